Background: an optimization exercise with open tools, aiming at small area. Do not read the settings as production practice.
RTL that was checked went through simulation tests only; none was proved equivalent to the original.
Order is by start time. A run may have started before the one above it ended, and the first run may already hold edits.
Some runs may be left out. An edit can pass the tests and still lose a function that they never use.
Only the layout flow was run in runs 1 to 3, 12, 14, 17 and 20; the RTL was not checked for function there.

==> flow/design.v <==
module cordic_pipeline(
    input  wire         clk,
    input  wire         rst,
    input  wire         valid_in,
    input  wire  signed [15:0] x_in,
    input  wire  signed [15:0] y_in,
    output reg   signed [15:0] magnitude,
    output reg          valid
);
    wire [15:0] x0 = x_in;
    wire        s0 = y_in[15];
    wire [15:0] u0 = y_in ^ {16{~y_in[15]}};
    wire [15:0] xo1 = ~(u0 >> 0) & 16'hffff;
    wire [15:0] ad1a = x0, ad1b = xo1;
    wire [15:0] ad1g = ad1a & ad1b, ad1p = ad1a ^ ad1b;
    wire [16:0] ad1c;
    assign ad1c[0] = s0;
    wire ad1G1 = ad1g[1] | (ad1p[1] & (ad1g[0] | (ad1p[0] & ad1c[0])));
    wire ad1G2 = ad1g[3] | (ad1p[3] & ad1g[2]);
    wire ad1P2 = ad1p[3] & ad1p[2];
    wire ad1G3 = ad1g[5] | (ad1p[5] & ad1g[4]);
    wire ad1P3 = ad1p[5] & ad1p[4];
    wire ad1G4 = ad1g[7] | (ad1p[7] & ad1g[6]);
    wire ad1P4 = ad1p[7] & ad1p[6];
    wire ad1G5 = ad1g[9] | (ad1p[9] & ad1g[8]);
    wire ad1P5 = ad1p[9] & ad1p[8];
    wire ad1G6 = ad1g[11] | (ad1p[11] & ad1g[10]);
    wire ad1P6 = ad1p[11] & ad1p[10];
    wire ad1G7 = ad1g[13] | (ad1p[13] & ad1g[12]);
    wire ad1P7 = ad1p[13] & ad1p[12];
    wire ad1G8 = ad1g[15] | (ad1p[15] & ad1g[14]);
    wire ad1P8 = ad1p[15] & ad1p[14];
    wire ad1G9 = ad1G2 | (ad1P2 & ad1G1);
    wire ad1G10 = ad1G4 | (ad1P4 & ad1G3);
    wire ad1P10 = ad1P4 & ad1P3;
    wire ad1G11 = ad1G6 | (ad1P6 & ad1G5);
    wire ad1P11 = ad1P6 & ad1P5;
    wire ad1G12 = ad1G8 | (ad1P8 & ad1G7);
    wire ad1P12 = ad1P8 & ad1P7;
    wire ad1G13 = ad1G10 | (ad1P10 & ad1G9);
    wire ad1G14 = ad1G12 | (ad1P12 & ad1G11);
    wire ad1P14 = ad1P12 & ad1P11;
    wire ad1G15 = ad1G14 | (ad1P14 & ad1G13);
    wire ad1G16 = ad1G11 | (ad1P11 & ad1G13);
    wire ad1G17 = ad1G3 | (ad1P3 & ad1G9);
    wire ad1G18 = ad1G5 | (ad1P5 & ad1G13);
    wire ad1G19 = ad1G7 | (ad1P7 & ad1G16);
    wire ad1G20 = ad1g[2] | (ad1p[2] & ad1G1);
    wire ad1G21 = ad1g[4] | (ad1p[4] & ad1G9);
    wire ad1G22 = ad1g[6] | (ad1p[6] & ad1G17);
    wire ad1G23 = ad1g[8] | (ad1p[8] & ad1G13);
    wire ad1G24 = ad1g[10] | (ad1p[10] & ad1G18);
    wire ad1G25 = ad1g[12] | (ad1p[12] & ad1G16);
    wire ad1G26 = ad1g[14] | (ad1p[14] & ad1G19);
    assign ad1c[1] = (ad1g[0] | (ad1p[0] & ad1c[0]));
    assign ad1c[2] = ad1G1;
    assign ad1c[3] = ad1G20;
    assign ad1c[4] = ad1G9;
    assign ad1c[5] = ad1G21;
    assign ad1c[6] = ad1G17;
    assign ad1c[7] = ad1G22;
    assign ad1c[8] = ad1G13;
    assign ad1c[9] = ad1G23;
    assign ad1c[10] = ad1G18;
    assign ad1c[11] = ad1G24;
    assign ad1c[12] = ad1G16;
    assign ad1c[13] = ad1G25;
    assign ad1c[14] = ad1G19;
    assign ad1c[15] = ad1G26;
    assign ad1c[16] = ad1G15;
    wire [15:0] ad1 = ad1p ^ ad1c[15:0];
    wire [15:0] xn1 = ad1;
    wire [15:0] xsh1 = $signed(x0) >>> 0;
    wire [15:0] ad2a = u0, ad2b = xsh1;
    wire [15:0] ad2g = ad2a & ad2b, ad2p = ad2a ^ ad2b;
    wire [16:0] ad2c;
    assign ad2c[0] = 1'b0;
    wire ad2G1 = ad2g[1] | (ad2p[1] & (ad2g[0] | (ad2p[0] & ad2c[0])));
    wire ad2G2 = ad2g[3] | (ad2p[3] & ad2g[2]);
    wire ad2P2 = ad2p[3] & ad2p[2];
    wire ad2G3 = ad2g[5] | (ad2p[5] & ad2g[4]);
    wire ad2P3 = ad2p[5] & ad2p[4];
    wire ad2G4 = ad2g[7] | (ad2p[7] & ad2g[6]);
    wire ad2P4 = ad2p[7] & ad2p[6];
    wire ad2G5 = ad2g[9] | (ad2p[9] & ad2g[8]);
    wire ad2P5 = ad2p[9] & ad2p[8];
    wire ad2G6 = ad2g[11] | (ad2p[11] & ad2g[10]);
    wire ad2P6 = ad2p[11] & ad2p[10];
    wire ad2G7 = ad2g[13] | (ad2p[13] & ad2g[12]);
    wire ad2P7 = ad2p[13] & ad2p[12];
    wire ad2G8 = ad2g[15] | (ad2p[15] & ad2g[14]);
    wire ad2P8 = ad2p[15] & ad2p[14];
    wire ad2G9 = ad2G2 | (ad2P2 & ad2G1);
    wire ad2G10 = ad2G4 | (ad2P4 & ad2G3);
    wire ad2P10 = ad2P4 & ad2P3;
    wire ad2G11 = ad2G6 | (ad2P6 & ad2G5);
    wire ad2P11 = ad2P6 & ad2P5;
    wire ad2G12 = ad2G8 | (ad2P8 & ad2G7);
    wire ad2P12 = ad2P8 & ad2P7;
    wire ad2G13 = ad2G10 | (ad2P10 & ad2G9);
    wire ad2G14 = ad2G12 | (ad2P12 & ad2G11);
    wire ad2P14 = ad2P12 & ad2P11;
    wire ad2G15 = ad2G14 | (ad2P14 & ad2G13);
    wire ad2G16 = ad2G11 | (ad2P11 & ad2G13);
    wire ad2G17 = ad2G3 | (ad2P3 & ad2G9);
    wire ad2G18 = ad2G5 | (ad2P5 & ad2G13);
    wire ad2G19 = ad2G7 | (ad2P7 & ad2G16);
    wire ad2G20 = ad2g[2] | (ad2p[2] & ad2G1);
    wire ad2G21 = ad2g[4] | (ad2p[4] & ad2G9);
    wire ad2G22 = ad2g[6] | (ad2p[6] & ad2G17);
    wire ad2G23 = ad2g[8] | (ad2p[8] & ad2G13);
    wire ad2G24 = ad2g[10] | (ad2p[10] & ad2G18);
    wire ad2G25 = ad2g[12] | (ad2p[12] & ad2G16);
    wire ad2G26 = ad2g[14] | (ad2p[14] & ad2G19);
    assign ad2c[1] = (ad2g[0] | (ad2p[0] & ad2c[0]));
    assign ad2c[2] = ad2G1;
    assign ad2c[3] = ad2G20;
    assign ad2c[4] = ad2G9;
    assign ad2c[5] = ad2G21;
    assign ad2c[6] = ad2G17;
    assign ad2c[7] = ad2G22;
    assign ad2c[8] = ad2G13;
    assign ad2c[9] = ad2G23;
    assign ad2c[10] = ad2G18;
    assign ad2c[11] = ad2G24;
    assign ad2c[12] = ad2G16;
    assign ad2c[13] = ad2G25;
    assign ad2c[14] = ad2G19;
    assign ad2c[15] = ad2G26;
    assign ad2c[16] = ad2G15;
    wire [15:0] ad2 = ad2p ^ ad2c[15:0];
    wire [15:0] w1 = ad2;
    wire [15:0] un1 = {1'b1, w1[14:0] ^ {15{~w1[15]}}};
    wire        sn1 = w1[15] ^ ~s0;
    reg [15:0] rx0; reg [14:0] ru0; reg rs0;
    always @(posedge clk) begin rx0 <= xn1; ru0 <= un1[14:0]; rs0 <= sn1; end
    wire [15:0] ux0 = {1'b1, ru0};
    wire [15:0] xo2 = ~(ux0 >> 1) & 16'h7fff;
    wire [15:0] ad3a = rx0, ad3b = xo2;
    wire [15:0] ad3g = ad3a & ad3b, ad3p = ad3a ^ ad3b;
    wire [16:0] ad3c;
    assign ad3c[0] = rs0;
    wire ad3G1 = ad3g[1] | (ad3p[1] & (ad3g[0] | (ad3p[0] & ad3c[0])));
    wire ad3G2 = ad3g[2] | (ad3p[2] & ad3G1);
    wire ad3G3 = ad3g[3] | (ad3p[3] & ad3G2);
    wire ad3G4 = ad3g[4] | (ad3p[4] & ad3G3);
    wire ad3G5 = ad3g[5] | (ad3p[5] & ad3G4);
    wire ad3G6 = ad3g[6] | (ad3p[6] & ad3G5);
    wire ad3G7 = ad3g[7] | (ad3p[7] & ad3G6);
    wire ad3G8 = ad3g[9] | (ad3p[9] & ad3g[8]);
    wire ad3P8 = ad3p[9] & ad3p[8];
    wire ad3G9 = ad3g[11] | (ad3p[11] & ad3g[10]);
    wire ad3P9 = ad3p[11] & ad3p[10];
    wire ad3G10 = ad3g[13] | (ad3p[13] & ad3g[12]);
    wire ad3P10 = ad3p[13] & ad3p[12];
    wire ad3G11 = ad3g[15] | (ad3p[15] & ad3g[14]);
    wire ad3P11 = ad3p[15] & ad3p[14];
    wire ad3G12 = ad3G9 | (ad3P9 & ad3G8);
    wire ad3P12 = ad3P9 & ad3P8;
    wire ad3G13 = ad3G11 | (ad3P11 & ad3G10);
    wire ad3P13 = ad3P11 & ad3P10;
    wire ad3G14 = ad3G13 | (ad3P13 & ad3G12);
    wire ad3P14 = ad3P13 & ad3P12;
    wire ad3G15 = ad3G10 | (ad3P10 & ad3G12);
    wire ad3P15 = ad3P10 & ad3P12;
    wire ad3G16 = ad3g[10] | (ad3p[10] & ad3G8);
    wire ad3P16 = ad3p[10] & ad3P8;
    wire ad3G17 = ad3g[12] | (ad3p[12] & ad3G12);
    wire ad3P17 = ad3p[12] & ad3P12;
    wire ad3G18 = ad3g[14] | (ad3p[14] & ad3G15);
    wire ad3P18 = ad3p[14] & ad3P15;
    wire ad3G19 = ad3g[8] | (ad3p[8] & ad3G7);
    wire ad3G20 = ad3G8 | (ad3P8 & ad3G7);
    wire ad3G21 = ad3G16 | (ad3P16 & ad3G7);
    wire ad3G22 = ad3G12 | (ad3P12 & ad3G7);
    wire ad3G23 = ad3G17 | (ad3P17 & ad3G7);
    wire ad3G24 = ad3G15 | (ad3P15 & ad3G7);
    wire ad3G25 = ad3G18 | (ad3P18 & ad3G7);
    wire ad3G26 = ad3G14 | (ad3P14 & ad3G7);
    assign ad3c[1] = (ad3g[0] | (ad3p[0] & ad3c[0]));
    assign ad3c[2] = ad3G1;
    assign ad3c[3] = ad3G2;
    assign ad3c[4] = ad3G3;
    assign ad3c[5] = ad3G4;
    assign ad3c[6] = ad3G5;
    assign ad3c[7] = ad3G6;
    assign ad3c[8] = ad3G7;
    assign ad3c[9] = ad3G19;
    assign ad3c[10] = ad3G20;
    assign ad3c[11] = ad3G21;
    assign ad3c[12] = ad3G22;
    assign ad3c[13] = ad3G23;
    assign ad3c[14] = ad3G24;
    assign ad3c[15] = ad3G25;
    assign ad3c[16] = ad3G26;
    wire [15:0] ad3 = ad3p ^ ad3c[15:0];
    wire [15:0] xn2 = ad3;
    wire [15:0] xsh2 = $signed(rx0) >>> 1;
    wire [15:0] ad4a = ux0, ad4b = xsh2;
    wire [15:0] ad4g = ad4a & ad4b, ad4p = ad4a ^ ad4b;
    wire [16:0] ad4c;
    assign ad4c[0] = 1'b0;
    wire ad4G1 = ad4g[1] | (ad4p[1] & (ad4g[0] | (ad4p[0] & ad4c[0])));
    wire ad4G2 = ad4g[2] | (ad4p[2] & ad4G1);
    wire ad4G3 = ad4g[3] | (ad4p[3] & ad4G2);
    wire ad4G4 = ad4g[4] | (ad4p[4] & ad4G3);
    wire ad4G5 = ad4g[5] | (ad4p[5] & ad4G4);
    wire ad4G6 = ad4g[6] | (ad4p[6] & ad4G5);
    wire ad4G7 = ad4g[7] | (ad4p[7] & ad4G6);
    wire ad4G8 = ad4g[9] | (ad4p[9] & ad4g[8]);
    wire ad4P8 = ad4p[9] & ad4p[8];
    wire ad4G9 = ad4g[11] | (ad4p[11] & ad4g[10]);
    wire ad4P9 = ad4p[11] & ad4p[10];
    wire ad4G10 = ad4g[13] | (ad4p[13] & ad4g[12]);
    wire ad4P10 = ad4p[13] & ad4p[12];
    wire ad4G11 = ad4g[15] | (ad4p[15] & ad4g[14]);
    wire ad4P11 = ad4p[15] & ad4p[14];
    wire ad4G12 = ad4G9 | (ad4P9 & ad4G8);
    wire ad4P12 = ad4P9 & ad4P8;
    wire ad4G13 = ad4G11 | (ad4P11 & ad4G10);
    wire ad4P13 = ad4P11 & ad4P10;
    wire ad4G14 = ad4G13 | (ad4P13 & ad4G12);
    wire ad4P14 = ad4P13 & ad4P12;
    wire ad4G15 = ad4G10 | (ad4P10 & ad4G12);
    wire ad4P15 = ad4P10 & ad4P12;
    wire ad4G16 = ad4g[10] | (ad4p[10] & ad4G8);
    wire ad4P16 = ad4p[10] & ad4P8;
    wire ad4G17 = ad4g[12] | (ad4p[12] & ad4G12);
    wire ad4P17 = ad4p[12] & ad4P12;
    wire ad4G18 = ad4g[14] | (ad4p[14] & ad4G15);
    wire ad4P18 = ad4p[14] & ad4P15;
    wire ad4G19 = ad4g[8] | (ad4p[8] & ad4G7);
    wire ad4G20 = ad4G8 | (ad4P8 & ad4G7);
    wire ad4G21 = ad4G16 | (ad4P16 & ad4G7);
    wire ad4G22 = ad4G12 | (ad4P12 & ad4G7);
    wire ad4G23 = ad4G17 | (ad4P17 & ad4G7);
    wire ad4G24 = ad4G15 | (ad4P15 & ad4G7);
    wire ad4G25 = ad4G18 | (ad4P18 & ad4G7);
    wire ad4G26 = ad4G14 | (ad4P14 & ad4G7);
    assign ad4c[1] = (ad4g[0] | (ad4p[0] & ad4c[0]));
    assign ad4c[2] = ad4G1;
    assign ad4c[3] = ad4G2;
    assign ad4c[4] = ad4G3;
    assign ad4c[5] = ad4G4;
    assign ad4c[6] = ad4G5;
    assign ad4c[7] = ad4G6;
    assign ad4c[8] = ad4G7;
    assign ad4c[9] = ad4G19;
    assign ad4c[10] = ad4G20;
    assign ad4c[11] = ad4G21;
    assign ad4c[12] = ad4G22;
    assign ad4c[13] = ad4G23;
    assign ad4c[14] = ad4G24;
    assign ad4c[15] = ad4G25;
    assign ad4c[16] = ad4G26;
    wire [15:0] ad4 = ad4p ^ ad4c[15:0];
    wire [15:0] w2 = ad4;
    wire [15:0] un2 = {1'b1, w2[14:0] ^ {15{~w2[15]}}};
    wire        sn2 = w2[15] ^ ~rs0;
    reg [15:0] rx1; reg [14:0] ru1; reg rs1;
    always @(posedge clk) begin rx1 <= xn2; ru1 <= un2[14:0]; rs1 <= sn2; end
    wire [15:0] ux1 = {1'b1, ru1};
    wire [15:0] xo3 = ~(ux1 >> 2) & 16'h3fff;
    wire [15:0] ad5a = rx1, ad5b = xo3;
    wire [15:0] ad5g = ad5a & ad5b, ad5p = ad5a ^ ad5b;
    wire [16:0] ad5c;
    assign ad5c[0] = rs1;
    wire ad5G1 = ad5g[1] | (ad5p[1] & (ad5g[0] | (ad5p[0] & ad5c[0])));
    wire ad5G2 = ad5g[2] | (ad5p[2] & ad5G1);
    wire ad5G3 = ad5g[3] | (ad5p[3] & ad5G2);
    wire ad5G4 = ad5g[4] | (ad5p[4] & ad5G3);
    wire ad5G5 = ad5g[5] | (ad5p[5] & ad5G4);
    wire ad5G6 = ad5g[6] | (ad5p[6] & ad5G5);
    wire ad5G7 = ad5g[7] | (ad5p[7] & ad5G6);
    wire ad5G8 = ad5g[9] | (ad5p[9] & ad5g[8]);
    wire ad5P8 = ad5p[9] & ad5p[8];
    wire ad5G9 = ad5g[11] | (ad5p[11] & ad5g[10]);
    wire ad5P9 = ad5p[11] & ad5p[10];
    wire ad5G10 = ad5g[13] | (ad5p[13] & ad5g[12]);
    wire ad5P10 = ad5p[13] & ad5p[12];
    wire ad5G11 = ad5g[15] | (ad5p[15] & ad5g[14]);
    wire ad5P11 = ad5p[15] & ad5p[14];
    wire ad5G12 = ad5G9 | (ad5P9 & ad5G8);
    wire ad5P12 = ad5P9 & ad5P8;
    wire ad5G13 = ad5G11 | (ad5P11 & ad5G10);
    wire ad5P13 = ad5P11 & ad5P10;
    wire ad5G14 = ad5G13 | (ad5P13 & ad5G12);
    wire ad5P14 = ad5P13 & ad5P12;
    wire ad5G15 = ad5G10 | (ad5P10 & ad5G12);
    wire ad5P15 = ad5P10 & ad5P12;
    wire ad5G16 = ad5g[10] | (ad5p[10] & ad5G8);
    wire ad5P16 = ad5p[10] & ad5P8;
    wire ad5G17 = ad5g[12] | (ad5p[12] & ad5G12);
    wire ad5P17 = ad5p[12] & ad5P12;
    wire ad5G18 = ad5g[14] | (ad5p[14] & ad5G15);
    wire ad5P18 = ad5p[14] & ad5P15;
    wire ad5G19 = ad5g[8] | (ad5p[8] & ad5G7);
    wire ad5G20 = ad5G8 | (ad5P8 & ad5G7);
    wire ad5G21 = ad5G16 | (ad5P16 & ad5G7);
    wire ad5G22 = ad5G12 | (ad5P12 & ad5G7);
    wire ad5G23 = ad5G17 | (ad5P17 & ad5G7);
    wire ad5G24 = ad5G15 | (ad5P15 & ad5G7);
    wire ad5G25 = ad5G18 | (ad5P18 & ad5G7);
    wire ad5G26 = ad5G14 | (ad5P14 & ad5G7);
    assign ad5c[1] = (ad5g[0] | (ad5p[0] & ad5c[0]));
    assign ad5c[2] = ad5G1;
    assign ad5c[3] = ad5G2;
    assign ad5c[4] = ad5G3;
    assign ad5c[5] = ad5G4;
    assign ad5c[6] = ad5G5;
    assign ad5c[7] = ad5G6;
    assign ad5c[8] = ad5G7;
    assign ad5c[9] = ad5G19;
    assign ad5c[10] = ad5G20;
    assign ad5c[11] = ad5G21;
    assign ad5c[12] = ad5G22;
    assign ad5c[13] = ad5G23;
    assign ad5c[14] = ad5G24;
    assign ad5c[15] = ad5G25;
    assign ad5c[16] = ad5G26;
    wire [15:0] ad5 = ad5p ^ ad5c[15:0];
    wire [15:0] xn3 = ad5;
    wire [15:0] xsh3 = $signed(rx1) >>> 2;
    wire [15:0] ad6a = ux1, ad6b = xsh3;
    wire [15:0] ad6g = ad6a & ad6b, ad6p = ad6a ^ ad6b;
    wire [16:0] ad6c;
    assign ad6c[0] = 1'b0;
    wire ad6G1 = ad6g[1] | (ad6p[1] & (ad6g[0] | (ad6p[0] & ad6c[0])));
    wire ad6G2 = ad6g[2] | (ad6p[2] & ad6G1);
    wire ad6G3 = ad6g[3] | (ad6p[3] & ad6G2);
    wire ad6G4 = ad6g[4] | (ad6p[4] & ad6G3);
    wire ad6G5 = ad6g[5] | (ad6p[5] & ad6G4);
    wire ad6G6 = ad6g[6] | (ad6p[6] & ad6G5);
    wire ad6G7 = ad6g[7] | (ad6p[7] & ad6G6);
    wire ad6G8 = ad6g[9] | (ad6p[9] & ad6g[8]);
    wire ad6P8 = ad6p[9] & ad6p[8];
    wire ad6G9 = ad6g[11] | (ad6p[11] & ad6g[10]);
    wire ad6P9 = ad6p[11] & ad6p[10];
    wire ad6G10 = ad6g[13] | (ad6p[13] & ad6g[12]);
    wire ad6P10 = ad6p[13] & ad6p[12];
    wire ad6G11 = ad6g[15] | (ad6p[15] & ad6g[14]);
    wire ad6P11 = ad6p[15] & ad6p[14];
    wire ad6G12 = ad6G9 | (ad6P9 & ad6G8);
    wire ad6P12 = ad6P9 & ad6P8;
    wire ad6G13 = ad6G11 | (ad6P11 & ad6G10);
    wire ad6P13 = ad6P11 & ad6P10;
    wire ad6G14 = ad6G13 | (ad6P13 & ad6G12);
    wire ad6P14 = ad6P13 & ad6P12;
    wire ad6G15 = ad6G10 | (ad6P10 & ad6G12);
    wire ad6P15 = ad6P10 & ad6P12;
    wire ad6G16 = ad6g[10] | (ad6p[10] & ad6G8);
    wire ad6P16 = ad6p[10] & ad6P8;
    wire ad6G17 = ad6g[12] | (ad6p[12] & ad6G12);
    wire ad6P17 = ad6p[12] & ad6P12;
    wire ad6G18 = ad6g[14] | (ad6p[14] & ad6G15);
    wire ad6P18 = ad6p[14] & ad6P15;
    wire ad6G19 = ad6g[8] | (ad6p[8] & ad6G7);
    wire ad6G20 = ad6G8 | (ad6P8 & ad6G7);
    wire ad6G21 = ad6G16 | (ad6P16 & ad6G7);
    wire ad6G22 = ad6G12 | (ad6P12 & ad6G7);
    wire ad6G23 = ad6G17 | (ad6P17 & ad6G7);
    wire ad6G24 = ad6G15 | (ad6P15 & ad6G7);
    wire ad6G25 = ad6G18 | (ad6P18 & ad6G7);
    wire ad6G26 = ad6G14 | (ad6P14 & ad6G7);
    assign ad6c[1] = (ad6g[0] | (ad6p[0] & ad6c[0]));
    assign ad6c[2] = ad6G1;
    assign ad6c[3] = ad6G2;
    assign ad6c[4] = ad6G3;
    assign ad6c[5] = ad6G4;
    assign ad6c[6] = ad6G5;
    assign ad6c[7] = ad6G6;
    assign ad6c[8] = ad6G7;
    assign ad6c[9] = ad6G19;
    assign ad6c[10] = ad6G20;
    assign ad6c[11] = ad6G21;
    assign ad6c[12] = ad6G22;
    assign ad6c[13] = ad6G23;
    assign ad6c[14] = ad6G24;
    assign ad6c[15] = ad6G25;
    assign ad6c[16] = ad6G26;
    wire [15:0] ad6 = ad6p ^ ad6c[15:0];
    wire [15:0] w3 = ad6;
    wire [15:0] un3 = {1'b1, w3[14:0] ^ {15{~w3[15]}}};
    wire        sn3 = w3[15] ^ ~rs1;
    reg [15:0] rx2; reg [14:0] ru2; reg rs2;
    always @(posedge clk) begin rx2 <= xn3; ru2 <= un3[14:0]; rs2 <= sn3; end
    wire [15:0] ux2 = {1'b1, ru2};
    wire [15:0] xo4 = ~(ux2 >> 3) & 16'h1fff;
    wire [15:0] ad7a = rx2, ad7b = xo4;
    wire [15:0] ad7g = ad7a & ad7b, ad7p = ad7a ^ ad7b;
    wire [16:0] ad7c;
    assign ad7c[0] = rs2;
    wire ad7G1 = ad7g[1] | (ad7p[1] & (ad7g[0] | (ad7p[0] & ad7c[0])));
    wire ad7G2 = ad7g[2] | (ad7p[2] & ad7G1);
    wire ad7G3 = ad7g[3] | (ad7p[3] & ad7G2);
    wire ad7G4 = ad7g[4] | (ad7p[4] & ad7G3);
    wire ad7G5 = ad7g[5] | (ad7p[5] & ad7G4);
    wire ad7G6 = ad7g[6] | (ad7p[6] & ad7G5);
    wire ad7G7 = ad7g[7] | (ad7p[7] & ad7G6);
    wire ad7G8 = ad7g[9] | (ad7p[9] & ad7g[8]);
    wire ad7P8 = ad7p[9] & ad7p[8];
    wire ad7G9 = ad7g[11] | (ad7p[11] & ad7g[10]);
    wire ad7P9 = ad7p[11] & ad7p[10];
    wire ad7G10 = ad7g[13] | (ad7p[13] & ad7g[12]);
    wire ad7P10 = ad7p[13] & ad7p[12];
    wire ad7G11 = ad7g[15] | (ad7p[15] & ad7g[14]);
    wire ad7P11 = ad7p[15] & ad7p[14];
    wire ad7G12 = ad7G9 | (ad7P9 & ad7G8);
    wire ad7P12 = ad7P9 & ad7P8;
    wire ad7G13 = ad7G11 | (ad7P11 & ad7G10);
    wire ad7P13 = ad7P11 & ad7P10;
    wire ad7G14 = ad7G13 | (ad7P13 & ad7G12);
    wire ad7P14 = ad7P13 & ad7P12;
    wire ad7G15 = ad7G10 | (ad7P10 & ad7G12);
    wire ad7P15 = ad7P10 & ad7P12;
    wire ad7G16 = ad7g[10] | (ad7p[10] & ad7G8);
    wire ad7P16 = ad7p[10] & ad7P8;
    wire ad7G17 = ad7g[12] | (ad7p[12] & ad7G12);
    wire ad7P17 = ad7p[12] & ad7P12;
    wire ad7G18 = ad7g[14] | (ad7p[14] & ad7G15);
    wire ad7P18 = ad7p[14] & ad7P15;
    wire ad7G19 = ad7g[8] | (ad7p[8] & ad7G7);
    wire ad7G20 = ad7G8 | (ad7P8 & ad7G7);
    wire ad7G21 = ad7G16 | (ad7P16 & ad7G7);
    wire ad7G22 = ad7G12 | (ad7P12 & ad7G7);
    wire ad7G23 = ad7G17 | (ad7P17 & ad7G7);
    wire ad7G24 = ad7G15 | (ad7P15 & ad7G7);
    wire ad7G25 = ad7G18 | (ad7P18 & ad7G7);
    wire ad7G26 = ad7G14 | (ad7P14 & ad7G7);
    assign ad7c[1] = (ad7g[0] | (ad7p[0] & ad7c[0]));
    assign ad7c[2] = ad7G1;
    assign ad7c[3] = ad7G2;
    assign ad7c[4] = ad7G3;
    assign ad7c[5] = ad7G4;
    assign ad7c[6] = ad7G5;
    assign ad7c[7] = ad7G6;
    assign ad7c[8] = ad7G7;
    assign ad7c[9] = ad7G19;
    assign ad7c[10] = ad7G20;
    assign ad7c[11] = ad7G21;
    assign ad7c[12] = ad7G22;
    assign ad7c[13] = ad7G23;
    assign ad7c[14] = ad7G24;
    assign ad7c[15] = ad7G25;
    assign ad7c[16] = ad7G26;
    wire [15:0] ad7 = ad7p ^ ad7c[15:0];
    wire [15:0] xn4 = ad7;
    wire [15:0] xsh4 = $signed(rx2) >>> 3;
    wire [15:0] ad8a = ux2, ad8b = xsh4;
    wire [15:0] ad8g = ad8a & ad8b, ad8p = ad8a ^ ad8b;
    wire [16:0] ad8c;
    assign ad8c[0] = 1'b0;
    wire ad8G1 = ad8g[1] | (ad8p[1] & (ad8g[0] | (ad8p[0] & ad8c[0])));
    wire ad8G2 = ad8g[2] | (ad8p[2] & ad8G1);
    wire ad8G3 = ad8g[3] | (ad8p[3] & ad8G2);
    wire ad8G4 = ad8g[4] | (ad8p[4] & ad8G3);
    wire ad8G5 = ad8g[5] | (ad8p[5] & ad8G4);
    wire ad8G6 = ad8g[6] | (ad8p[6] & ad8G5);
    wire ad8G7 = ad8g[7] | (ad8p[7] & ad8G6);
    wire ad8G8 = ad8g[9] | (ad8p[9] & ad8g[8]);
    wire ad8P8 = ad8p[9] & ad8p[8];
    wire ad8G9 = ad8g[11] | (ad8p[11] & ad8g[10]);
    wire ad8P9 = ad8p[11] & ad8p[10];
    wire ad8G10 = ad8g[13] | (ad8p[13] & ad8g[12]);
    wire ad8P10 = ad8p[13] & ad8p[12];
    wire ad8G11 = ad8g[15] | (ad8p[15] & ad8g[14]);
    wire ad8P11 = ad8p[15] & ad8p[14];
    wire ad8G12 = ad8G9 | (ad8P9 & ad8G8);
    wire ad8P12 = ad8P9 & ad8P8;
    wire ad8G13 = ad8G11 | (ad8P11 & ad8G10);
    wire ad8P13 = ad8P11 & ad8P10;
    wire ad8G14 = ad8G13 | (ad8P13 & ad8G12);
    wire ad8P14 = ad8P13 & ad8P12;
    wire ad8G15 = ad8G10 | (ad8P10 & ad8G12);
    wire ad8P15 = ad8P10 & ad8P12;
    wire ad8G16 = ad8g[10] | (ad8p[10] & ad8G8);
    wire ad8P16 = ad8p[10] & ad8P8;
    wire ad8G17 = ad8g[12] | (ad8p[12] & ad8G12);
    wire ad8P17 = ad8p[12] & ad8P12;
    wire ad8G18 = ad8g[14] | (ad8p[14] & ad8G15);
    wire ad8P18 = ad8p[14] & ad8P15;
    wire ad8G19 = ad8g[8] | (ad8p[8] & ad8G7);
    wire ad8G20 = ad8G8 | (ad8P8 & ad8G7);
    wire ad8G21 = ad8G16 | (ad8P16 & ad8G7);
    wire ad8G22 = ad8G12 | (ad8P12 & ad8G7);
    wire ad8G23 = ad8G17 | (ad8P17 & ad8G7);
    wire ad8G24 = ad8G15 | (ad8P15 & ad8G7);
    wire ad8G25 = ad8G18 | (ad8P18 & ad8G7);
    wire ad8G26 = ad8G14 | (ad8P14 & ad8G7);
    assign ad8c[1] = (ad8g[0] | (ad8p[0] & ad8c[0]));
    assign ad8c[2] = ad8G1;
    assign ad8c[3] = ad8G2;
    assign ad8c[4] = ad8G3;
    assign ad8c[5] = ad8G4;
    assign ad8c[6] = ad8G5;
    assign ad8c[7] = ad8G6;
    assign ad8c[8] = ad8G7;
    assign ad8c[9] = ad8G19;
    assign ad8c[10] = ad8G20;
    assign ad8c[11] = ad8G21;
    assign ad8c[12] = ad8G22;
    assign ad8c[13] = ad8G23;
    assign ad8c[14] = ad8G24;
    assign ad8c[15] = ad8G25;
    assign ad8c[16] = ad8G26;
    wire [15:0] ad8 = ad8p ^ ad8c[15:0];
    wire [15:0] w4 = ad8;
    wire [15:0] un4 = {1'b1, w4[14:0] ^ {15{~w4[15]}}};
    wire        sn4 = w4[15] ^ ~rs2;
    reg [15:0] rx3; reg [14:0] ru3; reg rs3;
    always @(posedge clk) begin rx3 <= xn4; ru3 <= un4[14:0]; rs3 <= sn4; end
    wire [15:0] ux3 = {1'b1, ru3};
    wire [15:0] xo5 = ~(ux3 >> 4) & 16'h0fff;
    wire [15:0] ad9a = rx3, ad9b = xo5;
    wire [15:0] ad9g = ad9a & ad9b, ad9p = ad9a ^ ad9b;
    wire [16:0] ad9c;
    assign ad9c[0] = rs3;
    wire ad9G1 = ad9g[1] | (ad9p[1] & (ad9g[0] | (ad9p[0] & ad9c[0])));
    wire ad9G2 = ad9g[2] | (ad9p[2] & ad9G1);
    wire ad9G3 = ad9g[3] | (ad9p[3] & ad9G2);
    wire ad9G4 = ad9g[4] | (ad9p[4] & ad9G3);
    wire ad9G5 = ad9g[5] | (ad9p[5] & ad9G4);
    wire ad9G6 = ad9g[6] | (ad9p[6] & ad9G5);
    wire ad9G7 = ad9g[7] | (ad9p[7] & ad9G6);
    wire ad9G8 = ad9g[9] | (ad9p[9] & ad9g[8]);
    wire ad9P8 = ad9p[9] & ad9p[8];
    wire ad9G9 = ad9g[11] | (ad9p[11] & ad9g[10]);
    wire ad9P9 = ad9p[11] & ad9p[10];
    wire ad9G10 = ad9g[13] | (ad9p[13] & ad9g[12]);
    wire ad9P10 = ad9p[13] & ad9p[12];
    wire ad9G11 = ad9g[15] | (ad9p[15] & ad9g[14]);
    wire ad9P11 = ad9p[15] & ad9p[14];
    wire ad9G12 = ad9G9 | (ad9P9 & ad9G8);
    wire ad9P12 = ad9P9 & ad9P8;
    wire ad9G13 = ad9G11 | (ad9P11 & ad9G10);
    wire ad9P13 = ad9P11 & ad9P10;
    wire ad9G14 = ad9G13 | (ad9P13 & ad9G12);
    wire ad9P14 = ad9P13 & ad9P12;
    wire ad9G15 = ad9G10 | (ad9P10 & ad9G12);
    wire ad9P15 = ad9P10 & ad9P12;
    wire ad9G16 = ad9g[10] | (ad9p[10] & ad9G8);
    wire ad9P16 = ad9p[10] & ad9P8;
    wire ad9G17 = ad9g[12] | (ad9p[12] & ad9G12);
    wire ad9P17 = ad9p[12] & ad9P12;
    wire ad9G18 = ad9g[14] | (ad9p[14] & ad9G15);
    wire ad9P18 = ad9p[14] & ad9P15;
    wire ad9G19 = ad9g[8] | (ad9p[8] & ad9G7);
    wire ad9G20 = ad9G8 | (ad9P8 & ad9G7);
    wire ad9G21 = ad9G16 | (ad9P16 & ad9G7);
    wire ad9G22 = ad9G12 | (ad9P12 & ad9G7);
    wire ad9G23 = ad9G17 | (ad9P17 & ad9G7);
    wire ad9G24 = ad9G15 | (ad9P15 & ad9G7);
    wire ad9G25 = ad9G18 | (ad9P18 & ad9G7);
    wire ad9G26 = ad9G14 | (ad9P14 & ad9G7);
    assign ad9c[1] = (ad9g[0] | (ad9p[0] & ad9c[0]));
    assign ad9c[2] = ad9G1;
    assign ad9c[3] = ad9G2;
    assign ad9c[4] = ad9G3;
    assign ad9c[5] = ad9G4;
    assign ad9c[6] = ad9G5;
    assign ad9c[7] = ad9G6;
    assign ad9c[8] = ad9G7;
    assign ad9c[9] = ad9G19;
    assign ad9c[10] = ad9G20;
    assign ad9c[11] = ad9G21;
    assign ad9c[12] = ad9G22;
    assign ad9c[13] = ad9G23;
    assign ad9c[14] = ad9G24;
    assign ad9c[15] = ad9G25;
    assign ad9c[16] = ad9G26;
    wire [15:0] ad9 = ad9p ^ ad9c[15:0];
    wire [15:0] xn5 = ad9;
    wire [15:0] xsh5 = $signed(rx3) >>> 4;
    wire [15:0] ad10a = ux3, ad10b = xsh5;
    wire [15:0] ad10g = ad10a & ad10b, ad10p = ad10a ^ ad10b;
    wire [16:0] ad10c;
    assign ad10c[0] = 1'b0;
    wire ad10G1 = ad10g[1] | (ad10p[1] & (ad10g[0] | (ad10p[0] & ad10c[0])));
    wire ad10G2 = ad10g[2] | (ad10p[2] & ad10G1);
    wire ad10G3 = ad10g[3] | (ad10p[3] & ad10G2);
    wire ad10G4 = ad10g[4] | (ad10p[4] & ad10G3);
    wire ad10G5 = ad10g[5] | (ad10p[5] & ad10G4);
    wire ad10G6 = ad10g[6] | (ad10p[6] & ad10G5);
    wire ad10G7 = ad10g[7] | (ad10p[7] & ad10G6);
    wire ad10G8 = ad10g[9] | (ad10p[9] & ad10g[8]);
    wire ad10P8 = ad10p[9] & ad10p[8];
    wire ad10G9 = ad10g[11] | (ad10p[11] & ad10g[10]);
    wire ad10P9 = ad10p[11] & ad10p[10];
    wire ad10G10 = ad10g[13] | (ad10p[13] & ad10g[12]);
    wire ad10P10 = ad10p[13] & ad10p[12];
    wire ad10G11 = ad10g[15] | (ad10p[15] & ad10g[14]);
    wire ad10P11 = ad10p[15] & ad10p[14];
    wire ad10G12 = ad10G9 | (ad10P9 & ad10G8);
    wire ad10P12 = ad10P9 & ad10P8;
    wire ad10G13 = ad10G11 | (ad10P11 & ad10G10);
    wire ad10P13 = ad10P11 & ad10P10;
    wire ad10G14 = ad10G13 | (ad10P13 & ad10G12);
    wire ad10P14 = ad10P13 & ad10P12;
    wire ad10G15 = ad10G10 | (ad10P10 & ad10G12);
    wire ad10P15 = ad10P10 & ad10P12;
    wire ad10G16 = ad10g[10] | (ad10p[10] & ad10G8);
    wire ad10P16 = ad10p[10] & ad10P8;
    wire ad10G17 = ad10g[12] | (ad10p[12] & ad10G12);
    wire ad10P17 = ad10p[12] & ad10P12;
    wire ad10G18 = ad10g[14] | (ad10p[14] & ad10G15);
    wire ad10P18 = ad10p[14] & ad10P15;
    wire ad10G19 = ad10g[8] | (ad10p[8] & ad10G7);
    wire ad10G20 = ad10G8 | (ad10P8 & ad10G7);
    wire ad10G21 = ad10G16 | (ad10P16 & ad10G7);
    wire ad10G22 = ad10G12 | (ad10P12 & ad10G7);
    wire ad10G23 = ad10G17 | (ad10P17 & ad10G7);
    wire ad10G24 = ad10G15 | (ad10P15 & ad10G7);
    wire ad10G25 = ad10G18 | (ad10P18 & ad10G7);
    wire ad10G26 = ad10G14 | (ad10P14 & ad10G7);
    assign ad10c[1] = (ad10g[0] | (ad10p[0] & ad10c[0]));
    assign ad10c[2] = ad10G1;
    assign ad10c[3] = ad10G2;
    assign ad10c[4] = ad10G3;
    assign ad10c[5] = ad10G4;
    assign ad10c[6] = ad10G5;
    assign ad10c[7] = ad10G6;
    assign ad10c[8] = ad10G7;
    assign ad10c[9] = ad10G19;
    assign ad10c[10] = ad10G20;
    assign ad10c[11] = ad10G21;
    assign ad10c[12] = ad10G22;
    assign ad10c[13] = ad10G23;
    assign ad10c[14] = ad10G24;
    assign ad10c[15] = ad10G25;
    assign ad10c[16] = ad10G26;
    wire [15:0] ad10 = ad10p ^ ad10c[15:0];
    wire [15:0] w5 = ad10;
    wire [15:0] un5 = {1'b1, w5[14:0] ^ {15{~w5[15]}}};
    wire        sn5 = w5[15] ^ ~rs3;
    reg [15:0] rx4; reg [14:0] ru4; reg rs4;
    always @(posedge clk) begin rx4 <= xn5; ru4 <= un5[14:0]; rs4 <= sn5; end
    wire [15:0] ux4 = {1'b1, ru4};
    wire [15:0] xo6 = ~(ux4 >> 5) & 16'h07ff;
    wire [15:0] ad11a = rx4, ad11b = xo6;
    wire [15:0] ad11g = ad11a & ad11b, ad11p = ad11a ^ ad11b;
    wire [16:0] ad11c;
    assign ad11c[0] = rs4;
    wire ad11G1 = ad11g[1] | (ad11p[1] & (ad11g[0] | (ad11p[0] & ad11c[0])));
    wire ad11G2 = ad11g[2] | (ad11p[2] & ad11G1);
    wire ad11G3 = ad11g[3] | (ad11p[3] & ad11G2);
    wire ad11G4 = ad11g[4] | (ad11p[4] & ad11G3);
    wire ad11G5 = ad11g[5] | (ad11p[5] & ad11G4);
    wire ad11G6 = ad11g[6] | (ad11p[6] & ad11G5);
    wire ad11G7 = ad11g[7] | (ad11p[7] & ad11G6);
    wire ad11G8 = ad11g[9] | (ad11p[9] & ad11g[8]);
    wire ad11P8 = ad11p[9] & ad11p[8];
    wire ad11G9 = ad11g[11] | (ad11p[11] & ad11g[10]);
    wire ad11P9 = ad11p[11] & ad11p[10];
    wire ad11G10 = ad11g[13] | (ad11p[13] & ad11g[12]);
    wire ad11P10 = ad11p[13] & ad11p[12];
    wire ad11G11 = ad11g[15] | (ad11p[15] & ad11g[14]);
    wire ad11P11 = ad11p[15] & ad11p[14];
    wire ad11G12 = ad11G9 | (ad11P9 & ad11G8);
    wire ad11P12 = ad11P9 & ad11P8;
    wire ad11G13 = ad11G11 | (ad11P11 & ad11G10);
    wire ad11P13 = ad11P11 & ad11P10;
    wire ad11G14 = ad11G13 | (ad11P13 & ad11G12);
    wire ad11P14 = ad11P13 & ad11P12;
    wire ad11G15 = ad11G10 | (ad11P10 & ad11G12);
    wire ad11P15 = ad11P10 & ad11P12;
    wire ad11G16 = ad11g[10] | (ad11p[10] & ad11G8);
    wire ad11P16 = ad11p[10] & ad11P8;
    wire ad11G17 = ad11g[12] | (ad11p[12] & ad11G12);
    wire ad11P17 = ad11p[12] & ad11P12;
    wire ad11G18 = ad11g[14] | (ad11p[14] & ad11G15);
    wire ad11P18 = ad11p[14] & ad11P15;
    wire ad11G19 = ad11g[8] | (ad11p[8] & ad11G7);
    wire ad11G20 = ad11G8 | (ad11P8 & ad11G7);
    wire ad11G21 = ad11G16 | (ad11P16 & ad11G7);
    wire ad11G22 = ad11G12 | (ad11P12 & ad11G7);
    wire ad11G23 = ad11G17 | (ad11P17 & ad11G7);
    wire ad11G24 = ad11G15 | (ad11P15 & ad11G7);
    wire ad11G25 = ad11G18 | (ad11P18 & ad11G7);
    wire ad11G26 = ad11G14 | (ad11P14 & ad11G7);
    assign ad11c[1] = (ad11g[0] | (ad11p[0] & ad11c[0]));
    assign ad11c[2] = ad11G1;
    assign ad11c[3] = ad11G2;
    assign ad11c[4] = ad11G3;
    assign ad11c[5] = ad11G4;
    assign ad11c[6] = ad11G5;
    assign ad11c[7] = ad11G6;
    assign ad11c[8] = ad11G7;
    assign ad11c[9] = ad11G19;
    assign ad11c[10] = ad11G20;
    assign ad11c[11] = ad11G21;
    assign ad11c[12] = ad11G22;
    assign ad11c[13] = ad11G23;
    assign ad11c[14] = ad11G24;
    assign ad11c[15] = ad11G25;
    assign ad11c[16] = ad11G26;
    wire [15:0] ad11 = ad11p ^ ad11c[15:0];
    wire [15:0] xn6 = ad11;
    wire [15:0] xsh6 = $signed(rx4) >>> 5;
    wire [15:0] ad12a = ux4, ad12b = xsh6;
    wire [15:0] ad12g = ad12a & ad12b, ad12p = ad12a ^ ad12b;
    wire [16:0] ad12c;
    assign ad12c[0] = 1'b0;
    wire ad12G1 = ad12g[1] | (ad12p[1] & (ad12g[0] | (ad12p[0] & ad12c[0])));
    wire ad12G2 = ad12g[2] | (ad12p[2] & ad12G1);
    wire ad12G3 = ad12g[3] | (ad12p[3] & ad12G2);
    wire ad12G4 = ad12g[4] | (ad12p[4] & ad12G3);
    wire ad12G5 = ad12g[5] | (ad12p[5] & ad12G4);
    wire ad12G6 = ad12g[6] | (ad12p[6] & ad12G5);
    wire ad12G7 = ad12g[7] | (ad12p[7] & ad12G6);
    wire ad12G8 = ad12g[9] | (ad12p[9] & ad12g[8]);
    wire ad12P8 = ad12p[9] & ad12p[8];
    wire ad12G9 = ad12g[11] | (ad12p[11] & ad12g[10]);
    wire ad12P9 = ad12p[11] & ad12p[10];
    wire ad12G10 = ad12g[13] | (ad12p[13] & ad12g[12]);
    wire ad12P10 = ad12p[13] & ad12p[12];
    wire ad12G11 = ad12g[15] | (ad12p[15] & ad12g[14]);
    wire ad12P11 = ad12p[15] & ad12p[14];
    wire ad12G12 = ad12G9 | (ad12P9 & ad12G8);
    wire ad12P12 = ad12P9 & ad12P8;
    wire ad12G13 = ad12G11 | (ad12P11 & ad12G10);
    wire ad12P13 = ad12P11 & ad12P10;
    wire ad12G14 = ad12G13 | (ad12P13 & ad12G12);
    wire ad12P14 = ad12P13 & ad12P12;
    wire ad12G15 = ad12G10 | (ad12P10 & ad12G12);
    wire ad12P15 = ad12P10 & ad12P12;
    wire ad12G16 = ad12g[10] | (ad12p[10] & ad12G8);
    wire ad12P16 = ad12p[10] & ad12P8;
    wire ad12G17 = ad12g[12] | (ad12p[12] & ad12G12);
    wire ad12P17 = ad12p[12] & ad12P12;
    wire ad12G18 = ad12g[14] | (ad12p[14] & ad12G15);
    wire ad12P18 = ad12p[14] & ad12P15;
    wire ad12G19 = ad12g[8] | (ad12p[8] & ad12G7);
    wire ad12G20 = ad12G8 | (ad12P8 & ad12G7);
    wire ad12G21 = ad12G16 | (ad12P16 & ad12G7);
    wire ad12G22 = ad12G12 | (ad12P12 & ad12G7);
    wire ad12G23 = ad12G17 | (ad12P17 & ad12G7);
    wire ad12G24 = ad12G15 | (ad12P15 & ad12G7);
    wire ad12G25 = ad12G18 | (ad12P18 & ad12G7);
    wire ad12G26 = ad12G14 | (ad12P14 & ad12G7);
    assign ad12c[1] = (ad12g[0] | (ad12p[0] & ad12c[0]));
    assign ad12c[2] = ad12G1;
    assign ad12c[3] = ad12G2;
    assign ad12c[4] = ad12G3;
    assign ad12c[5] = ad12G4;
    assign ad12c[6] = ad12G5;
    assign ad12c[7] = ad12G6;
    assign ad12c[8] = ad12G7;
    assign ad12c[9] = ad12G19;
    assign ad12c[10] = ad12G20;
    assign ad12c[11] = ad12G21;
    assign ad12c[12] = ad12G22;
    assign ad12c[13] = ad12G23;
    assign ad12c[14] = ad12G24;
    assign ad12c[15] = ad12G25;
    assign ad12c[16] = ad12G26;
    wire [15:0] ad12 = ad12p ^ ad12c[15:0];
    wire [15:0] w6 = ad12;
    wire [15:0] un6 = {1'b1, w6[14:0] ^ {15{~w6[15]}}};
    wire        sn6 = w6[15] ^ ~rs4;
    reg [15:0] rx5; reg [14:0] ru5; reg rs5;
    always @(posedge clk) begin rx5 <= xn6; ru5 <= un6[14:0]; rs5 <= sn6; end
    wire [15:0] ux5 = {1'b1, ru5};
    wire [15:0] xo7 = ~(ux5 >> 6) & 16'h03ff;
    wire [15:0] ad13a = rx5, ad13b = xo7;
    wire [15:0] ad13g = ad13a & ad13b, ad13p = ad13a ^ ad13b;
    wire [16:0] ad13c;
    assign ad13c[0] = rs5;
    wire ad13G1 = ad13g[1] | (ad13p[1] & (ad13g[0] | (ad13p[0] & ad13c[0])));
    wire ad13G2 = ad13g[2] | (ad13p[2] & ad13G1);
    wire ad13G3 = ad13g[3] | (ad13p[3] & ad13G2);
    wire ad13G4 = ad13g[4] | (ad13p[4] & ad13G3);
    wire ad13G5 = ad13g[5] | (ad13p[5] & ad13G4);
    wire ad13G6 = ad13g[6] | (ad13p[6] & ad13G5);
    wire ad13G7 = ad13g[7] | (ad13p[7] & ad13G6);
    wire ad13G8 = ad13g[9] | (ad13p[9] & ad13g[8]);
    wire ad13P8 = ad13p[9] & ad13p[8];
    wire ad13G9 = ad13g[11] | (ad13p[11] & ad13g[10]);
    wire ad13P9 = ad13p[11] & ad13p[10];
    wire ad13G10 = ad13g[13] | (ad13p[13] & ad13g[12]);
    wire ad13P10 = ad13p[13] & ad13p[12];
    wire ad13G11 = ad13g[15] | (ad13p[15] & ad13g[14]);
    wire ad13P11 = ad13p[15] & ad13p[14];
    wire ad13G12 = ad13G9 | (ad13P9 & ad13G8);
    wire ad13P12 = ad13P9 & ad13P8;
    wire ad13G13 = ad13G11 | (ad13P11 & ad13G10);
    wire ad13P13 = ad13P11 & ad13P10;
    wire ad13G14 = ad13G13 | (ad13P13 & ad13G12);
    wire ad13P14 = ad13P13 & ad13P12;
    wire ad13G15 = ad13G10 | (ad13P10 & ad13G12);
    wire ad13P15 = ad13P10 & ad13P12;
    wire ad13G16 = ad13g[10] | (ad13p[10] & ad13G8);
    wire ad13P16 = ad13p[10] & ad13P8;
    wire ad13G17 = ad13g[12] | (ad13p[12] & ad13G12);
    wire ad13P17 = ad13p[12] & ad13P12;
    wire ad13G18 = ad13g[14] | (ad13p[14] & ad13G15);
    wire ad13P18 = ad13p[14] & ad13P15;
    wire ad13G19 = ad13g[8] | (ad13p[8] & ad13G7);
    wire ad13G20 = ad13G8 | (ad13P8 & ad13G7);
    wire ad13G21 = ad13G16 | (ad13P16 & ad13G7);
    wire ad13G22 = ad13G12 | (ad13P12 & ad13G7);
    wire ad13G23 = ad13G17 | (ad13P17 & ad13G7);
    wire ad13G24 = ad13G15 | (ad13P15 & ad13G7);
    wire ad13G25 = ad13G18 | (ad13P18 & ad13G7);
    wire ad13G26 = ad13G14 | (ad13P14 & ad13G7);
    assign ad13c[1] = (ad13g[0] | (ad13p[0] & ad13c[0]));
    assign ad13c[2] = ad13G1;
    assign ad13c[3] = ad13G2;
    assign ad13c[4] = ad13G3;
    assign ad13c[5] = ad13G4;
    assign ad13c[6] = ad13G5;
    assign ad13c[7] = ad13G6;
    assign ad13c[8] = ad13G7;
    assign ad13c[9] = ad13G19;
    assign ad13c[10] = ad13G20;
    assign ad13c[11] = ad13G21;
    assign ad13c[12] = ad13G22;
    assign ad13c[13] = ad13G23;
    assign ad13c[14] = ad13G24;
    assign ad13c[15] = ad13G25;
    assign ad13c[16] = ad13G26;
    wire [15:0] ad13 = ad13p ^ ad13c[15:0];
    wire [15:0] xn7 = ad13;
    wire [15:0] xsh7 = $signed(rx5) >>> 6;
    wire [15:0] ad14a = ux5, ad14b = xsh7;
    wire [15:0] ad14g = ad14a & ad14b, ad14p = ad14a ^ ad14b;
    wire [16:0] ad14c;
    assign ad14c[0] = 1'b0;
    wire ad14G1 = ad14g[1] | (ad14p[1] & (ad14g[0] | (ad14p[0] & ad14c[0])));
    wire ad14G2 = ad14g[2] | (ad14p[2] & ad14G1);
    wire ad14G3 = ad14g[3] | (ad14p[3] & ad14G2);
    wire ad14G4 = ad14g[4] | (ad14p[4] & ad14G3);
    wire ad14G5 = ad14g[5] | (ad14p[5] & ad14G4);
    wire ad14G6 = ad14g[6] | (ad14p[6] & ad14G5);
    wire ad14G7 = ad14g[7] | (ad14p[7] & ad14G6);
    wire ad14G8 = ad14g[9] | (ad14p[9] & ad14g[8]);
    wire ad14P8 = ad14p[9] & ad14p[8];
    wire ad14G9 = ad14g[11] | (ad14p[11] & ad14g[10]);
    wire ad14P9 = ad14p[11] & ad14p[10];
    wire ad14G10 = ad14g[13] | (ad14p[13] & ad14g[12]);
    wire ad14P10 = ad14p[13] & ad14p[12];
    wire ad14G11 = ad14g[15] | (ad14p[15] & ad14g[14]);
    wire ad14P11 = ad14p[15] & ad14p[14];
    wire ad14G12 = ad14G9 | (ad14P9 & ad14G8);
    wire ad14P12 = ad14P9 & ad14P8;
    wire ad14G13 = ad14G11 | (ad14P11 & ad14G10);
    wire ad14P13 = ad14P11 & ad14P10;
    wire ad14G14 = ad14G13 | (ad14P13 & ad14G12);
    wire ad14P14 = ad14P13 & ad14P12;
    wire ad14G15 = ad14G10 | (ad14P10 & ad14G12);
    wire ad14P15 = ad14P10 & ad14P12;
    wire ad14G16 = ad14g[10] | (ad14p[10] & ad14G8);
    wire ad14P16 = ad14p[10] & ad14P8;
    wire ad14G17 = ad14g[12] | (ad14p[12] & ad14G12);
    wire ad14P17 = ad14p[12] & ad14P12;
    wire ad14G18 = ad14g[14] | (ad14p[14] & ad14G15);
    wire ad14P18 = ad14p[14] & ad14P15;
    wire ad14G19 = ad14g[8] | (ad14p[8] & ad14G7);
    wire ad14G20 = ad14G8 | (ad14P8 & ad14G7);
    wire ad14G21 = ad14G16 | (ad14P16 & ad14G7);
    wire ad14G22 = ad14G12 | (ad14P12 & ad14G7);
    wire ad14G23 = ad14G17 | (ad14P17 & ad14G7);
    wire ad14G24 = ad14G15 | (ad14P15 & ad14G7);
    wire ad14G25 = ad14G18 | (ad14P18 & ad14G7);
    wire ad14G26 = ad14G14 | (ad14P14 & ad14G7);
    assign ad14c[1] = (ad14g[0] | (ad14p[0] & ad14c[0]));
    assign ad14c[2] = ad14G1;
    assign ad14c[3] = ad14G2;
    assign ad14c[4] = ad14G3;
    assign ad14c[5] = ad14G4;
    assign ad14c[6] = ad14G5;
    assign ad14c[7] = ad14G6;
    assign ad14c[8] = ad14G7;
    assign ad14c[9] = ad14G19;
    assign ad14c[10] = ad14G20;
    assign ad14c[11] = ad14G21;
    assign ad14c[12] = ad14G22;
    assign ad14c[13] = ad14G23;
    assign ad14c[14] = ad14G24;
    assign ad14c[15] = ad14G25;
    assign ad14c[16] = ad14G26;
    wire [15:0] ad14 = ad14p ^ ad14c[15:0];
    wire [15:0] w7 = ad14;
    wire [15:0] un7 = {1'b1, w7[14:0] ^ {15{~w7[15]}}};
    wire        sn7 = w7[15] ^ ~rs5;
    reg [15:0] rx6; reg [14:0] ru6; reg rs6;
    always @(posedge clk) begin rx6 <= xn7; ru6 <= un7[14:0]; rs6 <= sn7; end
    wire [15:0] ux6 = {1'b1, ru6};
    wire [15:0] xo8 = ~(ux6 >> 7) & 16'h01ff;
    wire [15:0] ad15a = rx6, ad15b = xo8;
    wire [15:0] ad15g = ad15a & ad15b, ad15p = ad15a ^ ad15b;
    wire [16:0] ad15c;
    assign ad15c[0] = rs6;
    wire ad15G1 = ad15g[1] | (ad15p[1] & (ad15g[0] | (ad15p[0] & ad15c[0])));
    wire ad15G2 = ad15g[2] | (ad15p[2] & ad15G1);
    wire ad15G3 = ad15g[3] | (ad15p[3] & ad15G2);
    wire ad15G4 = ad15g[4] | (ad15p[4] & ad15G3);
    wire ad15G5 = ad15g[5] | (ad15p[5] & ad15G4);
    wire ad15G6 = ad15g[6] | (ad15p[6] & ad15G5);
    wire ad15G7 = ad15g[7] | (ad15p[7] & ad15G6);
    wire ad15G8 = ad15g[9] | (ad15p[9] & ad15g[8]);
    wire ad15P8 = ad15p[9] & ad15p[8];
    wire ad15G9 = ad15g[11] | (ad15p[11] & ad15g[10]);
    wire ad15P9 = ad15p[11] & ad15p[10];
    wire ad15G10 = ad15g[13] | (ad15p[13] & ad15g[12]);
    wire ad15P10 = ad15p[13] & ad15p[12];
    wire ad15G11 = ad15g[15] | (ad15p[15] & ad15g[14]);
    wire ad15P11 = ad15p[15] & ad15p[14];
    wire ad15G12 = ad15G9 | (ad15P9 & ad15G8);
    wire ad15P12 = ad15P9 & ad15P8;
    wire ad15G13 = ad15G11 | (ad15P11 & ad15G10);
    wire ad15P13 = ad15P11 & ad15P10;
    wire ad15G14 = ad15G13 | (ad15P13 & ad15G12);
    wire ad15P14 = ad15P13 & ad15P12;
    wire ad15G15 = ad15G10 | (ad15P10 & ad15G12);
    wire ad15P15 = ad15P10 & ad15P12;
    wire ad15G16 = ad15g[10] | (ad15p[10] & ad15G8);
    wire ad15P16 = ad15p[10] & ad15P8;
    wire ad15G17 = ad15g[12] | (ad15p[12] & ad15G12);
    wire ad15P17 = ad15p[12] & ad15P12;
    wire ad15G18 = ad15g[14] | (ad15p[14] & ad15G15);
    wire ad15P18 = ad15p[14] & ad15P15;
    wire ad15G19 = ad15g[8] | (ad15p[8] & ad15G7);
    wire ad15G20 = ad15G8 | (ad15P8 & ad15G7);
    wire ad15G21 = ad15G16 | (ad15P16 & ad15G7);
    wire ad15G22 = ad15G12 | (ad15P12 & ad15G7);
    wire ad15G23 = ad15G17 | (ad15P17 & ad15G7);
    wire ad15G24 = ad15G15 | (ad15P15 & ad15G7);
    wire ad15G25 = ad15G18 | (ad15P18 & ad15G7);
    wire ad15G26 = ad15G14 | (ad15P14 & ad15G7);
    assign ad15c[1] = (ad15g[0] | (ad15p[0] & ad15c[0]));
    assign ad15c[2] = ad15G1;
    assign ad15c[3] = ad15G2;
    assign ad15c[4] = ad15G3;
    assign ad15c[5] = ad15G4;
    assign ad15c[6] = ad15G5;
    assign ad15c[7] = ad15G6;
    assign ad15c[8] = ad15G7;
    assign ad15c[9] = ad15G19;
    assign ad15c[10] = ad15G20;
    assign ad15c[11] = ad15G21;
    assign ad15c[12] = ad15G22;
    assign ad15c[13] = ad15G23;
    assign ad15c[14] = ad15G24;
    assign ad15c[15] = ad15G25;
    assign ad15c[16] = ad15G26;
    wire [15:0] ad15 = ad15p ^ ad15c[15:0];
    wire [15:0] xn8 = ad15;
    wire [15:0] xsh8 = $signed(rx6) >>> 7;
    wire [15:0] ad16a = ux6, ad16b = xsh8;
    wire [15:0] ad16g = ad16a & ad16b, ad16p = ad16a ^ ad16b;
    wire [16:0] ad16c;
    assign ad16c[0] = 1'b0;
    wire ad16G1 = ad16g[1] | (ad16p[1] & (ad16g[0] | (ad16p[0] & ad16c[0])));
    wire ad16G2 = ad16g[2] | (ad16p[2] & ad16G1);
    wire ad16G3 = ad16g[3] | (ad16p[3] & ad16G2);
    wire ad16G4 = ad16g[4] | (ad16p[4] & ad16G3);
    wire ad16G5 = ad16g[5] | (ad16p[5] & ad16G4);
    wire ad16G6 = ad16g[6] | (ad16p[6] & ad16G5);
    wire ad16G7 = ad16g[7] | (ad16p[7] & ad16G6);
    wire ad16G8 = ad16g[9] | (ad16p[9] & ad16g[8]);
    wire ad16P8 = ad16p[9] & ad16p[8];
    wire ad16G9 = ad16g[11] | (ad16p[11] & ad16g[10]);
    wire ad16P9 = ad16p[11] & ad16p[10];
    wire ad16G10 = ad16g[13] | (ad16p[13] & ad16g[12]);
    wire ad16P10 = ad16p[13] & ad16p[12];
    wire ad16G11 = ad16g[15] | (ad16p[15] & ad16g[14]);
    wire ad16P11 = ad16p[15] & ad16p[14];
    wire ad16G12 = ad16G9 | (ad16P9 & ad16G8);
    wire ad16P12 = ad16P9 & ad16P8;
    wire ad16G13 = ad16G11 | (ad16P11 & ad16G10);
    wire ad16P13 = ad16P11 & ad16P10;
    wire ad16G14 = ad16G13 | (ad16P13 & ad16G12);
    wire ad16P14 = ad16P13 & ad16P12;
    wire ad16G15 = ad16G10 | (ad16P10 & ad16G12);
    wire ad16P15 = ad16P10 & ad16P12;
    wire ad16G16 = ad16g[10] | (ad16p[10] & ad16G8);
    wire ad16P16 = ad16p[10] & ad16P8;
    wire ad16G17 = ad16g[12] | (ad16p[12] & ad16G12);
    wire ad16P17 = ad16p[12] & ad16P12;
    wire ad16G18 = ad16g[14] | (ad16p[14] & ad16G15);
    wire ad16P18 = ad16p[14] & ad16P15;
    wire ad16G19 = ad16g[8] | (ad16p[8] & ad16G7);
    wire ad16G20 = ad16G8 | (ad16P8 & ad16G7);
    wire ad16G21 = ad16G16 | (ad16P16 & ad16G7);
    wire ad16G22 = ad16G12 | (ad16P12 & ad16G7);
    wire ad16G23 = ad16G17 | (ad16P17 & ad16G7);
    wire ad16G24 = ad16G15 | (ad16P15 & ad16G7);
    wire ad16G25 = ad16G18 | (ad16P18 & ad16G7);
    wire ad16G26 = ad16G14 | (ad16P14 & ad16G7);
    assign ad16c[1] = (ad16g[0] | (ad16p[0] & ad16c[0]));
    assign ad16c[2] = ad16G1;
    assign ad16c[3] = ad16G2;
    assign ad16c[4] = ad16G3;
    assign ad16c[5] = ad16G4;
    assign ad16c[6] = ad16G5;
    assign ad16c[7] = ad16G6;
    assign ad16c[8] = ad16G7;
    assign ad16c[9] = ad16G19;
    assign ad16c[10] = ad16G20;
    assign ad16c[11] = ad16G21;
    assign ad16c[12] = ad16G22;
    assign ad16c[13] = ad16G23;
    assign ad16c[14] = ad16G24;
    assign ad16c[15] = ad16G25;
    assign ad16c[16] = ad16G26;
    wire [15:0] ad16 = ad16p ^ ad16c[15:0];
    wire [15:0] w8 = ad16;
    wire [15:0] un8 = {1'b1, w8[14:0] ^ {15{~w8[15]}}};
    wire        sn8 = w8[15] ^ ~rs6;
    reg [15:0] rx7; reg [14:0] ru7; reg rs7;
    always @(posedge clk) begin rx7 <= xn8; ru7 <= un8[14:0]; rs7 <= sn8; end
    wire [15:0] ux7 = {1'b1, ru7};
    wire [15:0] xo9 = ~(ux7 >> 8) & 16'h00ff;
    wire [15:0] ad17a = rx7, ad17b = xo9;
    wire [15:0] ad17g = ad17a & ad17b, ad17p = ad17a ^ ad17b;
    wire [16:0] ad17c;
    assign ad17c[0] = rs7;
    wire ad17G1 = ad17g[1] | (ad17p[1] & (ad17g[0] | (ad17p[0] & ad17c[0])));
    wire ad17G2 = ad17g[2] | (ad17p[2] & ad17G1);
    wire ad17G3 = ad17g[3] | (ad17p[3] & ad17G2);
    wire ad17G4 = ad17g[4] | (ad17p[4] & ad17G3);
    wire ad17G5 = ad17g[5] | (ad17p[5] & ad17G4);
    wire ad17G6 = ad17g[6] | (ad17p[6] & ad17G5);
    wire ad17G7 = ad17g[7] | (ad17p[7] & ad17G6);
    wire ad17G8 = ad17g[9] | (ad17p[9] & ad17g[8]);
    wire ad17P8 = ad17p[9] & ad17p[8];
    wire ad17G9 = ad17g[11] | (ad17p[11] & ad17g[10]);
    wire ad17P9 = ad17p[11] & ad17p[10];
    wire ad17G10 = ad17g[13] | (ad17p[13] & ad17g[12]);
    wire ad17P10 = ad17p[13] & ad17p[12];
    wire ad17G11 = ad17g[15] | (ad17p[15] & ad17g[14]);
    wire ad17P11 = ad17p[15] & ad17p[14];
    wire ad17G12 = ad17G9 | (ad17P9 & ad17G8);
    wire ad17P12 = ad17P9 & ad17P8;
    wire ad17G13 = ad17G11 | (ad17P11 & ad17G10);
    wire ad17P13 = ad17P11 & ad17P10;
    wire ad17G14 = ad17G13 | (ad17P13 & ad17G12);
    wire ad17P14 = ad17P13 & ad17P12;
    wire ad17G15 = ad17G10 | (ad17P10 & ad17G12);
    wire ad17P15 = ad17P10 & ad17P12;
    wire ad17G16 = ad17g[10] | (ad17p[10] & ad17G8);
    wire ad17P16 = ad17p[10] & ad17P8;
    wire ad17G17 = ad17g[12] | (ad17p[12] & ad17G12);
    wire ad17P17 = ad17p[12] & ad17P12;
    wire ad17G18 = ad17g[14] | (ad17p[14] & ad17G15);
    wire ad17P18 = ad17p[14] & ad17P15;
    wire ad17G19 = ad17g[8] | (ad17p[8] & ad17G7);
    wire ad17G20 = ad17G8 | (ad17P8 & ad17G7);
    wire ad17G21 = ad17G16 | (ad17P16 & ad17G7);
    wire ad17G22 = ad17G12 | (ad17P12 & ad17G7);
    wire ad17G23 = ad17G17 | (ad17P17 & ad17G7);
    wire ad17G24 = ad17G15 | (ad17P15 & ad17G7);
    wire ad17G25 = ad17G18 | (ad17P18 & ad17G7);
    wire ad17G26 = ad17G14 | (ad17P14 & ad17G7);
    assign ad17c[1] = (ad17g[0] | (ad17p[0] & ad17c[0]));
    assign ad17c[2] = ad17G1;
    assign ad17c[3] = ad17G2;
    assign ad17c[4] = ad17G3;
    assign ad17c[5] = ad17G4;
    assign ad17c[6] = ad17G5;
    assign ad17c[7] = ad17G6;
    assign ad17c[8] = ad17G7;
    assign ad17c[9] = ad17G19;
    assign ad17c[10] = ad17G20;
    assign ad17c[11] = ad17G21;
    assign ad17c[12] = ad17G22;
    assign ad17c[13] = ad17G23;
    assign ad17c[14] = ad17G24;
    assign ad17c[15] = ad17G25;
    assign ad17c[16] = ad17G26;
    wire [15:0] ad17 = ad17p ^ ad17c[15:0];
    wire [15:0] xn9 = ad17;
    wire [15:0] xsh9 = $signed(rx7) >>> 8;
    wire [15:0] ad18a = ux7, ad18b = xsh9;
    wire [15:0] ad18g = ad18a & ad18b, ad18p = ad18a ^ ad18b;
    wire [16:0] ad18c;
    assign ad18c[0] = 1'b0;
    wire ad18G1 = ad18g[1] | (ad18p[1] & (ad18g[0] | (ad18p[0] & ad18c[0])));
    wire ad18G2 = ad18g[2] | (ad18p[2] & ad18G1);
    wire ad18G3 = ad18g[3] | (ad18p[3] & ad18G2);
    wire ad18G4 = ad18g[4] | (ad18p[4] & ad18G3);
    wire ad18G5 = ad18g[5] | (ad18p[5] & ad18G4);
    wire ad18G6 = ad18g[6] | (ad18p[6] & ad18G5);
    wire ad18G7 = ad18g[7] | (ad18p[7] & ad18G6);
    wire ad18G8 = ad18g[9] | (ad18p[9] & ad18g[8]);
    wire ad18P8 = ad18p[9] & ad18p[8];
    wire ad18G9 = ad18g[11] | (ad18p[11] & ad18g[10]);
    wire ad18P9 = ad18p[11] & ad18p[10];
    wire ad18G10 = ad18g[13] | (ad18p[13] & ad18g[12]);
    wire ad18P10 = ad18p[13] & ad18p[12];
    wire ad18G11 = ad18g[15] | (ad18p[15] & ad18g[14]);
    wire ad18P11 = ad18p[15] & ad18p[14];
    wire ad18G12 = ad18G9 | (ad18P9 & ad18G8);
    wire ad18P12 = ad18P9 & ad18P8;
    wire ad18G13 = ad18G11 | (ad18P11 & ad18G10);
    wire ad18P13 = ad18P11 & ad18P10;
    wire ad18G14 = ad18G13 | (ad18P13 & ad18G12);
    wire ad18P14 = ad18P13 & ad18P12;
    wire ad18G15 = ad18G10 | (ad18P10 & ad18G12);
    wire ad18P15 = ad18P10 & ad18P12;
    wire ad18G16 = ad18g[10] | (ad18p[10] & ad18G8);
    wire ad18P16 = ad18p[10] & ad18P8;
    wire ad18G17 = ad18g[12] | (ad18p[12] & ad18G12);
    wire ad18P17 = ad18p[12] & ad18P12;
    wire ad18G18 = ad18g[14] | (ad18p[14] & ad18G15);
    wire ad18P18 = ad18p[14] & ad18P15;
    wire ad18G19 = ad18g[8] | (ad18p[8] & ad18G7);
    wire ad18G20 = ad18G8 | (ad18P8 & ad18G7);
    wire ad18G21 = ad18G16 | (ad18P16 & ad18G7);
    wire ad18G22 = ad18G12 | (ad18P12 & ad18G7);
    wire ad18G23 = ad18G17 | (ad18P17 & ad18G7);
    wire ad18G24 = ad18G15 | (ad18P15 & ad18G7);
    wire ad18G25 = ad18G18 | (ad18P18 & ad18G7);
    wire ad18G26 = ad18G14 | (ad18P14 & ad18G7);
    assign ad18c[1] = (ad18g[0] | (ad18p[0] & ad18c[0]));
    assign ad18c[2] = ad18G1;
    assign ad18c[3] = ad18G2;
    assign ad18c[4] = ad18G3;
    assign ad18c[5] = ad18G4;
    assign ad18c[6] = ad18G5;
    assign ad18c[7] = ad18G6;
    assign ad18c[8] = ad18G7;
    assign ad18c[9] = ad18G19;
    assign ad18c[10] = ad18G20;
    assign ad18c[11] = ad18G21;
    assign ad18c[12] = ad18G22;
    assign ad18c[13] = ad18G23;
    assign ad18c[14] = ad18G24;
    assign ad18c[15] = ad18G25;
    assign ad18c[16] = ad18G26;
    wire [15:0] ad18 = ad18p ^ ad18c[15:0];
    wire [15:0] w9 = ad18;
    wire [15:0] un9 = {1'b1, w9[14:0] ^ {15{~w9[15]}}};
    wire        sn9 = w9[15] ^ ~rs7;
    reg [15:0] rx8; reg [14:0] ru8; reg rs8;
    always @(posedge clk) begin rx8 <= xn9; ru8 <= un9[14:0]; rs8 <= sn9; end
    wire [15:0] ux8 = {1'b1, ru8};
    wire [15:0] xo10 = ~(ux8 >> 9) & 16'h007f;
    wire [15:0] ad19a = rx8, ad19b = xo10;
    wire [15:0] ad19g = ad19a & ad19b, ad19p = ad19a ^ ad19b;
    wire [16:0] ad19c;
    assign ad19c[0] = rs8;
    wire ad19G1 = ad19g[1] | (ad19p[1] & (ad19g[0] | (ad19p[0] & ad19c[0])));
    wire ad19G2 = ad19g[2] | (ad19p[2] & ad19G1);
    wire ad19G3 = ad19g[3] | (ad19p[3] & ad19G2);
    wire ad19G4 = ad19g[4] | (ad19p[4] & ad19G3);
    wire ad19G5 = ad19g[5] | (ad19p[5] & ad19G4);
    wire ad19G6 = ad19g[6] | (ad19p[6] & ad19G5);
    wire ad19G7 = ad19g[7] | (ad19p[7] & ad19G6);
    wire ad19G8 = ad19g[9] | (ad19p[9] & ad19g[8]);
    wire ad19P8 = ad19p[9] & ad19p[8];
    wire ad19G9 = ad19g[11] | (ad19p[11] & ad19g[10]);
    wire ad19P9 = ad19p[11] & ad19p[10];
    wire ad19G10 = ad19g[13] | (ad19p[13] & ad19g[12]);
    wire ad19P10 = ad19p[13] & ad19p[12];
    wire ad19G11 = ad19g[15] | (ad19p[15] & ad19g[14]);
    wire ad19P11 = ad19p[15] & ad19p[14];
    wire ad19G12 = ad19G9 | (ad19P9 & ad19G8);
    wire ad19P12 = ad19P9 & ad19P8;
    wire ad19G13 = ad19G11 | (ad19P11 & ad19G10);
    wire ad19P13 = ad19P11 & ad19P10;
    wire ad19G14 = ad19G13 | (ad19P13 & ad19G12);
    wire ad19P14 = ad19P13 & ad19P12;
    wire ad19G15 = ad19G10 | (ad19P10 & ad19G12);
    wire ad19P15 = ad19P10 & ad19P12;
    wire ad19G16 = ad19g[10] | (ad19p[10] & ad19G8);
    wire ad19P16 = ad19p[10] & ad19P8;
    wire ad19G17 = ad19g[12] | (ad19p[12] & ad19G12);
    wire ad19P17 = ad19p[12] & ad19P12;
    wire ad19G18 = ad19g[14] | (ad19p[14] & ad19G15);
    wire ad19P18 = ad19p[14] & ad19P15;
    wire ad19G19 = ad19g[8] | (ad19p[8] & ad19G7);
    wire ad19G20 = ad19G8 | (ad19P8 & ad19G7);
    wire ad19G21 = ad19G16 | (ad19P16 & ad19G7);
    wire ad19G22 = ad19G12 | (ad19P12 & ad19G7);
    wire ad19G23 = ad19G17 | (ad19P17 & ad19G7);
    wire ad19G24 = ad19G15 | (ad19P15 & ad19G7);
    wire ad19G25 = ad19G18 | (ad19P18 & ad19G7);
    wire ad19G26 = ad19G14 | (ad19P14 & ad19G7);
    assign ad19c[1] = (ad19g[0] | (ad19p[0] & ad19c[0]));
    assign ad19c[2] = ad19G1;
    assign ad19c[3] = ad19G2;
    assign ad19c[4] = ad19G3;
    assign ad19c[5] = ad19G4;
    assign ad19c[6] = ad19G5;
    assign ad19c[7] = ad19G6;
    assign ad19c[8] = ad19G7;
    assign ad19c[9] = ad19G19;
    assign ad19c[10] = ad19G20;
    assign ad19c[11] = ad19G21;
    assign ad19c[12] = ad19G22;
    assign ad19c[13] = ad19G23;
    assign ad19c[14] = ad19G24;
    assign ad19c[15] = ad19G25;
    assign ad19c[16] = ad19G26;
    wire [15:0] ad19 = ad19p ^ ad19c[15:0];
    wire [15:0] xn10 = ad19;
    wire [15:0] xsh10 = $signed(rx8) >>> 9;
    wire [15:0] ad20a = ux8, ad20b = xsh10;
    wire [15:0] ad20g = ad20a & ad20b, ad20p = ad20a ^ ad20b;
    wire [16:0] ad20c;
    assign ad20c[0] = 1'b0;
    wire ad20G1 = ad20g[1] | (ad20p[1] & (ad20g[0] | (ad20p[0] & ad20c[0])));
    wire ad20G2 = ad20g[2] | (ad20p[2] & ad20G1);
    wire ad20G3 = ad20g[3] | (ad20p[3] & ad20G2);
    wire ad20G4 = ad20g[4] | (ad20p[4] & ad20G3);
    wire ad20G5 = ad20g[5] | (ad20p[5] & ad20G4);
    wire ad20G6 = ad20g[6] | (ad20p[6] & ad20G5);
    wire ad20G7 = ad20g[7] | (ad20p[7] & ad20G6);
    wire ad20G8 = ad20g[9] | (ad20p[9] & ad20g[8]);
    wire ad20P8 = ad20p[9] & ad20p[8];
    wire ad20G9 = ad20g[11] | (ad20p[11] & ad20g[10]);
    wire ad20P9 = ad20p[11] & ad20p[10];
    wire ad20G10 = ad20g[13] | (ad20p[13] & ad20g[12]);
    wire ad20P10 = ad20p[13] & ad20p[12];
    wire ad20G11 = ad20g[15] | (ad20p[15] & ad20g[14]);
    wire ad20P11 = ad20p[15] & ad20p[14];
    wire ad20G12 = ad20G9 | (ad20P9 & ad20G8);
    wire ad20P12 = ad20P9 & ad20P8;
    wire ad20G13 = ad20G11 | (ad20P11 & ad20G10);
    wire ad20P13 = ad20P11 & ad20P10;
    wire ad20G14 = ad20G13 | (ad20P13 & ad20G12);
    wire ad20P14 = ad20P13 & ad20P12;
    wire ad20G15 = ad20G10 | (ad20P10 & ad20G12);
    wire ad20P15 = ad20P10 & ad20P12;
    wire ad20G16 = ad20g[10] | (ad20p[10] & ad20G8);
    wire ad20P16 = ad20p[10] & ad20P8;
    wire ad20G17 = ad20g[12] | (ad20p[12] & ad20G12);
    wire ad20P17 = ad20p[12] & ad20P12;
    wire ad20G18 = ad20g[14] | (ad20p[14] & ad20G15);
    wire ad20P18 = ad20p[14] & ad20P15;
    wire ad20G19 = ad20g[8] | (ad20p[8] & ad20G7);
    wire ad20G20 = ad20G8 | (ad20P8 & ad20G7);
    wire ad20G21 = ad20G16 | (ad20P16 & ad20G7);
    wire ad20G22 = ad20G12 | (ad20P12 & ad20G7);
    wire ad20G23 = ad20G17 | (ad20P17 & ad20G7);
    wire ad20G24 = ad20G15 | (ad20P15 & ad20G7);
    wire ad20G25 = ad20G18 | (ad20P18 & ad20G7);
    wire ad20G26 = ad20G14 | (ad20P14 & ad20G7);
    assign ad20c[1] = (ad20g[0] | (ad20p[0] & ad20c[0]));
    assign ad20c[2] = ad20G1;
    assign ad20c[3] = ad20G2;
    assign ad20c[4] = ad20G3;
    assign ad20c[5] = ad20G4;
    assign ad20c[6] = ad20G5;
    assign ad20c[7] = ad20G6;
    assign ad20c[8] = ad20G7;
    assign ad20c[9] = ad20G19;
    assign ad20c[10] = ad20G20;
    assign ad20c[11] = ad20G21;
    assign ad20c[12] = ad20G22;
    assign ad20c[13] = ad20G23;
    assign ad20c[14] = ad20G24;
    assign ad20c[15] = ad20G25;
    assign ad20c[16] = ad20G26;
    wire [15:0] ad20 = ad20p ^ ad20c[15:0];
    wire [15:0] w10 = ad20;
    wire [15:0] un10 = {1'b1, w10[14:0] ^ {15{~w10[15]}}};
    wire        sn10 = w10[15] ^ ~rs8;
    reg [15:0] rx9; reg [14:0] ru9; reg rs9;
    always @(posedge clk) begin rx9 <= xn10; ru9 <= un10[14:0]; rs9 <= sn10; end
    wire [15:0] ux9 = {1'b1, ru9};
    wire [15:0] xo11 = ~(ux9 >> 10) & 16'h003f;
    wire [15:0] ad21a = rx9, ad21b = xo11;
    wire [15:0] ad21g = ad21a & ad21b, ad21p = ad21a ^ ad21b;
    wire [16:0] ad21c;
    assign ad21c[0] = rs9;
    wire ad21G1 = ad21g[1] | (ad21p[1] & (ad21g[0] | (ad21p[0] & ad21c[0])));
    wire ad21G2 = ad21g[2] | (ad21p[2] & ad21G1);
    wire ad21G3 = ad21g[3] | (ad21p[3] & ad21G2);
    wire ad21G4 = ad21g[4] | (ad21p[4] & ad21G3);
    wire ad21G5 = ad21g[5] | (ad21p[5] & ad21G4);
    wire ad21G6 = ad21g[6] | (ad21p[6] & ad21G5);
    wire ad21G7 = ad21g[7] | (ad21p[7] & ad21G6);
    wire ad21G8 = ad21g[9] | (ad21p[9] & ad21g[8]);
    wire ad21P8 = ad21p[9] & ad21p[8];
    wire ad21G9 = ad21g[11] | (ad21p[11] & ad21g[10]);
    wire ad21P9 = ad21p[11] & ad21p[10];
    wire ad21G10 = ad21g[13] | (ad21p[13] & ad21g[12]);
    wire ad21P10 = ad21p[13] & ad21p[12];
    wire ad21G11 = ad21g[15] | (ad21p[15] & ad21g[14]);
    wire ad21P11 = ad21p[15] & ad21p[14];
    wire ad21G12 = ad21G9 | (ad21P9 & ad21G8);
    wire ad21P12 = ad21P9 & ad21P8;
    wire ad21G13 = ad21G11 | (ad21P11 & ad21G10);
    wire ad21P13 = ad21P11 & ad21P10;
    wire ad21G14 = ad21G13 | (ad21P13 & ad21G12);
    wire ad21P14 = ad21P13 & ad21P12;
    wire ad21G15 = ad21G10 | (ad21P10 & ad21G12);
    wire ad21P15 = ad21P10 & ad21P12;
    wire ad21G16 = ad21g[10] | (ad21p[10] & ad21G8);
    wire ad21P16 = ad21p[10] & ad21P8;
    wire ad21G17 = ad21g[12] | (ad21p[12] & ad21G12);
    wire ad21P17 = ad21p[12] & ad21P12;
    wire ad21G18 = ad21g[14] | (ad21p[14] & ad21G15);
    wire ad21P18 = ad21p[14] & ad21P15;
    wire ad21G19 = ad21g[8] | (ad21p[8] & ad21G7);
    wire ad21G20 = ad21G8 | (ad21P8 & ad21G7);
    wire ad21G21 = ad21G16 | (ad21P16 & ad21G7);
    wire ad21G22 = ad21G12 | (ad21P12 & ad21G7);
    wire ad21G23 = ad21G17 | (ad21P17 & ad21G7);
    wire ad21G24 = ad21G15 | (ad21P15 & ad21G7);
    wire ad21G25 = ad21G18 | (ad21P18 & ad21G7);
    wire ad21G26 = ad21G14 | (ad21P14 & ad21G7);
    assign ad21c[1] = (ad21g[0] | (ad21p[0] & ad21c[0]));
    assign ad21c[2] = ad21G1;
    assign ad21c[3] = ad21G2;
    assign ad21c[4] = ad21G3;
    assign ad21c[5] = ad21G4;
    assign ad21c[6] = ad21G5;
    assign ad21c[7] = ad21G6;
    assign ad21c[8] = ad21G7;
    assign ad21c[9] = ad21G19;
    assign ad21c[10] = ad21G20;
    assign ad21c[11] = ad21G21;
    assign ad21c[12] = ad21G22;
    assign ad21c[13] = ad21G23;
    assign ad21c[14] = ad21G24;
    assign ad21c[15] = ad21G25;
    assign ad21c[16] = ad21G26;
    wire [15:0] ad21 = ad21p ^ ad21c[15:0];
    wire [15:0] xn11 = ad21;
    wire [15:0] xsh11 = $signed(rx9) >>> 10;
    wire [15:0] ad22a = ux9, ad22b = xsh11;
    wire [15:0] ad22g = ad22a & ad22b, ad22p = ad22a ^ ad22b;
    wire [16:0] ad22c;
    assign ad22c[0] = 1'b0;
    wire ad22G1 = ad22g[1] | (ad22p[1] & (ad22g[0] | (ad22p[0] & ad22c[0])));
    wire ad22G2 = ad22g[2] | (ad22p[2] & ad22G1);
    wire ad22G3 = ad22g[3] | (ad22p[3] & ad22G2);
    wire ad22G4 = ad22g[4] | (ad22p[4] & ad22G3);
    wire ad22G5 = ad22g[5] | (ad22p[5] & ad22G4);
    wire ad22G6 = ad22g[6] | (ad22p[6] & ad22G5);
    wire ad22G7 = ad22g[7] | (ad22p[7] & ad22G6);
    wire ad22G8 = ad22g[9] | (ad22p[9] & ad22g[8]);
    wire ad22P8 = ad22p[9] & ad22p[8];
    wire ad22G9 = ad22g[11] | (ad22p[11] & ad22g[10]);
    wire ad22P9 = ad22p[11] & ad22p[10];
    wire ad22G10 = ad22g[13] | (ad22p[13] & ad22g[12]);
    wire ad22P10 = ad22p[13] & ad22p[12];
    wire ad22G11 = ad22g[15] | (ad22p[15] & ad22g[14]);
    wire ad22P11 = ad22p[15] & ad22p[14];
    wire ad22G12 = ad22G9 | (ad22P9 & ad22G8);
    wire ad22P12 = ad22P9 & ad22P8;
    wire ad22G13 = ad22G11 | (ad22P11 & ad22G10);
    wire ad22P13 = ad22P11 & ad22P10;
    wire ad22G14 = ad22G13 | (ad22P13 & ad22G12);
    wire ad22P14 = ad22P13 & ad22P12;
    wire ad22G15 = ad22G10 | (ad22P10 & ad22G12);
    wire ad22P15 = ad22P10 & ad22P12;
    wire ad22G16 = ad22g[10] | (ad22p[10] & ad22G8);
    wire ad22P16 = ad22p[10] & ad22P8;
    wire ad22G17 = ad22g[12] | (ad22p[12] & ad22G12);
    wire ad22P17 = ad22p[12] & ad22P12;
    wire ad22G18 = ad22g[14] | (ad22p[14] & ad22G15);
    wire ad22P18 = ad22p[14] & ad22P15;
    wire ad22G19 = ad22g[8] | (ad22p[8] & ad22G7);
    wire ad22G20 = ad22G8 | (ad22P8 & ad22G7);
    wire ad22G21 = ad22G16 | (ad22P16 & ad22G7);
    wire ad22G22 = ad22G12 | (ad22P12 & ad22G7);
    wire ad22G23 = ad22G17 | (ad22P17 & ad22G7);
    wire ad22G24 = ad22G15 | (ad22P15 & ad22G7);
    wire ad22G25 = ad22G18 | (ad22P18 & ad22G7);
    wire ad22G26 = ad22G14 | (ad22P14 & ad22G7);
    assign ad22c[1] = (ad22g[0] | (ad22p[0] & ad22c[0]));
    assign ad22c[2] = ad22G1;
    assign ad22c[3] = ad22G2;
    assign ad22c[4] = ad22G3;
    assign ad22c[5] = ad22G4;
    assign ad22c[6] = ad22G5;
    assign ad22c[7] = ad22G6;
    assign ad22c[8] = ad22G7;
    assign ad22c[9] = ad22G19;
    assign ad22c[10] = ad22G20;
    assign ad22c[11] = ad22G21;
    assign ad22c[12] = ad22G22;
    assign ad22c[13] = ad22G23;
    assign ad22c[14] = ad22G24;
    assign ad22c[15] = ad22G25;
    assign ad22c[16] = ad22G26;
    wire [15:0] ad22 = ad22p ^ ad22c[15:0];
    wire [15:0] w11 = ad22;
    wire [15:0] un11 = {1'b1, w11[14:0] ^ {15{~w11[15]}}};
    wire        sn11 = w11[15] ^ ~rs9;
    reg [15:0] rx10; reg [14:0] ru10; reg rs10;
    always @(posedge clk) begin rx10 <= xn11; ru10 <= un11[14:0]; rs10 <= sn11; end
    wire [15:0] ux10 = {1'b1, ru10};
    wire [15:0] xo12 = ~(ux10 >> 11) & 16'h001f;
    wire [15:0] ad23a = rx10, ad23b = xo12;
    wire [15:0] ad23g = ad23a & ad23b, ad23p = ad23a ^ ad23b;
    wire [16:0] ad23c;
    assign ad23c[0] = rs10;
    wire ad23G1 = ad23g[1] | (ad23p[1] & (ad23g[0] | (ad23p[0] & ad23c[0])));
    wire ad23G2 = ad23g[2] | (ad23p[2] & ad23G1);
    wire ad23G3 = ad23g[3] | (ad23p[3] & ad23G2);
    wire ad23G4 = ad23g[4] | (ad23p[4] & ad23G3);
    wire ad23G5 = ad23g[5] | (ad23p[5] & ad23G4);
    wire ad23G6 = ad23g[6] | (ad23p[6] & ad23G5);
    wire ad23G7 = ad23g[7] | (ad23p[7] & ad23G6);
    wire ad23G8 = ad23g[9] | (ad23p[9] & ad23g[8]);
    wire ad23P8 = ad23p[9] & ad23p[8];
    wire ad23G9 = ad23g[11] | (ad23p[11] & ad23g[10]);
    wire ad23P9 = ad23p[11] & ad23p[10];
    wire ad23G10 = ad23g[13] | (ad23p[13] & ad23g[12]);
    wire ad23P10 = ad23p[13] & ad23p[12];
    wire ad23G11 = ad23g[15] | (ad23p[15] & ad23g[14]);
    wire ad23P11 = ad23p[15] & ad23p[14];
    wire ad23G12 = ad23G9 | (ad23P9 & ad23G8);
    wire ad23P12 = ad23P9 & ad23P8;
    wire ad23G13 = ad23G11 | (ad23P11 & ad23G10);
    wire ad23P13 = ad23P11 & ad23P10;
    wire ad23G14 = ad23G13 | (ad23P13 & ad23G12);
    wire ad23P14 = ad23P13 & ad23P12;
    wire ad23G15 = ad23G10 | (ad23P10 & ad23G12);
    wire ad23P15 = ad23P10 & ad23P12;
    wire ad23G16 = ad23g[10] | (ad23p[10] & ad23G8);
    wire ad23P16 = ad23p[10] & ad23P8;
    wire ad23G17 = ad23g[12] | (ad23p[12] & ad23G12);
    wire ad23P17 = ad23p[12] & ad23P12;
    wire ad23G18 = ad23g[14] | (ad23p[14] & ad23G15);
    wire ad23P18 = ad23p[14] & ad23P15;
    wire ad23G19 = ad23g[8] | (ad23p[8] & ad23G7);
    wire ad23G20 = ad23G8 | (ad23P8 & ad23G7);
    wire ad23G21 = ad23G16 | (ad23P16 & ad23G7);
    wire ad23G22 = ad23G12 | (ad23P12 & ad23G7);
    wire ad23G23 = ad23G17 | (ad23P17 & ad23G7);
    wire ad23G24 = ad23G15 | (ad23P15 & ad23G7);
    wire ad23G25 = ad23G18 | (ad23P18 & ad23G7);
    wire ad23G26 = ad23G14 | (ad23P14 & ad23G7);
    assign ad23c[1] = (ad23g[0] | (ad23p[0] & ad23c[0]));
    assign ad23c[2] = ad23G1;
    assign ad23c[3] = ad23G2;
    assign ad23c[4] = ad23G3;
    assign ad23c[5] = ad23G4;
    assign ad23c[6] = ad23G5;
    assign ad23c[7] = ad23G6;
    assign ad23c[8] = ad23G7;
    assign ad23c[9] = ad23G19;
    assign ad23c[10] = ad23G20;
    assign ad23c[11] = ad23G21;
    assign ad23c[12] = ad23G22;
    assign ad23c[13] = ad23G23;
    assign ad23c[14] = ad23G24;
    assign ad23c[15] = ad23G25;
    assign ad23c[16] = ad23G26;
    wire [15:0] ad23 = ad23p ^ ad23c[15:0];
    wire [15:0] xn12 = ad23;
    wire [15:0] xsh12 = $signed(rx10) >>> 11;
    wire [15:0] ad24a = ux10, ad24b = xsh12;
    wire [15:0] ad24g = ad24a & ad24b, ad24p = ad24a ^ ad24b;
    wire [16:0] ad24c;
    assign ad24c[0] = 1'b0;
    wire ad24G1 = ad24g[1] | (ad24p[1] & (ad24g[0] | (ad24p[0] & ad24c[0])));
    wire ad24G2 = ad24g[2] | (ad24p[2] & ad24G1);
    wire ad24G3 = ad24g[3] | (ad24p[3] & ad24G2);
    wire ad24G4 = ad24g[4] | (ad24p[4] & ad24G3);
    wire ad24G5 = ad24g[5] | (ad24p[5] & ad24G4);
    wire ad24G6 = ad24g[6] | (ad24p[6] & ad24G5);
    wire ad24G7 = ad24g[7] | (ad24p[7] & ad24G6);
    wire ad24G8 = ad24g[9] | (ad24p[9] & ad24g[8]);
    wire ad24P8 = ad24p[9] & ad24p[8];
    wire ad24G9 = ad24g[11] | (ad24p[11] & ad24g[10]);
    wire ad24P9 = ad24p[11] & ad24p[10];
    wire ad24G10 = ad24g[13] | (ad24p[13] & ad24g[12]);
    wire ad24P10 = ad24p[13] & ad24p[12];
    wire ad24G11 = ad24g[15] | (ad24p[15] & ad24g[14]);
    wire ad24P11 = ad24p[15] & ad24p[14];
    wire ad24G12 = ad24G9 | (ad24P9 & ad24G8);
    wire ad24P12 = ad24P9 & ad24P8;
    wire ad24G13 = ad24G11 | (ad24P11 & ad24G10);
    wire ad24P13 = ad24P11 & ad24P10;
    wire ad24G14 = ad24G13 | (ad24P13 & ad24G12);
    wire ad24P14 = ad24P13 & ad24P12;
    wire ad24G15 = ad24G10 | (ad24P10 & ad24G12);
    wire ad24P15 = ad24P10 & ad24P12;
    wire ad24G16 = ad24g[10] | (ad24p[10] & ad24G8);
    wire ad24P16 = ad24p[10] & ad24P8;
    wire ad24G17 = ad24g[12] | (ad24p[12] & ad24G12);
    wire ad24P17 = ad24p[12] & ad24P12;
    wire ad24G18 = ad24g[14] | (ad24p[14] & ad24G15);
    wire ad24P18 = ad24p[14] & ad24P15;
    wire ad24G19 = ad24g[8] | (ad24p[8] & ad24G7);
    wire ad24G20 = ad24G8 | (ad24P8 & ad24G7);
    wire ad24G21 = ad24G16 | (ad24P16 & ad24G7);
    wire ad24G22 = ad24G12 | (ad24P12 & ad24G7);
    wire ad24G23 = ad24G17 | (ad24P17 & ad24G7);
    wire ad24G24 = ad24G15 | (ad24P15 & ad24G7);
    wire ad24G25 = ad24G18 | (ad24P18 & ad24G7);
    wire ad24G26 = ad24G14 | (ad24P14 & ad24G7);
    assign ad24c[1] = (ad24g[0] | (ad24p[0] & ad24c[0]));
    assign ad24c[2] = ad24G1;
    assign ad24c[3] = ad24G2;
    assign ad24c[4] = ad24G3;
    assign ad24c[5] = ad24G4;
    assign ad24c[6] = ad24G5;
    assign ad24c[7] = ad24G6;
    assign ad24c[8] = ad24G7;
    assign ad24c[9] = ad24G19;
    assign ad24c[10] = ad24G20;
    assign ad24c[11] = ad24G21;
    assign ad24c[12] = ad24G22;
    assign ad24c[13] = ad24G23;
    assign ad24c[14] = ad24G24;
    assign ad24c[15] = ad24G25;
    assign ad24c[16] = ad24G26;
    wire [15:0] ad24 = ad24p ^ ad24c[15:0];
    wire [15:0] w12 = ad24;
    wire [15:0] un12 = {1'b1, w12[14:0] ^ {15{~w12[15]}}};
    wire        sn12 = w12[15] ^ ~rs10;
    reg [15:0] rx11; reg [14:0] ru11; reg rs11;
    always @(posedge clk) begin rx11 <= xn12; ru11 <= un12[14:0]; rs11 <= sn12; end
    wire [15:0] ux11 = {1'b1, ru11};
    wire [15:0] xo13 = ~(ux11 >> 12) & 16'h000f;
    wire [15:0] ad25a = rx11, ad25b = xo13;
    wire [15:0] ad25g = ad25a & ad25b, ad25p = ad25a ^ ad25b;
    wire [16:0] ad25c;
    assign ad25c[0] = rs11;
    wire ad25G1 = ad25g[1] | (ad25p[1] & (ad25g[0] | (ad25p[0] & ad25c[0])));
    wire ad25G2 = ad25g[2] | (ad25p[2] & ad25G1);
    wire ad25G3 = ad25g[3] | (ad25p[3] & ad25G2);
    wire ad25G4 = ad25g[4] | (ad25p[4] & ad25G3);
    wire ad25G5 = ad25g[5] | (ad25p[5] & ad25G4);
    wire ad25G6 = ad25g[6] | (ad25p[6] & ad25G5);
    wire ad25G7 = ad25g[7] | (ad25p[7] & ad25G6);
    wire ad25G8 = ad25g[9] | (ad25p[9] & ad25g[8]);
    wire ad25P8 = ad25p[9] & ad25p[8];
    wire ad25G9 = ad25g[11] | (ad25p[11] & ad25g[10]);
    wire ad25P9 = ad25p[11] & ad25p[10];
    wire ad25G10 = ad25g[13] | (ad25p[13] & ad25g[12]);
    wire ad25P10 = ad25p[13] & ad25p[12];
    wire ad25G11 = ad25g[15] | (ad25p[15] & ad25g[14]);
    wire ad25P11 = ad25p[15] & ad25p[14];
    wire ad25G12 = ad25G9 | (ad25P9 & ad25G8);
    wire ad25P12 = ad25P9 & ad25P8;
    wire ad25G13 = ad25G11 | (ad25P11 & ad25G10);
    wire ad25P13 = ad25P11 & ad25P10;
    wire ad25G14 = ad25G13 | (ad25P13 & ad25G12);
    wire ad25P14 = ad25P13 & ad25P12;
    wire ad25G15 = ad25G10 | (ad25P10 & ad25G12);
    wire ad25P15 = ad25P10 & ad25P12;
    wire ad25G16 = ad25g[10] | (ad25p[10] & ad25G8);
    wire ad25P16 = ad25p[10] & ad25P8;
    wire ad25G17 = ad25g[12] | (ad25p[12] & ad25G12);
    wire ad25P17 = ad25p[12] & ad25P12;
    wire ad25G18 = ad25g[14] | (ad25p[14] & ad25G15);
    wire ad25P18 = ad25p[14] & ad25P15;
    wire ad25G19 = ad25g[8] | (ad25p[8] & ad25G7);
    wire ad25G20 = ad25G8 | (ad25P8 & ad25G7);
    wire ad25G21 = ad25G16 | (ad25P16 & ad25G7);
    wire ad25G22 = ad25G12 | (ad25P12 & ad25G7);
    wire ad25G23 = ad25G17 | (ad25P17 & ad25G7);
    wire ad25G24 = ad25G15 | (ad25P15 & ad25G7);
    wire ad25G25 = ad25G18 | (ad25P18 & ad25G7);
    wire ad25G26 = ad25G14 | (ad25P14 & ad25G7);
    assign ad25c[1] = (ad25g[0] | (ad25p[0] & ad25c[0]));
    assign ad25c[2] = ad25G1;
    assign ad25c[3] = ad25G2;
    assign ad25c[4] = ad25G3;
    assign ad25c[5] = ad25G4;
    assign ad25c[6] = ad25G5;
    assign ad25c[7] = ad25G6;
    assign ad25c[8] = ad25G7;
    assign ad25c[9] = ad25G19;
    assign ad25c[10] = ad25G20;
    assign ad25c[11] = ad25G21;
    assign ad25c[12] = ad25G22;
    assign ad25c[13] = ad25G23;
    assign ad25c[14] = ad25G24;
    assign ad25c[15] = ad25G25;
    assign ad25c[16] = ad25G26;
    wire [15:0] ad25 = ad25p ^ ad25c[15:0];
    wire [15:0] xn13 = ad25;
    wire [15:0] xsh13 = $signed(rx11) >>> 12;
    wire [15:0] ad26a = ux11, ad26b = xsh13;
    wire [15:0] ad26g = ad26a & ad26b, ad26p = ad26a ^ ad26b;
    wire [16:0] ad26c;
    assign ad26c[0] = 1'b0;
    wire ad26G1 = ad26g[1] | (ad26p[1] & (ad26g[0] | (ad26p[0] & ad26c[0])));
    wire ad26G2 = ad26g[2] | (ad26p[2] & ad26G1);
    wire ad26G3 = ad26g[3] | (ad26p[3] & ad26G2);
    wire ad26G4 = ad26g[4] | (ad26p[4] & ad26G3);
    wire ad26G5 = ad26g[5] | (ad26p[5] & ad26G4);
    wire ad26G6 = ad26g[6] | (ad26p[6] & ad26G5);
    wire ad26G7 = ad26g[7] | (ad26p[7] & ad26G6);
    wire ad26G8 = ad26g[9] | (ad26p[9] & ad26g[8]);
    wire ad26P8 = ad26p[9] & ad26p[8];
    wire ad26G9 = ad26g[11] | (ad26p[11] & ad26g[10]);
    wire ad26P9 = ad26p[11] & ad26p[10];
    wire ad26G10 = ad26g[13] | (ad26p[13] & ad26g[12]);
    wire ad26P10 = ad26p[13] & ad26p[12];
    wire ad26G11 = ad26g[15] | (ad26p[15] & ad26g[14]);
    wire ad26P11 = ad26p[15] & ad26p[14];
    wire ad26G12 = ad26G9 | (ad26P9 & ad26G8);
    wire ad26P12 = ad26P9 & ad26P8;
    wire ad26G13 = ad26G11 | (ad26P11 & ad26G10);
    wire ad26P13 = ad26P11 & ad26P10;
    wire ad26G14 = ad26G13 | (ad26P13 & ad26G12);
    wire ad26P14 = ad26P13 & ad26P12;
    wire ad26G15 = ad26G10 | (ad26P10 & ad26G12);
    wire ad26P15 = ad26P10 & ad26P12;
    wire ad26G16 = ad26g[10] | (ad26p[10] & ad26G8);
    wire ad26P16 = ad26p[10] & ad26P8;
    wire ad26G17 = ad26g[12] | (ad26p[12] & ad26G12);
    wire ad26P17 = ad26p[12] & ad26P12;
    wire ad26G18 = ad26g[14] | (ad26p[14] & ad26G15);
    wire ad26P18 = ad26p[14] & ad26P15;
    wire ad26G19 = ad26g[8] | (ad26p[8] & ad26G7);
    wire ad26G20 = ad26G8 | (ad26P8 & ad26G7);
    wire ad26G21 = ad26G16 | (ad26P16 & ad26G7);
    wire ad26G22 = ad26G12 | (ad26P12 & ad26G7);
    wire ad26G23 = ad26G17 | (ad26P17 & ad26G7);
    wire ad26G24 = ad26G15 | (ad26P15 & ad26G7);
    wire ad26G25 = ad26G18 | (ad26P18 & ad26G7);
    wire ad26G26 = ad26G14 | (ad26P14 & ad26G7);
    assign ad26c[1] = (ad26g[0] | (ad26p[0] & ad26c[0]));
    assign ad26c[2] = ad26G1;
    assign ad26c[3] = ad26G2;
    assign ad26c[4] = ad26G3;
    assign ad26c[5] = ad26G4;
    assign ad26c[6] = ad26G5;
    assign ad26c[7] = ad26G6;
    assign ad26c[8] = ad26G7;
    assign ad26c[9] = ad26G19;
    assign ad26c[10] = ad26G20;
    assign ad26c[11] = ad26G21;
    assign ad26c[12] = ad26G22;
    assign ad26c[13] = ad26G23;
    assign ad26c[14] = ad26G24;
    assign ad26c[15] = ad26G25;
    assign ad26c[16] = ad26G26;
    wire [15:0] ad26 = ad26p ^ ad26c[15:0];
    wire [15:0] w13 = ad26;
    wire [15:0] un13 = {1'b1, w13[14:0] ^ {15{~w13[15]}}};
    wire        sn13 = w13[15] ^ ~rs11;
    reg [15:0] rx12; reg [14:0] ru12; reg rs12;
    always @(posedge clk) begin rx12 <= xn13; ru12 <= un13[14:0]; rs12 <= sn13; end
    wire [15:0] ux12 = {1'b1, ru12};
    wire [15:0] xo14 = ~(ux12 >> 13) & 16'h0007;
    wire [15:0] ad27a = rx12, ad27b = xo14;
    wire [15:0] ad27g = ad27a & ad27b, ad27p = ad27a ^ ad27b;
    wire [16:0] ad27c;
    assign ad27c[0] = rs12;
    wire ad27G1 = ad27g[1] | (ad27p[1] & (ad27g[0] | (ad27p[0] & ad27c[0])));
    wire ad27G2 = ad27g[2] | (ad27p[2] & ad27G1);
    wire ad27G3 = ad27g[3] | (ad27p[3] & ad27G2);
    wire ad27G4 = ad27g[4] | (ad27p[4] & ad27G3);
    wire ad27G5 = ad27g[5] | (ad27p[5] & ad27G4);
    wire ad27G6 = ad27g[6] | (ad27p[6] & ad27G5);
    wire ad27G7 = ad27g[7] | (ad27p[7] & ad27G6);
    wire ad27G8 = ad27g[9] | (ad27p[9] & ad27g[8]);
    wire ad27P8 = ad27p[9] & ad27p[8];
    wire ad27G9 = ad27g[11] | (ad27p[11] & ad27g[10]);
    wire ad27P9 = ad27p[11] & ad27p[10];
    wire ad27G10 = ad27g[13] | (ad27p[13] & ad27g[12]);
    wire ad27P10 = ad27p[13] & ad27p[12];
    wire ad27G11 = ad27g[15] | (ad27p[15] & ad27g[14]);
    wire ad27P11 = ad27p[15] & ad27p[14];
    wire ad27G12 = ad27G9 | (ad27P9 & ad27G8);
    wire ad27P12 = ad27P9 & ad27P8;
    wire ad27G13 = ad27G11 | (ad27P11 & ad27G10);
    wire ad27P13 = ad27P11 & ad27P10;
    wire ad27G14 = ad27G13 | (ad27P13 & ad27G12);
    wire ad27P14 = ad27P13 & ad27P12;
    wire ad27G15 = ad27G10 | (ad27P10 & ad27G12);
    wire ad27P15 = ad27P10 & ad27P12;
    wire ad27G16 = ad27g[10] | (ad27p[10] & ad27G8);
    wire ad27P16 = ad27p[10] & ad27P8;
    wire ad27G17 = ad27g[12] | (ad27p[12] & ad27G12);
    wire ad27P17 = ad27p[12] & ad27P12;
    wire ad27G18 = ad27g[14] | (ad27p[14] & ad27G15);
    wire ad27P18 = ad27p[14] & ad27P15;
    wire ad27G19 = ad27g[8] | (ad27p[8] & ad27G7);
    wire ad27G20 = ad27G8 | (ad27P8 & ad27G7);
    wire ad27G21 = ad27G16 | (ad27P16 & ad27G7);
    wire ad27G22 = ad27G12 | (ad27P12 & ad27G7);
    wire ad27G23 = ad27G17 | (ad27P17 & ad27G7);
    wire ad27G24 = ad27G15 | (ad27P15 & ad27G7);
    wire ad27G25 = ad27G18 | (ad27P18 & ad27G7);
    wire ad27G26 = ad27G14 | (ad27P14 & ad27G7);
    assign ad27c[1] = (ad27g[0] | (ad27p[0] & ad27c[0]));
    assign ad27c[2] = ad27G1;
    assign ad27c[3] = ad27G2;
    assign ad27c[4] = ad27G3;
    assign ad27c[5] = ad27G4;
    assign ad27c[6] = ad27G5;
    assign ad27c[7] = ad27G6;
    assign ad27c[8] = ad27G7;
    assign ad27c[9] = ad27G19;
    assign ad27c[10] = ad27G20;
    assign ad27c[11] = ad27G21;
    assign ad27c[12] = ad27G22;
    assign ad27c[13] = ad27G23;
    assign ad27c[14] = ad27G24;
    assign ad27c[15] = ad27G25;
    assign ad27c[16] = ad27G26;
    wire [15:0] ad27 = ad27p ^ ad27c[15:0];
    wire [15:0] xn14 = ad27;
    wire [15:0] xsh14 = $signed(rx12) >>> 13;
    wire [15:0] ad28a = ux12, ad28b = xsh14;
    wire [15:0] ad28g = ad28a & ad28b, ad28p = ad28a ^ ad28b;
    wire [16:0] ad28c;
    assign ad28c[0] = 1'b0;
    wire ad28G1 = ad28g[1] | (ad28p[1] & (ad28g[0] | (ad28p[0] & ad28c[0])));
    wire ad28G2 = ad28g[2] | (ad28p[2] & ad28G1);
    wire ad28G3 = ad28g[3] | (ad28p[3] & ad28G2);
    wire ad28G4 = ad28g[4] | (ad28p[4] & ad28G3);
    wire ad28G5 = ad28g[5] | (ad28p[5] & ad28G4);
    wire ad28G6 = ad28g[6] | (ad28p[6] & ad28G5);
    wire ad28G7 = ad28g[7] | (ad28p[7] & ad28G6);
    wire ad28G8 = ad28g[9] | (ad28p[9] & ad28g[8]);
    wire ad28P8 = ad28p[9] & ad28p[8];
    wire ad28G9 = ad28g[11] | (ad28p[11] & ad28g[10]);
    wire ad28P9 = ad28p[11] & ad28p[10];
    wire ad28G10 = ad28g[13] | (ad28p[13] & ad28g[12]);
    wire ad28P10 = ad28p[13] & ad28p[12];
    wire ad28G11 = ad28g[15] | (ad28p[15] & ad28g[14]);
    wire ad28P11 = ad28p[15] & ad28p[14];
    wire ad28G12 = ad28G9 | (ad28P9 & ad28G8);
    wire ad28P12 = ad28P9 & ad28P8;
    wire ad28G13 = ad28G11 | (ad28P11 & ad28G10);
    wire ad28P13 = ad28P11 & ad28P10;
    wire ad28G14 = ad28G13 | (ad28P13 & ad28G12);
    wire ad28P14 = ad28P13 & ad28P12;
    wire ad28G15 = ad28G10 | (ad28P10 & ad28G12);
    wire ad28P15 = ad28P10 & ad28P12;
    wire ad28G16 = ad28g[10] | (ad28p[10] & ad28G8);
    wire ad28P16 = ad28p[10] & ad28P8;
    wire ad28G17 = ad28g[12] | (ad28p[12] & ad28G12);
    wire ad28P17 = ad28p[12] & ad28P12;
    wire ad28G18 = ad28g[14] | (ad28p[14] & ad28G15);
    wire ad28P18 = ad28p[14] & ad28P15;
    wire ad28G19 = ad28g[8] | (ad28p[8] & ad28G7);
    wire ad28G20 = ad28G8 | (ad28P8 & ad28G7);
    wire ad28G21 = ad28G16 | (ad28P16 & ad28G7);
    wire ad28G22 = ad28G12 | (ad28P12 & ad28G7);
    wire ad28G23 = ad28G17 | (ad28P17 & ad28G7);
    wire ad28G24 = ad28G15 | (ad28P15 & ad28G7);
    wire ad28G25 = ad28G18 | (ad28P18 & ad28G7);
    wire ad28G26 = ad28G14 | (ad28P14 & ad28G7);
    assign ad28c[1] = (ad28g[0] | (ad28p[0] & ad28c[0]));
    assign ad28c[2] = ad28G1;
    assign ad28c[3] = ad28G2;
    assign ad28c[4] = ad28G3;
    assign ad28c[5] = ad28G4;
    assign ad28c[6] = ad28G5;
    assign ad28c[7] = ad28G6;
    assign ad28c[8] = ad28G7;
    assign ad28c[9] = ad28G19;
    assign ad28c[10] = ad28G20;
    assign ad28c[11] = ad28G21;
    assign ad28c[12] = ad28G22;
    assign ad28c[13] = ad28G23;
    assign ad28c[14] = ad28G24;
    assign ad28c[15] = ad28G25;
    assign ad28c[16] = ad28G26;
    wire [15:0] ad28 = ad28p ^ ad28c[15:0];
    wire [15:0] w14 = ad28;
    wire [15:0] un14 = {1'b1, w14[14:0] ^ {15{~w14[15]}}};
    wire        sn14 = w14[15] ^ ~rs12;
    reg [15:0] rx13; reg [14:0] ru13; reg rs13;
    always @(posedge clk) begin rx13 <= xn14; ru13 <= un14[14:0]; rs13 <= sn14; end
    wire [15:0] ux13 = {1'b1, ru13};
    wire [15:0] xo15 = ~(ux13 >> 14) & 16'h0003;
    wire [15:0] ad29a = rx13, ad29b = xo15;
    wire [15:0] ad29g = ad29a & ad29b, ad29p = ad29a ^ ad29b;
    wire [16:0] ad29c;
    assign ad29c[0] = rs13;
    wire ad29G1 = ad29g[1] | (ad29p[1] & (ad29g[0] | (ad29p[0] & ad29c[0])));
    wire ad29G2 = ad29g[2] | (ad29p[2] & ad29G1);
    wire ad29G3 = ad29g[3] | (ad29p[3] & ad29G2);
    wire ad29G4 = ad29g[4] | (ad29p[4] & ad29G3);
    wire ad29G5 = ad29g[5] | (ad29p[5] & ad29G4);
    wire ad29G6 = ad29g[6] | (ad29p[6] & ad29G5);
    wire ad29G7 = ad29g[7] | (ad29p[7] & ad29G6);
    wire ad29G8 = ad29g[9] | (ad29p[9] & ad29g[8]);
    wire ad29P8 = ad29p[9] & ad29p[8];
    wire ad29G9 = ad29g[11] | (ad29p[11] & ad29g[10]);
    wire ad29P9 = ad29p[11] & ad29p[10];
    wire ad29G10 = ad29g[13] | (ad29p[13] & ad29g[12]);
    wire ad29P10 = ad29p[13] & ad29p[12];
    wire ad29G11 = ad29g[15] | (ad29p[15] & ad29g[14]);
    wire ad29P11 = ad29p[15] & ad29p[14];
    wire ad29G12 = ad29G9 | (ad29P9 & ad29G8);
    wire ad29P12 = ad29P9 & ad29P8;
    wire ad29G13 = ad29G11 | (ad29P11 & ad29G10);
    wire ad29P13 = ad29P11 & ad29P10;
    wire ad29G14 = ad29G13 | (ad29P13 & ad29G12);
    wire ad29P14 = ad29P13 & ad29P12;
    wire ad29G15 = ad29G10 | (ad29P10 & ad29G12);
    wire ad29P15 = ad29P10 & ad29P12;
    wire ad29G16 = ad29g[10] | (ad29p[10] & ad29G8);
    wire ad29P16 = ad29p[10] & ad29P8;
    wire ad29G17 = ad29g[12] | (ad29p[12] & ad29G12);
    wire ad29P17 = ad29p[12] & ad29P12;
    wire ad29G18 = ad29g[14] | (ad29p[14] & ad29G15);
    wire ad29P18 = ad29p[14] & ad29P15;
    wire ad29G19 = ad29g[8] | (ad29p[8] & ad29G7);
    wire ad29G20 = ad29G8 | (ad29P8 & ad29G7);
    wire ad29G21 = ad29G16 | (ad29P16 & ad29G7);
    wire ad29G22 = ad29G12 | (ad29P12 & ad29G7);
    wire ad29G23 = ad29G17 | (ad29P17 & ad29G7);
    wire ad29G24 = ad29G15 | (ad29P15 & ad29G7);
    wire ad29G25 = ad29G18 | (ad29P18 & ad29G7);
    wire ad29G26 = ad29G14 | (ad29P14 & ad29G7);
    assign ad29c[1] = (ad29g[0] | (ad29p[0] & ad29c[0]));
    assign ad29c[2] = ad29G1;
    assign ad29c[3] = ad29G2;
    assign ad29c[4] = ad29G3;
    assign ad29c[5] = ad29G4;
    assign ad29c[6] = ad29G5;
    assign ad29c[7] = ad29G6;
    assign ad29c[8] = ad29G7;
    assign ad29c[9] = ad29G19;
    assign ad29c[10] = ad29G20;
    assign ad29c[11] = ad29G21;
    assign ad29c[12] = ad29G22;
    assign ad29c[13] = ad29G23;
    assign ad29c[14] = ad29G24;
    assign ad29c[15] = ad29G25;
    assign ad29c[16] = ad29G26;
    wire [15:0] ad29 = ad29p ^ ad29c[15:0];
    wire [15:0] xn15 = ad29;
    reg [14:0] vp;
    always @(posedge clk) begin
        magnitude <= {xn15[15], xn15[15:1]};
        if (rst) vp <= 15'd0;
        else     vp <= {vp[13:0], valid_in};
    end
    always @(*) valid = vp[14];
endmodule
==> flow/run.sh <==
#!/bin/bash
# synth_recipe.tcl (not shown) runs the flow's synth.tcl, then flattens the netlist and writes it again
# the make line also repeats each setting of config.mk as NAME=value (left out here)
make -C /OpenROAD-flow-scripts/flow DESIGN_CONFIG=/design/flow/config.mk WORK_HOME=/design/flow/orfs CLKGATE_MAP_FILE= SYNTH_SCRIPT=/design/flow/synth_recipe.tcl finish
==> flow/config.mk <==
export PLATFORM = sky130hd
export DESIGN_NAME = cordic_pipeline
export DESIGN_NICKNAME = cordic_pipeline
export VERILOG_FILES = /design/flow/design.v
export SDC_FILE = /design/flow/constraint.sdc
export NUM_CORES = 4
export LEC_CHECK = 0
export CAP_MARGIN = 20
export CORE_MARGIN = 2
export CORE_UTILIZATION = 40
export PLACE_DENSITY = 0.6
export SLEW_MARGIN = 20
==> flow/constraint.sdc <==
create_clock -name core_clock -period 5.0 [get_ports {clk}]
set_input_delay 1.0000 -clock core_clock [delete_from_list [all_inputs] [get_ports {clk}]]
set_output_delay 1.0000 -clock core_clock [all_outputs]
set_load 0.01 [all_outputs]
==> impl_metrics.ini, run 1 <==
[timing]
final_hold_viol_count = 0
setup_tns_ps = 0
fin_skew_ps = 19.4
relSlewSlack_pct = 54.6
setup_ws_ps = 204
finalCritPeriodShare_pct = 95.9
worst_pin_slew_ps = 680
finalCriticalPeriod_ps = 4800
slew_viol_final = 0
setup_viol = 0
fmax_mhz = 208

[clock_tree]
cts_num_sinks = 464
path_clk_slew_ps = 60
numCtsBuffers = 48
cts_root_buf = clkbuf_16
h-tree-depth = 2
hold_buffers = 0
clk_path_buf_depth = 3
clk-insertion-delay-late_ps = 590
tritoncts = yes

[synth]
ys_types = 66
ys_ff_latch = 464
syn_nets = 2627
syn_area_per_cell_um2 = 10.8
synth-main-ff-cell = dfxtp_1
yosys_warnings = 1
syn_area_mm2 = 0.0238
synth_cells = 2198
seq_area_frac_synth_pct = 39.0
synth_edf_count = 0
synthArstFlopShare_pct = 0

[global_route]
grt_pass1_wl_um = 68100
grt_pass1_vias = 15000
grtUsageTotal_pct = 13.6
antenna_found_initial = 0
grt_max_degree = 17
gr-total-overflow = 0

[floorplan]
die_w_um = 248
die_y_um = 248
dieArea_mm2 = 0.0615
coreArea_mm2 = 0.0589
start_util_pct = 40.4
num_rows = 89
io_pins = 52

[routing]
ant_nets = 0
drt_wl_total_um = 39300
drt-initial-drc-count = 313
routed_via_density = 4.42
route.detailed.drc = 0
vias = 13800
wire_per_inst_um = 12.6
drt-pass1-iter-count = 5

[layout]
diodes = 0
drive_gt1_share_pct = 6.91
syn_to_final_growth_pct = 14.6
fin_nets = 2736
nFillCells = 5415

[critical_path]
worstSetupPathType = flip-flop to flip-flop
crit_arrival_ps = 5310
critPathMaxFanout = 8
end_kind = flip-flop
worstPathRequired_ps = 5510
cpMaxStageDelayCell = fa_1
path_cells = ha_1, inv_1, fa_1, fa_1, fa_1, fa_1, fa_1, fa_2, fa_2, nor2b_1, o31a_2, nor2_2, a221o_1, nor2b_1, o21ai_4, buf_12, xor2_1
start_kind = flip-flop
crit_family = adder cells
crit_top_cell = fa_1
cpPeakStageDelay_ps = 420
crit_buf_inv = 2

[outcome]
status = timing/DRC/antenna clean

[placed_design]
gp_congestion = 0.805
dpl_worst_slack_ps = -71.6
portBuffers = 51
dpl.hpwl_um = 31300

[job]
drv_cap = 0

[worst_hold_path]
hold_path_class = flip-flop to flip-flop
-- per-layer routing --
metal  track usage [%]  share of wire [%]
met1              15.2                 42
met3              2.27                3.0
met5                 0                  0
met2              25.5                 52
met4              5.14                2.9
-- synth_stat cells (3+ instances only) --
cell type | instances | area (um2)
buf_4 | 7 | 52.6
dfxtp_1 | 464 | 9290
o21ai_0 | 44 | 220
or3_1 | 8 | 50.1
inv_1 | 414 | 1550
mux2i_1 | 8 | 80.1
o21a_1 | 38 | 285
buf_2 | 4 | 20.0
o31ai_1 | 7 | 52.6
or2_2 | 6 | 37.5
nor2b_1 | 44 | 275
a311o_1 | 3 | 30.0
a21oi_1 | 44 | 220
a31oi_1 | 5 | 31.3
nor2_1 | 100 | 375
nand4_1 | 3 | 18.8
nor3_1 | 31 | 155
a311oi_4 | 4 | 105
nand3b_1 | 5 | 37.5
ha_1 | 193 | 2410
a21o_1 | 4 | 30.0
o211ai_1 | 6 | 45.0
o21bai_1 | 5 | 37.5
a21boi_1 | 5 | 37.5
buf_6 | 7 | 78.8
a21boi_0 | 5 | 37.5
nand2b_1 | 12 | 75.1
xnor2_1 | 268 | 2350
nand3_1 | 26 | 130
fa_1 | 201 | 4020
and3_1 | 7 | 43.8
a211oi_1 | 3 | 22.5
nand2_1 | 52 | 195
clkbuf_1 | 11 | 41.3
xor2_1 | 114 | 998
-- area by class of cell --
type                    instances  area [um2]  share of cell area [%]
repair buffers                 89         977                    3.58
clock inverters                21         274                    1.00
multi-input cells            1290       12800                    47.0
inverters                     414        1550                    5.69
flip-flops and latches        464        9290                    34.0
clock buffers                  66        1400                    5.13
well taps                     773         967                    3.54
-- kinds of logic (layout without fill, tap and decap cells) --
kind of cell,Yosys count,count (layout),share of synthesized area [%]
AO/OA/AOI/OAI,195,195,5.75
XOR/XNOR,384,384,14.2
adder cells (fa/ha/maj),394,394,27.0
buffers and inverters,444,590,7.35
flip-flops,464,464,39.0
multiplexers,9,9,0.384
AND/OR/NAND/NOR,308,308,6.30
-- cell usage in the layout, fill, tap and decap left out, types with 44 or more instances in the layout --
cell type	instances
dfxtp_1	462
inv_1	414
xnor2_1	267
ha_1	193
fa_1	189
xor2_1	114
nor2_1	100
nand2_1	52
clkbuf_16	51
clkdlybuf4s50_1	51
nor2b_1	44
-- final timing paths --
| check | start | endpoint | slack (ps) | depth (start not counted) |
|---|---|---|---|---|
| setup / recovery | ru6[0]$_DFF_P_ | ru7[0]$_DFF_P_ | 200 | 17 |
| hold / removal | rx13[15]$_DFF_P_ | magnitude[14]$_DFF_P_ | 430 | 1 |
| setup reg to reg | ru6[0]$_DFF_P_ | ru7[0]$_DFF_P_ | 200 | 17 |
| hold reg to reg | rx13[15]$_DFF_P_ | magnitude[14]$_DFF_P_ | 430 | 1 |
-- what timing repair did --
action,in CTS,in global routing
resized for setup,1,24
endpoints found under the setup margin,23,62
pin swaps,2,10
cloned,0,3
buffers inserted,2,5
-- metrics by stage --
| stage | instances | cell area [um2] | hold WS [ps] | utilization [%] |
|---|---|---|---|---|
| after global placement | 3020 | 25400 | 418 | 43.1 |
| after global routing | 3117 | 27300 | 455 | 46.3 |
| after CTS | 3109 | 27100 | 429 | 46.0 |
| final | 3117 | 27300 | 427 | 46.3 |
| after floorplan | 2198 | 23800 | 413 | - |
| after detailed placement | 3020 | 25400 | 420 | 43.1 |
Power of run 1 is not shown: default switching activity piles up to over one toggle a cycle in this logic, so the estimate is an artifact.
==> run 2: changes to the inputs <==
--- a/flow/config.mk
+++ b/flow/config.mk
@@ -9,4 +9,5 @@
 export CORE_MARGIN = 2
 export CORE_UTILIZATION = 40
+export CTS_BUF_LIST = sky130_fd_sc_hd__clkbuf_4
 export PLACE_DENSITY = 0.6
 export SLEW_MARGIN = 20
==> run 2 against run 1 <==
Register-to-register slack worse by 30 ps. Clock-buffer cell count increased by 94. Hold slack better by 1.4 ps. Global-route usage grew 0.065 points. Design area decreased by 0.88%. Synthesized cell count unchanged. Synthesized area stayed put. Sequential share of layout area is 0.30 points higher. Critical path depth unchanged. Clock skew grew 37 ps. Setup slack got worse by 26 ps. Critical path type unchanged. Critical endpoint unchanged. Largest cell class unchanged.
==> impl_metrics.ini, run 2 <==
[outcome]
status = timing/DRC/antenna clean

[floorplan]
start_util_pct = 40.4
io_pins = 52
die_y_um = 248
coreArea_mm2 = 0.0589
die_w_um = 248
num_rows = 89
dieArea_mm2 = 0.0615

[critical_path]
worstSetupPathType = flip-flop to flip-flop
critPathMaxFanout = 8
worstPathRequired_ps = 5770
reg2reg_depth = 17
end_kind = flip-flop
start_kind = flip-flop
r2r_start = rx6[7]$_DFF_P_
crit_arrival_ps = 5590
r2r_slack_ps = 180
r2r_end = ru7[0]$_DFF_P_

[synth]
ys_types = 66
syn_nets = 2627
synth_edf_count = 0
synth_top_area_cell = dfxtp_1
synth-main-ff-cell = dfxtp_1
synth.most_common_cell = dfxtp_1
ys_ff_latch = 464
synth_cells = 2198
synthArstFlopShare_pct = 0
syn_area_per_cell_um2 = 10.8
syn_area_mm2 = 0.0238
yosys-top-cells-count = dfxtp_1, inv_1, xnor2_1, fa_1, ha_1
seq_area_frac_synth_pct = 39.0
yosys_warnings = 1
synth_top_area_share_pct = 39.0
synthTopCellsByArea = dfxtp_1, fa_1, ha_1

[routing]
drt-initial-drc-count = 327
wire_per_inst_um = 12.1
vias = 14200
ant_nets = 0
route.detailed.drc = 0
routed_via_density = 4.38
drt_wl_total_um = 39100
drt-pass1-iter-count = 4

[global_route]
grtUsageTotal_pct = 13.6
grt_pass1_wl_um = 68200
grt_pass1_vias = 15500
gr-usage-met2_pct = 25.4
gr-total-overflow = 0
top_usage_layer = met2
antenna_found_initial = 2
grt_max_degree = 19
grt_use_met1_pct = 14.8
grtUsageMet3_pct = 3.30

[timing]
finalCriticalPeriod_ps = 4820
setup_viol = 0
relSlewSlack_pct = 55.6
slew_viol_final = 0
setup_tns_ps = 0
fin_skew_ps = 56.8
setup_ws_ps = 177
worst_pin_slew_ps = 663
final_hold_viol_count = 0
finalCritPeriodShare_pct = 96.5
fmax_mhz = 207

[layout]
final_cell_mix = dfxtp_1, inv_1, xnor2_1
fin_nets = 2802
syn_to_final_growth_pct = 13.6
stdcell_count = 3241
seqCellArea_mm2 = 0.00929
nFillCells = 5536
mostFrequentLayoutCell = dfxtp_1
fin_util_pct = 45.9
multi_input_area_mm2 = 0.0128
drive_gt1_share_pct = 10.4

[worst_hold_path]
hold_path_class = flip-flop to flip-flop
hold_depth = 1
min_from = rx13[15]$_DFF_P_
whs_endpoint = magnitude[14]$_DFF_P_

[placed_design]
dpl.hpwl_um = 31300
dp.cells = 3020
dpl_worst_slack_ps = -71.6
gp_congestion = 0.805
portBuffers = 51

[clock_tree]
cts_num_sinks = 464
tritoncts = yes
path_clk_slew_ps = 70
clk_path_buf_depth = 3
numCtsBuffers = 116
h-tree-depth = 3
clk-insertion-delay-late_ps = 840
cts_root_buf = clkbuf_4

[job]
drv_cap = 0
[run 2: cell counts after synthesis]
No cell type changed its count.
[run 2: worst max-delay path: stages, from the launching register on]
cell     delay (ps)
dfxtp_1         330
ha_1            140
inv_1            50
fa_1            370
fa_1            420
fa_1            420
fa_1            410
fa_1            400
fa_2            360
fa_2            360
nor2b_1         160
o31a_2          190
nor2_2           60
a221o_1         320
nor2b_1         160
o21ai_4         250
buf_12          180
xor2_1          160
[run 2: kinds of logic after synthesis]
group / Yosys count / share of synthesized area [%]
adder cells (fa/ha/maj): 394 / 27.0
AND/OR/NAND/NOR: 308 / 6.30
multiplexers: 9 / 0.384
buffers and inverters: 444 / 7.35
XOR/XNOR: 384 / 14.2
AO/OA/AOI/OAI: 195 / 5.75
flip-flops: 464 / 39.0
[run 2: through the flow]
step | hold slack [ps] | area, um2
after global routing | 457 | 27000
after CTS | 428 | 26900
after floorplan | 413 | 23800
final | 429 | 27000
after global placement | 418 | 25400
after detailed placement | 420 | 25400
[run 2: layer usage]
layer / part of all wire (%) / vias up
li1: - / 7219
met1: 42 / 6706
met2: 52 / 186
met3: 3.6 / 76
met4: 2.7 / 0
met5: 0 / -
[run 2: worst max path at each step]
| stage | start | end | cells after the start |
|---|---|---|---|
| after floorplan | y_in[15] | ru0[11]$_DFF_P_ | 16 |
| after global placement | ru3[4]$_DFF_P_ | rx4[15]$_DFF_P_ | 17 |
| after detailed placement | rx4[5]$_DFF_P_ | ru5[13]$_DFF_P_ | 16 |
| after CTS | ru3[4]$_DFF_P_ | rx4[13]$_DFF_P_ | 17 |
| after global routing | rx7[8]$_DFF_P_ | ru8[1]$_DFF_P_ | 18 |
| final | rx6[7]$_DFF_P_ | ru7[0]$_DFF_P_ | 17 |
[run 2: layout make-up]
cell class                      count  area share (%)
Antenna cell                        3          0.0278
Inverter                          414            5.74
Tap cell                          773            3.58
Timing Repair Buffer               87            3.49
Multi-Input combinational cell   1290            47.4
Clock inverter                     50           0.967
Clock buffer                      160            4.44
Sequential cell                   464            34.3
[run 2: what timing repair did]
item | in CTS | in global routing
cloned | 0 | 2
setup buffers | 3 | 3
gates resized for setup | 1 | 22
pin swaps | 2 | 10
hold buffers | 0 | 0
setup endpoints to repair | 21 | 74
hold endpoints to repair | 0 | 0
Power of run 2 is left out for the same reason.
==> run 3: changes to the inputs <==
--- a/flow/design.v
+++ b/flow/design.v
@@ -136,6 +136,7 @@
     always @(posedge clk) begin rx0 <= xn1; ru0 <= un1[14:0]; rs0 <= sn1; end
     wire [15:0] ux0 = {1'b1, ru0};
+    wire [15:0] xx0 = rx0;
     wire [15:0] xo2 = ~(ux0 >> 1) & 16'h7fff;
-    wire [15:0] ad3a = rx0, ad3b = xo2;
+    wire [15:0] ad3a = xx0, ad3b = xo2;
     wire [15:0] ad3g = ad3a & ad3b, ad3p = ad3a ^ ad3b;
     wire [16:0] ad3c;
@@ -196,5 +197,5 @@
     wire [15:0] ad3 = ad3p ^ ad3c[15:0];
     wire [15:0] xn2 = ad3;
-    wire [15:0] xsh2 = $signed(rx0) >>> 1;
+    wire [15:0] xsh2 = $signed(xx0) >>> 1;
     wire [15:0] ad4a = ux0, ad4b = xsh2;
     wire [15:0] ad4g = ad4a & ad4b, ad4p = ad4a ^ ad4b;
@@ -261,6 +262,7 @@
     always @(posedge clk) begin rx1 <= xn2; ru1 <= un2[14:0]; rs1 <= sn2; end
     wire [15:0] ux1 = {1'b1, ru1};
+    wire [15:0] xx1 = rx1;
     wire [15:0] xo3 = ~(ux1 >> 2) & 16'h3fff;
-    wire [15:0] ad5a = rx1, ad5b = xo3;
+    wire [15:0] ad5a = xx1, ad5b = xo3;
     wire [15:0] ad5g = ad5a & ad5b, ad5p = ad5a ^ ad5b;
     wire [16:0] ad5c;
@@ -321,5 +323,5 @@
     wire [15:0] ad5 = ad5p ^ ad5c[15:0];
     wire [15:0] xn3 = ad5;
-    wire [15:0] xsh3 = $signed(rx1) >>> 2;
+    wire [15:0] xsh3 = $signed(xx1) >>> 2;
     wire [15:0] ad6a = ux1, ad6b = xsh3;
     wire [15:0] ad6g = ad6a & ad6b, ad6p = ad6a ^ ad6b;
@@ -386,6 +388,7 @@
     always @(posedge clk) begin rx2 <= xn3; ru2 <= un3[14:0]; rs2 <= sn3; end
     wire [15:0] ux2 = {1'b1, ru2};
+    wire [15:0] xx2 = rx2;
     wire [15:0] xo4 = ~(ux2 >> 3) & 16'h1fff;
-    wire [15:0] ad7a = rx2, ad7b = xo4;
+    wire [15:0] ad7a = xx2, ad7b = xo4;
     wire [15:0] ad7g = ad7a & ad7b, ad7p = ad7a ^ ad7b;
     wire [16:0] ad7c;
@@ -446,5 +449,5 @@
     wire [15:0] ad7 = ad7p ^ ad7c[15:0];
     wire [15:0] xn4 = ad7;
-    wire [15:0] xsh4 = $signed(rx2) >>> 3;
+    wire [15:0] xsh4 = $signed(xx2) >>> 3;
     wire [15:0] ad8a = ux2, ad8b = xsh4;
     wire [15:0] ad8g = ad8a & ad8b, ad8p = ad8a ^ ad8b;
@@ -511,6 +514,7 @@
     always @(posedge clk) begin rx3 <= xn4; ru3 <= un4[14:0]; rs3 <= sn4; end
     wire [15:0] ux3 = {1'b1, ru3};
+    wire [15:0] xx3 = rx3;
     wire [15:0] xo5 = ~(ux3 >> 4) & 16'h0fff;
-    wire [15:0] ad9a = rx3, ad9b = xo5;
+    wire [15:0] ad9a = xx3, ad9b = xo5;
     wire [15:0] ad9g = ad9a & ad9b, ad9p = ad9a ^ ad9b;
     wire [16:0] ad9c;
@@ -571,5 +575,5 @@
     wire [15:0] ad9 = ad9p ^ ad9c[15:0];
     wire [15:0] xn5 = ad9;
-    wire [15:0] xsh5 = $signed(rx3) >>> 4;
+    wire [15:0] xsh5 = $signed(xx3) >>> 4;
     wire [15:0] ad10a = ux3, ad10b = xsh5;
     wire [15:0] ad10g = ad10a & ad10b, ad10p = ad10a ^ ad10b;
@@ -636,6 +640,7 @@
     always @(posedge clk) begin rx4 <= xn5; ru4 <= un5[14:0]; rs4 <= sn5; end
     wire [15:0] ux4 = {1'b1, ru4};
+    wire [15:0] xx4 = rx4;
     wire [15:0] xo6 = ~(ux4 >> 5) & 16'h07ff;
-    wire [15:0] ad11a = rx4, ad11b = xo6;
+    wire [15:0] ad11a = xx4, ad11b = xo6;
     wire [15:0] ad11g = ad11a & ad11b, ad11p = ad11a ^ ad11b;
     wire [16:0] ad11c;
@@ -696,5 +701,5 @@
     wire [15:0] ad11 = ad11p ^ ad11c[15:0];
     wire [15:0] xn6 = ad11;
-    wire [15:0] xsh6 = $signed(rx4) >>> 5;
+    wire [15:0] xsh6 = $signed(xx4) >>> 5;
     wire [15:0] ad12a = ux4, ad12b = xsh6;
     wire [15:0] ad12g = ad12a & ad12b, ad12p = ad12a ^ ad12b;
@@ -761,6 +766,7 @@
     always @(posedge clk) begin rx5 <= xn6; ru5 <= un6[14:0]; rs5 <= sn6; end
     wire [15:0] ux5 = {1'b1, ru5};
+    wire [15:0] xx5 = rx5;
     wire [15:0] xo7 = ~(ux5 >> 6) & 16'h03ff;
-    wire [15:0] ad13a = rx5, ad13b = xo7;
+    wire [15:0] ad13a = xx5, ad13b = xo7;
     wire [15:0] ad13g = ad13a & ad13b, ad13p = ad13a ^ ad13b;
     wire [16:0] ad13c;
@@ -821,5 +827,5 @@
     wire [15:0] ad13 = ad13p ^ ad13c[15:0];
     wire [15:0] xn7 = ad13;
-    wire [15:0] xsh7 = $signed(rx5) >>> 6;
+    wire [15:0] xsh7 = $signed(xx5) >>> 6;
     wire [15:0] ad14a = ux5, ad14b = xsh7;
     wire [15:0] ad14g = ad14a & ad14b, ad14p = ad14a ^ ad14b;
@@ -886,6 +892,7 @@
     always @(posedge clk) begin rx6 <= xn7; ru6 <= un7[14:0]; rs6 <= sn7; end
     wire [15:0] ux6 = {1'b1, ru6};
+    wire [15:0] xx6 = rx6;
     wire [15:0] xo8 = ~(ux6 >> 7) & 16'h01ff;
-    wire [15:0] ad15a = rx6, ad15b = xo8;
+    wire [15:0] ad15a = xx6, ad15b = xo8;
     wire [15:0] ad15g = ad15a & ad15b, ad15p = ad15a ^ ad15b;
     wire [16:0] ad15c;
@@ -946,5 +953,5 @@
     wire [15:0] ad15 = ad15p ^ ad15c[15:0];
     wire [15:0] xn8 = ad15;
-    wire [15:0] xsh8 = $signed(rx6) >>> 7;
+    wire [15:0] xsh8 = $signed(xx6) >>> 7;
     wire [15:0] ad16a = ux6, ad16b = xsh8;
     wire [15:0] ad16g = ad16a & ad16b, ad16p = ad16a ^ ad16b;
@@ -1011,6 +1018,7 @@
     always @(posedge clk) begin rx7 <= xn8; ru7 <= un8[14:0]; rs7 <= sn8; end
     wire [15:0] ux7 = {1'b1, ru7};
+    wire [15:0] xx7 = rx7;
     wire [15:0] xo9 = ~(ux7 >> 8) & 16'h00ff;
-    wire [15:0] ad17a = rx7, ad17b = xo9;
+    wire [15:0] ad17a = xx7, ad17b = xo9;
     wire [15:0] ad17g = ad17a & ad17b, ad17p = ad17a ^ ad17b;
     wire [16:0] ad17c;
@@ -1071,5 +1079,5 @@
     wire [15:0] ad17 = ad17p ^ ad17c[15:0];
     wire [15:0] xn9 = ad17;
-    wire [15:0] xsh9 = $signed(rx7) >>> 8;
+    wire [15:0] xsh9 = $signed(xx7) >>> 8;
     wire [15:0] ad18a = ux7, ad18b = xsh9;
     wire [15:0] ad18g = ad18a & ad18b, ad18p = ad18a ^ ad18b;
@@ -1136,6 +1144,7 @@
     always @(posedge clk) begin rx8 <= xn9; ru8 <= un9[14:0]; rs8 <= sn9; end
     wire [15:0] ux8 = {1'b1, ru8};
+    wire [15:0] xx8 = rx8;
     wire [15:0] xo10 = ~(ux8 >> 9) & 16'h007f;
-    wire [15:0] ad19a = rx8, ad19b = xo10;
+    wire [15:0] ad19a = xx8, ad19b = xo10;
     wire [15:0] ad19g = ad19a & ad19b, ad19p = ad19a ^ ad19b;
     wire [16:0] ad19c;
@@ -1196,5 +1205,5 @@
     wire [15:0] ad19 = ad19p ^ ad19c[15:0];
     wire [15:0] xn10 = ad19;
-    wire [15:0] xsh10 = $signed(rx8) >>> 9;
+    wire [15:0] xsh10 = $signed(xx8) >>> 9;
     wire [15:0] ad20a = ux8, ad20b = xsh10;
     wire [15:0] ad20g = ad20a & ad20b, ad20p = ad20a ^ ad20b;
@@ -1261,6 +1270,7 @@
     always @(posedge clk) begin rx9 <= xn10; ru9 <= un10[14:0]; rs9 <= sn10; end
     wire [15:0] ux9 = {1'b1, ru9};
+    wire [15:0] xx9 = rx9;
     wire [15:0] xo11 = ~(ux9 >> 10) & 16'h003f;
-    wire [15:0] ad21a = rx9, ad21b = xo11;
+    wire [15:0] ad21a = xx9, ad21b = xo11;
     wire [15:0] ad21g = ad21a & ad21b, ad21p = ad21a ^ ad21b;
     wire [16:0] ad21c;
@@ -1321,5 +1331,5 @@
     wire [15:0] ad21 = ad21p ^ ad21c[15:0];
     wire [15:0] xn11 = ad21;
-    wire [15:0] xsh11 = $signed(rx9) >>> 10;
+    wire [15:0] xsh11 = $signed(xx9) >>> 10;
     wire [15:0] ad22a = ux9, ad22b = xsh11;
     wire [15:0] ad22g = ad22a & ad22b, ad22p = ad22a ^ ad22b;
@@ -1386,6 +1396,7 @@
     always @(posedge clk) begin rx10 <= xn11; ru10 <= un11[14:0]; rs10 <= sn11; end
     wire [15:0] ux10 = {1'b1, ru10};
+    wire [15:0] xx10 = rx10;
     wire [15:0] xo12 = ~(ux10 >> 11) & 16'h001f;
-    wire [15:0] ad23a = rx10, ad23b = xo12;
+    wire [15:0] ad23a = xx10, ad23b = xo12;
     wire [15:0] ad23g = ad23a & ad23b, ad23p = ad23a ^ ad23b;
     wire [16:0] ad23c;
@@ -1446,5 +1457,5 @@
     wire [15:0] ad23 = ad23p ^ ad23c[15:0];
     wire [15:0] xn12 = ad23;
-    wire [15:0] xsh12 = $signed(rx10) >>> 11;
+    wire [15:0] xsh12 = $signed(xx10) >>> 11;
     wire [15:0] ad24a = ux10, ad24b = xsh12;
     wire [15:0] ad24g = ad24a & ad24b, ad24p = ad24a ^ ad24b;
@@ -1511,6 +1522,7 @@
     always @(posedge clk) begin rx11 <= xn12; ru11 <= un12[14:0]; rs11 <= sn12; end
     wire [15:0] ux11 = {1'b1, ru11};
+    wire [15:0] xx11 = rx11;
     wire [15:0] xo13 = ~(ux11 >> 12) & 16'h000f;
-    wire [15:0] ad25a = rx11, ad25b = xo13;
+    wire [15:0] ad25a = xx11, ad25b = xo13;
     wire [15:0] ad25g = ad25a & ad25b, ad25p = ad25a ^ ad25b;
     wire [16:0] ad25c;
@@ -1571,5 +1583,5 @@
     wire [15:0] ad25 = ad25p ^ ad25c[15:0];
     wire [15:0] xn13 = ad25;
-    wire [15:0] xsh13 = $signed(rx11) >>> 12;
+    wire [15:0] xsh13 = $signed(xx11) >>> 12;
     wire [15:0] ad26a = ux11, ad26b = xsh13;
     wire [15:0] ad26g = ad26a & ad26b, ad26p = ad26a ^ ad26b;
@@ -1636,6 +1648,7 @@
     always @(posedge clk) begin rx12 <= xn13; ru12 <= un13[14:0]; rs12 <= sn13; end
     wire [15:0] ux12 = {1'b1, ru12};
+    wire [15:0] xx12 = rx12;
     wire [15:0] xo14 = ~(ux12 >> 13) & 16'h0007;
-    wire [15:0] ad27a = rx12, ad27b = xo14;
+    wire [15:0] ad27a = xx12, ad27b = xo14;
     wire [15:0] ad27g = ad27a & ad27b, ad27p = ad27a ^ ad27b;
     wire [16:0] ad27c;
@@ -1696,5 +1709,5 @@
     wire [15:0] ad27 = ad27p ^ ad27c[15:0];
     wire [15:0] xn14 = ad27;
-    wire [15:0] xsh14 = $signed(rx12) >>> 13;
+    wire [15:0] xsh14 = $signed(xx12) >>> 13;
     wire [15:0] ad28a = ux12, ad28b = xsh14;
     wire [15:0] ad28g = ad28a & ad28b, ad28p = ad28a ^ ad28b;
@@ -1761,6 +1774,7 @@
     always @(posedge clk) begin rx13 <= xn14; ru13 <= un14[14:0]; rs13 <= sn14; end
     wire [15:0] ux13 = {1'b1, ru13};
+    wire [15:0] xx13 = rx13;
     wire [15:0] xo15 = ~(ux13 >> 14) & 16'h0003;
-    wire [15:0] ad29a = rx13, ad29b = xo15;
+    wire [15:0] ad29a = xx13, ad29b = xo15;
     wire [15:0] ad29g = ad29a & ad29b, ad29p = ad29a ^ ad29b;
     wire [16:0] ad29c;
@@ -1821,10 +1835,12 @@
     wire [15:0] ad29 = ad29p ^ ad29c[15:0];
     wire [15:0] xn15 = ad29;
-    reg [14:0] vp;
+    reg [13:0] vp;
     always @(posedge clk) begin
-        magnitude <= {xn15[15], xn15[15:1]};
-        if (rst) vp <= 15'd0;
-        else     vp <= {vp[13:0], valid_in};
+        if (rst) vp <= 14'd0;
+        else     vp <= {vp[12:0], valid_in};
+    end
+    always @(*) begin
+        magnitude = {xn15[15], xn15[15:1]};
+        valid = vp[13];
     end
-    always @(*) valid = vp[14];
 endmodule
--- a/flow/config.mk
+++ b/flow/config.mk
@@ -8,6 +8,8 @@
 export CAP_MARGIN = 20
 export CORE_MARGIN = 2
-export CORE_UTILIZATION = 40
-export CTS_BUF_LIST = sky130_fd_sc_hd__clkbuf_4
-export PLACE_DENSITY = 0.6
+export CORE_UTILIZATION = 60
+export CTS_BUF_LIST = sky130_fd_sc_hd__clkbuf_8
+export CTS_CLUSTER_DIAMETER = 60
+export CTS_CLUSTER_SIZE = 20
+export PLACE_DENSITY = 0.7
 export SLEW_MARGIN = 20
==> run 3 against run 2 <==
Critical path depth unchanged. Via count decreased by 3.6%. Global-route usage up 5.7 points. Clock-buffer cell count decreased by 123. Critical path type unchanged. Largest cell class unchanged. Highest routed layer unchanged.
==> impl_metrics.ini, run 3 <==
[routing]
routed_via_density = 4.86
wire_per_inst_um = 13.2
vias = 13700
ant_nets = 0
drt-pass1-iter-count = 4
route.detailed.drc = 0
drt_wl_total_um = 37100
drt-initial-drc-count = 298

[layout]
fin_nets = 2708
nFillCells = 3056
diodes = 0
mostFrequentLayoutCell = dfxtp_1
final_cell_mix = dfxtp_1, inv_1, xnor2_1
final_area_mm2 = 0.0257
syn_to_final_growth_pct = 9.49
drive_gt1_share_pct = 6.13
stdcell_count = 2818

[timing]
final_hold_viol_count = 0
finalCriticalPeriod_ps = 4820
setup_viol = 0
worst_pin_slew_ps = 1070
relSlewSlack_pct = 28.2
fmax_mhz = 208
fin_skew_ps = 35.7
setup_tns_ps = 0
slew_viol_final = 0
finalCritPeriodShare_pct = 96.4
rsz0062_at_grt = true

[outcome]
status = timing/DRC/antenna clean

[worst_hold_path]
hold_depth = 1
min_from = vp[9]$_SDFF_PP0_
hold_path_class = flip-flop to flip-flop
whs_endpoint = vp[10]$_SDFF_PP0_

[clock_tree]
clk-insertion-delay-late_ps = 580
clk_path_buf_depth = 3
path_clk_slew_ps = 110
h-tree-depth = 2
hold_buffers = 0
cts_num_sinks = 448
numCtsBuffers = 35
cts_root_buf = clkbuf_8
tritoncts = yes

[synth]
synth_top_area_share_pct = 38.2
synth_top_area_cell = dfxtp_1
yosys-top-cells-count = dfxtp_1, inv_1, xnor2_1, fa_1, ha_1
synth.area.mux_share_pct = 0.261
ys_ff_latch = 448
synth_edf_count = 0
synthTopCellsByArea = dfxtp_1, fa_1, ha_1
synth-xor-area-share_pct = 14.4
synth_top_family_by_area = adder cells
synthAdderAreaFrac_pct = 27.4
synth_cells = 2186
synth-main-ff-cell = dfxtp_1
syn_area_per_cell_um2 = 10.8
synth-simple-area-share_pct = 6.44
ys_types = 68
syn_nets = 2615
yosys_warnings = 1
synth-compound-area-share_pct = 5.73
synth.most_common_cell = dfxtp_1
synthArstFlopShare_pct = 0
syn_area_mm2 = 0.0235
seq_area_frac_synth_pct = 38.2

[global_route]
gr-total-overflow = 0
grt_pass1_wl_um = 65600
grt_pass1_vias = 14700
grtUsageTotal_pct = 19.3
grtUsageMet3_pct = 2.21
grt_use_met1_pct = 22.6
top_usage_layer = met2
grt_max_degree = 21
gr-usage-met2_pct = 37.2
antenna_found_initial = 0

[placed_design]
gp_congestion = 0.819
portBuffers = 51
dp.cells = 2753
dpl.hpwl_um = 30300
post_dp_cell_area_mm2 = 0.0248

[critical_path]
startpoint = rx3[4]$_DFF_P_
cpMaxStageDelayCell = fa_1
end_kind = flip-flop
r2r_start = rx3[4]$_DFF_P_
start_kind = flip-flop
reg2reg_depth = 17
cpPeakStageDelay_ps = 420
worstSetupPathType = flip-flop to flip-flop
path_cells = ha_1, inv_1, fa_1, fa_1, fa_1, fa_1, fa_1, fa_1, fa_1, nor2b_1, o31a_2, nor2_2, a221o_1, nor2b_1, o21ai_4, buf_12, xor2_2
crit_top_cell = fa_1
worstPathRequired_ps = 5490
critPathMaxFanout = 15
crit_arrival_ps = 5310
r2r_slack_ps = 180
r2r_end = ru4[0]$_DFF_P_

[floorplan]
start_util_pct = 60.8
die_w_um = 202
num_rows = 72
io_pins = 52
die_y_um = 202
dieArea_mm2 = 0.0408
coreArea_mm2 = 0.0386

[job]
drv_cap = 0
run 3: worst max path at each step:
stage / cells past startpoint / to
finish: 17 / ru4[0]$_DFF_P_
global route: 17 / rx4[15]$_DFF_P_
CTS: 17 / rx4[15]$_DFF_P_
detailed placement: 15 / ru0[7]$_DFF_P_
global placement: 15 / ru0[13]$_DFF_P_
floorplan: 16 / ru0[11]$_DFF_P_
run 3: critical path: cells and delay by family, from the launching register on:
kind | cells | cell delay [ps]
fa+ha+maj | 8 | 2900
xor+xnor | 1 | 170
compound gates | 3 | 640
buf+inv | 2 | 220
simple gates | 3 | 400
flops | 1 | 370
run 3: metrics by stage:
step / worst slack (ps) / hold slack [ps] / util, %
floorplan: 26.1 / 414 / -
global placement: -7.73 / 421 / 64.1
detailed placement: -161 / 431 / 64.1
CTS: 37.4 / 459 / 66.2
global route: -49.0 / 465 / 66.6
finish: 181 / 452 / 66.6
run 3: kinds of logic (layout without fill, tap and decap cells):
family,after synthesis,after routing
xor+xnor,386,386
compound gates,195,195
fa+ha+maj,394,394
flops,448,448
buf+inv,451,565
simple gates,306,306
mux,6,6
run 3: what timing repair did:
item                       in CTS  in global routing
gates cloned                    0                  1
setup endpoints to repair      20                147
gates resized for setup         5                 29
pin swaps                       1                 13
setup buffers                   1                  5
run 3: final cells by class:
cell class	count	area (um2)	share of cell area, %
clock buffers	37	509	1.98
clock inverters	21	297	1.15
inverters	420	1580	6.13
multi-input cells	1287	12800	49.8
flip-flops and latches	448	8970	34.9
well taps	518	648	2.52
repair buffers	87	911	3.54
run 3: per-layer routing:
metal  wire length (um)  part of all wire [%]
met4                894                   2.4
met1              15900                    43
met5                  0                     0
met3                695                   1.9
met2              19600                    53
Power of run 3 is left out for the same reason.
==> run 4: changes to the inputs <==
--- a/flow/design.v
+++ b/flow/design.v
@@ -71,5 +71,5 @@
     wire [15:0] ad1 = ad1p ^ ad1c[15:0];
     wire [15:0] xn1 = ad1;
-    wire [15:0] xsh1 = $signed(x0) >>> 0;
+    wire [15:0] xsh1 = x0;
     wire [15:0] ad2a = u0, ad2b = xsh1;
     wire [15:0] ad2g = ad2a & ad2b, ad2p = ad2a ^ ad2b;
@@ -197,5 +197,5 @@
     wire [15:0] ad3 = ad3p ^ ad3c[15:0];
     wire [15:0] xn2 = ad3;
-    wire [15:0] xsh2 = $signed(xx0) >>> 1;
+    wire [15:0] xsh2 = {{1{xx0[15]}}, xx0[15:1]};
     wire [15:0] ad4a = ux0, ad4b = xsh2;
     wire [15:0] ad4g = ad4a & ad4b, ad4p = ad4a ^ ad4b;
@@ -323,5 +323,5 @@
     wire [15:0] ad5 = ad5p ^ ad5c[15:0];
     wire [15:0] xn3 = ad5;
-    wire [15:0] xsh3 = $signed(xx1) >>> 2;
+    wire [15:0] xsh3 = {{2{xx1[15]}}, xx1[15:2]};
     wire [15:0] ad6a = ux1, ad6b = xsh3;
     wire [15:0] ad6g = ad6a & ad6b, ad6p = ad6a ^ ad6b;
@@ -449,5 +449,5 @@
     wire [15:0] ad7 = ad7p ^ ad7c[15:0];
     wire [15:0] xn4 = ad7;
-    wire [15:0] xsh4 = $signed(xx2) >>> 3;
+    wire [15:0] xsh4 = {{3{xx2[15]}}, xx2[15:3]};
     wire [15:0] ad8a = ux2, ad8b = xsh4;
     wire [15:0] ad8g = ad8a & ad8b, ad8p = ad8a ^ ad8b;
@@ -575,5 +575,5 @@
     wire [15:0] ad9 = ad9p ^ ad9c[15:0];
     wire [15:0] xn5 = ad9;
-    wire [15:0] xsh5 = $signed(xx3) >>> 4;
+    wire [15:0] xsh5 = {{4{xx3[15]}}, xx3[15:4]};
     wire [15:0] ad10a = ux3, ad10b = xsh5;
     wire [15:0] ad10g = ad10a & ad10b, ad10p = ad10a ^ ad10b;
@@ -701,5 +701,5 @@
     wire [15:0] ad11 = ad11p ^ ad11c[15:0];
     wire [15:0] xn6 = ad11;
-    wire [15:0] xsh6 = $signed(xx4) >>> 5;
+    wire [15:0] xsh6 = {{5{xx4[15]}}, xx4[15:5]};
     wire [15:0] ad12a = ux4, ad12b = xsh6;
     wire [15:0] ad12g = ad12a & ad12b, ad12p = ad12a ^ ad12b;
@@ -827,5 +827,5 @@
     wire [15:0] ad13 = ad13p ^ ad13c[15:0];
     wire [15:0] xn7 = ad13;
-    wire [15:0] xsh7 = $signed(xx5) >>> 6;
+    wire [15:0] xsh7 = {{6{xx5[15]}}, xx5[15:6]};
     wire [15:0] ad14a = ux5, ad14b = xsh7;
     wire [15:0] ad14g = ad14a & ad14b, ad14p = ad14a ^ ad14b;
@@ -953,5 +953,5 @@
     wire [15:0] ad15 = ad15p ^ ad15c[15:0];
     wire [15:0] xn8 = ad15;
-    wire [15:0] xsh8 = $signed(xx6) >>> 7;
+    wire [15:0] xsh8 = {{7{xx6[15]}}, xx6[15:7]};
     wire [15:0] ad16a = ux6, ad16b = xsh8;
     wire [15:0] ad16g = ad16a & ad16b, ad16p = ad16a ^ ad16b;
@@ -1079,5 +1079,5 @@
     wire [15:0] ad17 = ad17p ^ ad17c[15:0];
     wire [15:0] xn9 = ad17;
-    wire [15:0] xsh9 = $signed(xx7) >>> 8;
+    wire [15:0] xsh9 = {{8{xx7[15]}}, xx7[15:8]};
     wire [15:0] ad18a = ux7, ad18b = xsh9;
     wire [15:0] ad18g = ad18a & ad18b, ad18p = ad18a ^ ad18b;
@@ -1205,5 +1205,5 @@
     wire [15:0] ad19 = ad19p ^ ad19c[15:0];
     wire [15:0] xn10 = ad19;
-    wire [15:0] xsh10 = $signed(xx8) >>> 9;
+    wire [15:0] xsh10 = {{9{xx8[15]}}, xx8[15:9]};
     wire [15:0] ad20a = ux8, ad20b = xsh10;
     wire [15:0] ad20g = ad20a & ad20b, ad20p = ad20a ^ ad20b;
@@ -1331,5 +1331,5 @@
     wire [15:0] ad21 = ad21p ^ ad21c[15:0];
     wire [15:0] xn11 = ad21;
-    wire [15:0] xsh11 = $signed(xx9) >>> 10;
+    wire [15:0] xsh11 = {{10{xx9[15]}}, xx9[15:10]};
     wire [15:0] ad22a = ux9, ad22b = xsh11;
     wire [15:0] ad22g = ad22a & ad22b, ad22p = ad22a ^ ad22b;
@@ -1457,5 +1457,5 @@
     wire [15:0] ad23 = ad23p ^ ad23c[15:0];
     wire [15:0] xn12 = ad23;
-    wire [15:0] xsh12 = $signed(xx10) >>> 11;
+    wire [15:0] xsh12 = {{11{xx10[15]}}, xx10[15:11]};
     wire [15:0] ad24a = ux10, ad24b = xsh12;
     wire [15:0] ad24g = ad24a & ad24b, ad24p = ad24a ^ ad24b;
@@ -1583,5 +1583,5 @@
     wire [15:0] ad25 = ad25p ^ ad25c[15:0];
     wire [15:0] xn13 = ad25;
-    wire [15:0] xsh13 = $signed(xx11) >>> 12;
+    wire [15:0] xsh13 = {{12{xx11[15]}}, xx11[15:12]};
     wire [15:0] ad26a = ux11, ad26b = xsh13;
     wire [15:0] ad26g = ad26a & ad26b, ad26p = ad26a ^ ad26b;
@@ -1709,5 +1709,5 @@
     wire [15:0] ad27 = ad27p ^ ad27c[15:0];
     wire [15:0] xn14 = ad27;
-    wire [15:0] xsh14 = $signed(xx12) >>> 13;
+    wire [15:0] xsh14 = {{13{xx12[15]}}, xx12[15:13]};
     wire [15:0] ad28a = ux12, ad28b = xsh14;
     wire [15:0] ad28g = ad28a & ad28b, ad28p = ad28a ^ ad28b;
==> run 4 against run 3 <==
Still clean on timing, DRC and antenna. Sequential share of layout area about the same. Sequential cell count unchanged. Clock-buffer cell count increased by 3. Largest cell class unchanged. Highest routed layer unchanged.
==> impl_metrics.ini, run 4 <==
[outcome]
status = timing/DRC/antenna clean

[critical_path]
startpoint = rx11[12]$_DFF_P_
worstSetupPathType = flip-flop to flip-flop
path_cells = ha_1, inv_1, fa_1, fa_2, fa_2, fa_1, fa_1, fa_1, fa_2, nor2b_1, o21a_1, o21ai_2, and4_1, a41o_1, a311oi_4, clkbuf_16, xor2_1
crit_arrival_ps = 5360
r2r_start = rx11[12]$_DFF_P_
end_kind = flip-flop
worstPathRequired_ps = 5560
crit_family = adder cells
cpMaxStageDelayCell = fa_1
start_kind = flip-flop
critPathMaxFanout = 7
crit_top_cell = fa_1
crit_buf_inv = 2
cpPeakStageDelay_ps = 400

[global_route]
grt_pass1_wl_um = 66500
grt_use_met1_pct = 22.8
gr-usage-met2_pct = 37.6
grtUsageMet3_pct = 3.34
top_usage_layer = met2
grt_pass1_vias = 14700
gr-total-overflow = 0
antenna_found_initial = 0
grt_max_degree = 21
grtUsageTotal_pct = 19.7

[routing]
drt_wl_total_um = 37400
route.detailed.drc = 0
routed_via_density = 4.86
drt-initial-drc-count = 396
drt-pass1-iter-count = 5
ant_nets = 0
vias = 13700
wire_per_inst_um = 13.3

[clock_tree]
h-tree-depth = 2
clk-insertion-delay-late_ps = 620
cts_root_buf = clkbuf_8
path_clk_slew_ps = 110
clk_path_buf_depth = 3
numCtsBuffers = 36
tritoncts = yes
cts_num_sinks = 448

[layout]
drive_gt1_share_pct = 6.60
syn_to_final_growth_pct = 9.44
diodes = 0
fin_nets = 2707
final_cell_mix = dfxtp_1, inv_1, xnor2_1
nFillCells = 3027
stdcell_count = 2821
mostFrequentLayoutCell = dfxtp_1

[synth]
yosys_warnings = 1
ys_types = 70
synth.most_common_cell = dfxtp_1
syn_area_per_cell_um2 = 10.8
seq_area_frac_synth_pct = 38.2
syn_area_mm2 = 0.0235
synth_cells = 2185
syn_nets = 2614
yosys-top-cells-count = dfxtp_1, inv_1, xnor2_1, fa_1, ha_1
synthArstFlopShare_pct = 0
synth_top_area_cell = dfxtp_1
ys_ff_latch = 448
synthTopCellsByArea = dfxtp_1, fa_1, ha_1
synth_top_area_share_pct = 38.2
synth_edf_count = 0
synth-main-ff-cell = dfxtp_1

[job]
drv_cap = 0

[worst_hold_path]
hold_path_class = flip-flop to flip-flop
min_from = rx8[10]$_DFF_P_

[placed_design]
gp_congestion = 0.830
dpl_worst_slack_ps = -108
dpl.hpwl_um = 30600
portBuffers = 51
dp.cells = 2752

[timing]
setup_ws_ps = 195
setup_tns_ps = 0
finalCritPeriodShare_pct = 96.1
worst_pin_slew_ps = 972
slew_viol_final = 0
relSlewSlack_pct = 35.0
setup_viol = 0
fin_skew_ps = 29.4
final_hold_viol_count = 0
finalCriticalPeriod_ps = 4800
fmax_mhz = 208

[floorplan]
die_y_um = 202
start_util_pct = 60.8
die_w_um = 202
io_pins = 52
coreArea_mm2 = 0.0386
dieArea_mm2 = 0.0408
num_rows = 72
[run 4: through the flow]
| step | instance area (um2) | utilization, % | hold slack [ps] |
|---|---|---|---|
| floorplan | 23500 | - | 414 |
| global placement | 24800 | 64.1 | 422 |
| detailed placement | 24800 | 64.1 | 427 |
| CTS | 25600 | 66.2 | 458 |
| global route | 25700 | 66.5 | 465 |
| finish | 25700 | 66.5 | 450 |
[run 4: cell families after synthesis]
| kind of cell | synth area share (%) |
|---|---|
| DFF | 38.2 |
| muxes | 0.261 |
| xor gates and xnor gates | 14.4 |
| adders and majority gates | 27.4 |
| AOI/OAI and AO/OA | 5.70 |
| and+or+nand+nor | 6.53 |
| buffers and inverters | 7.54 |
[run 4: layer usage]
metal,up-vias,wire length [um]
li1,6915,-
met1,6640,15700
met2,110,20100
met3,56,932
met4,0,682
met5,-,0
[run 4: path summary, 6_finish.rpt]
| kind | end | slack, ps | depth (start not counted) |
|---|---|---|---|
| min | rx9[10]$_DFF_P_ | 450 | 1 |
| max | ru12[3]$_DFF_P_ | 200 | 17 |
| min reg2reg | rx9[10]$_DFF_P_ | 450 | 1 |
| max reg2reg | ru12[3]$_DFF_P_ | 200 | 17 |
[run 4: worst register-to-register path, delay by kind of cell, from the launching register on]
kind / cells / cell delay [ps]
buffers and inverters: 2 / 290
XOR/XNOR: 1 / 140
adder cells (fa/ha/maj): 8 / 2800
AO/OA/AOI/OAI: 4 / 870
AND/OR/NAND/NOR: 2 / 300
flip-flops: 1 / 360
[run 4: cell type report]
class / count / area [um2] / area share, %
clock buffer: 40 / 551 / 2.14
clock inverter: 23 / 234 / 0.910
inverter: 419 / 1570 / 6.12
multi-input combinational: 1288 / 12800 / 49.9
sequential: 448 / 8980 / 34.9
tap: 518 / 648 / 2.52
timing repair buffer: 85 / 891 / 3.46
[run 4: timing repair]
action	in CTS	in global routing
setup endpoints to repair	19	109
gates cloned	0	1
setup buffers	1	4
hold buffers	0	0
gates resized for setup	7	37
pin swaps	2	10
Power of run 4 is left out for the same reason.
## Run 5: large edit since run 4, in outline
flow/design.v: 1846 -> 1619 lines; modules unchanged: 0
  cordic_pipeline: edited, 1846 -> 1615 lines, shown in part
  cordic_fa: new, 4 lines
==> module cordic_pipeline as of run 5, first 45 of 1615 lines <==
module cordic_pipeline(
    input  wire         clk,
    input  wire         rst,
    input  wire         valid_in,
    input  wire  signed [15:0] x_in,
    input  wire  signed [15:0] y_in,
    output reg   signed [15:0] magnitude,
    output reg          valid
);
    wire [15:0] x0 = x_in;
    wire        s0 = y_in[15];
    wire [15:0] u0 = y_in ^ {16{~y_in[15]}};
    wire [15:0] xo1 = ~(u0 >> 0) & 16'hffff;
    wire [15:0] ad1a = x0, ad1b = xo1;
    wire [15:0] ad1g = ad1a & ad1b, ad1p = ad1a ^ ad1b;
    wire [16:0] ad1c;
    assign ad1c[0] = s0;
    wire ad1G1 = ad1g[1] | (ad1p[1] & (ad1g[0] | (ad1p[0] & ad1c[0])));
    wire ad1G2 = ad1g[3] | (ad1p[3] & ad1g[2]);
    wire ad1P2 = ad1p[3] & ad1p[2];
    wire ad1G3 = ad1g[5] | (ad1p[5] & ad1g[4]);
    wire ad1P3 = ad1p[5] & ad1p[4];
    wire ad1G4 = ad1g[7] | (ad1p[7] & ad1g[6]);
    wire ad1P4 = ad1p[7] & ad1p[6];
    wire ad1G5 = ad1g[9] | (ad1p[9] & ad1g[8]);
    wire ad1P5 = ad1p[9] & ad1p[8];
    wire ad1G6 = ad1g[11] | (ad1p[11] & ad1g[10]);
    wire ad1P6 = ad1p[11] & ad1p[10];
    wire ad1G7 = ad1g[13] | (ad1p[13] & ad1g[12]);
    wire ad1P7 = ad1p[13] & ad1p[12];
    wire ad1G8 = ad1g[15] | (ad1p[15] & ad1g[14]);
    wire ad1P8 = ad1p[15] & ad1p[14];
    wire ad1G9 = ad1G2 | (ad1P2 & ad1G1);
    wire ad1G10 = ad1G4 | (ad1P4 & ad1G3);
    wire ad1P10 = ad1P4 & ad1P3;
    wire ad1G11 = ad1G6 | (ad1P6 & ad1G5);
    wire ad1P11 = ad1P6 & ad1P5;
    wire ad1G12 = ad1G8 | (ad1P8 & ad1G7);
    wire ad1P12 = ad1P8 & ad1P7;
    wire ad1G13 = ad1G10 | (ad1P10 & ad1G9);
    wire ad1G14 = ad1G12 | (ad1P12 & ad1G11);
    wire ad1P14 = ad1P12 & ad1P11;
    wire ad1G15 = ad1G14 | (ad1P14 & ad1G13);
    wire ad1G16 = ad1G11 | (ad1P11 & ad1G13);
    wire ad1G17 = ad1G3 | (ad1P3 & ad1G9);
==> module cordic_fa as of run 5 <==
module cordic_fa(input wire a, input wire b, input wire c, output wire s, output wire co);
    assign s  = a ^ b ^ c;
    assign co = (a & b) | (c & (a ^ b));
endmodule
--- a/flow/config.mk
+++ b/flow/config.mk
@@ -14,2 +14,4 @@
 export PLACE_DENSITY = 0.7
 export SLEW_MARGIN = 20
+export SYNTH_HIERARCHICAL = 1
+export SYNTH_MINIMUM_KEEP_SIZE = 0
==> run 5 against run 4 <==
Critical path type is now flip-flop to output port. Highest routed layer unchanged. Sequential share of layout area down 0.066 points. Global-route usage down 0.44 points. Core utilization increased by 1.2 points.
==> impl_metrics.ini, run 5 <==
[timing]
slew_viol_final = 0
relSlewSlack_pct = 32.9
final_hold_viol_count = 0
fin_skew_ps = 25.1
finalCritPeriodShare_pct = 98.2
hold_slack_ps = 442
finalCriticalPeriod_ps = 4910
rsz0062_at_grt = true
worst_pin_slew_ps = 1000
fmax_mhz = 204
setup_viol = 0

[global_route]
grtUsageTotal_pct = 19.3
grt_max_degree = 21
grt_pass1_wl_um = 60300
antenna_found_initial = 0
grt_pass1_vias = 13100
gr-total-overflow = 0

[synth]
syn_area_mm2 = 0.0220
seq_area_frac_synth_pct = 38.9
synth-main-ff-cell = dfxtp_1
synth_cells = 1864
synth_edf_count = 0
ys_types = 59
synth.most_common_cell = dfxtp_1
ys_ff_latch = 429
yosys_warnings = 7
synthArstFlopShare_pct = 0
syn_area_per_cell_um2 = 11.8
synth_top_area_share_pct = 38.9
synth_top_area_cell = dfxtp_1
synthTopCellsByArea = dfxtp_1, fa_1, ha_1
syn_nets = 2280
yosys-top-cells-count = dfxtp_1, xnor2_1, fa_1, xor2_1, ha_1

[placed_design]
portBuffers = 51
dpl.hpwl_um = 28600
dp.cells = 2393
gp_congestion = 0.837

[floorplan]
start_util_pct = 60.5
io_pins = 52
dieArea_mm2 = 0.0383
coreArea_mm2 = 0.0364
die_w_um = 196
num_rows = 70
die_y_um = 196

[clock_tree]
hold_buffers = 0
clk_path_buf_depth = 3
clk-insertion-delay-late_ps = 570
cts_root_buf = clkbuf_8
h-tree-depth = 2
numCtsBuffers = 34
path_clk_slew_ps = 100
tritoncts = yes
cts_num_sinks = 429

[layout]
mostFrequentLayoutCell = dfxtp_1
fin_util_pct = 67.8
fin_nets = 2394
stdcell_count = 2468
drive_gt1_share_pct = 11.3
final_cell_mix = dfxtp_1, xnor2_1, xor2_1
syn_to_final_growth_pct = 12.0
diodes = 0

[routing]
drt_wl_total_um = 36400
ant_nets = 0
route.detailed.drc = 0
drt-initial-drc-count = 351
routed_via_density = 4.99
wire_per_inst_um = 14.7
vias = 12300
drt-pass1-iter-count = 4

[outcome]
status = timing/DRC/antenna clean

[critical_path]
crit_arrival_ps = 3910
critPathMaxFanout = 5
end_kind = output port
start_kind = flip-flop
worstPathRequired_ps = 4000
worstSetupPathType = flip-flop to output port

[worst_hold_path]
hold_path_class = flip-flop to flip-flop

[job]
drv_cap = 0
run 5: cells by family after synthesis:
group           share of synthesized area [%]
flops                                    38.9
xor+xnor                                 17.2
fa+ha+maj                                28.5
simple gates                             6.08
buf+inv                                  3.67
compound gates                           4.89
mux                                     0.687
run 5: what timing repair did:
item	in CTS	in global routing
pin swaps	8	30
resized for setup	34	60
hold endpoints to repair	0	0
gates cloned	0	12
endpoints found under the setup margin	20	125
setup buffers	2	3
run 5: layer usage:
layer,part of all wire [%],vias to the layer above,global-route usage [%]
met3,2.6,48,2.72
met5,0,-,0
met1,40,5968,21.7
met4,1.7,0,4.60
li1,-,6186,-
met2,55,102,38.0
run 5: Yosys stat by module, one instance, submodules excluded:
module           times used  area [um2]  flops+latches
cordic_fa               165        20.0              0
cordic_pipeline           1       18700            429
run 5: worst max-delay path, stage by stage, from the launching register on:
cell	delay, ps
dfxtp_4	380
buf_6	130
ha_1	310
a21oi_2	160
nor2b_1	60
o21ai_1	130
nand2b_1	100
a221o_1	330
fa_2	350
xnor3_1	180
nand2_1	90
o2111a_2	230
and4b_4	270
nand4_1	160
nor2_2	190
xnor2_2	130
buf_2	150
run 5: final timing paths:
check | start | endpoint | slack (ps) | cells past startpoint
setup / recovery | rx12[15]$_DFF_P_ | magnitude[14] | 90 | 16
hold / removal | vp[7]$_SDFF_PP0_ | vp[8]$_SDFF_PP0_ | 440 | 1
setup reg to reg | rx9[10]$_DFF_P_ | ru10[5]$_DFF_P_ | 170 | 16
hold reg to reg | vp[7]$_SDFF_PP0_ | vp[8]$_SDFF_PP0_ | 440 | 1
run 5: layout make-up:
class | count | area, um2
Clock buffer | 37 | 509
Clock inverter | 21 | 230
Fill cell | 2775 | 11700
Inverter | 171 | 642
Multi-Input combinational cell | 1237 | 12900
Sequential cell | 429 | 8600
Tap cell | 468 | 586
Timing Repair Buffer | 105 | 1230
run 5: through the flow:
| stage | TNS [ps] | setup slack [ps] | area (um2) |
|---|---|---|---|
| 2_1_floorplan | 0 | 25.3 | 22000 |
| 3_3_place_gp | -3.01 | -3.01 | 23400 |
| 3_5_place_dp | -795 | -128 | 23400 |
| 4_1_cts | 0 | 4.74 | 24200 |
| 5_1_grt | -487 | -132 | 24700 |
| 6_report | 0 | 89.0 | 24700 |
Power of run 5 is left out for the same reason.
==> run 6: changes to the inputs <==
==> flow/flow/run.sh (new file) <==
#!/bin/bash
set -euo pipefail
CTS="-sink_clustering_enable -repair_clock_nets -dont_use_dummy_load"
CTS="$CTS -buf_list sky130_fd_sc_hd__clkbuf_8 -sink_clustering_size 20 -sink_clustering_max_diameter 60"
bash standard.sh "CTS_ARGS=$CTS" finish > flow_make.log 2>&1
==> flow/standard.sh (new file) <==
#!/bin/bash
# synth_recipe.tcl (not shown) runs the flow's synth.tcl, then flattens the netlist and writes it again
# the make line also repeats each setting of config.mk as NAME=value (left out here)
make -C /OpenROAD-flow-scripts/flow DESIGN_CONFIG=/design/flow/config.mk WORK_HOME=/design/flow/orfs CLKGATE_MAP_FILE= SYNTH_SCRIPT=/design/flow/synth_recipe.tcl "${@:-finish}"
removed: flow/run.sh
==> run 6 against run 5 <==
Global-route usage decreased by 0.17 points. Highest routed layer unchanged. Sequential share of layout area grew 0.33 points. Critical endpoint unchanged. Synthesized cell count unchanged. Design area shrank 0.92%. Synthesized area is the same. Non-clock buffer count decreased by 1.
==> impl_metrics.ini, run 6 <==
[global_route]
grt_pass1_vias = 13000
antenna_found_initial = 0
grt_max_degree = 21
grtUsageTotal_pct = 19.1
grt_pass1_wl_um = 59900
gr-total-overflow = 0

[critical_path]
worstSetupPathType = flip-flop to output port
end_kind = output port
cpMaxStageDelayCell = dfxtp_4
crit_family = compound AO/OA/AOI/OAI gates
start_kind = flip-flop
crit_buf_inv = 2
cpPeakStageDelay_ps = 370
crit_arrival_ps = 3920
path_cells = buf_6, ha_4, a21o_1, a21oi_2, nor2b_1, o21ai_1, nand2b_1, a221o_1, fa_2, xnor3_1, nand2_1, o2111a_2, and4b_4, nand4_1, nor2_2, xnor2_2, buf_2
critPathMaxFanout = 5
worstPathRequired_ps = 4000

[synth]
syn_area_per_cell_um2 = 11.8
yosys-top-cells-count = dfxtp_1, xnor2_1, fa_1, xor2_1, ha_1
synth_edf_count = 0
yosys_warnings = 7
synth_top_area_share_pct = 38.9
synthArstFlopShare_pct = 0
synth.most_common_cell = dfxtp_1
syn_nets = 2280
synth-main-ff-cell = dfxtp_1
synth_top_area_cell = dfxtp_1
ys_ff_latch = 429
syn_area_mm2 = 0.0220
seq_area_frac_synth_pct = 38.9
synthTopCellsByArea = dfxtp_1, fa_1, ha_1
synth_cells = 1864
ys_types = 59

[clock_tree]
numCtsBuffers = 34
clk-insertion-delay-late_ps = 560
h-tree-depth = 2
cts_num_sinks = 429
cts_root_buf = clkbuf_8
tritoncts = yes
clk_path_buf_depth = 3
path_clk_slew_ps = 90

[placed_design]
dpl.hpwl_um = 28600
gp_congestion = 0.837
portBuffers = 51

[timing]
setup_tns_ps = 0
slew_viol_final = 0
final_hold_viol_count = 0
setup_viol = 0
fmax_mhz = 203
fin_skew_ps = 64.0
rsz0062_at_grt = true
finalCritPeriodShare_pct = 98.4
worst_pin_slew_ps = 1000
finalCriticalPeriod_ps = 4920
relSlewSlack_pct = 32.9

[layout]
fin_nets = 2393
syn_to_final_growth_pct = 10.9
diodes = 0
drive_gt1_share_pct = 10.5
mostFrequentLayoutCell = dfxtp_1
final_cell_mix = dfxtp_1, xnor2_1, xor2_1

[routing]
drt-pass1-iter-count = 5
ant_nets = 0
wire_per_inst_um = 14.8
vias = 12200
drt_wl_total_um = 36100
drt-initial-drc-count = 336
route.detailed.drc = 0
routed_via_density = 5.01

[job]
drv_cap = 0

[outcome]
status = timing/DRC/antenna clean

[worst_hold_path]
hold_path_class = flip-flop to flip-flop

[floorplan]
dieArea_mm2 = 0.0383
num_rows = 70
die_y_um = 196
io_pins = 52
coreArea_mm2 = 0.0364
die_w_um = 196
start_util_pct = 60.5
## run 6: cell counts after synthesis
Identical to the previous run, type by type.
## run 6: modules after synthesis (local to each module, per instance)
module / copies in the design / flops+latches / cell area [um2] / cells inside
cordic_fa: 165 / 0 / 20.0 / 1
cordic_pipeline: 1 / 429 / 18700 / 1699
## run 6: path summary, 6_finish.rpt
check	start	to	slack (ps)	cells past startpoint
hold / removal	vp[7]$_SDFF_PP0_	vp[8]$_SDFF_PP0_	400	1
hold reg to reg	vp[7]$_SDFF_PP0_	vp[8]$_SDFF_PP0_	400	1
setup / recovery	rx12[15]$_DFF_P_	magnitude[14]	80	17
setup reg to reg	ru0[1]$_DFF_P_	rx1[15]$_DFF_P_	180	16
## run 6: what timing repair did
action,in CTS,in global routing
setup endpoints to repair,18,123
hold endpoints to repair,0,0
resized for setup,31,71
hold buffers,0,0
gates cloned,0,12
pin swaps,8,36
buffers inserted,1,3
## run 6: kinds of logic after synthesis
group	share of synthesized area, %
fa+ha+maj	28.5
buf+inv	3.67
flops	38.9
compound gates	4.89
simple gates	6.08
mux	0.687
xor+xnor	17.2
## run 6: layer usage
| metal | track usage, % | wire (um) | part of all wire [%] | vias to the layer above |
|---|---|---|---|---|
| li1 | - | - | - | 6172 |
| met1 | 21.7 | 14700 | 41 | 5911 |
| met3 | 2.56 | 845 | 2.3 | 43 |
| met5 | 0 | 0 | 0 | - |
| met2 | 37.7 | 19900 | 55 | 109 |
| met4 | 4.38 | 666 | 1.8 | 0 |
## run 6: worst register-to-register path, delay by kind of cell, from the launching register on
kind            cells  cell delay [ps]
compound gates      4              570
xor+xnor            1              140
fa+ha+maj           8             3080
buf+inv             1               60
flops               1              350
simple gates        2              520
## run 6: area by class of cell
class	count	area [um2]
multi-input cells	1237	12900
clock buffers	34	468
fillers	2810	12000
repair buffers	104	1220
well taps	468	586
inverters	171	642
flip-flops and latches	429	8600
## run 6: per-stage QoR
step           instance area, um2  instances  hold WS, ps  setup WS (ps)  util (%)
6_report                    24500       2443          401           80.8      67.1
5_1_grt                     24500       2443          409           -101      67.1
4_1_cts                     23900       2428          399           2.53      65.6
3_5_place_dp                23400       2393          425           -128      64.2
3_3_place_gp                23400       2393          422          -3.01      64.2
2_1_floorplan               22000       1864          414           25.3         -
Power of run 6 is left out for the same reason.
==> run 7: changes to the inputs <==
==> flow/flow/run.sh (replaced) <==
#!/bin/bash
set -euo pipefail
CTS="-sink_clustering_enable -repair_clock_nets -dont_use_dummy_load"
CTS="$CTS -buf_list {sky130_fd_sc_hd__clkbuf_4 sky130_fd_sc_hd__clkbuf_8} -sink_clustering_size 16 -sink_clustering_max_diameter 50"
bash standard.sh "CTS_ARGS=$CTS" "BUFFER_PORTS_ARGS=-buffer_cell sky130_fd_sc_hd__buf_1" finish > flow_make.log 2>&1
==> run 7 against run 6 <==
Still clean. Setup slack better by 2.4 ps. Core utilization is 0.54 points lower. Die area did not move. Synthesized cell count unchanged. Via count grew 1.9%. Hold slack better by 13 ps. Register-to-register slack hardly changed. Clock skew is 5.3 ps higher. Critical path depth stayed put. Synthesized area is the same. Non-clock buffer count shrank 3. Critical path type unchanged. Critical endpoint unchanged.
==> impl_metrics.ini, run 7 <==
[clock_tree]
path_clk_slew_ps = 80
cts_num_sinks = 429
h-tree-depth = 2
cts_root_buf = clkbuf_8
tritoncts = yes
hold_buffers = 0
numCtsBuffers = 42
clk-insertion-delay-late_ps = 620
clk_path_buf_depth = 3

[synth]
syn_area_per_cell_um2 = 11.8
synth_top_area_cell = dfxtp_1
synth_cells = 1864
synthTopCellsByArea = dfxtp_1, fa_1, ha_1
synth_top_area_share_pct = 38.9
synth-main-ff-cell = dfxtp_1
syn_area_mm2 = 0.0220
seq_area_frac_synth_pct = 38.9
yosys-top-cells-count = dfxtp_1, xnor2_1, fa_1, xor2_1, ha_1
ys_ff_latch = 429
yosys_warnings = 7
synth.most_common_cell = dfxtp_1
synth_edf_count = 0
synthArstFlopShare_pct = 0
syn_nets = 2280
ys_types = 59

[layout]
fin_nets = 2398
mostFrequentLayoutCell = dfxtp_1
drive_gt1_share_pct = 11.1
stdcell_count = 2448
fin_util_pct = 66.6
syn_to_final_growth_pct = 10.0
diodes = 0
final_cell_mix = dfxtp_1, xnor2_1, xor2_1

[timing]
relSlewSlack_pct = 27.6
finalCritPeriodShare_pct = 98.3
fmax_mhz = 203
rsz0062_at_grt = true
setup_ws_ps = 83.2
final_hold_viol_count = 0
fin_skew_ps = 69.4
setup_viol = 0
finalCriticalPeriod_ps = 4920
slew_viol_final = 0
worst_pin_slew_ps = 1080

[critical_path]
critPathMaxFanout = 8
end_kind = output port
path_cells = buf_8, ha_4, a21o_1, a21oi_2, nor2b_1, o21ai_1, nand2b_1, a221o_1, fa_2, xnor3_1, nand2_1, o2111a_2, and4b_4, nand4_1, nor2_2, xnor2_2, buf_2
start_kind = flip-flop
cpMaxStageDelayCell = dfxtp_4
crit_family = compound AO/OA/AOI/OAI gates
worstPathRequired_ps = 4000
crit_buf_inv = 2
cpPeakStageDelay_ps = 390
worstSetupPathType = flip-flop to output port
crit_arrival_ps = 3920

[placed_design]
portBuffers = 51
dpl.hpwl_um = 28800
gp_congestion = 0.833
dp.cells = 2387
dpl_worst_slack_ps = 2.67

[global_route]
antenna_found_initial = 0
grt_pass1_vias = 13400
gr-total-overflow = 0
grt_pass1_wl_um = 61400
grt_max_degree = 17
grtUsageTotal_pct = 19.7

[worst_hold_path]
hold_path_class = flip-flop to flip-flop

[routing]
wire_per_inst_um = 14.9
drt-pass1-iter-count = 4
routed_via_density = 5.09
ant_nets = 0
vias = 12500
drt-initial-drc-count = 379
route.detailed.drc = 0
drt_wl_total_um = 36500

[floorplan]
die_y_um = 196
io_pins = 52
die_w_um = 196
start_util_pct = 60.5
num_rows = 70
dieArea_mm2 = 0.0383
coreArea_mm2 = 0.0364

[outcome]
status = timing/DRC/antenna clean

[job]
drv_cap = 0
run 7: cell counts after synthesis:
Identical to the previous run, type by type.
run 7: path summary, 6_finish.rpt:
kind                      endpoint  cells after the start  slack, ps             start
setup / recovery     magnitude[14]                     17         80  rx12[15]$_DFF_P_
hold / removal    vp[7]$_SDFF_PP0_                      1        410  vp[6]$_SDFF_PP0_
setup reg to reg   ru2[12]$_DFF_P_                     16        170    rx1[2]$_DFF_P_
hold reg to reg   vp[7]$_SDFF_PP0_                      1        410  vp[6]$_SDFF_PP0_
run 7: cell families (layout without fill, tap and decap cells):
kind of cell	after synthesis	count (layout)	synth area share (%)
xor gates and xnor gates	421	421	17.2
AOI/OAI and AO/OA	147	147	4.89
muxes	15	15	0.687
buffers and inverters	198	314	3.67
adders and majority gates	381	381	28.5
and+or+nand+nor	273	273	6.08
DFF	429	429	38.9
run 7: timing repair:
action                                  CTS  global route
pin swaps                                13            30
setup buffers                             5             3
resized for setup                        21            64
hold endpoints to repair                  0             0
endpoints found under the setup margin   14           131
cloned                                    0            11
run 7: metal layers:
layer / wire [um] / track usage [%] / vias up
met5: 0 / 0 / -
met4: 905 / 6.00 / 0
met3: 1210 / 3.47 / 57
met2: 19700 / 37.6 / 126
met1: 14700 / 22.5 / 6112
li1: - / - / 6173
run 7: modules after synthesis, one instance, submodules excluded:
| module | flops+latches | cell area [um2] | copies in the design | cells |
|---|---|---|---|---|
| cordic_pipeline | 429 | 18700 | 1 | 1699 |
| cordic_fa | 0 | 20.0 | 165 | 1 |
run 7: final cells by class:
class / instances / area [um2]
flip-flops and latches: 429 / 8600
fillers: 2797 / 12200
inverters: 171 / 642
well taps: 468 / 586
multi-input cells: 1237 / 12900
repair buffers: 101 / 926
clock buffers: 42 / 578
run 7: per-stage QoR:
stage | instance area [um2] | TNS [ps] | hold slack (ps)
global route | 24300 | -1080 | 421
CTS | 23700 | 0 | 413
floorplan | 22000 | 0 | 414
global placement | 23000 | 0 | 418
detailed placement | 23000 | 0 | 426
finish | 24300 | 0 | 413
run 7: worst reg2reg max path, delay by kind of cell (launching register included):
family | cells | cell delay [ps]
buffers and inverters | 1 | 250
adders and majority gates | 8 | 2890
DFF | 1 | 350
xor gates and xnor gates | 2 | 340
AOI/OAI and AO/OA | 5 | 920
Power of run 7 is left out for the same reason.
==> run 8: changes to the inputs <==
==> flow/flow/run.sh (replaced) <==
#!/bin/bash
set -euo pipefail
CTS="-sink_clustering_enable -repair_clock_nets -dont_use_dummy_load"
CTS="$CTS -buf_list sky130_fd_sc_hd__clkbuf_8 -sink_clustering_size 20 -sink_clustering_max_diameter 60"
bash standard.sh "CTS_ARGS=$CTS" "BUFFER_PORTS_ARGS=-buffer_cell sky130_fd_sc_hd__buf_1" finish > flow_make.log 2>&1
==> run 8 against run 7 <==
Sequential cell count is the same. Critical path depth down 2. Clock-buffer cell count down 8. Non-clock buffer count unchanged. Critical endpoint unchanged. Highest routed layer unchanged.
==> impl_metrics.ini, run 8 <==
[outcome]
status = timing/DRC/antenna clean

[synth]
yosys_warnings = 7
synthTopCellsByArea = dfxtp_1, fa_1, ha_1
syn_area_per_cell_um2 = 11.8
synth-main-ff-cell = dfxtp_1
synth.most_common_cell = dfxtp_1
ys_types = 59
synth_top_area_cell = dfxtp_1
yosys-top-cells-count = dfxtp_1, xnor2_1, fa_1, xor2_1, ha_1
syn_nets = 2280
synth_top_area_share_pct = 38.9
synth_edf_count = 0
synthArstFlopShare_pct = 0
synth_cells = 1864
seq_area_frac_synth_pct = 38.9
ys_ff_latch = 429
syn_area_mm2 = 0.0220

[job]
drv_cap = 0

[clock_tree]
tritoncts = yes
cts_root_buf = clkbuf_8
clk_path_buf_depth = 3
path_clk_slew_ps = 80
clk-insertion-delay-late_ps = 570
cts_num_sinks = 429
h-tree-depth = 2
numCtsBuffers = 34

[floorplan]
num_rows = 70
start_util_pct = 60.5
dieArea_mm2 = 0.0383
coreArea_mm2 = 0.0364
die_y_um = 196
die_w_um = 196
io_pins = 52

[layout]
mostFrequentLayoutCell = dfxtp_1
diodes = 0
final_cell_mix = dfxtp_1, xnor2_1, xor2_1
fin_nets = 2390
syn_to_final_growth_pct = 9.35
nFillCells = 2828
drive_gt1_share_pct = 10.6

[timing]
finalCriticalPeriod_ps = 4920
hold_slack_ps = 402
slew_viol_final = 0
final_hold_viol_count = 0
setup_tns_ps = 0
rsz0062_at_grt = true
fin_skew_ps = 58.4
worst_pin_slew_ps = 1070
finalCritPeriodShare_pct = 98.3
setup_viol = 0
relSlewSlack_pct = 28.4
fmax_mhz = 203

[routing]
drt-initial-drc-count = 379
wire_per_inst_um = 14.9
routed_via_density = 5.07
drt_wl_total_um = 36300
drt-pass1-iter-count = 4
vias = 12400
ant_nets = 0
route.detailed.drc = 0

[worst_hold_path]
hold_path_class = flip-flop to flip-flop
hold_depth = 1

[critical_path]
cpMaxStageDelayCell = dfxtp_4
worstSetupPathType = flip-flop to output port
start_kind = flip-flop
crit_arrival_ps = 3920
critPathMaxFanout = 7
path_cells = buf_12, buf_4, ha_1, o211ai_1, nor2_1, a221o_1, fa_2, xnor3_1, nand2_1, o2111a_2, and4b_4, nand4_1, nor2_2, xnor2_2, buf_2
cpPeakStageDelay_ps = 380
worstPathRequired_ps = 4000
reg2reg_depth = 16
end_kind = output port

[global_route]
gr-total-overflow = 0
grtUsageTotal_pct = 19.4
grt_pass1_vias = 13300
grt_pass1_wl_um = 60900
antenna_found_initial = 0
grt_max_degree = 21

[placed_design]
portBuffers = 51
gp_congestion = 0.833
dpl.hpwl_um = 28800
[run 8: cells by family after synthesis]
kind of cell | share of synthesized area, %
AOI/OAI and AO/OA | 4.89
xor gates and xnor gates | 17.2
adders and majority gates | 28.5
buffers and inverters | 3.67
DFF | 38.9
muxes | 0.687
and+or+nand+nor | 6.08
[run 8: layer usage]
layer  vias to the layer above  wire length [um]  part of all wire (%)  GRT usage, %
met5                         -                 0                     0             0
met2                       116             19500                    54          37.4
met1                      6066             15000                    41          22.6
met3                        49              1010                   2.8          2.63
met4                         0               813                   2.2          5.44
li1                       6151                 -                     -             -
[run 8: what timing repair did]
action                                  in CTS  in global routing
pin swaps                                   10                 35
hold endpoints to repair                     0                  0
cloned                                       0                 10
resized for setup                           18                 62
endpoints found under the setup margin      13                137
buffers inserted                             4                  5
hold buffers                                 0                  0
[run 8: worst max-delay path: cells and delay by family (launching register included)]
family	cells	cell delay, ps
buffers and inverters	3	470
AO/OA/AOI/OAI	3	790
XOR/XNOR	2	320
flip-flops	1	380
AND/OR/NAND/NOR	5	800
adder cells (fa/ha/maj)	2	620
[run 8: metrics by stage]
stage	cell area, um2	setup WS (ps)	util (%)	instances
after CTS	23600	6.56	64.7	2425
after detailed placement	23000	2.67	63.2	2387
after global placement	23000	32.8	63.2	2387
after floorplan	22000	25.3	-	1864
after global routing	24100	-121	66.2	2440
final	24100	84.5	66.2	2440
[run 8: Yosys stat by module (local to each module, per instance)]
| module | area, um2 | flops+latches | cells inside | copies in the design |
|---|---|---|---|---|
| cordic_pipeline | 18700 | 429 | 1699 | 1 |
| cordic_fa | 20.0 | 0 | 1 | 165 |
[run 8: worst paths after layout]
check                   start  slack, ps          endpoint
min          vp[6]$_SDFF_PP0_        400  vp[7]$_SDFF_PP0_
min reg2reg  vp[6]$_SDFF_PP0_        400  vp[7]$_SDFF_PP0_
max reg2reg    ru0[1]$_DFF_P_        170   rx1[15]$_DFF_P_
max          rx12[15]$_DFF_P_         80     magnitude[14]
[run 8: layout make-up]
cell class	count	area (um2)	area share [%]
clock buffer	34	468	1.94
tap	468	586	2.43
inverter	171	642	2.66
timing repair buffer	101	911	3.78
sequential	429	8600	35.7
multi-input combinational	1237	12900	53.5
Power of run 8 is left out for the same reason.
==> run 9: changes to the inputs <==
--- a/flow/config.mk
+++ b/flow/config.mk
@@ -8,9 +8,9 @@
 export CAP_MARGIN = 20
 export CORE_MARGIN = 2
-export CORE_UTILIZATION = 60
+export CORE_UTILIZATION = 72
 export CTS_BUF_LIST = sky130_fd_sc_hd__clkbuf_8
 export CTS_CLUSTER_DIAMETER = 60
 export CTS_CLUSTER_SIZE = 20
-export PLACE_DENSITY = 0.7
+export PLACE_DENSITY = 0.82
 export SLEW_MARGIN = 20
 export SYNTH_HIERARCHICAL = 1
==> run 9 against run 8 <==
Still clean on timing, DRC and antenna. Global-route usage increased by 4.7 points. Core utilization increased by 13 points. Critical path depth unchanged. Design area decreased by 0.38%. Synthesized cell count unchanged. First-iteration DRC count increased by 19%. Non-clock buffer count decreased by 1. Sequential cell count unchanged. Register-to-register slack got worse by 60 ps. Synthesized area unchanged. Final cell count decreased by 3.2%. Largest cell class unchanged.
==> impl_metrics.ini, run 9 <==
[layout]
nFillCells = 1828
drive_gt1_share_pct = 10.7
final_cell_mix = dfxtp_1, xnor2_1, xor2_1
mostFrequentLayoutCell = dfxtp_1
stdcell_count = 2362
fin_nets = 2384
diodes = 0
syn_to_final_growth_pct = 8.93

[timing]
setup_viol = 0
slew_viol_final = 0
rsz0062_at_grt = true
finalCriticalPeriod_ps = 4920
hold_slack_ps = 450
relSlewSlack_pct = 24.3
finalCritPeriodShare_pct = 98.4
fmax_mhz = 203
setup_tns_ps = 0
final_hold_viol_count = 0
fin_skew_ps = 41.7
worst_pin_slew_ps = 1130

[synth]
syn_nets = 2280
syn_area_per_cell_um2 = 11.8
synth_cells = 1864
synthTopCellsByArea = dfxtp_1, fa_1, ha_1
synth_top_area_share_pct = 38.9
seq_area_frac_synth_pct = 38.9
yosys-top-cells-count = dfxtp_1, xnor2_1, fa_1, xor2_1, ha_1
ys_types = 59
syn_area_mm2 = 0.0220
synthArstFlopShare_pct = 0
synth_top_area_cell = dfxtp_1
synth_edf_count = 0
ys_ff_latch = 429
synth-main-ff-cell = dfxtp_1
synth.most_common_cell = dfxtp_1
yosys_warnings = 7

[routing]
wl_met3_um = 977
vias = 12500
wire_per_inst_um = 16.3
m1WireLength_um = 15200
route.detailed.drc = 0
drt_wl_total_um = 38400
top_layer_used = met4
ant_nets = 0
drt-pass1-iter-count = 4
routed_via_density = 5.29
met2WireLength_um = 21300
drt-initial-drc-count = 452

[clock_tree]
cts_num_sinks = 429
cts_root_buf = clkbuf_8
tritoncts = yes
h-tree-depth = 1
path_clk_slew_ps = 110
clk_path_buf_depth = 3
numCtsBuffers = 29
clk-insertion-delay-late_ps = 610
hold_buffers = 0

[worst_hold_path]
hold_depth = 1
min_from = vp[9]$_SDFF_PP0_
hold_path_class = flip-flop to flip-flop

[floorplan]
coreArea_mm2 = 0.0303
die_w_um = 179
dieArea_mm2 = 0.0320
num_rows = 64
start_util_pct = 72.7
die_y_um = 179
io_pins = 52

[global_route]
grt_max_degree = 21
grt_pass1_wl_um = 61700
gr-total-overflow = 0
grt_pass1_vias = 13300
antenna_found_initial = 0
grtUsageTotal_pct = 24.1

[placed_design]
portBuffers = 51
dpl.hpwl_um = 29600
gp_congestion = 0.846
dp.cells = 2314

[critical_path]
critPathMaxFanout = 8
crit_arrival_ps = 3920
end_kind = output port
r2r_start = rx3[4]$_DFF_P_
reg2reg_depth = 16
worstSetupPathType = flip-flop to output port
start_kind = flip-flop
worstPathRequired_ps = 4000
startpoint = rx12[15]$_DFF_P_

[outcome]
status = timing/DRC/antenna clean

[job]
drv_cap = 0
## run 9: area by class of cell
class / instances / area, um2 / share of cell area (%)
inverter: 171 / 642 / 2.67
sequential: 429 / 8610 / 35.8
multi-input combinational: 1237 / 12900 / 53.8
clock buffer: 29 / 399 / 1.66
timing repair buffer: 100 / 950 / 3.95
tap: 396 / 495 / 2.06
## run 9: cells by family (layout without fill, tap and decap cells)
family          count (synthesis)  count (layout)  share of synthesized area [%]
buf+inv                       198             300                           3.67
simple gates                  273             273                           6.08
fa+ha+maj                     381             381                           28.5
xor+xnor                      421             421                           17.2
flops                         429             429                           38.9
compound gates                147             147                           4.89
mux                            15              15                          0.687
## run 9: path summary, 6_finish.rpt
check,to,slack (ps)
worst max-delay path,magnitude[13],80
worst min-delay path,vp[10]$_SDFF_PP0_,450
worst max register to register,ru4[6]$_DFF_P_,110
worst min register to register,vp[10]$_SDFF_PP0_,450
## run 9: routing by layer
metal  vias to the layer above  GRT usage, %
met4                         0          6.64
met5                         -             0
met3                        60          2.57
li1                       6155             -
met1                      6134          27.9
met2                       147          46.7
## run 9: stage by stage
step,utilization (%),setup WS (ps),area (um2)
after global placement,75.6,-1.62,22900
after floorplan,-,25.3,22000
after global routing,79.1,-139,24000
after detailed placement,75.6,-104,22900
after CTS,77.2,0.557,23400
final,79.1,82.2,24000
## run 9: critical path: stages (launching register included)
cell and delay [ps]:
dfxtp_4 390, buf_12 140, buf_4 160, ha_1 310, o211ai_1 110, nor2_1 80
a221o_1 380, fa_2 370, xnor3_1 200, nand2_2 100, o2111a_2 230, and4b_4 270
nand4_1 160, buf_4 180, xor2_1 120, buf_2 150
## run 9: what timing repair did
item                       4_1_cts  5_1_grt
cloned                           0       12
setup buffers                    3        4
setup endpoints to repair       14      167
gates resized for setup         17       80
pin swaps                       11       33
## run 9: Yosys stat by module, one instance, submodules excluded
module           area [um2]  cells  flip-flops and latches
cordic_fa              20.0      1                       0
cordic_pipeline       18700   1699                     429
Power of run 9 is left out for the same reason.
==> run 10: changes to the inputs <==
==> flow/flow/run.sh (replaced) <==
#!/bin/bash
set -euo pipefail
CTS="-sink_clustering_enable -repair_clock_nets -dont_use_dummy_load"
CTS="$CTS -buf_list sky130_fd_sc_hd__clkbuf_16 -sink_clustering_size 28 -sink_clustering_max_diameter 70"
bash standard.sh "CTS_ARGS=$CTS" "BUFFER_PORTS_ARGS=-buffer_cell sky130_fd_sc_hd__buf_1" finish > flow_make.log 2>&1
--- a/flow/config.mk
+++ b/flow/config.mk
@@ -8,9 +8,9 @@
 export CAP_MARGIN = 20
 export CORE_MARGIN = 2
-export CORE_UTILIZATION = 72
+export CORE_UTILIZATION = 60
 export CTS_BUF_LIST = sky130_fd_sc_hd__clkbuf_8
 export CTS_CLUSTER_DIAMETER = 60
 export CTS_CLUSTER_SIZE = 20
-export PLACE_DENSITY = 0.82
+export PLACE_DENSITY = 0.7
 export SLEW_MARGIN = 20
 export SYNTH_HIERARCHICAL = 1
==> run 10 against run 9 <==
Still clean on timing, DRC and antenna. Synthesized cell count did not move. Synthesized area unchanged. Setup slack got worse by 21 ps. Clock skew is 26 ps higher. Global-route usage is 4.6 points lower. Design area is 1.4% higher. Hold slack worse by 16 ps.
==> impl_metrics.ini, run 10 <==
[floorplan]
io_pins = 52
coreArea_mm2 = 0.0364
dieArea_mm2 = 0.0383
die_w_um = 196
num_rows = 70
die_y_um = 196
start_util_pct = 60.5

[routing]
wire_per_inst_um = 15.1
drt-initial-drc-count = 347
route.detailed.drc = 0
ant_nets = 0
drt_wl_total_um = 36700
vias = 12400
drt-pass1-iter-count = 4
routed_via_density = 5.11

[layout]
drive_gt1_share_pct = 9.86
fin_util_pct = 66.9
syn_to_final_growth_pct = 10.5
fin_nets = 2385
final_cell_mix = dfxtp_1, xnor2_1, xor2_1
diodes = 0
mostFrequentLayoutCell = dfxtp_1
nFillCells = 2766

[synth]
ys_types = 59
synthArstFlopShare_pct = 0
synth_top_area_cell = dfxtp_1
syn_area_mm2 = 0.0220
ys_ff_latch = 429
synth.most_common_cell = dfxtp_1
yosys_warnings = 7
synth_cells = 1864
syn_area_per_cell_um2 = 11.8
synth_top_area_share_pct = 38.9
seq_area_frac_synth_pct = 38.9
yosys-top-cells-count = dfxtp_1, xnor2_1, fa_1, xor2_1, ha_1
synth-main-ff-cell = dfxtp_1
synth_edf_count = 0
syn_nets = 2280
synthTopCellsByArea = dfxtp_1, fa_1, ha_1

[critical_path]
crit_end = magnitude[14]
start_kind = flip-flop
r2r_start = ru3[0]$_DFF_P_
crit_cells = 17
reg2reg_depth = 16
critPathMaxFanout = 5
crit_arrival_ps = 3940
worstPathRequired_ps = 4000
r2r_slack_ps = 150
cpPeakStageDelay_ps = 370
r2r_end = ru4[2]$_DFF_P_
end_kind = output port
path_cells = buf_6, ha_4, a21o_1, a21oi_2, nor2b_1, o21ai_1, nand2b_1, a221o_1, fa_2, xnor3_1, nand2_1, o2111a_2, and4b_4, nand4_1, nor2_2, xnor2_2, buf_2
cpMaxStageDelayCell = dfxtp_4
startpoint = rx12[15]$_DFF_P_
worstSetupPathType = flip-flop to output port
crit_family = compound AO/OA/AOI/OAI gates
crit_buf_inv = 2

[timing]
finalCritPeriodShare_pct = 98.8
rsz0062_at_grt = true
relSlewSlack_pct = 28.3
finalCriticalPeriod_ps = 4940
slew_viol_final = 0
fin_skew_ps = 67.6
hold_slack_ps = 434
setup_viol = 0
worst_pin_slew_ps = 1070
final_hold_viol_count = 0
fmax_mhz = 202
setup_ws_ps = 61.2

[global_route]
antenna_found_initial = 0
grt_pass1_wl_um = 61300
gr-usage-met2_pct = 37.7
grtUsageMet3_pct = 2.36
grtUsageTotal_pct = 19.5
grt_use_met1_pct = 22.8
top_usage_layer = met2
grt_pass1_vias = 13400
grt_max_degree = 29
gr-total-overflow = 0

[clock_tree]
cts_root_buf = clkbuf_16
clk-insertion-delay-late_ps = 600
path_clk_slew_ps = 80
numCtsBuffers = 29
tritoncts = yes
cts_num_sinks = 429
h-tree-depth = 1
clk_path_buf_depth = 3

[placed_design]
dpl_worst_slack_ps = 2.67
gp_congestion = 0.833
portBuffers = 51
dpl.hpwl_um = 28800

[job]
drv_cap = 0

[outcome]
status = timing/DRC/antenna clean

[worst_hold_path]
min_from = vp[4]$_SDFF_PP0_
hold_path_class = flip-flop to flip-flop
==> run 10: layout make-up <==
cell class,instances,area [um2],share of cell area [%]
Multi-Input combinational cell,1237,12900,53.0
Inverter,171,642,2.64
Clock buffer,29,726,2.98
Sequential cell,429,8600,35.3
Timing Repair Buffer,101,910,3.73
Tap cell,468,586,2.40
==> run 10: worst register-to-register path, stage by stage (launching register included) <==
cell       delay (ps)
dfxtp_1           340
ha_1              220
fa_1              380
fa_1              380
fa_1              390
fa_1              390
fa_1              410
fa_2              370
fa_2              360
a21o_1            170
a21oi_2           170
o21ai_1           100
a31o_2            270
a21oi_2           180
xnor2_2           200
clkbuf_16         240
xor2_1            190
==> run 10: per-stage QoR <==
stage,area [um2],cells,TNS [ps]
finish,24400,2435,0
floorplan,22000,1864,0
detailed placement,23000,2387,0
global route,24400,2435,-1160
CTS,23900,2421,0
global placement,23000,2387,0
==> run 10: cells by family (layout without fill, tap and decap cells) <==
logic type                 after synthesis  count (layout)  share of synthesized area [%]
buffers and inverters                  198             301                           3.67
DFF                                    429             429                           38.9
adders and majority gates              381             381                           28.5
AOI/OAI and AO/OA                      147             147                           4.89
muxes                                   15              15                          0.687
and+or+nand+nor                        273             273                           6.08
xor gates and xnor gates               421             421                           17.2
==> run 10: Yosys stat by module (local to each module, per instance) <==
module / flops+latches / copies in the design
cordic_pipeline: 429 / 1
cordic_fa: 0 / 165
==> run 10: worst min-delay path by stage <==
stage                   endpoint  slack, ps  depth (start not counted)
3_3_place_gp    vp[5]$_SDFF_PP0_        420                          1
2_1_floorplan  vp[10]$_SDFF_PP0_        410                          1
6_report        vp[5]$_SDFF_PP0_        430                          1
5_1_grt         vp[7]$_SDFF_PP0_        450                          1
4_1_cts         vp[5]$_SDFF_PP0_        440                          1
3_5_place_dp    vp[5]$_SDFF_PP0_        430                          1
==> run 10: timing repair <==
item / CTS / global route
pin swaps: 8 / 30
gates cloned: 0 / 10
gates resized for setup: 15 / 57
setup endpoints to repair: 10 / 128
hold endpoints to repair: 0 / 0
buffers inserted: 5 / 4
hold buffers: 0 / 0
==> run 10: routing by layer <==
metal  share of wire, %  vias to the layer above
met1                 41                     6121
met3                2.6                       51
met2                 54                      120
met4                2.5                        0
li1                   -                     6151
met5                  0                        -
Power of run 10 is left out for the same reason.
==> run 11: changes to the inputs <==
==> flow/flow/run.sh (replaced) <==
#!/bin/bash
set -euo pipefail
CTS="-sink_clustering_enable -repair_clock_nets -dont_use_dummy_load"
CTS="$CTS -buf_list sky130_fd_sc_hd__clkbuf_8 -sink_clustering_size 20 -sink_clustering_max_diameter 60"
bash standard.sh "CTS_ARGS=$CTS" "BUFFER_PORTS_ARGS=-buffer_cell sky130_fd_sc_hd__buf_1" finish > flow_make.log 2>&1
--- a/flow/config.mk
+++ b/flow/config.mk
@@ -6,5 +6,5 @@
 export NUM_CORES = 4
 export LEC_CHECK = 0
-export CAP_MARGIN = 20
+export CAP_MARGIN = 5
 export CORE_MARGIN = 2
 export CORE_UTILIZATION = 60
@@ -13,5 +13,5 @@
 export CTS_CLUSTER_SIZE = 20
 export PLACE_DENSITY = 0.7
-export SLEW_MARGIN = 20
+export SLEW_MARGIN = 5
 export SYNTH_HIERARCHICAL = 1
 export SYNTH_MINIMUM_KEEP_SIZE = 0
==> run 11 against run 10 <==
Die area is the same. Routed wire length shrank 1.1%. Sequential cell count is the same. Hold slack lost 31 ps. Largest cell class unchanged.
==> impl_metrics.ini, run 11 <==
[synth]
synth_edf_count = 0
yosys-top-cells-count = dfxtp_1, xnor2_1, fa_1, xor2_1, ha_1
syn_area_per_cell_um2 = 11.8
seq_area_frac_synth_pct = 38.9
synthTopCellsByArea = dfxtp_1, fa_1, ha_1
synth_top_area_cell = dfxtp_1
synth.most_common_cell = dfxtp_1
yosys_warnings = 7
ys_ff_latch = 429
synth-main-ff-cell = dfxtp_1
syn_nets = 2280
synth_top_area_share_pct = 38.9
syn_area_mm2 = 0.0220
synth_cells = 1864
synthArstFlopShare_pct = 0
ys_types = 59

[job]
drv_cap = 0

[layout]
mostFrequentLayoutCell = dfxtp_1
drive_gt1_share_pct = 10.5
fin_nets = 2390
final_cell_mix = dfxtp_1, xnor2_1, xor2_1
diodes = 0
syn_to_final_growth_pct = 9.32

[global_route]
grt_pass1_wl_um = 60900
grt_pass1_vias = 13300
grt_max_degree = 21
antenna_found_initial = 0
gr-total-overflow = 0
grtUsageTotal_pct = 19.4

[timing]
finalCriticalPeriod_ps = 4920
hold_slack_ps = 402
setup_viol = 0
final_hold_viol_count = 0
slew_viol_final = 0
finalCritPeriodShare_pct = 98.4
fmax_mhz = 203
rsz0062_at_grt = true
worst_pin_slew_ps = 1150
fin_skew_ps = 58.4
relSlewSlack_pct = 22.5
setup_ws_ps = 82.3

[routing]
drt-initial-drc-count = 384
vias = 12400
wire_per_inst_um = 14.9
ant_nets = 0
drt_wl_total_um = 36300
routed_via_density = 5.07
drt-pass1-iter-count = 4
route.detailed.drc = 0

[worst_hold_path]
hold_path_class = flip-flop to flip-flop

[placed_design]
dpl_worst_slack_ps = 2.67
portBuffers = 51
dpl.hpwl_um = 28800
gp_congestion = 0.833

[clock_tree]
h-tree-depth = 2
tritoncts = yes
path_clk_slew_ps = 80
cts_num_sinks = 429
hold_buffers = 0
numCtsBuffers = 34
clk_path_buf_depth = 3
cts_root_buf = clkbuf_8
clk-insertion-delay-late_ps = 570

[critical_path]
r2r_start = ru0[1]$_DFF_P_
crit_arrival_ps = 3920
r2r_end = rx1[15]$_DFF_P_
r2r_slack_ps = 170
end_kind = output port
crit_family = simple AND/OR/NAND/NOR gates
cpMaxStageDelayCell = dfxtp_4
reg2reg_depth = 16
crit_cells = 15
path_cells = buf_12, buf_4, ha_1, o211ai_1, nor2_1, a221o_1, fa_2, xnor3_1, nand2_1, o2111a_2, and4b_4, nand4_1, nor2_2, xnor2_2, buf_2
startpoint = rx12[15]$_DFF_P_
crit_buf_inv = 3
crit_end = magnitude[14]
worstSetupPathType = flip-flop to output port
critPathMaxFanout = 7
cpPeakStageDelay_ps = 380
worstPathRequired_ps = 4000
start_kind = flip-flop

[floorplan]
start_util_pct = 60.5
die_y_um = 196
num_rows = 70
io_pins = 52
die_w_um = 196
dieArea_mm2 = 0.0383
coreArea_mm2 = 0.0364

[outcome]
status = timing/DRC/antenna clean
==> run 11: cell counts after synthesis <==
No cell type changed its count.
==> run 11: worst min path at each step <==
stage,startpoint,end,slack [ps],cells after the start
global placement,vp[4]$_SDFF_PP0_,vp[5]$_SDFF_PP0_,420,1
CTS,vp[6]$_SDFF_PP0_,vp[7]$_SDFF_PP0_,400,1
global route,vp[6]$_SDFF_PP0_,vp[7]$_SDFF_PP0_,410,1
detailed placement,vp[4]$_SDFF_PP0_,vp[5]$_SDFF_PP0_,430,1
finish,vp[6]$_SDFF_PP0_,vp[7]$_SDFF_PP0_,400,1
floorplan,vp[9]$_SDFF_PP0_,vp[10]$_SDFF_PP0_,410,1
==> run 11: stage by stage <==
stage,instance area [um2],std cells,TNS (ps),utilization (%)
finish,24100,2440,0,66.2
global route,24100,2440,-634,66.2
CTS,23600,2425,0,64.7
detailed placement,23000,2387,0,63.2
global placement,23000,2387,0,63.2
floorplan,22000,1864,0,-
==> run 11: final cells by class <==
type                            instances  area [um2]
Multi-Input combinational cell       1237       12900
Fill cell                            2830       12300
Sequential cell                       429        8600
Timing Repair Buffer                  101         911
Inverter                              171         642
Tap cell                              468         586
Clock buffer                           34         468
==> run 11: kinds of logic after synthesis <==
kind of cell             share of synthesized area (%)
AND/OR/NAND/NOR                                   6.08
multiplexers                                     0.687
buffers and inverters                             3.67
AO/OA/AOI/OAI                                     4.89
adder cells (fa/ha/maj)                           28.5
XOR/XNOR                                          17.2
flip-flops                                        38.9
==> run 11: repair_timing <==
item                       in CTS  in global routing
cloned                          0                 10
hold endpoints to repair        0                  0
gates resized for setup        18                 62
pin swaps                      10                 35
setup endpoints to repair      13                137
buffers inserted                4                  5
==> run 11: Yosys stat by module, one instance, submodules excluded <==
module / times used / cells / cell area (um2) / flip-flops and latches
cordic_fa: 165 / 1 / 20.0 / 0
cordic_pipeline: 1 / 1699 / 18700 / 429
==> run 11: metal layers <==
metal | vias to the layer above | track usage (%) | routed length [um]
li1 | 6151 | - | -
met1 | 6064 | 22.6 | 15000
met2 | 112 | 37.4 | 19500
met3 | 47 | 2.63 | 1010
met4 | 0 | 5.44 | 824
met5 | - | 0 | 0
Power of run 11 is left out for the same reason.
==> run 12: changes to the inputs <==
--- a/flow/design.v
+++ b/flow/design.v
@@ -8,9 +8,8 @@
     output reg          valid
 );
-    wire [15:0] x0 = x_in;
     wire        s0 = y_in[15];
     wire [15:0] u0 = y_in ^ {16{~y_in[15]}};
     wire [15:0] xo1 = ~(u0 >> 0) & 16'hffff;
-    wire [15:0] ad1a = x0, ad1b = xo1;
+    wire [15:0] ad1a = x_in, ad1b = xo1;
     wire [15:0] ad1g = ad1a & ad1b, ad1p = ad1a ^ ad1b;
     wire [16:0] ad1c;
@@ -71,5 +70,5 @@
     wire [15:0] ad1 = ad1p ^ ad1c[15:0];
     wire [15:0] xn1 = ad1;
-    wire [15:0] xsh1 = x0;
+    wire [15:0] xsh1 = x_in;
     wire [15:0] ad2a = u0, ad2b = xsh1;
     wire [15:0] ad2g = ad2a & ad2b, ad2p = ad2a ^ ad2b;
@@ -130,13 +129,11 @@
     assign ad2c[16] = ad2G15;
     wire [15:0] ad2 = ad2p ^ ad2c[15:0];
-    wire [15:0] w1 = ad2;
-    wire [15:0] un1 = {1'b1, w1[14:0] ^ {15{~w1[15]}}};
-    wire        sn1 = w1[15] ^ ~s0;
+    wire [15:0] q1 = ad2;
+    wire        sn1 = q1[15] ^ ~s0;
     reg [15:0] rx0; reg [14:0] ru0; reg rs0;
-    always @(posedge clk) begin rx0 <= xn1; ru0 <= un1[14:0]; rs0 <= sn1; end
+    always @(posedge clk) begin rx0 <= xn1; ru0 <= q1[14:0] ^ {15{~q1[15]}}; rs0 <= sn1; end
     wire [15:0] ux0 = {1'b1, ru0};
-    wire [15:0] xx0 = rx0;
     wire [15:0] xo2 = ~(ux0 >> 1) & 16'h7fff;
-    wire [15:0] ad3a = xx0, ad3b = xo2;
+    wire [15:0] ad3a = rx0, ad3b = xo2;
     wire [15:0] ad3g = ad3a & ad3b, ad3p = ad3a ^ ad3b;
     wire [16:0] ad3c;
@@ -191,5 +188,5 @@
     wire [15:0] ad3 = {ad3p[15:8] ^ ad3c[15:8], ad3fs};
     wire [15:0] xn2 = ad3;
-    wire [15:0] xsh2 = {{1{xx0[15]}}, xx0[15:1]};
+    wire [15:0] xsh2 = {{1{rx0[15]}}, rx0[15:1]};
     wire [15:0] ad4a = ux0, ad4b = xsh2;
     wire [15:0] ad4g = ad4a & ad4b, ad4p = ad4a ^ ad4b;
@@ -245,13 +242,11 @@
     assign ad4c[16] = ad4G19;
     wire [15:0] ad4 = {ad4p[15:8] ^ ad4c[15:8], ad4fs};
-    wire [15:0] w2 = ad4;
-    wire [15:0] un2 = {1'b1, w2[14:0] ^ {15{~w2[15]}}};
-    wire        sn2 = w2[15] ^ ~rs0;
+    wire [15:0] q2 = ad4;
+    wire        sn2 = q2[15] ^ ~rs0;
     reg [15:0] rx1; reg [14:0] ru1; reg rs1;
-    always @(posedge clk) begin rx1 <= xn2; ru1 <= un2[14:0]; rs1 <= sn2; end
+    always @(posedge clk) begin rx1 <= xn2; ru1 <= q2[14:0] ^ {15{~q2[15]}}; rs1 <= sn2; end
     wire [15:0] ux1 = {1'b1, ru1};
-    wire [15:0] xx1 = rx1;
     wire [15:0] xo3 = ~(ux1 >> 2) & 16'h3fff;
-    wire [15:0] ad5a = xx1, ad5b = xo3;
+    wire [15:0] ad5a = rx1, ad5b = xo3;
     wire [15:0] ad5g = ad5a & ad5b, ad5p = ad5a ^ ad5b;
     wire [16:0] ad5c;
@@ -306,5 +301,5 @@
     wire [15:0] ad5 = {ad5p[15:8] ^ ad5c[15:8], ad5fs};
     wire [15:0] xn3 = ad5;
-    wire [15:0] xsh3 = {{2{xx1[15]}}, xx1[15:2]};
+    wire [15:0] xsh3 = {{2{rx1[15]}}, rx1[15:2]};
     wire [15:0] ad6a = ux1, ad6b = xsh3;
     wire [15:0] ad6g = ad6a & ad6b, ad6p = ad6a ^ ad6b;
@@ -360,13 +355,11 @@
     assign ad6c[16] = ad6G19;
     wire [15:0] ad6 = {ad6p[15:8] ^ ad6c[15:8], ad6fs};
-    wire [15:0] w3 = ad6;
-    wire [15:0] un3 = {1'b1, w3[14:0] ^ {15{~w3[15]}}};
-    wire        sn3 = w3[15] ^ ~rs1;
+    wire [15:0] q3 = ad6;
+    wire        sn3 = q3[15] ^ ~rs1;
     reg [15:0] rx2; reg [14:0] ru2; reg rs2;
-    always @(posedge clk) begin rx2 <= xn3; ru2 <= un3[14:0]; rs2 <= sn3; end
+    always @(posedge clk) begin rx2 <= xn3; ru2 <= q3[14:0] ^ {15{~q3[15]}}; rs2 <= sn3; end
     wire [15:0] ux2 = {1'b1, ru2};
-    wire [15:0] xx2 = rx2;
     wire [15:0] xo4 = ~(ux2 >> 3) & 16'h1fff;
-    wire [15:0] ad7a = xx2, ad7b = xo4;
+    wire [15:0] ad7a = rx2, ad7b = xo4;
     wire [15:0] ad7g = ad7a & ad7b, ad7p = ad7a ^ ad7b;
     wire [16:0] ad7c;
@@ -421,5 +414,5 @@
     wire [15:0] ad7 = {ad7p[15:8] ^ ad7c[15:8], ad7fs};
     wire [15:0] xn4 = ad7;
-    wire [15:0] xsh4 = {{3{xx2[15]}}, xx2[15:3]};
+    wire [15:0] xsh4 = {{3{rx2[15]}}, rx2[15:3]};
     wire [15:0] ad8a = ux2, ad8b = xsh4;
     wire [15:0] ad8g = ad8a & ad8b, ad8p = ad8a ^ ad8b;
@@ -475,13 +468,11 @@
     assign ad8c[16] = ad8G19;
     wire [15:0] ad8 = {ad8p[15:8] ^ ad8c[15:8], ad8fs};
-    wire [15:0] w4 = ad8;
-    wire [15:0] un4 = {1'b1, w4[14:0] ^ {15{~w4[15]}}};
-    wire        sn4 = w4[15] ^ ~rs2;
+    wire [15:0] q4 = ad8;
+    wire        sn4 = q4[15] ^ ~rs2;
     reg [15:0] rx3; reg [14:0] ru3; reg rs3;
-    always @(posedge clk) begin rx3 <= xn4; ru3 <= un4[14:0]; rs3 <= sn4; end
+    always @(posedge clk) begin rx3 <= xn4; ru3 <= q4[14:0] ^ {15{~q4[15]}}; rs3 <= sn4; end
     wire [15:0] ux3 = {1'b1, ru3};
-    wire [15:0] xx3 = rx3;
     wire [15:0] xo5 = ~(ux3 >> 4) & 16'h0fff;
-    wire [15:0] ad9a = xx3, ad9b = xo5;
+    wire [15:0] ad9a = rx3, ad9b = xo5;
     wire [15:0] ad9g = ad9a & ad9b, ad9p = ad9a ^ ad9b;
     wire [16:0] ad9c;
@@ -536,5 +527,5 @@
     wire [15:0] ad9 = {ad9p[15:8] ^ ad9c[15:8], ad9fs};
     wire [15:0] xn5 = ad9;
-    wire [15:0] xsh5 = {{4{xx3[15]}}, xx3[15:4]};
+    wire [15:0] xsh5 = {{4{rx3[15]}}, rx3[15:4]};
     wire [15:0] ad10a = ux3, ad10b = xsh5;
     wire [15:0] ad10g = ad10a & ad10b, ad10p = ad10a ^ ad10b;
@@ -590,13 +581,11 @@
     assign ad10c[16] = ad10G19;
     wire [15:0] ad10 = {ad10p[15:8] ^ ad10c[15:8], ad10fs};
-    wire [15:0] w5 = ad10;
-    wire [15:0] un5 = {1'b1, w5[14:0] ^ {15{~w5[15]}}};
-    wire        sn5 = w5[15] ^ ~rs3;
+    wire [15:0] q5 = ad10;
+    wire        sn5 = q5[15] ^ ~rs3;
     reg [15:0] rx4; reg [14:0] ru4; reg rs4;
-    always @(posedge clk) begin rx4 <= xn5; ru4 <= un5[14:0]; rs4 <= sn5; end
+    always @(posedge clk) begin rx4 <= xn5; ru4 <= q5[14:0] ^ {15{~q5[15]}}; rs4 <= sn5; end
     wire [15:0] ux4 = {1'b1, ru4};
-    wire [15:0] xx4 = rx4;
     wire [15:0] xo6 = ~(ux4 >> 5) & 16'h07ff;
-    wire [15:0] ad11a = xx4, ad11b = xo6;
+    wire [15:0] ad11a = rx4, ad11b = xo6;
     wire [15:0] ad11g = ad11a & ad11b, ad11p = ad11a ^ ad11b;
     wire [16:0] ad11c;
@@ -651,5 +640,5 @@
     wire [15:0] ad11 = {ad11p[15:8] ^ ad11c[15:8], ad11fs};
     wire [15:0] xn6 = ad11;
-    wire [15:0] xsh6 = {{5{xx4[15]}}, xx4[15:5]};
+    wire [15:0] xsh6 = {{5{rx4[15]}}, rx4[15:5]};
     wire [15:0] ad12a = ux4, ad12b = xsh6;
     wire [15:0] ad12g = ad12a & ad12b, ad12p = ad12a ^ ad12b;
@@ -705,13 +694,11 @@
     assign ad12c[16] = ad12G19;
     wire [15:0] ad12 = {ad12p[15:8] ^ ad12c[15:8], ad12fs};
-    wire [15:0] w6 = ad12;
-    wire [15:0] un6 = {1'b1, w6[14:0] ^ {15{~w6[15]}}};
-    wire        sn6 = w6[15] ^ ~rs4;
+    wire [15:0] q6 = ad12;
+    wire        sn6 = q6[15] ^ ~rs4;
     reg [15:0] rx5; reg [14:0] ru5; reg rs5;
-    always @(posedge clk) begin rx5 <= xn6; ru5 <= un6[14:0]; rs5 <= sn6; end
+    always @(posedge clk) begin rx5 <= xn6; ru5 <= q6[14:0] ^ {15{~q6[15]}}; rs5 <= sn6; end
     wire [15:0] ux5 = {1'b1, ru5};
-    wire [15:0] xx5 = rx5;
     wire [15:0] xo7 = ~(ux5 >> 6) & 16'h03ff;
-    wire [15:0] ad13a = xx5, ad13b = xo7;
+    wire [15:0] ad13a = rx5, ad13b = xo7;
     wire [15:0] ad13g = ad13a & ad13b, ad13p = ad13a ^ ad13b;
     wire [16:0] ad13c;
@@ -766,5 +753,5 @@
     wire [15:0] ad13 = {ad13p[15:8] ^ ad13c[15:8], ad13fs};
     wire [15:0] xn7 = ad13;
-    wire [15:0] xsh7 = {{6{xx5[15]}}, xx5[15:6]};
+    wire [15:0] xsh7 = {{6{rx5[15]}}, rx5[15:6]};
     wire [15:0] ad14a = ux5, ad14b = xsh7;
     wire [15:0] ad14g = ad14a & ad14b, ad14p = ad14a ^ ad14b;
@@ -820,13 +807,11 @@
     assign ad14c[16] = ad14G19;
     wire [15:0] ad14 = {ad14p[15:8] ^ ad14c[15:8], ad14fs};
-    wire [15:0] w7 = ad14;
-    wire [15:0] un7 = {1'b1, w7[14:0] ^ {15{~w7[15]}}};
-    wire        sn7 = w7[15] ^ ~rs5;
+    wire [15:0] q7 = ad14;
+    wire        sn7 = q7[15] ^ ~rs5;
     reg [15:0] rx6; reg [14:0] ru6; reg rs6;
-    always @(posedge clk) begin rx6 <= xn7; ru6 <= un7[14:0]; rs6 <= sn7; end
+    always @(posedge clk) begin rx6 <= xn7; ru6 <= q7[14:0] ^ {15{~q7[15]}}; rs6 <= sn7; end
     wire [15:0] ux6 = {1'b1, ru6};
-    wire [15:0] xx6 = rx6;
     wire [15:0] xo8 = ~(ux6 >> 7) & 16'h01ff;
-    wire [15:0] ad15a = xx6, ad15b = xo8;
+    wire [15:0] ad15a = rx6, ad15b = xo8;
     wire [15:0] ad15g = ad15a & ad15b, ad15p = ad15a ^ ad15b;
     wire [16:0] ad15c;
@@ -881,5 +866,5 @@
     wire [15:0] ad15 = {ad15p[15:8] ^ ad15c[15:8], ad15fs};
     wire [15:0] xn8 = ad15;
-    wire [15:0] xsh8 = {{7{xx6[15]}}, xx6[15:7]};
+    wire [15:0] xsh8 = {{7{rx6[15]}}, rx6[15:7]};
     wire [15:0] ad16a = ux6, ad16b = xsh8;
     wire [15:0] ad16g = ad16a & ad16b, ad16p = ad16a ^ ad16b;
@@ -935,13 +920,11 @@
     assign ad16c[16] = ad16G19;
     wire [15:0] ad16 = {ad16p[15:8] ^ ad16c[15:8], ad16fs};
-    wire [15:0] w8 = ad16;
-    wire [15:0] un8 = {1'b1, w8[14:0] ^ {15{~w8[15]}}};
-    wire        sn8 = w8[15] ^ ~rs6;
-    reg [15:0] rx7; reg [14:0] ru7; reg rs7;
-    always @(posedge clk) begin rx7 <= xn8; ru7 <= un8[14:0]; rs7 <= sn8; end
-    wire [15:0] ux7 = {1'b1, ru7};
-    wire [15:0] xx7 = rx7;
-    wire [15:0] xo9 = ~(ux7 >> 8) & 16'h00ff;
-    wire [15:0] ad17a = xx7, ad17b = xo9;
+    wire [15:0] q8 = ad16;
+    wire        sn8 = q8[15] ^ ~rs6;
+    reg [15:0] rx7; reg [15:0] rr7; reg rs7;
+    always @(posedge clk) begin rx7 <= xn8; rr7 <= q8; rs7 <= sn8; end
+    wire [15:0] nu9 = rr7 ^ {16{rr7[15]}};
+    wire [15:0] xo9 = (nu9 >> 8) & 16'h00ff;
+    wire [15:0] ad17a = rx7, ad17b = xo9;
     wire [15:0] ad17g = ad17a & ad17b, ad17p = ad17a ^ ad17b;
     wire [16:0] ad17c;
@@ -997,12 +980,13 @@
     wire [15:0] ad17 = {ad17p[15:8] ^ ad17c[15:8], ad17fs};
     wire [15:0] xn9 = ad17;
-    wire [15:0] xsh9 = {{8{xx7[15]}}, xx7[15:8]};
-    wire [15:0] ad18a = ux7, ad18b = xsh9;
+    wire [15:0] xsh9 = {{8{rx7[15]}}, rx7[15:8]};
+    wire        g9 = ~rr7[15];
+    wire [15:0] xg9 = xsh9 ^ {16{g9}};
+    wire [15:0] ad18a = rr7, ad18b = xg9;
     wire [15:0] ad18g = ad18a & ad18b, ad18p = ad18a ^ ad18b;
     wire [16:0] ad18c;
     wire [7:0] ad18fs;
-    assign ad18c[0] = 1'b0;
-    assign ad18fs[0] = ad18a[0] ^ ad18b[0];
-    assign ad18c[1] = ad18a[0] & ad18b[0];
+    assign ad18c[0] = g9;
+    cordic_fa ad18_fa0 (.a(ad18a[0]), .b(ad18b[0]), .c(ad18c[0]), .s(ad18fs[0]), .co(ad18c[1]));
     cordic_fa ad18_fa1 (.a(ad18a[1]), .b(ad18b[1]), .c(ad18c[1]), .s(ad18fs[1]), .co(ad18c[2]));
     cordic_fa ad18_fa2 (.a(ad18a[2]), .b(ad18b[2]), .c(ad18c[2]), .s(ad18fs[2]), .co(ad18c[3]));
@@ -1051,13 +1035,11 @@
     assign ad18c[16] = ad18G19;
     wire [15:0] ad18 = {ad18p[15:8] ^ ad18c[15:8], ad18fs};
-    wire [15:0] w9 = ad18;
-    wire [15:0] un9 = {1'b1, w9[14:0] ^ {15{~w9[15]}}};
-    wire        sn9 = w9[15] ^ ~rs7;
-    reg [15:0] rx8; reg [14:0] ru8; reg rs8;
-    always @(posedge clk) begin rx8 <= xn9; ru8 <= un9[14:0]; rs8 <= sn9; end
-    wire [15:0] ux8 = {1'b1, ru8};
-    wire [15:0] xx8 = rx8;
-    wire [15:0] xo10 = ~(ux8 >> 9) & 16'h007f;
-    wire [15:0] ad19a = xx8, ad19b = xo10;
+    wire [15:0] q9 = ad18;
+    wire        sn9 = q9[15] ^ g9 ^ ~rs7;
+    reg [15:0] rx8; reg [15:0] rr8; reg rs8;
+    always @(posedge clk) begin rx8 <= xn9; rr8 <= q9; rs8 <= sn9; end
+    wire [15:0] nu10 = rr8 ^ {16{rr8[15]}};
+    wire [15:0] xo10 = (nu10 >> 9) & 16'h007f;
+    wire [15:0] ad19a = rx8, ad19b = xo10;
     wire [15:0] ad19g = ad19a & ad19b, ad19p = ad19a ^ ad19b;
     wire [16:0] ad19c;
@@ -1114,12 +1096,13 @@
     wire [15:0] ad19 = {ad19p[15:8] ^ ad19c[15:8], ad19fs};
     wire [15:0] xn10 = ad19;
-    wire [15:0] xsh10 = {{9{xx8[15]}}, xx8[15:9]};
-    wire [15:0] ad20a = ux8, ad20b = xsh10;
+    wire [15:0] xsh10 = {{9{rx8[15]}}, rx8[15:9]};
+    wire        g10 = ~rr8[15];
+    wire [15:0] xg10 = xsh10 ^ {16{g10}};
+    wire [15:0] ad20a = rr8, ad20b = xg10;
     wire [15:0] ad20g = ad20a & ad20b, ad20p = ad20a ^ ad20b;
     wire [16:0] ad20c;
     wire [7:0] ad20fs;
-    assign ad20c[0] = 1'b0;
-    assign ad20fs[0] = ad20a[0] ^ ad20b[0];
-    assign ad20c[1] = ad20a[0] & ad20b[0];
+    assign ad20c[0] = g10;
+    cordic_fa ad20_fa0 (.a(ad20a[0]), .b(ad20b[0]), .c(ad20c[0]), .s(ad20fs[0]), .co(ad20c[1]));
     cordic_fa ad20_fa1 (.a(ad20a[1]), .b(ad20b[1]), .c(ad20c[1]), .s(ad20fs[1]), .co(ad20c[2]));
     cordic_fa ad20_fa2 (.a(ad20a[2]), .b(ad20b[2]), .c(ad20c[2]), .s(ad20fs[2]), .co(ad20c[3]));
@@ -1168,13 +1151,11 @@
     assign ad20c[16] = ad20G19;
     wire [15:0] ad20 = {ad20p[15:8] ^ ad20c[15:8], ad20fs};
-    wire [15:0] w10 = ad20;
-    wire [15:0] un10 = {1'b1, w10[14:0] ^ {15{~w10[15]}}};
-    wire        sn10 = w10[15] ^ ~rs8;
-    reg [15:0] rx9; reg [14:0] ru9; reg rs9;
-    always @(posedge clk) begin rx9 <= xn10; ru9 <= un10[14:0]; rs9 <= sn10; end
-    wire [15:0] ux9 = {1'b1, ru9};
-    wire [15:0] xx9 = rx9;
-    wire [15:0] xo11 = ~(ux9 >> 10) & 16'h003f;
-    wire [15:0] ad21a = xx9, ad21b = xo11;
+    wire [15:0] q10 = ad20;
+    wire        sn10 = q10[15] ^ g10 ^ ~rs8;
+    reg [15:0] rx9; reg [15:0] rr9; reg rs9;
+    always @(posedge clk) begin rx9 <= xn10; rr9 <= q10; rs9 <= sn10; end
+    wire [15:0] nu11 = rr9 ^ {16{rr9[15]}};
+    wire [15:0] xo11 = (nu11 >> 10) & 16'h003f;
+    wire [15:0] ad21a = rx9, ad21b = xo11;
     wire [15:0] ad21g = ad21a & ad21b, ad21p = ad21a ^ ad21b;
     wire [16:0] ad21c;
@@ -1232,12 +1213,13 @@
     wire [15:0] ad21 = {ad21p[15:8] ^ ad21c[15:8], ad21fs};
     wire [15:0] xn11 = ad21;
-    wire [15:0] xsh11 = {{10{xx9[15]}}, xx9[15:10]};
-    wire [15:0] ad22a = ux9, ad22b = xsh11;
+    wire [15:0] xsh11 = {{10{rx9[15]}}, rx9[15:10]};
+    wire        g11 = ~rr9[15];
+    wire [15:0] xg11 = xsh11 ^ {16{g11}};
+    wire [15:0] ad22a = rr9, ad22b = xg11;
     wire [15:0] ad22g = ad22a & ad22b, ad22p = ad22a ^ ad22b;
     wire [16:0] ad22c;
     wire [7:0] ad22fs;
-    assign ad22c[0] = 1'b0;
-    assign ad22fs[0] = ad22a[0] ^ ad22b[0];
-    assign ad22c[1] = ad22a[0] & ad22b[0];
+    assign ad22c[0] = g11;
+    cordic_fa ad22_fa0 (.a(ad22a[0]), .b(ad22b[0]), .c(ad22c[0]), .s(ad22fs[0]), .co(ad22c[1]));
     cordic_fa ad22_fa1 (.a(ad22a[1]), .b(ad22b[1]), .c(ad22c[1]), .s(ad22fs[1]), .co(ad22c[2]));
     cordic_fa ad22_fa2 (.a(ad22a[2]), .b(ad22b[2]), .c(ad22c[2]), .s(ad22fs[2]), .co(ad22c[3]));
@@ -1286,13 +1268,11 @@
     assign ad22c[16] = ad22G19;
     wire [15:0] ad22 = {ad22p[15:8] ^ ad22c[15:8], ad22fs};
-    wire [15:0] w11 = ad22;
-    wire [15:0] un11 = {1'b1, w11[14:0] ^ {15{~w11[15]}}};
-    wire        sn11 = w11[15] ^ ~rs9;
-    reg [15:0] rx10; reg [14:0] ru10; reg rs10;
-    always @(posedge clk) begin rx10 <= xn11; ru10 <= un11[14:0]; rs10 <= sn11; end
-    wire [15:0] ux10 = {1'b1, ru10};
-    wire [15:0] xx10 = rx10;
-    wire [15:0] xo12 = ~(ux10 >> 11) & 16'h001f;
-    wire [15:0] ad23a = xx10, ad23b = xo12;
+    wire [15:0] q11 = ad22;
+    wire        sn11 = q11[15] ^ g11 ^ ~rs9;
+    reg [15:0] rx10; reg [15:0] rr10; reg rs10;
+    always @(posedge clk) begin rx10 <= xn11; rr10 <= q11; rs10 <= sn11; end
+    wire [15:0] nu12 = rr10 ^ {16{rr10[15]}};
+    wire [15:0] xo12 = (nu12 >> 11) & 16'h001f;
+    wire [15:0] ad23a = rx10, ad23b = xo12;
     wire [15:0] ad23g = ad23a & ad23b, ad23p = ad23a ^ ad23b;
     wire [16:0] ad23c;
@@ -1351,12 +1331,13 @@
     wire [15:0] ad23 = {ad23p[15:8] ^ ad23c[15:8], ad23fs};
     wire [15:0] xn12 = ad23;
-    wire [15:0] xsh12 = {{11{xx10[15]}}, xx10[15:11]};
-    wire [15:0] ad24a = ux10, ad24b = xsh12;
+    wire [15:0] xsh12 = {{11{rx10[15]}}, rx10[15:11]};
+    wire        g12 = ~rr10[15];
+    wire [15:0] xg12 = xsh12 ^ {16{g12}};
+    wire [15:0] ad24a = rr10, ad24b = xg12;
     wire [15:0] ad24g = ad24a & ad24b, ad24p = ad24a ^ ad24b;
     wire [16:0] ad24c;
     wire [7:0] ad24fs;
-    assign ad24c[0] = 1'b0;
-    assign ad24fs[0] = ad24a[0] ^ ad24b[0];
-    assign ad24c[1] = ad24a[0] & ad24b[0];
+    assign ad24c[0] = g12;
+    cordic_fa ad24_fa0 (.a(ad24a[0]), .b(ad24b[0]), .c(ad24c[0]), .s(ad24fs[0]), .co(ad24c[1]));
     cordic_fa ad24_fa1 (.a(ad24a[1]), .b(ad24b[1]), .c(ad24c[1]), .s(ad24fs[1]), .co(ad24c[2]));
     cordic_fa ad24_fa2 (.a(ad24a[2]), .b(ad24b[2]), .c(ad24c[2]), .s(ad24fs[2]), .co(ad24c[3]));
@@ -1405,13 +1386,11 @@
     assign ad24c[16] = ad24G19;
     wire [15:0] ad24 = {ad24p[15:8] ^ ad24c[15:8], ad24fs};
-    wire [15:0] w12 = ad24;
-    wire [15:0] un12 = {1'b1, w12[14:0] ^ {15{~w12[15]}}};
-    wire        sn12 = w12[15] ^ ~rs10;
-    reg [15:0] rx11; reg [14:0] ru11; reg rs11;
-    always @(posedge clk) begin rx11 <= xn12; ru11 <= un12[14:0]; rs11 <= sn12; end
-    wire [15:0] ux11 = {1'b1, ru11};
-    wire [15:0] xx11 = rx11;
-    wire [15:0] xo13 = ~(ux11 >> 12) & 16'h000f;
-    wire [15:0] ad25a = xx11, ad25b = xo13;
+    wire [15:0] q12 = ad24;
+    wire        sn12 = q12[15] ^ g12 ^ ~rs10;
+    reg [15:0] rx11; reg [15:0] rr11; reg rs11;
+    always @(posedge clk) begin rx11 <= xn12; rr11 <= q12; rs11 <= sn12; end
+    wire [15:0] nu13 = rr11 ^ {16{rr11[15]}};
+    wire [15:0] xo13 = (nu13 >> 12) & 16'h000f;
+    wire [15:0] ad25a = rx11, ad25b = xo13;
     wire [15:0] ad25g = ad25a & ad25b, ad25p = ad25a ^ ad25b;
     wire [16:0] ad25c;
@@ -1471,12 +1450,13 @@
     wire [15:0] ad25 = {ad25p[15:8] ^ ad25c[15:8], ad25fs};
     wire [15:0] xn13 = ad25;
-    wire [15:0] xsh13 = {{12{xx11[15]}}, xx11[15:12]};
-    wire [15:0] ad26a = ux11, ad26b = xsh13;
+    wire [15:0] xsh13 = {{12{rx11[15]}}, rx11[15:12]};
+    wire        g13 = ~rr11[15];
+    wire [15:0] xg13 = xsh13 ^ {16{g13}};
+    wire [15:0] ad26a = rr11, ad26b = xg13;
     wire [15:0] ad26g = ad26a & ad26b, ad26p = ad26a ^ ad26b;
     wire [16:0] ad26c;
     wire [7:0] ad26fs;
-    assign ad26c[0] = 1'b0;
-    assign ad26fs[0] = ad26a[0] ^ ad26b[0];
-    assign ad26c[1] = ad26a[0] & ad26b[0];
+    assign ad26c[0] = g13;
+    cordic_fa ad26_fa0 (.a(ad26a[0]), .b(ad26b[0]), .c(ad26c[0]), .s(ad26fs[0]), .co(ad26c[1]));
     cordic_fa ad26_fa1 (.a(ad26a[1]), .b(ad26b[1]), .c(ad26c[1]), .s(ad26fs[1]), .co(ad26c[2]));
     cordic_fa ad26_fa2 (.a(ad26a[2]), .b(ad26b[2]), .c(ad26c[2]), .s(ad26fs[2]), .co(ad26c[3]));
@@ -1525,17 +1505,16 @@
     assign ad26c[16] = ad26G19;
     wire [15:0] ad26 = {ad26p[15:8] ^ ad26c[15:8], ad26fs};
-    wire [15:0] w13 = ad26;
-    wire [15:0] un13 = {1'b1, w13[14:0] ^ {15{~w13[15]}}};
-    wire        sn13 = w13[15] ^ ~rs11;
-    reg [15:0] rx12; reg [14:0] ru12; reg rs12;
-    always @(posedge clk) begin rx12 <= xn13; ru12 <= un13[14:0]; rs12 <= sn13; end
-    wire [15:0] ux12 = {1'b1, ru12};
-    wire [15:0] xx12 = rx12;
-    wire [15:0] x14 = xx12 + {14'd0, ~ux12[14:13]} + {15'd0, rs12};
-    wire [15:0] xsh14 = {{13{xx12[15]}}, xx12[15:13]};
-    wire [15:0] ad27a = ux12, ad27b = xsh14;
+    wire [15:0] q13 = ad26;
+    wire        sn13 = q13[15] ^ g13 ^ ~rs11;
+    reg [15:0] rx12; reg [15:0] rr12; reg rs12;
+    always @(posedge clk) begin rx12 <= xn13; rr12 <= q13; rs12 <= sn13; end
+    wire [15:0] xsh14 = {{13{rx12[15]}}, rx12[15:13]};
+    wire [15:0] x14 = rx12 + {14'd0, rr12[14:13] ^ {2{rr12[15]}}} + {15'd0, rs12};
+    wire g14 = ~rr12[15];
+    wire [15:0] xg14 = xsh14 ^ {16{g14}};
+    wire [15:0] ad27a = rr12, ad27b = xg14;
     wire [15:0] ad27g = ad27a & ad27b, ad27p = ad27a ^ ad27b;
     wire [16:0] ad27c;
-    assign ad27c[0] = 1'b0;
+    assign ad27c[0] = g14;
     wire ad27G1 = ad27g[1] | (ad27p[1] & (ad27g[0] | (ad27p[0] & ad27c[0])));
     wire ad27G2 = ad27g[3] | (ad27p[3] & ad27g[2]);
@@ -1592,7 +1571,7 @@
     assign ad27c[16] = ad27G15;
     wire [15:0] ad27 = ad27p ^ ad27c[15:0];
-    wire [15:0] w14 = ad27;
-    wire u14b = w14[14] ^ ~w14[15];
-    wire s14 = w14[15] ^ ~rs12;
+    wire [15:0] q14 = ad27;
+    wire u14b = q14[14] ^ ~q14[15];
+    wire s14 = q14[15] ^ g14 ^ ~rs12;
     wire e15 = (x14[0] & ~u14b) | (x14[0] & s14) | (~u14b & s14);
     wire [14:0] ones15;   
@@ -1602,6 +1581,5 @@
         assign ones15[gj] = &x14[gj:1];
     end endgenerate
-    wire [14:0] xn15h = x14[15:1] ^ ({15{e15}} & ones15);
-    wire [15:0] xn15 = {xn15h, 1'b0};
+    wire [14:0] x15h = x14[15:1] ^ ({15{e15}} & ones15);
     reg [12:0] vp;
     always @(posedge clk) begin
@@ -1610,5 +1588,5 @@
     end
     always @(*) begin
-        magnitude = {xn15[15], xn15[15:1]};
+        magnitude = {x15h[14], x15h};
         valid = vp[12];
     end
--- a/flow/config.mk
+++ b/flow/config.mk
@@ -6,5 +6,5 @@
 export NUM_CORES = 4
 export LEC_CHECK = 0
-export CAP_MARGIN = 5
+export CAP_MARGIN = 20
 export CORE_MARGIN = 2
 export CORE_UTILIZATION = 60
@@ -13,5 +13,5 @@
 export CTS_CLUSTER_SIZE = 20
 export PLACE_DENSITY = 0.7
-export SLEW_MARGIN = 5
+export SLEW_MARGIN = 20
 export SYNTH_HIERARCHICAL = 1
 export SYNTH_MINIMUM_KEEP_SIZE = 0
==> run 12 against run 11 <==
Now fails the layout checks on negative setup slack. Largest cell class unchanged. First-iteration DRC count down 28%. Routed wire length down 4.8%. Critical path depth up 3. Register-to-register slack better by 20 ps.
==> impl_metrics.ini, run 12 <==
[outcome]
status = failed layout checks
so.violations = negative setup slack

[routing]
wire_per_inst_um = 14.6
drt-pass1-iter-count = 4
drt-initial-drc-count = 275
drt_wl_total_um = 34600
route.detailed.drc = 0
routed_via_density = 4.98
vias = 11800
ant_nets = 0

[synth]
synthArstFlopShare_pct = 0
synth_cells = 1760
ys_types = 59
seq_area_frac_synth_pct = 40.6
synth-main-ff-cell = dfxtp_1
synth.most_common_cell = dfxtp_1
ys_ff_latch = 435
syn_area_per_cell_um2 = 12.2
syn_nets = 2175
synth_top_area_cell = dfxtp_1
synth_edf_count = 0
synth_top_area_share_pct = 40.6
synthTopCellsByArea = dfxtp_1, fa_1, ha_1
yosys_warnings = 7
syn_area_mm2 = 0.0215
yosys-top-cells-count = dfxtp_1, xnor2_1, fa_1, ha_1, xor2_1

[timing]
relSlewSlack_pct = 61.1
slew_viol_final = 0
setup_ws_ps = -88.7
worst_pin_slew_ps = 582
finalCriticalPeriod_ps = 5090
fmax_mhz = 197
finalCritPeriodShare_pct = 102
rsz0062_at_grt = true
final_hold_viol_count = 0
setup_viol = 6
fin_skew_ps = 53.5

[placed_design]
dp.cells = 2309
gp_congestion = 0.806
portBuffers = 51
dpl.hpwl_um = 28200

[layout]
mostFrequentLayoutCell = dfxtp_1
drive_gt1_share_pct = 14.0
diodes = 0
syn_to_final_growth_pct = 10.7
final_cell_mix = dfxtp_1, xnor2_1, ha_1
fin_nets = 2322
stdcell_count = 2366

[clock_tree]
tritoncts = yes
numCtsBuffers = 34
cts_root_buf = clkbuf_8
h-tree-depth = 2
path_clk_slew_ps = 110
clk-insertion-delay-late_ps = 570
cts_num_sinks = 435
clk_path_buf_depth = 3
hold_buffers = 0

[floorplan]
die_w_um = 193
die_y_um = 193
coreArea_mm2 = 0.0354
num_rows = 69
start_util_pct = 60.6
dieArea_mm2 = 0.0373
io_pins = 52

[critical_path]
r2r_end = ru3[8]$_DFF_P_
startpoint = rr12[15]$_DFF_P_
critPathMaxFanout = 4
worstPathRequired_ps = 4000
worstSetupPathType = flip-flop to output port
start_kind = flip-flop
end_kind = output port
reg2reg_depth = 17
r2r_slack_ps = 190
r2r_start = rx2[3]$_DFF_P_
crit_arrival_ps = 4090

[worst_hold_path]
whs_endpoint = vp[2]$_SDFF_PP0_
min_from = vp[1]$_SDFF_PP0_
hold_depth = 1
hold_path_class = flip-flop to flip-flop

[global_route]
grt_max_degree = 21
antenna_found_initial = 0
gr-total-overflow = 0
grt_pass1_vias = 12700
grt_pass1_wl_um = 59100
grtUsageTotal_pct = 19.9

[job]
drv_cap = 0
run 12: cell count changes after synthesis, sizes merged, moves of 6 or more:
cell,before,now
a21oi,42,65
nor2,91,40
nor3,34,10
mux2i,14,0
buf,18,11
o21a,18,6
o21ai,22,29
o21bai,2,14
a21o,22,39
xor2,202,174
dfxtp,429,435
nand3,14,20
a31o,15,5
inv,171,147
run 12: timing repair:
item	4_1_cts	5_1_grt
cloned	2	0
setup endpoints to repair	94	132
resized for setup	65	64
buffers inserted	16	5
pin swaps	29	16
run 12: metal layers:
metal  share of wire (%)  global-route usage, %  vias up
met5                   0                      0        -
met4                 2.4                   5.59        0
met3                 2.4                   2.52       54
met2                  54                   37.6       99
met1                  42                   23.8     5728
li1                    -                      -     5906
run 12: area by class of cell:
cell class / instances / area (um2)
Clock buffer: 34 / 468
Fill cell: 2665 / 11600
Inverter: 147 / 552
Multi-Input combinational cell: 1154 / 12500
Sequential cell: 435 / 8730
Tap cell: 461 / 577
Timing Repair Buffer: 135 / 945
run 12: worst max path at each step:
stage / cells past startpoint / slack [ps] / to
CTS: 15 / -90 / magnitude[13]
global route: 17 / -280 / magnitude[10]
detailed placement: 15 / -340 / ru6[1]$_DFF_P_
global placement: 15 / -230 / ru6[11]$_DFF_P_
finish: 18 / -90 / magnitude[5]
floorplan: 17 / 5 / rr11[15]$_DFF_P_
run 12: kinds of logic (layout without fill, tap and decap cells):
family,after synthesis,count (layout),share of synthesized area (%)
DFF,435,435,40.6
xor gates and xnor gates,392,392,16.2
adders and majority gates,382,382,29.5
and+or+nand+nor,192,192,4.58
AOI/OAI and AO/OA,187,187,5.80
buffers and inverters,171,316,3.24
muxes,1,1,0.0525
run 12: through the flow:
stage,setup slack (ps),hold slack [ps],util (%),cell area (um2),TNS (ps)
5_1_grt,-278,437,67.1,23800,-2660
4_1_cts,-85.6,429,66.5,23500,-357
3_3_place_gp,-229,422,63.9,22600,-10560
3_5_place_dp,-342,426,63.9,22600,-17620
2_1_floorplan,5.47,414,-,21500,0
6_report,-88.7,428,67.1,23800,-315
run 12: critical path, stage by stage, from the launching register on:
cell and delay, ps:
dfxtp_4 390, xnor2_4 190, ha_1 280, a21o_1 170
a21oi_2 100, nor2b_1 50, o21ai_1 120, nand2b_1 80
a21oi_2 140, o21ai_2 70, fa_2 540, maj3_2 200
o22ai_4 100, buf_4 160, o41ai_4 330, a31oi_2 80
nor2_1 160, xor2_1 160, buf_2 160
run 12: per-module statistics from Yosys (local to each module, per instance):
| module | area [um2] | flip-flops and latches | cells | copies in the design |
|---|---|---|---|---|
| cordic_pipeline | 18100 | 435 | 1590 | 1 |
| cordic_fa | 20.0 | 0 | 1 | 170 |
Power of run 12 is left out for the same reason.
==> run 13: changes to the inputs <==
==> flow/design.v: back to that of run 5 <==
==> flow/flow/run.sh (replaced) <==
#!/bin/bash
set -euo pipefail
CTS="-sink_clustering_enable -repair_clock_nets -dont_use_dummy_load"
CTS="$CTS -buf_list sky130_fd_sc_hd__clkbuf_8 -sink_clustering_size 20 -sink_clustering_max_diameter 60"
bash standard.sh "CTS_ARGS=$CTS" "BUFFER_PORTS_ARGS=-buffer_cell sky130_fd_sc_hd__buf_1" RECOVER_POWER=100 finish > flow_make.log 2>&1
==> run 13 against run 12 <==
Now clean on timing, DRC and antenna. Fmax grew 3.6%. Routed wire length grew 5.1%. Sequential share of layout area shrank 1.0 points. Global-route usage shrank 0.50 points. Critical path depth shrank 3. Via count grew 5.0%. Core utilization shrank 1.0 points. Critical path type unchanged. Critical endpoint is now magnitude[14]. Highest routed layer unchanged.
==> impl_metrics.ini, run 13 <==
[timing]
rsz0062_at_grt = true
finalCriticalPeriod_ps = 4910
fin_skew_ps = 58.4
worst_pin_slew_ps = 1150
slew_viol_final = 0
final_hold_viol_count = 0
relSlewSlack_pct = 22.5
finalCritPeriodShare_pct = 98.2
setup_viol = 0
fmax_mhz = 204

[global_route]
grt_max_degree = 21
antenna_found_initial = 0
gr-total-overflow = 0
grt_pass1_vias = 13300
grtUsageTotal_pct = 19.4
grt_pass1_wl_um = 60900

[floorplan]
num_rows = 70
start_util_pct = 60.5
die_y_um = 196
io_pins = 52
dieArea_mm2 = 0.0383
die_w_um = 196
coreArea_mm2 = 0.0364

[synth]
synthArstFlopShare_pct = 0
synth_top_area_share_pct = 38.9
syn_area_per_cell_um2 = 11.8
yosys-top-cells-count = dfxtp_1, xnor2_1, fa_1, xor2_1, ha_1
synth_cells = 1864
synthTopCellsByArea = dfxtp_1, fa_1, ha_1
syn_nets = 2280
synth_top_area_cell = dfxtp_1
synth_edf_count = 0
ys_ff_latch = 429
synth-main-ff-cell = dfxtp_1
seq_area_frac_synth_pct = 38.9
synth.most_common_cell = dfxtp_1
yosys_warnings = 7
syn_area_mm2 = 0.0220
ys_types = 59

[clock_tree]
clk_path_buf_depth = 3
path_clk_slew_ps = 80
h-tree-depth = 2
tritoncts = yes
cts_num_sinks = 429
hold_buffers = 0
clk-insertion-delay-late_ps = 570
numCtsBuffers = 34
cts_root_buf = clkbuf_8

[placed_design]
dp.cells = 2387
dpl.hpwl_um = 28800
portBuffers = 51
gp_congestion = 0.833
post_dp_cell_area_mm2 = 0.0230

[routing]
drt-initial-drc-count = 356
drt_wl_total_um = 36300
vias = 12400
drt-pass1-iter-count = 4
routed_via_density = 5.07
route.detailed.drc = 0
wire_per_inst_um = 14.9
ant_nets = 0

[critical_path]
crit_cells = 15
end_kind = output port
cpMaxStageDelayCell = dfxtp_4
critPathMaxFanout = 7
crit_arrival_ps = 3910
worstPathRequired_ps = 4000
path_cells = buf_12, buf_4, ha_1, o211ai_1, nor2_1, a221o_1, fa_2, xnor3_1, nand2_1, o2111a_2, and4b_4, nand4_1, nor2_2, xnor2_2, buf_2
crit_family = compound AO/OA/AOI/OAI gates
start_kind = flip-flop
cpPeakStageDelay_ps = 380
reg2reg_depth = 16
worstSetupPathType = flip-flop to output port
crit_buf_inv = 3

[outcome]
status = timing/DRC/antenna clean

[layout]
drive_gt1_share_pct = 10.1
mostFrequentLayoutCell = dfxtp_1
syn_to_final_growth_pct = 9.18
stdcell_count = 2440
diodes = 0
nFillCells = 2839
fin_nets = 2390
final_area_mm2 = 0.0241
final_cell_mix = dfxtp_1, xnor2_1, xor2_1

[worst_hold_path]
hold_path_class = flip-flop to flip-flop
hold_depth = 1

[job]
drv_cap = 0
[run 13: per-stage QoR]
stage          setup WS [ps]  utilization, %  setup TNS (ps)  hold WS (ps)
2_1_floorplan           25.3               -               0           414
3_3_place_gp            32.8            63.2               0           418
3_5_place_dp            2.67            63.2               0           426
4_1_cts                 6.56            64.7               0           401
5_1_grt                 -121            66.1           -1780           407
6_report                89.9            66.1               0           402
[run 13: cell families after synthesis]
family                     count (synthesis)  synth area share, %
DFF                                      429                 38.9
adders and majority gates                381                 28.5
muxes                                     15                0.687
AOI/OAI and AO/OA                        147                 4.89
xor gates and xnor gates                 421                 17.2
and+or+nand+nor                          273                 6.08
buffers and inverters                    198                 3.67
[run 13: per-layer routing]
metal / vias up / track usage [%] / part of all wire [%]
met5: - / 0 / 0
met3: 47 / 2.63 / 2.7
met4: 0 / 5.44 / 2.3
met2: 121 / 37.4 / 54
met1: 6058 / 22.6 / 41
li1: 6152 / - / -
[run 13: final timing paths]
kind,start,to,slack [ps]
hold / removal,vp[6]$_SDFF_PP0_,vp[7]$_SDFF_PP0_,400
hold reg to reg,vp[6]$_SDFF_PP0_,vp[7]$_SDFF_PP0_,400
setup reg to reg,ru0[1]$_DFF_P_,rx1[15]$_DFF_P_,130
setup / recovery,rx12[15]$_DFF_P_,magnitude[14],90
[run 13: layout make-up]
cell class                      instances  area, um2  area share [%]
Multi-Input combinational cell       1237      12900            53.5
Sequential cell                       429       8600            35.7
Timing Repair Buffer                  101        907            3.77
Inverter                              171        642            2.67
Tap cell                              468        586            2.43
Clock buffer                           34        468            1.94
[run 13: modules after synthesis, one instance, submodules excluded]
module,cell area (um2),times used,cells
cordic_pipeline,18700,1,1699
cordic_fa,20.0,165,1
[run 13: repair_timing]
action	4_1_cts	5_1_grt
pin swaps	10	35
endpoints found under the hold margin	0	0
setup buffers	4	5
cloned	0	10
setup endpoints to repair	13	137
gates resized for setup	18	62
Power of run 13 is left out for the same reason.
==> run 14: too many edits to list; what changed since run 13 <==
flow/design.v: 1619 -> 1427 lines; modules unchanged: 1
  cordic_pipeline: edited, 1615 -> 1423 lines, shown in part
==> module cordic_pipeline, changes in run 14, first 44 of 1656 lines <==
@@ -153,40 +153,32 @@
     wire ad3G1 = ad3g[9] | (ad3p[9] & ad3g[8]);
     wire ad3P1 = ad3p[9] & ad3p[8];
-    wire ad3G2 = ad3g[11] | (ad3p[11] & ad3g[10]);
-    wire ad3P2 = ad3p[11] & ad3p[10];
-    wire ad3G3 = ad3g[13] | (ad3p[13] & ad3g[12]);
-    wire ad3P3 = ad3p[13] & ad3p[12];
-    wire ad3G4 = ad3g[15] | (ad3p[15] & ad3g[14]);
-    wire ad3P4 = ad3p[15] & ad3p[14];
-    wire ad3G5 = ad3G2 | (ad3P2 & ad3G1);
-    wire ad3P5 = ad3P2 & ad3P1;
-    wire ad3G6 = ad3G4 | (ad3P4 & ad3G3);
-    wire ad3P6 = ad3P4 & ad3P3;
-    wire ad3G7 = ad3G6 | (ad3P6 & ad3G5);
-    wire ad3P7 = ad3P6 & ad3P5;
-    wire ad3G8 = ad3G3 | (ad3P3 & ad3G5);
-    wire ad3P8 = ad3P3 & ad3P5;
-    wire ad3G9 = ad3g[10] | (ad3p[10] & ad3G1);
-    wire ad3P9 = ad3p[10] & ad3P1;
-    wire ad3G10 = ad3g[12] | (ad3p[12] & ad3G5);
-    wire ad3P10 = ad3p[12] & ad3P5;
-    wire ad3G11 = ad3g[14] | (ad3p[14] & ad3G8);
-    wire ad3P11 = ad3p[14] & ad3P8;
-    wire ad3G12 = ad3g[8] | (ad3p[8] & ad3c[8]);
-    assign ad3c[9] = ad3G12;
-    wire ad3G13 = ad3G1 | (ad3P1 & ad3c[8]);
-    assign ad3c[10] = ad3G13;
-    wire ad3G14 = ad3G9 | (ad3P9 & ad3c[8]);
-    assign ad3c[11] = ad3G14;
-    wire ad3G15 = ad3G5 | (ad3P5 & ad3c[8]);
-    assign ad3c[12] = ad3G15;
-    wire ad3G16 = ad3G10 | (ad3P10 & ad3c[8]);
-    assign ad3c[13] = ad3G16;
-    wire ad3G17 = ad3G8 | (ad3P8 & ad3c[8]);
-    assign ad3c[14] = ad3G17;
-    wire ad3G18 = ad3G11 | (ad3P11 & ad3c[8]);
-    assign ad3c[15] = ad3G18;
-    wire ad3G19 = ad3G7 | (ad3P7 & ad3c[8]);
-    assign ad3c[16] = ad3G19;
+    wire ad3G2 = ad3g[10] | (ad3p[10] & ad3G1);
+    wire ad3P2 = ad3p[10] & ad3P1;
+    wire ad3G3 = ad3g[11] | (ad3p[11] & ad3G2);
+    wire ad3P3 = ad3p[11] & ad3P2;
+    wire ad3G4 = ad3g[12] | (ad3p[12] & ad3G3);
==> run 14 against run 13 <==
The layout now fails its checks (negative setup slack). Synthesized cell count down 1.2%. Core utilization up 1.8 points. Non-clock buffer count up 17. Clock-buffer cell count down 3. Register-to-register slack worse by 160 ps. Global-route usage down 0.096 points. Routed wire length down 1.9%. Fmax down 9.9%. First-iteration DRC count up 4.2%.
==> impl_metrics.ini, run 14 <==
[outcome]
so.violations = negative setup slack
status = failed layout checks

[floorplan]
coreArea_mm2 = 0.0357
dieArea_mm2 = 0.0378
io_pins = 52
start_util_pct = 61.0
die_y_um = 194
die_w_um = 194
num_rows = 69

[job]
drv_cap = 0

[synth]
synth-xor-area-share_pct = 17.1
seq_area_frac_synth_pct = 39.5
synth.most_common_cell = dfxtp_1
yosys_warnings = 7
synthArstFlopShare_pct = 0
synth-simple-area-share_pct = 5.79
ys_types = 59
synth_edf_count = 0
syn_area_per_cell_um2 = 11.8
synth-main-ff-cell = dfxtp_1
synthTopCellsByArea = dfxtp_1, fa_1, ha_1
yosys-top-cells-count = dfxtp_1, xnor2_1, fa_1, xor2_1, inv_1
synth.area.mux_share_pct = 0.558
ys_ff_latch = 429
synthAdderAreaFrac_pct = 28.9
synth_top_area_cell = dfxtp_1
synth_top_area_share_pct = 39.5
synth-compound-area-share_pct = 4.60
syn_nets = 2258
synth_top_family_by_area = adder cells
synth_cells = 1842
syn_area_mm2 = 0.0218

[clock_tree]
clk_path_buf_depth = 3
tritoncts = yes
numCtsBuffers = 31
hold_buffers = 0
h-tree-depth = 1
cts_num_sinks = 429
clk-insertion-delay-late_ps = 640
cts_root_buf = clkbuf_8
path_clk_slew_ps = 90

[critical_path]
end_kind = output port
r2r_end = rx1[15]$_DFF_P_
start_kind = flip-flop
critPathMaxFanout = 2
path_cells = ha_4, a31o_4, a21oi_2, nor2b_1, o21ai_1, nand2b_1, a2111oi_4, o21ai_2, fa_2, xor2_2, xnor2_2, a2111oi_4, or4b_4, nor4b_4, o21ai_2, xnor2_2, buf_2
worstPathRequired_ps = 4000
cpPeakStageDelay_ps = 530
worstSetupPathType = flip-flop to output port
r2r_start = ru0[1]$_DFF_P_
reg2reg_depth = 16
r2r_slack_ps = -30
crit_arrival_ps = 4450
cpMaxStageDelayCell = or4b_4

[placed_design]
portBuffers = 51
gp_congestion = 0.821
dpl.hpwl_um = 28200

[timing]
setup_ws_ps = -449
fin_skew_ps = 59.9
finalCriticalPeriod_ps = 5450
rsz0062_at_grt = true
slew_viol_final = 0
fmax_mhz = 184
setup_viol = 11
finalCritPeriodShare_pct = 109
final_hold_viol_count = 0
worst_pin_slew_ps = 1230
relSlewSlack_pct = 17.7
hold_slack_ps = 417

[global_route]
grt_max_degree = 21
grtUsageTotal_pct = 19.4
grt_pass1_vias = 13100
gr-total-overflow = 0
antenna_found_initial = 0
grt_pass1_wl_um = 60200

[routing]
drt-initial-drc-count = 371
routed_via_density = 4.99
drt_wl_total_um = 35700
route.detailed.drc = 0
vias = 12100
drt-pass1-iter-count = 4
ant_nets = 0
wire_per_inst_um = 14.7

[layout]
syn_to_final_growth_pct = 11.2
drive_gt1_share_pct = 10.4
fin_nets = 2388
mostFrequentLayoutCell = dfxtp_1
fin_util_pct = 67.9
diodes = 0
seqCellArea_mm2 = 0.00860
nFillCells = 2681
final_cell_mix = dfxtp_1, xnor2_1, xor2_1
multi_input_area_mm2 = 0.0129

[worst_hold_path]
whs_endpoint = vp[8]$_SDFF_PP0_
hold_path_class = flip-flop to flip-flop
min_from = vp[7]$_SDFF_PP0_
hold_depth = 1
## run 14: cell count changes in the layout (fill, tap and decap cells not counted), sizes merged, moves of 6 or more
cell	previous run	this run
xnor2	218	234
buf	88	101
nor2	91	78
xor2	202	189
nand2	45	33
inv	171	180
a21oi	42	48
## run 14: Yosys stat by module (local to each module, per instance)
module / flops+latches / cells inside / times used
cordic_pipeline: 429 / 1677 / 1
cordic_fa: 0 / 1 / 165
## run 14: worst max path at each step
stage / from / to / slack, ps / depth (start not counted)
2_1_floorplan: rx12[14]$_DFF_P_ / magnitude[15] / 6 / 17
3_3_place_gp: rx2[3]$_DFF_P_ / ru3[3]$_DFF_P_ / -20 / 16
3_5_place_dp: rx9[10]$_DFF_P_ / ru10[2]$_DFF_P_ / -80 / 16
4_1_cts: ru12[1]$_DFF_P_ / magnitude[14] / -650 / 17
5_1_grt: ru12[1]$_DFF_P_ / magnitude[14] / -670 / 17
6_report: ru12[1]$_DFF_P_ / magnitude[14] / -450 / 17
## run 14: repair_timing
item	in CTS	in global routing
setup buffers	5	12
setup endpoints to repair	97	193
hold endpoints to repair	0	0
gates resized for setup	52	71
pin swaps	25	43
cloned	2	9
## run 14: critical path: cells and delay by family (launching register included)
family,cells,cell delay (ps)
xor+xnor,3,480
simple gates,4,1010
compound gates,7,1280
fa+ha+maj,2,590
flops,1,330
buf+inv,1,150
## run 14: layer usage
layer  wire, um  vias to the layer above  share of wire (%)  GRT usage [%]
li1           -                     6102                  -              -
met1      14800                     5888                 42           22.8
met2      19300                       91                 54           37.1
met3        779                       47                2.2           2.46
met4        792                        0                2.2           4.76
met5          0                        -                  0              0
## run 14: area by class of cell
class	instances	share of cell area (%)
Multi-Input combinational cell	1212	53.2
Sequential cell	429	35.5
Timing Repair Buffer	118	4.32
Inverter	180	2.79
Tap cell	461	2.38
Clock buffer	31	1.76
## run 14: logic make-up after synthesis
family / count (synthesis)
XOR/XNOR: 423
AND/OR/NAND/NOR: 247
buffers and inverters: 201
AO/OA/AOI/OAI: 149
adder cells (fa/ha/maj): 381
flip-flops: 429
multiplexers: 12
## run 14: stage by stage
stage	instance area (um2)	cells	setup WS (ps)	setup TNS, ps
6_report	24200	2431	-449	-2850
3_5_place_dp	23000	2375	-79.2	-1430
3_3_place_gp	23000	2375	-19.2	-19.2
4_1_cts	23800	2413	-652	-5550
5_1_grt	24200	2431	-670	-13880
2_1_floorplan	21800	1842	6.41	0
Power of run 14 is left out for the same reason.
==> run 15: changes to the inputs <==
==> flow/design.v: back to that of run 5 <==
==> run 15 against run 14 <==
The run now finishes clean. Core utilization down 1.8 points. Critical path type unchanged. Routed wire length up 1.9%. Clock-buffer cell count up 3. Via count up 2.1%. Non-clock buffer count down 17. Synthesized cell count up 1.2%. Setup slack better by 540 ps. Global-route usage up 0.096 points. Sequential share of layout area up 0.17 points.
==> impl_metrics.ini, run 15 <==
[outcome]
status = timing/DRC/antenna clean

[timing]
setup_viol = 0
final_hold_viol_count = 0
setup_ws_ps = 89.9
slew_viol_final = 0
rsz0062_at_grt = true
relSlewSlack_pct = 22.5
setup_tns_ps = 0
finalCritPeriodShare_pct = 98.2
fin_skew_ps = 58.4
worst_pin_slew_ps = 1150
fmax_mhz = 204
finalCriticalPeriod_ps = 4910

[synth]
synth_cells = 1864
ys_ff_latch = 429
ys_types = 59
synthTopCellsByArea = dfxtp_1, fa_1, ha_1
syn_nets = 2280
synthArstFlopShare_pct = 0
yosys_warnings = 7
syn_area_per_cell_um2 = 11.8
synth_top_area_share_pct = 38.9
seq_area_frac_synth_pct = 38.9
synth-main-ff-cell = dfxtp_1
syn_area_mm2 = 0.0220
synth_edf_count = 0
yosys-top-cells-count = dfxtp_1, xnor2_1, fa_1, xor2_1, ha_1
synth_top_area_cell = dfxtp_1
synth.most_common_cell = dfxtp_1

[critical_path]
cpMaxStageDelayCell = dfxtp_4
r2r_end = rx1[15]$_DFF_P_
crit_family = compound AO/OA/AOI/OAI gates
start_kind = flip-flop
cpPeakStageDelay_ps = 380
reg2reg_depth = 16
worstSetupPathType = flip-flop to output port
end_kind = output port
r2r_slack_ps = 130
critPathMaxFanout = 7
crit_cells = 15
crit_end = magnitude[14]
r2r_start = ru0[1]$_DFF_P_
path_cells = buf_12, buf_4, ha_1, o211ai_1, nor2_1, a221o_1, fa_2, xnor3_1, nand2_1, o2111a_2, and4b_4, nand4_1, nor2_2, xnor2_2, buf_2
startpoint = rx12[15]$_DFF_P_
crit_buf_inv = 3
crit_arrival_ps = 3910
worstPathRequired_ps = 4000

[global_route]
grt_use_met1_pct = 22.6
top_usage_layer = met2
grt_max_degree = 21
grt_pass1_wl_um = 60900
grtUsageTotal_pct = 19.4
gr-total-overflow = 0
gr-usage-met2_pct = 37.4
grt_pass1_vias = 13300
antenna_found_initial = 0
grtUsageMet3_pct = 2.63

[clock_tree]
h-tree-depth = 2
cts_root_buf = clkbuf_8
cts_num_sinks = 429
tritoncts = yes
path_clk_slew_ps = 80
hold_buffers = 0
clk-insertion-delay-late_ps = 570
clk_path_buf_depth = 3
numCtsBuffers = 34

[routing]
drt_wl_total_um = 36300
ant_nets = 0
routed_via_density = 5.07
drt-initial-drc-count = 356
vias = 12400
wire_per_inst_um = 14.9
route.detailed.drc = 0
drt-pass1-iter-count = 4

[floorplan]
start_util_pct = 60.5
io_pins = 52
num_rows = 70
die_y_um = 196
die_w_um = 196
dieArea_mm2 = 0.0383
coreArea_mm2 = 0.0364

[layout]
mostFrequentLayoutCell = dfxtp_1
diodes = 0
fin_nets = 2390
drive_gt1_share_pct = 10.1
final_cell_mix = dfxtp_1, xnor2_1, xor2_1
syn_to_final_growth_pct = 9.18

[placed_design]
gp_congestion = 0.833
portBuffers = 51
dpl_worst_slack_ps = 2.67
dpl.hpwl_um = 28800

[job]
drv_cap = 0

[worst_hold_path]
hold_path_class = flip-flop to flip-flop
run 15: cell count changes after synthesis, sizes merged, moves of 4 or more:
cell and change:
nor2 +13, a31oi +4, a31o +5, xnor2 -16, nand2 +12, a21oi -6
buf +4, xor2 +13, inv -9, o21bai -5, a2111oi -4
run 15: worst min path at each step:
stage	slack (ps)	to	depth (start not counted)	startpoint
6_report	400	vp[7]$_SDFF_PP0_	1	vp[6]$_SDFF_PP0_
3_5_place_dp	430	vp[5]$_SDFF_PP0_	1	vp[4]$_SDFF_PP0_
5_1_grt	410	vp[7]$_SDFF_PP0_	1	vp[6]$_SDFF_PP0_
4_1_cts	400	vp[7]$_SDFF_PP0_	1	vp[6]$_SDFF_PP0_
3_3_place_gp	420	vp[5]$_SDFF_PP0_	1	vp[4]$_SDFF_PP0_
2_1_floorplan	410	vp[10]$_SDFF_PP0_	1	vp[9]$_SDFF_PP0_
run 15: timing repair:
item,in CTS,in global routing
endpoints found under the setup margin,13,137
setup buffers,4,5
gates cloned,0,10
pin swaps,10,35
resized for setup,18,62
run 15: per-stage QoR:
stage	utilization (%)	hold WS [ps]	instance area, um2	cells
finish	66.1	402	24100	2440
global route	66.1	407	24100	2440
CTS	64.7	401	23600	2425
detailed placement	63.2	426	23000	2387
global placement	63.2	418	23000	2387
floorplan	-	414	22000	1864
run 15: modules after synthesis (local to each module, per instance):
module / copies in the design / cells inside / area, um2 / flip-flops and latches
cordic_fa: 165 / 1 / 20.0 / 0
cordic_pipeline: 1 / 1699 / 18700 / 429
run 15: per-layer routing:
metal	vias to the layer above	wire (um)
li1	6152	-
met1	6058	15000
met2	121	19500
met3	47	997
met4	0	824
met5	-	0
run 15: worst reg2reg max path, cell delays in order (launching register included):
cell and delay, ps:
dfxtp_1 330, inv_1 50, fa_1 400, fa_1 390
fa_1 390, fa_1 390, fa_1 390, fa_1 390
fa_1 380, fa_1 390, a21o_1 210, a21oi_2 150
nor2b_1 90, or4_4 430, o2111ai_2 110, a21boi_1 120
xor2_1 150
run 15: logic make-up (layout without fill, tap and decap cells):
group / after synthesis / after routing / synth area share, %
multiplexers: 15 / 15 / 0.687
flip-flops: 429 / 429 / 38.9
XOR/XNOR: 421 / 421 / 17.2
AO/OA/AOI/OAI: 147 / 147 / 4.89
buffers and inverters: 198 / 306 / 3.67
adder cells (fa/ha/maj): 381 / 381 / 28.5
AND/OR/NAND/NOR: 273 / 273 / 6.08
run 15: cell type report:
type	count	area [um2]
multi-input combinational	1237	12900
tap	468	586
timing repair buffer	101	907
sequential	429	8600
clock buffer	34	468
inverter	171	642
fill	2839	12400
Power of run 15 is left out for the same reason.
==> run 16: too many edits to list; what changed since run 15 <==
flow/design.v: 1619 -> 1457 lines; modules unchanged: 1
  cordic_pipeline: edited, 1615 -> 1453 lines, shown in part
==> module cordic_pipeline as of run 16, first 45 of 1453 lines <==
module cordic_pipeline(
    input  wire         clk,
    input  wire         rst,
    input  wire         valid_in,
    input  wire  signed [15:0] x_in,
    input  wire  signed [15:0] y_in,
    output reg   signed [15:0] magnitude,
    output reg          valid
);
    wire [15:0] x0 = x_in;
    wire        s0 = y_in[15];
    wire [15:0] u0 = y_in ^ {16{~y_in[15]}};
    wire [15:0] xo1 = ~(u0 >> 0) & 16'hffff;
    wire [15:0] ad1a = x0, ad1b = xo1;
    wire [15:0] ad1g = ad1a & ad1b, ad1p = ad1a ^ ad1b;
    wire [16:0] ad1c;
    assign ad1c[0] = s0;
    wire ad1G1 = ad1g[1] | (ad1p[1] & (ad1g[0] | (ad1p[0] & ad1c[0])));
    wire ad1G2 = ad1g[3] | (ad1p[3] & ad1g[2]);
    wire ad1P2 = ad1p[3] & ad1p[2];
    wire ad1G3 = ad1g[5] | (ad1p[5] & ad1g[4]);
    wire ad1P3 = ad1p[5] & ad1p[4];
    wire ad1G4 = ad1g[7] | (ad1p[7] & ad1g[6]);
    wire ad1P4 = ad1p[7] & ad1p[6];
    wire ad1G5 = ad1g[9] | (ad1p[9] & ad1g[8]);
    wire ad1P5 = ad1p[9] & ad1p[8];
    wire ad1G6 = ad1g[11] | (ad1p[11] & ad1g[10]);
    wire ad1P6 = ad1p[11] & ad1p[10];
    wire ad1G7 = ad1g[13] | (ad1p[13] & ad1g[12]);
    wire ad1P7 = ad1p[13] & ad1p[12];
    wire ad1G8 = ad1g[15] | (ad1p[15] & ad1g[14]);
    wire ad1P8 = ad1p[15] & ad1p[14];
    wire ad1G9 = ad1G2 | (ad1P2 & ad1G1);
    wire ad1G10 = ad1G4 | (ad1P4 & ad1G3);
    wire ad1P10 = ad1P4 & ad1P3;
    wire ad1G11 = ad1G6 | (ad1P6 & ad1G5);
    wire ad1P11 = ad1P6 & ad1P5;
    wire ad1G12 = ad1G8 | (ad1P8 & ad1G7);
    wire ad1P12 = ad1P8 & ad1P7;
    wire ad1G13 = ad1G10 | (ad1P10 & ad1G9);
    wire ad1G14 = ad1G12 | (ad1P12 & ad1G11);
    wire ad1P14 = ad1P12 & ad1P11;
    wire ad1G15 = ad1G14 | (ad1P14 & ad1G13);
    wire ad1G16 = ad1G11 | (ad1P11 & ad1G13);
    wire ad1G17 = ad1G3 | (ad1P3 & ad1G9);
--- a/flow/config.mk
+++ b/flow/config.mk
@@ -6,4 +6,5 @@
 export NUM_CORES = 4
 export LEC_CHECK = 0
+export ABC_AREA = 1
 export CAP_MARGIN = 20
 export CORE_MARGIN = 2
==> run 16 against run 15 <==
First-iteration DRC count is 0.56% lower. Core utilization fell by 2.1 points. Global-route usage is 0.37 points higher. Clock-buffer cell count did not move.
==> impl_metrics.ini, run 16 <==
[floorplan]
num_rows = 70
die_y_um = 196
dieArea_mm2 = 0.0384
start_util_pct = 60.7
io_pins = 52
die_w_um = 196
coreArea_mm2 = 0.0364

[synth]
synth_cells = 2056
synth_top_area_cell = dfxtp_1
synthArstFlopShare_pct = 0
ys_types = 35
synthTopCellsByArea = dfxtp_1, fa_1, xor2_1
ys_ff_latch = 429
yosys_warnings = 7
synth.most_common_cell = dfxtp_1
synth-main-ff-cell = dfxtp_1
syn_area_per_cell_um2 = 10.8
syn_area_mm2 = 0.0221
syn_nets = 2478
seq_area_frac_synth_pct = 38.8
synth_top_area_share_pct = 38.8
synth_edf_count = 0
yosys-top-cells-count = dfxtp_1, xor2_1, inv_1, fa_1, nand2_1

[routing]
route.detailed.drc = 0
vias = 12800
drt-pass1-iter-count = 4
ant_nets = 0
routed_via_density = 4.93
wire_per_inst_um = 13.5
drt_wl_total_um = 34900
drt-initial-drc-count = 354

[job]
drv_cap = 0

[timing]
slew_viol_final = 0
final_hold_viol_count = 0
fmax_mhz = 208
fin_skew_ps = 85.0
finalCriticalPeriod_ps = 4810
setup_tns_ps = 0
relSlewSlack_pct = 47.3
setup_viol = 0
setup_ws_ps = 191
finalCritPeriodShare_pct = 96.2
worst_pin_slew_ps = 791

[layout]
syn_to_final_growth_pct = 5.40
drive_gt1_share_pct = 4.43
fin_util_pct = 64.0
stdcell_count = 2592
mostFrequentLayoutCell = dfxtp_1
diodes = 0
fin_nets = 2548
final_cell_mix = dfxtp_1, xor2_1, inv_1

[global_route]
grt_max_degree = 21
grt_pass1_vias = 13900
grtUsageTotal_pct = 19.8
antenna_found_initial = 0
gr-total-overflow = 0
grt_pass1_wl_um = 62200

[critical_path]
critPathMaxFanout = 3
crit_family = adder cells
start_kind = flip-flop
crit_top_cell = fa_1
crit_arrival_ps = 5260
cpMaxStageDelayCell = fa_1
worstPathRequired_ps = 5450
worstSetupPathType = flip-flop to flip-flop
crit_buf_inv = 1
end_kind = flip-flop
cpPeakStageDelay_ps = 430
path_cells = inv_1, fa_1, fa_1, fa_1, fa_1, fa_1, fa_1, fa_1, fa_1, fa_2, nand3_1, nand2_1, a21oi_2, nor2_1, and3_1, xor2_1

[outcome]
status = timing/DRC/antenna clean

[clock_tree]
clk-insertion-delay-late_ps = 570
tritoncts = yes
clk_path_buf_depth = 3
cts_num_sinks = 429
path_clk_slew_ps = 100
h-tree-depth = 2
cts_root_buf = clkbuf_8
numCtsBuffers = 34

[placed_design]
dp.cells = 2556
portBuffers = 51
dpl_worst_slack_ps = 61.6
dpl.hpwl_um = 29100
gp_congestion = 0.830

[worst_hold_path]
hold_path_class = flip-flop to flip-flop
run 16: cell types whose count changed after synthesis, moves of 28 or more:
cell / previous run / this run
nor3_1: 34 / 2
nor2b_1: 28 / 0
xor2_1: 202 / 269
nand3_1: 14 / 68
inv_1: 171 / 261
a21oi_1: 17 / 101
nand2_1: 45 / 202
xnor2_1: 206 / 83
run 16: worst paths after layout:
| path | from | end | slack [ps] | depth (start not counted) |
|---|---|---|---|---|
| worst max-delay path | ru2[3]$_DFF_P_ | rx3[15]$_DFF_P_ | 190 | 16 |
| worst min-delay path | vp[11]$_SDFF_PP0_ | vp[12]$_SDFF_PP0_ | 360 | 2 |
| worst max register to register | ru2[3]$_DFF_P_ | rx3[15]$_DFF_P_ | 190 | 16 |
| worst min register to register | vp[11]$_SDFF_PP0_ | vp[12]$_SDFF_PP0_ | 360 | 2 |
run 16: logic make-up (layout without fill, tap and decap cells):
group	count (synthesis)	count (layout)	share of synthesized area, %
multiplexers	1	1	0.0509
AO/OA/AOI/OAI	147	147	3.49
XOR/XNOR	352	352	13.9
adder cells (fa/ha/maj)	387	387	29.4
AND/OR/NAND/NOR	457	457	9.09
buffers and inverters	283	351	5.25
flip-flops	429	429	38.8
run 16: metal layers:
metal	routed length [um]	global-route usage (%)	vias to the layer above
li1	-	-	6494
met1	13600	21.1	6138
met2	19900	40.5	98
met3	698	2.41	57
met4	729	5.47	0
met5	0	0	-
run 16: modules after synthesis, one instance, submodules excluded:
| module | flops+latches | cells inside | times used |
|---|---|---|---|
| cordic_pipeline | 429 | 1873 | 1 |
| cordic_fa | 0 | 1 | 183 |
run 16: stage by stage:
step / instance area, um2 / hold slack (ps)
floorplan: 22100 / 388
global placement: 22700 / 390
detailed placement: 22700 / 394
CTS: 23200 / 359
global route: 23300 / 368
finish: 23300 / 357
run 16: timing repair:
action,CTS,global route
setup buffers,0,2
endpoints found under the setup margin,9,86
hold buffers,0,0
gates resized for setup,1,28
pin swaps,0,2
run 16: final cells by class:
class	instances	area [um2]
multi-input combinational	1344	12500
clock buffer	34	468
tap	468	586
fill	2915	13100
inverter	261	980
timing repair buffer	56	223
sequential	429	8600
run 16: worst reg2reg max path: cells and delay by family (launching register included):
| kind | cells | cell delay [ps] |
|---|---|---|
| flops | 1 | 380 |
| buf+inv | 1 | 80 |
| xor+xnor | 1 | 140 |
| fa+ha+maj | 9 | 3530 |
| compound gates | 1 | 160 |
| simple gates | 4 | 430 |
Power of run 16 is left out for the same reason.
==> run 17: changes to the inputs <==
--- a/flow/design.v
+++ b/flow/design.v
@@ -188,5 +188,5 @@
     wire [15:0] ad4g = ad4a & ad4b, ad4p = ad4a ^ ad4b;
     wire [16:0] ad4c;
-    wire [8:0] ad4fs;
+    wire [9:0] ad4fs;
     assign ad4c[0] = 1'b0;
     assign ad4fs[0] = ad4a[0] ^ ad4b[0];
@@ -200,35 +200,32 @@
     cordic_fa ad4_fa7 (.a(ad4a[7]), .b(ad4b[7]), .c(ad4c[7]), .s(ad4fs[7]), .co(ad4c[8]));
     cordic_fa ad4_fa8 (.a(ad4a[8]), .b(ad4b[8]), .c(ad4c[8]), .s(ad4fs[8]), .co(ad4c[9]));
-    wire ad4G1 = ad4g[10] | (ad4p[10] & ad4g[9]);
-    wire ad4P1 = ad4p[10] & ad4p[9];
-    wire ad4G2 = ad4g[12] | (ad4p[12] & ad4g[11]);
-    wire ad4P2 = ad4p[12] & ad4p[11];
-    wire ad4G3 = ad4g[14] | (ad4p[14] & ad4g[13]);
-    wire ad4P3 = ad4p[14] & ad4p[13];
+    cordic_fa ad4_fa9 (.a(ad4a[9]), .b(ad4b[9]), .c(ad4c[9]), .s(ad4fs[9]), .co(ad4c[10]));
+    wire ad4G1 = ad4g[11] | (ad4p[11] & ad4g[10]);
+    wire ad4P1 = ad4p[11] & ad4p[10];
+    wire ad4G2 = ad4g[13] | (ad4p[13] & ad4g[12]);
+    wire ad4P2 = ad4p[13] & ad4p[12];
+    wire ad4G3 = ad4g[15] | (ad4p[15] & ad4g[14]);
+    wire ad4P3 = ad4p[15] & ad4p[14];
     wire ad4G4 = ad4G2 | (ad4P2 & ad4G1);
     wire ad4P4 = ad4P2 & ad4P1;
     wire ad4G5 = ad4G3 | (ad4P3 & ad4G4);
     wire ad4P5 = ad4P3 & ad4P4;
-    wire ad4G6 = ad4g[11] | (ad4p[11] & ad4G1);
-    wire ad4P6 = ad4p[11] & ad4P1;
-    wire ad4G7 = ad4g[13] | (ad4p[13] & ad4G4);
-    wire ad4P7 = ad4p[13] & ad4P4;
-    wire ad4G8 = ad4g[15] | (ad4p[15] & ad4G5);
-    wire ad4P8 = ad4p[15] & ad4P5;
-    wire ad4G9 = ad4g[9] | (ad4p[9] & ad4c[9]);
-    assign ad4c[10] = ad4G9;
-    wire ad4G10 = ad4G1 | (ad4P1 & ad4c[9]);
-    assign ad4c[11] = ad4G10;
-    wire ad4G11 = ad4G6 | (ad4P6 & ad4c[9]);
-    assign ad4c[12] = ad4G11;
-    wire ad4G12 = ad4G4 | (ad4P4 & ad4c[9]);
-    assign ad4c[13] = ad4G12;
-    wire ad4G13 = ad4G7 | (ad4P7 & ad4c[9]);
-    assign ad4c[14] = ad4G13;
-    wire ad4G14 = ad4G5 | (ad4P5 & ad4c[9]);
-    assign ad4c[15] = ad4G14;
-    wire ad4G15 = ad4G8 | (ad4P8 & ad4c[9]);
-    assign ad4c[16] = ad4G15;
-    wire [15:0] ad4 = {ad4p[15:9] ^ ad4c[15:9], ad4fs};
+    wire ad4G6 = ad4g[12] | (ad4p[12] & ad4G1);
+    wire ad4P6 = ad4p[12] & ad4P1;
+    wire ad4G7 = ad4g[14] | (ad4p[14] & ad4G4);
+    wire ad4P7 = ad4p[14] & ad4P4;
+    wire ad4G8 = ad4g[10] | (ad4p[10] & ad4c[10]);
+    assign ad4c[11] = ad4G8;
+    wire ad4G9 = ad4G1 | (ad4P1 & ad4c[10]);
+    assign ad4c[12] = ad4G9;
+    wire ad4G10 = ad4G6 | (ad4P6 & ad4c[10]);
+    assign ad4c[13] = ad4G10;
+    wire ad4G11 = ad4G4 | (ad4P4 & ad4c[10]);
+    assign ad4c[14] = ad4G11;
+    wire ad4G12 = ad4G7 | (ad4P7 & ad4c[10]);
+    assign ad4c[15] = ad4G12;
+    wire ad4G13 = ad4G5 | (ad4P5 & ad4c[10]);
+    assign ad4c[16] = ad4G13;
+    wire [15:0] ad4 = {ad4p[15:10] ^ ad4c[15:10], ad4fs};
     wire [15:0] w2 = ad4;
     wire [15:0] un2 = {1'b1, w2[14:0] ^ {15{~w2[15]}}};
@@ -289,5 +286,5 @@
     wire [15:0] ad6g = ad6a & ad6b, ad6p = ad6a ^ ad6b;
     wire [16:0] ad6c;
-    wire [8:0] ad6fs;
+    wire [9:0] ad6fs;
     assign ad6c[0] = 1'b0;
     assign ad6fs[0] = ad6a[0] ^ ad6b[0];
@@ -301,35 +298,32 @@
     cordic_fa ad6_fa7 (.a(ad6a[7]), .b(ad6b[7]), .c(ad6c[7]), .s(ad6fs[7]), .co(ad6c[8]));
     cordic_fa ad6_fa8 (.a(ad6a[8]), .b(ad6b[8]), .c(ad6c[8]), .s(ad6fs[8]), .co(ad6c[9]));
-    wire ad6G1 = ad6g[10] | (ad6p[10] & ad6g[9]);
-    wire ad6P1 = ad6p[10] & ad6p[9];
-    wire ad6G2 = ad6g[12] | (ad6p[12] & ad6g[11]);
-    wire ad6P2 = ad6p[12] & ad6p[11];
-    wire ad6G3 = ad6g[14] | (ad6p[14] & ad6g[13]);
-    wire ad6P3 = ad6p[14] & ad6p[13];
+    cordic_fa ad6_fa9 (.a(ad6a[9]), .b(ad6b[9]), .c(ad6c[9]), .s(ad6fs[9]), .co(ad6c[10]));
+    wire ad6G1 = ad6g[11] | (ad6p[11] & ad6g[10]);
+    wire ad6P1 = ad6p[11] & ad6p[10];
+    wire ad6G2 = ad6g[13] | (ad6p[13] & ad6g[12]);
+    wire ad6P2 = ad6p[13] & ad6p[12];
+    wire ad6G3 = ad6g[15] | (ad6p[15] & ad6g[14]);
+    wire ad6P3 = ad6p[15] & ad6p[14];
     wire ad6G4 = ad6G2 | (ad6P2 & ad6G1);
     wire ad6P4 = ad6P2 & ad6P1;
     wire ad6G5 = ad6G3 | (ad6P3 & ad6G4);
     wire ad6P5 = ad6P3 & ad6P4;
-    wire ad6G6 = ad6g[11] | (ad6p[11] & ad6G1);
-    wire ad6P6 = ad6p[11] & ad6P1;
-    wire ad6G7 = ad6g[13] | (ad6p[13] & ad6G4);
-    wire ad6P7 = ad6p[13] & ad6P4;
-    wire ad6G8 = ad6g[15] | (ad6p[15] & ad6G5);
-    wire ad6P8 = ad6p[15] & ad6P5;
-    wire ad6G9 = ad6g[9] | (ad6p[9] & ad6c[9]);
-    assign ad6c[10] = ad6G9;
-    wire ad6G10 = ad6G1 | (ad6P1 & ad6c[9]);
-    assign ad6c[11] = ad6G10;
-    wire ad6G11 = ad6G6 | (ad6P6 & ad6c[9]);
-    assign ad6c[12] = ad6G11;
-    wire ad6G12 = ad6G4 | (ad6P4 & ad6c[9]);
-    assign ad6c[13] = ad6G12;
-    wire ad6G13 = ad6G7 | (ad6P7 & ad6c[9]);
-    assign ad6c[14] = ad6G13;
-    wire ad6G14 = ad6G5 | (ad6P5 & ad6c[9]);
-    assign ad6c[15] = ad6G14;
-    wire ad6G15 = ad6G8 | (ad6P8 & ad6c[9]);
-    assign ad6c[16] = ad6G15;
-    wire [15:0] ad6 = {ad6p[15:9] ^ ad6c[15:9], ad6fs};
+    wire ad6G6 = ad6g[12] | (ad6p[12] & ad6G1);
+    wire ad6P6 = ad6p[12] & ad6P1;
+    wire ad6G7 = ad6g[14] | (ad6p[14] & ad6G4);
+    wire ad6P7 = ad6p[14] & ad6P4;
+    wire ad6G8 = ad6g[10] | (ad6p[10] & ad6c[10]);
+    assign ad6c[11] = ad6G8;
+    wire ad6G9 = ad6G1 | (ad6P1 & ad6c[10]);
+    assign ad6c[12] = ad6G9;
+    wire ad6G10 = ad6G6 | (ad6P6 & ad6c[10]);
+    assign ad6c[13] = ad6G10;
+    wire ad6G11 = ad6G4 | (ad6P4 & ad6c[10]);
+    assign ad6c[14] = ad6G11;
+    wire ad6G12 = ad6G7 | (ad6P7 & ad6c[10]);
+    assign ad6c[15] = ad6G12;
+    wire ad6G13 = ad6G5 | (ad6P5 & ad6c[10]);
+    assign ad6c[16] = ad6G13;
+    wire [15:0] ad6 = {ad6p[15:10] ^ ad6c[15:10], ad6fs};
     wire [15:0] w3 = ad6;
     wire [15:0] un3 = {1'b1, w3[14:0] ^ {15{~w3[15]}}};
@@ -390,5 +384,5 @@
     wire [15:0] ad8g = ad8a & ad8b, ad8p = ad8a ^ ad8b;
     wire [16:0] ad8c;
-    wire [8:0] ad8fs;
+    wire [9:0] ad8fs;
     assign ad8c[0] = 1'b0;
     assign ad8fs[0] = ad8a[0] ^ ad8b[0];
@@ -402,35 +396,32 @@
     cordic_fa ad8_fa7 (.a(ad8a[7]), .b(ad8b[7]), .c(ad8c[7]), .s(ad8fs[7]), .co(ad8c[8]));
     cordic_fa ad8_fa8 (.a(ad8a[8]), .b(ad8b[8]), .c(ad8c[8]), .s(ad8fs[8]), .co(ad8c[9]));
-    wire ad8G1 = ad8g[10] | (ad8p[10] & ad8g[9]);
-    wire ad8P1 = ad8p[10] & ad8p[9];
-    wire ad8G2 = ad8g[12] | (ad8p[12] & ad8g[11]);
-    wire ad8P2 = ad8p[12] & ad8p[11];
-    wire ad8G3 = ad8g[14] | (ad8p[14] & ad8g[13]);
-    wire ad8P3 = ad8p[14] & ad8p[13];
+    cordic_fa ad8_fa9 (.a(ad8a[9]), .b(ad8b[9]), .c(ad8c[9]), .s(ad8fs[9]), .co(ad8c[10]));
+    wire ad8G1 = ad8g[11] | (ad8p[11] & ad8g[10]);
+    wire ad8P1 = ad8p[11] & ad8p[10];
+    wire ad8G2 = ad8g[13] | (ad8p[13] & ad8g[12]);
+    wire ad8P2 = ad8p[13] & ad8p[12];
+    wire ad8G3 = ad8g[15] | (ad8p[15] & ad8g[14]);
+    wire ad8P3 = ad8p[15] & ad8p[14];
     wire ad8G4 = ad8G2 | (ad8P2 & ad8G1);
     wire ad8P4 = ad8P2 & ad8P1;
     wire ad8G5 = ad8G3 | (ad8P3 & ad8G4);
     wire ad8P5 = ad8P3 & ad8P4;
-    wire ad8G6 = ad8g[11] | (ad8p[11] & ad8G1);
-    wire ad8P6 = ad8p[11] & ad8P1;
-    wire ad8G7 = ad8g[13] | (ad8p[13] & ad8G4);
-    wire ad8P7 = ad8p[13] & ad8P4;
-    wire ad8G8 = ad8g[15] | (ad8p[15] & ad8G5);
-    wire ad8P8 = ad8p[15] & ad8P5;
-    wire ad8G9 = ad8g[9] | (ad8p[9] & ad8c[9]);
-    assign ad8c[10] = ad8G9;
-    wire ad8G10 = ad8G1 | (ad8P1 & ad8c[9]);
-    assign ad8c[11] = ad8G10;
-    wire ad8G11 = ad8G6 | (ad8P6 & ad8c[9]);
-    assign ad8c[12] = ad8G11;
-    wire ad8G12 = ad8G4 | (ad8P4 & ad8c[9]);
-    assign ad8c[13] = ad8G12;
-    wire ad8G13 = ad8G7 | (ad8P7 & ad8c[9]);
-    assign ad8c[14] = ad8G13;
-    wire ad8G14 = ad8G5 | (ad8P5 & ad8c[9]);
-    assign ad8c[15] = ad8G14;
-    wire ad8G15 = ad8G8 | (ad8P8 & ad8c[9]);
-    assign ad8c[16] = ad8G15;
-    wire [15:0] ad8 = {ad8p[15:9] ^ ad8c[15:9], ad8fs};
+    wire ad8G6 = ad8g[12] | (ad8p[12] & ad8G1);
+    wire ad8P6 = ad8p[12] & ad8P1;
+    wire ad8G7 = ad8g[14] | (ad8p[14] & ad8G4);
+    wire ad8P7 = ad8p[14] & ad8P4;
+    wire ad8G8 = ad8g[10] | (ad8p[10] & ad8c[10]);
+    assign ad8c[11] = ad8G8;
+    wire ad8G9 = ad8G1 | (ad8P1 & ad8c[10]);
+    assign ad8c[12] = ad8G9;
+    wire ad8G10 = ad8G6 | (ad8P6 & ad8c[10]);
+    assign ad8c[13] = ad8G10;
+    wire ad8G11 = ad8G4 | (ad8P4 & ad8c[10]);
+    assign ad8c[14] = ad8G11;
+    wire ad8G12 = ad8G7 | (ad8P7 & ad8c[10]);
+    assign ad8c[15] = ad8G12;
+    wire ad8G13 = ad8G5 | (ad8P5 & ad8c[10]);
+    assign ad8c[16] = ad8G13;
+    wire [15:0] ad8 = {ad8p[15:10] ^ ad8c[15:10], ad8fs};
     wire [15:0] w4 = ad8;
     wire [15:0] un4 = {1'b1, w4[14:0] ^ {15{~w4[15]}}};
@@ -491,5 +482,5 @@
     wire [15:0] ad10g = ad10a & ad10b, ad10p = ad10a ^ ad10b;
     wire [16:0] ad10c;
-    wire [8:0] ad10fs;
+    wire [9:0] ad10fs;
     assign ad10c[0] = 1'b0;
     assign ad10fs[0] = ad10a[0] ^ ad10b[0];
@@ -503,35 +494,32 @@
     cordic_fa ad10_fa7 (.a(ad10a[7]), .b(ad10b[7]), .c(ad10c[7]), .s(ad10fs[7]), .co(ad10c[8]));
     cordic_fa ad10_fa8 (.a(ad10a[8]), .b(ad10b[8]), .c(ad10c[8]), .s(ad10fs[8]), .co(ad10c[9]));
-    wire ad10G1 = ad10g[10] | (ad10p[10] & ad10g[9]);
-    wire ad10P1 = ad10p[10] & ad10p[9];
-    wire ad10G2 = ad10g[12] | (ad10p[12] & ad10g[11]);
-    wire ad10P2 = ad10p[12] & ad10p[11];
-    wire ad10G3 = ad10g[14] | (ad10p[14] & ad10g[13]);
-    wire ad10P3 = ad10p[14] & ad10p[13];
+    cordic_fa ad10_fa9 (.a(ad10a[9]), .b(ad10b[9]), .c(ad10c[9]), .s(ad10fs[9]), .co(ad10c[10]));
+    wire ad10G1 = ad10g[11] | (ad10p[11] & ad10g[10]);
+    wire ad10P1 = ad10p[11] & ad10p[10];
+    wire ad10G2 = ad10g[13] | (ad10p[13] & ad10g[12]);
+    wire ad10P2 = ad10p[13] & ad10p[12];
+    wire ad10G3 = ad10g[15] | (ad10p[15] & ad10g[14]);
+    wire ad10P3 = ad10p[15] & ad10p[14];
     wire ad10G4 = ad10G2 | (ad10P2 & ad10G1);
     wire ad10P4 = ad10P2 & ad10P1;
     wire ad10G5 = ad10G3 | (ad10P3 & ad10G4);
     wire ad10P5 = ad10P3 & ad10P4;
-    wire ad10G6 = ad10g[11] | (ad10p[11] & ad10G1);
-    wire ad10P6 = ad10p[11] & ad10P1;
-    wire ad10G7 = ad10g[13] | (ad10p[13] & ad10G4);
-    wire ad10P7 = ad10p[13] & ad10P4;
-    wire ad10G8 = ad10g[15] | (ad10p[15] & ad10G5);
-    wire ad10P8 = ad10p[15] & ad10P5;
-    wire ad10G9 = ad10g[9] | (ad10p[9] & ad10c[9]);
-    assign ad10c[10] = ad10G9;
-    wire ad10G10 = ad10G1 | (ad10P1 & ad10c[9]);
-    assign ad10c[11] = ad10G10;
-    wire ad10G11 = ad10G6 | (ad10P6 & ad10c[9]);
-    assign ad10c[12] = ad10G11;
-    wire ad10G12 = ad10G4 | (ad10P4 & ad10c[9]);
-    assign ad10c[13] = ad10G12;
-    wire ad10G13 = ad10G7 | (ad10P7 & ad10c[9]);
-    assign ad10c[14] = ad10G13;
-    wire ad10G14 = ad10G5 | (ad10P5 & ad10c[9]);
-    assign ad10c[15] = ad10G14;
-    wire ad10G15 = ad10G8 | (ad10P8 & ad10c[9]);
-    assign ad10c[16] = ad10G15;
-    wire [15:0] ad10 = {ad10p[15:9] ^ ad10c[15:9], ad10fs};
+    wire ad10G6 = ad10g[12] | (ad10p[12] & ad10G1);
+    wire ad10P6 = ad10p[12] & ad10P1;
+    wire ad10G7 = ad10g[14] | (ad10p[14] & ad10G4);
+    wire ad10P7 = ad10p[14] & ad10P4;
+    wire ad10G8 = ad10g[10] | (ad10p[10] & ad10c[10]);
+    assign ad10c[11] = ad10G8;
+    wire ad10G9 = ad10G1 | (ad10P1 & ad10c[10]);
+    assign ad10c[12] = ad10G9;
+    wire ad10G10 = ad10G6 | (ad10P6 & ad10c[10]);
+    assign ad10c[13] = ad10G10;
+    wire ad10G11 = ad10G4 | (ad10P4 & ad10c[10]);
+    assign ad10c[14] = ad10G11;
+    wire ad10G12 = ad10G7 | (ad10P7 & ad10c[10]);
+    assign ad10c[15] = ad10G12;
+    wire ad10G13 = ad10G5 | (ad10P5 & ad10c[10]);
+    assign ad10c[16] = ad10G13;
+    wire [15:0] ad10 = {ad10p[15:10] ^ ad10c[15:10], ad10fs};
     wire [15:0] w5 = ad10;
     wire [15:0] un5 = {1'b1, w5[14:0] ^ {15{~w5[15]}}};
@@ -592,5 +580,5 @@
     wire [15:0] ad12g = ad12a & ad12b, ad12p = ad12a ^ ad12b;
     wire [16:0] ad12c;
-    wire [8:0] ad12fs;
+    wire [9:0] ad12fs;
     assign ad12c[0] = 1'b0;
     assign ad12fs[0] = ad12a[0] ^ ad12b[0];
@@ -604,35 +592,32 @@
     cordic_fa ad12_fa7 (.a(ad12a[7]), .b(ad12b[7]), .c(ad12c[7]), .s(ad12fs[7]), .co(ad12c[8]));
     cordic_fa ad12_fa8 (.a(ad12a[8]), .b(ad12b[8]), .c(ad12c[8]), .s(ad12fs[8]), .co(ad12c[9]));
-    wire ad12G1 = ad12g[10] | (ad12p[10] & ad12g[9]);
-    wire ad12P1 = ad12p[10] & ad12p[9];
-    wire ad12G2 = ad12g[12] | (ad12p[12] & ad12g[11]);
-    wire ad12P2 = ad12p[12] & ad12p[11];
-    wire ad12G3 = ad12g[14] | (ad12p[14] & ad12g[13]);
-    wire ad12P3 = ad12p[14] & ad12p[13];
+    cordic_fa ad12_fa9 (.a(ad12a[9]), .b(ad12b[9]), .c(ad12c[9]), .s(ad12fs[9]), .co(ad12c[10]));
+    wire ad12G1 = ad12g[11] | (ad12p[11] & ad12g[10]);
+    wire ad12P1 = ad12p[11] & ad12p[10];
+    wire ad12G2 = ad12g[13] | (ad12p[13] & ad12g[12]);
+    wire ad12P2 = ad12p[13] & ad12p[12];
+    wire ad12G3 = ad12g[15] | (ad12p[15] & ad12g[14]);
+    wire ad12P3 = ad12p[15] & ad12p[14];
     wire ad12G4 = ad12G2 | (ad12P2 & ad12G1);
     wire ad12P4 = ad12P2 & ad12P1;
     wire ad12G5 = ad12G3 | (ad12P3 & ad12G4);
     wire ad12P5 = ad12P3 & ad12P4;
-    wire ad12G6 = ad12g[11] | (ad12p[11] & ad12G1);
-    wire ad12P6 = ad12p[11] & ad12P1;
-    wire ad12G7 = ad12g[13] | (ad12p[13] & ad12G4);
-    wire ad12P7 = ad12p[13] & ad12P4;
-    wire ad12G8 = ad12g[15] | (ad12p[15] & ad12G5);
-    wire ad12P8 = ad12p[15] & ad12P5;
-    wire ad12G9 = ad12g[9] | (ad12p[9] & ad12c[9]);
-    assign ad12c[10] = ad12G9;
-    wire ad12G10 = ad12G1 | (ad12P1 & ad12c[9]);
-    assign ad12c[11] = ad12G10;
-    wire ad12G11 = ad12G6 | (ad12P6 & ad12c[9]);
-    assign ad12c[12] = ad12G11;
-    wire ad12G12 = ad12G4 | (ad12P4 & ad12c[9]);
-    assign ad12c[13] = ad12G12;
-    wire ad12G13 = ad12G7 | (ad12P7 & ad12c[9]);
-    assign ad12c[14] = ad12G13;
-    wire ad12G14 = ad12G5 | (ad12P5 & ad12c[9]);
-    assign ad12c[15] = ad12G14;
-    wire ad12G15 = ad12G8 | (ad12P8 & ad12c[9]);
-    assign ad12c[16] = ad12G15;
-    wire [15:0] ad12 = {ad12p[15:9] ^ ad12c[15:9], ad12fs};
+    wire ad12G6 = ad12g[12] | (ad12p[12] & ad12G1);
+    wire ad12P6 = ad12p[12] & ad12P1;
+    wire ad12G7 = ad12g[14] | (ad12p[14] & ad12G4);
+    wire ad12P7 = ad12p[14] & ad12P4;
+    wire ad12G8 = ad12g[10] | (ad12p[10] & ad12c[10]);
+    assign ad12c[11] = ad12G8;
+    wire ad12G9 = ad12G1 | (ad12P1 & ad12c[10]);
+    assign ad12c[12] = ad12G9;
+    wire ad12G10 = ad12G6 | (ad12P6 & ad12c[10]);
+    assign ad12c[13] = ad12G10;
+    wire ad12G11 = ad12G4 | (ad12P4 & ad12c[10]);
+    assign ad12c[14] = ad12G11;
+    wire ad12G12 = ad12G7 | (ad12P7 & ad12c[10]);
+    assign ad12c[15] = ad12G12;
+    wire ad12G13 = ad12G5 | (ad12P5 & ad12c[10]);
+    assign ad12c[16] = ad12G13;
+    wire [15:0] ad12 = {ad12p[15:10] ^ ad12c[15:10], ad12fs};
     wire [15:0] w6 = ad12;
     wire [15:0] un6 = {1'b1, w6[14:0] ^ {15{~w6[15]}}};
@@ -693,5 +678,5 @@
     wire [15:0] ad14g = ad14a & ad14b, ad14p = ad14a ^ ad14b;
     wire [16:0] ad14c;
-    wire [8:0] ad14fs;
+    wire [9:0] ad14fs;
     assign ad14c[0] = 1'b0;
     assign ad14fs[0] = ad14a[0] ^ ad14b[0];
@@ -705,35 +690,32 @@
     cordic_fa ad14_fa7 (.a(ad14a[7]), .b(ad14b[7]), .c(ad14c[7]), .s(ad14fs[7]), .co(ad14c[8]));
     cordic_fa ad14_fa8 (.a(ad14a[8]), .b(ad14b[8]), .c(ad14c[8]), .s(ad14fs[8]), .co(ad14c[9]));
-    wire ad14G1 = ad14g[10] | (ad14p[10] & ad14g[9]);
-    wire ad14P1 = ad14p[10] & ad14p[9];
-    wire ad14G2 = ad14g[12] | (ad14p[12] & ad14g[11]);
-    wire ad14P2 = ad14p[12] & ad14p[11];
-    wire ad14G3 = ad14g[14] | (ad14p[14] & ad14g[13]);
-    wire ad14P3 = ad14p[14] & ad14p[13];
+    cordic_fa ad14_fa9 (.a(ad14a[9]), .b(ad14b[9]), .c(ad14c[9]), .s(ad14fs[9]), .co(ad14c[10]));
+    wire ad14G1 = ad14g[11] | (ad14p[11] & ad14g[10]);
+    wire ad14P1 = ad14p[11] & ad14p[10];
+    wire ad14G2 = ad14g[13] | (ad14p[13] & ad14g[12]);
+    wire ad14P2 = ad14p[13] & ad14p[12];
+    wire ad14G3 = ad14g[15] | (ad14p[15] & ad14g[14]);
+    wire ad14P3 = ad14p[15] & ad14p[14];
     wire ad14G4 = ad14G2 | (ad14P2 & ad14G1);
     wire ad14P4 = ad14P2 & ad14P1;
     wire ad14G5 = ad14G3 | (ad14P3 & ad14G4);
     wire ad14P5 = ad14P3 & ad14P4;
-    wire ad14G6 = ad14g[11] | (ad14p[11] & ad14G1);
-    wire ad14P6 = ad14p[11] & ad14P1;
-    wire ad14G7 = ad14g[13] | (ad14p[13] & ad14G4);
-    wire ad14P7 = ad14p[13] & ad14P4;
-    wire ad14G8 = ad14g[15] | (ad14p[15] & ad14G5);
-    wire ad14P8 = ad14p[15] & ad14P5;
-    wire ad14G9 = ad14g[9] | (ad14p[9] & ad14c[9]);
-    assign ad14c[10] = ad14G9;
-    wire ad14G10 = ad14G1 | (ad14P1 & ad14c[9]);
-    assign ad14c[11] = ad14G10;
-    wire ad14G11 = ad14G6 | (ad14P6 & ad14c[9]);
-    assign ad14c[12] = ad14G11;
-    wire ad14G12 = ad14G4 | (ad14P4 & ad14c[9]);
-    assign ad14c[13] = ad14G12;
-    wire ad14G13 = ad14G7 | (ad14P7 & ad14c[9]);
-    assign ad14c[14] = ad14G13;
-    wire ad14G14 = ad14G5 | (ad14P5 & ad14c[9]);
-    assign ad14c[15] = ad14G14;
-    wire ad14G15 = ad14G8 | (ad14P8 & ad14c[9]);
-    assign ad14c[16] = ad14G15;
-    wire [15:0] ad14 = {ad14p[15:9] ^ ad14c[15:9], ad14fs};
+    wire ad14G6 = ad14g[12] | (ad14p[12] & ad14G1);
+    wire ad14P6 = ad14p[12] & ad14P1;
+    wire ad14G7 = ad14g[14] | (ad14p[14] & ad14G4);
+    wire ad14P7 = ad14p[14] & ad14P4;
+    wire ad14G8 = ad14g[10] | (ad14p[10] & ad14c[10]);
+    assign ad14c[11] = ad14G8;
+    wire ad14G9 = ad14G1 | (ad14P1 & ad14c[10]);
+    assign ad14c[12] = ad14G9;
+    wire ad14G10 = ad14G6 | (ad14P6 & ad14c[10]);
+    assign ad14c[13] = ad14G10;
+    wire ad14G11 = ad14G4 | (ad14P4 & ad14c[10]);
+    assign ad14c[14] = ad14G11;
+    wire ad14G12 = ad14G7 | (ad14P7 & ad14c[10]);
+    assign ad14c[15] = ad14G12;
+    wire ad14G13 = ad14G5 | (ad14P5 & ad14c[10]);
+    assign ad14c[16] = ad14G13;
+    wire [15:0] ad14 = {ad14p[15:10] ^ ad14c[15:10], ad14fs};
     wire [15:0] w7 = ad14;
     wire [15:0] un7 = {1'b1, w7[14:0] ^ {15{~w7[15]}}};
@@ -795,5 +777,5 @@
     wire [15:0] ad16g = ad16a & ad16b, ad16p = ad16a ^ ad16b;
     wire [16:0] ad16c;
-    wire [8:0] ad16fs;
+    wire [9:0] ad16fs;
     assign ad16c[0] = 1'b0;
     assign ad16fs[0] = ad16a[0] ^ ad16b[0];
@@ -807,35 +789,32 @@
     cordic_fa ad16_fa7 (.a(ad16a[7]), .b(ad16b[7]), .c(ad16c[7]), .s(ad16fs[7]), .co(ad16c[8]));
     cordic_fa ad16_fa8 (.a(ad16a[8]), .b(ad16b[8]), .c(ad16c[8]), .s(ad16fs[8]), .co(ad16c[9]));
-    wire ad16G1 = ad16g[10] | (ad16p[10] & ad16g[9]);
-    wire ad16P1 = ad16p[10] & ad16p[9];
-    wire ad16G2 = ad16g[12] | (ad16p[12] & ad16g[11]);
-    wire ad16P2 = ad16p[12] & ad16p[11];
-    wire ad16G3 = ad16g[14] | (ad16p[14] & ad16g[13]);
-    wire ad16P3 = ad16p[14] & ad16p[13];
+    cordic_fa ad16_fa9 (.a(ad16a[9]), .b(ad16b[9]), .c(ad16c[9]), .s(ad16fs[9]), .co(ad16c[10]));
+    wire ad16G1 = ad16g[11] | (ad16p[11] & ad16g[10]);
+    wire ad16P1 = ad16p[11] & ad16p[10];
+    wire ad16G2 = ad16g[13] | (ad16p[13] & ad16g[12]);
+    wire ad16P2 = ad16p[13] & ad16p[12];
+    wire ad16G3 = ad16g[15] | (ad16p[15] & ad16g[14]);
+    wire ad16P3 = ad16p[15] & ad16p[14];
     wire ad16G4 = ad16G2 | (ad16P2 & ad16G1);
     wire ad16P4 = ad16P2 & ad16P1;
     wire ad16G5 = ad16G3 | (ad16P3 & ad16G4);
     wire ad16P5 = ad16P3 & ad16P4;
-    wire ad16G6 = ad16g[11] | (ad16p[11] & ad16G1);
-    wire ad16P6 = ad16p[11] & ad16P1;
-    wire ad16G7 = ad16g[13] | (ad16p[13] & ad16G4);
-    wire ad16P7 = ad16p[13] & ad16P4;
-    wire ad16G8 = ad16g[15] | (ad16p[15] & ad16G5);
-    wire ad16P8 = ad16p[15] & ad16P5;
-    wire ad16G9 = ad16g[9] | (ad16p[9] & ad16c[9]);
-    assign ad16c[10] = ad16G9;
-    wire ad16G10 = ad16G1 | (ad16P1 & ad16c[9]);
-    assign ad16c[11] = ad16G10;
-    wire ad16G11 = ad16G6 | (ad16P6 & ad16c[9]);
-    assign ad16c[12] = ad16G11;
-    wire ad16G12 = ad16G4 | (ad16P4 & ad16c[9]);
-    assign ad16c[13] = ad16G12;
-    wire ad16G13 = ad16G7 | (ad16P7 & ad16c[9]);
-    assign ad16c[14] = ad16G13;
-    wire ad16G14 = ad16G5 | (ad16P5 & ad16c[9]);
-    assign ad16c[15] = ad16G14;
-    wire ad16G15 = ad16G8 | (ad16P8 & ad16c[9]);
-    assign ad16c[16] = ad16G15;
-    wire [15:0] ad16 = {ad16p[15:9] ^ ad16c[15:9], ad16fs};
+    wire ad16G6 = ad16g[12] | (ad16p[12] & ad16G1);
+    wire ad16P6 = ad16p[12] & ad16P1;
+    wire ad16G7 = ad16g[14] | (ad16p[14] & ad16G4);
+    wire ad16P7 = ad16p[14] & ad16P4;
+    wire ad16G8 = ad16g[10] | (ad16p[10] & ad16c[10]);
+    assign ad16c[11] = ad16G8;
+    wire ad16G9 = ad16G1 | (ad16P1 & ad16c[10]);
+    assign ad16c[12] = ad16G9;
+    wire ad16G10 = ad16G6 | (ad16P6 & ad16c[10]);
+    assign ad16c[13] = ad16G10;
+    wire ad16G11 = ad16G4 | (ad16P4 & ad16c[10]);
+    assign ad16c[14] = ad16G11;
+    wire ad16G12 = ad16G7 | (ad16P7 & ad16c[10]);
+    assign ad16c[15] = ad16G12;
+    wire ad16G13 = ad16G5 | (ad16P5 & ad16c[10]);
+    assign ad16c[16] = ad16G13;
+    wire [15:0] ad16 = {ad16p[15:10] ^ ad16c[15:10], ad16fs};
     wire [15:0] w8 = ad16;
     wire [15:0] un8 = {1'b1, w8[14:0] ^ {15{~w8[15]}}};
@@ -898,5 +877,5 @@
     wire [15:0] ad18g = ad18a & ad18b, ad18p = ad18a ^ ad18b;
     wire [16:0] ad18c;
-    wire [8:0] ad18fs;
+    wire [9:0] ad18fs;
     assign ad18c[0] = 1'b0;
     assign ad18fs[0] = ad18a[0] ^ ad18b[0];
@@ -910,35 +889,32 @@
     cordic_fa ad18_fa7 (.a(ad18a[7]), .b(ad18b[7]), .c(ad18c[7]), .s(ad18fs[7]), .co(ad18c[8]));
     cordic_fa ad18_fa8 (.a(ad18a[8]), .b(ad18b[8]), .c(ad18c[8]), .s(ad18fs[8]), .co(ad18c[9]));
-    wire ad18G1 = ad18g[10] | (ad18p[10] & ad18g[9]);
-    wire ad18P1 = ad18p[10] & ad18p[9];
-    wire ad18G2 = ad18g[12] | (ad18p[12] & ad18g[11]);
-    wire ad18P2 = ad18p[12] & ad18p[11];
-    wire ad18G3 = ad18g[14] | (ad18p[14] & ad18g[13]);
-    wire ad18P3 = ad18p[14] & ad18p[13];
+    cordic_fa ad18_fa9 (.a(ad18a[9]), .b(ad18b[9]), .c(ad18c[9]), .s(ad18fs[9]), .co(ad18c[10]));
+    wire ad18G1 = ad18g[11] | (ad18p[11] & ad18g[10]);
+    wire ad18P1 = ad18p[11] & ad18p[10];
+    wire ad18G2 = ad18g[13] | (ad18p[13] & ad18g[12]);
+    wire ad18P2 = ad18p[13] & ad18p[12];
+    wire ad18G3 = ad18g[15] | (ad18p[15] & ad18g[14]);
+    wire ad18P3 = ad18p[15] & ad18p[14];
     wire ad18G4 = ad18G2 | (ad18P2 & ad18G1);
     wire ad18P4 = ad18P2 & ad18P1;
     wire ad18G5 = ad18G3 | (ad18P3 & ad18G4);
     wire ad18P5 = ad18P3 & ad18P4;
-    wire ad18G6 = ad18g[11] | (ad18p[11] & ad18G1);
-    wire ad18P6 = ad18p[11] & ad18P1;
-    wire ad18G7 = ad18g[13] | (ad18p[13] & ad18G4);
-    wire ad18P7 = ad18p[13] & ad18P4;
-    wire ad18G8 = ad18g[15] | (ad18p[15] & ad18G5);
-    wire ad18P8 = ad18p[15] & ad18P5;
-    wire ad18G9 = ad18g[9] | (ad18p[9] & ad18c[9]);
-    assign ad18c[10] = ad18G9;
-    wire ad18G10 = ad18G1 | (ad18P1 & ad18c[9]);
-    assign ad18c[11] = ad18G10;
-    wire ad18G11 = ad18G6 | (ad18P6 & ad18c[9]);
-    assign ad18c[12] = ad18G11;
-    wire ad18G12 = ad18G4 | (ad18P4 & ad18c[9]);
-    assign ad18c[13] = ad18G12;
-    wire ad18G13 = ad18G7 | (ad18P7 & ad18c[9]);
-    assign ad18c[14] = ad18G13;
-    wire ad18G14 = ad18G5 | (ad18P5 & ad18c[9]);
-    assign ad18c[15] = ad18G14;
-    wire ad18G15 = ad18G8 | (ad18P8 & ad18c[9]);
-    assign ad18c[16] = ad18G15;
-    wire [15:0] ad18 = {ad18p[15:9] ^ ad18c[15:9], ad18fs};
+    wire ad18G6 = ad18g[12] | (ad18p[12] & ad18G1);
+    wire ad18P6 = ad18p[12] & ad18P1;
+    wire ad18G7 = ad18g[14] | (ad18p[14] & ad18G4);
+    wire ad18P7 = ad18p[14] & ad18P4;
+    wire ad18G8 = ad18g[10] | (ad18p[10] & ad18c[10]);
+    assign ad18c[11] = ad18G8;
+    wire ad18G9 = ad18G1 | (ad18P1 & ad18c[10]);
+    assign ad18c[12] = ad18G9;
+    wire ad18G10 = ad18G6 | (ad18P6 & ad18c[10]);
+    assign ad18c[13] = ad18G10;
+    wire ad18G11 = ad18G4 | (ad18P4 & ad18c[10]);
+    assign ad18c[14] = ad18G11;
+    wire ad18G12 = ad18G7 | (ad18P7 & ad18c[10]);
+    assign ad18c[15] = ad18G12;
+    wire ad18G13 = ad18G5 | (ad18P5 & ad18c[10]);
+    assign ad18c[16] = ad18G13;
+    wire [15:0] ad18 = {ad18p[15:10] ^ ad18c[15:10], ad18fs};
     wire [15:0] w9 = ad18;
     wire [15:0] un9 = {1'b1, w9[14:0] ^ {15{~w9[15]}}};
@@ -1002,5 +978,5 @@
     wire [15:0] ad20g = ad20a & ad20b, ad20p = ad20a ^ ad20b;
     wire [16:0] ad20c;
-    wire [8:0] ad20fs;
+    wire [9:0] ad20fs;
     assign ad20c[0] = 1'b0;
     assign ad20fs[0] = ad20a[0] ^ ad20b[0];
@@ -1014,35 +990,32 @@
     cordic_fa ad20_fa7 (.a(ad20a[7]), .b(ad20b[7]), .c(ad20c[7]), .s(ad20fs[7]), .co(ad20c[8]));
     cordic_fa ad20_fa8 (.a(ad20a[8]), .b(ad20b[8]), .c(ad20c[8]), .s(ad20fs[8]), .co(ad20c[9]));
-    wire ad20G1 = ad20g[10] | (ad20p[10] & ad20g[9]);
-    wire ad20P1 = ad20p[10] & ad20p[9];
-    wire ad20G2 = ad20g[12] | (ad20p[12] & ad20g[11]);
-    wire ad20P2 = ad20p[12] & ad20p[11];
-    wire ad20G3 = ad20g[14] | (ad20p[14] & ad20g[13]);
-    wire ad20P3 = ad20p[14] & ad20p[13];
+    cordic_fa ad20_fa9 (.a(ad20a[9]), .b(ad20b[9]), .c(ad20c[9]), .s(ad20fs[9]), .co(ad20c[10]));
+    wire ad20G1 = ad20g[11] | (ad20p[11] & ad20g[10]);
+    wire ad20P1 = ad20p[11] & ad20p[10];
+    wire ad20G2 = ad20g[13] | (ad20p[13] & ad20g[12]);
+    wire ad20P2 = ad20p[13] & ad20p[12];
+    wire ad20G3 = ad20g[15] | (ad20p[15] & ad20g[14]);
+    wire ad20P3 = ad20p[15] & ad20p[14];
     wire ad20G4 = ad20G2 | (ad20P2 & ad20G1);
     wire ad20P4 = ad20P2 & ad20P1;
     wire ad20G5 = ad20G3 | (ad20P3 & ad20G4);
     wire ad20P5 = ad20P3 & ad20P4;
-    wire ad20G6 = ad20g[11] | (ad20p[11] & ad20G1);
-    wire ad20P6 = ad20p[11] & ad20P1;
-    wire ad20G7 = ad20g[13] | (ad20p[13] & ad20G4);
-    wire ad20P7 = ad20p[13] & ad20P4;
-    wire ad20G8 = ad20g[15] | (ad20p[15] & ad20G5);
-    wire ad20P8 = ad20p[15] & ad20P5;
-    wire ad20G9 = ad20g[9] | (ad20p[9] & ad20c[9]);
-    assign ad20c[10] = ad20G9;
-    wire ad20G10 = ad20G1 | (ad20P1 & ad20c[9]);
-    assign ad20c[11] = ad20G10;
-    wire ad20G11 = ad20G6 | (ad20P6 & ad20c[9]);
-    assign ad20c[12] = ad20G11;
-    wire ad20G12 = ad20G4 | (ad20P4 & ad20c[9]);
-    assign ad20c[13] = ad20G12;
-    wire ad20G13 = ad20G7 | (ad20P7 & ad20c[9]);
-    assign ad20c[14] = ad20G13;
-    wire ad20G14 = ad20G5 | (ad20P5 & ad20c[9]);
-    assign ad20c[15] = ad20G14;
-    wire ad20G15 = ad20G8 | (ad20P8 & ad20c[9]);
-    assign ad20c[16] = ad20G15;
-    wire [15:0] ad20 = {ad20p[15:9] ^ ad20c[15:9], ad20fs};
+    wire ad20G6 = ad20g[12] | (ad20p[12] & ad20G1);
+    wire ad20P6 = ad20p[12] & ad20P1;
+    wire ad20G7 = ad20g[14] | (ad20p[14] & ad20G4);
+    wire ad20P7 = ad20p[14] & ad20P4;
+    wire ad20G8 = ad20g[10] | (ad20p[10] & ad20c[10]);
+    assign ad20c[11] = ad20G8;
+    wire ad20G9 = ad20G1 | (ad20P1 & ad20c[10]);
+    assign ad20c[12] = ad20G9;
+    wire ad20G10 = ad20G6 | (ad20P6 & ad20c[10]);
+    assign ad20c[13] = ad20G10;
+    wire ad20G11 = ad20G4 | (ad20P4 & ad20c[10]);
+    assign ad20c[14] = ad20G11;
+    wire ad20G12 = ad20G7 | (ad20P7 & ad20c[10]);
+    assign ad20c[15] = ad20G12;
+    wire ad20G13 = ad20G5 | (ad20P5 & ad20c[10]);
+    assign ad20c[16] = ad20G13;
+    wire [15:0] ad20 = {ad20p[15:10] ^ ad20c[15:10], ad20fs};
     wire [15:0] w10 = ad20;
     wire [15:0] un10 = {1'b1, w10[14:0] ^ {15{~w10[15]}}};
@@ -1107,5 +1080,5 @@
     wire [15:0] ad22g = ad22a & ad22b, ad22p = ad22a ^ ad22b;
     wire [16:0] ad22c;
-    wire [8:0] ad22fs;
+    wire [9:0] ad22fs;
     assign ad22c[0] = 1'b0;
     assign ad22fs[0] = ad22a[0] ^ ad22b[0];
@@ -1119,35 +1092,32 @@
     cordic_fa ad22_fa7 (.a(ad22a[7]), .b(ad22b[7]), .c(ad22c[7]), .s(ad22fs[7]), .co(ad22c[8]));
     cordic_fa ad22_fa8 (.a(ad22a[8]), .b(ad22b[8]), .c(ad22c[8]), .s(ad22fs[8]), .co(ad22c[9]));
-    wire ad22G1 = ad22g[10] | (ad22p[10] & ad22g[9]);
-    wire ad22P1 = ad22p[10] & ad22p[9];
-    wire ad22G2 = ad22g[12] | (ad22p[12] & ad22g[11]);
-    wire ad22P2 = ad22p[12] & ad22p[11];
-    wire ad22G3 = ad22g[14] | (ad22p[14] & ad22g[13]);
-    wire ad22P3 = ad22p[14] & ad22p[13];
+    cordic_fa ad22_fa9 (.a(ad22a[9]), .b(ad22b[9]), .c(ad22c[9]), .s(ad22fs[9]), .co(ad22c[10]));
+    wire ad22G1 = ad22g[11] | (ad22p[11] & ad22g[10]);
+    wire ad22P1 = ad22p[11] & ad22p[10];
+    wire ad22G2 = ad22g[13] | (ad22p[13] & ad22g[12]);
+    wire ad22P2 = ad22p[13] & ad22p[12];
+    wire ad22G3 = ad22g[15] | (ad22p[15] & ad22g[14]);
+    wire ad22P3 = ad22p[15] & ad22p[14];
     wire ad22G4 = ad22G2 | (ad22P2 & ad22G1);
     wire ad22P4 = ad22P2 & ad22P1;
     wire ad22G5 = ad22G3 | (ad22P3 & ad22G4);
     wire ad22P5 = ad22P3 & ad22P4;
-    wire ad22G6 = ad22g[11] | (ad22p[11] & ad22G1);
-    wire ad22P6 = ad22p[11] & ad22P1;
-    wire ad22G7 = ad22g[13] | (ad22p[13] & ad22G4);
-    wire ad22P7 = ad22p[13] & ad22P4;
-    wire ad22G8 = ad22g[15] | (ad22p[15] & ad22G5);
-    wire ad22P8 = ad22p[15] & ad22P5;
-    wire ad22G9 = ad22g[9] | (ad22p[9] & ad22c[9]);
-    assign ad22c[10] = ad22G9;
-    wire ad22G10 = ad22G1 | (ad22P1 & ad22c[9]);
-    assign ad22c[11] = ad22G10;
-    wire ad22G11 = ad22G6 | (ad22P6 & ad22c[9]);
-    assign ad22c[12] = ad22G11;
-    wire ad22G12 = ad22G4 | (ad22P4 & ad22c[9]);
-    assign ad22c[13] = ad22G12;
-    wire ad22G13 = ad22G7 | (ad22P7 & ad22c[9]);
-    assign ad22c[14] = ad22G13;
-    wire ad22G14 = ad22G5 | (ad22P5 & ad22c[9]);
-    assign ad22c[15] = ad22G14;
-    wire ad22G15 = ad22G8 | (ad22P8 & ad22c[9]);
-    assign ad22c[16] = ad22G15;
-    wire [15:0] ad22 = {ad22p[15:9] ^ ad22c[15:9], ad22fs};
+    wire ad22G6 = ad22g[12] | (ad22p[12] & ad22G1);
+    wire ad22P6 = ad22p[12] & ad22P1;
+    wire ad22G7 = ad22g[14] | (ad22p[14] & ad22G4);
+    wire ad22P7 = ad22p[14] & ad22P4;
+    wire ad22G8 = ad22g[10] | (ad22p[10] & ad22c[10]);
+    assign ad22c[11] = ad22G8;
+    wire ad22G9 = ad22G1 | (ad22P1 & ad22c[10]);
+    assign ad22c[12] = ad22G9;
+    wire ad22G10 = ad22G6 | (ad22P6 & ad22c[10]);
+    assign ad22c[13] = ad22G10;
+    wire ad22G11 = ad22G4 | (ad22P4 & ad22c[10]);
+    assign ad22c[14] = ad22G11;
+    wire ad22G12 = ad22G7 | (ad22P7 & ad22c[10]);
+    assign ad22c[15] = ad22G12;
+    wire ad22G13 = ad22G5 | (ad22P5 & ad22c[10]);
+    assign ad22c[16] = ad22G13;
+    wire [15:0] ad22 = {ad22p[15:10] ^ ad22c[15:10], ad22fs};
     wire [15:0] w11 = ad22;
     wire [15:0] un11 = {1'b1, w11[14:0] ^ {15{~w11[15]}}};
@@ -1213,5 +1183,5 @@
     wire [15:0] ad24g = ad24a & ad24b, ad24p = ad24a ^ ad24b;
     wire [16:0] ad24c;
-    wire [8:0] ad24fs;
+    wire [9:0] ad24fs;
     assign ad24c[0] = 1'b0;
     assign ad24fs[0] = ad24a[0] ^ ad24b[0];
@@ -1225,35 +1195,32 @@
     cordic_fa ad24_fa7 (.a(ad24a[7]), .b(ad24b[7]), .c(ad24c[7]), .s(ad24fs[7]), .co(ad24c[8]));
     cordic_fa ad24_fa8 (.a(ad24a[8]), .b(ad24b[8]), .c(ad24c[8]), .s(ad24fs[8]), .co(ad24c[9]));
-    wire ad24G1 = ad24g[10] | (ad24p[10] & ad24g[9]);
-    wire ad24P1 = ad24p[10] & ad24p[9];
-    wire ad24G2 = ad24g[12] | (ad24p[12] & ad24g[11]);
-    wire ad24P2 = ad24p[12] & ad24p[11];
-    wire ad24G3 = ad24g[14] | (ad24p[14] & ad24g[13]);
-    wire ad24P3 = ad24p[14] & ad24p[13];
+    cordic_fa ad24_fa9 (.a(ad24a[9]), .b(ad24b[9]), .c(ad24c[9]), .s(ad24fs[9]), .co(ad24c[10]));
+    wire ad24G1 = ad24g[11] | (ad24p[11] & ad24g[10]);
+    wire ad24P1 = ad24p[11] & ad24p[10];
+    wire ad24G2 = ad24g[13] | (ad24p[13] & ad24g[12]);
+    wire ad24P2 = ad24p[13] & ad24p[12];
+    wire ad24G3 = ad24g[15] | (ad24p[15] & ad24g[14]);
+    wire ad24P3 = ad24p[15] & ad24p[14];
     wire ad24G4 = ad24G2 | (ad24P2 & ad24G1);
     wire ad24P4 = ad24P2 & ad24P1;
     wire ad24G5 = ad24G3 | (ad24P3 & ad24G4);
     wire ad24P5 = ad24P3 & ad24P4;
-    wire ad24G6 = ad24g[11] | (ad24p[11] & ad24G1);
-    wire ad24P6 = ad24p[11] & ad24P1;
-    wire ad24G7 = ad24g[13] | (ad24p[13] & ad24G4);
-    wire ad24P7 = ad24p[13] & ad24P4;
-    wire ad24G8 = ad24g[15] | (ad24p[15] & ad24G5);
-    wire ad24P8 = ad24p[15] & ad24P5;
-    wire ad24G9 = ad24g[9] | (ad24p[9] & ad24c[9]);
-    assign ad24c[10] = ad24G9;
-    wire ad24G10 = ad24G1 | (ad24P1 & ad24c[9]);
-    assign ad24c[11] = ad24G10;
-    wire ad24G11 = ad24G6 | (ad24P6 & ad24c[9]);
-    assign ad24c[12] = ad24G11;
-    wire ad24G12 = ad24G4 | (ad24P4 & ad24c[9]);
-    assign ad24c[13] = ad24G12;
-    wire ad24G13 = ad24G7 | (ad24P7 & ad24c[9]);
-    assign ad24c[14] = ad24G13;
-    wire ad24G14 = ad24G5 | (ad24P5 & ad24c[9]);
-    assign ad24c[15] = ad24G14;
-    wire ad24G15 = ad24G8 | (ad24P8 & ad24c[9]);
-    assign ad24c[16] = ad24G15;
-    wire [15:0] ad24 = {ad24p[15:9] ^ ad24c[15:9], ad24fs};
+    wire ad24G6 = ad24g[12] | (ad24p[12] & ad24G1);
+    wire ad24P6 = ad24p[12] & ad24P1;
+    wire ad24G7 = ad24g[14] | (ad24p[14] & ad24G4);
+    wire ad24P7 = ad24p[14] & ad24P4;
+    wire ad24G8 = ad24g[10] | (ad24p[10] & ad24c[10]);
+    assign ad24c[11] = ad24G8;
+    wire ad24G9 = ad24G1 | (ad24P1 & ad24c[10]);
+    assign ad24c[12] = ad24G9;
+    wire ad24G10 = ad24G6 | (ad24P6 & ad24c[10]);
+    assign ad24c[13] = ad24G10;
+    wire ad24G11 = ad24G4 | (ad24P4 & ad24c[10]);
+    assign ad24c[14] = ad24G11;
+    wire ad24G12 = ad24G7 | (ad24P7 & ad24c[10]);
+    assign ad24c[15] = ad24G12;
+    wire ad24G13 = ad24G5 | (ad24P5 & ad24c[10]);
+    assign ad24c[16] = ad24G13;
+    wire [15:0] ad24 = {ad24p[15:10] ^ ad24c[15:10], ad24fs};
     wire [15:0] w12 = ad24;
     wire [15:0] un12 = {1'b1, w12[14:0] ^ {15{~w12[15]}}};
@@ -1320,5 +1287,5 @@
     wire [15:0] ad26g = ad26a & ad26b, ad26p = ad26a ^ ad26b;
     wire [16:0] ad26c;
-    wire [8:0] ad26fs;
+    wire [9:0] ad26fs;
     assign ad26c[0] = 1'b0;
     assign ad26fs[0] = ad26a[0] ^ ad26b[0];
@@ -1332,35 +1299,32 @@
     cordic_fa ad26_fa7 (.a(ad26a[7]), .b(ad26b[7]), .c(ad26c[7]), .s(ad26fs[7]), .co(ad26c[8]));
     cordic_fa ad26_fa8 (.a(ad26a[8]), .b(ad26b[8]), .c(ad26c[8]), .s(ad26fs[8]), .co(ad26c[9]));
-    wire ad26G1 = ad26g[10] | (ad26p[10] & ad26g[9]);
-    wire ad26P1 = ad26p[10] & ad26p[9];
-    wire ad26G2 = ad26g[12] | (ad26p[12] & ad26g[11]);
-    wire ad26P2 = ad26p[12] & ad26p[11];
-    wire ad26G3 = ad26g[14] | (ad26p[14] & ad26g[13]);
-    wire ad26P3 = ad26p[14] & ad26p[13];
+    cordic_fa ad26_fa9 (.a(ad26a[9]), .b(ad26b[9]), .c(ad26c[9]), .s(ad26fs[9]), .co(ad26c[10]));
+    wire ad26G1 = ad26g[11] | (ad26p[11] & ad26g[10]);
+    wire ad26P1 = ad26p[11] & ad26p[10];
+    wire ad26G2 = ad26g[13] | (ad26p[13] & ad26g[12]);
+    wire ad26P2 = ad26p[13] & ad26p[12];
+    wire ad26G3 = ad26g[15] | (ad26p[15] & ad26g[14]);
+    wire ad26P3 = ad26p[15] & ad26p[14];
     wire ad26G4 = ad26G2 | (ad26P2 & ad26G1);
     wire ad26P4 = ad26P2 & ad26P1;
     wire ad26G5 = ad26G3 | (ad26P3 & ad26G4);
     wire ad26P5 = ad26P3 & ad26P4;
-    wire ad26G6 = ad26g[11] | (ad26p[11] & ad26G1);
-    wire ad26P6 = ad26p[11] & ad26P1;
-    wire ad26G7 = ad26g[13] | (ad26p[13] & ad26G4);
-    wire ad26P7 = ad26p[13] & ad26P4;
-    wire ad26G8 = ad26g[15] | (ad26p[15] & ad26G5);
-    wire ad26P8 = ad26p[15] & ad26P5;
-    wire ad26G9 = ad26g[9] | (ad26p[9] & ad26c[9]);
-    assign ad26c[10] = ad26G9;
-    wire ad26G10 = ad26G1 | (ad26P1 & ad26c[9]);
-    assign ad26c[11] = ad26G10;
-    wire ad26G11 = ad26G6 | (ad26P6 & ad26c[9]);
-    assign ad26c[12] = ad26G11;
-    wire ad26G12 = ad26G4 | (ad26P4 & ad26c[9]);
-    assign ad26c[13] = ad26G12;
-    wire ad26G13 = ad26G7 | (ad26P7 & ad26c[9]);
-    assign ad26c[14] = ad26G13;
-    wire ad26G14 = ad26G5 | (ad26P5 & ad26c[9]);
-    assign ad26c[15] = ad26G14;
-    wire ad26G15 = ad26G8 | (ad26P8 & ad26c[9]);
-    assign ad26c[16] = ad26G15;
-    wire [15:0] ad26 = {ad26p[15:9] ^ ad26c[15:9], ad26fs};
+    wire ad26G6 = ad26g[12] | (ad26p[12] & ad26G1);
+    wire ad26P6 = ad26p[12] & ad26P1;
+    wire ad26G7 = ad26g[14] | (ad26p[14] & ad26G4);
+    wire ad26P7 = ad26p[14] & ad26P4;
+    wire ad26G8 = ad26g[10] | (ad26p[10] & ad26c[10]);
+    assign ad26c[11] = ad26G8;
+    wire ad26G9 = ad26G1 | (ad26P1 & ad26c[10]);
+    assign ad26c[12] = ad26G9;
+    wire ad26G10 = ad26G6 | (ad26P6 & ad26c[10]);
+    assign ad26c[13] = ad26G10;
+    wire ad26G11 = ad26G4 | (ad26P4 & ad26c[10]);
+    assign ad26c[14] = ad26G11;
+    wire ad26G12 = ad26G7 | (ad26P7 & ad26c[10]);
+    assign ad26c[15] = ad26G12;
+    wire ad26G13 = ad26G5 | (ad26P5 & ad26c[10]);
+    assign ad26c[16] = ad26G13;
+    wire [15:0] ad26 = {ad26p[15:10] ^ ad26c[15:10], ad26fs};
     wire [15:0] w13 = ad26;
     wire [15:0] un13 = {1'b1, w13[14:0] ^ {15{~w13[15]}}};
==> run 17 against run 16 <==
Via count shrank 2.6%. Register-to-register slack worse by 40 ps. Global-route usage down 0.50 points. Routed wire length shrank 1.1%. Sequential cell count is the same. Highest routed layer unchanged. Design area is 1.4% higher. Critical path depth is 1 higher. Sequential share of layout area is 0.49 points lower. Critical path type unchanged. Clock-buffer cell count is the same. Final cell count shrank 0.66%.
==> impl_metrics.ini, run 17 <==
[routing]
drt-initial-drc-count = 314
vias = 12500
top_layer_used = met4
drt_wl_total_um = 34500
ant_nets = 0
wl_met3_um = 861
route.detailed.drc = 0
m1WireLength_um = 14000
drt-pass1-iter-count = 4
met2WireLength_um = 18900
routed_via_density = 4.84
wire_per_inst_um = 13.4

[timing]
setup_viol = 0
worst_pin_slew_ps = 772
relSlewSlack_pct = 48.4
finalCritPeriodShare_pct = 97.1
setup_ws_ps = 147
finalCriticalPeriod_ps = 4850
final_hold_viol_count = 0
fmax_mhz = 206
fin_skew_ps = 69.8
slew_viol_final = 0

[layout]
fin_util_pct = 66.4
nFillCells = 2751
drive_gt1_share_pct = 10.7
mostFrequentLayoutCell = dfxtp_1
syn_to_final_growth_pct = 8.84
diodes = 0
seqCellArea_mm2 = 0.00860
fin_nets = 2538
final_cell_mix = dfxtp_1, xor2_1, inv_1
multi_input_area_mm2 = 0.0122

[clock_tree]
clk-insertion-delay-late_ps = 570
tritoncts = yes
numCtsBuffers = 34
cts_root_buf = clkbuf_8
clk_path_buf_depth = 3
cts_num_sinks = 429
path_clk_slew_ps = 100
h-tree-depth = 2

[synth]
syn_area_per_cell_um2 = 10.9
synth_edf_count = 0
yosys-top-cells-count = dfxtp_1, xor2_1, inv_1, fa_1, nand2_1
synth-main-ff-cell = dfxtp_1
synth_cells = 1987
ys_ff_latch = 429
synthTopCellsByArea = dfxtp_1, fa_1, xor2_1
seq_area_frac_synth_pct = 39.6
ys_types = 35
yosys_warnings = 7
synth_top_area_share_pct = 39.6
syn_area_mm2 = 0.0217
synth_top_area_cell = dfxtp_1
syn_nets = 2409
synthArstFlopShare_pct = 0
synth.most_common_cell = dfxtp_1

[floorplan]
dieArea_mm2 = 0.0377
start_util_pct = 61.0
die_y_um = 194
num_rows = 69
coreArea_mm2 = 0.0356
die_w_um = 194
io_pins = 52

[global_route]
gr-total-overflow = 0
grt_pass1_vias = 13400
grt_max_degree = 21
antenna_found_initial = 0
grt_pass1_wl_um = 59900
grtUsageTotal_pct = 19.3

[critical_path]
start_kind = flip-flop
critPathMaxFanout = 2
crit_arrival_ps = 5290
worstPathRequired_ps = 5440
worstSetupPathType = flip-flop to flip-flop
r2r_slack_ps = 150
r2r_end = ru1[13]$_DFF_P_
reg2reg_depth = 17
end_kind = flip-flop
r2r_start = rx0[1]$_DFF_P_

[worst_hold_path]
hold_depth = 2
hold_path_class = flip-flop to flip-flop
whs_endpoint = vp[9]$_SDFF_PP0_
min_from = vp[8]$_SDFF_PP0_

[placed_design]
dpl.hpwl_um = 28900
dpl_worst_slack_ps = -79.4
portBuffers = 51
gp_congestion = 0.825

[outcome]
status = timing/DRC/antenna clean

[job]
drv_cap = 0
==> run 17: kinds of logic after synthesis <==
family	after synthesis	synth area share, %
AND/OR/NAND/NOR	459	9.30
flip-flops	429	39.6
adder cells (fa/ha/maj)	387	30.3
XOR/XNOR	319	12.9
buffers and inverters	268	4.89
AO/OA/AOI/OAI	124	3.02
multiplexers	1	0.0519
==> run 17: layer usage <==
layer,track usage (%),vias up
met5,0,-
met3,2.49,55
met2,37.9,115
li1,-,6334
met1,21.7,5947
met4,5.39,0
==> run 17: per-module statistics from Yosys, one instance, submodules excluded <==
module,flip-flops and latches,times used,cells inside,area [um2]
cordic_fa,0,195,1,20.0
cordic_pipeline,429,1,1792,17800
==> run 17: per-stage QoR <==
stage / TNS, ps / instances / instance area, um2 / hold slack, ps
floorplan: 0 / 1987 / 21700 / 388
global placement: -4.61 / 2536 / 22900 / 390
detailed placement: -284 / 2536 / 22900 / 394
CTS: 0 / 2570 / 23500 / 406
global route: -51.7 / 2575 / 23600 / 414
finish: 0 / 2575 / 23600 / 401
==> run 17: timing repair <==
| action | 4_1_cts | 5_1_grt |
|---|---|---|
| buffers inserted | 0 | 5 |
| pin swaps | 0 | 3 |
| hold buffers | 0 | 0 |
| setup endpoints to repair | 19 | 132 |
| gates resized for setup | 16 | 68 |
| cloned | 0 | 0 |
==> run 17: worst max-delay path, cell delays in order (launching register included) <==
cell	delay, ps
dfxtp_1	320
ha_1	200
fa_1	390
fa_1	390
fa_1	380
fa_1	390
fa_1	400
fa_1	400
fa_2	350
fa_2	340
fa_2	340
inv_1	70
o21ai_0	100
nand2_1	70
nand2_1	60
or2_2	260
and2_0	140
xor2_1	150
==> run 17: cell type report <==
class,count,share of cell area (%)
multi-input cells,1290,51.8
flip-flops and latches,429,36.4
inverters,246,3.91
clock buffers,34,1.98
well taps,461,2.44
repair buffers,115,3.45
==> run 17: worst max path at each step <==
stage,end,cells after the start,from
finish,ru1[13]$_DFF_P_,17,rx0[1]$_DFF_P_
global route,ru1[13]$_DFF_P_,17,rx0[1]$_DFF_P_
CTS,ru12[13]$_DFF_P_,17,rx11[12]$_DFF_P_
detailed placement,ru10[13]$_DFF_P_,17,rx9[10]$_DFF_P_
global placement,ru10[13]$_DFF_P_,17,rx9[10]$_DFF_P_
floorplan,ru6[13]$_DFF_P_,17,rx5[6]$_DFF_P_
Power of run 17 is left out for the same reason.
==> run 18: changes to the inputs <==
==> flow/design.v: back to that of run 16 <==
--- a/flow/config.mk
+++ b/flow/config.mk
@@ -9,9 +9,9 @@
 export CAP_MARGIN = 20
 export CORE_MARGIN = 2
-export CORE_UTILIZATION = 60
+export CORE_UTILIZATION = 70
 export CTS_BUF_LIST = sky130_fd_sc_hd__clkbuf_8
 export CTS_CLUSTER_DIAMETER = 60
 export CTS_CLUSTER_SIZE = 20
-export PLACE_DENSITY = 0.7
+export PLACE_DENSITY = 0.8
 export SLEW_MARGIN = 20
 export SYNTH_HIERARCHICAL = 1
==> run 18 against run 17 <==
Routed wire length increased by 5.8%. Design area decreased by 1.8%. Setup slack improved by 28 ps. Synthesized cell count increased by 3.5%. Synthesized area increased by 1.9%. Final cell count decreased by 1.8%. Via count increased by 4.5%. Largest cell class unchanged.
==> impl_metrics.ini, run 18 <==
[clock_tree]
clk_path_buf_depth = 3
clk-insertion-delay-late_ps = 600
numCtsBuffers = 29
path_clk_slew_ps = 110
h-tree-depth = 1
cts_root_buf = clkbuf_8
hold_buffers = 0
tritoncts = yes
cts_num_sinks = 429

[floorplan]
coreArea_mm2 = 0.0313
start_util_pct = 70.6
die_w_um = 182
io_pins = 52
num_rows = 65
die_y_um = 182
dieArea_mm2 = 0.0330

[critical_path]
crit_family = adder cells
crit_top_cell = fa_1
cpMaxStageDelayCell = fa_1
start_kind = flip-flop
critPathMaxFanout = 3
end_kind = flip-flop
worstSetupPathType = flip-flop to flip-flop
cpPeakStageDelay_ps = 410
crit_buf_inv = 1
worstPathRequired_ps = 5500
crit_arrival_ps = 5320
path_cells = inv_1, fa_1, fa_1, fa_1, fa_1, fa_1, fa_1, fa_1, fa_1, fa_2, nand3_1, nand2_1, a21oi_2, nor2_1, and3_1, xor2_1

[worst_hold_path]
hold_path_class = flip-flop to flip-flop

[layout]
drive_gt1_share_pct = 4.66
fin_nets = 2550
syn_to_final_growth_pct = 4.91
fin_util_pct = 74.1
diodes = 0
mostFrequentLayoutCell = dfxtp_1
final_cell_mix = dfxtp_1, xor2_1, inv_1

[synth]
synthTopCellsByArea = dfxtp_1, fa_1, xor2_1
synth-compound-area-share_pct = 3.49
syn_area_per_cell_um2 = 10.8
synth.area.mux_share_pct = 0.0509
yosys-top-cells-count = dfxtp_1, xor2_1, inv_1, fa_1, nand2_1
synth_top_area_share_pct = 38.8
synth-xor-area-share_pct = 13.9
synthArstFlopShare_pct = 0
synth_top_family_by_area = adder cells
synth-main-ff-cell = dfxtp_1
synth_top_area_cell = dfxtp_1
ys_ff_latch = 429
synth-simple-area-share_pct = 9.09
syn_nets = 2478
synth_cells = 2056
ys_types = 35
synth_edf_count = 0
seq_area_frac_synth_pct = 38.8
synth.most_common_cell = dfxtp_1
syn_area_mm2 = 0.0221
synthAdderAreaFrac_pct = 29.4
yosys_warnings = 7

[global_route]
grt_pass1_wl_um = 63100
grt_max_degree = 21
grt_pass1_vias = 14200
antenna_found_initial = 0
gr-total-overflow = 0
grtUsageTotal_pct = 23.4

[routing]
drt-initial-drc-count = 392
vias = 13000
wire_per_inst_um = 14.5
route.detailed.drc = 0
drt_wl_total_um = 36600
drt-pass1-iter-count = 5
ant_nets = 0
routed_via_density = 5.15

[timing]
relSlewSlack_pct = 46.8
setup_ws_ps = 176
setup_viol = 0
finalCritPeriodShare_pct = 96.5
worst_pin_slew_ps = 798
finalCriticalPeriod_ps = 4820
fin_skew_ps = 68.9
final_hold_viol_count = 0
fmax_mhz = 207
slew_viol_final = 0

[job]
drv_cap = 0

[placed_design]
gp_congestion = 0.879
portBuffers = 51
dpl.hpwl_um = 29600
dpl_worst_slack_ps = -19.8

[outcome]
status = timing/DRC/antenna clean
-- run 18: metal layers --
layer  routed length (um)  track usage, %
met1                14000            24.9
met4                 1010            6.70
met3                  781            2.39
met2                20700            48.1
met5                    0               0
-- run 18: through the flow --
stage,cells,hold slack [ps],TNS [ps],instance area (um2)
6_report,2528,407,0,23200
2_1_floorplan,2056,388,0,22100
5_1_grt,2528,421,-20.1,23200
3_3_place_gp,2491,390,0,22700
3_5_place_dp,2491,396,-26.3,22700
4_1_cts,2520,411,0,23100
-- run 18: final timing paths --
kind,start,end,slack [ps],depth (start not counted)
hold reg to reg,vp[2]$_SDFF_PP0_,vp[3]$_SDFF_PP0_,410,2
setup reg to reg,ru2[3]$_DFF_P_,rx3[15]$_DFF_P_,180,16
setup / recovery,ru2[3]$_DFF_P_,rx3[15]$_DFF_P_,180,16
hold / removal,vp[2]$_SDFF_PP0_,vp[3]$_SDFF_PP0_,410,2
-- run 18: final cells by class --
type	count	area (um2)
clock buffer	29	399
timing repair buffer	59	245
fill	2171	8100
inverter	261	980
sequential	429	8600
multi-input combinational	1348	12500
tap	402	503
-- run 18: Yosys stat by module, one instance, submodules excluded --
module,times used,cell area [um2]
cordic_fa,183,20.0
cordic_pipeline,1,18500
-- run 18: what timing repair did --
action	CTS	global route
gates cloned	0	4
setup buffers	0	4
pin swaps	0	7
gates resized for setup	3	34
setup endpoints to repair	18	109
-- run 18: logic make-up after synthesis --
family | count (synthesis)
AOI/OAI and AO/OA | 147
xor gates and xnor gates | 352
adders and majority gates | 387
buffers and inverters | 283
DFF | 429
muxes | 1
and+or+nand+nor | 457
-- run 18: worst reg2reg max path, cell delays in order, from the launching register on --
cell and delay, ps:
dfxtp_2 360, inv_1 60, fa_1 410, fa_1 390
fa_1 390, fa_1 390, fa_1 390, fa_1 410
fa_1 410, fa_1 390, fa_2 370, nand3_1 90
nand2_1 100, a21oi_2 180, nor2_1 90, and3_1 170
xor2_1 140
Power of run 18 is left out for the same reason.
==> run 19: changes to the inputs <==
--- a/flow/design.v
+++ b/flow/design.v
@@ -141,5 +141,5 @@
     wire [15:0] ad3g = ad3a & ad3b, ad3p = ad3a ^ ad3b;
     wire [16:0] ad3c;
-    wire [8:0] ad3fs;
+    wire [7:0] ad3fs;
     assign ad3c[0] = rs0;
     cordic_fa ad3_fa0 (.a(ad3a[0]), .b(ad3b[0]), .c(ad3c[0]), .s(ad3fs[0]), .co(ad3c[1]));
@@ -151,36 +151,43 @@
     cordic_fa ad3_fa6 (.a(ad3a[6]), .b(ad3b[6]), .c(ad3c[6]), .s(ad3fs[6]), .co(ad3c[7]));
     cordic_fa ad3_fa7 (.a(ad3a[7]), .b(ad3b[7]), .c(ad3c[7]), .s(ad3fs[7]), .co(ad3c[8]));
-    cordic_fa ad3_fa8 (.a(ad3a[8]), .b(ad3b[8]), .c(ad3c[8]), .s(ad3fs[8]), .co(ad3c[9]));
-    wire ad3G1 = ad3g[10] | (ad3p[10] & ad3g[9]);
-    wire ad3P1 = ad3p[10] & ad3p[9];
-    wire ad3G2 = ad3g[12] | (ad3p[12] & ad3g[11]);
-    wire ad3P2 = ad3p[12] & ad3p[11];
-    wire ad3G3 = ad3g[14] | (ad3p[14] & ad3g[13]);
-    wire ad3P3 = ad3p[14] & ad3p[13];
-    wire ad3G4 = ad3G2 | (ad3P2 & ad3G1);
-    wire ad3P4 = ad3P2 & ad3P1;
-    wire ad3G5 = ad3G3 | (ad3P3 & ad3G4);
-    wire ad3P5 = ad3P3 & ad3P4;
-    wire ad3G6 = ad3g[11] | (ad3p[11] & ad3G1);
-    wire ad3P6 = ad3p[11] & ad3P1;
-    wire ad3G7 = ad3g[13] | (ad3p[13] & ad3G4);
-    wire ad3P7 = ad3p[13] & ad3P4;
-    wire ad3G8 = ad3g[15] | (ad3p[15] & ad3G5);
-    wire ad3P8 = ad3p[15] & ad3P5;
-    wire ad3G9 = ad3g[9] | (ad3p[9] & ad3c[9]);
-    assign ad3c[10] = ad3G9;
-    wire ad3G10 = ad3G1 | (ad3P1 & ad3c[9]);
-    assign ad3c[11] = ad3G10;
-    wire ad3G11 = ad3G6 | (ad3P6 & ad3c[9]);
-    assign ad3c[12] = ad3G11;
-    wire ad3G12 = ad3G4 | (ad3P4 & ad3c[9]);
-    assign ad3c[13] = ad3G12;
-    wire ad3G13 = ad3G7 | (ad3P7 & ad3c[9]);
-    assign ad3c[14] = ad3G13;
-    wire ad3G14 = ad3G5 | (ad3P5 & ad3c[9]);
-    assign ad3c[15] = ad3G14;
-    wire ad3G15 = ad3G8 | (ad3P8 & ad3c[9]);
-    assign ad3c[16] = ad3G15;
-    wire [15:0] ad3 = {ad3p[15:9] ^ ad3c[15:9], ad3fs};
+    wire ad3G1 = ad3g[9] | (ad3p[9] & ad3g[8]);
+    wire ad3P1 = ad3p[9] & ad3p[8];
+    wire ad3G2 = ad3g[11] | (ad3p[11] & ad3g[10]);
+    wire ad3P2 = ad3p[11] & ad3p[10];
+    wire ad3G3 = ad3g[13] | (ad3p[13] & ad3g[12]);
+    wire ad3P3 = ad3p[13] & ad3p[12];
+    wire ad3G4 = ad3g[15] | (ad3p[15] & ad3g[14]);
+    wire ad3P4 = ad3p[15] & ad3p[14];
+    wire ad3G5 = ad3G2 | (ad3P2 & ad3G1);
+    wire ad3P5 = ad3P2 & ad3P1;
+    wire ad3G6 = ad3G4 | (ad3P4 & ad3G3);
+    wire ad3P6 = ad3P4 & ad3P3;
+    wire ad3G7 = ad3G6 | (ad3P6 & ad3G5);
+    wire ad3P7 = ad3P6 & ad3P5;
+    wire ad3G8 = ad3G3 | (ad3P3 & ad3G5);
+    wire ad3P8 = ad3P3 & ad3P5;
+    wire ad3G9 = ad3g[10] | (ad3p[10] & ad3G1);
+    wire ad3P9 = ad3p[10] & ad3P1;
+    wire ad3G10 = ad3g[12] | (ad3p[12] & ad3G5);
+    wire ad3P10 = ad3p[12] & ad3P5;
+    wire ad3G11 = ad3g[14] | (ad3p[14] & ad3G8);
+    wire ad3P11 = ad3p[14] & ad3P8;
+    wire ad3G12 = ad3g[8] | (ad3p[8] & ad3c[8]);
+    assign ad3c[9] = ad3G12;
+    wire ad3G13 = ad3G1 | (ad3P1 & ad3c[8]);
+    assign ad3c[10] = ad3G13;
+    wire ad3G14 = ad3G9 | (ad3P9 & ad3c[8]);
+    assign ad3c[11] = ad3G14;
+    wire ad3G15 = ad3G5 | (ad3P5 & ad3c[8]);
+    assign ad3c[12] = ad3G15;
+    wire ad3G16 = ad3G10 | (ad3P10 & ad3c[8]);
+    assign ad3c[13] = ad3G16;
+    wire ad3G17 = ad3G8 | (ad3P8 & ad3c[8]);
+    assign ad3c[14] = ad3G17;
+    wire ad3G18 = ad3G11 | (ad3P11 & ad3c[8]);
+    assign ad3c[15] = ad3G18;
+    wire ad3G19 = ad3G7 | (ad3P7 & ad3c[8]);
+    assign ad3c[16] = ad3G19;
+    wire [15:0] ad3 = {ad3p[15:8] ^ ad3c[15:8], ad3fs};
     wire [15:0] xn2 = ad3;
     wire [15:0] xsh2 = {{1{xx0[15]}}, xx0[15:1]};
@@ -242,5 +249,5 @@
     wire [15:0] ad5g = ad5a & ad5b, ad5p = ad5a ^ ad5b;
     wire [16:0] ad5c;
-    wire [8:0] ad5fs;
+    wire [7:0] ad5fs;
     assign ad5c[0] = rs1;
     cordic_fa ad5_fa0 (.a(ad5a[0]), .b(ad5b[0]), .c(ad5c[0]), .s(ad5fs[0]), .co(ad5c[1]));
@@ -252,36 +259,43 @@
     cordic_fa ad5_fa6 (.a(ad5a[6]), .b(ad5b[6]), .c(ad5c[6]), .s(ad5fs[6]), .co(ad5c[7]));
     cordic_fa ad5_fa7 (.a(ad5a[7]), .b(ad5b[7]), .c(ad5c[7]), .s(ad5fs[7]), .co(ad5c[8]));
-    cordic_fa ad5_fa8 (.a(ad5a[8]), .b(ad5b[8]), .c(ad5c[8]), .s(ad5fs[8]), .co(ad5c[9]));
-    wire ad5G1 = ad5g[10] | (ad5p[10] & ad5g[9]);
-    wire ad5P1 = ad5p[10] & ad5p[9];
-    wire ad5G2 = ad5g[12] | (ad5p[12] & ad5g[11]);
-    wire ad5P2 = ad5p[12] & ad5p[11];
-    wire ad5G3 = ad5g[14] | (ad5p[14] & ad5g[13]);
-    wire ad5P3 = ad5p[14] & ad5p[13];
-    wire ad5G4 = ad5G2 | (ad5P2 & ad5G1);
-    wire ad5P4 = ad5P2 & ad5P1;
-    wire ad5G5 = ad5G3 | (ad5P3 & ad5G4);
-    wire ad5P5 = ad5P3 & ad5P4;
-    wire ad5G6 = ad5g[11] | (ad5p[11] & ad5G1);
-    wire ad5P6 = ad5p[11] & ad5P1;
-    wire ad5G7 = ad5g[13] | (ad5p[13] & ad5G4);
-    wire ad5P7 = ad5p[13] & ad5P4;
-    wire ad5G8 = ad5g[15] | (ad5p[15] & ad5G5);
-    wire ad5P8 = ad5p[15] & ad5P5;
-    wire ad5G9 = ad5g[9] | (ad5p[9] & ad5c[9]);
-    assign ad5c[10] = ad5G9;
-    wire ad5G10 = ad5G1 | (ad5P1 & ad5c[9]);
-    assign ad5c[11] = ad5G10;
-    wire ad5G11 = ad5G6 | (ad5P6 & ad5c[9]);
-    assign ad5c[12] = ad5G11;
-    wire ad5G12 = ad5G4 | (ad5P4 & ad5c[9]);
-    assign ad5c[13] = ad5G12;
-    wire ad5G13 = ad5G7 | (ad5P7 & ad5c[9]);
-    assign ad5c[14] = ad5G13;
-    wire ad5G14 = ad5G5 | (ad5P5 & ad5c[9]);
-    assign ad5c[15] = ad5G14;
-    wire ad5G15 = ad5G8 | (ad5P8 & ad5c[9]);
-    assign ad5c[16] = ad5G15;
-    wire [15:0] ad5 = {ad5p[15:9] ^ ad5c[15:9], ad5fs};
+    wire ad5G1 = ad5g[9] | (ad5p[9] & ad5g[8]);
+    wire ad5P1 = ad5p[9] & ad5p[8];
+    wire ad5G2 = ad5g[11] | (ad5p[11] & ad5g[10]);
+    wire ad5P2 = ad5p[11] & ad5p[10];
+    wire ad5G3 = ad5g[13] | (ad5p[13] & ad5g[12]);
+    wire ad5P3 = ad5p[13] & ad5p[12];
+    wire ad5G4 = ad5g[15] | (ad5p[15] & ad5g[14]);
+    wire ad5P4 = ad5p[15] & ad5p[14];
+    wire ad5G5 = ad5G2 | (ad5P2 & ad5G1);
+    wire ad5P5 = ad5P2 & ad5P1;
+    wire ad5G6 = ad5G4 | (ad5P4 & ad5G3);
+    wire ad5P6 = ad5P4 & ad5P3;
+    wire ad5G7 = ad5G6 | (ad5P6 & ad5G5);
+    wire ad5P7 = ad5P6 & ad5P5;
+    wire ad5G8 = ad5G3 | (ad5P3 & ad5G5);
+    wire ad5P8 = ad5P3 & ad5P5;
+    wire ad5G9 = ad5g[10] | (ad5p[10] & ad5G1);
+    wire ad5P9 = ad5p[10] & ad5P1;
+    wire ad5G10 = ad5g[12] | (ad5p[12] & ad5G5);
+    wire ad5P10 = ad5p[12] & ad5P5;
+    wire ad5G11 = ad5g[14] | (ad5p[14] & ad5G8);
+    wire ad5P11 = ad5p[14] & ad5P8;
+    wire ad5G12 = ad5g[8] | (ad5p[8] & ad5c[8]);
+    assign ad5c[9] = ad5G12;
+    wire ad5G13 = ad5G1 | (ad5P1 & ad5c[8]);
+    assign ad5c[10] = ad5G13;
+    wire ad5G14 = ad5G9 | (ad5P9 & ad5c[8]);
+    assign ad5c[11] = ad5G14;
+    wire ad5G15 = ad5G5 | (ad5P5 & ad5c[8]);
+    assign ad5c[12] = ad5G15;
+    wire ad5G16 = ad5G10 | (ad5P10 & ad5c[8]);
+    assign ad5c[13] = ad5G16;
+    wire ad5G17 = ad5G8 | (ad5P8 & ad5c[8]);
+    assign ad5c[14] = ad5G17;
+    wire ad5G18 = ad5G11 | (ad5P11 & ad5c[8]);
+    assign ad5c[15] = ad5G18;
+    wire ad5G19 = ad5G7 | (ad5P7 & ad5c[8]);
+    assign ad5c[16] = ad5G19;
+    wire [15:0] ad5 = {ad5p[15:8] ^ ad5c[15:8], ad5fs};
     wire [15:0] xn3 = ad5;
     wire [15:0] xsh3 = {{2{xx1[15]}}, xx1[15:2]};
@@ -343,5 +357,5 @@
     wire [15:0] ad7g = ad7a & ad7b, ad7p = ad7a ^ ad7b;
     wire [16:0] ad7c;
-    wire [8:0] ad7fs;
+    wire [7:0] ad7fs;
     assign ad7c[0] = rs2;
     cordic_fa ad7_fa0 (.a(ad7a[0]), .b(ad7b[0]), .c(ad7c[0]), .s(ad7fs[0]), .co(ad7c[1]));
@@ -353,36 +367,43 @@
     cordic_fa ad7_fa6 (.a(ad7a[6]), .b(ad7b[6]), .c(ad7c[6]), .s(ad7fs[6]), .co(ad7c[7]));
     cordic_fa ad7_fa7 (.a(ad7a[7]), .b(ad7b[7]), .c(ad7c[7]), .s(ad7fs[7]), .co(ad7c[8]));
-    cordic_fa ad7_fa8 (.a(ad7a[8]), .b(ad7b[8]), .c(ad7c[8]), .s(ad7fs[8]), .co(ad7c[9]));
-    wire ad7G1 = ad7g[10] | (ad7p[10] & ad7g[9]);
-    wire ad7P1 = ad7p[10] & ad7p[9];
-    wire ad7G2 = ad7g[12] | (ad7p[12] & ad7g[11]);
-    wire ad7P2 = ad7p[12] & ad7p[11];
-    wire ad7G3 = ad7g[14] | (ad7p[14] & ad7g[13]);
-    wire ad7P3 = ad7p[14] & ad7p[13];
-    wire ad7G4 = ad7G2 | (ad7P2 & ad7G1);
-    wire ad7P4 = ad7P2 & ad7P1;
-    wire ad7G5 = ad7G3 | (ad7P3 & ad7G4);
-    wire ad7P5 = ad7P3 & ad7P4;
-    wire ad7G6 = ad7g[11] | (ad7p[11] & ad7G1);
-    wire ad7P6 = ad7p[11] & ad7P1;
-    wire ad7G7 = ad7g[13] | (ad7p[13] & ad7G4);
-    wire ad7P7 = ad7p[13] & ad7P4;
-    wire ad7G8 = ad7g[15] | (ad7p[15] & ad7G5);
-    wire ad7P8 = ad7p[15] & ad7P5;
-    wire ad7G9 = ad7g[9] | (ad7p[9] & ad7c[9]);
-    assign ad7c[10] = ad7G9;
-    wire ad7G10 = ad7G1 | (ad7P1 & ad7c[9]);
-    assign ad7c[11] = ad7G10;
-    wire ad7G11 = ad7G6 | (ad7P6 & ad7c[9]);
-    assign ad7c[12] = ad7G11;
-    wire ad7G12 = ad7G4 | (ad7P4 & ad7c[9]);
-    assign ad7c[13] = ad7G12;
-    wire ad7G13 = ad7G7 | (ad7P7 & ad7c[9]);
-    assign ad7c[14] = ad7G13;
-    wire ad7G14 = ad7G5 | (ad7P5 & ad7c[9]);
-    assign ad7c[15] = ad7G14;
-    wire ad7G15 = ad7G8 | (ad7P8 & ad7c[9]);
-    assign ad7c[16] = ad7G15;
-    wire [15:0] ad7 = {ad7p[15:9] ^ ad7c[15:9], ad7fs};
+    wire ad7G1 = ad7g[9] | (ad7p[9] & ad7g[8]);
+    wire ad7P1 = ad7p[9] & ad7p[8];
+    wire ad7G2 = ad7g[11] | (ad7p[11] & ad7g[10]);
+    wire ad7P2 = ad7p[11] & ad7p[10];
+    wire ad7G3 = ad7g[13] | (ad7p[13] & ad7g[12]);
+    wire ad7P3 = ad7p[13] & ad7p[12];
+    wire ad7G4 = ad7g[15] | (ad7p[15] & ad7g[14]);
+    wire ad7P4 = ad7p[15] & ad7p[14];
+    wire ad7G5 = ad7G2 | (ad7P2 & ad7G1);
+    wire ad7P5 = ad7P2 & ad7P1;
+    wire ad7G6 = ad7G4 | (ad7P4 & ad7G3);
+    wire ad7P6 = ad7P4 & ad7P3;
+    wire ad7G7 = ad7G6 | (ad7P6 & ad7G5);
+    wire ad7P7 = ad7P6 & ad7P5;
+    wire ad7G8 = ad7G3 | (ad7P3 & ad7G5);
+    wire ad7P8 = ad7P3 & ad7P5;
+    wire ad7G9 = ad7g[10] | (ad7p[10] & ad7G1);
+    wire ad7P9 = ad7p[10] & ad7P1;
+    wire ad7G10 = ad7g[12] | (ad7p[12] & ad7G5);
+    wire ad7P10 = ad7p[12] & ad7P5;
+    wire ad7G11 = ad7g[14] | (ad7p[14] & ad7G8);
+    wire ad7P11 = ad7p[14] & ad7P8;
+    wire ad7G12 = ad7g[8] | (ad7p[8] & ad7c[8]);
+    assign ad7c[9] = ad7G12;
+    wire ad7G13 = ad7G1 | (ad7P1 & ad7c[8]);
+    assign ad7c[10] = ad7G13;
+    wire ad7G14 = ad7G9 | (ad7P9 & ad7c[8]);
+    assign ad7c[11] = ad7G14;
+    wire ad7G15 = ad7G5 | (ad7P5 & ad7c[8]);
+    assign ad7c[12] = ad7G15;
+    wire ad7G16 = ad7G10 | (ad7P10 & ad7c[8]);
+    assign ad7c[13] = ad7G16;
+    wire ad7G17 = ad7G8 | (ad7P8 & ad7c[8]);
+    assign ad7c[14] = ad7G17;
+    wire ad7G18 = ad7G11 | (ad7P11 & ad7c[8]);
+    assign ad7c[15] = ad7G18;
+    wire ad7G19 = ad7G7 | (ad7P7 & ad7c[8]);
+    assign ad7c[16] = ad7G19;
+    wire [15:0] ad7 = {ad7p[15:8] ^ ad7c[15:8], ad7fs};
     wire [15:0] xn4 = ad7;
     wire [15:0] xsh4 = {{3{xx2[15]}}, xx2[15:3]};
@@ -444,5 +465,5 @@
     wire [15:0] ad9g = ad9a & ad9b, ad9p = ad9a ^ ad9b;
     wire [16:0] ad9c;
-    wire [8:0] ad9fs;
+    wire [7:0] ad9fs;
     assign ad9c[0] = rs3;
     cordic_fa ad9_fa0 (.a(ad9a[0]), .b(ad9b[0]), .c(ad9c[0]), .s(ad9fs[0]), .co(ad9c[1]));
@@ -454,36 +475,43 @@
     cordic_fa ad9_fa6 (.a(ad9a[6]), .b(ad9b[6]), .c(ad9c[6]), .s(ad9fs[6]), .co(ad9c[7]));
     cordic_fa ad9_fa7 (.a(ad9a[7]), .b(ad9b[7]), .c(ad9c[7]), .s(ad9fs[7]), .co(ad9c[8]));
-    cordic_fa ad9_fa8 (.a(ad9a[8]), .b(ad9b[8]), .c(ad9c[8]), .s(ad9fs[8]), .co(ad9c[9]));
-    wire ad9G1 = ad9g[10] | (ad9p[10] & ad9g[9]);
-    wire ad9P1 = ad9p[10] & ad9p[9];
-    wire ad9G2 = ad9g[12] | (ad9p[12] & ad9g[11]);
-    wire ad9P2 = ad9p[12] & ad9p[11];
-    wire ad9G3 = ad9g[14] | (ad9p[14] & ad9g[13]);
-    wire ad9P3 = ad9p[14] & ad9p[13];
-    wire ad9G4 = ad9G2 | (ad9P2 & ad9G1);
-    wire ad9P4 = ad9P2 & ad9P1;
-    wire ad9G5 = ad9G3 | (ad9P3 & ad9G4);
-    wire ad9P5 = ad9P3 & ad9P4;
-    wire ad9G6 = ad9g[11] | (ad9p[11] & ad9G1);
-    wire ad9P6 = ad9p[11] & ad9P1;
-    wire ad9G7 = ad9g[13] | (ad9p[13] & ad9G4);
-    wire ad9P7 = ad9p[13] & ad9P4;
-    wire ad9G8 = ad9g[15] | (ad9p[15] & ad9G5);
-    wire ad9P8 = ad9p[15] & ad9P5;
-    wire ad9G9 = ad9g[9] | (ad9p[9] & ad9c[9]);
-    assign ad9c[10] = ad9G9;
-    wire ad9G10 = ad9G1 | (ad9P1 & ad9c[9]);
-    assign ad9c[11] = ad9G10;
-    wire ad9G11 = ad9G6 | (ad9P6 & ad9c[9]);
-    assign ad9c[12] = ad9G11;
-    wire ad9G12 = ad9G4 | (ad9P4 & ad9c[9]);
-    assign ad9c[13] = ad9G12;
-    wire ad9G13 = ad9G7 | (ad9P7 & ad9c[9]);
-    assign ad9c[14] = ad9G13;
-    wire ad9G14 = ad9G5 | (ad9P5 & ad9c[9]);
-    assign ad9c[15] = ad9G14;
-    wire ad9G15 = ad9G8 | (ad9P8 & ad9c[9]);
-    assign ad9c[16] = ad9G15;
-    wire [15:0] ad9 = {ad9p[15:9] ^ ad9c[15:9], ad9fs};
+    wire ad9G1 = ad9g[9] | (ad9p[9] & ad9g[8]);
+    wire ad9P1 = ad9p[9] & ad9p[8];
+    wire ad9G2 = ad9g[11] | (ad9p[11] & ad9g[10]);
+    wire ad9P2 = ad9p[11] & ad9p[10];
+    wire ad9G3 = ad9g[13] | (ad9p[13] & ad9g[12]);
+    wire ad9P3 = ad9p[13] & ad9p[12];
+    wire ad9G4 = ad9g[15] | (ad9p[15] & ad9g[14]);
+    wire ad9P4 = ad9p[15] & ad9p[14];
+    wire ad9G5 = ad9G2 | (ad9P2 & ad9G1);
+    wire ad9P5 = ad9P2 & ad9P1;
+    wire ad9G6 = ad9G4 | (ad9P4 & ad9G3);
+    wire ad9P6 = ad9P4 & ad9P3;
+    wire ad9G7 = ad9G6 | (ad9P6 & ad9G5);
+    wire ad9P7 = ad9P6 & ad9P5;
+    wire ad9G8 = ad9G3 | (ad9P3 & ad9G5);
+    wire ad9P8 = ad9P3 & ad9P5;
+    wire ad9G9 = ad9g[10] | (ad9p[10] & ad9G1);
+    wire ad9P9 = ad9p[10] & ad9P1;
+    wire ad9G10 = ad9g[12] | (ad9p[12] & ad9G5);
+    wire ad9P10 = ad9p[12] & ad9P5;
+    wire ad9G11 = ad9g[14] | (ad9p[14] & ad9G8);
+    wire ad9P11 = ad9p[14] & ad9P8;
+    wire ad9G12 = ad9g[8] | (ad9p[8] & ad9c[8]);
+    assign ad9c[9] = ad9G12;
+    wire ad9G13 = ad9G1 | (ad9P1 & ad9c[8]);
+    assign ad9c[10] = ad9G13;
+    wire ad9G14 = ad9G9 | (ad9P9 & ad9c[8]);
+    assign ad9c[11] = ad9G14;
+    wire ad9G15 = ad9G5 | (ad9P5 & ad9c[8]);
+    assign ad9c[12] = ad9G15;
+    wire ad9G16 = ad9G10 | (ad9P10 & ad9c[8]);
+    assign ad9c[13] = ad9G16;
+    wire ad9G17 = ad9G8 | (ad9P8 & ad9c[8]);
+    assign ad9c[14] = ad9G17;
+    wire ad9G18 = ad9G11 | (ad9P11 & ad9c[8]);
+    assign ad9c[15] = ad9G18;
+    wire ad9G19 = ad9G7 | (ad9P7 & ad9c[8]);
+    assign ad9c[16] = ad9G19;
+    wire [15:0] ad9 = {ad9p[15:8] ^ ad9c[15:8], ad9fs};
     wire [15:0] xn5 = ad9;
     wire [15:0] xsh5 = {{4{xx3[15]}}, xx3[15:4]};
@@ -545,5 +573,5 @@
     wire [15:0] ad11g = ad11a & ad11b, ad11p = ad11a ^ ad11b;
     wire [16:0] ad11c;
-    wire [8:0] ad11fs;
+    wire [7:0] ad11fs;
     assign ad11c[0] = rs4;
     cordic_fa ad11_fa0 (.a(ad11a[0]), .b(ad11b[0]), .c(ad11c[0]), .s(ad11fs[0]), .co(ad11c[1]));
@@ -555,36 +583,43 @@
     cordic_fa ad11_fa6 (.a(ad11a[6]), .b(ad11b[6]), .c(ad11c[6]), .s(ad11fs[6]), .co(ad11c[7]));
     cordic_fa ad11_fa7 (.a(ad11a[7]), .b(ad11b[7]), .c(ad11c[7]), .s(ad11fs[7]), .co(ad11c[8]));
-    cordic_fa ad11_fa8 (.a(ad11a[8]), .b(ad11b[8]), .c(ad11c[8]), .s(ad11fs[8]), .co(ad11c[9]));
-    wire ad11G1 = ad11g[10] | (ad11p[10] & ad11g[9]);
-    wire ad11P1 = ad11p[10] & ad11p[9];
-    wire ad11G2 = ad11g[12] | (ad11p[12] & ad11g[11]);
-    wire ad11P2 = ad11p[12] & ad11p[11];
-    wire ad11G3 = ad11g[14] | (ad11p[14] & ad11g[13]);
-    wire ad11P3 = ad11p[14] & ad11p[13];
-    wire ad11G4 = ad11G2 | (ad11P2 & ad11G1);
-    wire ad11P4 = ad11P2 & ad11P1;
-    wire ad11G5 = ad11G3 | (ad11P3 & ad11G4);
-    wire ad11P5 = ad11P3 & ad11P4;
-    wire ad11G6 = ad11g[11] | (ad11p[11] & ad11G1);
-    wire ad11P6 = ad11p[11] & ad11P1;
-    wire ad11G7 = ad11g[13] | (ad11p[13] & ad11G4);
-    wire ad11P7 = ad11p[13] & ad11P4;
-    wire ad11G8 = ad11g[15] | (ad11p[15] & ad11G5);
-    wire ad11P8 = ad11p[15] & ad11P5;
-    wire ad11G9 = ad11g[9] | (ad11p[9] & ad11c[9]);
-    assign ad11c[10] = ad11G9;
-    wire ad11G10 = ad11G1 | (ad11P1 & ad11c[9]);
-    assign ad11c[11] = ad11G10;
-    wire ad11G11 = ad11G6 | (ad11P6 & ad11c[9]);
-    assign ad11c[12] = ad11G11;
-    wire ad11G12 = ad11G4 | (ad11P4 & ad11c[9]);
-    assign ad11c[13] = ad11G12;
-    wire ad11G13 = ad11G7 | (ad11P7 & ad11c[9]);
-    assign ad11c[14] = ad11G13;
-    wire ad11G14 = ad11G5 | (ad11P5 & ad11c[9]);
-    assign ad11c[15] = ad11G14;
-    wire ad11G15 = ad11G8 | (ad11P8 & ad11c[9]);
-    assign ad11c[16] = ad11G15;
-    wire [15:0] ad11 = {ad11p[15:9] ^ ad11c[15:9], ad11fs};
+    wire ad11G1 = ad11g[9] | (ad11p[9] & ad11g[8]);
+    wire ad11P1 = ad11p[9] & ad11p[8];
+    wire ad11G2 = ad11g[11] | (ad11p[11] & ad11g[10]);
+    wire ad11P2 = ad11p[11] & ad11p[10];
+    wire ad11G3 = ad11g[13] | (ad11p[13] & ad11g[12]);
+    wire ad11P3 = ad11p[13] & ad11p[12];
+    wire ad11G4 = ad11g[15] | (ad11p[15] & ad11g[14]);
+    wire ad11P4 = ad11p[15] & ad11p[14];
+    wire ad11G5 = ad11G2 | (ad11P2 & ad11G1);
+    wire ad11P5 = ad11P2 & ad11P1;
+    wire ad11G6 = ad11G4 | (ad11P4 & ad11G3);
+    wire ad11P6 = ad11P4 & ad11P3;
+    wire ad11G7 = ad11G6 | (ad11P6 & ad11G5);
+    wire ad11P7 = ad11P6 & ad11P5;
+    wire ad11G8 = ad11G3 | (ad11P3 & ad11G5);
+    wire ad11P8 = ad11P3 & ad11P5;
+    wire ad11G9 = ad11g[10] | (ad11p[10] & ad11G1);
+    wire ad11P9 = ad11p[10] & ad11P1;
+    wire ad11G10 = ad11g[12] | (ad11p[12] & ad11G5);
+    wire ad11P10 = ad11p[12] & ad11P5;
+    wire ad11G11 = ad11g[14] | (ad11p[14] & ad11G8);
+    wire ad11P11 = ad11p[14] & ad11P8;
+    wire ad11G12 = ad11g[8] | (ad11p[8] & ad11c[8]);
+    assign ad11c[9] = ad11G12;
+    wire ad11G13 = ad11G1 | (ad11P1 & ad11c[8]);
+    assign ad11c[10] = ad11G13;
+    wire ad11G14 = ad11G9 | (ad11P9 & ad11c[8]);
+    assign ad11c[11] = ad11G14;
+    wire ad11G15 = ad11G5 | (ad11P5 & ad11c[8]);
+    assign ad11c[12] = ad11G15;
+    wire ad11G16 = ad11G10 | (ad11P10 & ad11c[8]);
+    assign ad11c[13] = ad11G16;
+    wire ad11G17 = ad11G8 | (ad11P8 & ad11c[8]);
+    assign ad11c[14] = ad11G17;
+    wire ad11G18 = ad11G11 | (ad11P11 & ad11c[8]);
+    assign ad11c[15] = ad11G18;
+    wire ad11G19 = ad11G7 | (ad11P7 & ad11c[8]);
+    assign ad11c[16] = ad11G19;
+    wire [15:0] ad11 = {ad11p[15:8] ^ ad11c[15:8], ad11fs};
     wire [15:0] xn6 = ad11;
     wire [15:0] xsh6 = {{5{xx4[15]}}, xx4[15:5]};
@@ -646,5 +681,5 @@
     wire [15:0] ad13g = ad13a & ad13b, ad13p = ad13a ^ ad13b;
     wire [16:0] ad13c;
-    wire [8:0] ad13fs;
+    wire [7:0] ad13fs;
     assign ad13c[0] = rs5;
     cordic_fa ad13_fa0 (.a(ad13a[0]), .b(ad13b[0]), .c(ad13c[0]), .s(ad13fs[0]), .co(ad13c[1]));
@@ -656,36 +691,43 @@
     cordic_fa ad13_fa6 (.a(ad13a[6]), .b(ad13b[6]), .c(ad13c[6]), .s(ad13fs[6]), .co(ad13c[7]));
     cordic_fa ad13_fa7 (.a(ad13a[7]), .b(ad13b[7]), .c(ad13c[7]), .s(ad13fs[7]), .co(ad13c[8]));
-    cordic_fa ad13_fa8 (.a(ad13a[8]), .b(ad13b[8]), .c(ad13c[8]), .s(ad13fs[8]), .co(ad13c[9]));
-    wire ad13G1 = ad13g[10] | (ad13p[10] & ad13g[9]);
-    wire ad13P1 = ad13p[10] & ad13p[9];
-    wire ad13G2 = ad13g[12] | (ad13p[12] & ad13g[11]);
-    wire ad13P2 = ad13p[12] & ad13p[11];
-    wire ad13G3 = ad13g[14] | (ad13p[14] & ad13g[13]);
-    wire ad13P3 = ad13p[14] & ad13p[13];
-    wire ad13G4 = ad13G2 | (ad13P2 & ad13G1);
-    wire ad13P4 = ad13P2 & ad13P1;
-    wire ad13G5 = ad13G3 | (ad13P3 & ad13G4);
-    wire ad13P5 = ad13P3 & ad13P4;
-    wire ad13G6 = ad13g[11] | (ad13p[11] & ad13G1);
-    wire ad13P6 = ad13p[11] & ad13P1;
-    wire ad13G7 = ad13g[13] | (ad13p[13] & ad13G4);
-    wire ad13P7 = ad13p[13] & ad13P4;
-    wire ad13G8 = ad13g[15] | (ad13p[15] & ad13G5);
-    wire ad13P8 = ad13p[15] & ad13P5;
-    wire ad13G9 = ad13g[9] | (ad13p[9] & ad13c[9]);
-    assign ad13c[10] = ad13G9;
-    wire ad13G10 = ad13G1 | (ad13P1 & ad13c[9]);
-    assign ad13c[11] = ad13G10;
-    wire ad13G11 = ad13G6 | (ad13P6 & ad13c[9]);
-    assign ad13c[12] = ad13G11;
-    wire ad13G12 = ad13G4 | (ad13P4 & ad13c[9]);
-    assign ad13c[13] = ad13G12;
-    wire ad13G13 = ad13G7 | (ad13P7 & ad13c[9]);
-    assign ad13c[14] = ad13G13;
-    wire ad13G14 = ad13G5 | (ad13P5 & ad13c[9]);
-    assign ad13c[15] = ad13G14;
-    wire ad13G15 = ad13G8 | (ad13P8 & ad13c[9]);
-    assign ad13c[16] = ad13G15;
-    wire [15:0] ad13 = {ad13p[15:9] ^ ad13c[15:9], ad13fs};
+    wire ad13G1 = ad13g[9] | (ad13p[9] & ad13g[8]);
+    wire ad13P1 = ad13p[9] & ad13p[8];
+    wire ad13G2 = ad13g[11] | (ad13p[11] & ad13g[10]);
+    wire ad13P2 = ad13p[11] & ad13p[10];
+    wire ad13G3 = ad13g[13] | (ad13p[13] & ad13g[12]);
+    wire ad13P3 = ad13p[13] & ad13p[12];
+    wire ad13G4 = ad13g[15] | (ad13p[15] & ad13g[14]);
+    wire ad13P4 = ad13p[15] & ad13p[14];
+    wire ad13G5 = ad13G2 | (ad13P2 & ad13G1);
+    wire ad13P5 = ad13P2 & ad13P1;
+    wire ad13G6 = ad13G4 | (ad13P4 & ad13G3);
+    wire ad13P6 = ad13P4 & ad13P3;
+    wire ad13G7 = ad13G6 | (ad13P6 & ad13G5);
+    wire ad13P7 = ad13P6 & ad13P5;
+    wire ad13G8 = ad13G3 | (ad13P3 & ad13G5);
+    wire ad13P8 = ad13P3 & ad13P5;
+    wire ad13G9 = ad13g[10] | (ad13p[10] & ad13G1);
+    wire ad13P9 = ad13p[10] & ad13P1;
+    wire ad13G10 = ad13g[12] | (ad13p[12] & ad13G5);
+    wire ad13P10 = ad13p[12] & ad13P5;
+    wire ad13G11 = ad13g[14] | (ad13p[14] & ad13G8);
+    wire ad13P11 = ad13p[14] & ad13P8;
+    wire ad13G12 = ad13g[8] | (ad13p[8] & ad13c[8]);
+    assign ad13c[9] = ad13G12;
+    wire ad13G13 = ad13G1 | (ad13P1 & ad13c[8]);
+    assign ad13c[10] = ad13G13;
+    wire ad13G14 = ad13G9 | (ad13P9 & ad13c[8]);
+    assign ad13c[11] = ad13G14;
+    wire ad13G15 = ad13G5 | (ad13P5 & ad13c[8]);
+    assign ad13c[12] = ad13G15;
+    wire ad13G16 = ad13G10 | (ad13P10 & ad13c[8]);
+    assign ad13c[13] = ad13G16;
+    wire ad13G17 = ad13G8 | (ad13P8 & ad13c[8]);
+    assign ad13c[14] = ad13G17;
+    wire ad13G18 = ad13G11 | (ad13P11 & ad13c[8]);
+    assign ad13c[15] = ad13G18;
+    wire ad13G19 = ad13G7 | (ad13P7 & ad13c[8]);
+    assign ad13c[16] = ad13G19;
+    wire [15:0] ad13 = {ad13p[15:8] ^ ad13c[15:8], ad13fs};
     wire [15:0] xn7 = ad13;
     wire [15:0] xsh7 = {{6{xx5[15]}}, xx5[15:6]};
@@ -747,5 +789,5 @@
     wire [15:0] ad15g = ad15a & ad15b, ad15p = ad15a ^ ad15b;
     wire [16:0] ad15c;
-    wire [8:0] ad15fs;
+    wire [7:0] ad15fs;
     assign ad15c[0] = rs6;
     cordic_fa ad15_fa0 (.a(ad15a[0]), .b(ad15b[0]), .c(ad15c[0]), .s(ad15fs[0]), .co(ad15c[1]));
@@ -757,37 +799,43 @@
     cordic_fa ad15_fa6 (.a(ad15a[6]), .b(ad15b[6]), .c(ad15c[6]), .s(ad15fs[6]), .co(ad15c[7]));
     cordic_fa ad15_fa7 (.a(ad15a[7]), .b(ad15b[7]), .c(ad15c[7]), .s(ad15fs[7]), .co(ad15c[8]));
-    assign ad15fs[8] = ad15a[8] ^ ad15c[8];
-    assign ad15c[9] = ad15a[8] & ad15c[8];
-    wire ad15G1 = ad15g[10] | (ad15p[10] & ad15g[9]);
-    wire ad15P1 = ad15p[10] & ad15p[9];
-    wire ad15G2 = ad15g[12] | (ad15p[12] & ad15g[11]);
-    wire ad15P2 = ad15p[12] & ad15p[11];
-    wire ad15G3 = ad15g[14] | (ad15p[14] & ad15g[13]);
-    wire ad15P3 = ad15p[14] & ad15p[13];
-    wire ad15G4 = ad15G2 | (ad15P2 & ad15G1);
-    wire ad15P4 = ad15P2 & ad15P1;
-    wire ad15G5 = ad15G3 | (ad15P3 & ad15G4);
-    wire ad15P5 = ad15P3 & ad15P4;
-    wire ad15G6 = ad15g[11] | (ad15p[11] & ad15G1);
-    wire ad15P6 = ad15p[11] & ad15P1;
-    wire ad15G7 = ad15g[13] | (ad15p[13] & ad15G4);
-    wire ad15P7 = ad15p[13] & ad15P4;
-    wire ad15G8 = ad15g[15] | (ad15p[15] & ad15G5);
-    wire ad15P8 = ad15p[15] & ad15P5;
-    wire ad15G9 = ad15g[9] | (ad15p[9] & ad15c[9]);
-    assign ad15c[10] = ad15G9;
-    wire ad15G10 = ad15G1 | (ad15P1 & ad15c[9]);
-    assign ad15c[11] = ad15G10;
-    wire ad15G11 = ad15G6 | (ad15P6 & ad15c[9]);
-    assign ad15c[12] = ad15G11;
-    wire ad15G12 = ad15G4 | (ad15P4 & ad15c[9]);
-    assign ad15c[13] = ad15G12;
-    wire ad15G13 = ad15G7 | (ad15P7 & ad15c[9]);
-    assign ad15c[14] = ad15G13;
-    wire ad15G14 = ad15G5 | (ad15P5 & ad15c[9]);
-    assign ad15c[15] = ad15G14;
-    wire ad15G15 = ad15G8 | (ad15P8 & ad15c[9]);
-    assign ad15c[16] = ad15G15;
-    wire [15:0] ad15 = {ad15p[15:9] ^ ad15c[15:9], ad15fs};
+    wire ad15G1 = ad15g[9] | (ad15p[9] & ad15g[8]);
+    wire ad15P1 = ad15p[9] & ad15p[8];
+    wire ad15G2 = ad15g[11] | (ad15p[11] & ad15g[10]);
+    wire ad15P2 = ad15p[11] & ad15p[10];
+    wire ad15G3 = ad15g[13] | (ad15p[13] & ad15g[12]);
+    wire ad15P3 = ad15p[13] & ad15p[12];
+    wire ad15G4 = ad15g[15] | (ad15p[15] & ad15g[14]);
+    wire ad15P4 = ad15p[15] & ad15p[14];
+    wire ad15G5 = ad15G2 | (ad15P2 & ad15G1);
+    wire ad15P5 = ad15P2 & ad15P1;
+    wire ad15G6 = ad15G4 | (ad15P4 & ad15G3);
+    wire ad15P6 = ad15P4 & ad15P3;
+    wire ad15G7 = ad15G6 | (ad15P6 & ad15G5);
+    wire ad15P7 = ad15P6 & ad15P5;
+    wire ad15G8 = ad15G3 | (ad15P3 & ad15G5);
+    wire ad15P8 = ad15P3 & ad15P5;
+    wire ad15G9 = ad15g[10] | (ad15p[10] & ad15G1);
+    wire ad15P9 = ad15p[10] & ad15P1;
+    wire ad15G10 = ad15g[12] | (ad15p[12] & ad15G5);
+    wire ad15P10 = ad15p[12] & ad15P5;
+    wire ad15G11 = ad15g[14] | (ad15p[14] & ad15G8);
+    wire ad15P11 = ad15p[14] & ad15P8;
+    wire ad15G12 = ad15g[8] | (ad15p[8] & ad15c[8]);
+    assign ad15c[9] = ad15G12;
+    wire ad15G13 = ad15G1 | (ad15P1 & ad15c[8]);
+    assign ad15c[10] = ad15G13;
+    wire ad15G14 = ad15G9 | (ad15P9 & ad15c[8]);
+    assign ad15c[11] = ad15G14;
+    wire ad15G15 = ad15G5 | (ad15P5 & ad15c[8]);
+    assign ad15c[12] = ad15G15;
+    wire ad15G16 = ad15G10 | (ad15P10 & ad15c[8]);
+    assign ad15c[13] = ad15G16;
+    wire ad15G17 = ad15G8 | (ad15P8 & ad15c[8]);
+    assign ad15c[14] = ad15G17;
+    wire ad15G18 = ad15G11 | (ad15P11 & ad15c[8]);
+    assign ad15c[15] = ad15G18;
+    wire ad15G19 = ad15G7 | (ad15P7 & ad15c[8]);
+    assign ad15c[16] = ad15G19;
+    wire [15:0] ad15 = {ad15p[15:8] ^ ad15c[15:8], ad15fs};
     wire [15:0] xn8 = ad15;
     wire [15:0] xsh8 = {{7{xx6[15]}}, xx6[15:7]};
@@ -849,5 +897,5 @@
     wire [15:0] ad17g = ad17a & ad17b, ad17p = ad17a ^ ad17b;
     wire [16:0] ad17c;
-    wire [8:0] ad17fs;
+    wire [7:0] ad17fs;
     assign ad17c[0] = rs7;
     cordic_fa ad17_fa0 (.a(ad17a[0]), .b(ad17b[0]), .c(ad17c[0]), .s(ad17fs[0]), .co(ad17c[1]));
@@ -860,37 +908,43 @@
     assign ad17fs[7] = ad17a[7] ^ ad17c[7];
     assign ad17c[8] = ad17a[7] & ad17c[7];
-    assign ad17fs[8] = ad17a[8] ^ ad17c[8];
-    assign ad17c[9] = ad17a[8] & ad17c[8];
-    wire ad17G1 = ad17g[10] | (ad17p[10] & ad17g[9]);
-    wire ad17P1 = ad17p[10] & ad17p[9];
-    wire ad17G2 = ad17g[12] | (ad17p[12] & ad17g[11]);
-    wire ad17P2 = ad17p[12] & ad17p[11];
-    wire ad17G3 = ad17g[14] | (ad17p[14] & ad17g[13]);
-    wire ad17P3 = ad17p[14] & ad17p[13];
-    wire ad17G4 = ad17G2 | (ad17P2 & ad17G1);
-    wire ad17P4 = ad17P2 & ad17P1;
-    wire ad17G5 = ad17G3 | (ad17P3 & ad17G4);
-    wire ad17P5 = ad17P3 & ad17P4;
-    wire ad17G6 = ad17g[11] | (ad17p[11] & ad17G1);
-    wire ad17P6 = ad17p[11] & ad17P1;
-    wire ad17G7 = ad17g[13] | (ad17p[13] & ad17G4);
-    wire ad17P7 = ad17p[13] & ad17P4;
-    wire ad17G8 = ad17g[15] | (ad17p[15] & ad17G5);
-    wire ad17P8 = ad17p[15] & ad17P5;
-    wire ad17G9 = ad17g[9] | (ad17p[9] & ad17c[9]);
-    assign ad17c[10] = ad17G9;
-    wire ad17G10 = ad17G1 | (ad17P1 & ad17c[9]);
-    assign ad17c[11] = ad17G10;
-    wire ad17G11 = ad17G6 | (ad17P6 & ad17c[9]);
-    assign ad17c[12] = ad17G11;
-    wire ad17G12 = ad17G4 | (ad17P4 & ad17c[9]);
-    assign ad17c[13] = ad17G12;
-    wire ad17G13 = ad17G7 | (ad17P7 & ad17c[9]);
-    assign ad17c[14] = ad17G13;
-    wire ad17G14 = ad17G5 | (ad17P5 & ad17c[9]);
-    assign ad17c[15] = ad17G14;
-    wire ad17G15 = ad17G8 | (ad17P8 & ad17c[9]);
-    assign ad17c[16] = ad17G15;
-    wire [15:0] ad17 = {ad17p[15:9] ^ ad17c[15:9], ad17fs};
+    wire ad17G1 = ad17g[9] | (ad17p[9] & ad17g[8]);
+    wire ad17P1 = ad17p[9] & ad17p[8];
+    wire ad17G2 = ad17g[11] | (ad17p[11] & ad17g[10]);
+    wire ad17P2 = ad17p[11] & ad17p[10];
+    wire ad17G3 = ad17g[13] | (ad17p[13] & ad17g[12]);
+    wire ad17P3 = ad17p[13] & ad17p[12];
+    wire ad17G4 = ad17g[15] | (ad17p[15] & ad17g[14]);
+    wire ad17P4 = ad17p[15] & ad17p[14];
+    wire ad17G5 = ad17G2 | (ad17P2 & ad17G1);
+    wire ad17P5 = ad17P2 & ad17P1;
+    wire ad17G6 = ad17G4 | (ad17P4 & ad17G3);
+    wire ad17P6 = ad17P4 & ad17P3;
+    wire ad17G7 = ad17G6 | (ad17P6 & ad17G5);
+    wire ad17P7 = ad17P6 & ad17P5;
+    wire ad17G8 = ad17G3 | (ad17P3 & ad17G5);
+    wire ad17P8 = ad17P3 & ad17P5;
+    wire ad17G9 = ad17g[10] | (ad17p[10] & ad17G1);
+    wire ad17P9 = ad17p[10] & ad17P1;
+    wire ad17G10 = ad17g[12] | (ad17p[12] & ad17G5);
+    wire ad17P10 = ad17p[12] & ad17P5;
+    wire ad17G11 = ad17g[14] | (ad17p[14] & ad17G8);
+    wire ad17P11 = ad17p[14] & ad17P8;
+    wire ad17G12 = ad17g[8] | (ad17p[8] & ad17c[8]);
+    assign ad17c[9] = ad17G12;
+    wire ad17G13 = ad17G1 | (ad17P1 & ad17c[8]);
+    assign ad17c[10] = ad17G13;
+    wire ad17G14 = ad17G9 | (ad17P9 & ad17c[8]);
+    assign ad17c[11] = ad17G14;
+    wire ad17G15 = ad17G5 | (ad17P5 & ad17c[8]);
+    assign ad17c[12] = ad17G15;
+    wire ad17G16 = ad17G10 | (ad17P10 & ad17c[8]);
+    assign ad17c[13] = ad17G16;
+    wire ad17G17 = ad17G8 | (ad17P8 & ad17c[8]);
+    assign ad17c[14] = ad17G17;
+    wire ad17G18 = ad17G11 | (ad17P11 & ad17c[8]);
+    assign ad17c[15] = ad17G18;
+    wire ad17G19 = ad17G7 | (ad17P7 & ad17c[8]);
+    assign ad17c[16] = ad17G19;
+    wire [15:0] ad17 = {ad17p[15:8] ^ ad17c[15:8], ad17fs};
     wire [15:0] xn9 = ad17;
     wire [15:0] xsh9 = {{8{xx7[15]}}, xx7[15:8]};
@@ -952,5 +1006,5 @@
     wire [15:0] ad19g = ad19a & ad19b, ad19p = ad19a ^ ad19b;
     wire [16:0] ad19c;
-    wire [8:0] ad19fs;
+    wire [7:0] ad19fs;
     assign ad19c[0] = rs8;
     cordic_fa ad19_fa0 (.a(ad19a[0]), .b(ad19b[0]), .c(ad19c[0]), .s(ad19fs[0]), .co(ad19c[1]));
@@ -964,37 +1018,43 @@
     assign ad19fs[7] = ad19a[7] ^ ad19c[7];
     assign ad19c[8] = ad19a[7] & ad19c[7];
-    assign ad19fs[8] = ad19a[8] ^ ad19c[8];
-    assign ad19c[9] = ad19a[8] & ad19c[8];
-    wire ad19G1 = ad19g[10] | (ad19p[10] & ad19g[9]);
-    wire ad19P1 = ad19p[10] & ad19p[9];
-    wire ad19G2 = ad19g[12] | (ad19p[12] & ad19g[11]);
-    wire ad19P2 = ad19p[12] & ad19p[11];
-    wire ad19G3 = ad19g[14] | (ad19p[14] & ad19g[13]);
-    wire ad19P3 = ad19p[14] & ad19p[13];
-    wire ad19G4 = ad19G2 | (ad19P2 & ad19G1);
-    wire ad19P4 = ad19P2 & ad19P1;
-    wire ad19G5 = ad19G3 | (ad19P3 & ad19G4);
-    wire ad19P5 = ad19P3 & ad19P4;
-    wire ad19G6 = ad19g[11] | (ad19p[11] & ad19G1);
-    wire ad19P6 = ad19p[11] & ad19P1;
-    wire ad19G7 = ad19g[13] | (ad19p[13] & ad19G4);
-    wire ad19P7 = ad19p[13] & ad19P4;
-    wire ad19G8 = ad19g[15] | (ad19p[15] & ad19G5);
-    wire ad19P8 = ad19p[15] & ad19P5;
-    wire ad19G9 = ad19g[9] | (ad19p[9] & ad19c[9]);
-    assign ad19c[10] = ad19G9;
-    wire ad19G10 = ad19G1 | (ad19P1 & ad19c[9]);
-    assign ad19c[11] = ad19G10;
-    wire ad19G11 = ad19G6 | (ad19P6 & ad19c[9]);
-    assign ad19c[12] = ad19G11;
-    wire ad19G12 = ad19G4 | (ad19P4 & ad19c[9]);
-    assign ad19c[13] = ad19G12;
-    wire ad19G13 = ad19G7 | (ad19P7 & ad19c[9]);
-    assign ad19c[14] = ad19G13;
-    wire ad19G14 = ad19G5 | (ad19P5 & ad19c[9]);
-    assign ad19c[15] = ad19G14;
-    wire ad19G15 = ad19G8 | (ad19P8 & ad19c[9]);
-    assign ad19c[16] = ad19G15;
-    wire [15:0] ad19 = {ad19p[15:9] ^ ad19c[15:9], ad19fs};
+    wire ad19G1 = ad19g[9] | (ad19p[9] & ad19g[8]);
+    wire ad19P1 = ad19p[9] & ad19p[8];
+    wire ad19G2 = ad19g[11] | (ad19p[11] & ad19g[10]);
+    wire ad19P2 = ad19p[11] & ad19p[10];
+    wire ad19G3 = ad19g[13] | (ad19p[13] & ad19g[12]);
+    wire ad19P3 = ad19p[13] & ad19p[12];
+    wire ad19G4 = ad19g[15] | (ad19p[15] & ad19g[14]);
+    wire ad19P4 = ad19p[15] & ad19p[14];
+    wire ad19G5 = ad19G2 | (ad19P2 & ad19G1);
+    wire ad19P5 = ad19P2 & ad19P1;
+    wire ad19G6 = ad19G4 | (ad19P4 & ad19G3);
+    wire ad19P6 = ad19P4 & ad19P3;
+    wire ad19G7 = ad19G6 | (ad19P6 & ad19G5);
+    wire ad19P7 = ad19P6 & ad19P5;
+    wire ad19G8 = ad19G3 | (ad19P3 & ad19G5);
+    wire ad19P8 = ad19P3 & ad19P5;
+    wire ad19G9 = ad19g[10] | (ad19p[10] & ad19G1);
+    wire ad19P9 = ad19p[10] & ad19P1;
+    wire ad19G10 = ad19g[12] | (ad19p[12] & ad19G5);
+    wire ad19P10 = ad19p[12] & ad19P5;
+    wire ad19G11 = ad19g[14] | (ad19p[14] & ad19G8);
+    wire ad19P11 = ad19p[14] & ad19P8;
+    wire ad19G12 = ad19g[8] | (ad19p[8] & ad19c[8]);
+    assign ad19c[9] = ad19G12;
+    wire ad19G13 = ad19G1 | (ad19P1 & ad19c[8]);
+    assign ad19c[10] = ad19G13;
+    wire ad19G14 = ad19G9 | (ad19P9 & ad19c[8]);
+    assign ad19c[11] = ad19G14;
+    wire ad19G15 = ad19G5 | (ad19P5 & ad19c[8]);
+    assign ad19c[12] = ad19G15;
+    wire ad19G16 = ad19G10 | (ad19P10 & ad19c[8]);
+    assign ad19c[13] = ad19G16;
+    wire ad19G17 = ad19G8 | (ad19P8 & ad19c[8]);
+    assign ad19c[14] = ad19G17;
+    wire ad19G18 = ad19G11 | (ad19P11 & ad19c[8]);
+    assign ad19c[15] = ad19G18;
+    wire ad19G19 = ad19G7 | (ad19P7 & ad19c[8]);
+    assign ad19c[16] = ad19G19;
+    wire [15:0] ad19 = {ad19p[15:8] ^ ad19c[15:8], ad19fs};
     wire [15:0] xn10 = ad19;
     wire [15:0] xsh10 = {{9{xx8[15]}}, xx8[15:9]};
@@ -1056,5 +1116,5 @@
     wire [15:0] ad21g = ad21a & ad21b, ad21p = ad21a ^ ad21b;
     wire [16:0] ad21c;
-    wire [8:0] ad21fs;
+    wire [7:0] ad21fs;
     assign ad21c[0] = rs9;
     cordic_fa ad21_fa0 (.a(ad21a[0]), .b(ad21b[0]), .c(ad21c[0]), .s(ad21fs[0]), .co(ad21c[1]));
@@ -1069,37 +1129,43 @@
     assign ad21fs[7] = ad21a[7] ^ ad21c[7];
     assign ad21c[8] = ad21a[7] & ad21c[7];
-    assign ad21fs[8] = ad21a[8] ^ ad21c[8];
-    assign ad21c[9] = ad21a[8] & ad21c[8];
-    wire ad21G1 = ad21g[10] | (ad21p[10] & ad21g[9]);
-    wire ad21P1 = ad21p[10] & ad21p[9];
-    wire ad21G2 = ad21g[12] | (ad21p[12] & ad21g[11]);
-    wire ad21P2 = ad21p[12] & ad21p[11];
-    wire ad21G3 = ad21g[14] | (ad21p[14] & ad21g[13]);
-    wire ad21P3 = ad21p[14] & ad21p[13];
-    wire ad21G4 = ad21G2 | (ad21P2 & ad21G1);
-    wire ad21P4 = ad21P2 & ad21P1;
-    wire ad21G5 = ad21G3 | (ad21P3 & ad21G4);
-    wire ad21P5 = ad21P3 & ad21P4;
-    wire ad21G6 = ad21g[11] | (ad21p[11] & ad21G1);
-    wire ad21P6 = ad21p[11] & ad21P1;
-    wire ad21G7 = ad21g[13] | (ad21p[13] & ad21G4);
-    wire ad21P7 = ad21p[13] & ad21P4;
-    wire ad21G8 = ad21g[15] | (ad21p[15] & ad21G5);
-    wire ad21P8 = ad21p[15] & ad21P5;
-    wire ad21G9 = ad21g[9] | (ad21p[9] & ad21c[9]);
-    assign ad21c[10] = ad21G9;
-    wire ad21G10 = ad21G1 | (ad21P1 & ad21c[9]);
-    assign ad21c[11] = ad21G10;
-    wire ad21G11 = ad21G6 | (ad21P6 & ad21c[9]);
-    assign ad21c[12] = ad21G11;
-    wire ad21G12 = ad21G4 | (ad21P4 & ad21c[9]);
-    assign ad21c[13] = ad21G12;
-    wire ad21G13 = ad21G7 | (ad21P7 & ad21c[9]);
-    assign ad21c[14] = ad21G13;
-    wire ad21G14 = ad21G5 | (ad21P5 & ad21c[9]);
-    assign ad21c[15] = ad21G14;
-    wire ad21G15 = ad21G8 | (ad21P8 & ad21c[9]);
-    assign ad21c[16] = ad21G15;
-    wire [15:0] ad21 = {ad21p[15:9] ^ ad21c[15:9], ad21fs};
+    wire ad21G1 = ad21g[9] | (ad21p[9] & ad21g[8]);
+    wire ad21P1 = ad21p[9] & ad21p[8];
+    wire ad21G2 = ad21g[11] | (ad21p[11] & ad21g[10]);
+    wire ad21P2 = ad21p[11] & ad21p[10];
+    wire ad21G3 = ad21g[13] | (ad21p[13] & ad21g[12]);
+    wire ad21P3 = ad21p[13] & ad21p[12];
+    wire ad21G4 = ad21g[15] | (ad21p[15] & ad21g[14]);
+    wire ad21P4 = ad21p[15] & ad21p[14];
+    wire ad21G5 = ad21G2 | (ad21P2 & ad21G1);
+    wire ad21P5 = ad21P2 & ad21P1;
+    wire ad21G6 = ad21G4 | (ad21P4 & ad21G3);
+    wire ad21P6 = ad21P4 & ad21P3;
+    wire ad21G7 = ad21G6 | (ad21P6 & ad21G5);
+    wire ad21P7 = ad21P6 & ad21P5;
+    wire ad21G8 = ad21G3 | (ad21P3 & ad21G5);
+    wire ad21P8 = ad21P3 & ad21P5;
+    wire ad21G9 = ad21g[10] | (ad21p[10] & ad21G1);
+    wire ad21P9 = ad21p[10] & ad21P1;
+    wire ad21G10 = ad21g[12] | (ad21p[12] & ad21G5);
+    wire ad21P10 = ad21p[12] & ad21P5;
+    wire ad21G11 = ad21g[14] | (ad21p[14] & ad21G8);
+    wire ad21P11 = ad21p[14] & ad21P8;
+    wire ad21G12 = ad21g[8] | (ad21p[8] & ad21c[8]);
+    assign ad21c[9] = ad21G12;
+    wire ad21G13 = ad21G1 | (ad21P1 & ad21c[8]);
+    assign ad21c[10] = ad21G13;
+    wire ad21G14 = ad21G9 | (ad21P9 & ad21c[8]);
+    assign ad21c[11] = ad21G14;
+    wire ad21G15 = ad21G5 | (ad21P5 & ad21c[8]);
+    assign ad21c[12] = ad21G15;
+    wire ad21G16 = ad21G10 | (ad21P10 & ad21c[8]);
+    assign ad21c[13] = ad21G16;
+    wire ad21G17 = ad21G8 | (ad21P8 & ad21c[8]);
+    assign ad21c[14] = ad21G17;
+    wire ad21G18 = ad21G11 | (ad21P11 & ad21c[8]);
+    assign ad21c[15] = ad21G18;
+    wire ad21G19 = ad21G7 | (ad21P7 & ad21c[8]);
+    assign ad21c[16] = ad21G19;
+    wire [15:0] ad21 = {ad21p[15:8] ^ ad21c[15:8], ad21fs};
     wire [15:0] xn11 = ad21;
     wire [15:0] xsh11 = {{10{xx9[15]}}, xx9[15:10]};
@@ -1161,5 +1227,5 @@
     wire [15:0] ad23g = ad23a & ad23b, ad23p = ad23a ^ ad23b;
     wire [16:0] ad23c;
-    wire [8:0] ad23fs;
+    wire [7:0] ad23fs;
     assign ad23c[0] = rs10;
     cordic_fa ad23_fa0 (.a(ad23a[0]), .b(ad23b[0]), .c(ad23c[0]), .s(ad23fs[0]), .co(ad23c[1]));
@@ -1175,37 +1241,43 @@
     assign ad23fs[7] = ad23a[7] ^ ad23c[7];
     assign ad23c[8] = ad23a[7] & ad23c[7];
-    assign ad23fs[8] = ad23a[8] ^ ad23c[8];
-    assign ad23c[9] = ad23a[8] & ad23c[8];
-    wire ad23G1 = ad23g[10] | (ad23p[10] & ad23g[9]);
-    wire ad23P1 = ad23p[10] & ad23p[9];
-    wire ad23G2 = ad23g[12] | (ad23p[12] & ad23g[11]);
-    wire ad23P2 = ad23p[12] & ad23p[11];
-    wire ad23G3 = ad23g[14] | (ad23p[14] & ad23g[13]);
-    wire ad23P3 = ad23p[14] & ad23p[13];
-    wire ad23G4 = ad23G2 | (ad23P2 & ad23G1);
-    wire ad23P4 = ad23P2 & ad23P1;
-    wire ad23G5 = ad23G3 | (ad23P3 & ad23G4);
-    wire ad23P5 = ad23P3 & ad23P4;
-    wire ad23G6 = ad23g[11] | (ad23p[11] & ad23G1);
-    wire ad23P6 = ad23p[11] & ad23P1;
-    wire ad23G7 = ad23g[13] | (ad23p[13] & ad23G4);
-    wire ad23P7 = ad23p[13] & ad23P4;
-    wire ad23G8 = ad23g[15] | (ad23p[15] & ad23G5);
-    wire ad23P8 = ad23p[15] & ad23P5;
-    wire ad23G9 = ad23g[9] | (ad23p[9] & ad23c[9]);
-    assign ad23c[10] = ad23G9;
-    wire ad23G10 = ad23G1 | (ad23P1 & ad23c[9]);
-    assign ad23c[11] = ad23G10;
-    wire ad23G11 = ad23G6 | (ad23P6 & ad23c[9]);
-    assign ad23c[12] = ad23G11;
-    wire ad23G12 = ad23G4 | (ad23P4 & ad23c[9]);
-    assign ad23c[13] = ad23G12;
-    wire ad23G13 = ad23G7 | (ad23P7 & ad23c[9]);
-    assign ad23c[14] = ad23G13;
-    wire ad23G14 = ad23G5 | (ad23P5 & ad23c[9]);
-    assign ad23c[15] = ad23G14;
-    wire ad23G15 = ad23G8 | (ad23P8 & ad23c[9]);
-    assign ad23c[16] = ad23G15;
-    wire [15:0] ad23 = {ad23p[15:9] ^ ad23c[15:9], ad23fs};
+    wire ad23G1 = ad23g[9] | (ad23p[9] & ad23g[8]);
+    wire ad23P1 = ad23p[9] & ad23p[8];
+    wire ad23G2 = ad23g[11] | (ad23p[11] & ad23g[10]);
+    wire ad23P2 = ad23p[11] & ad23p[10];
+    wire ad23G3 = ad23g[13] | (ad23p[13] & ad23g[12]);
+    wire ad23P3 = ad23p[13] & ad23p[12];
+    wire ad23G4 = ad23g[15] | (ad23p[15] & ad23g[14]);
+    wire ad23P4 = ad23p[15] & ad23p[14];
+    wire ad23G5 = ad23G2 | (ad23P2 & ad23G1);
+    wire ad23P5 = ad23P2 & ad23P1;
+    wire ad23G6 = ad23G4 | (ad23P4 & ad23G3);
+    wire ad23P6 = ad23P4 & ad23P3;
+    wire ad23G7 = ad23G6 | (ad23P6 & ad23G5);
+    wire ad23P7 = ad23P6 & ad23P5;
+    wire ad23G8 = ad23G3 | (ad23P3 & ad23G5);
+    wire ad23P8 = ad23P3 & ad23P5;
+    wire ad23G9 = ad23g[10] | (ad23p[10] & ad23G1);
+    wire ad23P9 = ad23p[10] & ad23P1;
+    wire ad23G10 = ad23g[12] | (ad23p[12] & ad23G5);
+    wire ad23P10 = ad23p[12] & ad23P5;
+    wire ad23G11 = ad23g[14] | (ad23p[14] & ad23G8);
+    wire ad23P11 = ad23p[14] & ad23P8;
+    wire ad23G12 = ad23g[8] | (ad23p[8] & ad23c[8]);
+    assign ad23c[9] = ad23G12;
+    wire ad23G13 = ad23G1 | (ad23P1 & ad23c[8]);
+    assign ad23c[10] = ad23G13;
+    wire ad23G14 = ad23G9 | (ad23P9 & ad23c[8]);
+    assign ad23c[11] = ad23G14;
+    wire ad23G15 = ad23G5 | (ad23P5 & ad23c[8]);
+    assign ad23c[12] = ad23G15;
+    wire ad23G16 = ad23G10 | (ad23P10 & ad23c[8]);
+    assign ad23c[13] = ad23G16;
+    wire ad23G17 = ad23G8 | (ad23P8 & ad23c[8]);
+    assign ad23c[14] = ad23G17;
+    wire ad23G18 = ad23G11 | (ad23P11 & ad23c[8]);
+    assign ad23c[15] = ad23G18;
+    wire ad23G19 = ad23G7 | (ad23P7 & ad23c[8]);
+    assign ad23c[16] = ad23G19;
+    wire [15:0] ad23 = {ad23p[15:8] ^ ad23c[15:8], ad23fs};
     wire [15:0] xn12 = ad23;
     wire [15:0] xsh12 = {{11{xx10[15]}}, xx10[15:11]};
@@ -1267,5 +1339,5 @@
     wire [15:0] ad25g = ad25a & ad25b, ad25p = ad25a ^ ad25b;
     wire [16:0] ad25c;
-    wire [8:0] ad25fs;
+    wire [7:0] ad25fs;
     assign ad25c[0] = rs11;
     cordic_fa ad25_fa0 (.a(ad25a[0]), .b(ad25b[0]), .c(ad25c[0]), .s(ad25fs[0]), .co(ad25c[1]));
@@ -1282,37 +1354,43 @@
     assign ad25fs[7] = ad25a[7] ^ ad25c[7];
     assign ad25c[8] = ad25a[7] & ad25c[7];
-    assign ad25fs[8] = ad25a[8] ^ ad25c[8];
-    assign ad25c[9] = ad25a[8] & ad25c[8];
-    wire ad25G1 = ad25g[10] | (ad25p[10] & ad25g[9]);
-    wire ad25P1 = ad25p[10] & ad25p[9];
-    wire ad25G2 = ad25g[12] | (ad25p[12] & ad25g[11]);
-    wire ad25P2 = ad25p[12] & ad25p[11];
-    wire ad25G3 = ad25g[14] | (ad25p[14] & ad25g[13]);
-    wire ad25P3 = ad25p[14] & ad25p[13];
-    wire ad25G4 = ad25G2 | (ad25P2 & ad25G1);
-    wire ad25P4 = ad25P2 & ad25P1;
-    wire ad25G5 = ad25G3 | (ad25P3 & ad25G4);
-    wire ad25P5 = ad25P3 & ad25P4;
-    wire ad25G6 = ad25g[11] | (ad25p[11] & ad25G1);
-    wire ad25P6 = ad25p[11] & ad25P1;
-    wire ad25G7 = ad25g[13] | (ad25p[13] & ad25G4);
-    wire ad25P7 = ad25p[13] & ad25P4;
-    wire ad25G8 = ad25g[15] | (ad25p[15] & ad25G5);
-    wire ad25P8 = ad25p[15] & ad25P5;
-    wire ad25G9 = ad25g[9] | (ad25p[9] & ad25c[9]);
-    assign ad25c[10] = ad25G9;
-    wire ad25G10 = ad25G1 | (ad25P1 & ad25c[9]);
-    assign ad25c[11] = ad25G10;
-    wire ad25G11 = ad25G6 | (ad25P6 & ad25c[9]);
-    assign ad25c[12] = ad25G11;
-    wire ad25G12 = ad25G4 | (ad25P4 & ad25c[9]);
-    assign ad25c[13] = ad25G12;
-    wire ad25G13 = ad25G7 | (ad25P7 & ad25c[9]);
-    assign ad25c[14] = ad25G13;
-    wire ad25G14 = ad25G5 | (ad25P5 & ad25c[9]);
-    assign ad25c[15] = ad25G14;
-    wire ad25G15 = ad25G8 | (ad25P8 & ad25c[9]);
-    assign ad25c[16] = ad25G15;
-    wire [15:0] ad25 = {ad25p[15:9] ^ ad25c[15:9], ad25fs};
+    wire ad25G1 = ad25g[9] | (ad25p[9] & ad25g[8]);
+    wire ad25P1 = ad25p[9] & ad25p[8];
+    wire ad25G2 = ad25g[11] | (ad25p[11] & ad25g[10]);
+    wire ad25P2 = ad25p[11] & ad25p[10];
+    wire ad25G3 = ad25g[13] | (ad25p[13] & ad25g[12]);
+    wire ad25P3 = ad25p[13] & ad25p[12];
+    wire ad25G4 = ad25g[15] | (ad25p[15] & ad25g[14]);
+    wire ad25P4 = ad25p[15] & ad25p[14];
+    wire ad25G5 = ad25G2 | (ad25P2 & ad25G1);
+    wire ad25P5 = ad25P2 & ad25P1;
+    wire ad25G6 = ad25G4 | (ad25P4 & ad25G3);
+    wire ad25P6 = ad25P4 & ad25P3;
+    wire ad25G7 = ad25G6 | (ad25P6 & ad25G5);
+    wire ad25P7 = ad25P6 & ad25P5;
+    wire ad25G8 = ad25G3 | (ad25P3 & ad25G5);
+    wire ad25P8 = ad25P3 & ad25P5;
+    wire ad25G9 = ad25g[10] | (ad25p[10] & ad25G1);
+    wire ad25P9 = ad25p[10] & ad25P1;
+    wire ad25G10 = ad25g[12] | (ad25p[12] & ad25G5);
+    wire ad25P10 = ad25p[12] & ad25P5;
+    wire ad25G11 = ad25g[14] | (ad25p[14] & ad25G8);
+    wire ad25P11 = ad25p[14] & ad25P8;
+    wire ad25G12 = ad25g[8] | (ad25p[8] & ad25c[8]);
+    assign ad25c[9] = ad25G12;
+    wire ad25G13 = ad25G1 | (ad25P1 & ad25c[8]);
+    assign ad25c[10] = ad25G13;
+    wire ad25G14 = ad25G9 | (ad25P9 & ad25c[8]);
+    assign ad25c[11] = ad25G14;
+    wire ad25G15 = ad25G5 | (ad25P5 & ad25c[8]);
+    assign ad25c[12] = ad25G15;
+    wire ad25G16 = ad25G10 | (ad25P10 & ad25c[8]);
+    assign ad25c[13] = ad25G16;
+    wire ad25G17 = ad25G8 | (ad25P8 & ad25c[8]);
+    assign ad25c[14] = ad25G17;
+    wire ad25G18 = ad25G11 | (ad25P11 & ad25c[8]);
+    assign ad25c[15] = ad25G18;
+    wire ad25G19 = ad25G7 | (ad25P7 & ad25c[8]);
+    assign ad25c[16] = ad25G19;
+    wire [15:0] ad25 = {ad25p[15:8] ^ ad25c[15:8], ad25fs};
     wire [15:0] xn13 = ad25;
     wire [15:0] xsh13 = {{12{xx11[15]}}, xx11[15:12]};
--- a/flow/config.mk
+++ b/flow/config.mk
@@ -9,9 +9,9 @@
 export CAP_MARGIN = 20
 export CORE_MARGIN = 2
-export CORE_UTILIZATION = 70
+export CORE_UTILIZATION = 60
 export CTS_BUF_LIST = sky130_fd_sc_hd__clkbuf_8
 export CTS_CLUSTER_DIAMETER = 60
 export CTS_CLUSTER_SIZE = 20
-export PLACE_DENSITY = 0.8
+export PLACE_DENSITY = 0.7
 export SLEW_MARGIN = 20
 export SYNTH_HIERARCHICAL = 1
==> run 19 against run 18 <==
Routed wire length fell by 1.9%. Clock-buffer cell count rose by 5. Clock skew rose by 3.1 ps. Design area about the same. Sequential share of layout area shrank 0.066 points. Via count down 0.58%. Synthesized cell count grew 0.34%. Die area grew 16%. Core utilization is 11 points lower. Synthesized area grew 0.12%. Critical path depth decreased by 2. Critical path type unchanged. Critical endpoint is now ru7[13]$_DFF_P_.
==> impl_metrics.ini, run 19 <==
[outcome]
status = timing/DRC/antenna clean

[layout]
drive_gt1_share_pct = 3.29
fin_nets = 2546
stdcell_count = 2596
final_cell_mix = dfxtp_1, xor2_1, inv_1
mostFrequentLayoutCell = dfxtp_1
syn_to_final_growth_pct = 4.88
diodes = 0

[floorplan]
die_w_um = 196
dieArea_mm2 = 0.0385
coreArea_mm2 = 0.0365
num_rows = 70
die_y_um = 196
start_util_pct = 60.6
io_pins = 52

[timing]
worst_pin_slew_ps = 785
setup_viol = 0
rsz0062_at_grt = false
finalCriticalPeriod_ps = 4770
setup_tns_ps = 0
setup_ws_ps = 234
fmax_mhz = 210
fin_skew_ps = 72.1
relSlewSlack_pct = 47.7
finalCritPeriodShare_pct = 95.3
slew_viol_final = 0
final_hold_viol_count = 0

[synth]
synth-simple-area-share_pct = 9.30
ys_types = 37
synth.most_common_cell = dfxtp_1
synthTopCellsByArea = dfxtp_1, fa_1, xor2_1
seq_area_frac_synth_pct = 38.8
synthArstFlopShare_pct = 0
syn_nets = 2479
syn_area_mm2 = 0.0221
synth-compound-area-share_pct = 3.86
synth-main-ff-cell = dfxtp_1
synth_cells = 2063
yosys-top-cells-count = dfxtp_1, xor2_1, inv_1, nand2_1, fa_1
synth_top_area_share_pct = 38.8
ys_ff_latch = 429
synth.area.mux_share_pct = 0.0508
synth-xor-area-share_pct = 14.2
synth_edf_count = 0
synth_top_family_by_area = adder cells
yosys_warnings = 7
syn_area_per_cell_um2 = 10.7
synthAdderAreaFrac_pct = 28.8
synth_top_area_cell = dfxtp_1

[routing]
drt-initial-drc-count = 356
wire_per_inst_um = 13.8
ant_nets = 0
vias = 12900
routed_via_density = 4.98
drt_wl_total_um = 35900
route.detailed.drc = 0
drt-pass1-iter-count = 4

[placed_design]
portBuffers = 51
gp_congestion = 0.817
dpl_worst_slack_ps = 242
dp.cells = 2562
dpl.hpwl_um = 30000

[critical_path]
path_cells = ha_1, fa_1, fa_1, fa_1, fa_1, fa_1, fa_1, fa_1, fa_1, nand3_1, nand3_1, nand2_1, nand2_2, xor2_1
crit_arrival_ps = 5160
crit_top_cell = fa_1
cpPeakStageDelay_ps = 460
worstSetupPathType = flip-flop to flip-flop
start_kind = flip-flop
worstPathRequired_ps = 5400
cpMaxStageDelayCell = fa_1
critPathMaxFanout = 16
end_kind = flip-flop
reg2reg_depth = 14

[global_route]
grt_pass1_vias = 13900
grt_pass1_wl_um = 63000
antenna_found_initial = 0
grt_max_degree = 21
grtUsageTotal_pct = 20.1
gr-total-overflow = 0

[clock_tree]
h-tree-depth = 2
tritoncts = yes
postCtsSetupBuffers = 0
clk-insertion-delay-late_ps = 570
clk_path_buf_depth = 3
cts_num_sinks = 429
numCtsBuffers = 34
cts_root_buf = clkbuf_8
path_clk_slew_ps = 110

[job]
drv_cap = 0

[worst_hold_path]
hold_path_class = flip-flop to flip-flop
hold_depth = 2
==> run 19: changes by cell type in the layout (fill, tap and decap cells not counted), moves of 7 or more <==
cell,delta
nand2_4,-7
fa_2,-11
nand3_1,+8
inv_1,-13
nand2_1,+15
a21oi_1,+18
nor2_1,-21
nand3b_1,+12
==> run 19: metrics by stage <==
step                      hold slack [ps]  utilization [%]  cell area, um2
after floorplan                       388                -           22100
after global placement                389             62.3           22800
after detailed placement              396             62.3           22800
after CTS                             410             63.6           23200
after global routing                  423             63.6           23200
final                                 408             63.6           23200
==> run 19: worst max-delay path: cells and delay by family, from the launching register on <==
family        cells  cell delay (ps)
xor+xnor          1              250
flops             1              350
fa+ha+maj         9             3440
simple gates      4              570
==> run 19: cell families (layout without fill, tap and decap cells) <==
kind of cell               after synthesis  in the layout
and+or+nand+nor                        460            460
AOI/OAI and AO/OA                      163            163
xor gates and xnor gates               358            358
DFF                                    429            429
buffers and inverters                  271            336
muxes                                    1              1
adders and majority gates              381            381
==> run 19: repair_timing <==
item                                    in CTS  in global routing
hold buffers                                 0                  0
resized for setup                            1                  1
pin swaps                                    0                  0
endpoints found under the setup margin       2                  5
==> run 19: Yosys stat by module, one instance, submodules excluded <==
module	flip-flops and latches	cells
cordic_pipeline	429	1886
cordic_fa	0	1
==> run 19: per-layer routing <==
layer  vias to the layer above  track usage, %  share of wire (%)
li1                       6556               -                  -
met1                      6179            22.3                 40
met2                       131            39.6                 54
met3                        67            2.63                2.5
met4                         0            6.31                3.0
met5                         -               0                  0
==> run 19: worst paths after layout <==
kind / startpoint / endpoint / slack (ps)
worst max register to register: rx6[7]$_DFF_P_ / ru7[13]$_DFF_P_ / 230
worst max-delay path: rx6[7]$_DFF_P_ / ru7[13]$_DFF_P_ / 230
worst min-delay path: vp[7]$_SDFF_PP0_ / vp[8]$_SDFF_PP0_ / 410
worst min register to register: vp[7]$_SDFF_PP0_ / vp[8]$_SDFF_PP0_ / 410
==> run 19: final cells by class <==
type                       count  area [um2]
fill                        2970       13300
multi-input combinational   1363       12400
sequential                   429        8590
inverter                     249         935
tap                          468         586
clock buffer                  34         468
timing repair buffer          53         200
Power of run 19 is left out for the same reason.
==> run 20: changes to the inputs <==
--- a/flow/design.v
+++ b/flow/design.v
@@ -1469,42 +1469,54 @@
     wire ad27G8 = ad27g[15] | (ad27p[15] & ad27g[14]);
     wire ad27P8 = ad27p[15] & ad27p[14];
-    wire ad27G9 = ad27G2 | (ad27P2 & ad27G1);
-    wire ad27G10 = ad27G4 | (ad27P4 & ad27G3);
-    wire ad27P10 = ad27P4 & ad27P3;
-    wire ad27G11 = ad27G6 | (ad27P6 & ad27G5);
-    wire ad27P11 = ad27P6 & ad27P5;
-    wire ad27G12 = ad27G8 | (ad27P8 & ad27G7);
-    wire ad27P12 = ad27P8 & ad27P7;
-    wire ad27G13 = ad27G10 | (ad27P10 & ad27G9);
-    wire ad27G14 = ad27G12 | (ad27P12 & ad27G11);
-    wire ad27P14 = ad27P12 & ad27P11;
-    wire ad27G15 = ad27G14 | (ad27P14 & ad27G13);
-    wire ad27G16 = ad27G11 | (ad27P11 & ad27G13);
-    wire ad27G17 = ad27G3 | (ad27P3 & ad27G9);
-    wire ad27G18 = ad27G5 | (ad27P5 & ad27G13);
-    wire ad27G19 = ad27G7 | (ad27P7 & ad27G16);
-    wire ad27G20 = ad27g[2] | (ad27p[2] & ad27G1);
-    wire ad27G21 = ad27g[4] | (ad27p[4] & ad27G9);
-    wire ad27G22 = ad27g[6] | (ad27p[6] & ad27G17);
-    wire ad27G23 = ad27g[8] | (ad27p[8] & ad27G13);
-    wire ad27G24 = ad27g[10] | (ad27p[10] & ad27G18);
-    wire ad27G25 = ad27g[12] | (ad27p[12] & ad27G16);
-    wire ad27G26 = ad27g[14] | (ad27p[14] & ad27G19);
+    wire ad27G9 = ad27g[2] | (ad27p[2] & ad27G1);
+    wire ad27G10 = ad27G2 | (ad27P2 & ad27G1);
+    wire ad27G11 = ad27g[6] | (ad27p[6] & ad27G3);
+    wire ad27P11 = ad27p[6] & ad27P3;
+    wire ad27G12 = ad27G4 | (ad27P4 & ad27G3);
+    wire ad27P12 = ad27P4 & ad27P3;
+    wire ad27G13 = ad27g[10] | (ad27p[10] & ad27G5);
+    wire ad27P13 = ad27p[10] & ad27P5;
+    wire ad27G14 = ad27G6 | (ad27P6 & ad27G5);
+    wire ad27P14 = ad27P6 & ad27P5;
+    wire ad27G15 = ad27g[14] | (ad27p[14] & ad27G7);
+    wire ad27P15 = ad27p[14] & ad27P7;
+    wire ad27G16 = ad27G8 | (ad27P8 & ad27G7);
+    wire ad27P16 = ad27P8 & ad27P7;
+    wire ad27G17 = ad27g[4] | (ad27p[4] & ad27G10);
+    wire ad27G18 = ad27G3 | (ad27P3 & ad27G10);
+    wire ad27G19 = ad27G11 | (ad27P11 & ad27G10);
+    wire ad27G20 = ad27G12 | (ad27P12 & ad27G10);
+    wire ad27G21 = ad27g[12] | (ad27p[12] & ad27G14);
+    wire ad27P21 = ad27p[12] & ad27P14;
+    wire ad27G22 = ad27G7 | (ad27P7 & ad27G14);
+    wire ad27P22 = ad27P7 & ad27P14;
+    wire ad27G23 = ad27G15 | (ad27P15 & ad27G14);
+    wire ad27P23 = ad27P15 & ad27P14;
+    wire ad27G24 = ad27G16 | (ad27P16 & ad27G14);
+    wire ad27P24 = ad27P16 & ad27P14;
+    wire ad27G25 = ad27g[8] | (ad27p[8] & ad27G20);
+    wire ad27G26 = ad27G5 | (ad27P5 & ad27G20);
+    wire ad27G27 = ad27G13 | (ad27P13 & ad27G20);
+    wire ad27G28 = ad27G14 | (ad27P14 & ad27G20);
+    wire ad27G29 = ad27G21 | (ad27P21 & ad27G20);
+    wire ad27G30 = ad27G22 | (ad27P22 & ad27G20);
+    wire ad27G31 = ad27G23 | (ad27P23 & ad27G20);
+    wire ad27G32 = ad27G24 | (ad27P24 & ad27G20);
     assign ad27c[1] = (ad27g[0] | (ad27p[0] & ad27c[0]));
     assign ad27c[2] = ad27G1;
-    assign ad27c[3] = ad27G20;
-    assign ad27c[4] = ad27G9;
-    assign ad27c[5] = ad27G21;
-    assign ad27c[6] = ad27G17;
-    assign ad27c[7] = ad27G22;
-    assign ad27c[8] = ad27G13;
-    assign ad27c[9] = ad27G23;
-    assign ad27c[10] = ad27G18;
-    assign ad27c[11] = ad27G24;
-    assign ad27c[12] = ad27G16;
-    assign ad27c[13] = ad27G25;
-    assign ad27c[14] = ad27G19;
-    assign ad27c[15] = ad27G26;
-    assign ad27c[16] = ad27G15;
+    assign ad27c[3] = ad27G9;
+    assign ad27c[4] = ad27G10;
+    assign ad27c[5] = ad27G17;
+    assign ad27c[6] = ad27G18;
+    assign ad27c[7] = ad27G19;
+    assign ad27c[8] = ad27G20;
+    assign ad27c[9] = ad27G25;
+    assign ad27c[10] = ad27G26;
+    assign ad27c[11] = ad27G27;
+    assign ad27c[12] = ad27G28;
+    assign ad27c[13] = ad27G29;
+    assign ad27c[14] = ad27G30;
+    assign ad27c[15] = ad27G31;
+    assign ad27c[16] = ad27G32;
     wire [15:0] ad27 = ad27p ^ ad27c[15:0];
     wire [15:0] w14 = ad27;
==> run 20 against run 19 <==
Critical path depth is 8 higher. Routed wire length is 0.63% lower. Highest routed layer unchanged. Still clean. First-iteration DRC count is 32% lower.
==> impl_metrics.ini, run 20 <==
[outcome]
status = timing/DRC/antenna clean

[timing]
slew_viol_final = 0
fmax_mhz = 206
setup_tns_ps = 0
final_hold_viol_count = 0
relSlewSlack_pct = 23.9
setup_viol = 0
setup_ws_ps = 140
worst_pin_slew_ps = 1140
finalCritPeriodShare_pct = 97.2
finalCriticalPeriod_ps = 4860
fin_skew_ps = 65.9

[synth]
synth.most_common_cell = dfxtp_1
synthTopCellsByArea = dfxtp_1, fa_1, ha_1
ys_ff_latch = 429
synth_top_area_share_pct = 37.3
yosys-top-cells-count = dfxtp_1, inv_1, fa_1, xor2_1, ha_1
synth_top_area_cell = dfxtp_1
synth-main-ff-cell = dfxtp_1
seq_area_frac_synth_pct = 37.3
ys_types = 34
yosys_warnings = 7
syn_area_per_cell_um2 = 11.6
synth_edf_count = 0
synth_cells = 1977
synthArstFlopShare_pct = 0
syn_area_mm2 = 0.0230
syn_nets = 2392

[critical_path]
worstSetupPathType = flip-flop to flip-flop
r2r_start = rx5[6]$_DFF_P_
cpMaxStageDelayCell = fa_2
crit_arrival_ps = 5260
cpPeakStageDelay_ps = 420
end_kind = flip-flop
worstPathRequired_ps = 5400
critPathMaxFanout = 4
path_cells = ha_1, fa_1, fa_1, fa_1, fa_2, fa_2, fa_2, fa_2, fa_2, nand3_1, nand2_1, nand2_1, nand2_2, nand2_2, nand2_2, nand2_2, nand2_2, nand2_2, nand2_4, xor2_4, buf_4, xor2_2
startpoint = rx5[6]$_DFF_P_
crit_top_cell = nand2_2
reg2reg_depth = 22
r2r_slack_ps = 140
crit_family = adder cells
start_kind = flip-flop
crit_buf_inv = 1
r2r_end = ru6[11]$_DFF_P_

[global_route]
grt_pass1_vias = 13300
grtUsageTotal_pct = 19.0
gr-total-overflow = 0
grt_pass1_wl_um = 60000
grt_max_degree = 28
antenna_found_initial = 0

[clock_tree]
path_clk_slew_ps = 110
clk-insertion-delay-late_ps = 570
cts_num_sinks = 429
h-tree-depth = 2
tritoncts = yes
hold_buffers = 0
numCtsBuffers = 35
clk_path_buf_depth = 3
cts_root_buf = clkbuf_8

[layout]
syn_to_final_growth_pct = 9.75
diodes = 0
fin_util_pct = 66.9
fin_nets = 2544
mostFrequentLayoutCell = dfxtp_1
final_cell_mix = dfxtp_1, inv_1, xor2_1
drive_gt1_share_pct = 19.0

[job]
drv_cap = 0

[routing]
route.detailed.drc = 0
drt_wl_total_um = 35700
wire_per_inst_um = 13.5
drt-initial-drc-count = 243
routed_via_density = 4.66
ant_nets = 0
vias = 12300
drt-pass1-iter-count = 4

[floorplan]
die_y_um = 200
start_util_pct = 61.0
die_w_um = 200
io_pins = 52
coreArea_mm2 = 0.0378
dieArea_mm2 = 0.0399
num_rows = 71

[placed_design]
portBuffers = 51
gp_congestion = 0.806
dpl_worst_slack_ps = -434
dpl.hpwl_um = 28600

[worst_hold_path]
hold_path_class = flip-flop to flip-flop
min_from = vp[10]$_SDFF_PP0_
hold_depth = 2
whs_endpoint = vp[11]$_SDFF_PP0_
## run 20: layout make-up
type                       instances  area (um2)
multi-input combinational       1238       13300
fill                            2827       12500
sequential                       429        8590
timing repair buffer             139        1200
inverter                         286        1070
tap                              511         639
clock buffer                      35         482
## run 20: per-module statistics from Yosys, one instance, submodules excluded
| module | cells | flops+latches |
|---|---|---|
| cordic_pipeline | 1800 | 429 |
| cordic_fa | 1 | 0 |
## run 20: worst max-delay path by stage
stage / slack (ps) / cells after the start / endpoint
2_1_floorplan: 180 / 22 / ru1[4]$_DFF_P_
3_3_place_gp: -360 / 21 / ru3[3]$_DFF_P_
3_5_place_dp: -430 / 21 / ru3[3]$_DFF_P_
4_1_cts: 1 / 22 / ru10[0]$_DFF_P_
5_1_grt: -10 / 22 / ru10[0]$_DFF_P_
6_report: 140 / 22 / ru6[11]$_DFF_P_
## run 20: stage by stage
stage	instance area, um2	instances	hold WS (ps)
finish	25300	2638	388
floorplan	23000	1977	388
CTS	24900	2629	393
global placement	24000	2572	390
global route	25300	2638	398
detailed placement	24000	2572	394
## run 20: timing repair
item	CTS	global route
setup endpoints to repair	172	196
hold endpoints to repair	0	0
resized for setup	11	70
cloned	2	7
pin swaps	0	2
buffers inserted	20	2
## run 20: worst register-to-register path: stages, from the launching register on
cell	delay [ps]
dfxtp_1	330
ha_1	220
fa_1	390
fa_1	390
fa_1	400
fa_2	360
fa_2	350
fa_2	360
fa_2	360
fa_2	420
nand3_1	80
nand2_1	70
nand2_1	80
nand2_2	60
nand2_2	60
nand2_2	50
nand2_2	60
nand2_2	50
nand2_2	70
nand2_4	60
xor2_4	160
buf_4	190
xor2_2	140
## run 20: cell families after synthesis
family | share of synthesized area, %
adder cells (fa/ha/maj) | 27.6
XOR/XNOR | 19.1
AND/OR/NAND/NOR | 8.47
flip-flops | 37.3
AO/OA/AOI/OAI | 1.53
buffers and inverters | 5.94
## run 20: metal layers
metal / up-vias / wire length [um] / global-route usage [%]
li1: 6147 / - / -
met1: 5966 / 13600 / 20.3
met2: 112 / 20200 / 38.5
met3: 70 / 907 / 2.60
met4: 0 / 971 / 5.51
met5: - / 0 / 0
Power of run 20 is left out for the same reason.
==> run 21: changes to the inputs <==
--- a/flow/design.v
+++ b/flow/design.v
@@ -1469,54 +1469,42 @@
     wire ad27G8 = ad27g[15] | (ad27p[15] & ad27g[14]);
     wire ad27P8 = ad27p[15] & ad27p[14];
-    wire ad27G9 = ad27g[2] | (ad27p[2] & ad27G1);
-    wire ad27G10 = ad27G2 | (ad27P2 & ad27G1);
-    wire ad27G11 = ad27g[6] | (ad27p[6] & ad27G3);
-    wire ad27P11 = ad27p[6] & ad27P3;
-    wire ad27G12 = ad27G4 | (ad27P4 & ad27G3);
-    wire ad27P12 = ad27P4 & ad27P3;
-    wire ad27G13 = ad27g[10] | (ad27p[10] & ad27G5);
-    wire ad27P13 = ad27p[10] & ad27P5;
-    wire ad27G14 = ad27G6 | (ad27P6 & ad27G5);
-    wire ad27P14 = ad27P6 & ad27P5;
-    wire ad27G15 = ad27g[14] | (ad27p[14] & ad27G7);
-    wire ad27P15 = ad27p[14] & ad27P7;
-    wire ad27G16 = ad27G8 | (ad27P8 & ad27G7);
-    wire ad27P16 = ad27P8 & ad27P7;
-    wire ad27G17 = ad27g[4] | (ad27p[4] & ad27G10);
-    wire ad27G18 = ad27G3 | (ad27P3 & ad27G10);
-    wire ad27G19 = ad27G11 | (ad27P11 & ad27G10);
-    wire ad27G20 = ad27G12 | (ad27P12 & ad27G10);
-    wire ad27G21 = ad27g[12] | (ad27p[12] & ad27G14);
-    wire ad27P21 = ad27p[12] & ad27P14;
-    wire ad27G22 = ad27G7 | (ad27P7 & ad27G14);
-    wire ad27P22 = ad27P7 & ad27P14;
-    wire ad27G23 = ad27G15 | (ad27P15 & ad27G14);
-    wire ad27P23 = ad27P15 & ad27P14;
-    wire ad27G24 = ad27G16 | (ad27P16 & ad27G14);
-    wire ad27P24 = ad27P16 & ad27P14;
-    wire ad27G25 = ad27g[8] | (ad27p[8] & ad27G20);
-    wire ad27G26 = ad27G5 | (ad27P5 & ad27G20);
-    wire ad27G27 = ad27G13 | (ad27P13 & ad27G20);
-    wire ad27G28 = ad27G14 | (ad27P14 & ad27G20);
-    wire ad27G29 = ad27G21 | (ad27P21 & ad27G20);
-    wire ad27G30 = ad27G22 | (ad27P22 & ad27G20);
-    wire ad27G31 = ad27G23 | (ad27P23 & ad27G20);
-    wire ad27G32 = ad27G24 | (ad27P24 & ad27G20);
+    wire ad27G9 = ad27G2 | (ad27P2 & ad27G1);
+    wire ad27G10 = ad27G4 | (ad27P4 & ad27G3);
+    wire ad27P10 = ad27P4 & ad27P3;
+    wire ad27G11 = ad27G6 | (ad27P6 & ad27G5);
+    wire ad27P11 = ad27P6 & ad27P5;
+    wire ad27G12 = ad27G8 | (ad27P8 & ad27G7);
+    wire ad27P12 = ad27P8 & ad27P7;
+    wire ad27G13 = ad27G10 | (ad27P10 & ad27G9);
+    wire ad27G14 = ad27G12 | (ad27P12 & ad27G11);
+    wire ad27P14 = ad27P12 & ad27P11;
+    wire ad27G15 = ad27G14 | (ad27P14 & ad27G13);
+    wire ad27G16 = ad27G11 | (ad27P11 & ad27G13);
+    wire ad27G17 = ad27G3 | (ad27P3 & ad27G9);
+    wire ad27G18 = ad27G5 | (ad27P5 & ad27G13);
+    wire ad27G19 = ad27G7 | (ad27P7 & ad27G16);
+    wire ad27G20 = ad27g[2] | (ad27p[2] & ad27G1);
+    wire ad27G21 = ad27g[4] | (ad27p[4] & ad27G9);
+    wire ad27G22 = ad27g[6] | (ad27p[6] & ad27G17);
+    wire ad27G23 = ad27g[8] | (ad27p[8] & ad27G13);
+    wire ad27G24 = ad27g[10] | (ad27p[10] & ad27G18);
+    wire ad27G25 = ad27g[12] | (ad27p[12] & ad27G16);
+    wire ad27G26 = ad27g[14] | (ad27p[14] & ad27G19);
     assign ad27c[1] = (ad27g[0] | (ad27p[0] & ad27c[0]));
     assign ad27c[2] = ad27G1;
-    assign ad27c[3] = ad27G9;
-    assign ad27c[4] = ad27G10;
-    assign ad27c[5] = ad27G17;
-    assign ad27c[6] = ad27G18;
-    assign ad27c[7] = ad27G19;
-    assign ad27c[8] = ad27G20;
-    assign ad27c[9] = ad27G25;
-    assign ad27c[10] = ad27G26;
-    assign ad27c[11] = ad27G27;
-    assign ad27c[12] = ad27G28;
-    assign ad27c[13] = ad27G29;
-    assign ad27c[14] = ad27G30;
-    assign ad27c[15] = ad27G31;
-    assign ad27c[16] = ad27G32;
+    assign ad27c[3] = ad27G20;
+    assign ad27c[4] = ad27G9;
+    assign ad27c[5] = ad27G21;
+    assign ad27c[6] = ad27G17;
+    assign ad27c[7] = ad27G22;
+    assign ad27c[8] = ad27G13;
+    assign ad27c[9] = ad27G23;
+    assign ad27c[10] = ad27G18;
+    assign ad27c[11] = ad27G24;
+    assign ad27c[12] = ad27G16;
+    assign ad27c[13] = ad27G25;
+    assign ad27c[14] = ad27G19;
+    assign ad27c[15] = ad27G26;
+    assign ad27c[16] = ad27G15;
     wire [15:0] ad27 = ad27p ^ ad27c[15:0];
     wire [15:0] w14 = ad27;
@@ -1534,10 +1522,12 @@
     reg [12:0] vp;
     always @(posedge clk) begin
-        if (rst) vp <= 13'd0;
-        else     vp <= {vp[11:0], valid_in};
-    end
-    always @(*) begin
-        magnitude = {xn15[15], xn15[15:1]};
-        valid = vp[12];
+        magnitude <= {xn15[15], xn15[15:1]};
+        if (rst) begin
+            vp <= 13'd0;
+            valid <= 1'b0;
+        end else begin
+            vp <= {vp[11:0], valid_in};
+            valid <= vp[12];
+        end
     end
 endmodule
==> run 21 against run 20 <==
Synthesized area shrank 2.1%. Setup slack better by 97 ps. Via count is 6.4% higher. Register-to-register slack gained 97 ps. Hold slack gained 17 ps. Sequential share of layout area is 3.8 points higher. Critical path depth down 8. First-iteration DRC count is 81% higher.
==> impl_metrics.ini, run 21 <==
[outcome]
status = timing/DRC/antenna clean

[global_route]
grt_pass1_wl_um = 62600
grtUsageTotal_pct = 19.7
antenna_found_initial = 0
grt_pass1_vias = 13800
grt_max_degree = 21
gr-total-overflow = 0

[timing]
finalCritPeriodShare_pct = 95.3
finalCriticalPeriod_ps = 4760
fin_skew_ps = 59.9
setup_viol = 0
setup_tns_ps = 0
final_hold_viol_count = 0
rsz0062_at_grt = false
fmax_mhz = 210
worst_pin_slew_ps = 955
slew_viol_final = 0
relSlewSlack_pct = 36.3

[clock_tree]
hold_buffers = 0
path_clk_slew_ps = 100
cts_num_sinks = 445
tritoncts = yes
clk-insertion-delay-late_ps = 570
cts_resized = 0
cts_root_buf = clkbuf_8
numCtsBuffers = 34
clk_path_buf_depth = 3
postCtsSetupBuffers = 0
h-tree-depth = 2

[routing]
ant_nets = 0
routed_via_density = 5.00
wire_per_inst_um = 13.7
route.detailed.drc = 0
drt_wl_total_um = 35900
vias = 13100
drt-pass1-iter-count = 5
drt-initial-drc-count = 439

[critical_path]
end_kind = flip-flop
worstSetupPathType = flip-flop to flip-flop
worstPathRequired_ps = 5410
start_kind = flip-flop
cpMaxStageDelayCell = fa_1
crit_top_cell = fa_1
critPathMaxFanout = 16
cpPeakStageDelay_ps = 440
path_cells = ha_1, fa_1, fa_1, fa_1, fa_1, fa_1, fa_1, fa_1, fa_1, nand3_1, nand3_1, nand2_1, nand2_2, xor2_1
crit_arrival_ps = 5170

[synth]
synth_cells = 2083
synthTopCellsByArea = dfxtp_1, fa_1, xor2_1
seq_area_frac_synth_pct = 39.5
synth-main-ff-cell = dfxtp_1
yosys-top-cells-count = dfxtp_1, xor2_1, inv_1, fa_1, nand2_1
synthArstFlopShare_pct = 0
synth_top_area_share_pct = 39.5
ys_ff_latch = 445
syn_area_per_cell_um2 = 10.8
synth_edf_count = 0
synth_top_area_cell = dfxtp_1
syn_nets = 2499
yosys_warnings = 7
ys_types = 39
syn_area_mm2 = 0.0225
synth.most_common_cell = dfxtp_1

[floorplan]
coreArea_mm2 = 0.0368
num_rows = 70
start_util_pct = 61.3
io_pins = 52
die_y_um = 198
die_w_um = 198
dieArea_mm2 = 0.0391

[layout]
diodes = 0
mostFrequentLayoutCell = dfxtp_1
nFillCells = 2944
fin_nets = 2567
drive_gt1_share_pct = 3.30
final_cell_mix = dfxtp_1, xor2_1, inv_1
syn_to_final_growth_pct = 4.65

[worst_hold_path]
hold_path_class = flip-flop to flip-flop

[placed_design]
portBuffers = 51
dpl.hpwl_um = 29800
gp_congestion = 0.841

[job]
drv_cap = 0
## run 21: final cells by class
type	instances	area [um2]	area share, %
Multi-Input combinational cell	1364	12500	52.9
Sequential cell	445	8910	37.8
Clock buffer	34	468	1.98
Timing Repair Buffer	54	208	0.881
Tap cell	468	586	2.48
Inverter	252	946	4.01
## run 21: final timing paths
path         slack [ps]              from  cells past startpoint               end
max                 240    rx6[7]$_DFF_P_                     14   ru7[13]$_DFF_P_
min                 410  vp[6]$_SDFF_PP0_                      2  vp[7]$_SDFF_PP0_
max reg2reg         240    rx6[7]$_DFF_P_                     14   ru7[13]$_DFF_P_
min reg2reg         410  vp[6]$_SDFF_PP0_                      2  vp[7]$_SDFF_PP0_
## run 21: logic make-up (layout without fill, tap and decap cells)
logic type                 count (synthesis)  count (layout)  share of synthesized area (%)
and+or+nand+nor                          460             460                           9.35
muxes                                      1               1                         0.0500
xor gates and xnor gates                 358             358                           13.9
buffers and inverters                    274             340                           5.01
adders and majority gates                381             381                           28.3
AOI/OAI and AO/OA                        164             164                           3.83
DFF                                      445             445                           39.5
## run 21: per-layer routing
metal,track usage (%),vias to the layer above,routed length (um),share of wire [%]
li1,-,6613,-,-
met1,22.1,6284,14500,40
met2,38.7,128,19500,54
met3,2.47,60,882,2.5
met4,5.90,0,986,2.7
met5,0,-,0,0
## run 21: per-module statistics from Yosys, one instance, submodules excluded
module	area [um2]	cells
cordic_fa	20.0	1
cordic_pipeline	19000	1906
## run 21: stage by stage
step / hold slack, ps / instances / utilization [%] / setup WS (ps) / area (um2)
finish: 405 / 2617 / 64.1 / 237 / 23600
CTS: 409 / 2617 / 64.2 / 244 / 23600
floorplan: 388 / 2083 / - / 604 / 22500
global route: 421 / 2617 / 64.1 / 26.0 / 23600
detailed placement: 396 / 2583 / 63.0 / 253 / 23200
global placement: 390 / 2583 / 63.0 / 310 / 23200
## run 21: critical path: cells and delay by family, from the launching register on
kind	cells	cell delay, ps
simple gates	4	590
fa+ha+maj	9	3440
xor+xnor	1	270
flops	1	340
Power of run 21 is left out for the same reason.
==> run 22: changes to the inputs <==
--- a/flow/design.v
+++ b/flow/design.v
@@ -1522,12 +1522,10 @@
     reg [12:0] vp;
     always @(posedge clk) begin
-        magnitude <= {xn15[15], xn15[15:1]};
-        if (rst) begin
-            vp <= 13'd0;
-            valid <= 1'b0;
-        end else begin
-            vp <= {vp[11:0], valid_in};
-            valid <= vp[12];
-        end
+        if (rst) vp <= 13'd0;
+        else     vp <= {vp[11:0], valid_in};
+    end
+    always @(*) begin
+        magnitude = {xn15[15], xn15[15:1]};
+        valid = vp[12];
     end
 endmodule
==> flow/flow/run.sh (replaced) <==
#!/bin/bash
set -euo pipefail
CTS="-sink_clustering_enable -repair_clock_nets -dont_use_dummy_load"
CTS="$CTS -buf_list sky130_fd_sc_hd__clkbuf_4 -sink_clustering_size 12 -sink_clustering_max_diameter 45"
bash standard.sh "CTS_ARGS=$CTS" "BUFFER_PORTS_ARGS=-buffer_cell sky130_fd_sc_hd__buf_1" RECOVER_POWER=100 finish > flow_make.log 2>&1
==> run 22 against run 21 <==
Die area decreased by 1.7%. Synthesized area shrank 1.7%. Sequential share of layout area is 0.64 points lower. Design area fell by 1.9%. Setup slack got worse by 15 ps. Hold slack worse by 28 ps. Final cell count shrank 0.19%. Routed wire length about the same. Global-route usage grew 0.45 points. Critical path depth is the same.
==> impl_metrics.ini, run 22 <==
[routing]
drt-pass1-iter-count = 4
ant_nets = 0
drt_wl_total_um = 35900
drt-initial-drc-count = 336
m1WireLength_um = 14400
wl_met3_um = 941
wire_per_inst_um = 13.7
routed_via_density = 4.98
route.detailed.drc = 0
vias = 13000
met2WireLength_um = 19600
top_layer_used = met4

[floorplan]
die_y_um = 196
dieArea_mm2 = 0.0385
io_pins = 52
start_util_pct = 60.6
die_w_um = 196
num_rows = 70
coreArea_mm2 = 0.0365

[clock_tree]
cts_num_sinks = 429
path_clk_slew_ps = 110
clk_path_buf_depth = 3
hold_buffers = 0
cts_root_buf = clkbuf_4
numCtsBuffers = 48
tritoncts = yes
clk-insertion-delay-late_ps = 710
h-tree-depth = 2

[timing]
hold_slack_ps = 377
setup_ws_ps = 222
final_hold_viol_count = 0
finalCritPeriodShare_pct = 95.6
setup_viol = 0
fin_skew_ps = 72.8
relSlewSlack_pct = 47.7
finalCriticalPeriod_ps = 4780
fmax_mhz = 209
worst_pin_slew_ps = 785
slew_viol_final = 0

[critical_path]
end_kind = flip-flop
worstPathRequired_ps = 5540
start_kind = flip-flop
crit_arrival_ps = 5320
worstSetupPathType = flip-flop to flip-flop
critPathMaxFanout = 16

[global_route]
grt_max_degree = 17
grt_pass1_wl_um = 63100
grt_pass1_vias = 13900
grtUsageTotal_pct = 20.2
antenna_found_initial = 1
gr-total-overflow = 0

[layout]
mostFrequentLayoutCell = dfxtp_1
syn_to_final_growth_pct = 4.47
drive_gt1_share_pct = 4.01
fin_util_pct = 63.4
fin_nets = 2561
final_cell_mix = dfxtp_1, xor2_1, inv_1

[synth]
synth-main-ff-cell = dfxtp_1
synth_top_area_share_pct = 38.8
syn_area_mm2 = 0.0221
seq_area_frac_synth_pct = 38.8
syn_area_per_cell_um2 = 10.7
synthArstFlopShare_pct = 0
yosys-top-cells-count = dfxtp_1, xor2_1, inv_1, nand2_1, fa_1
synth_top_area_cell = dfxtp_1
synthTopCellsByArea = dfxtp_1, fa_1, xor2_1
synth_edf_count = 0
syn_nets = 2479
synth.most_common_cell = dfxtp_1
yosys_warnings = 7
synth_cells = 2063
ys_ff_latch = 429
ys_types = 37

[placed_design]
dpl_worst_slack_ps = 242
dpl.hpwl_um = 30000
portBuffers = 51
gp_congestion = 0.817

[job]
drv_cap = 0

[worst_hold_path]
hold_path_class = flip-flop to flip-flop

[outcome]
status = timing/DRC/antenna clean
[run 22: cell count changes in the layout (fill, tap and decap cells not counted), sizes merged, moves of 3 or more]
| cell | before | now |
|---|---|---|
| dfxtp | 445 | 429 |
| clkbuf | 38 | 52 |
| inv | 252 | 249 |
| nor2 | 105 | 102 |
[run 22: cell families after synthesis]
family / share of synthesized area, %
XOR/XNOR: 14.2
flip-flops: 38.8
adder cells (fa/ha/maj): 28.8
buffers and inverters: 5.04
AO/OA/AOI/OAI: 3.86
multiplexers: 0.0508
AND/OR/NAND/NOR: 9.30
[run 22: final cells by class]
type,instances,area (um2)
Fill cell,2997,13400
Multi-Input combinational cell,1363,12500
Sequential cell,429,8590
Inverter,249,935
Tap cell,468,586
Clock buffer,48,360
Timing Repair Buffer,54,208
Antenna cell,1,2.50
[run 22: path summary, 6_finish.rpt]
path | slack, ps | to | startpoint | cells after the start
worst max-delay path | 220 | ru6[8]$_DFF_P_ | rx5[6]$_DFF_P_ | 14
worst min-delay path | 380 | vp[12]$_SDFF_PP0_ | vp[11]$_SDFF_PP0_ | 2
worst max register to register | 220 | ru6[8]$_DFF_P_ | rx5[6]$_DFF_P_ | 14
worst min register to register | 380 | vp[12]$_SDFF_PP0_ | vp[11]$_SDFF_PP0_ | 2
[run 22: per-stage QoR]
stage               area [um2]  cells  TNS (ps)
detailed placement       22800   2562         0
finish                   23100   2612         0
global route             23100   2612    -0.445
CTS                      23100   2610         0
floorplan                22100   2063         0
global placement         22800   2562         0
[run 22: repair_timing]
| action | CTS | global route |
|---|---|---|
| pin swaps | 0 | 0 |
| setup endpoints to repair | 10 | 10 |
| gates resized for setup | 1 | 2 |
| setup buffers | 0 | 1 |
[run 22: modules after synthesis, one instance, submodules excluded]
| module | area, um2 | flops+latches | cells inside |
|---|---|---|---|
| cordic_pipeline | 18600 | 429 | 1886 |
| cordic_fa | 20.0 | 0 | 1 |
[run 22: routing by layer]
metal / global-route usage, % / vias to the layer above
li1: - / 6602
met1: 22.3 / 6206
met2: 39.7 / 131
met3: 3.06 / 66
met4: 5.81 / 0
met5: 0 / -
[run 22: critical path, cell delays in order (launching register included)]
cell and delay (ps):
dfxtp_1 370, ha_1 220, fa_1 380, fa_1 380
fa_1 400, fa_1 400, fa_1 390, fa_1 400
fa_1 390, fa_1 450, nand3_1 140, nand3_1 80
nand2_1 80, nand2_2 270, xor2_1 260
Power of run 22 is left out for the same reason.
==> run 23: changes to the inputs <==
==> flow/flow/run.sh (replaced) <==
#!/bin/bash
set -euo pipefail
CTS="-sink_clustering_enable -repair_clock_nets -dont_use_dummy_load"
CTS="$CTS -buf_list sky130_fd_sc_hd__clkbuf_4 -sink_clustering_size 10 -sink_clustering_max_diameter 40"
bash standard.sh "CTS_ARGS=$CTS" "BUFFER_PORTS_ARGS=-buffer_cell sky130_fd_sc_hd__buf_1" RECOVER_POWER=100 finish > flow_make.log 2>&1
==> run 23 against run 22 <==
Non-clock buffer count stayed put. Critical path depth did not move. Clock skew fell by 19 ps. Sequential cell count stayed put. Fmax is 0.91% higher. Die area stayed put. Sequential share of layout area is 0.088 points lower. Critical endpoint is now ru6[1]$_DFF_P_. Synthesized area did not move. Largest cell class unchanged. Highest routed layer unchanged. Clock-buffer cell count rose by 6. Core utilization rose by 0.15 points.
==> impl_metrics.ini, run 23 <==
[critical_path]
path_cells = ha_1, fa_1, fa_1, fa_1, fa_1, fa_1, fa_1, fa_1, fa_1, nand3_1, nand3_1, nand2_1, nand2_2, xor2_1
crit_top_cell = fa_1
end_kind = flip-flop
critPathMaxFanout = 16
cpPeakStageDelay_ps = 450
cpMaxStageDelayCell = fa_1
worstPathRequired_ps = 5600
reg2reg_depth = 14
crit_arrival_ps = 5340
start_kind = flip-flop
worstSetupPathType = flip-flop to flip-flop

[synth]
seq_area_frac_synth_pct = 38.8
synth_top_area_cell = dfxtp_1
syn_nets = 2479
ys_types = 37
synthTopCellsByArea = dfxtp_1, fa_1, xor2_1
syn_area_per_cell_um2 = 10.7
yosys-top-cells-count = dfxtp_1, xor2_1, inv_1, nand2_1, fa_1
synth_cells = 2063
synth.most_common_cell = dfxtp_1
synth_edf_count = 0
yosys_warnings = 7
ys_ff_latch = 429
synth-main-ff-cell = dfxtp_1
synthArstFlopShare_pct = 0
synth_top_area_share_pct = 38.8
syn_area_mm2 = 0.0221

[timing]
hold_slack_ps = 404
finalCriticalPeriod_ps = 4730
fmax_mhz = 211
relSlewSlack_pct = 47.7
fin_skew_ps = 54.0
final_hold_viol_count = 0
worst_pin_slew_ps = 785
setup_viol = 0
finalCritPeriodShare_pct = 94.7
slew_viol_final = 0

[floorplan]
io_pins = 52
die_y_um = 196
num_rows = 70
dieArea_mm2 = 0.0385
start_util_pct = 60.6
coreArea_mm2 = 0.0365
die_w_um = 196

[clock_tree]
path_clk_slew_ps = 90
tritoncts = yes
numCtsBuffers = 54
clk-insertion-delay-late_ps = 770
cts_root_buf = clkbuf_4
clk_path_buf_depth = 3
cts_num_sinks = 429
h-tree-depth = 2

[worst_hold_path]
hold_path_class = flip-flop to flip-flop
hold_depth = 2

[placed_design]
gp_congestion = 0.817
portBuffers = 51
dpl.hpwl_um = 30000

[routing]
drt-initial-drc-count = 341
drt-pass1-iter-count = 6
vias = 13100
drt_wl_total_um = 36100
ant_nets = 0
route.detailed.drc = 0
wire_per_inst_um = 13.8
routed_via_density = 4.99

[global_route]
grt_pass1_wl_um = 63400
grt_pass1_vias = 14000
grt_max_degree = 17
antenna_found_initial = 1
grtUsageTotal_pct = 20.4
gr-total-overflow = 0

[layout]
fin_nets = 2567
drive_gt1_share_pct = 4.28
syn_to_final_growth_pct = 4.72
mostFrequentLayoutCell = dfxtp_1
final_cell_mix = dfxtp_1, xor2_1, inv_1

[outcome]
status = timing/DRC/antenna clean

[job]
drv_cap = 0
==> run 23: changes by cell type in the layout (fill, tap and decap cells not counted), sizes merged <==
| cell | previous run | this run |
|---|---|---|
| clkbuf | 52 | 58 |
==> run 23: final timing paths <==
check	startpoint	to	slack [ps]
hold reg to reg	vp[7]$_SDFF_PP0_	vp[8]$_SDFF_PP0_	400
hold / removal	vp[7]$_SDFF_PP0_	vp[8]$_SDFF_PP0_	400
setup reg to reg	rx5[6]$_DFF_P_	ru6[1]$_DFF_P_	270
setup / recovery	rx5[6]$_DFF_P_	ru6[1]$_DFF_P_	270
==> run 23: worst max-delay path, delay by kind of cell, from the launching register on <==
family	cells	cell delay [ps]
xor+xnor	1	240
fa+ha+maj	9	3410
flops	1	360
simple gates	4	580
==> run 23: what timing repair did <==
item,CTS,global route
setup endpoints to repair,11,13
hold endpoints to repair,0,0
buffers inserted,0,1
gates cloned,0,0
hold buffers,0,0
gates resized for setup,1,4
==> run 23: cell families (layout without fill, tap and decap cells) <==
kind of cell | Yosys count | count (layout) | synth area share (%)
xor+xnor | 358 | 358 | 14.2
flops | 429 | 429 | 38.8
mux | 1 | 1 | 0.0508
simple gates | 460 | 460 | 9.30
fa+ha+maj | 381 | 381 | 28.8
compound gates | 163 | 163 | 3.86
other cells | 0 | 1 | 0
buf+inv | 271 | 357 | 5.04
==> run 23: final cells by class <==
class                      count  area, um2
clock buffer                  54        405
multi-input combinational   1363      12500
antenna                        1       2.50
timing repair buffer          54        208
inverter                     249        935
sequential                   429       8590
tap                          468        586
fill                        2985      13300
==> run 23: stage by stage <==
stage / cells / worst slack [ps] / utilization (%) / area, um2 / TNS [ps]
floorplan: 2063 / 604 / - / 22100 / 0
global placement: 2562 / 325 / 62.3 / 22800 / 0
detailed placement: 2562 / 242 / 62.3 / 22800 / 0
CTS: 2616 / 38.5 / 63.4 / 23200 / 0
global route: 2618 / -0.814 / 63.5 / 23200 / -0.814
finish: 2618 / 265 / 63.5 / 23200 / 0
==> run 23: per-layer routing <==
layer / routed length (um) / global-route usage, %
met5: 0 / 0
met1: 14400 / 22.3
met4: 1170 / 8.02
met3: 1000 / 3.21
met2: 19500 / 39.4
==> run 23: per-module statistics from Yosys (local to each module, per instance) <==
module,cell area (um2),flops+latches,cells
cordic_pipeline,18600,429,1886
cordic_fa,20.0,0,1
Power of run 23 is left out for the same reason.
==> run 24: changes to the inputs <==
==> flow/flow/run.sh (replaced) <==
#!/bin/bash
set -euo pipefail
CTS="-sink_clustering_enable -repair_clock_nets -dont_use_dummy_load"
CTS="$CTS -buf_list sky130_fd_sc_hd__clkbuf_4 -sink_clustering_size 12 -sink_clustering_max_diameter 45"
bash standard.sh "CTS_ARGS=$CTS" "BUFFER_PORTS_ARGS=-buffer_cell sky130_fd_sc_hd__buf_1" RECOVER_POWER=100 finish > flow_make.log 2>&1
==> run 24 against run 23 <==
Global-route usage shrank 0.25 points. Routed wire length shrank 0.54%. Hold slack lost 28 ps. Clock-buffer cell count shrank 6. Design area shrank 0.24%. Setup slack lost 43 ps. Critical path depth is the same. Sequential share of layout area grew 0.088 points. Sequential cell count is the same. Critical path type unchanged. Critical endpoint is now ru6[8]$_DFF_P_.
==> impl_metrics.ini, run 24 <==
[worst_hold_path]
min_from = vp[11]$_SDFF_PP0_
hold_path_class = flip-flop to flip-flop

[timing]
finalCriticalPeriod_ps = 4780
finalCritPeriodShare_pct = 95.6
setup_viol = 0
relSlewSlack_pct = 47.7
final_hold_viol_count = 0
fmax_mhz = 209
worst_pin_slew_ps = 785
slew_viol_final = 0
setup_ws_ps = 222
fin_skew_ps = 72.8
hold_slack_ps = 377

[critical_path]
crit_arrival_ps = 5320
startpoint = rx5[6]$_DFF_P_
r2r_start = rx5[6]$_DFF_P_
critPathMaxFanout = 16
worstPathRequired_ps = 5540
start_kind = flip-flop
worstSetupPathType = flip-flop to flip-flop
end_kind = flip-flop

[routing]
vias = 13000
drt-pass1-iter-count = 4
drt_wl_total_um = 35900
drt-initial-drc-count = 336
ant_nets = 0
routed_via_density = 4.98
route.detailed.drc = 0
wire_per_inst_um = 13.7

[job]
drv_cap = 0

[global_route]
grt_max_degree = 17
antenna_found_initial = 1
gr-total-overflow = 0
grt_pass1_wl_um = 63100
grt_pass1_vias = 13900
grtUsageTotal_pct = 20.2

[layout]
syn_to_final_growth_pct = 4.47
drive_gt1_share_pct = 4.01
stdcell_count = 2612
nFillCells = 2997
mostFrequentLayoutCell = dfxtp_1
final_cell_mix = dfxtp_1, xor2_1, inv_1
fin_nets = 2561

[placed_design]
gp_congestion = 0.817
dp.cells = 2562
dpl.hpwl_um = 30000
dpl_worst_slack_ps = 242
portBuffers = 51

[clock_tree]
numCtsBuffers = 48
clk-insertion-delay-late_ps = 710
path_clk_slew_ps = 110
hold_buffers = 0
tritoncts = yes
h-tree-depth = 2
clk_path_buf_depth = 3
cts_root_buf = clkbuf_4
cts_num_sinks = 429

[outcome]
status = timing/DRC/antenna clean

[floorplan]
die_w_um = 196
start_util_pct = 60.6
num_rows = 70
coreArea_mm2 = 0.0365
dieArea_mm2 = 0.0385
die_y_um = 196
io_pins = 52

[synth]
yosys_warnings = 7
synth.most_common_cell = dfxtp_1
synth-main-ff-cell = dfxtp_1
syn_area_per_cell_um2 = 10.7
ys_ff_latch = 429
synth_cells = 2063
synth_edf_count = 0
ys_types = 37
seq_area_frac_synth_pct = 38.8
synthArstFlopShare_pct = 0
synth_top_area_share_pct = 38.8
syn_nets = 2479
synthTopCellsByArea = dfxtp_1, fa_1, xor2_1
syn_area_mm2 = 0.0221
yosys-top-cells-count = dfxtp_1, xor2_1, inv_1, nand2_1, fa_1
synth_top_area_cell = dfxtp_1
[run 24: cell counts after synthesis]
No cell type changed its count.
[run 24: cell type report]
cell class	count	area (um2)	share of cell area [%]
tap	468	586	2.53
antenna	1	2.50	0.0108
clock buffer	48	360	1.56
sequential	429	8590	37.1
timing repair buffer	54	208	0.898
multi-input combinational	1363	12500	53.8
inverter	249	935	4.04
[run 24: per-stage QoR]
| stage | instance area, um2 | setup TNS (ps) | utilization, % |
|---|---|---|---|
| 2_1_floorplan | 22100 | 0 | - |
| 3_3_place_gp | 22800 | 0 | 62.3 |
| 3_5_place_dp | 22800 | 0 | 62.3 |
| 4_1_cts | 23100 | 0 | 63.3 |
| 5_1_grt | 23100 | -0.445 | 63.4 |
| 6_report | 23100 | 0 | 63.4 |
[run 24: worst paths after layout]
check	endpoint	slack, ps	cells after the start
setup / recovery	ru6[8]$_DFF_P_	220	14
hold reg to reg	vp[12]$_SDFF_PP0_	380	2
setup reg to reg	ru6[8]$_DFF_P_	220	14
hold / removal	vp[12]$_SDFF_PP0_	380	2
[run 24: critical path, stage by stage (launching register included)]
cell and delay [ps]:
dfxtp_1 370, ha_1 220, fa_1 380, fa_1 380, fa_1 400, fa_1 400
fa_1 390, fa_1 400, fa_1 390, fa_1 450, nand3_1 140, nand3_1 80
nand2_1 80, nand2_2 270, xor2_1 260
[run 24: layer usage]
layer	vias to the layer above	part of all wire, %	GRT usage [%]
met1	6206	40	22.3
met5	-	0	0
li1	6602	-	-
met3	66	2.6	3.06
met2	131	55	39.7
met4	0	2.5	5.81
[run 24: cells by family after synthesis]
logic type	share of synthesized area [%]
xor gates and xnor gates	14.2
AOI/OAI and AO/OA	3.86
DFF	38.8
buffers and inverters	5.04
and+or+nand+nor	9.30
muxes	0.0508
adders and majority gates	28.8
[run 24: modules after synthesis (local to each module, per instance)]
module / area, um2 / cells inside / copies in the design
cordic_pipeline: 18600 / 1886 / 1
cordic_fa: 20.0 / 1 / 177
[run 24: timing repair]
action                                 4_1_cts  5_1_grt
setup endpoints to repair                   10       10
endpoints found under the hold margin        0        0
gates resized for setup                      1        2
pin swaps                                    0        0
buffers inserted                             0        1
Power of run 24 is left out for the same reason.
==> run 25: changes to the inputs <==
==> flow/flow/run.sh (replaced) <==
#!/bin/bash
set -euo pipefail
CTS="-sink_clustering_enable -repair_clock_nets -dont_use_dummy_load"
CTS="$CTS -buf_list sky130_fd_sc_hd__clkbuf_4 -sink_clustering_size 10 -sink_clustering_max_diameter 40"
bash standard.sh "CTS_ARGS=$CTS" "BUFFER_PORTS_ARGS=-buffer_cell sky130_fd_sc_hd__buf_1" RECOVER_POWER=100 finish > flow_make.log 2>&1
==> run 25 against run 24 <==
Global-route usage rose by 0.25 points. Hold slack improved by 28 ps. Sequential cell count did not move.
==> impl_metrics.ini, run 25 <==
[routing]
wire_per_inst_um = 13.8
vias = 13100
drt-initial-drc-count = 341
ant_nets = 0
routed_via_density = 4.99
route.detailed.drc = 0
drt_wl_total_um = 36100
drt-pass1-iter-count = 6

[placed_design]
dpl.hpwl_um = 30000
portBuffers = 51
gp_congestion = 0.817

[clock_tree]
path_clk_slew_ps = 90
clk_path_buf_depth = 3
numCtsBuffers = 54
h-tree-depth = 2
cts_num_sinks = 429
cts_root_buf = clkbuf_4
clk-insertion-delay-late_ps = 770
tritoncts = yes

[synth]
ys_types = 37
syn_area_per_cell_um2 = 10.7
syn_nets = 2479
synthTopCellsByArea = dfxtp_1, fa_1, xor2_1
syn_area_mm2 = 0.0221
synthArstFlopShare_pct = 0
synth.most_common_cell = dfxtp_1
seq_area_frac_synth_pct = 38.8
yosys-top-cells-count = dfxtp_1, xor2_1, inv_1, nand2_1, fa_1
synth_edf_count = 0
yosys_warnings = 7
synth_top_area_cell = dfxtp_1
synth_cells = 2063
ys_ff_latch = 429
synth-main-ff-cell = dfxtp_1
synth_top_area_share_pct = 38.8

[floorplan]
num_rows = 70
start_util_pct = 60.6
die_w_um = 196
dieArea_mm2 = 0.0385
io_pins = 52
coreArea_mm2 = 0.0365
die_y_um = 196

[layout]
drive_gt1_share_pct = 4.28
mostFrequentLayoutCell = dfxtp_1
final_cell_mix = dfxtp_1, xor2_1, inv_1
fin_nets = 2567
nFillCells = 2985
syn_to_final_growth_pct = 4.72

[critical_path]
worstPathRequired_ps = 5600
r2r_end = ru6[1]$_DFF_P_
r2r_start = rx5[6]$_DFF_P_
crit_buf_inv = 0
critPathMaxFanout = 16
crit_top_cell = fa_1
crit_end = ru6[1]$_DFF_P_
cpMaxStageDelayCell = fa_1
startpoint = rx5[6]$_DFF_P_
crit_arrival_ps = 5340
crit_cells = 14
crit_family = adder cells
worstSetupPathType = flip-flop to flip-flop
path_cells = ha_1, fa_1, fa_1, fa_1, fa_1, fa_1, fa_1, fa_1, fa_1, nand3_1, nand3_1, nand2_1, nand2_2, xor2_1
end_kind = flip-flop
start_kind = flip-flop
reg2reg_depth = 14
cpPeakStageDelay_ps = 450
r2r_slack_ps = 270

[worst_hold_path]
hold_path_class = flip-flop to flip-flop

[timing]
hold_slack_ps = 404
worst_pin_slew_ps = 785
relSlewSlack_pct = 47.7
slew_viol_final = 0
final_hold_viol_count = 0
setup_viol = 0
fmax_mhz = 211
finalCriticalPeriod_ps = 4730
finalCritPeriodShare_pct = 94.7
fin_skew_ps = 54.0

[global_route]
grt_max_degree = 17
grtUsageTotal_pct = 20.4
grt_pass1_wl_um = 63400
gr-total-overflow = 0
antenna_found_initial = 1
grt_pass1_vias = 14000

[outcome]
status = timing/DRC/antenna clean

[job]
drv_cap = 0
-- run 25: logic make-up (layout without fill, tap and decap cells) --
logic type | after synthesis | count (layout) | share of synthesized area (%)
AO/OA/AOI/OAI | 163 | 163 | 3.86
XOR/XNOR | 358 | 358 | 14.2
adder cells (fa/ha/maj) | 381 | 381 | 28.8
buffers and inverters | 271 | 357 | 5.04
flip-flops | 429 | 429 | 38.8
multiplexers | 1 | 1 | 0.0508
other | 0 | 1 | 0
AND/OR/NAND/NOR | 460 | 460 | 9.30
-- run 25: worst register-to-register path: cells and delay by family (launching register included) --
family                     cells  cell delay [ps]
xor gates and xnor gates       1              240
and+or+nand+nor                4              580
DFF                            1              360
adders and majority gates      9             3410
-- run 25: how the worst min path moves through the flow --
stage	startpoint	slack, ps	to	cells after the start
after floorplan	vp[9]$_SDFF_PP0_	390	vp[10]$_SDFF_PP0_	2
after global placement	vp[3]$_SDFF_PP0_	390	vp[4]$_SDFF_PP0_	2
after detailed placement	vp[6]$_SDFF_PP0_	400	vp[7]$_SDFF_PP0_	2
after CTS	valid_in	320	vp[0]$_SDFF_PP0_	3
after global routing	valid_in	330	vp[0]$_SDFF_PP0_	3
final	vp[7]$_SDFF_PP0_	400	vp[8]$_SDFF_PP0_	2
-- run 25: cell type report --
| cell class | count | area (um2) | share of cell area, % |
|---|---|---|---|
| antenna | 1 | 2.50 | 0.0108 |
| clock buffer | 54 | 405 | 1.75 |
| inverter | 249 | 935 | 4.03 |
| multi-input combinational | 1363 | 12500 | 53.7 |
| sequential | 429 | 8590 | 37.0 |
| tap | 468 | 586 | 2.52 |
| timing repair buffer | 54 | 208 | 0.896 |
-- run 25: per-stage QoR --
step | util [%] | setup TNS (ps) | area [um2] | cells | setup WS, ps
floorplan | - | 0 | 22100 | 2063 | 604
CTS | 63.4 | 0 | 23200 | 2616 | 38.5
global route | 63.5 | -0.814 | 23200 | 2618 | -0.814
detailed placement | 62.3 | 0 | 22800 | 2562 | 242
finish | 63.5 | 0 | 23200 | 2618 | 265
global placement | 62.3 | 0 | 22800 | 2562 | 325
-- run 25: timing repair --
action                                  CTS  global route
gates resized for setup                   1             4
hold endpoints to repair                  0             0
buffers inserted                          0             1
hold buffers                              0             0
endpoints found under the setup margin   11            13
-- run 25: Yosys stat by module, one instance, submodules excluded --
module	cells inside	cell area (um2)	flip-flops and latches
cordic_fa	1	20.0	0
cordic_pipeline	1886	18600	429
-- run 25: layer usage --
layer | share of wire, % | up-vias | global-route usage [%]
li1 | - | 6625 | -
met1 | 40 | 6215 | 22.3
met5 | 0 | - | 0
met2 | 54 | 144 | 39.4
met4 | 3.2 | 0 | 8.02
met3 | 2.8 | 74 | 3.21
Power of run 25 is left out for the same reason.

[re-timing with driven ports]
The results above use ideal ports. As a check the final layouts listed here were re-extracted and re-timed, cells and wires unchanged.
Step 1 sets driving cells, clkbuf_16 on the clock port and buf_2 on the other inputs (assumed; they add their load-dependent delay and slew).
Step 2 also shifts input and output timing later by t, the mid clock arrival at the registers, as if the neighbouring blocks saw the same clock.
a / b / c = ideal / step 1 / step 2; a / b = the first two.
| run | t (ns) | slack for setup (ns) | latest minus earliest clock arrival (ns) | worst register clock-pin slew, ns |
|---|---|---|---|---|
| run 1 | 0.641 | 0.204 / 0.204 / 0.084 | 0.021 / 0.022 | 0.06 / 0.06 |
| run 2 | 0.869 | 0.177 / 0.177 / 0.057 | 0.065 / 0.065 | 0.08 / 0.08 |
| run 3 | 0.613 | 0.181 / 0.168 / -0.208 | 0.039 / 0.039 | 0.12 / 0.12 |
| run 4 | 0.653 | 0.195 / 0.164 / -0.124 | 0.032 / 0.032 | 0.12 / 0.12 |
| run 5 | 0.605 | 0.089 / 0.039 / -0.072 | 0.033 / 0.033 | 0.12 / 0.12 |
| run 6 | 0.583 | 0.081 / 0.031 / -0.086 | 0.067 / 0.067 | 0.12 / 0.12 |
| run 7 | 0.634 | 0.083 / 0.034 / 0.162 | 0.070 / 0.070 | 0.10 / 0.10 |
| run 8 | 0.589 | 0.084 / 0.036 / 0.149 | 0.059 / 0.060 | 0.12 / 0.12 |
| run 9 | 0.637 | 0.082 / 0.034 / 0.045 | 0.043 / 0.043 | 0.12 / 0.12 |
| run 10 | 0.615 | 0.061 / 0.008 / 0.153 | 0.069 / 0.069 | 0.10 / 0.10 |
| run 11 | 0.590 | 0.082 / 0.034 / 0.142 | 0.059 / 0.059 | 0.12 / 0.12 |
| run 12 | 0.593 | -0.089 / -0.136 / 0.192 | 0.054 / 0.054 | 0.12 / 0.12 |
| run 13 | 0.590 | 0.090 / 0.041 / 0.126 | 0.059 / 0.059 | 0.12 / 0.12 |
| run 14 | 0.661 | -0.449 / -0.502 / -0.196 | 0.061 / 0.061 | 0.12 / 0.12 |
| run 15 | 0.590 | 0.090 / 0.041 / 0.126 | 0.059 / 0.059 | 0.12 / 0.12 |
| run 16 | 0.574 | 0.191 / 0.191 / 0.165 | 0.085 / 0.086 | 0.12 / 0.12 |
| run 17 | 0.581 | 0.147 / 0.147 / 0.083 | 0.071 / 0.071 | 0.12 / 0.12 |
| run 18 | 0.621 | 0.176 / 0.176 / 0.124 | 0.078 / 0.079 | 0.12 / 0.12 |
| run 19 | 0.579 | 0.234 / 0.234 / 0.116 | 0.072 / 0.072 | 0.11 / 0.11 |
| run 20 | 0.585 | 0.140 / 0.140 / -0.130 | 0.072 / 0.072 | 0.12 / 0.12 |
| run 21 | 0.582 | 0.237 / 0.237 / 0.086 | 0.061 / 0.061 | 0.11 / 0.11 |
| run 22 | 0.724 | 0.222 / 0.222 / 0.134 | 0.081 / 0.081 | 0.12 / 0.12 |
| run 23 | 0.785 | 0.265 / 0.249 / 0.094 | 0.062 / 0.061 | 0.11 / 0.11 |
| run 24 | 0.724 | 0.222 / 0.222 / 0.134 | 0.081 / 0.081 | 0.12 / 0.12 |
| run 25 | 0.785 | 0.265 / 0.249 / 0.094 | 0.062 / 0.061 | 0.11 / 0.11 |
Met with ideal ports but missed after step 2: setup timing in 5 of these runs. The setup slack of run 3, which loses most, moves by -0.013 ns with the drivers and by -0.389 ns with both steps.
